From an optimization exercise on the open Yosys and OpenROAD flow, aimed at small area and a short achievable clock period; shortcuts taken in it are not production practice.
Where RTL was checked, it was by simulation tests only, not by an equivalence proof against the original.
Runs are listed by start time; runs that overlapped did not see each other's results, and the first one shown may already differ from the original design.
Some runs may be left out. An edit can pass the tests and still lose a function that they never use.
No functional check of the RTL was part of runs 2 to 4, 6, 7, 14 to 21, 23, 25 to 29, 32, 33, 42, 43 and 49.

==> flow/design.v <==
`timescale 1ns / 1ps
module iir(
    input clk,
    input rst_n,
    input [31:0] x,
    output reg [31:0] y
    );
parameter [31:0] a1 = 32'd4;
parameter [31:0] a2 = 32'd3;
parameter [31:0] b0 = 32'd6;
parameter [31:0] b1 = 32'd1;
parameter [31:0] b2 = 32'd2;
reg [31:0] xn1, xn2, yn1, yn2;
always @(posedge clk or negedge rst_n)
begin
    if(!rst_n)
    begin
        xn1 <= 32'd0;
        xn2 <= 32'd0;
        yn1 <= 32'd0;
        yn2 <= 32'd0;
        y <= 32'd0;
    end
    else
    begin
        xn2 <= xn1;
        xn1 <= x;
        yn2 <= yn1;
        y <= b0 * x + b1 * xn1 + b2 * xn2 - a1 * yn1 - a2 * yn2;
        yn1 <= b0 * x + b1 * xn1 + b2 * xn2 - a1 * yn1 - a2 * yn2;
    end
end
endmodule
==> flow/run.sh <==
#!/bin/bash
# synth_recipe.tcl (not shown) runs the flow's synth.tcl, then flattens the netlist and writes it again
# the make line also repeats each setting of config.mk as NAME=value (left out here)
make -C /OpenROAD-flow-scripts/flow DESIGN_CONFIG=/design/flow/config.mk WORK_HOME=/design/flow/orfs CLKGATE_MAP_FILE= SYNTH_SCRIPT=/design/flow/synth_recipe.tcl finish
==> flow/config.mk <==
export PLATFORM = sky130hd
export DESIGN_NAME = iir
export DESIGN_NICKNAME = iir
export VERILOG_FILES = /design/flow/design.v
export SDC_FILE = /design/flow/constraint.sdc
export NUM_CORES = 4
export LEC_CHECK = 0
export CAP_MARGIN = 20
export CORE_MARGIN = 2
export CORE_UTILIZATION = 40
export SLEW_MARGIN = 20
==> flow/constraint.sdc <==
create_clock -name core_clock -period 7.5 [get_ports {clk}]
set_input_delay 1.5000 -clock core_clock [delete_from_list [all_inputs] [get_ports {clk}]]
set_output_delay 1.5000 -clock core_clock [all_outputs]
set_load 0.01 [all_outputs]
==> summary.md, run 1 <==
| Metric | Value |
|---|---|
| CP Launch Type | `primary input` |
| Routed len/inst | `14.8 um` |
| Hpwl dp | `15800 um` |
| # H-tree levels | `4` |
| CP Data Arrival Time | `7.61 ns` |
| Clock slew at reported path FFs | `0.06 ns` |
| Routed via count | `6167` |
| Sequential area share after synthesis | `0.342` |
| DR iter-0 viols | `289` |
| # DRC | `0` |
| Post-synth EDFFs | `0` |
| TritonCTS Buffers | `17` |
| Setup slack, reg-to-reg | `2.95 ns` |
| Crit path capture type | `flop` |
| End of the critical path | `y[31]$_DFF_PN0_` |
| Post-route setup TNS | `0 ns` |
| RePlAce Congestion | `0.850` |
| FP Rows | `55` |
| Largest net degree at the start of global routing | `78` |
| Layout Area Growth over Synthesis | `27.4%` |
| Core area | `0.0227 mm^2` |
| Initial antenna violation count | `0` |
| Top post-synthesis cells by count | `229 x inv_1, 127 x dfrtp_1, 119 x fa_1, 64 x ha_1, 49 x a21oi_1` |
| Drt via density | `4.62` |
| Avg Cell Area, Syn | `10.9 um^2` |
| Post-Syn Instances | `850` |
| CTS tree | `done` |
| Post-synth cell types | `52` |
| DRT Pass-1 Iters | `4` |
| Root buf cell | `clkbuf_16` |
| Drt total wl | `19700 um` |
| Hold_buf cts | `0` |
| Netlist Area Pre-Place | `0.00930 mm^2` |
| Min-delay worst type | `reg2reg` |
| Max-Cap Viols | `0` |
| Worst-case reg-to-reg path depth | `17` |
| Global-route wire length before repair | `33800 um` |
| Slew headroom | `0.520` |
| Initial core utilization | `0.410` |
| Ys async rst share | `1.00` |
| Layout cells sized above 1 | `0.164` |
| Gr usage total | `0.180` |
| Fin. Hold Viols | `0` |
| Die ar. | `0.0245 mm^2` |
| Ys flop type | `dfrtp_1` |
| Critical path required time | `7.85 ns` |
| Top cells by area, synth | `dfrtp_1 34%, fa_1 26%, inv_1 9.2%` |
| Final setup viols | `0` |
| ANT nets after route | `0` |
| Vias in the first global route | `6782` |
| Slew Viols, Final | `0` |
| Synth area leader | `dfrtp_1` |
| Yosys top cell area share | `0.342` |
| Critical path class | `in2reg` |
| Synth Warn # | `1` |
| Port bufs | `65` |
| Min Tclk post-route | `7.26 ns` |
| Worst-Margin Slew | `0.719 ns` |
| Grt ovf | `0` |
| Worst clock skew | `0.00715 ns` |
| N_diodes | `0` |
| Final nets | `1253` |
| Sink Count | `127` |
| Worst-case clock buffer depth | `2` |
| Reg-to-reg critical path startpoint | `y[15]$_DFF_PN0_` |
| Register bit total from synthesis | `127` |
| Status | `complete, no violations` |
| Crit path from | `x[10]` |
| CP max FO | `3` |
| Clock latency (worst-skew pair) | `0.43 ns` |
| # IOs | `66` |
| Synthesized Nets | `1067` |
| Tcrit/Tclk final | `0.969` |
| Cell with the most instances after synthesis | `inv_1` |
| Chip Width | `157 um` |
| Die height | `157 um` |
| F_max | `138 MHz` |
| End of the worst register-to-register path | `y[31]$_DFF_PN0_` |
==> flip-flops by register name (all words and copies together), names as in the netlist <==
register	count
xn1	32
yn2	32
y	32
xn2	31
==> worst max-delay path, cell delays in order <==
cell             delay [ns]
clkdlybuf4s50_1        0.51
ha_1                   0.35
and3_1                 0.19
nand2_1                0.07
o32ai_2                0.33
nor2_2                 0.09
o31ai_4                0.25
a21o_1                 0.17
a21oi_1                0.07
xor2_1                 0.23
fa_1                   0.46
fa_1                   0.47
fa_1                   0.54
inv_1                  0.04
ha_1                   0.30
nand4_1                0.17
or4_4                  0.57
a311oi_4               0.27
nor3_2                 0.11
nor4b_2                0.27
buf_4                  0.17
a21oi_2                0.07
a21oi_2                0.13
xnor2_1                0.14
xnor2_1                0.13
==> kinds of logic (layout without fill, tap and decap cells) <==
kind of cell    count (synthesis)  in the layout  synth area share
compound gates                150            150             0.113
xor+xnor                       66             66            0.0621
fa+ha+maj                     183            183             0.342
buf+inv                       235            434            0.0953
flops                         127            127             0.342
simple gates                   89             89            0.0456
==> routing by layer <==
layer	global-route usage	share of wire	up-vias
met5	0	0	-
met4	0.0406	0.0070	0
met3	0.0352	0.030	12
met2	0.289	0.48	72
met1	0.256	0.49	3052
li1	-	-	3031
==> cell usage in the layout, fill, tap and decap left out, drive strengths merged, types with 2 or more instances in the layout <==
cell type,count
nand2b,2
o21ai,14
o21bai,6
a31oi,2
nor2,28
o22ai,2
clkdlybuf4s50,54
o2111ai,2
a211oi,2
a311oi,2
a21o,30
a2111oi,3
a211o,8
ha,64
and3,6
fa,119
nor2b,4
o31ai,3
inv,236
a21oi,51
clkinv,3
o211a,2
o211ai,3
nand3,10
dlymetal6s2s,6
clkbuf,20
dfrtp,127
clkinvlp,3
nand2,24
xor2,21
nor3,5
buf,110
o21a,10
xnor2,45
nand4,4
==> final cells by class <==
class,instances,area [um^2]
flip-flops and latches,127,3180
multi-input cells,488,5410
clock buffers,19,443
clock inverters,13,130
inverters,230,863
fillers,2062,10900
repair buffers,172,1470
well taps,285,357
==> how the worst min path moves through the flow <==
stage	from	to	cells past startpoint
6_report	xn1[29]$_DFF_PN0_	xn2[29]$_DFF_PN0_	0
5_1_grt	xn1[10]$_DFF_PN0_	xn2[10]$_DFF_PN0_	0
4_1_cts	xn1[17]$_DFF_PN0_	xn2[17]$_DFF_PN0_	0
3_5_place_dp	xn1[17]$_DFF_PN0_	xn2[17]$_DFF_PN0_	0
3_3_place_gp	xn1[18]$_DFF_PN0_	xn2[18]$_DFF_PN0_	0
2_1_floorplan	xn1[10]$_DFF_PN0_	xn2[10]$_DFF_PN0_	0
==> through the flow <==
| stage | cells | setup slack, ns | hold WS (ns) | area [um^2] | utilization |
|---|---|---|---|---|---|
| 2_1_floorplan | 850 | 0.181 | 0.354 | 9300 | - |
| 3_3_place_gp | 1284 | -0.765 | 0.357 | 11000 | 0.482 |
| 3_5_place_dp | 1284 | -0.921 | 0.359 | 11000 | 0.482 |
| 4_1_cts | 1330 | 0.0675 | 0.372 | 11700 | 0.514 |
| 5_1_grt | 1334 | -0.00929 | 0.385 | 11900 | 0.522 |
| 6_report | 1334 | 0.236 | 0.372 | 11900 | 0.522 |
==> what timing repair did <==
item,CTS,global route
setup buffers,14,4
setup endpoints to repair,7,9
gates resized for setup,15,38
pin swaps,24,26
Power of run 1 is not shown: default switching activity piles up to over one toggle a cycle in this logic, so the estimate is an artifact.
==> inputs of run 2 (changes only) <==
==> flow/design.v (replaced) <==
module iir(
    input clk,
    input rst_n,
    input [31:0] x,
    output reg [31:0] y
    );
reg [31:0] x1, p;
always @(posedge clk or negedge rst_n)
begin
    if (!rst_n)
    begin
        x1 <= 32'd0;
        p  <= 32'd0;
        y  <= 32'd0;
    end
    else
    begin
        x1 <= x;
        p  <= x + (x1 << 1) - 32'd3 * y;
        y  <= 32'd6 * x - (y << 2) + p;
    end
end
endmodule
==> run 2 against run 1 <==
Net effect:
- still clean on timing, DRC and antenna
- final area decreased by 13%
- die area shrank 2.9%
- first-iteration DRC count grew 16%
- wire length grew 3.9%
- highest routed layer unchanged
==> summary.md, run 2 <==
| Metric | Value |
|---|---|
| Hpwl dp | `16700 um (+5.5%)` |
| CTS resizes | `0 (-15)` |
| F_max | `147 MHz (+6.6%)` |
| Initial core utilization | `0.411 (+0.00141)` |
| FP Rows | `54 (-1.8%)` |
| Clock slew at reported path FFs | `0.07 ns (about the same)` |
| Synth area leader | `dfrtp_1` |
| Die height | `154 um (-1.5%)` |
| Hold Crit Start | `p[0]$_DFF_PN0_` |
| Initial antenna violation count | `0 (unchanged)` |
| Setup WS pre-CTS | `0.203 ns (+1.12 ns)` |
| Gr usage total | `0.185 (+0.00489)` |
| # H-tree levels | `3 (-1)` |
| Slew headroom | `0.434 (-0.0864)` |
| Top post-synthesis cells by count | `135 x inv_1, 95 x dfrtp_1, 94 x ha_1, 90 x fa_1, 63 x a21oi_1` |
| CP Launch Type | `primary input` |
| Dpl cells | `1243 (-3.2%)` |
| TritonCTS Buffers | `9 (-8)` |
| Synthesized Nets | `1118 (+4.8%)` |
| Crit path capture type | `flop` |
| Largest regs | `p: 32 flops, y: 32 flops, x1: 31 flops` |
| Avg Cell Area, Syn | `10.0 um^2 (-8.4%)` |
| End of the critical path | `y[30]$_DFF_PN0_` |
| Ys flop type | `dfrtp_1` |
| Slew Viols, Final | `0 (unchanged)` |
| Min-delay worst type | `reg2reg` |
| Number of fill cells in the layout | `2090 (+1.4%)` |
| Drt total wl | `20500 um (+3.9%)` |
| Global-route wire length before repair | `35200 um (+4.1%)` |
| Status | `complete, no violations` |
| Routed len/inst | `16.3 um (+10%)` |
| Worst-case reg-to-reg path depth | `13 (-4)` |
| ANT nets after route | `0 (unchanged)` |
| Layout cells sized above 1 | `0.0318 (-0.132)` |
| DRT Pass-1 Iters | `5 (+1)` |
| Final core utilization | `0.469 (-0.0528)` |
| Vias in the first global route | `6906 (+1.8%)` |
| Port bufs | `65 (unchanged)` |
| CTS tree | `done` |
| # DRC | `0 (unchanged)` |
| Cell with the most instances after synthesis | `inv_1` |
| Routed via count | `6535 (+6.0%)` |
| # IOs | `66 (unchanged)` |
| Top cells by area, synth | `dfrtp_1 26%, fa_1 20%, ha_1 13%` |
| Min Tclk post-route | `6.82 ns (-0.449 ns)` |
| Ys async rst share | `1.00 (unchanged)` |
| Synth Warn # | `1 (unchanged)` |
| CP max FO | `7 (+4)` |
| Clock latency (worst-skew pair) | `0.35 ns (-0.08 ns)` |
| Reg-to-reg critical path startpoint | `y[2]$_DFF_PN0_` |
| Worst clock skew | `0.00851 ns (+0.00136 ns)` |
| Tcrit/Tclk final | `0.909 (-0.0599)` |
| Setup ws final | `0.685 ns (+0.449 ns)` |
| Max-Cap Viols | `0 (unchanged)` |
| Worst-Margin Slew | `0.849 ns (+0.130 ns)` |
| Area post-placement | `0.0100 mm^2 (-8.5%)` |
| Post-synth cell types | `64 (+23%)` |
| Yosys top cell area share | `0.263 (-0.0782)` |
| N_diodes | `0 (unchanged)` |
| Chip Width | `154 um (-1.5%)` |
| CP Data Arrival Time | `7.05 ns (-0.56 ns)` |
| Sink Count | `95 (-25%)` |
| Hold_buf cts | `0 (unchanged)` |
| Post-route setup TNS | `0 ns (unchanged)` |
| Worst-case clock buffer depth | `2 (unchanged)` |
| Commonest non-fill, non-tap cell in the layout | `inv_1` |
| Critical path class | `in2reg` |
| Register bit total from synthesis | `95 (-25%)` |
| Netlist Area Pre-Place | `0.00903 mm^2 (-3.0%)` |
| Grt ovf | `0 (unchanged)` |
| Drt via density | `5.20 (+13%)` |
==> run 2: cell count changes after synthesis, moves of 15 or more <==
cell      change
fa_1         -29
inv_1        -94
ha_1         +30
o21ai_0      +24
dfrtp_1      -32
o21bai_1     +15
nor2_1       +17
==> run 2: cells by family (layout without fill, tap and decap cells) <==
| family | after synthesis | after routing | synth area share |
|---|---|---|---|
| AO/OA/AOI/OAI | 237 | 237 | 0.179 |
| adder cells (fa/ha/maj) | 184 | 184 | 0.330 |
| AND/OR/NAND/NOR | 152 | 152 | 0.0808 |
| buffers and inverters | 141 | 217 | 0.0590 |
| flip-flops | 95 | 95 | 0.263 |
| XOR/XNOR | 90 | 90 | 0.0873 |
| multiplexers | 1 | 1 | 0.00111 |
==> run 2: metal layers <==
metal	track usage	vias to the layer above	wire, um
li1	-	3222	-
met5	0	-	0
met3	0.0255	27	667
met4	0.0543	0	332
met2	0.296	106	9450
met1	0.264	3180	10000
==> run 2: worst max-delay path, cell delays in order <==
cell,delay (ns)
clkdlybuf4s50_1,0.51
ha_1,0.27
fa_1,0.42
a21o_1,0.19
a21oi_1,0.22
o21ai_0,0.32
a211o_1,0.36
a21oi_1,0.21
o21bai_1,0.09
a21oi_1,0.18
xor2_1,0.10
fa_1,0.49
inv_1,0.04
ha_1,0.35
nand2_1,0.19
o21ai_0,0.12
a2111oi_0,0.40
nor2_1,0.14
o41ai_2,0.32
a21oi_1,0.17
a31oi_1,0.21
o21bai_1,0.09
xor2_1,0.14
==> run 2: worst min-delay path by stage <==
stage	end	slack, ns	depth (start not counted)
after global placement	y[0]$_DFF_PN0_	0.33	0
after global routing	y[0]$_DFF_PN0_	0.36	0
after detailed placement	y[0]$_DFF_PN0_	0.33	0
after CTS	y[0]$_DFF_PN0_	0.35	0
after floorplan	y[0]$_DFF_PN0_	0.33	0
final	y[0]$_DFF_PN0_	0.35	0
==> run 2: cell type report <==
class | instances | area [um^2] | area share
flip-flops and latches | 95 | 2380 | 0.231
well taps | 280 | 350 | 0.0340
multi-input cells | 664 | 6120 | 0.594
clock buffers | 11 | 233 | 0.0226
inverters | 135 | 507 | 0.0492
clock inverters | 2 | 35.0 | 0.00340
repair buffers | 69 | 678 | 0.0658
Power of run 2 is left out for the same reason.
==> inputs of run 3 (changes only) <==
--- a/flow/config.mk
+++ b/flow/config.mk
@@ -5,6 +5,7 @@
 export SDC_FILE = /design/flow/constraint.sdc
 export NUM_CORES = 4
 export LEC_CHECK = 0
+export ABC_CLOCK_PERIOD_IN_PS = 2500
 export CAP_MARGIN = 20
 export CORE_MARGIN = 2
 export CORE_UTILIZATION = 40
==> run 3 against run 2 <==
Net effect:
- die area unchanged
- via count unchanged
- flip-flop and latch count unchanged
- synthesized area unchanged
- first-iteration DRC count unchanged
- critical path type unchanged
- synthesized cell count unchanged
- utilization unchanged
- still clean on timing, DRC and antenna
==> summary.md, run 3 <==
| Metric | Value |
|---|---|
| Status | `complete, no violations` |
| Global-route wire length before repair | `35200 um (unchanged)` |
| Port bufs | `65 (unchanged)` |
| Most frequent cells in the layout | `135 x inv_1, 95 x dfrtp_1, 94 x ha_1, 90 x fa_1, 64 x clkdlybuf4s50_1` |
| Layout Area Growth over Synthesis | `14.2%` |
| Slew headroom | `0.434 (unchanged)` |
| # DRC | `0 (unchanged)` |
| Crit path capture type | `flop` |
| # H-tree levels | `3 (unchanged)` |
| Slew Viols, Final | `0 (unchanged)` |
| Sequential area share after synthesis | `0.263` |
| Die height | `154 um (unchanged)` |
| CP Launch Type | `primary input` |
| Crit path from | `x[1]` |
| Gr usage total | `0.185 (unchanged)` |
| Post-synth EDFFs | `0` |
| Top post-synthesis cells by count | `135 x inv_1, 95 x dfrtp_1, 94 x ha_1, 90 x fa_1, 63 x a21oi_1` |
| Chip Width | `154 um (unchanged)` |
| FP Rows | `54 (unchanged)` |
| Clock latency (worst-skew pair) | `0.35 ns (about the same)` |
| CP Data Arrival Time | `7.05 ns (about the same)` |
| Final setup viols | `0` |
| Min-delay worst type | `reg2reg` |
| RSZ-0062 raised after global routing | `no` |
| TritonCTS Buffers | `9 (unchanged)` |
| Commonest non-fill, non-tap cell in the layout | `inv_1` |
| Worst-case clock buffer depth | `2 (unchanged)` |
| Fin. Hold Viols | `0` |
| Worst-case reg-to-reg path depth | `13 (unchanged)` |
| Worst clock skew | `0.00851 ns (unchanged)` |
| Hold_buf cts | `0 (unchanged)` |
| Sink Count | `95 (unchanged)` |
| N_diodes | `0 (unchanged)` |
| F_max | `147 MHz (unchanged)` |
| Ys async rst share | `1.00 (unchanged)` |
| Layout cells sized above 1 | `0.0318 (unchanged)` |
| Routed via count | `6535 (unchanged)` |
| Initial core utilization | `0.411 (unchanged)` |
| Post-route setup TNS | `0 ns (unchanged)` |
| Largest net degree at the start of global routing | `63` |
| Drt total wl | `20500 um (unchanged)` |
| DR iter-0 viols | `334` |
| Critical path required time | `7.74 ns` |
| Routed len/inst | `16.3 um (unchanged)` |
| CTS tree | `done` |
| Synthesized Nets | `1118 (unchanged)` |
| Dpl cells | `1243 (unchanged)` |
| Cell with the most instances after synthesis | `inv_1` |
| Number of fill cells in the layout | `2090 (unchanged)` |
| Worst hold path depth | `0 (unchanged)` |
| Register bit total from synthesis | `95 (unchanged)` |
| Netlist Area Pre-Place | `0.00903 mm^2 (unchanged)` |
| Filler-free cell count of the finished design | `1256` |
| Yosys top cell area share | `0.263 (unchanged)` |
| Critical path class | `in2reg` |
| Hold Crit Start | `p[0]$_DFF_PN0_` |
| Grt ovf | `0 (unchanged)` |
| Tcrit/Tclk final | `0.909 (unchanged)` |
| RePlAce Congestion | `0.851` |
| Max-Cap Viols | `0 (unchanged)` |
| Root buf cell | `clkbuf_16` |
| Setup slack, reg-to-reg | `2.78 ns` |
| Worst-Margin Slew | `0.849 ns (unchanged)` |
| End of the critical path | `y[30]$_DFF_PN0_` |
| Largest regs | `p: 32 flops, y: 32 flops, x1: 31 flops` |
| Synth area leader | `dfrtp_1` |
| ANT nets after route | `0 (unchanged)` |
| Hold Crit Endpoint | `y[0]$_DFF_PN0_` |
| Synth Warn # | `1 (unchanged)` |
| Drt via density | `5.20 (unchanged)` |
| Clock slew at reported path FFs | `0.07 ns (about the same)` |
| Die ar. | `0.0238 mm^2` |
| Initial antenna violation count | `0 (unchanged)` |
| End of the worst register-to-register path | `p[30]$_DFF_PN0_` |
| Ys flop type | `dfrtp_1` |
| Min Tclk post-route | `6.82 ns (unchanged)` |
| Reg-to-reg critical path startpoint | `y[2]$_DFF_PN0_` |
| CP max FO | `7 (unchanged)` |
| DRT Pass-1 Iters | `5 (unchanged)` |
| Avg Cell Area, Syn | `10.0 um^2 (unchanged)` |
| Top cells by area, synth | `dfrtp_1 26%, fa_1 20%, ha_1 13%` |
| Final nets | `1192` |
| Core area | `0.0220 mm^2` |
| # IOs | `66 (unchanged)` |
| Post-synth cell types | `64 (unchanged)` |
| Vias in the first global route | `6906 (unchanged)` |
| Post-Syn Instances | `900` |
| Hpwl dp | `16700 um (unchanged)` |
[run 3: cell counts after synthesis]
No cell type changed its count.
[run 3: logic make-up after synthesis]
kind of cell	synth area share
adders and majority gates	0.330
DFF	0.263
muxes	0.00111
and+or+nand+nor	0.0808
xor gates and xnor gates	0.0873
AOI/OAI and AO/OA	0.179
buffers and inverters	0.0590
[run 3: metal layers]
| layer | GRT usage | up-vias | part of all wire |
|---|---|---|---|
| met2 | 0.296 | 106 | 0.46 |
| met5 | 0 | - | 0 |
| li1 | - | 3222 | - |
| met1 | 0.264 | 3180 | 0.49 |
| met4 | 0.0543 | 0 | 0.016 |
| met3 | 0.0255 | 27 | 0.033 |
[run 3: critical path, cell delays in order]
cell and delay [ns]:
clkdlybuf4s50_1 0.51, ha_1 0.27, fa_1 0.42, a21o_1 0.19, a21oi_1 0.22, o21ai_0 0.32
a211o_1 0.36, a21oi_1 0.21, o21bai_1 0.09, a21oi_1 0.18, xor2_1 0.10, fa_1 0.49
inv_1 0.04, ha_1 0.35, nand2_1 0.19, o21ai_0 0.12, a2111oi_0 0.40, nor2_1 0.14
o41ai_2 0.32, a21oi_1 0.17, a31oi_1 0.21, o21bai_1 0.09, xor2_1 0.14
[run 3: cell type report]
type	instances	area, um^2	share of cell area
Clock buffer	11	233	0.0226
Clock inverter	2	35.0	0.00340
Inverter	135	507	0.0492
Multi-Input combinational cell	664	6120	0.594
Sequential cell	95	2380	0.231
Tap cell	280	350	0.0340
Timing Repair Buffer	69	678	0.0658
[run 3: stage by stage]
stage | setup WS, ns | hold WS, ns | instance area [um^2] | utilization
CTS | 0.579 | 0.350 | 10300 | 0.469
finish | 0.685 | 0.349 | 10300 | 0.469
detailed placement | 0.203 | 0.335 | 10000 | 0.457
global placement | 0.302 | 0.333 | 10000 | 0.457
global route | 0.0751 | 0.357 | 10300 | 0.469
floorplan | 1.35 | 0.331 | 9030 | -
[run 3: what timing repair did]
action                                  4_1_cts  5_1_grt
buffers inserted                              0        0
resized for setup                             0        1
endpoints found under the setup margin        0        2
Power of run 3 is left out for the same reason.
--- run 4: outline of the changes from run 3 ---
flow/design.v: 23 -> 691 lines; modules unchanged: 0
  iir: edited, 23 -> 691 lines, not shown
--- a/flow/config.mk
+++ b/flow/config.mk
@@ -5,7 +5,6 @@
 export SDC_FILE = /design/flow/constraint.sdc
 export NUM_CORES = 4
 export LEC_CHECK = 0
-export ABC_CLOCK_PERIOD_IN_PS = 2500
 export CAP_MARGIN = 20
 export CORE_MARGIN = 2
 export CORE_UTILIZATION = 40
==> run 4 against run 3 <==
Net effect:
- worst setup slack gained 1.1 ns
- die area fell by 13%
- non-clock buffer count is 3 lower
- worst hold slack improved by 0.0078 ns
- utilization up 0.34 points
- final cell count fell by 21%
- clock skew barely moved
==> summary.md, run 4 <==
| Metric | Value |
|---|---|
| Routed len/inst | `14.9 um (-8.6%)` |
| CP max FO | `4 (-3)` |
| ANT nets after route | `0 (unchanged)` |
| Reg-to-reg critical path startpoint | `y[0]$_DFF_PN0_` |
| Setup ws final | `1.83 ns (+1.15 ns)` |
| Netlist Area Pre-Place | `0.00786 mm^2 (-13%)` |
| Crit path capture type | `flop` |
| DR iter-0 viols | `170 (-49%)` |
| Top post-synthesis cells by count | `192 x inv_1, 145 x fa_1, 95 x dfrtp_1, 61 x ha_1, 23 x xor2_1` |
| Layout Area Growth over Synthesis | `16.7%` |
| Min-delay worst type | `reg2reg` |
| Gr usage total | `0.169 (-0.0166)` |
| End of the worst register-to-register path | `y[31]$_DFF_PN0_` |
| Avg Cell Area, Syn | `12.1 um^2 (+20%)` |
| Min Tclk post-route | `5.67 ns (-1.15 ns)` |
| Ys async rst share | `1.00 (unchanged)` |
| Cell with the most instances after synthesis | `inv_1` |
| Crit path from | `x[11]` |
| Post-CTS Setup Repair Bufs | `0 (unchanged)` |
| Vias in the first global route | `5637 (-18%)` |
| Final nets | `968 (-19%)` |
| DRT Pass-1 Iters | `6 (+1)` |
| Port bufs | `65 (unchanged)` |
| CP Launch Type | `primary input` |
| Worst-case clock buffer depth | `2 (unchanged)` |
| Routed via count | `4504 (-31%)` |
| Critical path class | `in2reg` |
| TritonCTS Buffers | `9 (unchanged)` |
| Die height | `144 um (-6.5%)` |
| Slew Viols, Final | `0 (unchanged)` |
| Hpwl dp | `12500 um (-25%)` |
| Critical path required time | `7.77 ns (+0.03 ns)` |
| Initial antenna violation count | `0 (unchanged)` |
| Register bit total from synthesis | `95 (unchanged)` |
| Most frequent cells in the layout | `192 x inv_1, 145 x fa_1, 95 x dfrtp_1, 64 x clkdlybuf4s50_1, 61 x ha_1` |
| Setup slack, reg-to-reg | `2.87 ns (+0.09 ns)` |
| N_diodes | `0 (unchanged)` |
| Largest regs | `p: 32 flops, y: 32 flops, x1: 31 flops` |
| Ys flop type | `dfrtp_1` |
| Core area | `0.0194 mm^2 (-12%)` |
| Synth area leader | `fa_1` |
| CTS tree | `done` |
| Setup WS pre-CTS | `1.47 ns (+1.26 ns)` |
| Commonest non-fill, non-tap cell in the layout | `inv_1` |
| Status | `complete, no violations` |
| Die ar. | `0.0208 mm^2 (-13%)` |
| Hold_buf cts | `0 (unchanged)` |
| Root buf cell | `clkbuf_16` |
| Worst clock skew | `0.00867 ns (+0.000162 ns)` |
| Clock latency (worst-skew pair) | `0.36 ns (about the same)` |
| CTS resizes | `0 (unchanged)` |
| # H-tree levels | `3 (unchanged)` |
| Hold Crit Start | `p[0]$_DFF_PN0_` |
| Clock slew at reported path FFs | `0.07 ns (about the same)` |
| Synth Warn # | `1 (unchanged)` |
| Post-route setup TNS | `0 ns (unchanged)` |
| # IOs | `66 (unchanged)` |
| Post-synth EDFFs | `0 (unchanged)` |
| RePlAce Congestion | `0.829 (-2.6%)` |
| FP Rows | `51 (-5.6%)` |
| Post-Syn Instances | `651 (-28%)` |
| End of the critical path | `y[31]$_DFF_PN0_` |
| RSZ-0062 raised after global routing | `no` |
| Slew headroom | `0.458 (+0.0241)` |
| CP Data Arrival Time | `5.94 ns (-1.11 ns)` |
| Drt via density | `4.51 (-13%)` |
| Yosys top cell area share | `0.369 (+0.106)` |
| Drt total wl | `14900 um (-27%)` |
| Grt ovf | `0 (unchanged)` |
| Tcrit/Tclk final | `0.756 (-0.153)` |
| F_max | `176 MHz (+20%)` |
| Final setup viols | `0 (unchanged)` |
| Post-synth cell types | `40 (-38%)` |
| Worst-case reg-to-reg path depth | `17 (+4)` |
| Layout cells sized above 1 | `0.0368 (+0.00507)` |
| Global-route wire length before repair | `26800 um (-24%)` |
| # DRC | `0 (unchanged)` |
| Initial core utilization | `0.405 (-0.00612)` |
| Max-Cap Viols | `0 (unchanged)` |
| Top cells by area, synth | `fa_1 37%, dfrtp_1 30%, ha_1 9.7%` |
| Fin. Hold Viols | `0 (unchanged)` |
| Largest net degree at the start of global routing | `61 (-3.2%)` |
| Worst-Margin Slew | `0.813 ns (-0.0361 ns)` |
| Synthesized Nets | `891 (-20%)` |
| Sequential area share after synthesis | `0.303 (+0.0393)` |
| Chip Width | `144 um (-6.5%)` |
| Sink Count | `95 (unchanged)` |
## run 4: metrics by stage
step	hold slack, ns	std cells	util	cell area, um^2
2_1_floorplan	0.331	651	-	7860
3_3_place_gp	0.334	982	0.456	8840
3_5_place_dp	0.338	982	0.456	8840
4_1_cts	0.354	998	0.473	9170
5_1_grt	0.373	998	0.473	9170
6_report	0.356	998	0.473	9170
## run 4: worst max-delay path, stage by stage
cell and delay, ns:
clkdlybuf4s50_1 0.59, inv_1 0.09, fa_1 0.50, inv_1 0.05, fa_1 0.43, ha_1 0.35
a21oi_2 0.18, o21bai_1 0.08, a221o_1 0.35, a311oi_2 0.45, o31ai_2 0.16, a31oi_1 0.22
o21ai_1 0.12, fa_1 0.38, xor2_1 0.16, xnor2_1 0.19, xnor2_1 0.14
## run 4: cells by family (layout without fill, tap and decap cells)
| kind of cell | after synthesis | in the layout | synth area share |
|---|---|---|---|
| adder cells (fa/ha/maj) | 206 | 206 | 0.467 |
| buffers and inverters | 192 | 274 | 0.0917 |
| flip-flops | 95 | 95 | 0.303 |
| AO/OA/AOI/OAI | 72 | 72 | 0.0650 |
| AND/OR/NAND/NOR | 46 | 46 | 0.0295 |
| XOR/XNOR | 40 | 40 | 0.0446 |
## run 4: worst min-delay path by stage
stage	endpoint	slack, ns	cells past startpoint
after floorplan	y[0]$_DFF_PN0_	0.33	0
after global placement	y[0]$_DFF_PN0_	0.33	0
after detailed placement	y[0]$_DFF_PN0_	0.34	0
after CTS	y[0]$_DFF_PN0_	0.35	0
after global routing	y[0]$_DFF_PN0_	0.37	0
final	y[0]$_DFF_PN0_	0.36	0
## run 4: final cells by class
cell class / count / area [um^2]
Clock buffer: 13 / 260
Clock inverter: 3 / 65.1
Fill cell: 1789 / 10200
Inverter: 192 / 721
Multi-Input combinational cell: 364 / 4760
Sequential cell: 95 / 2380
Tap cell: 265 / 332
Timing Repair Buffer: 66 / 656
## run 4: metal layers
metal	track usage	routed length, um	vias to the layer above
met1	0.202	6120	2327
met5	0	0	-
met3	0.0411	536	16
li1	-	-	2098
met4	0.0383	178	0
met2	0.308	8040	63
Power of run 4 is left out for the same reason.
--- run 5: outline of the changes from run 4 ---
flow/design.v: 691 -> 763 lines; modules unchanged: 0
  iir: edited, 691 -> 763 lines, not shown
==> run 5 against run 4 <==
Net effect:
- first-iteration DRC count fell by 3.5%
- register-to-register slack better by 0.32 ns
- critical path depth shrank 2
- highest routed layer unchanged
==> summary.md, run 5 <==
| Metric | Value |
|---|---|
| Initial core utilization | `0.405 (about the same)` |
| Status | `complete, no violations` |
| Sequential area share after synthesis | `0.305 (+0.00218)` |
| # DRC | `0 (unchanged)` |
| Die ar. | `0.0206 mm^2 (-0.70%)` |
| Synthesized Nets | `904 (+1.5%)` |
| Hold Crit Start | `p[0]$_DFF_PN0_` |
| Worst-Margin Slew | `0.794 ns (-0.0192 ns)` |
| Global-route wire length before repair | `26200 um (-2.1%)` |
| CP max FO | `5 (+1)` |
| Fin area | `0.00914 mm^2 (-0.29%)` |
| Clock latency (worst-skew pair) | `0.35 ns (about the same)` |
| Register bit total from synthesis | `95 (unchanged)` |
| Post-synth cell types | `49 (+23%)` |
| FP Rows | `51 (unchanged)` |
| ANT nets after route | `0 (unchanged)` |
| Drt total wl | `15100 um (+1.5%)` |
| Top post-synthesis cells by count | `181 x inv_1, 123 x fa_1, 95 x dfrtp_1, 63 x ha_1, 44 x nor2_1` |
| CP Data Arrival Time | `5.41 ns (-0.53 ns)` |
| DRT Pass-1 Iters | `7 (+1)` |
| Max-Cap Viols | `0 (unchanged)` |
| Vias in the first global route | `5540 (-1.7%)` |
| Top cells by area, synth | `fa_1 32%, dfrtp_1 30%, ha_1 10%` |
| Cell with the most instances after synthesis | `inv_1` |
| Routed len/inst | `14.6 um (-1.7%)` |
| Final setup viols | `0 (unchanged)` |
| F_max | `195 MHz (+10%)` |
| Largest regs | `p: 32 flops, y: 32 flops, x1: 31 flops` |
| Setup WS pre-CTS | `2.00 ns (+0.531 ns)` |
| Hold_buf cts | `0 (unchanged)` |
| Chip Width | `144 um (-0.35%)` |
| Register Area | `0.00238 mm^2 (unchanged)` |
| Synth area leader | `fa_1` |
| Post-CTS Setup Repair Bufs | `0 (unchanged)` |
| Min Tclk post-route | `5.14 ns (-0.529 ns)` |
| Clock slew at reported path FFs | `0.07 ns (about the same)` |
| Setup ws final | `2.36 ns (+0.529 ns)` |
| Most frequent cells in the layout | `181 x inv_1, 123 x fa_1, 95 x dfrtp_1, 64 x clkdlybuf4s50_1, 63 x ha_1` |
| Synth Warn # | `1 (unchanged)` |
| Netlist Area Pre-Place | `0.00780 mm^2 (-0.72%)` |
| Filler-free cell count of the finished design | `1031 (+3.3%)` |
| RePlAce Congestion | `0.840 (+1.3%)` |
| Sink Count | `95 (unchanged)` |
| Critical path class | `in2reg` |
| Root buf cell | `clkbuf_16` |
| Grt ovf | `0 (unchanged)` |
| TritonCTS Buffers | `9 (unchanged)` |
| Final nets | `981 (+1.3%)` |
| Initial antenna violation count | `0 (unchanged)` |
| RSZ-0062 raised after global routing | `no` |
| Ys async rst share | `1.00 (unchanged)` |
| Worst clock skew | `0.0104 ns (+0.00174 ns)` |
| Avg Cell Area, Syn | `11.4 um^2 (-5.5%)` |
| # H-tree levels | `3 (unchanged)` |
| Crit path capture type | `flop` |
| Yosys top cell area share | `0.316 (-0.0538)` |
| CP Launch Type | `primary input` |
| Tcrit/Tclk final | `0.685 (-0.0706)` |
| Critical path required time | `7.77 ns (about the same)` |
| Area post-placement | `0.00879 mm^2 (-0.64%)` |
| Worst Hold Margin | `0.358 ns (+0.00205 ns)` |
| N_diodes | `0 (unchanged)` |
| # IOs | `66 (unchanged)` |
| Largest net degree at the start of global routing | `61 (unchanged)` |
| Ys flop type | `dfrtp_1` |
| Post-synth EDFFs | `0 (unchanged)` |
| Reg-to-reg critical path startpoint | `y[8]$_DFF_PN0_` |
| DR iter-0 viols | `164 (-3.5%)` |
| Multi-input gate area | `0.00474 mm^2 (-0.32%)` |
| Hpwl dp | `12600 um (+0.26%)` |
| Layout cells sized above 1 | `0.0470 (+0.0102)` |
[run 5: cell types whose count changed in the layout (fill, tap and decap cells not counted), moves of 7 or more]
cell     before  now
nor2_1        8   44
fa_1        145  123
xnor2_1      17   33
inv_1       192  181
nor3_1        1   10
xor2_1       23   14
a21o_1       19   12
[run 5: path summary, 6_finish.rpt]
check / slack [ns] / endpoint / cells past startpoint
worst min register to register: 0.36 / y[0]$_DFF_PN0_ / 0
max in group asynchronous: 5.23 / x1[27]$_DFF_PN0_ / 2
worst max register to register: 3.19 / p[31]$_DFF_PN0_ / 13
worst min-delay path: 0.36 / y[0]$_DFF_PN0_ / 0
min in group asynchronous: 1.10 / p[2]$_DFF_PN0_ / 1
worst max-delay path: 2.36 / y[23]$_DFF_PN0_ / 15
[run 5: layout make-up]
type	instances	share of cell area
Multi-Input combinational cell	408	0.519
Clock inverter	6	0.0127
Timing Repair Buffer	66	0.0717
Inverter	181	0.0743
Sequential cell	95	0.260
Clock buffer	10	0.0261
Tap cell	265	0.0363
[run 5: per-layer routing]
| layer | track usage | vias to the layer above | share of wire |
|---|---|---|---|
| met2 | 0.302 | 74 | 0.52 |
| met5 | 0 | - | 0 |
| li1 | - | 2257 | - |
| met4 | 0.0335 | 0 | 0.0094 |
| met1 | 0.202 | 2422 | 0.44 |
| met3 | 0.0327 | 12 | 0.028 |
[run 5: kinds of logic (layout without fill, tap and decap cells)]
group                    after synthesis  after routing  synth area share
flip-flops                            95             95             0.305
AND/OR/NAND/NOR                       94             94            0.0569
buffers and inverters                181            263            0.0871
XOR/XNOR                              47             47            0.0528
adder cells (fa/ha/maj)              186            186             0.417
AO/OA/AOI/OAI                         81             81            0.0816
[run 5: critical path, cell delays in order]
cell,delay [ns]
clkdlybuf4s50_1,0.57
inv_1,0.12
fa_1,0.52
inv_1,0.05
fa_1,0.44
ha_1,0.36
a21oi_1,0.19
nor2_1,0.08
o31ai_1,0.31
a41oi_2,0.26
o21ai_0,0.35
a21boi_0,0.20
o21a_1,0.22
nor2_1,0.11
xnor2_1,0.13
Power of run 5 is left out for the same reason.
==> run 6: too many edits to list; what changed since run 5 <==
flow/design.v: 763 -> 899 lines; modules unchanged: 0
  iir: edited, 763 -> 899 lines, not shown
==> run 6 against run 5 <==
Net effect:
- critical path depth down 1
- flip-flop and latch count is the same
- largest cell class unchanged
- synthesized area increased by 9.0%
- critical endpoint is now y[28]$_DFF_PN0_
- global-route usage grew 1.8 points
- worst setup slack lost 0.0094 ns
- still clean on timing, DRC and antenna
- utilization down 0.86 points
- register-to-register slack improved by 0.05 ns
==> summary.md, run 6 <==
| Metric | Value |
|---|---|
| Post-CTS Setup Repair Bufs | `0 (unchanged)` |
| Tcrit/Tclk final | `0.687 (+0.00125)` |
| F_max | `194 MHz (-0.18%)` |
| Post-synthesis mux area share | `0.00294 (+0.00294)` |
| Top cells by area, synth | `dfrtp_1 28%, fa_1 28%, ha_1 9.3%` |
| Final nets | `1107 (+13%)` |
| Hpwl dp | `15100 um (+20%)` |
| Compound-Gate Fraction of Synth Area | `0.132 (+0.0499)` |
| Hold Crit Start | `p[0]$_DFF_PN0_` |
| Met1 Usage GRT | `0.264 (+0.0621)` |
| Worst-case reg-to-reg path depth | `16 (+3)` |
| Clock latency (worst-skew pair) | `0.36 ns (about the same)` |
| Initial core utilization | `0.406 (+0.00115)` |
| Min Tclk post-route | `5.15 ns (+0.00937 ns)` |
| ANT nets after route | `0 (unchanged)` |
| Worst-Margin Slew | `0.781 ns (-0.0125 ns)` |
| Initial antenna violation count | `0 (unchanged)` |
| Final setup viols | `0 (unchanged)` |
| Post-Synth Simple-Gate Area | `0.0706 (+0.0137)` |
| Crit path capture type | `flop` |
| DRT Pass-1 Iters | `4 (-3)` |
| Setup slack, reg-to-reg | `3.24 ns (+0.05 ns)` |
| # H-tree levels | `3 (unchanged)` |
| Die ar. | `0.0224 mm^2 (+8.8%)` |
| Hold_buf cts | `0 (unchanged)` |
| Root buf cell | `clkbuf_16` |
| Top post-synthesis cells by count | `171 x inv_1, 117 x fa_1, 95 x dfrtp_1, 66 x a21oi_1, 63 x ha_1` |
| CP Data Arrival Time | `5.37 ns (-0.04 ns)` |
| CP max FO | `4 (-1)` |
| Largest net degree at the start of global routing | `58 (-4.9%)` |
| Layout cells sized above 1 | `0.0334 (-0.0136)` |
| Yosys top cell area share | `0.279 (-0.0362)` |
| Worst clock skew | `0.0120 ns (+0.00163 ns)` |
| FP Rows | `53 (+3.9%)` |
| Worst hold path depth | `0 (unchanged)` |
| Synthesized Nets | `1040 (+15%)` |
| Reg-to-reg critical path startpoint | `y[0]$_DFF_PN0_` |
| Post-synth cell types | `53 (+8.2%)` |
| Critical path required time | `7.72 ns (-0.05 ns)` |
| RSZ-0062 raised after global routing | `no` |
| Largest regs | `p: 32 flops, y: 32 flops, x1: 31 flops` |
| TritonCTS Buffers | `9 (unchanged)` |
| Global-route wire length before repair | `31900 um (+22%)` |
| Cell with the most instances after synthesis | `inv_1` |
| Max-Cap Viols | `0 (unchanged)` |
| N_diodes | `0 (unchanged)` |
| Met2 Usage GRT | `0.289 (-0.0132)` |
| Ys flop type | `dfrtp_1` |
| Post-synth EDFFs | `0 (unchanged)` |
| Synth area leader | `dfrtp_1` |
| Grt ovf | `0 (unchanged)` |
| Vias in the first global route | `6228 (+12%)` |
| Ys async rst share | `1.00 (unchanged)` |
| Chip Width | `150 um (+4.3%)` |
| RePlAce Congestion | `0.843 (+0.44%)` |
| Grt peak-use layer | `met2` |
| End of the worst register-to-register path | `y[28]$_DFF_PN0_` |
| Drt total wl | `18600 um (+23%)` |
| CP Launch Type | `primary input` |
| Avg Cell Area, Syn | `10.3 um^2 (-9.7%)` |
| Register bit total from synthesis | `95 (unchanged)` |
| Critical path class | `in2reg` |
| Routed len/inst | `15.9 um (+8.5%)` |
| Status | `complete, no violations` |
| DR iter-0 viols | `255 (+55%)` |
| Post-synthesis adder-cell area fraction | `0.368 (-0.0487)` |
| Netlist Area Pre-Place | `0.00851 mm^2 (+9.0%)` |
| Synth Warn # | `1 (unchanged)` |
| # IOs | `66 (unchanged)` |
| CTS tree | `done` |
| # DRC | `0 (unchanged)` |
==> run 6: cell types whose count changed after synthesis, moves of 6 or more <==
cell,before,now
a21oi_1,17,66
nand2_1,11,47
o21ai_0,9,28
nor2_1,44,27
xnor2_1,33,46
inv_1,181,171
nand4_1,3,11
o21bai_1,2,10
clkbuf_1,0,6
fa_1,123,117
==> run 6: worst max-delay path, stage by stage <==
cell and delay [ns]:
clkdlybuf4s50_1 0.61, inv_1 0.09, fa_1 0.51, inv_1 0.05, fa_1 0.46, ha_1 0.37
a21oi_1 0.13, a21boi_0 0.16, o21ai_0 0.18, nand2_1 0.12, o31ai_1 0.53, a41oi_1 0.36
a21oi_1 0.19, o21ai_0 0.10
==> run 6: worst max-delay path by stage <==
stage / from / end / slack, ns / cells past startpoint
6_report: x[7] / y[28]$_DFF_PN0_ / 2.35 / 14
5_1_grt: x[7] / y[30]$_DFF_PN0_ / 2.07 / 14
4_1_cts: x[5] / y[29]$_DFF_PN0_ / 2.33 / 14
3_5_place_dp: x[5] / y[29]$_DFF_PN0_ / 1.94 / 14
3_3_place_gp: x[5] / y[28]$_DFF_PN0_ / 2.00 / 14
2_1_floorplan: x[7] / y[30]$_DFF_PN0_ / 2.97 / 13
==> run 6: layout make-up <==
cell class              instances  area, um^2
fillers                      2038       11200
multi-input cells             550        5440
flip-flops and latches         95        2380
repair buffers                 66         656
inverters                     171         642
well taps                     275         344
clock buffers                  10         239
clock inverters                 6        60.1
==> run 6: cells by family after synthesis <==
family          Yosys count
compound gates          175
simple gates            128
mux                       2
buf+inv                 181
fa+ha+maj               180
xor+xnor                 65
flops                    95
==> run 6: metrics by stage <==
step	utilization	cell area, um^2	hold WS, ns	std cells	setup WS [ns]
2_1_floorplan	-	8510	0.331	826	2.97
3_3_place_gp	0.452	9460	0.335	1157	2.00
3_5_place_dp	0.452	9460	0.336	1157	1.94
4_1_cts	0.466	9760	0.351	1173	2.33
5_1_grt	0.466	9760	0.371	1173	2.07
6_report	0.466	9760	0.349	1173	2.35
==> run 6: routing by layer <==
metal / wire length [um] / up-vias
li1: - / 2819
met1: 8930 / 2910
met2: 8700 / 105
met3: 693 / 22
met4: 322 / 0
met5: 0 / -
Power of run 6 is left out for the same reason.
==> inputs of run 7 (changes only) <==
==> flow/design.v (replaced) <==
module iir(
    input clk,
    input rst_n,
    input [31:0] x,
    output reg [31:0] y
    );
reg [31:0] x1, p;
wire s1 = 1'b1 ^ ~y[0] ^ p[2];
wire c2 = (1'b1 & ~y[0]) | (1'b1 & p[2]) | (~y[0] & p[2]);
wire s3 = s1 ^ x[0] ^ x[1];
wire c4 = (s1 & x[0]) | (s1 & x[1]) | (x[0] & x[1]);
wire s5 = ~y[1] ^ p[3] ^ c2;
wire c6 = (~y[1] & p[3]) | (~y[1] & c2) | (p[3] & c2);
wire s7 = s5 ^ x[1] ^ x[2];
wire c8 = (s5 & x[1]) | (s5 & x[2]) | (x[1] & x[2]);
wire s9 = ~y[2] ^ p[4] ^ c6;
wire c10 = (~y[2] & p[4]) | (~y[2] & c6) | (p[4] & c6);
wire s11 = x[2] ^ x[3] ^ s9;
wire c12 = (x[2] & x[3]) | (x[2] & s9) | (x[3] & s9);
wire s13 = ~y[3] ^ p[5] ^ x[3];
wire c14 = (~y[3] & p[5]) | (~y[3] & x[3]) | (p[5] & x[3]);
wire s15 = x[4] ^ c10 ^ s13;
wire c16 = (x[4] & c10) | (x[4] & s13) | (c10 & s13);
wire s17 = ~y[4] ^ p[6] ^ x[4];
wire c18 = (~y[4] & p[6]) | (~y[4] & x[4]) | (p[6] & x[4]);
wire s19 = x[5] ^ c14 ^ s17;
wire c20 = (x[5] & c14) | (x[5] & s17) | (c14 & s17);
wire s21 = ~y[5] ^ p[7] ^ x[5];
wire c22 = (~y[5] & p[7]) | (~y[5] & x[5]) | (p[7] & x[5]);
wire s23 = x[6] ^ c18 ^ s21;
wire c24 = (x[6] & c18) | (x[6] & s21) | (c18 & s21);
wire s25 = ~y[6] ^ p[8] ^ x[6];
wire c26 = (~y[6] & p[8]) | (~y[6] & x[6]) | (p[8] & x[6]);
wire s27 = x[7] ^ c22 ^ s25;
wire c28 = (x[7] & c22) | (x[7] & s25) | (c22 & s25);
wire s29 = ~y[7] ^ p[9] ^ x[7];
wire c30 = (~y[7] & p[9]) | (~y[7] & x[7]) | (p[9] & x[7]);
wire s31 = x[8] ^ c26 ^ s29;
wire c32 = (x[8] & c26) | (x[8] & s29) | (c26 & s29);
wire s33 = ~y[8] ^ p[10] ^ x[8];
wire c34 = (~y[8] & p[10]) | (~y[8] & x[8]) | (p[10] & x[8]);
wire s35 = x[9] ^ c30 ^ s33;
wire c36 = (x[9] & c30) | (x[9] & s33) | (c30 & s33);
wire s37 = ~y[9] ^ p[11] ^ x[9];
wire c38 = (~y[9] & p[11]) | (~y[9] & x[9]) | (p[11] & x[9]);
wire s39 = x[10] ^ c34 ^ s37;
wire c40 = (x[10] & c34) | (x[10] & s37) | (c34 & s37);
wire s41 = ~y[10] ^ p[12] ^ x[10];
wire c42 = (~y[10] & p[12]) | (~y[10] & x[10]) | (p[12] & x[10]);
wire s43 = x[11] ^ c38 ^ s41;
wire c44 = (x[11] & c38) | (x[11] & s41) | (c38 & s41);
wire s45 = ~y[11] ^ p[13] ^ x[11];
wire c46 = (~y[11] & p[13]) | (~y[11] & x[11]) | (p[13] & x[11]);
wire s47 = x[12] ^ c42 ^ s45;
wire c48 = (x[12] & c42) | (x[12] & s45) | (c42 & s45);
wire s49 = ~y[12] ^ p[14] ^ x[12];
wire c50 = (~y[12] & p[14]) | (~y[12] & x[12]) | (p[14] & x[12]);
wire s51 = x[13] ^ c46 ^ s49;
wire c52 = (x[13] & c46) | (x[13] & s49) | (c46 & s49);
wire s53 = ~y[13] ^ p[15] ^ x[13];
wire c54 = (~y[13] & p[15]) | (~y[13] & x[13]) | (p[15] & x[13]);
wire s55 = x[14] ^ c50 ^ s53;
wire c56 = (x[14] & c50) | (x[14] & s53) | (c50 & s53);
wire s57 = ~y[14] ^ p[16] ^ x[14];
wire c58 = (~y[14] & p[16]) | (~y[14] & x[14]) | (p[16] & x[14]);
wire s59 = x[15] ^ c54 ^ s57;
wire c60 = (x[15] & c54) | (x[15] & s57) | (c54 & s57);
wire s61 = ~y[15] ^ p[17] ^ x[15];
wire c62 = (~y[15] & p[17]) | (~y[15] & x[15]) | (p[17] & x[15]);
wire s63 = x[16] ^ c58 ^ s61;
wire c64 = (x[16] & c58) | (x[16] & s61) | (c58 & s61);
wire s65 = ~y[16] ^ p[18] ^ x[16];
wire c66 = (~y[16] & p[18]) | (~y[16] & x[16]) | (p[18] & x[16]);
wire s67 = x[17] ^ c62 ^ s65;
wire c68 = (x[17] & c62) | (x[17] & s65) | (c62 & s65);
wire s69 = ~y[17] ^ p[19] ^ x[17];
wire c70 = (~y[17] & p[19]) | (~y[17] & x[17]) | (p[19] & x[17]);
wire s71 = x[18] ^ c66 ^ s69;
wire c72 = (x[18] & c66) | (x[18] & s69) | (c66 & s69);
wire s73 = ~y[18] ^ p[20] ^ x[18];
wire c74 = (~y[18] & p[20]) | (~y[18] & x[18]) | (p[20] & x[18]);
wire s75 = x[19] ^ c70 ^ s73;
wire c76 = (x[19] & c70) | (x[19] & s73) | (c70 & s73);
wire s77 = ~y[19] ^ p[21] ^ x[19];
wire c78 = (~y[19] & p[21]) | (~y[19] & x[19]) | (p[21] & x[19]);
wire s79 = x[20] ^ c74 ^ s77;
wire c80 = (x[20] & c74) | (x[20] & s77) | (c74 & s77);
wire s81 = ~y[20] ^ p[22] ^ x[20];
wire c82 = (~y[20] & p[22]) | (~y[20] & x[20]) | (p[22] & x[20]);
wire s83 = x[21] ^ c78 ^ s81;
wire c84 = (x[21] & c78) | (x[21] & s81) | (c78 & s81);
wire s85 = ~y[21] ^ p[23] ^ x[21];
wire c86 = (~y[21] & p[23]) | (~y[21] & x[21]) | (p[23] & x[21]);
wire s87 = x[22] ^ c82 ^ s85;
wire c88 = (x[22] & c82) | (x[22] & s85) | (c82 & s85);
wire s89 = ~y[22] ^ p[24] ^ x[22];
wire c90 = (~y[22] & p[24]) | (~y[22] & x[22]) | (p[24] & x[22]);
wire s91 = x[23] ^ c86 ^ s89;
wire c92 = (x[23] & c86) | (x[23] & s89) | (c86 & s89);
wire s93 = ~y[23] ^ p[25] ^ x[23];
wire c94 = (~y[23] & p[25]) | (~y[23] & x[23]) | (p[25] & x[23]);
wire s95 = x[24] ^ c90 ^ s93;
wire c96 = (x[24] & c90) | (x[24] & s93) | (c90 & s93);
wire s97 = ~y[24] ^ p[26] ^ x[24];
wire c98 = (~y[24] & p[26]) | (~y[24] & x[24]) | (p[26] & x[24]);
wire s99 = x[25] ^ c94 ^ s97;
wire c100 = (x[25] & c94) | (x[25] & s97) | (c94 & s97);
wire s101 = ~y[25] ^ p[27] ^ x[25];
wire c102 = (~y[25] & p[27]) | (~y[25] & x[25]) | (p[27] & x[25]);
wire s103 = x[26] ^ c98 ^ s101;
wire c104 = (x[26] & c98) | (x[26] & s101) | (c98 & s101);
wire s105 = ~y[26] ^ p[28] ^ x[26];
wire c106 = (~y[26] & p[28]) | (~y[26] & x[26]) | (p[28] & x[26]);
wire s107 = x[27] ^ c102 ^ s105;
wire c108 = (x[27] & c102) | (x[27] & s105) | (c102 & s105);
wire s109 = ~y[27] ^ p[29] ^ x[27];
wire c110 = (~y[27] & p[29]) | (~y[27] & x[27]) | (p[29] & x[27]);
wire s111 = x[28] ^ c106 ^ s109;
wire c112 = (x[28] & c106) | (x[28] & s109) | (c106 & s109);
wire s113 = ~y[28] ^ p[30] ^ x[28];
wire c114 = (~y[28] & p[30]) | (~y[28] & x[28]) | (p[30] & x[28]);
wire s115 = x[29] ^ c110 ^ s113;
wire c116 = (x[29] & c110) | (x[29] & s113) | (c110 & s113);
wire s117 = ~y[29] ^ p[31] ^ x[29];
wire c118 = (~y[29] & p[31]) | (~y[29] & x[29]) | (p[31] & x[29]);
wire s119 = x[30] ^ c114 ^ s117;
wire c120 = (x[30] & c114) | (x[30] & s117) | (c114 & s117);
wire va121 = {c116, c112, c108, c104, c100, c96, c92, c88, c84, c80, c76, c72, c68, c64, c60, c56, c52, c48, c44, c40, c36, c32, c28, c24, c20, c16, c12, c8, c4, s3, p[1], p[0]};
wire s122 = 1'b1 ^ ~y[0] ^ x[0];
wire c123 = (1'b1 & ~y[0]) | (1'b1 & x[0]) | (~y[0] & x[0]);
wire s124 = 1'b1 ^ x1[0] ^ ~y[0];
wire c125 = (1'b1 & x1[0]) | (1'b1 & ~y[0]) | (x1[0] & ~y[0]);
wire s126 = ~y[1] ^ s124 ^ x[1];
wire c127 = (~y[1] & s124) | (~y[1] & x[1]) | (s124 & x[1]);
wire s128 = x1[1] ^ ~y[1] ^ ~y[2];
wire c129 = (x1[1] & ~y[1]) | (x1[1] & ~y[2]) | (~y[1] & ~y[2]);
wire s130 = c125 ^ s128 ^ x[2];
wire c131 = (c125 & s128) | (c125 & x[2]) | (s128 & x[2]);
wire s132 = x1[2] ^ ~y[2] ^ ~y[3];
wire c133 = (x1[2] & ~y[2]) | (x1[2] & ~y[3]) | (~y[2] & ~y[3]);
wire s134 = c129 ^ s132 ^ x[3];
wire c135 = (c129 & s132) | (c129 & x[3]) | (s132 & x[3]);
wire s136 = x1[3] ^ ~y[3] ^ ~y[4];
wire c137 = (x1[3] & ~y[3]) | (x1[3] & ~y[4]) | (~y[3] & ~y[4]);
wire s138 = c133 ^ s136 ^ x[4];
wire c139 = (c133 & s136) | (c133 & x[4]) | (s136 & x[4]);
wire s140 = x1[4] ^ ~y[4] ^ ~y[5];
wire c141 = (x1[4] & ~y[4]) | (x1[4] & ~y[5]) | (~y[4] & ~y[5]);
wire s142 = c137 ^ s140 ^ x[5];
wire c143 = (c137 & s140) | (c137 & x[5]) | (s140 & x[5]);
wire s144 = x1[5] ^ ~y[5] ^ ~y[6];
wire c145 = (x1[5] & ~y[5]) | (x1[5] & ~y[6]) | (~y[5] & ~y[6]);
wire s146 = c141 ^ s144 ^ x[6];
wire c147 = (c141 & s144) | (c141 & x[6]) | (s144 & x[6]);
wire s148 = x1[6] ^ ~y[6] ^ ~y[7];
wire c149 = (x1[6] & ~y[6]) | (x1[6] & ~y[7]) | (~y[6] & ~y[7]);
wire s150 = c145 ^ s148 ^ x[7];
wire c151 = (c145 & s148) | (c145 & x[7]) | (s148 & x[7]);
wire s152 = x1[7] ^ ~y[7] ^ ~y[8];
wire c153 = (x1[7] & ~y[7]) | (x1[7] & ~y[8]) | (~y[7] & ~y[8]);
wire s154 = c149 ^ s152 ^ x[8];
wire c155 = (c149 & s152) | (c149 & x[8]) | (s152 & x[8]);
wire s156 = x1[8] ^ ~y[8] ^ ~y[9];
wire c157 = (x1[8] & ~y[8]) | (x1[8] & ~y[9]) | (~y[8] & ~y[9]);
wire s158 = c153 ^ s156 ^ x[9];
wire c159 = (c153 & s156) | (c153 & x[9]) | (s156 & x[9]);
wire s160 = x1[9] ^ ~y[9] ^ ~y[10];
wire c161 = (x1[9] & ~y[9]) | (x1[9] & ~y[10]) | (~y[9] & ~y[10]);
wire s162 = c157 ^ s160 ^ x[10];
wire c163 = (c157 & s160) | (c157 & x[10]) | (s160 & x[10]);
wire s164 = x1[10] ^ ~y[10] ^ ~y[11];
wire c165 = (x1[10] & ~y[10]) | (x1[10] & ~y[11]) | (~y[10] & ~y[11]);
wire s166 = c161 ^ s164 ^ x[11];
wire c167 = (c161 & s164) | (c161 & x[11]) | (s164 & x[11]);
wire s168 = x1[11] ^ ~y[11] ^ ~y[12];
wire c169 = (x1[11] & ~y[11]) | (x1[11] & ~y[12]) | (~y[11] & ~y[12]);
wire s170 = c165 ^ s168 ^ x[12];
wire c171 = (c165 & s168) | (c165 & x[12]) | (s168 & x[12]);
wire s172 = x1[12] ^ ~y[12] ^ ~y[13];
wire c173 = (x1[12] & ~y[12]) | (x1[12] & ~y[13]) | (~y[12] & ~y[13]);
wire s174 = c169 ^ s172 ^ x[13];
wire c175 = (c169 & s172) | (c169 & x[13]) | (s172 & x[13]);
wire s176 = x1[13] ^ ~y[13] ^ ~y[14];
wire c177 = (x1[13] & ~y[13]) | (x1[13] & ~y[14]) | (~y[13] & ~y[14]);
wire s178 = c173 ^ s176 ^ x[14];
wire c179 = (c173 & s176) | (c173 & x[14]) | (s176 & x[14]);
wire s180 = x1[14] ^ ~y[14] ^ ~y[15];
wire c181 = (x1[14] & ~y[14]) | (x1[14] & ~y[15]) | (~y[14] & ~y[15]);
wire s182 = c177 ^ s180 ^ x[15];
wire c183 = (c177 & s180) | (c177 & x[15]) | (s180 & x[15]);
wire s184 = x1[15] ^ ~y[15] ^ ~y[16];
wire c185 = (x1[15] & ~y[15]) | (x1[15] & ~y[16]) | (~y[15] & ~y[16]);
wire s186 = c181 ^ s184 ^ x[16];
wire c187 = (c181 & s184) | (c181 & x[16]) | (s184 & x[16]);
wire s188 = x1[16] ^ ~y[16] ^ ~y[17];
wire c189 = (x1[16] & ~y[16]) | (x1[16] & ~y[17]) | (~y[16] & ~y[17]);
wire s190 = c185 ^ s188 ^ x[17];
wire c191 = (c185 & s188) | (c185 & x[17]) | (s188 & x[17]);
wire s192 = x1[17] ^ ~y[17] ^ ~y[18];
wire c193 = (x1[17] & ~y[17]) | (x1[17] & ~y[18]) | (~y[17] & ~y[18]);
wire s194 = c189 ^ s192 ^ x[18];
wire c195 = (c189 & s192) | (c189 & x[18]) | (s192 & x[18]);
wire s196 = x1[18] ^ ~y[18] ^ ~y[19];
wire c197 = (x1[18] & ~y[18]) | (x1[18] & ~y[19]) | (~y[18] & ~y[19]);
wire s198 = c193 ^ s196 ^ x[19];
wire c199 = (c193 & s196) | (c193 & x[19]) | (s196 & x[19]);
wire s200 = x1[19] ^ ~y[19] ^ ~y[20];
wire c201 = (x1[19] & ~y[19]) | (x1[19] & ~y[20]) | (~y[19] & ~y[20]);
wire s202 = c197 ^ s200 ^ x[20];
wire c203 = (c197 & s200) | (c197 & x[20]) | (s200 & x[20]);
wire s204 = x1[20] ^ ~y[20] ^ ~y[21];
wire c205 = (x1[20] & ~y[20]) | (x1[20] & ~y[21]) | (~y[20] & ~y[21]);
wire s206 = c201 ^ s204 ^ x[21];
wire c207 = (c201 & s204) | (c201 & x[21]) | (s204 & x[21]);
wire s208 = x1[21] ^ ~y[21] ^ ~y[22];
wire c209 = (x1[21] & ~y[21]) | (x1[21] & ~y[22]) | (~y[21] & ~y[22]);
wire s210 = c205 ^ s208 ^ x[22];
wire c211 = (c205 & s208) | (c205 & x[22]) | (s208 & x[22]);
wire s212 = x1[22] ^ ~y[22] ^ ~y[23];
wire c213 = (x1[22] & ~y[22]) | (x1[22] & ~y[23]) | (~y[22] & ~y[23]);
wire s214 = c209 ^ s212 ^ x[23];
wire c215 = (c209 & s212) | (c209 & x[23]) | (s212 & x[23]);
wire s216 = x1[23] ^ ~y[23] ^ ~y[24];
wire c217 = (x1[23] & ~y[23]) | (x1[23] & ~y[24]) | (~y[23] & ~y[24]);
wire s218 = c213 ^ s216 ^ x[24];
wire c219 = (c213 & s216) | (c213 & x[24]) | (s216 & x[24]);
wire s220 = x1[24] ^ ~y[24] ^ ~y[25];
wire c221 = (x1[24] & ~y[24]) | (x1[24] & ~y[25]) | (~y[24] & ~y[25]);
wire s222 = c217 ^ s220 ^ x[25];
wire c223 = (c217 & s220) | (c217 & x[25]) | (s220 & x[25]);
wire s224 = x1[25] ^ ~y[25] ^ ~y[26];
wire c225 = (x1[25] & ~y[25]) | (x1[25] & ~y[26]) | (~y[25] & ~y[26]);
wire s226 = c221 ^ s224 ^ x[26];
wire c227 = (c221 & s224) | (c221 & x[26]) | (s224 & x[26]);
wire s228 = x1[26] ^ ~y[26] ^ ~y[27];
wire c229 = (x1[26] & ~y[26]) | (x1[26] & ~y[27]) | (~y[26] & ~y[27]);
wire s230 = c225 ^ s228 ^ x[27];
wire c231 = (c225 & s228) | (c225 & x[27]) | (s228 & x[27]);
wire s232 = x1[27] ^ ~y[27] ^ ~y[28];
wire c233 = (x1[27] & ~y[27]) | (x1[27] & ~y[28]) | (~y[27] & ~y[28]);
wire s234 = c229 ^ s232 ^ x[28];
wire c235 = (c229 & s232) | (c229 & x[28]) | (s232 & x[28]);
wire s236 = x1[28] ^ ~y[28] ^ ~y[29];
wire c237 = (x1[28] & ~y[28]) | (x1[28] & ~y[29]) | (~y[28] & ~y[29]);
wire s238 = c233 ^ s236 ^ x[29];
wire c239 = (c233 & s236) | (c233 & x[29]) | (s236 & x[29]);
wire s240 = x1[29] ^ ~y[29] ^ ~y[30];
wire c241 = (x1[29] & ~y[29]) | (x1[29] & ~y[30]) | (~y[29] & ~y[30]);
wire s242 = c237 ^ s240 ^ x[30];
wire c243 = (c237 & s240) | (c237 & x[30]) | (s240 & x[30]);
wire s244 = x1[30] ^ ~y[30] ^ ~y[31];
wire c245 = (x1[30] & ~y[30]) | (x1[30] & ~y[31]) | (~y[30] & ~y[31]);
wire s246 = c241 ^ s244 ^ x[31];
wire c247 = (c241 & s244) | (c241 & x[31]) | (s244 & x[31]);
wire va248 = {c243, c239, c235, c231, c227, c223, c219, c215, c211, c207, c203, c199, c195, c191, c187, c183, c179, c175, c171, c167, c163, c159, c155, c151, c147, c143, c139, c135, c131, c127, c123, s122};
wire [31:0] y_next = {c116, c112, c108, c104, c100, c96, c92, c88, c84, c80, c76, c72, c68, c64, c60, c56, c52, c48, c44, c40, c36, c32, c28, c24, c20, c16, c12, c8, c4, s3, p[1], p[0]} + {s119, s115, s111, s107, s103, s99, s95, s91, s87, s83, s79, s75, s71, s67, s63, s59, s55, s51, s47, s43, s39, s35, s31, s27, s23, s19, s15, s11, s7, 1'b0, x[0], 1'b0};
wire [31:0] p_next = {c243, c239, c235, c231, c227, c223, c219, c215, c211, c207, c203, c199, c195, c191, c187, c183, c179, c175, c171, c167, c163, c159, c155, c151, c147, c143, c139, c135, c131, c127, c123, s122} + {s246, s242, s238, s234, s230, s226, s222, s218, s214, s210, s206, s202, s198, s194, s190, s186, s182, s178, s174, s170, s166, s162, s158, s154, s150, s146, s142, s138, s134, s130, s126, 1'b0};
always @(posedge clk or negedge rst_n)
begin
    if (!rst_n)
    begin
        x1 <= 32'd0;
        p  <= 32'd0;
        y  <= 32'd0;
    end
    else
    begin
        x1 <= x;
        p  <= p_next;
        y  <= y_next;
    end
end
endmodule
==> run 7 against run 6 <==
Net effect:
- die area grew 1.3%
- still clean
- synthesized cell count grew 0.61%
- utilization grew 0.29 points
- largest cell class unchanged
- global-route usage grew 0.48 points
==> summary.md, run 7 <==
| Metric | Value |
|---|---|
| Final setup viols | `0 (unchanged)` |
| Grt ovf | `0 (unchanged)` |
| Largest regs | `p: 32 flops, y: 32 flops, x1: 31 flops` |
| Netlist Area Pre-Place | `0.00862 mm^2 (+1.3%)` |
| Post-synth EDFFs | `0 (unchanged)` |
| RePlAce Congestion | `0.871 (+3.3%)` |
| Status | `complete, no violations` |
| Synthesized Nets | `1045 (+0.48%)` |
| FP Rows | `53 (unchanged)` |
| Routed via count | `5966` |
| Avg Cell Area, Syn | `10.4 um^2 (+0.69%)` |
| Post-CTS Setup Repair Bufs | `0 (unchanged)` |
| CTS tree | `done` |
| F_max | `196 MHz (+0.75%)` |
| Hold_buf cts | `0 (unchanged)` |
| Top cells by area, synth | `dfrtp_1 28%, fa_1 27%, ha_1 9.1%` |
| Tcrit/Tclk final | `0.682 (-0.00510)` |
| Critical path required time | `7.73 ns (about the same)` |
| Layout cells sized above 1 | `0.0313 (-0.00216)` |
| Global-route wire length before repair | `33100 um (+3.7%)` |
| Initial core utilization | `0.409 (+0.00267)` |
| Max-Cap Viols | `0 (unchanged)` |
| Family with the most delay on the worst path | `compound AO/OA/AOI/OAI gates` |
| CP max FO | `5 (+1)` |
| CP Data Arrival Time | `5.34 ns (-0.03 ns)` |
| Filler-free cell count of the finished design | `1171 (-0.17%)` |
| Vias in the first global route | `6396 (+2.7%)` |
| Setup slack, reg-to-reg | `3.17 ns (-0.07 ns)` |
| # H-tree levels | `3 (unchanged)` |
| Cell with the most instances after synthesis | `inv_1` |
| End of the worst register-to-register path | `y[24]$_DFF_PN0_` |
| # IOs | `66 (unchanged)` |
| Metal2 WL | `8930 um (+2.7%)` |
| Critical path class | `in2reg` |
| Hold Crit Endpoint | `y[0]$_DFF_PN0_` |
| ANT nets after route | `0 (unchanged)` |
| Buf/Inv on CP | `3 (unchanged)` |
| Synth area leader | `dfrtp_1` |
| Critical-path cell list | `clkdlybuf4s50_1, inv_1, fa_1, inv_1, fa_1, ha_1, or3_4, o221a_4, a221oi_4, o21ai_0, a21oi_1, o21ai_0, xor2_1` |
| WL met1 | `9400 um (+5.3%)` |
| N_diodes | `0 (unchanged)` |
| Ys async rst share | `1.00 (unchanged)` |
| Ys flop type | `dfrtp_1` |
| Hpwl dp | `15500 um (+2.2%)` |
| Drt total wl | `19200 um (+3.1%)` |
| DRT Pass-1 Iters | `5 (+1)` |
| Worst hold path depth | `0 (unchanged)` |
| RSZ-0062 raised after global routing | `no` |
| Root buf cell | `clkbuf_16` |
| # DRC | `0 (unchanged)` |
| Max layer used | `met4` |
| Routed len/inst | `16.4 um (+3.3%)` |
| Clock latency (worst-skew pair) | `0.36 ns (about the same)` |
| Hold Crit Start | `p[0]$_DFF_PN0_` |
| Reg-to-reg critical path startpoint | `y[0]$_DFF_PN0_` |
| Yosys top cell area share | `0.276 (-0.00357)` |
| Register bit total from synthesis | `95 (unchanged)` |
| Chip Width | `151 um (+0.63%)` |
| Initial antenna violation count | `0 (unchanged)` |
| CP Launch Type | `primary input` |
| Crit path capture type | `flop` |
| Top post-synthesis cells by count | `163 x inv_1, 117 x fa_1, 95 x dfrtp_1, 63 x ha_1, 59 x a21oi_1` |
| Die ar. | `0.0227 mm^2 (+1.3%)` |
| Worst-Margin Slew | `0.678 ns (-0.103 ns)` |
| DR iter-0 viols | `297 (+16%)` |
| Critical Path Max Stage Delay | `0.53 ns (-0.08 ns)` |
| Slowest CP cell | `clkdlybuf4s50_1` |
| Worst-case reg-to-reg path depth | `15 (-1)` |
| Post-synth cell types | `61 (+15%)` |
| Worst clock skew | `0.00871 ns (-0.00333 ns)` |
| TritonCTS Buffers | `9 (unchanged)` |
run 7: changes by cell type after synthesis, moves of 4 or more:
cell	delta
nor2b_1	+4
a21o_1	+11
o21ai_1	-5
nor4_1	+4
nand2_1	-11
buf_2	-4
clkbuf_1	+10
xnor2_1	-6
nor3_1	-4
inv_1	-8
a21oi_1	-7
a31oi_1	+6
run 7: layer usage:
layer,global-route usage,vias to the layer above
met2,0.296,118
met4,0.0374,0
met3,0.0273,15
li1,-,2848
met5,0,-
met1,0.278,2985
run 7: per-stage QoR:
stage          hold slack [ns]   util  setup WS (ns)  instance area, um^2
2_1_floorplan            0.331      -           2.89                 8620
6_report                 0.359  0.469           2.39                 9880
3_5_place_dp             0.349  0.453           2.03                 9550
3_3_place_gp             0.340  0.453           2.07                 9550
4_1_cts                  0.365  0.469           2.38                 9880
5_1_grt                  0.380  0.469           2.04                 9880
run 7: worst max path at each step:
stage / startpoint / to / slack [ns] / depth (start not counted)
2_1_floorplan: x[3] / y[26]$_DFF_PN0_ / 2.89 / 11
3_3_place_gp: x[3] / y[24]$_DFF_PN0_ / 2.07 / 13
3_5_place_dp: x[3] / y[24]$_DFF_PN0_ / 2.03 / 13
4_1_cts: x[21] / y[30]$_DFF_PN0_ / 2.38 / 13
5_1_grt: x[21] / y[30]$_DFF_PN0_ / 2.04 / 13
6_report: x[3] / y[24]$_DFF_PN0_ / 2.39 / 13
run 7: cells by family after synthesis:
family / Yosys count / share of synthesized area
XOR/XNOR: 62 / 0.0630
multiplexers: 1 / 0.00116
AO/OA/AOI/OAI: 178 / 0.139
buffers and inverters: 180 / 0.0784
flip-flops: 95 / 0.276
AND/OR/NAND/NOR: 135 / 0.0790
adder cells (fa/ha/maj): 180 / 0.363
run 7: area by class of cell:
| cell class | instances | area, um^2 |
|---|---|---|
| Sequential cell | 95 | 2380 |
| Clock inverter | 4 | 76.3 |
| Fill cell | 2004 | 11200 |
| Multi-Input combinational cell | 556 | 5560 |
| Clock buffer | 12 | 256 |
| Inverter | 163 | 612 |
| Timing Repair Buffer | 66 | 656 |
| Tap cell | 275 | 344 |
Power of run 7 is left out for the same reason.
==> inputs of run 8 (changes only) <==
==> flow/design.v: back to that of run 5 <==
--- a/flow/config.mk
+++ b/flow/config.mk
@@ -8,4 +8,5 @@
 export CAP_MARGIN = 20
 export CORE_MARGIN = 2
 export CORE_UTILIZATION = 40
+export SETUP_SLACK_MARGIN = 2
 export SLEW_MARGIN = 20
==> run 8 against run 7 <==
Net effect:
- final area shrank 7.5%
- synthesized area shrank 9.5%
- sequential share of layout area rose by 2.0 points
==> summary.md, run 8 <==
| Metric | Value |
|---|---|
| ANT nets after route | `0 (unchanged)` |
| Top post-synthesis cells by count | `181 x inv_1, 123 x fa_1, 95 x dfrtp_1, 63 x ha_1, 44 x nor2_1` |
| Ys flop type | `dfrtp_1` |
| Drt total wl | `15100 um (-21%)` |
| Core area | `0.0193 mm^2` |
| Ys async rst share | `1.00 (unchanged)` |
| Post-Syn Instances | `684` |
| Yosys top cell area share | `0.316 (+0.0398)` |
| Synth area leader | `fa_1` |
| Critical Path Max Stage Delay | `0.57 ns (+0.04 ns)` |
| Slowest CP cell | `clkdlybuf4s50_1` |
| # H-tree levels | `3 (unchanged)` |
| Die height | `144 um` |
| Filler-free cell count of the finished design | `1031 (-12%)` |
| Vias in the first global route | `5540 (-13%)` |
| Worst-Margin Slew | `0.794 ns (+0.116 ns)` |
| CP max FO | `5 (unchanged)` |
| Sink Count | `95` |
| Compound-Gate Fraction of Synth Area | `0.0816 (-0.0575)` |
| Die ar. | `0.0206 mm^2 (-9.2%)` |
| Final setup viols | `0 (unchanged)` |
| # DRC | `0 (unchanged)` |
| Crit path capture type | `flop` |
| Commonest non-fill, non-tap cell in the layout | `inv_1` |
| Slew Viols, Final | `0` |
| N_diodes | `0 (unchanged)` |
| Clock slew at reported path FFs | `0.07 ns` |
| Post-synth EDFFs | `0 (unchanged)` |
| Avg Cell Area, Syn | `11.4 um^2 (+10%)` |
| Post-synth cell types | `49 (-20%)` |
| Largest family of logic cells by synthesized area | `adder cells` |
| Min Tclk post-route | `5.14 ns` |
| Largest regs | `p: 32 flops, y: 32 flops, x1: 31 flops` |
| DR iter-0 viols | `164 (-45%)` |
| Routed len/inst | `14.6 um (-11%)` |
| Post-CTS Setup Repair Bufs | `0 (unchanged)` |
| Post-route setup TNS | `0 ns` |
| CP Launch Type | `primary input` |
| Drt via density | `4.62` |
| FP Rows | `51 (-3.8%)` |
| Max-Cap Viols | `0 (unchanged)` |
| CTS tree | `done` |
| XOR/XNOR Fraction of Synth Area | `0.0528 (-0.0103)` |
| Root buf cell | `clkbuf_16` |
| Post-Synth Simple-Gate Area | `0.0569 (-0.0221)` |
| Register bit total from synthesis | `95 (unchanged)` |
| Status | `complete, no violations` |
| Post-synthesis adder-cell area fraction | `0.417 (+0.0534)` |
| Worst clock skew | `0.0104 ns (+0.00170 ns)` |
| Global-route wire length before repair | `26200 um (-21%)` |
| Grt ovf | `0 (unchanged)` |
| Most frequent cells in the layout | `181 x inv_1, 123 x fa_1, 95 x dfrtp_1, 64 x clkdlybuf4s50_1, 63 x ha_1` |
| Clock latency (worst-skew pair) | `0.35 ns (about the same)` |
| Top cells by area, synth | `fa_1 32%, dfrtp_1 30%, ha_1 10%` |
| # IOs | `66 (unchanged)` |
| CP Data Arrival Time | `5.41 ns (+0.07 ns)` |
| Netlist Area Pre-Place | `0.00780 mm^2 (-9.5%)` |
| Tcrit/Tclk final | `0.685 (+0.00385)` |
| F_max | `195 MHz (-0.56%)` |
| Final nets | `981` |
| TritonCTS Buffers | `9 (unchanged)` |
| Dpl cells | `1015` |
| Post-synthesis mux area share | `0 (-0.00116)` |
| Layout Area Growth over Synthesis | `17.2%` |
| Synthesized Nets | `904 (-13%)` |
| Critical-path cell list | `clkdlybuf4s50_1, inv_1, fa_1, inv_1, fa_1, ha_1, a21oi_1, nor2_1, o31ai_1, a41oi_2, o21ai_0, a21boi_0, o21a_1, nor2_1, xnor2_1` |
| RSZ-0062 raised after global routing | `no` |
| CTS resizes | `0` |
| Layout cells sized above 1 | `0.0470 (+0.0157)` |
| Port bufs | `65` |
| Critical path class | `in2reg` |
| Hold_buf cts | `0 (unchanged)` |
| Slew headroom | `0.471` |
| Synth Warn # | `1` |
| Gr usage total | `0.165` |
| Routed via count | `4765 (-20%)` |
| Worst-case clock buffer depth | `2` |
| Initial core utilization | `0.405 (-0.00382)` |
| RePlAce Congestion | `0.840 (-3.6%)` |
| Cell with the most instances after synthesis | `inv_1` |
| Hpwl dp | `12600 um (-19%)` |
| Largest net degree at the start of global routing | `61` |
| Chip Width | `144 um (-4.7%)` |
| Min-delay worst type | `reg2reg` |
| Initial antenna violation count | `0 (unchanged)` |
| Fin. Hold Viols | `0` |
| Critical path required time | `7.77 ns (+0.04 ns)` |
| DRT Pass-1 Iters | `7 (+2)` |
| Sequential area share after synthesis | `0.305` |
-- run 8: changes by cell type in the layout (fill, tap and decap cells not counted), moves of 9 or more --
cell / change
o21ai_0: -19
nand2_1: -25
nor2_1: +14
a21o_1: -16
inv_1: +18
nand4_1: -10
a21oi_1: -42
a31oi_1: -9
-- run 8: metrics by stage --
step,setup WS (ns),hold WS [ns],utilization,cell area [um^2]
after floorplan,2.94,0.331,-,7800
after global placement,2.04,0.333,0.456,8790
after global routing,2.02,0.367,0.474,9140
final,2.36,0.358,0.474,9140
after detailed placement,2.00,0.346,0.456,8790
after CTS,2.33,0.363,0.474,9140
-- run 8: critical path: cells and delay by family --
family | cells | cell delay (ns)
buf+inv | 3 | 0.74
fa+ha+maj | 3 | 1.32
simple gates | 2 | 0.19
xor+xnor | 1 | 0.13
compound gates | 6 | 1.53
-- run 8: final cells by class --
type                            count  area (um^2)
Clock buffer                       10          239
Clock inverter                      6          116
Fill cell                        1796        10100
Inverter                          181          679
Multi-Input combinational cell    408         4740
Sequential cell                    95         2380
Tap cell                          265          332
Timing Repair Buffer               66          656
-- run 8: path summary, 6_finish.rpt --
check,from,endpoint,slack (ns),cells past startpoint
min reg2reg,p[0]$_DFF_PN0_,y[0]$_DFF_PN0_,0.36,0
max reg2reg,y[8]$_DFF_PN0_,p[31]$_DFF_PN0_,3.19,13
max in group asynchronous,rst_n,x1[27]$_DFF_PN0_,5.23,2
min,p[0]$_DFF_PN0_,y[0]$_DFF_PN0_,0.36,0
min in group asynchronous,rst_n,p[2]$_DFF_PN0_,1.10,1
max,x[5],y[23]$_DFF_PN0_,2.36,15
-- run 8: logic make-up (layout without fill, tap and decap cells) --
| kind of cell | Yosys count | count (layout) |
|---|---|---|
| fa+ha+maj | 186 | 186 |
| buf+inv | 181 | 263 |
| flops | 95 | 95 |
| simple gates | 94 | 94 |
| compound gates | 81 | 81 |
| xor+xnor | 47 | 47 |
-- run 8: per-layer routing --
layer  vias to the layer above  share of wire  track usage
met2                        74           0.52        0.302
met4                         0         0.0094       0.0335
met3                        12          0.028       0.0327
met5                         -              0            0
met1                      2422           0.44        0.202
li1                       2257              -            -
Power of run 8 is left out for the same reason.
==> inputs of run 9 (changes only) <==
--- a/flow/config.mk
+++ b/flow/config.mk
@@ -8,5 +8,5 @@
 export CAP_MARGIN = 20
 export CORE_MARGIN = 2
 export CORE_UTILIZATION = 40
-export SETUP_SLACK_MARGIN = 2
+export SETUP_SLACK_MARGIN = 3
 export SLEW_MARGIN = 20
==> run 9 against run 8 <==
Net effect:
- worst setup slack improved by 0.68 ns
- count of clock-buffer cells in the layout increased by 1
- worst hold slack got worse by 0.0044 ns
- still clean
- global-route usage increased by 0.87 points
- non-clock buffer count increased by 23
- highest routed layer unchanged
- synthesized area unchanged
- critical path depth increased by 1
- die area unchanged
- sequential share of layout area decreased by 1.3 points
- maximum frequency increased by 15%
- clock skew increased by 0.0022 ns
==> summary.md, run 9 <==
| Metric | Value |
|---|---|
| Status | `complete, no violations` |
| Initial core utilization | `0.405 (unchanged)` |
| Initial antenna violation count | `0 (unchanged)` |
| Vias in the first global route | `5672 (+2.4%)` |
| Largest net degree at the start of global routing | `57 (-6.6%)` |
| Port bufs | `65 (unchanged)` |
| TritonCTS Buffers | `9 (unchanged)` |
| # DRC | `0 (unchanged)` |
| Drt total wl | `15800 um (+4.6%)` |
| Setup slack, reg-to-reg | `3.42 ns (+0.23 ns)` |
| CP max FO | `4 (-1)` |
| Core area | `0.0193 mm^2 (unchanged)` |
| Slew Viols, Final | `0 (unchanged)` |
| Filler-free cell count of the finished design | `1053 (+2.1%)` |
| DR iter-0 viols | `259 (+58%)` |
| Min Tclk post-route | `4.46 ns (-0.680 ns)` |
| Top post-synthesis cells by count | `181 x inv_1, 123 x fa_1, 95 x dfrtp_1, 63 x ha_1, 44 x nor2_1` |
| Cell with the most instances after synthesis | `inv_1` |
| Worst clock skew | `0.0126 ns (+0.00220 ns)` |
| Yosys top cell area share | `0.316 (unchanged)` |
| Worst Hold Margin | `0.354 ns (-0.00444 ns)` |
| CP Launch Type | `primary input` |
| RSZ-0062 raised after global routing | `yes` |
| Post-route setup TNS | `0 ns (unchanged)` |
| Final setup viols | `0 (unchanged)` |
| Clock slew at reported path FFs | `0.07 ns (about the same)` |
| Drt via density | `4.65 (+0.58%)` |
| Commonest non-fill, non-tap cell in the layout | `inv_1` |
| Synth area leader | `fa_1` |
| # IOs | `66 (unchanged)` |
| Crit path capture type | `flop` |
| Routed via count | `4895 (+2.7%)` |
| Clock latency (worst-skew pair) | `0.36 ns (about the same)` |
| Layout Area Growth over Synthesis | `23.4%` |
| Max-Cap Viols | `0 (unchanged)` |
| Dpl cells | `1015 (unchanged)` |
| Global-route wire length before repair | `27500 um (+4.8%)` |
| FP Rows | `51 (unchanged)` |
| Worst-case clock buffer depth | `2 (unchanged)` |
| Post-Syn Instances | `684 (unchanged)` |
| # H-tree levels | `3 (unchanged)` |
| Worst-Margin Slew | `0.748 ns (-0.0461 ns)` |
| Largest regs | `p: 32 flops, y: 32 flops, x1: 31 flops` |
| Area post-placement | `0.00882 mm^2 (+0.43%)` |
| F_max | `224 MHz (+15%)` |
| Ys async rst share | `1.00 (unchanged)` |
| Critical path required time | `7.74 ns (-0.03 ns)` |
| Grt ovf | `0 (unchanged)` |
| CP Data Arrival Time | `4.70 ns (-0.71 ns)` |
| Final nets | `1004 (+2.3%)` |
| Setup WS pre-CTS | `2.05 ns (+0.0521 ns)` |
| N_diodes | `0 (unchanged)` |
| Final core utilization | `0.499 (+0.0250)` |
| Layout cells sized above 1 | `0.155 (+0.108)` |
| Root buf cell | `clkbuf_16` |
| Fin. Hold Viols | `0 (unchanged)` |
| Critical path class | `in2reg` |
| Top cells by area, synth | `fa_1 32%, dfrtp_1 30%, ha_1 10%` |
| Tcrit/Tclk final | `0.595 (-0.0907)` |
| Chip Width | `144 um (unchanged)` |
| Die ar. | `0.0206 mm^2 (unchanged)` |
| Register bit total from synthesis | `95 (unchanged)` |
| Avg Cell Area, Syn | `11.4 um^2 (unchanged)` |
| Hpwl dp | `12700 um (+0.91%)` |
| Min-delay worst type | `reg2reg` |
| Sequential area share after synthesis | `0.305 (unchanged)` |
| Most frequent cells in the layout | `169 x inv_1, 120 x fa_1, 95 x dfrtp_1, 49 x ha_1, 41 x clkdlybuf4s50_1` |
| Setup ws final | `3.04 ns (+0.680 ns)` |
| Synthesized Nets | `904 (unchanged)` |
| Netlist Area Pre-Place | `0.00780 mm^2 (unchanged)` |
| Sink Count | `95 (unchanged)` |
-- run 9: changes by cell type in the layout (fill, tap and decap cells not counted), sizes merged --
| cell | delta |
|---|---|
| dlymetal6s2s | +2 |
| dlygate4sd2 | +5 |
| buf | +35 |
| clkdlybuf4s15 | +2 |
| clkinv | -1 |
| clkbuf | +3 |
| inv | -1 |
| clkdlybuf4s50 | -23 |
-- run 9: timing repair --
item / CTS / global route
hold buffers: 0 / 0
gates resized for setup: 112 / 35
endpoints found under the setup margin: 27 / 18
hold endpoints to repair: 0 / 0
pin swaps: 36 / 25
buffers inserted: 17 / 6
-- run 9: logic make-up after synthesis --
logic type / Yosys count / synth area share
fa+ha+maj: 186 / 0.417
compound gates: 81 / 0.0816
xor+xnor: 47 / 0.0528
simple gates: 94 / 0.0569
flops: 95 / 0.305
buf+inv: 181 / 0.0871
-- run 9: routing by layer --
metal,global-route usage,vias to the layer above,part of all wire
li1,-,2300,-
met1,0.217,2525,0.43
met2,0.316,57,0.54
met3,0.0237,13,0.021
met4,0.0449,0,0.012
met5,0,-,0
-- run 9: final cells by class --
| class | instances | area, um^2 |
|---|---|---|
| clock inverter | 4 | 95.1 |
| sequential | 95 | 2380 |
| clock buffer | 11 | 233 |
| inverter | 181 | 684 |
| timing repair buffer | 89 | 817 |
| fill | 1764 | 9650 |
| multi-input combinational | 408 | 5090 |
| tap | 265 | 332 |
-- run 9: final timing paths --
check,to,cells after the start,startpoint
min reg2reg,y[0]$_DFF_PN0_,0,p[0]$_DFF_PN0_
max reg2reg,p[31]$_DFF_PN0_,13,y[8]$_DFF_PN0_
max in group asynchronous,x1[29]$_DFF_PN0_,2,rst_n
max,y[29]$_DFF_PN0_,16,x[7]
min,y[0]$_DFF_PN0_,0,p[0]$_DFF_PN0_
min in group asynchronous,p[2]$_DFF_PN0_,1,rst_n
-- run 9: critical path, stage by stage --
cell and delay (ns):
buf_8 0.08, inv_2 0.03, fa_1 0.49, inv_2 0.05
fa_1 0.52, ha_4 0.30, nand4_1 0.17, nor2_2 0.23
o31ai_4 0.11, a41oi_4 0.29, a21oi_4 0.12, buf_12 0.14
a2111oi_4 0.30, o21a_1 0.17, nor2_1 0.06, xnor2_1 0.12
Power of run 9 is left out for the same reason.
==> inputs of run 10 (changes only) <==
--- a/flow/config.mk
+++ b/flow/config.mk
@@ -8,5 +8,5 @@
 export CAP_MARGIN = 20
 export CORE_MARGIN = 2
 export CORE_UTILIZATION = 40
-export SETUP_SLACK_MARGIN = 3
+export SETUP_SLACK_MARGIN = 4
 export SLEW_MARGIN = 20
==> run 10 against run 9 <==
Net effect:
- still clean on timing, DRC and antenna
- synthesized cell count stayed put
- synthesized area stayed put
- first-iteration DRC count is 60% lower
- final cell count is 4.0% higher
- via count is 4.0% higher
- non-clock buffer count is 42 higher
- maximum frequency is 2.8% higher
- critical path type unchanged
- largest cell class unchanged
==> summary.md, run 10 <==
| Metric | Value |
|---|---|
| Post-route setup TNS | `0 ns (unchanged)` |
| Max layer used | `met4` |
| Largest family of logic cells by synthesized area | `adder cells` |
| Ys async rst share | `1.00 (unchanged)` |
| Critical path class | `in2reg` |
| # IOs | `66 (unchanged)` |
| Number of fill cells in the layout | `1696 (-3.9%)` |
| Crit path from | `x[12]` |
| Yosys top cell area share | `0.316 (unchanged)` |
| TritonCTS Buffers | `9 (unchanged)` |
| Register Area | `0.00238 mm^2 (unchanged)` |
| Slew Viols, Final | `0 (unchanged)` |
| Top post-synthesis cells by count | `181 x inv_1, 123 x fa_1, 95 x dfrtp_1, 63 x ha_1, 44 x nor2_1` |
| Synth area leader | `fa_1` |
| Core area | `0.0193 mm^2 (unchanged)` |
| CP Launch Type | `primary input` |
| Clock latency (worst-skew pair) | `0.36 ns (about the same)` |
| Clock slew at reported path FFs | `0.07 ns (about the same)` |
| Reg-to-reg critical path startpoint | `y[0]$_DFF_PN0_` |
| DR iter-0 viols | `104 (-60%)` |
| Area post-placement | `0.00913 mm^2 (+3.5%)` |
| Register bit total from synthesis | `95 (unchanged)` |
| Crit path capture type | `flop` |
| Initial antenna violation count | `0 (unchanged)` |
| Chip Width | `144 um (unchanged)` |
| Root buf cell | `clkbuf_16` |
| Most frequent cells in the layout | `165 x inv_1, 113 x fa_1, 95 x dfrtp_1, 55 x buf_4, 41 x clkdlybuf4s50_1` |
| Die ar. | `0.0206 mm^2 (unchanged)` |
| Routed via count | `5089 (+4.0%)` |
| Drt via density | `4.65 (about the same)` |
| # H-tree levels | `3 (unchanged)` |
| Sequential area share after synthesis | `0.305 (unchanged)` |
| Hold_buf cts | `0 (unchanged)` |
| FP Rows | `51 (unchanged)` |
| Netlist Area Pre-Place | `0.00780 mm^2 (unchanged)` |
| Final nets | `1046 (+4.2%)` |
| RSZ-0062 raised after global routing | `yes` |
| Routed len/inst | `14.8 um` |
| Global-route wire length before repair | `27700 um (+0.60%)` |
| Hpwl dp | `12300 um (-3.0%)` |
| Dpl cells | `1015 (unchanged)` |
| XOR/XNOR Fraction of Synth Area | `0.0528 (unchanged)` |
| CP max FO | `4 (unchanged)` |
| Critical path required time | `7.74 ns (about the same)` |
| Port bufs | `65 (unchanged)` |
| Synth Warn # | `1` |
| Layout cells sized above 1 | `0.270 (+0.115)` |
| Cell with the most instances after synthesis | `inv_1` |
| Grt ovf | `0 (unchanged)` |
| Worst-case clock buffer depth | `2 (unchanged)` |
| Top cells by area, synth | `fa_1 32%, dfrtp_1 30%, ha_1 10%` |
| F_max | `230 MHz (+2.8%)` |
| Post-synthesis mux area share | `0 (unchanged)` |
| Largest net degree at the start of global routing | `51 (-11%)` |
| Final setup viols | `0 (unchanged)` |
| End of the worst register-to-register path | `y[29]$_DFF_PN0_` |
| Post-Syn Instances | `684 (unchanged)` |
| Min Tclk post-route | `4.34 ns (-0.122 ns)` |
| Drt total wl | `16200 um (+2.8%)` |
| Post-synthesis adder-cell area fraction | `0.417 (unchanged)` |
| Setup slack, reg-to-reg | `3.50 ns (+0.08 ns)` |
| Min-delay worst type | `reg2reg` |
| Met2 Usage GRT | `0.298 (-0.0173)` |
| Tcrit/Tclk final | `0.579 (-0.0162)` |
| Worst-Margin Slew | `0.667 ns (-0.0806 ns)` |
| N_diodes | `0 (unchanged)` |
| Compound-Gate Fraction of Synth Area | `0.0816 (unchanged)` |
| Status | `complete, no violations` |
| Worst clock skew | `0.00756 ns (-0.00506 ns)` |
| Commonest non-fill, non-tap cell in the layout | `inv_1` |
| Met3 usage | `0.0267 (+0.00300)` |
run 10: cell counts after synthesis:
Identical to the previous run, type by type.
run 10: worst min-delay path by stage:
stage / from / end / slack, ns / cells past startpoint
2_1_floorplan: p[0]$_DFF_PN0_ / y[0]$_DFF_PN0_ / 0.33 / 0
3_3_place_gp: p[0]$_DFF_PN0_ / y[0]$_DFF_PN0_ / 0.33 / 0
3_5_place_dp: p[0]$_DFF_PN0_ / y[0]$_DFF_PN0_ / 0.34 / 0
4_1_cts: p[0]$_DFF_PN0_ / y[0]$_DFF_PN0_ / 0.36 / 0
5_1_grt: p[0]$_DFF_PN0_ / y[0]$_DFF_PN0_ / 0.38 / 0
6_report: p[0]$_DFF_PN0_ / y[0]$_DFF_PN0_ / 0.36 / 0
run 10: critical path, stage by stage:
cell and delay [ns]:
buf_8 0.09, inv_2 0.04, fa_1 0.50, inv_1 0.05, fa_1 0.49, ha_4 0.31, buf_4 0.11, and4_2 0.27
o31ai_4 0.09, a41oi_4 0.18, a21oi_4 0.11, buf_6 0.14, a2111oi_4 0.32, o21a_1 0.21, nor2_2 0.05, xnor2_1 0.12
run 10: area by class of cell:
type | count | share of cell area
clock buffers | 11 | 0.0243
flip-flops and latches | 95 | 0.229
repair buffers | 131 | 0.118
well taps | 265 | 0.0319
inverters | 181 | 0.0692
clock inverters | 4 | 0.00433
multi-input cells | 408 | 0.523
run 10: through the flow:
step	hold WS (ns)	util	setup WS, ns
after detailed placement	0.343	0.474	2.09
after CTS	0.359	0.524	3.10
after global routing	0.378	0.539	3.01
final	0.356	0.539	3.16
after global placement	0.334	0.474	2.14
after floorplan	0.331	-	3.07
run 10: logic make-up (layout without fill, tap and decap cells):
family	Yosys count	after routing
adders and majority gates	186	186
buffers and inverters	181	327
DFF	95	95
and+or+nand+nor	94	94
AOI/OAI and AO/OA	81	81
xor gates and xnor gates	47	47
run 10: repair_timing:
item                                    CTS  global route
endpoints found under the setup margin   53            48
pin swaps                                70            53
cloned                                    0             0
gates resized for setup                 180            41
buffers inserted                         44            21
Power of run 10 is left out for the same reason.
==> inputs of run 11 (changes only) <==
==> flow/flow/run.sh (new file) <==
#!/bin/bash
# Standard ORFS layout (standard.sh, standard synthesis unchanged); the
# only change is the cell used for the input/output port buffers.
set -euo pipefail
export BUFFER_PORTS_ARGS="-buffer_cell sky130_fd_sc_hd__buf_2"
bash standard.sh finish > standard_flow.log 2>&1
==> flow/standard.sh (new file) <==
#!/bin/bash
# synth_recipe.tcl (not shown) runs the flow's synth.tcl, then flattens the netlist and writes it again
# the make line also repeats each setting of config.mk as NAME=value (left out here)
make -C /OpenROAD-flow-scripts/flow DESIGN_CONFIG=/design/flow/config.mk WORK_HOME=/design/flow/orfs CLKGATE_MAP_FILE= SYNTH_SCRIPT=/design/flow/synth_recipe.tcl "${@:-finish}"
--- a/flow/config.mk
+++ b/flow/config.mk
@@ -8,5 +8,5 @@
 export CAP_MARGIN = 20
 export CORE_MARGIN = 2
 export CORE_UTILIZATION = 40
-export SETUP_SLACK_MARGIN = 4
+export SETUP_SLACK_MARGIN = 3
 export SLEW_MARGIN = 20
removed: flow/run.sh
==> run 11 against run 10 <==
Net effect:
- synthesized area unchanged
- via count decreased by 6.2%
- wire length decreased by 8.6%
- clock skew about the same
- worst setup slack got worse by 0.16 ns
- sequential share of layout area increased by 3.0 points
- still clean
- non-clock buffer count decreased by 53
- critical endpoint unchanged
- register-to-register slack got worse by 0.11 ns
- maximum frequency decreased by 3.6%
- critical path depth increased by 1
- final cell count decreased by 4.7%
- worst hold slack improved by 0.0072 ns
==> summary.md, run 11 <==
| Metric | Value |
|---|---|
| DR iter-0 viols | `136 (+31%)` |
| Root buf cell | `clkbuf_16` |
| Fin. Hold Viols | `0` |
| Core area | `0.0193 mm^2 (unchanged)` |
| Slew headroom | `0.456` |
| Global-route wire length before repair | `24900 um (-9.9%)` |
| Top post-synthesis cells by count | `181 x inv_1, 123 x fa_1, 95 x dfrtp_1, 63 x ha_1, 44 x nor2_1` |
| Min Tclk post-route | `4.50 ns (+0.162 ns)` |
| Synthesized Nets | `904` |
| Routed len/inst | `14.2 um (-4.0%)` |
| Number of fill cells in the layout | `1825 (+7.6%)` |
| Dpl cells | `1015 (unchanged)` |
| Layout cells sized above 1 | `0.186 (-0.0835)` |
| Post-route setup TNS | `0 ns (unchanged)` |
| CP Launch Type | `primary input` |
| Layout Area Growth over Synthesis | `17.6%` |
| Port bufs | `65 (unchanged)` |
| F_max | `222 MHz (-3.6%)` |
| Worst clock skew | `0.00746 ns (-0.0000971 ns)` |
| Final nets | `993 (-5.1%)` |
| Drt via density | `4.58 (-1.6%)` |
| Initial antenna violation count | `0 (unchanged)` |
| TritonCTS Buffers | `9 (unchanged)` |
| Filler-free cell count of the finished design | `1043` |
| Largest net degree at the start of global routing | `61 (+20%)` |
| Critical path required time | `7.74 ns (about the same)` |
| Hold_buf cts | `0 (unchanged)` |
| Die ar. | `0.0206 mm^2 (unchanged)` |
| Commonest non-fill, non-tap cell in the layout | `inv_1` |
| Routed via count | `4772 (-6.2%)` |
| Sink Count | `95` |
| DRT Pass-1 Iters | `4` |
| Chip Width | `144 um (unchanged)` |
| Post-Syn Instances | `684 (unchanged)` |
| Worst-Margin Slew | `0.817 ns (+0.150 ns)` |
| Worst-case clock buffer depth | `2 (unchanged)` |
| Avg Cell Area, Syn | `11.4 um^2` |
| Largest regs | `p: 32 flops, y: 32 flops, x1: 31 flops` |
| RePlAce Congestion | `0.790` |
| Max-Cap Viols | `0` |
| CTS tree | `done` |
| Most frequent cells in the layout | `174 x inv_1, 119 x fa_1, 95 x dfrtp_1, 56 x buf_2, 52 x ha_1` |
| Clock slew at reported path FFs | `0.07 ns (about the same)` |
| Setup WS pre-CTS | `2.55 ns (+0.460 ns)` |
| Setup ws final | `3.00 ns (-0.162 ns)` |
| Final core utilization | `0.476 (-0.0632)` |
| Min-delay worst type | `reg2reg` |
| Initial core utilization | `0.405` |
| RSZ-0062 raised after global routing | `yes` |
| Status | `complete, no violations` |
| Synth area leader | `fa_1` |
| Grt ovf | `0 (unchanged)` |
| Area post-placement | `0.00850 mm^2 (-6.9%)` |
| Hpwl dp | `12200 um (-1.0%)` |
| ANT nets after route | `0` |
| Vias in the first global route | `5184` |
| N_diodes | `0 (unchanged)` |
| Fin area | `0.00918 mm^2` |
| Register bit total from synthesis | `95 (unchanged)` |
| Ys flop type | `dfrtp_1` |
| Final setup viols | `0 (unchanged)` |
| Critical path class | `in2reg` |
| Die height | `144 um` |
| Sequential area share after synthesis | `0.305 (unchanged)` |
| Yosys top cell area share | `0.316 (unchanged)` |
| CP Data Arrival Time | `4.74 ns` |
| CP max FO | `4 (unchanged)` |
| Worst Hold Margin | `0.363 ns (+0.00721 ns)` |
| # DRC | `0` |
| FP Rows | `51 (unchanged)` |
| Drt total wl | `14900 um (-8.6%)` |
| # H-tree levels | `3 (unchanged)` |
| Gr usage total | `0.158` |
| Synth Warn # | `1 (unchanged)` |
| Slew Viols, Final | `0 (unchanged)` |
| Tcrit/Tclk final | `0.600 (+0.0216)` |
| Post-synth EDFFs | `0` |
| Ys async rst share | `1.00 (unchanged)` |
| Crit path capture type | `flop` |
| # IOs | `66 (unchanged)` |
| Cell with the most instances after synthesis | `inv_1` |
| Netlist Area Pre-Place | `0.00780 mm^2 (unchanged)` |
| Clock latency (worst-skew pair) | `0.36 ns (about the same)` |
| Top cells by area, synth | `fa_1 32%, dfrtp_1 30%, ha_1 10%` |
| Post-synth cell types | `49` |
==> run 11: per-layer routing <==
layer | wire length (um) | GRT usage | part of all wire | vias to the layer above
li1 | - | - | - | 2283
met1 | 6590 | 0.201 | 0.44 | 2426
met2 | 7800 | 0.282 | 0.53 | 53
met3 | 321 | 0.0267 | 0.022 | 10
met4 | 141 | 0.0341 | 0.0095 | 0
met5 | 0 | 0 | 0 | -
==> run 11: layout make-up <==
class                           count  area [um^2]  area share
Clock buffer                       12          256      0.0280
Clock inverter                      4         37.5     0.00409
Inverter                          181          687      0.0749
Multi-Input combinational cell    408         4990       0.544
Sequential cell                    95         2380       0.259
Tap cell                          265          332      0.0361
Timing Repair Buffer               78          492      0.0536
==> run 11: critical path, cell delays in order <==
cell and delay, ns:
buf_8 0.09, inv_1 0.05, fa_1 0.48, inv_1 0.05, fa_1 0.51, ha_4 0.32, nand4_1 0.15, nor2_1 0.16
o2111ai_2 0.13, a41oi_2 0.19, buf_6 0.15, a21oi_4 0.07, buf_6 0.13, a2111oi_4 0.39, o21a_1 0.22, nor2_2 0.04
xnor2_1 0.11
==> run 11: worst paths after layout <==
path / from / to / slack [ns] / cells past startpoint
max in group asynchronous: rst_n / x1[23]$_DFF_PN0_ / 5.19 / 2
min in group asynchronous: rst_n / p[4]$_DFF_PN0_ / 1.10 / 1
hold reg to reg: p[0]$_DFF_PN0_ / y[0]$_DFF_PN0_ / 0.36 / 0
setup / recovery: x[7] / y[29]$_DFF_PN0_ / 3.00 / 17
hold / removal: p[0]$_DFF_PN0_ / y[0]$_DFF_PN0_ / 0.36 / 0
setup reg to reg: y[0]$_DFF_PN0_ / y[31]$_DFF_PN0_ / 3.39 / 18
==> run 11: cell families (layout without fill, tap and decap cells) <==
kind of cell             Yosys count  in the layout  share of synthesized area
AO/OA/AOI/OAI                     81             81                     0.0816
XOR/XNOR                          47             47                     0.0528
adder cells (fa/ha/maj)          186            186                      0.417
buffers and inverters            181            275                     0.0871
flip-flops                        95             95                      0.305
AND/OR/NAND/NOR                   94             94                     0.0569
==> run 11: what timing repair did <==
item | 4_1_cts | 5_1_grt
endpoints found under the setup margin | 4 | 8
setup buffers | 2 | 10
resized for setup | 4 | 59
pin swaps | 3 | 28
endpoints found under the hold margin | 0 | 0
Power of run 11 is left out for the same reason.
==> inputs of run 12 (changes only) <==
--- a/flow/config.mk
+++ b/flow/config.mk
@@ -7,6 +7,6 @@
 export LEC_CHECK = 0
 export CAP_MARGIN = 20
 export CORE_MARGIN = 2
-export CORE_UTILIZATION = 40
+export CORE_UTILIZATION = 75
 export SETUP_SLACK_MARGIN = 3
 export SLEW_MARGIN = 20
==> run 12 against run 11 <==
Net effect:
- synthesized cell count stayed put
- final cell count is 12% lower
- critical path depth is 2 lower
- worst hold slack better by 0.016 ns
- final area is 2.7% lower
- count of clock-buffer cells in the layout is 1 lower
- still clean
- die area is 46% lower
- global-route usage is 16 points higher
- maximum frequency is 0.61% higher
- critical endpoint is now y[30]$_DFF_PN0_
- wire length is 10% higher
- synthesized area stayed put
- sequential share of layout area is 0.73 points higher
==> summary.md, run 12 <==
| Metric | Value |
|---|---|
| Status | `complete, no violations` |
| # DRC | `0 (unchanged)` |
| Post-route setup TNS | `0 ns (unchanged)` |
| Routed len/inst | `17.9 um (+26%)` |
| Synth area leader | `fa_1` |
| CTS tree | `done` |
| Gr usage total | `0.314 (+0.156)` |
| Yosys top cell area share | `0.316 (unchanged)` |
| Setup WS pre-CTS | `2.56 ns (+0.0140 ns)` |
| Initial core utilization | `0.762 (+0.358)` |
| Initial antenna violation count | `0 (unchanged)` |
| Commonest non-fill, non-tap cell in the layout | `inv_1` |
| Synthesized Nets | `904 (unchanged)` |
| # IOs | `66 (unchanged)` |
| Port bufs | `65 (unchanged)` |
| Hold_buf cts | `0 (unchanged)` |
| Cell with the most instances after synthesis | `inv_1` |
| Sequential area share after synthesis | `0.305 (unchanged)` |
| Top cells by area, synth | `fa_1 32%, dfrtp_1 30%, ha_1 10%` |
| Number of fill cells in the layout | `485 (-73%)` |
| Worst Hold Margin | `0.379 ns (+0.0162 ns)` |
| Largest net degree at the start of global routing | `53 (-13%)` |
| Slew headroom | `0.537 (+0.0810)` |
| Core area | `0.0102 mm^2 (-47%)` |
| Max-Cap Viols | `0 (unchanged)` |
| Min Tclk post-route | `4.47 ns (-0.0271 ns)` |
| Post-Syn Instances | `684 (unchanged)` |
| Ys async rst share | `1.00 (unchanged)` |
| RSZ-0062 raised after global routing | `no` |
| Grt ovf | `0 (unchanged)` |
| ANT nets after route | `0 (unchanged)` |
| Post-synth cell types | `49 (unchanged)` |
| Final core utilization | `0.872 (+0.396)` |
| Critical path class | `in2reg` |
| DR iter-0 viols | `262 (+93%)` |
| Fin. Hold Viols | `0 (unchanged)` |
| Clock slew at reported path FFs | `0.10 ns (+0.03 ns)` |
| N_diodes | `0 (unchanged)` |
| Die height | `106 um (-26%)` |
| Post-synth EDFFs | `0 (unchanged)` |
| Worst clock skew | `0.0105 ns (+0.00302 ns)` |
| Die ar. | `0.0112 mm^2 (-46%)` |
| Sink Count | `95 (unchanged)` |
| Clock latency (worst-skew pair) | `0.39 ns (+0.03 ns)` |
| Top post-synthesis cells by count | `181 x inv_1, 123 x fa_1, 95 x dfrtp_1, 63 x ha_1, 44 x nor2_1` |
| Most frequent cells in the layout | `173 x inv_1, 118 x fa_1, 95 x dfrtp_1, 55 x buf_2, 53 x ha_1` |
| Largest regs | `p: 32 flops, y: 32 flops, x1: 31 flops` |
| Final nets | `993 (unchanged)` |
| Slew Viols, Final | `0 (unchanged)` |
| Critical-path cell list | `buf_2, inv_1, fa_1, inv_1, fa_2, ha_4, a21o_1, a21o_1, nand2_1, a41oi_2, a21oi_4, a2111oi_4, a2111oi_4, buf_4, xnor2_1` |
| TritonCTS Buffers | `9 (unchanged)` |
| Drt via density | `5.52 (+21%)` |
| Drt total wl | `16400 um (+10%)` |
| CP max FO | `6 (+2)` |
| Register bit total from synthesis | `95 (unchanged)` |
| RePlAce Congestion | `0.858 (+8.7%)` |
| # H-tree levels | `3 (unchanged)` |
| Tcrit/Tclk final | `0.597 (-0.00361)` |
| Global-route wire length before repair | `26600 um (+6.7%)` |
| Final setup viols | `0 (unchanged)` |
| Avg Cell Area, Syn | `11.4 um^2 (unchanged)` |
| Slowest CP cell | `fa_2` |
| Root buf cell | `clkbuf_8` |
| Worst-case clock buffer depth | `2 (unchanged)` |
| Min-delay worst type | `reg2reg` |
| DRT Pass-1 Iters | `4 (unchanged)` |
| Worst-Margin Slew | `0.690 ns (-0.127 ns)` |
| CP Launch Type | `primary input` |
| Routed via count | `5045 (+5.7%)` |
| Layout cells sized above 1 | `0.189 (+0.00257)` |
| Setup ws final | `3.03 ns (+0.0271 ns)` |
| Chip Width | `106 um (-26%)` |
| CP Data Arrival Time | `4.78 ns (+0.04 ns)` |
| Layout Area Growth over Synthesis | `14.4%` |
| FP Rows | `37 (-27%)` |
| Synth Warn # | `1 (unchanged)` |
| Crit path capture type | `flop` |
| Critical Path Max Stage Delay | `0.56 ns (+0.05 ns)` |
| Netlist Area Pre-Place | `0.00780 mm^2 (unchanged)` |
| Critical path required time | `7.81 ns (+0.07 ns)` |
| Ys flop type | `dfrtp_1` |
| Hpwl dp | `12200 um (about the same)` |
| Vias in the first global route | `5655 (+9.1%)` |
| F_max | `224 MHz (+0.61%)` |
==> run 12: worst paths after layout <==
check                      cells past startpoint         endpoint            from  slack, ns
max                                           15  y[30]$_DFF_PN0_           x[11]       3.03
min                                            0   y[0]$_DFF_PN0_  p[0]$_DFF_PN0_       0.38
max reg2reg                                   16  p[29]$_DFF_PN0_  y[1]$_DFF_PN0_       3.25
min reg2reg                                    0   y[0]$_DFF_PN0_  p[0]$_DFF_PN0_       0.38
max in group asynchronous                      2  p[20]$_DFF_PN0_           rst_n       5.27
min in group asynchronous                      1  x1[1]$_DFF_PN0_           rst_n       1.11
==> run 12: repair_timing <==
item / in CTS / in global routing
buffers inserted: 5 / 7
pin swaps: 15 / 27
gates resized for setup: 18 / 39
setup endpoints to repair: 3 / 11
==> run 12: layout make-up <==
cell class / instances / area, um^2 / area share
multi-input combinational: 408 / 4990 / 0.560
inverter: 181 / 682 / 0.0764
tap: 136 / 170 / 0.0191
sequential: 95 / 2380 / 0.266
clock buffer: 11 / 151 / 0.0170
clock inverter: 5 / 80.1 / 0.00897
timing repair buffer: 78 / 468 / 0.0524
==> run 12: routing by layer <==
metal	global-route usage	wire, um	share of wire	vias to the layer above
li1	-	-	-	2281
met1	0.399	6720	0.41	2595
met2	0.540	8580	0.52	135
met3	0.0723	675	0.041	34
met4	0.102	397	0.024	0
met5	0	0	0	-
==> run 12: cell families after synthesis <==
family / synth area share
AOI/OAI and AO/OA: 0.0816
xor gates and xnor gates: 0.0528
adders and majority gates: 0.417
buffers and inverters: 0.0871
DFF: 0.305
and+or+nand+nor: 0.0569
==> run 12: critical path, delay by kind of cell <==
family,cells,cell delay (ns)
XOR/XNOR,1,0.12
AO/OA/AOI/OAI,6,1.28
AND/OR/NAND/NOR,1,0.12
buffers and inverters,4,0.47
adder cells (fa/ha/maj),3,1.30
==> run 12: per-stage QoR <==
stage	instances	instance area, um^2
2_1_floorplan	684	7840
3_3_place_gp	886	8340
3_5_place_dp	886	8340
4_1_cts	907	8700
5_1_grt	914	8920
6_report	914	8920
Power of run 12 is left out for the same reason.
==> inputs of run 13 (changes only) <==
--- a/flow/config.mk
+++ b/flow/config.mk
@@ -7,6 +7,6 @@
 export LEC_CHECK = 0
 export CAP_MARGIN = 20
 export CORE_MARGIN = 2
-export CORE_UTILIZATION = 75
+export CORE_UTILIZATION = 60
 export SETUP_SLACK_MARGIN = 3
 export SLEW_MARGIN = 20
==> run 13 against run 12 <==
Net effect:
- final area increased by 0.55%
- largest cell class unchanged
- via count decreased by 5.0%
- critical path depth increased by 1
- highest routed layer unchanged
- die area increased by 24%
- still clean
==> summary.md, run 13 <==
| Metric | Value |
|---|---|
| Status | `complete, no violations` |
| Min Tclk post-route | `4.39 ns (-0.0865 ns)` |
| Fin. Hold Viols | `0 (unchanged)` |
| Worst-case clock buffer depth | `2 (unchanged)` |
| Netlist Area Pre-Place | `0.00780 mm^2 (unchanged)` |
| RePlAce Congestion | `0.880 (+2.5%)` |
| TritonCTS Buffers | `9 (unchanged)` |
| CP max FO | `3 (-3)` |
| Worst hold path depth | `0 (unchanged)` |
| Slowest CP cell | `fa_1` |
| FP Rows | `41 (+11%)` |
| Min-delay worst type | `reg2reg` |
| Met2 Usage GRT | `0.390 (-0.150)` |
| Critical path class | `in2reg` |
| Tcrit/Tclk final | `0.585 (-0.0115)` |
| CP Launch Type | `primary input` |
| RSZ-0062 raised after global routing | `no` |
| Gr usage total | `0.229 (-0.0846)` |
| Sequential area share after synthesis | `0.305 (unchanged)` |
| Synthesized Nets | `904 (unchanged)` |
| Critical-path cell list | `buf_4, inv_2, fa_1, inv_1, fa_1, ha_4, nand4_1, nor2_2, o2111ai_2, a41oi_2, a21oi_4, buf_6, a2111oi_4, o21a_1, nor2_1, xnor2_1` |
| Die ar. | `0.0139 mm^2 (+24%)` |
| Crit path capture type | `flop` |
| Buf/Inv on CP | `4 (unchanged)` |
| CP Data Arrival Time | `4.62 ns (-0.16 ns)` |
| Post-synth EDFFs | `0 (unchanged)` |
| Drt via density | `5.05 (-8.5%)` |
| Routed via count | `4793 (-5.0%)` |
| Hold_buf cts | `0 (unchanged)` |
| WL met1 | `6690 um (-0.46%)` |
| Synth area leader | `fa_1` |
| Largest regs | `p: 32 flops, y: 32 flops, x1: 31 flops` |
| Root buf cell | `clkbuf_16` |
| Slew Viols, Final | `0 (unchanged)` |
| Grt peak-use layer | `met2` |
| Top cells by area, synth | `fa_1 32%, dfrtp_1 30%, ha_1 10%` |
| Critical path required time | `7.73 ns (-0.08 ns)` |
| Vias in the first global route | `5385 (-4.8%)` |
| Family with the most delay on the worst path | `adder cells` |
| Port bufs | `65 (unchanged)` |
| Drt total wl | `14500 um (-12%)` |
| Metal2 WL | `7310 um (-15%)` |
| DRT Pass-1 Iters | `4 (unchanged)` |
| Post-Syn Instances | `684 (unchanged)` |
| Initial core utilization | `0.616 (-0.147)` |
| CTS tree | `done` |
| Top post-synthesis cells by count | `181 x inv_1, 123 x fa_1, 95 x dfrtp_1, 63 x ha_1, 44 x nor2_1` |
| Worst path depth | `16 (+1)` |
| Final setup viols | `0 (unchanged)` |
| Worst clock skew | `0.00870 ns (-0.00178 ns)` |
| Ys async rst share | `1.00 (unchanged)` |
| # H-tree levels | `3 (unchanged)` |
| Post-synth cell types | `49 (unchanged)` |
| Routed len/inst | `15.3 um (-15%)` |
| # DRC | `0 (unchanged)` |
| Slew headroom | `0.384 (-0.153)` |
| Met1 Usage GRT | `0.310 (-0.0886)` |
| Synth Warn # | `1 (unchanged)` |
| Final nets | `992 (-0.10%)` |
| Post-route setup TNS | `0 ns (unchanged)` |
| ANT nets after route | `0 (unchanged)` |
| Worst-Margin Slew | `0.924 ns (+0.235 ns)` |
| Worst-case reg-to-reg path depth | `15 (-1)` |
| Met3 usage | `0.0281 (-0.0442)` |
| Clock latency (worst-skew pair) | `0.35 ns (-0.04 ns)` |
| Met3 WL | `285 um (-58%)` |
| Max layer used | `met4` |
| Global-route wire length before repair | `24900 um (-6.4%)` |
| N_diodes | `0 (unchanged)` |
| DR iter-0 viols | `182 (-31%)` |
| Hpwl dp | `11800 um (-2.9%)` |
-- run 13: cell count changes in the layout (fill, tap and decap cells not counted), moves of 2 or more --
cell,previous run,this run
inv_2,7,5
clkbuf_8,11,1
inv_1,173,176
fa_1,118,120
clkinv_2,1,3
fa_2,5,3
buf_4,17,15
buf_2,55,58
clkbuf_16,0,9
-- run 13: final cells by class --
cell class,instances,area (um^2)
Clock buffer,10,239
Clock inverter,6,60.1
Fill cell,952,3700
Inverter,181,679
Multi-Input combinational cell,408,4960
Sequential cell,95,2380
Tap cell,172,215
Timing Repair Buffer,77,440
-- run 13: path summary, 6_finish.rpt --
check / slack, ns / startpoint / end
hold / removal: 0.35 / p[0]$_DFF_PN0_ / y[0]$_DFF_PN0_
hold reg to reg: 0.35 / p[0]$_DFF_PN0_ / y[0]$_DFF_PN0_
min in group asynchronous: 1.05 / rst_n / x1[3]$_DFF_PN0_
setup reg to reg: 3.39 / y[1]$_DFF_PN0_ / p[31]$_DFF_PN0_
max in group asynchronous: 5.21 / rst_n / y[17]$_DFF_PN0_
setup / recovery: 3.11 / x[6] / y[29]$_DFF_PN0_
-- run 13: stage by stage --
stage | cells | hold slack, ns | utilization | worst slack [ns] | instance area, um^2
after floorplan | 684 | 0.331 | - | 3.04 | 7840
after global placement | 922 | 0.335 | 0.662 | 2.59 | 8390
after detailed placement | 922 | 0.342 | 0.662 | 2.51 | 8390
after CTS | 946 | 0.356 | 0.697 | 3.00 | 8830
after global routing | 949 | 0.359 | 0.708 | 2.98 | 8970
final | 949 | 0.351 | 0.708 | 3.11 | 8970
-- run 13: cell families (layout without fill, tap and decap cells) --
group,Yosys count,after routing,share of synthesized area
buffers and inverters,181,274,0.0871
adders and majority gates,186,186,0.417
DFF,95,95,0.305
AOI/OAI and AO/OA,81,81,0.0816
and+or+nand+nor,94,94,0.0569
xor gates and xnor gates,47,47,0.0528
-- run 13: timing repair --
action,4_1_cts,5_1_grt
pin swaps,14,24
resized for setup,14,27
endpoints found under the setup margin,4,10
buffers inserted,8,3
cloned,0,0
Power of run 13 is left out for the same reason.
## Run 14: large edit since run 13, in outline
flow/design.v: 763 -> 872 lines; modules unchanged: 0
  iir: edited, 763 -> 872 lines, not shown
new, not shown: flow/flow/gen2.py
==> flow/flow/run.sh (replaced) <==
#!/bin/bash
# Layout flow: the standard ORFS flow (standard.sh), with two changes:
#  1. the combinational logic of the standard synthesis is replaced by the
#     gate-level netlist that gen2.py writes from the same description as
#     rtl/iir.v (same registers, same names and cell types; checked by
#     swap_netlist.py, and the standard netlist is kept if they differ);
#  2. the port buffers are buf_2 cells instead of the default.
set -euo pipefail
export BUFFER_PORTS_ARGS="-buffer_cell sky130_fd_sc_hd__buf_2"
R=orfs/results/sky130hd/iir/base
bash standard.sh synth > standard_synth.log 2>&1
python3 flow/gen2.py --net custom_netlist.v > gen2.log 2>&1
if python3 flow/swap_netlist.py $R/1_2_yosys.v custom_netlist.v > swap_netlist.log 2>&1; then
  cp $R/1_2_yosys.v standard_1_2_yosys.v
  cp custom_netlist.v $R/1_2_yosys.v
  touch $R/1_2_yosys.v
  rm -f $R/1_synth.odb $R/1_synth.sdc
fi
bash standard.sh finish > standard_finish.log 2>&1
==> flow/flow/swap_netlist.py (new file) <==
#!/usr/bin/env python3
"""Check that a hand-built netlist keeps the standard synthesis's registers
(same instance names and cell types) and ports; exit 1 if not.
usage: swap_netlist.py STANDARD.v CUSTOM.v"""
import re, sys

def info(path):
    t = open(path).read()
    ffs = {}
    for cell, name in re.findall(r'\b(sky130_fd_sc_hd__df\w+)\s+(\\\S+|\S+)\s*\(', t):
        ffs[name.lstrip('\\')] = cell
    m = re.search(r'module\s+iir\s*\((.*?)\);', t, re.S)
    ports = sorted(p.strip() for p in m.group(1).split(','))
    decl = sorted(re.findall(r'^\s*(input|output)\s+(\[[^\]]*\])?\s*(\w+);', t, re.M))
    return ffs, ports, decl

a = info(sys.argv[1])
b = info(sys.argv[2])
ok = True
if a[0] != b[0]:
    ok = False
    print('registers differ:')
    for k in sorted(set(a[0]) | set(b[0])):
        if a[0].get(k) != b[0].get(k):
            print('  ', k, a[0].get(k), b[0].get(k))
if a[1] != b[1] or a[2] != b[2]:
    ok = False
    print('ports differ:', a[1:], b[1:])
print('registers:', len(a[0]), 'match' if ok else 'MISMATCH')
sys.exit(0 if ok else 1)
==> run 14 against run 13 <==
Net effect:
- global-route usage rose by 2.2 points
- die area rose by 0.39%
- flip-flop and latch count unchanged
- via count up 13%
- clock skew is essentially flat
- critical path depth down 5
- worst hold slack better by 0.013 ns
==> summary.md, run 14 <==
| Metric | Value |
|---|---|
| Grt peak-use layer | `met2` |
| Routed len/inst | `14.7 um (-3.7%)` |
| Synthesized Nets | `970 (+7.3%)` |
| # DRC | `0 (unchanged)` |
| Final core utilization | `0.691 (-0.0168)` |
| Port bufs | `65 (unchanged)` |
| Slowest CP cell | `o21ai_1` |
| Initial core utilization | `0.618 (+0.00247)` |
| Critical-path cell list | `buf_2, fa_1, fa_1, nor2_1, nor2_1, a21oi_1, o21ai_1, a21oi_1, buf_4, o21ai_1, xor2_1` |
| Min Tclk post-route | `4.05 ns (-0.339 ns)` |
| Final setup viols | `0 (unchanged)` |
| Commonest non-fill, non-tap cell in the layout | `inv_1` |
| CP Launch Type | `primary input` |
| Tcrit/Tclk final | `0.540 (-0.0452)` |
| Final nets | `1050 (+5.8%)` |
| Critical path required time | `7.77 ns (+0.04 ns)` |
| Fin. Hold Viols | `0 (unchanged)` |
| Reg-to-reg critical path startpoint | `y[14]$_DFF_PN0_` |
| Chip Width | `118 um` |
| Crit path from | `x[1]` |
| Hold_buf cts | `0 (unchanged)` |
| Clock latency (worst-skew pair) | `0.35 ns (about the same)` |
| Worst-case reg-to-reg path depth | `10 (-5)` |
| F_max | `247 MHz` |
| Setup ws final | `3.45 ns (+0.339 ns)` |
| Die height | `118 um` |
| TritonCTS Buffers | `9 (unchanged)` |
| CP Data Arrival Time | `4.32 ns (-0.30 ns)` |
| Netlist Area Pre-Place | `0.00783 mm^2 (+0.40%)` |
| Met3 usage | `0.0598 (+0.0317)` |
| Setup WS pre-CTS | `3.08 ns (+0.571 ns)` |
| RSZ-0062 raised after global routing | `no` |
| Worst-Margin Slew | `0.872 ns (-0.0519 ns)` |
| Routed via count | `5433 (+13%)` |
| # H-tree levels | `3 (unchanged)` |
| RePlAce Congestion | `0.817 (-7.1%)` |
| Slew headroom | `0.418 (+0.0346)` |
| Worst-case clock buffer depth | `2 (unchanged)` |
| Clock slew at reported path FFs | `0.07 ns` |
| End of the worst register-to-register path | `p[27]$_DFF_PN0_` |
| Grt ovf | `0` |
| Post-route setup TNS | `0 ns (unchanged)` |
| Vias in the first global route | `6020 (+12%)` |
| Hpwl dp | `12800 um (+8.7%)` |
| Largest regs | `p: 32 flops, y: 32 flops, x1: 31 flops` |
| CTS resizes | `0 (-14)` |
| Largest net degree at the start of global routing | `69` |
| CP max FO | `16 (+13)` |
| Number of fill cells in the layout | `1021 (+7.2%)` |
| ANT nets after route | `0 (unchanged)` |
| CTS tree | `done` |
| Root buf cell | `clkbuf_16` |
| Most frequent cells in the layout | `123 x inv_1, 119 x fa_1, 107 x nor2_1, 101 x nand2_1, 100 x xor2_1` |
| Global-route wire length before repair | `27700 um (+11%)` |
| Status | `complete, no violations` |
| Slew Viols, Final | `0 (unchanged)` |
| Met2 Usage GRT | `0.451 (+0.0610)` |
| Layout Area Growth over Synthesis | `11.9%` |
| Crit path capture type | `flop` |
| Max-Cap Viols | `0` |
| N_diodes | `0 (unchanged)` |
| DRT Pass-1 Iters | `4 (unchanged)` |
| Sink Count | `95` |
| Worst clock skew | `0.00863 ns (-0.0000695 ns)` |
| End of the critical path | `y[24]$_DFF_PN0_` |
| FP Rows | `41 (unchanged)` |
| Critical path class | `in2reg` |
| # IOs | `66` |
| Post-CTS Setup Repair Bufs | `0 (-8)` |
| Min-delay worst type | `reg2reg` |
| Post-Syn Instances | `817 (+19%)` |
| Critical Path Max Stage Delay | `0.59 ns` |
| DR iter-0 viols | `305 (+68%)` |
| Core area | `0.0127 mm^2` |
| Synth Warn # | `1 (unchanged)` |
| Drt total wl | `15800 um (+8.9%)` |
| Layout cells sized above 1 | `0.0942` |
| Die ar. | `0.0140 mm^2 (+0.39%)` |
| Initial antenna violation count | `0` |
| Met1 Usage GRT | `0.308 (-0.00234)` |
| Setup slack, reg-to-reg | `4.04 ns (+0.65 ns)` |
| Drt via density | `5.06 (+0.16%)` |
| Gr usage total | `0.251 (+0.0216)` |
| Worst hold path depth | `0 (unchanged)` |
| Avg Cell Area, Syn | `9.59 um^2` |
-- run 14: metal layers --
layer,part of all wire,vias to the layer above
li1,-,2647
met1,0.42,2687
met2,0.54,84
met3,0.033,15
met4,0.012,0
met5,0,-
-- run 14: metrics by stage --
stage	instances	area [um^2]	hold WS, ns
2_1_floorplan	817	7830	0.331
3_3_place_gp	1058	8400	0.339
3_5_place_dp	1058	8400	0.344
4_1_cts	1074	8760	0.366
5_1_grt	1074	8760	0.382
6_report	1074	8760	0.364
-- run 14: worst min path at each step --
| stage | endpoint | start |
|---|---|---|
| after floorplan | y[0]$_DFF_PN0_ | p[0]$_DFF_PN0_ |
| after global placement | y[0]$_DFF_PN0_ | p[0]$_DFF_PN0_ |
| after detailed placement | y[0]$_DFF_PN0_ | p[0]$_DFF_PN0_ |
| after CTS | y[0]$_DFF_PN0_ | p[0]$_DFF_PN0_ |
| after global routing | y[0]$_DFF_PN0_ | p[0]$_DFF_PN0_ |
| final | y[0]$_DFF_PN0_ | p[0]$_DFF_PN0_ |
-- run 14: critical path, delay by kind of cell --
kind	cells	cell delay (ns)
buf+inv	2	0.37
compound gates	4	1.09
simple gates	2	0.15
fa+ha+maj	2	1.02
xor+xnor	1	0.18
-- run 14: area by class of cell --
cell class / count / area, um^2 / share of cell area
multi-input cells: 599 / 4990 / 0.570
flip-flops and latches: 95 / 2380 / 0.271
inverters: 123 / 462 / 0.0527
repair buffers: 69 / 358 / 0.0409
clock buffers: 10 / 239 / 0.0273
well taps: 172 / 215 / 0.0246
clock inverters: 6 / 116 / 0.0133
Power of run 14 is left out for the same reason.
==> inputs of run 15 (changes only) <==
--- a/flow/config.mk
+++ b/flow/config.mk
@@ -8,5 +8,5 @@
 export CAP_MARGIN = 20
 export CORE_MARGIN = 2
 export CORE_UTILIZATION = 60
-export SETUP_SLACK_MARGIN = 3
+export SETUP_SLACK_MARGIN = 4
 export SLEW_MARGIN = 20
==> run 15 against run 14 <==
Net effect:
- register-to-register slack better by 0.35 ns
- maximum frequency is 12% higher
- critical path type unchanged
- final area is 6.9% higher
- utilization is 4.8 points higher
- final cell count is 1.5% higher
- count of clock-buffer cells in the layout stayed put
==> summary.md, run 15 <==
| Metric | Value |
|---|---|
| Status | `complete, no violations` |
| Final nets | `1066 (+1.5%)` |
| Netlist Area Pre-Place | `0.00783 mm^2 (unchanged)` |
| Max-Cap Viols | `0 (unchanged)` |
| Largest net degree at the start of global routing | `67 (-2.9%)` |
| Avg Cell Area, Syn | `9.59 um^2 (unchanged)` |
| Sink Count | `95 (unchanged)` |
| DRT Pass-1 Iters | `5 (+1)` |
| Drt via density | `5.25 (+3.8%)` |
| Critical path required time | `7.72 ns (-0.05 ns)` |
| Core area | `0.0127 mm^2 (unchanged)` |
| Routed via count | `5723 (+5.3%)` |
| Clock slew at reported path FFs | `0.07 ns (about the same)` |
| Worst-case clock buffer depth | `2 (unchanged)` |
| Crit path capture type | `flop` |
| Die ar. | `0.0140 mm^2 (unchanged)` |
| Root buf cell | `clkbuf_16` |
| Layout cells sized above 1 | `0.195 (+0.101)` |
| Number of fill cells in the layout | `940 (-7.9%)` |
| CP Data Arrival Time | `3.83 ns (-0.49 ns)` |
| Final setup viols | `0 (unchanged)` |
| Clock latency (worst-skew pair) | `0.35 ns (about the same)` |
| RePlAce Congestion | `0.821 (+0.45%)` |
| Hold_buf cts | `0 (unchanged)` |
| Slew headroom | `0.434 (+0.0152)` |
| Drt total wl | `17400 um (+11%)` |
| Synth Warn # | `1 (unchanged)` |
| CP max FO | `8 (-8)` |
| Port bufs | `65 (unchanged)` |
| Initial antenna violation count | `0 (unchanged)` |
| FP Rows | `41 (unchanged)` |
| # DRC | `0 (unchanged)` |
| Die height | `118 um (unchanged)` |
| ANT nets after route | `0 (unchanged)` |
| Grt ovf | `0 (unchanged)` |
| Largest regs | `p: 32 flops, y: 32 flops, x1: 31 flops` |
| Critical-path cell list | `buf_8, fa_1, fa_1, nor2_2, nor2_2, a21oi_2, o21ai_4, a21oi_4, buf_12, o21ai_2, xor2_1` |
| Commonest non-fill, non-tap cell in the layout | `inv_1` |
| Post-route setup TNS | `0 ns (unchanged)` |
| Min-delay worst type | `reg2reg` |
| Slew Viols, Final | `0 (unchanged)` |
| Layout Area Growth over Synthesis | `19.6%` |
| Multi-input gate area | `0.00543 mm^2 (+8.7%)` |
| Critical Path Max Stage Delay | `0.55 ns (-0.04 ns)` |
| CTS tree | `done` |
| Worst clock skew | `0.0113 ns (+0.00264 ns)` |
| Most frequent cells in the layout | `123 x inv_1, 112 x fa_1, 100 x xor2_1, 95 x nand2_1, 95 x dfrtp_1` |
| # H-tree levels | `3 (unchanged)` |
| Synthesized Nets | `970 (unchanged)` |
| Slowest CP cell | `fa_1` |
| Chip Width | `118 um (unchanged)` |
| Critical path class | `in2reg` |
| Fin. Hold Viols | `0 (unchanged)` |
| Initial core utilization | `0.618 (unchanged)` |
| DR iter-0 viols | `334 (+9.5%)` |
| Min Tclk post-route | `3.61 ns (-0.440 ns)` |
| Routed len/inst | `16.0 um (+8.9%)` |
| Tcrit/Tclk final | `0.481 (-0.0587)` |
| Global-route wire length before repair | `28800 um (+3.8%)` |
| Vias in the first global route | `6059 (+0.65%)` |
| Hpwl dp | `13100 um (+2.3%)` |
| Gr usage total | `0.262 (+0.0110)` |
| N_diodes | `0 (unchanged)` |
| TritonCTS Buffers | `9 (unchanged)` |
| CP Launch Type | `primary input` |
| RSZ-0062 raised after global routing | `yes` |
| Worst-Margin Slew | `0.850 ns (-0.0228 ns)` |
| Register Area | `0.00238 mm^2 (unchanged)` |
| F_max | `277 MHz (+12%)` |
| # IOs | `66 (unchanged)` |
| Post-Syn Instances | `817 (unchanged)` |
| Final core utilization | `0.739 (+0.0478)` |
==> run 15: path summary, 6_finish.rpt <==
kind | start | depth (start not counted) | slack, ns | end
min | p[0]$_DFF_PN0_ | 0 | 0.36 | y[0]$_DFF_PN0_
max reg2reg | y[15]$_DFF_PN0_ | 10 | 4.39 | p[25]$_DFF_PN0_
min reg2reg | p[0]$_DFF_PN0_ | 0 | 0.36 | y[0]$_DFF_PN0_
min in group asynchronous | rst_n | 1 | 1.07 | p[7]$_DFF_PN0_
max | x[5] | 11 | 3.89 | y[25]$_DFF_PN0_
max in group asynchronous | rst_n | 2 | 5.26 | p[15]$_DFF_PN0_
==> run 15: worst max-delay path: cells and delay by family <==
kind / cells / cell delay, ns
simple gates: 2 / 0.24
fa+ha+maj: 2 / 1.07
xor+xnor: 1 / 0.17
buf+inv: 2 / 0.29
compound gates: 4 / 0.55
==> run 15: metal layers <==
metal,share of wire,vias to the layer above,global-route usage,wire (um)
met3,0.033,32,0.0526,571
li1,-,2689,-,-
met4,0.023,0,0.0730,403
met2,0.54,123,0.465,9500
met1,0.40,2879,0.326,6960
met5,0,-,0,0
==> run 15: metrics by stage <==
stage                     instance area [um^2]  hold WS, ns  worst slack (ns)  instances
after global routing                      9370        0.377              3.82       1090
after CTS                                 8910        0.371              3.98       1077
final                                     9370        0.364              3.89       1090
after floorplan                           7880        0.331              3.81        817
after detailed placement                  8430        0.358              3.29       1056
after global placement                    8430        0.338              3.38       1056
==> run 15: timing repair <==
| item | in CTS | in global routing |
|---|---|---|
| resized for setup | 21 | 84 |
| pin swaps | 5 | 22 |
| buffers inserted | 5 | 12 |
| gates cloned | 0 | 1 |
| setup endpoints to repair | 31 | 37 |
==> run 15: cell type report <==
| cell class | count | area share |
|---|---|---|
| Multi-Input combinational cell | 599 | 0.579 |
| Sequential cell | 95 | 0.254 |
| Timing Repair Buffer | 85 | 0.0593 |
| Inverter | 123 | 0.0493 |
| Clock buffer | 10 | 0.0255 |
| Tap cell | 172 | 0.0230 |
| Clock inverter | 6 | 0.00975 |
Power of run 15 is left out for the same reason.
==> inputs of run 16 (changes only) <==
--- a/flow/config.mk
+++ b/flow/config.mk
@@ -8,5 +8,5 @@
 export CAP_MARGIN = 20
 export CORE_MARGIN = 2
 export CORE_UTILIZATION = 60
-export SETUP_SLACK_MARGIN = 4
+export SETUP_SLACK_MARGIN = 4.5
 export SLEW_MARGIN = 20
==> run 16 against run 15 <==
Net effect:
- still clean on timing, DRC and antenna
- sequential share of layout area fell by 3.0 points
- first-iteration DRC count rose by 24%
- flip-flop and latch count is the same
- utilization grew 9.8 points
- die area stayed put
- register-to-register slack about the same
- non-clock buffer count is 53 higher
==> summary.md, run 16 <==
| Metric | Value |
|---|---|
| Status | `complete, no violations` |
| CP max FO | `8 (unchanged)` |
| Largest regs | `p: 32 flops, y: 32 flops, x1: 31 flops` |
| N_diodes | `0 (unchanged)` |
| Post-route setup TNS | `0 ns (unchanged)` |
| Drt total wl | `22300 um (+28%)` |
| Die ar. | `0.0140 mm^2 (unchanged)` |
| Global-route wire length before repair | `31300 um (+8.8%)` |
| ANT nets after route | `0 (unchanged)` |
| Netlist Area Pre-Place | `0.00783 mm^2 (unchanged)` |
| Grt ovf | `0 (unchanged)` |
| Chip Width | `118 um (unchanged)` |
| # DRC | `0 (unchanged)` |
| RSZ-0062 raised after global routing | `yes` |
| Fin. Hold Viols | `0 (unchanged)` |
| Routed len/inst | `19.5 um (+22%)` |
| Layout cells sized above 1 | `0.351 (+0.156)` |
| Final nets | `1119 (+5.0%)` |
| Clock latency (worst-skew pair) | `0.35 ns (about the same)` |
| Worst-Margin Slew | `0.701 ns (-0.149 ns)` |
| Most frequent cells in the layout | `122 x inv_1, 100 x fa_1, 100 x xor2_1, 95 x dfrtp_1, 86 x nand2_1` |
| Largest net degree at the start of global routing | `53 (-21%)` |
| Sink Count | `95 (unchanged)` |
| Synthesized Nets | `970 (unchanged)` |
| Final core utilization | `0.837 (+0.0981)` |
| Clock slew at reported path FFs | `0.07 ns (about the same)` |
| Hold_buf cts | `0 (unchanged)` |
| Critical path required time | `7.72 ns (about the same)` |
| Critical path class | `in2reg` |
| Crit path capture type | `flop` |
| TritonCTS Buffers | `9 (unchanged)` |
| Post-CTS Setup Repair Bufs | `41 (+36)` |
| FP Rows | `41 (unchanged)` |
| Port bufs | `65 (unchanged)` |
| CP Data Arrival Time | `3.90 ns (+0.07 ns)` |
| Final setup viols | `0 (unchanged)` |
| Slew Viols, Final | `0 (unchanged)` |
| Slew headroom | `0.533 (+0.0994)` |
| Avg Cell Area, Syn | `9.59 um^2 (unchanged)` |
| Worst clock skew | `0.00911 ns (-0.00216 ns)` |
| F_max | `272 MHz (-1.8%)` |
| Min Tclk post-route | `3.68 ns (+0.0672 ns)` |
| Tcrit/Tclk final | `0.490 (+0.00896)` |
| DR iter-0 viols | `415 (+24%)` |
| Layout Area Growth over Synthesis | `35.5%` |
| Root buf cell | `clkbuf_16` |
| Vias in the first global route | `6468 (+6.8%)` |
| Initial core utilization | `0.618 (unchanged)` |
| DRT Pass-1 Iters | `5 (unchanged)` |
| CP Launch Type | `primary input` |
| Worst-case clock buffer depth | `2 (unchanged)` |
| Drt via density | `5.58 (+6.2%)` |
| Core area | `0.0127 mm^2 (unchanged)` |
| RePlAce Congestion | `0.838 (+2.0%)` |
| Min-delay worst type | `reg2reg` |
| Post-Syn Instances | `817 (unchanged)` |
| Hpwl dp | `12900 um (-1.9%)` |
| CTS tree | `done` |
| Die height | `118 um (unchanged)` |
| Initial antenna violation count | `0 (unchanged)` |
| Routed via count | `6376 (+11%)` |
| CTS resizes | `137 (+550%)` |
| # IOs | `66 (unchanged)` |
| Synth Warn # | `1 (unchanged)` |
| Gr usage total | `0.287 (+0.0252)` |
| Commonest non-fill, non-tap cell in the layout | `inv_1` |
| Max-Cap Viols | `0 (unchanged)` |
| # H-tree levels | `3 (unchanged)` |
-- run 16: changes by cell type in the layout (fill, tap and decap cells not counted), moves of 22 or more --
cell / before / now
o21ai_1: 63 / 38
nor2_2: 14 / 36
nor2_1: 89 / 54
buf_4: 17 / 44
buf_6: 0 / 24
a21oi_1: 39 / 16
-- run 16: layer usage --
layer  routed length, um  vias up  global-route usage
met3                 953       85              0.0541
met2               12400      232               0.529
met1                7970     3255               0.350
met5                   0        -                   0
li1                    -     2804                   -
met4                 963        0              0.0633
-- run 16: path summary, 6_finish.rpt --
| check | from | cells after the start | endpoint | slack (ns) |
|---|---|---|---|---|
| worst min register to register | p[0]$_DFF_PN0_ | 0 | y[0]$_DFF_PN0_ | 0.35 |
| worst max register to register | y[2]$_DFF_PN0_ | 12 | p[22]$_DFF_PN0_ | 4.40 |
| min in group asynchronous | rst_n | 1 | y[2]$_DFF_PN0_ | 1.14 |
| worst max-delay path | x[5] | 11 | y[29]$_DFF_PN0_ | 3.82 |
| worst min-delay path | p[0]$_DFF_PN0_ | 0 | y[0]$_DFF_PN0_ | 0.35 |
| max in group asynchronous | rst_n | 2 | y[31]$_DFF_PN0_ | 5.24 |
-- run 16: critical path, cell delays in order --
cell and delay [ns]:
buf_8 0.11, fa_1 0.51, fa_1 0.49, nor2_1 0.23, o21ai_1 0.12, a21oi_2 0.17
o21ai_4 0.11, a21oi_4 0.22, clkbuf_16 0.22, o21ai_4 0.06, xor2_1 0.15
-- run 16: final cells by class --
cell class	instances	area (um^2)
clock inverters	7	73.8
fillers	720	2060
inverters	123	464
well taps	172	215
clock buffers	9	225
multi-input cells	599	6050
repair buffers	138	1200
flip-flops and latches	95	2380
-- run 16: per-stage QoR --
stage / std cells / hold WS (ns) / instance area (um^2) / setup slack (ns)
6_report: 1143 / 0.352 / 10600 / 3.82
5_1_grt: 1143 / 0.369 / 10600 / 3.78
4_1_cts: 1113 / 0.352 / 9630 / 3.99
3_5_place_dp: 1055 / 0.336 / 8450 / 3.31
3_3_place_gp: 1055 / 0.338 / 8450 / 3.43
2_1_floorplan: 817 / 0.331 / 7900 / 3.81
Power of run 16 is left out for the same reason.
==> inputs of run 17 (changes only) <==
--- a/flow/flow/run.sh
+++ b/flow/flow/run.sh
@@ -4,9 +4,9 @@
 #     gate-level netlist that gen2.py writes from the same description as
 #     rtl/iir.v (same registers, same names and cell types; checked by
 #     swap_netlist.py, and the standard netlist is kept if they differ);
-#  2. the port buffers are buf_2 cells instead of the default.
+#  2. the port buffers are buf_1 cells instead of the default.
 set -euo pipefail
-export BUFFER_PORTS_ARGS="-buffer_cell sky130_fd_sc_hd__buf_2"
+export BUFFER_PORTS_ARGS="-buffer_cell sky130_fd_sc_hd__buf_1"
 R=orfs/results/sky130hd/iir/base
 bash standard.sh synth > standard_synth.log 2>&1
 python3 flow/gen2.py --net custom_netlist.v > gen2.log 2>&1
--- a/flow/config.mk
+++ b/flow/config.mk
@@ -8,5 +8,5 @@
 export CAP_MARGIN = 20
 export CORE_MARGIN = 2
 export CORE_UTILIZATION = 60
-export SETUP_SLACK_MARGIN = 4.5
+export SETUP_SLACK_MARGIN = 4
 export SLEW_MARGIN = 20
==> run 17 against run 16 <==
Net effect:
- first-iteration DRC count down 36%
- register-to-register slack worse by 0.02 ns
- largest cell class unchanged
- via count down 10%
- synthesized area unchanged
- worst setup slack better by 0.11 ns
- maximum frequency up 3.0%
- final area down 13%
- non-clock buffer count down 50
- still clean
- final cell count down 4.4%
- utilization down 11 points
- wire length down 24%
- sequential share of layout area up 3.3 points
==> summary.md, run 17 <==
| Metric | Value |
|---|---|
| Fin. Hold Viols | `0 (unchanged)` |
| Synth Warn # | `1 (unchanged)` |
| Crit path capture type | `flop` |
| RePlAce Congestion | `0.831 (-0.84%)` |
| Routed via count | `5724 (-10%)` |
| # H-tree levels | `3 (unchanged)` |
| Gr usage total | `0.256 (-0.0306)` |
| Slew headroom | `0.552 (+0.0186)` |
| Post-route setup TNS | `0 ns (unchanged)` |
| Netlist Area Pre-Place | `0.00783 mm^2 (unchanged)` |
| Most frequent cells in the layout | `123 x inv_1, 111 x fa_1, 100 x xor2_1, 95 x dfrtp_1, 94 x nand2_1` |
| Layout cells sized above 1 | `0.138 (-0.213)` |
| Buf/Inv on CP | `2 (unchanged)` |
| DRT Pass-1 Iters | `5 (unchanged)` |
| Slowest CP cell | `fa_2` |
| FP Rows | `41 (unchanged)` |
| Vias in the first global route | `5934 (-8.3%)` |
| Area post-placement | `0.00835 mm^2 (-1.1%)` |
| Final setup viols | `0 (unchanged)` |
| F_max | `280 MHz (+3.0%)` |
| CP Launch Type | `primary input` |
| Hpwl dp | `12800 um (-0.65%)` |
| Worst-Margin Slew | `0.673 ns (-0.0279 ns)` |
| Die ar. | `0.0140 mm^2 (unchanged)` |
| Clock latency (worst-skew pair) | `0.35 ns (about the same)` |
| Critical-path cell list | `buf_2, fa_1, fa_2, nor2_2, nor2_2, nand2_2, nor2_4, a21oi_4, clkbuf_16, o21ai_2, xor2_1` |
| Hold_buf cts | `0 (unchanged)` |
| Slew Viols, Final | `0 (unchanged)` |
| TritonCTS Buffers | `9 (unchanged)` |
| Largest net degree at the start of global routing | `53 (unchanged)` |
| Min Tclk post-route | `3.57 ns (-0.108 ns)` |
| Worst clock skew | `0.00977 ns (+0.000666 ns)` |
| Critical path required time | `7.76 ns (+0.04 ns)` |
| Sink Count | `95 (unchanged)` |
| Largest regs | `p: 32 flops, y: 32 flops, x1: 31 flops` |
| Port bufs | `65 (unchanged)` |
| Root buf cell | `clkbuf_16` |
| Most Frequent Cell on Critical Path | `nor2_2` |
| Avg Cell Area, Syn | `9.59 um^2 (unchanged)` |
| Fin area | `0.00924 mm^2 (-13%)` |
| CP max FO | `8 (unchanged)` |
| Drt via density | `5.24 (-6.1%)` |
| Tcrit/Tclk final | `0.476 (-0.0144)` |
| # IOs | `66 (unchanged)` |
| RSZ-0062 raised after global routing | `yes` |
| Max-Cap Viols | `0 (unchanged)` |
| DR iter-0 viols | `266 (-36%)` |
| Clock slew at reported path FFs | `0.07 ns (about the same)` |
| Global-route wire length before repair | `28200 um (-9.8%)` |
| Status | `complete, no violations` |
| Core area | `0.0127 mm^2 (unchanged)` |
| Final nets | `1069 (-4.5%)` |
| Initial antenna violation count | `0 (unchanged)` |
| Family with the most delay on the worst path | `adder cells` |
| Commonest non-fill, non-tap cell in the layout | `inv_1` |
| Post-Syn Instances | `817 (unchanged)` |
| Critical path class | `in2reg` |
| ANT nets after route | `0 (unchanged)` |
| CP Data Arrival Time | `3.83 ns (-0.07 ns)` |
| Chip Width | `118 um (unchanged)` |
| # DRC | `0 (unchanged)` |
| N_diodes | `0 (unchanged)` |
| Layout Area Growth over Synthesis | `18.0%` |
| Critical Path Max Stage Delay | `0.59 ns (+0.08 ns)` |
| Routed len/inst | `15.6 um (-20%)` |
| Grt ovf | `0 (unchanged)` |
| CTS tree | `done` |
| Drt total wl | `17000 um (-24%)` |
| Synthesized Nets | `970 (unchanged)` |
| Min-delay worst type | `reg2reg` |
| Die height | `118 um (unchanged)` |
| Initial core utilization | `0.618 (unchanged)` |
| Worst-case clock buffer depth | `2 (unchanged)` |
## run 17: final timing paths
path,cells after the start,endpoint,from,slack [ns]
worst max-delay path,11,y[18]$_DFF_PN0_,x[7],3.93
worst min-delay path,0,y[0]$_DFF_PN0_,p[0]$_DFF_PN0_,0.36
worst max register to register,10,p[27]$_DFF_PN0_,y[15]$_DFF_PN0_,4.38
worst min register to register,0,y[0]$_DFF_PN0_,p[0]$_DFF_PN0_,0.36
max in group asynchronous,2,y[26]$_DFF_PN0_,rst_n,5.21
min in group asynchronous,1,p[1]$_DFF_PN0_,rst_n,1.19
## run 17: stage by stage
stage	hold WS (ns)	cells	worst slack [ns]	util
CTS	0.358	1077	3.98	0.700
detailed placement	0.350	1056	3.14	0.659
finish	0.356	1093	3.93	0.730
global route	0.367	1093	3.88	0.730
global placement	0.337	1056	3.25	0.659
floorplan	0.331	817	3.81	-
## run 17: worst register-to-register path: stages (launching register included)
cell and delay (ns):
dfrtp_1 0.42, inv_1 0.14, fa_1 0.47, fa_1 0.59, nor2_1 0.08, nor2_1 0.26, nand2_1 0.25, nor2_2 0.37
nand2_1 0.11, o21ai_1 0.17, xor2_1 0.18
## run 17: routing by layer
layer,GRT usage,part of all wire
met1,0.318,0.41
met2,0.461,0.54
met3,0.0555,0.034
met4,0.0550,0.017
met5,0,0
## run 17: layout make-up
cell class,count,area (um^2)
fillers,984,3430
clock inverters,3,90.1
multi-input cells,599,5330
flip-flops and latches,95,2380
clock buffers,13,250
repair buffers,88,519
inverters,123,462
well taps,172,215
## run 17: what timing repair did
action                                  CTS  global route
pin swaps                                 5            11
buffers inserted                          5            15
gates resized for setup                  44            69
cloned                                    0             1
endpoints found under the setup margin   39            38
Power of run 17 is left out for the same reason.
==> inputs of run 18 (changes only) <==
--- a/flow/flow/run.sh
+++ b/flow/flow/run.sh
@@ -4,9 +4,9 @@
 #     gate-level netlist that gen2.py writes from the same description as
 #     rtl/iir.v (same registers, same names and cell types; checked by
 #     swap_netlist.py, and the standard netlist is kept if they differ);
-#  2. the port buffers are buf_1 cells instead of the default.
+#  2. the port buffers are buf_2 cells instead of the default.
 set -euo pipefail
-export BUFFER_PORTS_ARGS="-buffer_cell sky130_fd_sc_hd__buf_1"
+export BUFFER_PORTS_ARGS="-buffer_cell sky130_fd_sc_hd__buf_2"
 R=orfs/results/sky130hd/iir/base
 bash standard.sh synth > standard_synth.log 2>&1
 python3 flow/gen2.py --net custom_netlist.v > gen2.log 2>&1
--- a/flow/config.mk
+++ b/flow/config.mk
@@ -7,6 +7,7 @@
 export LEC_CHECK = 0
 export CAP_MARGIN = 20
 export CORE_MARGIN = 2
-export CORE_UTILIZATION = 60
+export CORE_UTILIZATION = 70
+export CTS_BUF_LIST = sky130_fd_sc_hd__clkbuf_4 sky130_fd_sc_hd__clkbuf_8
 export SETUP_SLACK_MARGIN = 4
 export SLEW_MARGIN = 20
==> run 18 against run 17 <==
Net effect:
- flip-flop and latch count is the same
- global-route usage grew 5.8 points
- largest cell class unchanged
- worst hold slack gained 0.014 ns
- first-iteration DRC count grew 46%
- die area shrank 14%
==> summary.md, run 18 <==
| Metric | Value |
|---|---|
| Layout Area Growth over Synthesis | `17.4%` |
| Area post-placement | `0.00839 mm^2 (+0.48%)` |
| Crit path capture type | `flop` |
| N_diodes | `0 (unchanged)` |
| Sink Count | `95 (unchanged)` |
| Synth Warn # | `1 (unchanged)` |
| Fin area | `0.00919 mm^2 (-0.57%)` |
| Min-delay worst type | `reg2reg` |
| Drt via density | `5.60 (+6.9%)` |
| Gr usage total | `0.314 (+0.0578)` |
| Final nets | `1070 (+0.094%)` |
| Grt ovf | `0 (unchanged)` |
| Worst clock skew | `0.0165 ns (+0.00673 ns)` |
| # IOs | `66 (unchanged)` |
| Die ar. | `0.0120 mm^2 (-14%)` |
| Status | `complete, no violations` |
| Post-Syn Instances | `817 (unchanged)` |
| Tcrit/Tclk final | `0.484 (+0.00868)` |
| Largest net degree at the start of global routing | `56 (+5.7%)` |
| FP Rows | `38 (-7.3%)` |
| Post-route setup TNS | `0 ns (unchanged)` |
| Crit path from | `x[10]` |
| CP Data Arrival Time | `3.89 ns (+0.06 ns)` |
| F_max | `275 MHz (-1.8%)` |
| Most frequent cells in the layout | `123 x inv_1, 114 x fa_1, 100 x xor2_1, 95 x dfrtp_1, 93 x nand2_1` |
| Final core utilization | `0.844 (+0.115)` |
| Layout cells sized above 1 | `0.187 (+0.0487)` |
| Worst-case clock buffer depth | `2 (unchanged)` |
| ANT nets after route | `0 (unchanged)` |
| Critical path class | `in2reg` |
| Reg-to-reg critical path startpoint | `y[7]$_DFF_PN0_` |
| CTS tree | `done` |
| DR iter-0 viols | `388 (+46%)` |
| Initial antenna violation count | `0 (unchanged)` |
| Commonest non-fill, non-tap cell in the layout | `inv_1` |
| CP max FO | `8 (unchanged)` |
| Initial core utilization | `0.719 (+0.101)` |
| Vias in the first global route | `6119 (+3.1%)` |
| Root buf cell | `clkbuf_8` |
| Final setup viols | `0 (unchanged)` |
| Min Tclk post-route | `3.63 ns (+0.0651 ns)` |
| Clock slew at reported path FFs | `0.10 ns (+0.03 ns)` |
| Largest regs | `p: 32 flops, y: 32 flops, x1: 31 flops` |
| Critical path required time | `7.76 ns (about the same)` |
| Max-Cap Viols | `0 (unchanged)` |
| Fin. Hold Viols | `0 (unchanged)` |
| Hpwl dp | `13100 um (+2.3%)` |
| Slew headroom | `0.527 (-0.0249)` |
| Slew Viols, Final | `0 (unchanged)` |
| Netlist Area Pre-Place | `0.00783 mm^2 (unchanged)` |
| # DRC | `0 (unchanged)` |
| Routed via count | `5946 (+3.9%)` |
| Avg Cell Area, Syn | `9.59 um^2 (unchanged)` |
| Chip Width | `110 um (-7.2%)` |
| Hold Crit Start | `p[0]$_DFF_PN0_` |
| Worst Hold Margin | `0.370 ns (+0.0144 ns)` |
| Global-route wire length before repair | `28500 um (+0.93%)` |
| Die height | `110 um (-7.2%)` |
| CP Launch Type | `primary input` |
| DRT Pass-1 Iters | `5 (unchanged)` |
| RePlAce Congestion | `0.856 (+3.1%)` |
| RSZ-0062 raised after global routing | `yes` |
| Synthesized Nets | `970 (unchanged)` |
| # H-tree levels | `3 (unchanged)` |
| Clock latency (worst-skew pair) | `0.39 ns (+0.04 ns)` |
| Routed len/inst | `17.8 um (+14%)` |
| Worst-Margin Slew | `0.710 ns (+0.0373 ns)` |
| Drt total wl | `18900 um (+11%)` |
| Port bufs | `65 (unchanged)` |
| Core area | `0.0109 mm^2 (-14%)` |
| Number of fill cells in the layout | `594 (-40%)` |
| TritonCTS Buffers | `9 (unchanged)` |
run 18: worst paths after layout:
check                              endpoint  slack [ns]  cells after the start
setup / recovery            y[29]$_DFF_PN0_        3.87                     11
hold / removal               y[0]$_DFF_PN0_        0.37                      0
setup reg to reg            p[20]$_DFF_PN0_        4.12                     11
hold reg to reg              y[0]$_DFF_PN0_        0.37                      0
max in group asynchronous  x1[27]$_DFF_PN0_        5.31                      2
min in group asynchronous    y[2]$_DFF_PN0_        1.07                      1
run 18: layer usage:
| layer | track usage | share of wire | up-vias |
|---|---|---|---|
| li1 | - | - | 2697 |
| met1 | 0.383 | 0.38 | 3015 |
| met2 | 0.570 | 0.55 | 176 |
| met3 | 0.0462 | 0.040 | 58 |
| met4 | 0.110 | 0.034 | 0 |
| met5 | 0 | 0 | - |
run 18: worst max-delay path, stage by stage:
cell and delay, ns:
buf_2 0.17, fa_1 0.45, fa_1 0.52, nor2_1 0.30, nor2_2 0.10, nand2_2 0.12, nor2_4 0.06, a21oi_4 0.22
clkbuf_16 0.21, o21ai_4 0.07, xor2_1 0.18
run 18: layout make-up:
| type | count | area [um^2] | area share |
|---|---|---|---|
| Sequential cell | 95 | 2380 | 0.259 |
| Timing Repair Buffer | 89 | 596 | 0.0648 |
| Multi-Input combinational cell | 599 | 5330 | 0.580 |
| Tap cell | 140 | 175 | 0.0191 |
| Clock inverter | 6 | 115 | 0.0125 |
| Clock buffer | 10 | 138 | 0.0150 |
| Inverter | 123 | 462 | 0.0502 |
run 18: metrics by stage:
step / setup slack, ns / std cells
finish: 3.87 / 1062
global route: 3.83 / 1062
CTS: 3.94 / 1047
detailed placement: 3.27 / 1024
global placement: 3.41 / 1024
floorplan: 3.81 / 817
run 18: repair_timing:
action	4_1_cts	5_1_grt
hold buffers	0	0
pin swaps	8	30
buffers inserted	7	14
gates resized for setup	16	79
cloned	0	1
setup endpoints to repair	31	32
Power of run 18 is left out for the same reason.
--- run 19: outline of the changes from run 18 ---
flow/design.v: 872 -> 931 lines; modules unchanged: 0
  iir: edited, 872 -> 931 lines, not shown
changed, not shown: flow/flow/gen2.py
--- a/flow/flow/run.sh
+++ b/flow/flow/run.sh
@@ -9,7 +9,7 @@
 export BUFFER_PORTS_ARGS="-buffer_cell sky130_fd_sc_hd__buf_2"
 R=orfs/results/sky130hd/iir/base
 bash standard.sh synth > standard_synth.log 2>&1
-python3 flow/gen2.py --net custom_netlist.v > gen2.log 2>&1
+python3 flow/gen2.py --fa mix --net custom_netlist.v > gen2.log 2>&1
 if python3 flow/swap_netlist.py $R/1_2_yosys.v custom_netlist.v > swap_netlist.log 2>&1; then
   cp $R/1_2_yosys.v standard_1_2_yosys.v
   cp custom_netlist.v $R/1_2_yosys.v
--- a/flow/config.mk
+++ b/flow/config.mk
@@ -7,7 +7,6 @@
 export LEC_CHECK = 0
 export CAP_MARGIN = 20
 export CORE_MARGIN = 2
-export CORE_UTILIZATION = 70
-export CTS_BUF_LIST = sky130_fd_sc_hd__clkbuf_4 sky130_fd_sc_hd__clkbuf_8
+export CORE_UTILIZATION = 60
 export SETUP_SLACK_MARGIN = 4
 export SLEW_MARGIN = 20
==> run 19 against run 18 <==
Net effect:
- flip-flop and latch count unchanged
- count of clock-buffer cells in the layout is 4 higher
- maximum frequency rose by 4.9%
- synthesized area up 5.4%
- via count up 1.1%
- utilization is 14 points lower
- die area rose by 22%
- final area is 2.7% higher
- non-clock buffer count decreased by 14
- worst hold slack worse by 0.0064 ns
==> summary.md, run 19 <==
| Metric | Value |
|---|---|
| Critical path required time | `7.77 ns (about the same)` |
| Tcrit/Tclk final | `0.462 (-0.0226)` |
| Largest regs | `p: 32 flops, y: 32 flops, x1: 31 flops` |
| Grt ovf | `0 (unchanged)` |
| Synthesized Nets | `1027 (+5.9%)` |
| # DRC | `0 (unchanged)` |
| Initial antenna violation count | `0 (unchanged)` |
| Layout cells sized above 1 | `0.141 (-0.0451)` |
| F_max | `289 MHz (+4.9%)` |
| Synth Warn # | `1 (unchanged)` |
| Routed via count | `6013 (+1.1%)` |
| CP Launch Type | `primary input` |
| Max-Cap Viols | `0 (unchanged)` |
| Layout Area Growth over Synthesis | `14.3%` |
| Post-route setup TNS | `0 ns (unchanged)` |
| Largest net degree at the start of global routing | `70 (+25%)` |
| Die height | `121 um (+11%)` |
| # IOs | `66 (unchanged)` |
| Slew headroom | `0.395 (-0.131)` |
| Root buf cell | `clkbuf_16` |
| Most frequent cells in the layout | `219 x xor2_1, 122 x inv_1, 97 x nand2_1, 95 x dfrtp_1, 89 x nor2_1` |
| Chip Width | `121 um (+11%)` |
| Slew Viols, Final | `0 (unchanged)` |
| Min Tclk post-route | `3.46 ns (-0.169 ns)` |
| Global-route wire length before repair | `27600 um (-3.3%)` |
| TritonCTS Buffers | `9 (unchanged)` |
| Worst-Margin Slew | `0.907 ns (+0.197 ns)` |
| Drt total wl | `16200 um (-14%)` |
| Core area | `0.0133 mm^2 (+23%)` |
| Drt via density | `5.01 (-11%)` |
| Gr usage total | `0.239 (-0.0756)` |
| Die ar. | `0.0147 mm^2 (+22%)` |
| DRT Pass-1 Iters | `4 (-1)` |
| CP max FO | `16 (+8)` |
| Commonest non-fill, non-tap cell in the layout | `xor2_1` |
| Final core utilization | `0.707 (-0.137)` |
| Netlist Area Pre-Place | `0.00826 mm^2 (+5.4%)` |
| Hold_buf cts | `0 (unchanged)` |
| Filler-free cell count of the finished design | `1201 (+13%)` |
| Status | `complete, no violations` |
| Initial core utilization | `0.619 (-0.101)` |
| DR iter-0 viols | `233 (-40%)` |
| Critical path class | `in2reg` |
| Worst-case clock buffer depth | `2 (unchanged)` |
| Fin. Hold Viols | `0 (unchanged)` |
| RSZ-0062 raised after global routing | `yes` |
| Avg Cell Area, Syn | `8.84 um^2 (-7.8%)` |
| CTS tree | `done` |
| Worst clock skew | `0.00757 ns (-0.00894 ns)` |
| Vias in the first global route | `5964 (-2.5%)` |
| N_diodes | `0 (unchanged)` |
| CP Data Arrival Time | `3.74 ns (-0.15 ns)` |
| Final setup viols | `0 (unchanged)` |
| Crit path capture type | `flop` |
| Sink Count | `95 (unchanged)` |
| Final nets | `1113 (+4.0%)` |
| FP Rows | `42 (+11%)` |
| Dpl cells | `1177 (+15%)` |
| Clock latency (worst-skew pair) | `0.35 ns (-0.04 ns)` |
| Number of fill cells in the layout | `1110 (+87%)` |
| RePlAce Congestion | `0.826 (-3.6%)` |
| Routed len/inst | `13.5 um (-24%)` |
| Post-Syn Instances | `934 (+14%)` |
| Hpwl dp | `12500 um (-4.7%)` |
| Port bufs | `65 (unchanged)` |
| # H-tree levels | `3 (unchanged)` |
| ANT nets after route | `0 (unchanged)` |
| Min-delay worst type | `reg2reg` |
| Clock slew at reported path FFs | `0.06 ns (-0.04 ns)` |
[run 19: final timing paths]
kind / start / to / slack (ns) / depth (start not counted)
min in group asynchronous: rst_n / p[26]$_DFF_PN0_ / 1.07 / 1
max: x[9] / y[22]$_DFF_PN0_ / 4.04 / 11
min: p[0]$_DFF_PN0_ / y[0]$_DFF_PN0_ / 0.36 / 0
max reg2reg: y[17]$_DFF_PN0_ / p[31]$_DFF_PN0_ / 4.27 / 11
min reg2reg: p[0]$_DFF_PN0_ / y[0]$_DFF_PN0_ / 0.36 / 0
max in group asynchronous: rst_n / p[12]$_DFF_PN0_ / 5.19 / 2
[run 19: worst max-delay path, stage by stage]
cell and delay, ns:
buf_2 0.15, maj3_1 0.40, fa_2 0.57, nor2_1 0.09, nor2_2 0.18, nand2_1 0.12
o21ai_2 0.19, a21oi_4 0.05, buf_12 0.15, o21ai_1 0.17, xor2_1 0.16
[run 19: final cells by class]
cell class | count | area (um^2) | share of cell area
Multi-Input combinational cell | 717 | 5650 | 0.599
Sequential cell | 95 | 2380 | 0.252
Timing Repair Buffer | 75 | 433 | 0.0459
Clock inverter | 2 | 12.5 | 0.00133
Inverter | 122 | 458 | 0.0485
Tap cell | 176 | 220 | 0.0233
Clock buffer | 14 | 284 | 0.0301
[run 19: metal layers]
metal,vias up,track usage,wire length [um]
met3,13,0.0301,465
met5,-,0,0
li1,3096,-,-
met1,2840,0.309,7340
met2,64,0.421,8230
met4,0,0.0682,179
[run 19: through the flow]
stage	instance area (um^2)	hold WS (ns)	setup WS (ns)
after floorplan	8330	0.331	3.94
after global placement	8890	0.347	3.46
after detailed placement	8890	0.337	3.40
after CTS	9250	0.366	4.02
after global routing	9440	0.380	3.91
final	9440	0.364	4.04
[run 19: repair_timing]
action,in CTS,in global routing
pin swaps,3,12
endpoints found under the setup margin,31,24
buffers inserted,4,4
gates resized for setup,3,48
Power of run 19 is left out for the same reason.
## Run 20: large edit since run 19, in outline
flow/design.v: 931 -> 990 lines; modules unchanged: 0
  iir: edited, 931 -> 990 lines, not shown
--- a/flow/flow/run.sh
+++ b/flow/flow/run.sh
@@ -9,7 +9,7 @@
 export BUFFER_PORTS_ARGS="-buffer_cell sky130_fd_sc_hd__buf_2"
 R=orfs/results/sky130hd/iir/base
 bash standard.sh synth > standard_synth.log 2>&1
-python3 flow/gen2.py --fa mix --net custom_netlist.v > gen2.log 2>&1
+python3 flow/gen2.py --fa xor --net custom_netlist.v > gen2.log 2>&1
 if python3 flow/swap_netlist.py $R/1_2_yosys.v custom_netlist.v > swap_netlist.log 2>&1; then
   cp $R/1_2_yosys.v standard_1_2_yosys.v
   cp custom_netlist.v $R/1_2_yosys.v
==> run 20 against run 19 <==
Net effect:
- highest routed layer unchanged
- still clean on timing, DRC and antenna
- non-clock buffer count unchanged
- critical path type unchanged
- synthesized area up 5.1%
- count of clock-buffer cells in the layout fell by 4
- clock skew is 0.0029 ns lower
- largest cell class unchanged
==> summary.md, run 20 <==
| Metric | Value |
|---|---|
| Status | `complete, no violations` |
| DRT Pass-1 Iters | `4 (unchanged)` |
| Most Frequent Cell on Critical Path | `maj3_1` |
| Register Area | `0.00238 mm^2 (unchanged)` |
| Most frequent cells in the layout | `330 x xor2_1, 122 x inv_1, 111 x maj3_1, 99 x nand2_1, 97 x nor2_1` |
| # H-tree levels | `3 (unchanged)` |
| Routed len/inst | `13.3 um (-1.8%)` |
| Worst-case clock buffer depth | `2 (unchanged)` |
| Critical-path cell list | `buf_2, maj3_1, maj3_1, nor2_1, o21ai_2, a21oi_2, o21ai_4, a21oi_1, o21ai_1, xor2_1` |
| # DRC | `0 (unchanged)` |
| Slew headroom | `0.396 (about the same)` |
| Critical path class | `in2reg` |
| Fin. Hold Viols | `0 (unchanged)` |
| Worst clock skew | `0.00465 ns (-0.00292 ns)` |
| CP max FO | `8 (-8)` |
| Vias in the first global route | `6510 (+9.2%)` |
| N_diodes | `0 (unchanged)` |
| Hpwl dp | `13300 um (+6.3%)` |
| End of the worst register-to-register path | `p[20]$_DFF_PN0_` |
| Min Tclk post-route | `3.41 ns (-0.0545 ns)` |
| TritonCTS Buffers | `9 (unchanged)` |
| Clock latency (worst-skew pair) | `0.35 ns (about the same)` |
| Reg-to-reg critical path startpoint | `y[1]$_DFF_PN0_` |
| DR iter-0 viols | `223 (-4.3%)` |
| Setup slack, reg-to-reg | `4.53 ns (+0.26 ns)` |
| RePlAce Congestion | `0.822 (-0.38%)` |
| Tcrit/Tclk final | `0.455 (-0.00727)` |
| Crit path capture type | `flop` |
| ANT nets after route | `0 (unchanged)` |
| Hold Crit Start | `p[0]$_DFF_PN0_` |
| Layout Area Growth over Synthesis | `13.4%` |
| Drt total wl | `17500 um (+8.0%)` |
| Critical Path Max Stage Delay | `0.42 ns (-0.15 ns)` |
| Worst Hold Margin | `0.349 ns (-0.0150 ns)` |
| Post-Syn Instances | `1050 (+12%)` |
| Root buf cell | `clkbuf_16` |
| Avg Cell Area, Syn | `8.27 um^2 (-6.5%)` |
| Port bufs | `65 (unchanged)` |
| Commonest non-fill, non-tap cell in the layout | `xor2_1` |
| Slowest CP cell | `maj3_1` |
| CP Launch Type | `primary input` |
| CTS tree | `done` |
| Final setup viols | `0 (unchanged)` |
| Core area | `0.0140 mm^2 (+4.8%)` |
| Synth Warn # | `1 (unchanged)` |
| Grt ovf | `0 (unchanged)` |
| Hold_buf cts | `0 (unchanged)` |
| Layout cells sized above 1 | `0.114 (-0.0275)` |
| Final nets | `1170 (+5.1%)` |
| Worst hold path depth | `0 (unchanged)` |
| Chip Width | `124 um (+2.4%)` |
| F_max | `293 MHz (+1.6%)` |
| Synthesized Nets | `1084 (+5.6%)` |
| Largest regs | `p: 32 flops, y: 32 flops, x1: 31 flops` |
| Multi-input gate area | `0.00604 mm^2 (+6.8%)` |
| Number of fill cells in the layout | `1211 (+9.1%)` |
| Max-Cap Viols | `0 (unchanged)` |
| Critical path required time | `7.73 ns (-0.04 ns)` |
| Die height | `124 um (+2.4%)` |
| Largest net degree at the start of global routing | `70 (unchanged)` |
| Initial antenna violation count | `0 (unchanged)` |
| Dpl cells | `1296 (+10%)` |
| Routed via count | `6806 (+13%)` |
| Slew Viols, Final | `0 (unchanged)` |
| # IOs | `66 (unchanged)` |
| CP Data Arrival Time | `3.64 ns (-0.10 ns)` |
| Drt via density | `5.15 (+2.9%)` |
| Min-delay worst type | `reg2reg` |
| Gr usage total | `0.230 (-0.00885)` |
| Post-route setup TNS | `0 ns (unchanged)` |
| Worst-Margin Slew | `0.907 ns (-0.000578 ns)` |
| Global-route wire length before repair | `29400 um (+6.7%)` |
| Netlist Area Pre-Place | `0.00868 mm^2 (+5.1%)` |
| Hold Crit Endpoint | `y[0]$_DFF_PN0_` |
| Sink Count | `95 (unchanged)` |
| Die ar. | `0.0154 mm^2 (+5.0%)` |
| Worst-case reg-to-reg path depth | `12 (+1)` |
| FP Rows | `43 (+2.4%)` |
| Filler-free cell count of the finished design | `1321 (+10%)` |
| RSZ-0062 raised after global routing | `no` |
| Clock slew at reported path FFs | `0.07 ns (about the same)` |
| Initial core utilization | `0.621 (+0.00190)` |
## run 20: critical path: cells and delay by family
kind	cells	cell delay, ns
buffers and inverters	1	0.16
XOR/XNOR	1	0.15
adder cells (fa/ha/maj)	2	0.84
AND/OR/NAND/NOR	1	0.23
AO/OA/AOI/OAI	5	0.75
## run 20: layer usage
| layer | share of wire | up-vias | track usage |
|---|---|---|---|
| met1 | 0.45 | 3201 | 0.284 |
| met2 | 0.51 | 87 | 0.418 |
| li1 | - | 3501 | - |
| met5 | 0 | - | 0 |
| met4 | 0.016 | 0 | 0.0740 |
| met3 | 0.022 | 17 | 0.0258 |
## run 20: worst max path at each step
stage | start | to | slack (ns) | depth (start not counted)
floorplan | x[1] | y[17]$_DFF_PN0_ | 4.01 | 9
global route | x[17] | y[31]$_DFF_PN0_ | 3.95 | 10
global placement | x[2] | p[20]$_DFF_PN0_ | 3.45 | 9
CTS | x[13] | y[30]$_DFF_PN0_ | 4.00 | 10
finish | x[17] | y[31]$_DFF_PN0_ | 4.09 | 10
detailed placement | x[2] | p[20]$_DFF_PN0_ | 3.33 | 9
## run 20: what timing repair did
item                                    in CTS  in global routing
cloned                                       0                  0
buffers inserted                             5                  4
gates resized for setup                      4                 32
endpoints found under the setup margin      32                 24
pin swaps                                    3                 18
## run 20: area by class of cell
type / instances / share of cell area
Sequential cell: 95 / 0.241
Clock inverter: 6 / 0.00851
Multi-Input combinational cell: 833 / 0.613
Clock buffer: 10 / 0.0243
Timing Repair Buffer: 75 / 0.0435
Tap cell: 180 / 0.0229
Inverter: 122 / 0.0465
## run 20: metrics by stage
| stage | util | instance area, um^2 | setup slack [ns] |
|---|---|---|---|
| global route | 0.704 | 9850 | 3.95 |
| finish | 0.704 | 9850 | 4.09 |
| CTS | 0.692 | 9680 | 4.00 |
| detailed placement | 0.663 | 9280 | 3.33 |
| global placement | 0.663 | 9280 | 3.45 |
| floorplan | - | 8720 | 4.01 |
Power of run 20 is left out for the same reason.
--- run 21: outline of the changes from run 20 ---
flow/design.v: 990 -> 900 lines; modules unchanged: 0
  iir: edited, 990 -> 900 lines, not shown
changed, not shown: flow/flow/gen2.py
==> flow/flow/run.sh (replaced) <==
#!/bin/bash
# Layout flow: the standard ORFS flow (standard.sh), with two changes:
#  1. the combinational logic of the standard synthesis is replaced by the
#     gate-level netlist that gen2.py writes from the same description as
#     rtl/iir.v (same registers, same names and cell types; checked by
#     swap_netlist.py, and the standard netlist is kept if they differ);
#  2. the port buffers are buf_1 cells instead of the default.
set -euo pipefail
export BUFFER_PORTS_ARGS="-buffer_cell sky130_fd_sc_hd__buf_1"
R=orfs/results/sky130hd/iir/base
bash standard.sh synth > standard_synth.log 2>&1
python3 flow/gen2.py --fay mix --fap cell --net custom_netlist.v > gen2.log 2>&1
if python3 flow/swap_netlist.py $R/1_2_yosys.v custom_netlist.v > swap_netlist.log 2>&1; then
  cp $R/1_2_yosys.v standard_1_2_yosys.v
  cp custom_netlist.v $R/1_2_yosys.v
  touch $R/1_2_yosys.v
  rm -f $R/1_synth.odb $R/1_synth.sdc
fi
bash standard.sh finish > standard_finish.log 2>&1
--- a/flow/config.mk
+++ b/flow/config.mk
@@ -7,6 +7,7 @@
 export LEC_CHECK = 0
 export CAP_MARGIN = 20
 export CORE_MARGIN = 2
-export CORE_UTILIZATION = 60
+export CORE_UTILIZATION = 70
+export CTS_BUF_LIST = sky130_fd_sc_hd__clkbuf_4 sky130_fd_sc_hd__clkbuf_8
 export SETUP_SLACK_MARGIN = 4
 export SLEW_MARGIN = 20
==> run 21 against run 20 <==
Net effect:
- still clean on timing, DRC and antenna
- critical path depth rose by 1
- sequential share of layout area rose by 1.5 points
- synthesized area fell by 7.4%
- utilization rose by 12 points
==> summary.md, run 21 <==
| Metric | Value |
|---|---|
| Min-delay worst type | `reg2reg` |
| Worst-Margin Slew | `0.874 ns (-0.0322 ns)` |
| DR iter-0 viols | `361 (+62%)` |
| RSZ-0062 raised after global routing | `yes` |
| Post-route setup TNS | `0 ns (unchanged)` |
| Sink Count | `95 (unchanged)` |
| Root buf cell | `clkbuf_8` |
| CTS tree | `done` |
| FP Rows | `39 (-9.3%)` |
| Fin. Hold Viols | `0 (unchanged)` |
| Routed via count | `6160 (-9.5%)` |
| DRT Pass-1 Iters | `5 (+1)` |
| ANT nets after route | `0 (unchanged)` |
| Initial core utilization | `0.710 (+0.0892)` |
| Synth Warn # | `1 (unchanged)` |
| Critical path required time | `7.77 ns (+0.04 ns)` |
| Setup ws final | `4.00 ns (-0.0904 ns)` |
| Initial antenna violation count | `0 (unchanged)` |
| Largest net degree at the start of global routing | `69 (-1.4%)` |
| Max-Cap Viols | `0 (unchanged)` |
| Core area | `0.0113 mm^2 (-19%)` |
| Layout Area Growth over Synthesis | `15.6%` |
| Drt via density | `5.53 (+7.4%)` |
| Tcrit/Tclk final | `0.467 (+0.0121)` |
| Gr usage total | `0.306 (+0.0766)` |
| Slew Viols, Final | `0 (unchanged)` |
| Routed len/inst | `16.6 um (+25%)` |
| CP Data Arrival Time | `3.77 ns (+0.13 ns)` |
| Critical path class | `in2reg` |
| # DRC | `0 (unchanged)` |
| TritonCTS Buffers | `9 (unchanged)` |
| Status | `complete, no violations` |
| Hpwl dp | `13200 um (-0.53%)` |
| Slew headroom | `0.417 (+0.0215)` |
| Largest regs | `p: 32 flops, y: 32 flops, x1: 31 flops` |
| # H-tree levels | `3 (unchanged)` |
| Worst clock skew | `0.0173 ns (+0.0127 ns)` |
| Drt total wl | `18500 um (+5.5%)` |
| Grt ovf | `0 (unchanged)` |
| Final core utilization | `0.820 (+0.116)` |
| Layout cells sized above 1 | `0.133 (+0.0191)` |
| N_diodes | `0 (unchanged)` |
| Met3 usage | `0.0623 (+0.0366)` |
| Synthesized Nets | `997 (-8.0%)` |
| Met2 Usage GRT | `0.540 (+0.123)` |
| Post-Syn Instances | `873 (-17%)` |
| Worst Hold Margin | `0.359 ns (+0.0106 ns)` |
| F_max | `286 MHz (-2.6%)` |
| # IOs | `66 (unchanged)` |
| Most frequent cells in the layout | `156 x xor2_1, 122 x inv_1, 95 x nand2_1, 95 x dfrtp_1, 83 x nor2_1` |
| Port bufs | `65 (unchanged)` |
| Global-route wire length before repair | `30100 um (+2.5%)` |
| Clock latency (worst-skew pair) | `0.39 ns (+0.04 ns)` |
| Netlist Area Pre-Place | `0.00804 mm^2 (-7.4%)` |
| Setup WS pre-CTS | `3.19 ns (-0.138 ns)` |
| Avg Cell Area, Syn | `9.20 um^2 (+11%)` |
| Die ar. | `0.0124 mm^2 (-20%)` |
| Chip Width | `111 um (-11%)` |
| Met1 Usage GRT | `0.372 (+0.0877)` |
| CP max FO | `8 (unchanged)` |
| Crit path capture type | `flop` |
| Commonest non-fill, non-tap cell in the layout | `xor2_1` |
| Final nets | `1090 (-6.8%)` |
| CP Launch Type | `primary input` |
| Clock slew at reported path FFs | `0.09 ns (+0.02 ns)` |
| Die height | `111 um (-11%)` |
| RePlAce Congestion | `0.885 (+7.6%)` |
| Final setup viols | `0 (unchanged)` |
| Worst-case clock buffer depth | `2 (unchanged)` |
| Grt peak-use layer | `met2` |
| Min Tclk post-route | `3.50 ns (+0.0904 ns)` |
| Vias in the first global route | `6551 (+0.63%)` |
[run 21: metrics by stage]
stage / instance area [um^2] / std cells
after CTS: 8910 / 1102
after global routing: 9290 / 1113
after floorplan: 8100 / 873
after detailed placement: 8540 / 1082
after global placement: 8540 / 1082
final: 9290 / 1113
[run 21: final timing paths]
check / depth (start not counted) / end / from / slack (ns)
max in group asynchronous: 2 / x1[30]$_DFF_PN0_ / rst_n / 5.20
worst min-delay path: 0 / y[0]$_DFF_PN0_ / p[0]$_DFF_PN0_ / 0.36
worst min register to register: 0 / y[0]$_DFF_PN0_ / p[0]$_DFF_PN0_ / 0.36
min in group asynchronous: 1 / x1[3]$_DFF_PN0_ / rst_n / 1.07
worst max register to register: 11 / p[30]$_DFF_PN0_ / y[3]$_DFF_PN0_ / 4.41
worst max-delay path: 11 / y[17]$_DFF_PN0_ / x[6] / 4.00
[run 21: final cells by class]
cell class | instances | area, um^2
Sequential cell | 95 | 2380
Timing Repair Buffer | 82 | 442
Multi-Input combinational cell | 656 | 5580
Tap cell | 143 | 179
Inverter | 122 | 458
Fill cell | 694 | 2030
Clock inverter | 3 | 90.1
Clock buffer | 12 | 159
[run 21: worst max-delay path: stages]
cell	delay (ns)
clkbuf_2	0.15
maj3_2	0.36
fa_2	0.51
nor2_4	0.19
o21ai_4	0.09
a21oi_4	0.21
o21ai_2	0.09
a21oi_4	0.21
clkbuf_16	0.22
o21ai_1	0.07
xor2_1	0.15
[run 21: repair_timing]
item                                    4_1_cts  5_1_grt
pin swaps                                     8       28
buffers inserted                              5       10
gates cloned                                  0        1
endpoints found under the setup margin       33       36
hold buffers                                  0        0
gates resized for setup                      19       88
[run 21: routing by layer]
metal | wire (um) | share of wire
met1 | 7220 | 0.39
met4 | 560 | 0.030
met5 | 0 | 0
met2 | 10000 | 0.54
met3 | 714 | 0.039
Power of run 21 is left out for the same reason.
## Run 22: large edit since run 21, in outline
flow/design.v: 900 -> 930 lines; modules unchanged: 0
  iir: edited, 900 -> 930 lines, not shown
--- a/flow/flow/run.sh
+++ b/flow/flow/run.sh
@@ -9,7 +9,7 @@
 export BUFFER_PORTS_ARGS="-buffer_cell sky130_fd_sc_hd__buf_1"
 R=orfs/results/sky130hd/iir/base
 bash standard.sh synth > standard_synth.log 2>&1
-python3 flow/gen2.py --fay mix --fap cell --net custom_netlist.v > gen2.log 2>&1
+python3 flow/gen2.py --fay xor --fap cell --net custom_netlist.v > gen2.log 2>&1
 if python3 flow/swap_netlist.py $R/1_2_yosys.v custom_netlist.v > swap_netlist.log 2>&1; then
   cp $R/1_2_yosys.v standard_1_2_yosys.v
   cp custom_netlist.v $R/1_2_yosys.v
==> run 22 against run 21 <==
Net effect:
- final cell count grew 4.8%
- still clean on timing, DRC and antenna
- maximum frequency is 0.99% higher
- clock skew down 0.0044 ns
- final area is 1.0% lower
- die area increased by 2.6%
- sequential share of layout area increased by 0.27 points
- critical endpoint is now y[30]$_DFF_PN0_
==> summary.md, run 22 <==
| Metric | Value |
|---|---|
| Status | `complete, no violations` |
| Number of fill cells in the layout | `760 (+9.5%)` |
| Drt via density | `5.47 (-1.1%)` |
| Grt ovf | `0 (unchanged)` |
| Min-delay worst type | `reg2reg` |
| Critical path required time | `7.76 ns (about the same)` |
| DR iter-0 viols | `406 (+12%)` |
| Global-route wire length before repair | `30500 um (+1.3%)` |
| Root buf cell | `clkbuf_8` |
| Critical Path Max Stage Delay | `0.44 ns (-0.07 ns)` |
| Final setup viols | `0 (unchanged)` |
| Post-Syn Instances | `932 (+6.8%)` |
| Largest net degree at the start of global routing | `69 (unchanged)` |
| Critical-path cell list | `clkbuf_2, maj3_1, maj3_1, nor2_2, o21ai_2, a21oi_2, o21ai_4, a21oi_1, o21ai_1, xor2_1` |
| Worst clock skew | `0.0129 ns (-0.00439 ns)` |
| TritonCTS Buffers | `9 (unchanged)` |
| Most frequent cells in the layout | `210 x xor2_1, 122 x inv_1, 100 x nor2_1, 99 x nand2_1, 95 x dfrtp_1` |
| Largest regs | `p: 32 flops, y: 32 flops, x1: 31 flops` |
| Vias in the first global route | `6550 (-0.015%)` |
| Tcrit/Tclk final | `0.462 (-0.00459)` |
| CTS tree | `done` |
| Slew Viols, Final | `0 (unchanged)` |
| Initial antenna violation count | `0 (unchanged)` |
| Layout Area Growth over Synthesis | `11.4%` |
| Met1 Usage GRT | `0.385 (+0.0136)` |
| Max-Cap Viols | `0 (unchanged)` |
| CP Data Arrival Time | `3.73 ns (-0.04 ns)` |
| Critical path class | `in2reg` |
| # DRC | `0 (unchanged)` |
| Core area | `0.0115 mm^2 (+1.3%)` |
| Hold_buf cts | `0 (unchanged)` |
| Crit path capture type | `flop` |
| Die ar. | `0.0127 mm^2 (+2.6%)` |
| Worst-Margin Slew | `0.877 ns (+0.00266 ns)` |
| Post-route setup TNS | `0 ns (unchanged)` |
| Commonest non-fill, non-tap cell in the layout | `xor2_1` |
| Routed len/inst | `15.3 um (-8.1%)` |
| Most Frequent Cell on Critical Path | `maj3_1` |
| Synthesized Nets | `1026 (+2.9%)` |
| Layout cells sized above 1 | `0.0792 (-0.0538)` |
| RePlAce Congestion | `0.875 (-1.1%)` |
| # H-tree levels | `3 (unchanged)` |
| Chip Width | `113 um (+1.3%)` |
| Port bufs | `65 (unchanged)` |
| Netlist Area Pre-Place | `0.00825 mm^2 (+2.7%)` |
| Setup WS pre-CTS | `3.21 ns (+0.0185 ns)` |
| Filler-free cell count of the finished design | `1166 (+4.8%)` |
| CP Launch Type | `primary input` |
| Routed via count | `6382 (+3.6%)` |
| F_max | `289 MHz (+0.99%)` |
| Initial core utilization | `0.719 (+0.00971)` |
| Die height | `113 um (+1.3%)` |
| Slowest CP cell | `maj3_1` |
| Hpwl dp | `13400 um (+1.7%)` |
| Avg Cell Area, Syn | `8.85 um^2 (-3.8%)` |
| Met2 Usage GRT | `0.525 (-0.0153)` |
| Worst-case clock buffer depth | `2 (unchanged)` |
| Dpl cells | `1141 (+5.5%)` |
| Sink Count | `95 (unchanged)` |
| Drt total wl | `17800 um (-3.7%)` |
| Met3 usage | `0.0346 (-0.0278)` |
| Fin area | `0.00919 mm^2 (-1.0%)` |
| Slew headroom | `0.415 (-0.00178)` |
| Final nets | `1112 (+2.0%)` |
| Setup ws final | `4.04 ns (+0.0344 ns)` |
| Gr usage total | `0.299 (-0.00758)` |
| Synth Warn # | `1 (unchanged)` |
| ANT nets after route | `0 (unchanged)` |
| Clock slew at reported path FFs | `0.09 ns (about the same)` |
| RSZ-0062 raised after global routing | `yes` |
| N_diodes | `0 (unchanged)` |
| Area post-placement | `0.00872 mm^2 (+2.2%)` |
| Buf/Inv on CP | `1 (-1)` |
| DRT Pass-1 Iters | `8 (+3)` |
| Grt peak-use layer | `met2` |
| # IOs | `66 (unchanged)` |
| Family with the most delay on the worst path | `compound AO/OA/AOI/OAI gates` |
| Clock latency (worst-skew pair) | `0.38 ns (about the same)` |
| Fin. Hold Viols | `0 (unchanged)` |
| Min Tclk post-route | `3.46 ns (-0.0344 ns)` |
| CP max FO | `8 (unchanged)` |
| FP Rows | `39 (unchanged)` |
==> run 22: cell count changes in the layout (fill, tap and decap cells not counted), moves of 7 or more <==
cell,before,now
nor2_1,83,100
xor2_1,156,210
o21ai_1,70,81
fa_2,9,0
fa_1,81,60
maj3_1,19,54
nor2_4,11,1
clkbuf_2,11,19
nor2_2,13,6
==> run 22: worst paths after layout <==
check	startpoint	slack, ns	cells past startpoint	end
max	x[13]	4.04	10	y[30]$_DFF_PN0_
min	p[0]$_DFF_PN0_	0.36	0	y[0]$_DFF_PN0_
max reg2reg	y[17]$_DFF_PN0_	4.36	10	p[30]$_DFF_PN0_
min reg2reg	p[0]$_DFF_PN0_	0.36	0	y[0]$_DFF_PN0_
max in group asynchronous	rst_n	5.21	2	y[14]$_DFF_PN0_
min in group asynchronous	rst_n	1.06	1	y[21]$_DFF_PN0_
==> run 22: layout make-up <==
class	instances	area, um^2	share of cell area
clock inverters	7	96.3	0.0105
repair buffers	75	374	0.0407
clock buffers	9	124	0.0135
inverters	122	458	0.0498
multi-input cells	715	5580	0.607
flip-flops and latches	95	2380	0.259
well taps	143	179	0.0195
==> run 22: metal layers <==
layer  up-vias  wire (um)
met5         -          0
met3        25        495
met4         0        329
li1       3072          -
met2       142       9210
met1      3143       7770
==> run 22: what timing repair did <==
item / 4_1_cts / 5_1_grt
pin swaps: 4 / 15
setup endpoints to repair: 33 / 38
buffers inserted: 4 / 5
resized for setup: 9 / 41
==> run 22: metrics by stage <==
step                       util  hold slack [ns]
after floorplan               -            0.331
after global placement    0.761            0.335
after detailed placement  0.761            0.339
after CTS                 0.787            0.360
final                     0.801            0.362
after global routing      0.801            0.362
Power of run 22 is left out for the same reason.
==> run 23: too many edits to list; what changed since run 22 <==
flow/design.v: 930 -> 1074 lines; modules unchanged: 0
  iir: edited, 930 -> 1074 lines, not shown
changed, not shown: flow/flow/gen2.py
--- a/flow/flow/run.sh
+++ b/flow/flow/run.sh
@@ -9,7 +9,7 @@
 export BUFFER_PORTS_ARGS="-buffer_cell sky130_fd_sc_hd__buf_1"
 R=orfs/results/sky130hd/iir/base
 bash standard.sh synth > standard_synth.log 2>&1
-python3 flow/gen2.py --fay xor --fap cell --net custom_netlist.v > gen2.log 2>&1
+python3 flow/gen2.py --ytree fast42 --fap mix --net custom_netlist.v > gen2.log 2>&1
 if python3 flow/swap_netlist.py $R/1_2_yosys.v custom_netlist.v > swap_netlist.log 2>&1; then
   cp $R/1_2_yosys.v standard_1_2_yosys.v
   cp custom_netlist.v $R/1_2_yosys.v
==> run 23 against run 22 <==
Net effect:
- final cell count increased by 17%
- global-route usage decreased by 1.7 points
- synthesized area up 6.2%
- worst hold slack improved by 0.00072 ns
- synthesized cell count increased by 19%
- critical path type unchanged
- critical endpoint is now p[26]$_DFF_PN0_
- highest routed layer unchanged
==> summary.md, run 23 <==
| Metric | Value |
|---|---|
| Root buf cell | `clkbuf_8` |
| Slew Viols, Final | `0 (unchanged)` |
| Worst-Margin Slew | `0.930 ns (+0.0525 ns)` |
| Slew headroom | `0.380 (-0.0350)` |
| Crit path capture type | `flop` |
| N_diodes | `0 (unchanged)` |
| Final setup viols | `0 (unchanged)` |
| Fin. Hold Viols | `0 (unchanged)` |
| Max-Cap Viols | `0 (unchanged)` |
| # IOs | `66 (unchanged)` |
| Hpwl dp | `13500 um (+0.74%)` |
| Core area | `0.0121 mm^2 (+5.6%)` |
| Synth Warn # | `1 (unchanged)` |
| Clock slew at reported path FFs | `0.10 ns (about the same)` |
| # H-tree levels | `3 (unchanged)` |
| Most Frequent Cell on Critical Path | `o21ai_1` |
| Drt via density | `5.20 (-5.0%)` |
| Min-delay worst type | `reg2reg` |
| Slowest CP cell | `a21oi_1` |
| Post-route setup TNS | `0 ns (unchanged)` |
| Initial antenna violation count | `0 (unchanged)` |
| Buf/Inv on CP | `2 (+1)` |
| Vias in the first global route | `6653 (+1.6%)` |
| Sink Count | `95 (unchanged)` |
| Tcrit/Tclk final | `0.456 (-0.00582)` |
| Critical-path cell list | `clkbuf_2, maj3_1, nor2_1, o21ai_1, a21oi_1, o21ai_1, a21oi_4, buf_12, o21ai_1, xor2_1` |
| CP max FO | `12 (+4)` |
| Commonest non-fill, non-tap cell in the layout | `xor2_1` |
| Most frequent cells in the layout | `246 x xor2_1, 133 x nor2_1, 129 x nand2_1, 123 x inv_1, 106 x a21oi_1` |
| Layout cells sized above 1 | `0.0569 (-0.0223)` |
| Chip Width | `116 um (+3.0%)` |
| CP Launch Type | `primary input` |
| CTS tree | `done` |
| Family with the most delay on the worst path | `compound AO/OA/AOI/OAI gates` |
| Netlist Area Pre-Place | `0.00876 mm^2 (+6.2%)` |
| ANT nets after route | `0 (unchanged)` |
| Post-Syn Instances | `1108 (+19%)` |
| # DRC | `0 (unchanged)` |
| Synthesized Nets | `1171 (+14%)` |
| Worst-case clock buffer depth | `2 (unchanged)` |
| Min Tclk post-route | `3.42 ns (-0.0437 ns)` |
| DR iter-0 viols | `274 (-33%)` |
| FP Rows | `40 (+2.6%)` |
| Largest regs | `p: 32 flops, y: 32 flops, x1: 31 flops` |
| Critical Path Max Stage Delay | `0.52 ns (+0.08 ns)` |
| Layout Area Growth over Synthesis | `10.7%` |
| Port bufs | `65 (unchanged)` |
| Status | `complete, no violations` |
| Die ar. | `0.0134 mm^2 (+6.0%)` |
| Die height | `116 um (+3.0%)` |
| F_max | `292 MHz (+1.3%)` |
| Gr usage total | `0.282 (-0.0173)` |
| CP Data Arrival Time | `3.69 ns (-0.04 ns)` |
| Worst Hold Margin | `0.362 ns (+0.000723 ns)` |
| RSZ-0062 raised after global routing | `yes` |
| Clock latency (worst-skew pair) | `0.39 ns (about the same)` |
| TritonCTS Buffers | `9 (unchanged)` |
| Drt total wl | `18100 um (+1.7%)` |
| Number of fill cells in the layout | `898 (+18%)` |
| Critical path required time | `7.77 ns (about the same)` |
| Final nets | `1254 (+13%)` |
| Routed via count | `7090 (+11%)` |
| Global-route wire length before repair | `29900 um (-2.1%)` |
| Avg Cell Area, Syn | `7.91 um^2 (-11%)` |
| RePlAce Congestion | `0.846 (-3.2%)` |
| Largest net degree at the start of global routing | `71 (+2.9%)` |
| Initial core utilization | `0.724 (+0.00418)` |
| Routed len/inst | `13.3 um (-13%)` |
| Grt ovf | `0 (unchanged)` |
| Critical path class | `in2reg` |
| Worst clock skew | `0.00962 ns (-0.00333 ns)` |
| DRT Pass-1 Iters | `5 (-3)` |
==> run 23: worst paths after layout <==
path                                    to      startpoint  cells after the start  slack (ns)
setup / recovery           p[26]$_DFF_PN0_            x[8]                     10        4.08
min in group asynchronous   p[0]$_DFF_PN0_           rst_n                      1        1.03
hold reg to reg             y[0]$_DFF_PN0_  p[0]$_DFF_PN0_                      0        0.36
setup reg to reg           p[26]$_DFF_PN0_  y[7]$_DFF_PN0_                     12        4.31
max in group asynchronous  p[27]$_DFF_PN0_           rst_n                      2        5.21
hold / removal              y[0]$_DFF_PN0_  p[0]$_DFF_PN0_                      0        0.36
==> run 23: final cells by class <==
type                    count  area [um^2]  share of cell area
multi-input cells         890         6070               0.626
flip-flops and latches     95         2380               0.245
inverters                 123          462              0.0476
repair buffers             72          352              0.0362
well taps                 168          210              0.0217
clock buffers              10          138              0.0142
clock inverters             6         93.8             0.00967
==> run 23: routing by layer <==
layer,up-vias,track usage,wire (um)
met3,30,0.0345,402
met4,0,0.104,397
met1,3310,0.344,7920
li1,3646,-,-
met2,104,0.511,9380
met5,-,0,0
==> run 23: repair_timing <==
item | in CTS | in global routing
hold buffers | 0 | 0
gates resized for setup | 11 | 34
endpoints found under the hold margin | 0 | 0
pin swaps | 2 | 4
endpoints found under the setup margin | 39 | 27
setup buffers | 3 | 2
==> run 23: stage by stage <==
stage / setup slack [ns] / cells / cell area, um^2 / util
2_1_floorplan: 4.00 / 1108 / 8790 / -
3_3_place_gp: 3.32 / 1343 / 9260 / 0.765
3_5_place_dp: 3.21 / 1343 / 9260 / 0.765
4_1_cts: 4.04 / 1362 / 9570 / 0.790
5_1_grt: 3.95 / 1364 / 9710 / 0.801
6_report: 4.08 / 1364 / 9710 / 0.801
Power of run 23 is left out for the same reason.
--- run 24: outline of the changes from run 23 ---
flow/design.v: 1074 -> 1043 lines; modules unchanged: 0
  iir: edited, 1074 -> 1043 lines, not shown
--- a/flow/flow/run.sh
+++ b/flow/flow/run.sh
@@ -9,7 +9,7 @@
 export BUFFER_PORTS_ARGS="-buffer_cell sky130_fd_sc_hd__buf_1"
 R=orfs/results/sky130hd/iir/base
 bash standard.sh synth > standard_synth.log 2>&1
-python3 flow/gen2.py --ytree fast42 --fap mix --net custom_netlist.v > gen2.log 2>&1
+python3 flow/gen2.py --ytree fast42 --fap cell --net custom_netlist.v > gen2.log 2>&1
 if python3 flow/swap_netlist.py $R/1_2_yosys.v custom_netlist.v > swap_netlist.log 2>&1; then
   cp $R/1_2_yosys.v standard_1_2_yosys.v
   cp custom_netlist.v $R/1_2_yosys.v
==> run 24 against run 23 <==
Net effect:
- maximum frequency is 1.6% higher
- utilization decreased by 1.2 points
- critical path depth is 2 higher
- still clean
- worst hold slack improved by 0.0044 ns
- global-route usage increased by 1.3 points
- register-to-register slack better by 0.07 ns
- critical endpoint is now y[23]$_DFF_PN0_
==> summary.md, run 24 <==
| Metric | Value |
|---|---|
| Number of fill cells in the layout | `892 (-0.67%)` |
| Slew headroom | `0.432 (+0.0519)` |
| CP Launch Type | `primary input` |
| TritonCTS Buffers | `9 (unchanged)` |
| Initial core utilization | `0.714 (-0.00954)` |
| Largest regs | `p: 32 flops, y: 32 flops, x1: 31 flops` |
| Initial antenna violation count | `0 (unchanged)` |
| Chip Width | `114 um (-1.2%)` |
| Root buf cell | `clkbuf_8` |
| Synth Warn # | `1 (unchanged)` |
| Status | `complete, no violations` |
| Post-Syn Instances | `1047 (-5.5%)` |
| Drt via density | `5.30 (+1.9%)` |
| Dpl cells | `1261 (-6.1%)` |
| Drt total wl | `18100 um (-0.20%)` |
| Hold_buf cts | `0 (unchanged)` |
| Layout cells sized above 1 | `0.0591 (+0.00223)` |
| ANT nets after route | `0 (unchanged)` |
| Reg-to-reg critical path startpoint | `y[1]$_DFF_PN0_` |
| Avg Cell Area, Syn | `8.16 um^2 (+3.1%)` |
| Routed len/inst | `14.1 um (+6.3%)` |
| FP Rows | `40 (unchanged)` |
| Routed via count | `6783 (-4.3%)` |
| Worst-Margin Slew | `0.852 ns (-0.0779 ns)` |
| F_max | `297 MHz (+1.6%)` |
| Setup WS pre-CTS | `3.23 ns (+0.0198 ns)` |
| Multi-input gate area | `0.00585 mm^2 (-3.7%)` |
| Commonest non-fill, non-tap cell in the layout | `xor2_1` |
| Critical path class | `in2reg` |
| Clock slew at reported path FFs | `0.10 ns (about the same)` |
| End of the critical path | `y[23]$_DFF_PN0_` |
| Filler-free cell count of the finished design | `1281 (-6.1%)` |
| Hpwl dp | `13800 um (+1.8%)` |
| Setup ws final | `4.13 ns (+0.0526 ns)` |
| Netlist Area Pre-Place | `0.00854 mm^2 (-2.5%)` |
| Min-delay worst type | `reg2reg` |
| Die height | `114 um (-1.2%)` |
| Worst-case clock buffer depth | `2 (unchanged)` |
| Worst-case reg-to-reg path depth | `12 (unchanged)` |
| Port bufs | `65 (unchanged)` |
| Vias in the first global route | `6817 (+2.5%)` |
| Max-Cap Viols | `0 (unchanged)` |
| Register Area | `0.00238 mm^2 (unchanged)` |
| CP Data Arrival Time | `3.68 ns (about the same)` |
| Gr usage total | `0.295 (+0.0132)` |
| Tcrit/Tclk final | `0.449 (-0.00701)` |
| Most frequent cells in the layout | `187 x xor2_1, 133 x nor2_1, 129 x nand2_1, 123 x inv_1, 105 x a21oi_1` |
| DR iter-0 viols | `443 (+62%)` |
| Grt ovf | `0 (unchanged)` |
| N_diodes | `0 (unchanged)` |
| Die ar. | `0.0131 mm^2 (-2.5%)` |
| Global-route wire length before repair | `30600 um (+2.5%)` |
| RePlAce Congestion | `0.884 (+4.4%)` |
| RSZ-0062 raised after global routing | `yes` |
| Sink Count | `95 (unchanged)` |
| # IOs | `66 (unchanged)` |
| Min Tclk post-route | `3.37 ns (-0.0526 ns)` |
| Crit path capture type | `flop` |
| Worst hold path depth | `0 (unchanged)` |
| CTS tree | `done` |
| DRT Pass-1 Iters | `5 (unchanged)` |
| Final setup viols | `0 (unchanged)` |
| CP max FO | `16 (+4)` |
| Post-route setup TNS | `0 ns (unchanged)` |
| Slew Viols, Final | `0 (unchanged)` |
| Critical path required time | `7.81 ns (+0.04 ns)` |
| Largest net degree at the start of global routing | `65 (-8.5%)` |
| End of the worst register-to-register path | `p[28]$_DFF_PN0_` |
| Layout Area Growth over Synthesis | `10.5%` |
| Final nets | `1223 (-2.5%)` |
| # DRC | `0 (unchanged)` |
| Setup slack, reg-to-reg | `4.38 ns (+0.07 ns)` |
| Worst clock skew | `0.0116 ns (+0.00200 ns)` |
| Synthesized Nets | `1141 (-2.6%)` |
| Core area | `0.0120 mm^2 (-1.2%)` |
| # H-tree levels | `3 (unchanged)` |
| Worst Hold Margin | `0.367 ns (+0.00438 ns)` |
| Clock latency (worst-skew pair) | `0.38 ns (about the same)` |
| Crit path from | `x[1]` |
| Fin. Hold Viols | `0 (unchanged)` |
[run 24: how the worst min path moves through the flow]
stage,endpoint,slack (ns),from
global placement,y[0]$_DFF_PN0_,0.33,p[0]$_DFF_PN0_
floorplan,y[0]$_DFF_PN0_,0.33,p[0]$_DFF_PN0_
global route,y[0]$_DFF_PN0_,0.39,p[0]$_DFF_PN0_
CTS,y[0]$_DFF_PN0_,0.37,p[0]$_DFF_PN0_
detailed placement,y[0]$_DFF_PN0_,0.34,p[0]$_DFF_PN0_
finish,y[0]$_DFF_PN0_,0.37,p[0]$_DFF_PN0_
[run 24: repair_timing]
action	in CTS	in global routing
cloned	0	0
setup buffers	3	1
gates resized for setup	10	36
pin swaps	2	2
setup endpoints to repair	39	35
[run 24: layout make-up]
class | count | area share
Multi-Input combinational cell | 829 | 0.620
Sequential cell | 95 | 0.252
Inverter | 123 | 0.0489
Timing Repair Buffer | 71 | 0.0366
Tap cell | 147 | 0.0195
Clock buffer | 9 | 0.0131
Clock inverter | 7 | 0.0103
[run 24: per-stage QoR]
| stage | util | instance area (um^2) |
|---|---|---|
| final | 0.789 | 9440 |
| after global routing | 0.789 | 9440 |
| after CTS | 0.779 | 9320 |
| after detailed placement | 0.753 | 9010 |
| after global placement | 0.753 | 9010 |
| after floorplan | - | 8560 |
[run 24: per-layer routing]
| metal | vias up | global-route usage | routed length [um] |
|---|---|---|---|
| met5 | - | 0 | 0 |
| met4 | 0 | 0.111 | 425 |
| met3 | 33 | 0.0360 | 618 |
| met2 | 144 | 0.514 | 9060 |
| met1 | 3193 | 0.376 | 7960 |
| li1 | 3413 | - | - |
[run 24: worst max-delay path: stages]
cell and delay [ns]:
buf_1 0.24, xor2_1 0.28, xor2_1 0.13, xnor2_1 0.29, nor2_1 0.09, nor2_1 0.22
a21oi_4 0.13, o21ai_4 0.22, a21oi_4 0.08, buf_12 0.15, o21ai_1 0.16, xor2_1 0.16
Power of run 24 is left out for the same reason.
==> run 25: too many edits to list; what changed since run 24 <==
flow/design.v: 1043 -> 892 lines; modules unchanged: 0
  iir: edited, 1043 -> 892 lines, not shown
==> flow/flow/run.sh (replaced) <==
#!/bin/bash
# Layout flow: the standard ORFS flow (standard.sh), with two changes:
#  1. the combinational logic of the standard synthesis is replaced by the
#     gate-level netlist that gen2.py writes from the same description as
#     rtl/iir.v (same registers, same names and cell types; checked by
#     swap_netlist.py, and the standard netlist is kept if they differ);
#  2. the port buffers are buf_2 cells instead of the default.
set -euo pipefail
export BUFFER_PORTS_ARGS="-buffer_cell sky130_fd_sc_hd__buf_2"
R=orfs/results/sky130hd/iir/base
bash standard.sh synth > standard_synth.log 2>&1
python3 flow/gen2.py --fay xor --fap cell --polmode 1 --net custom_netlist.v > gen2.log 2>&1
if python3 flow/swap_netlist.py $R/1_2_yosys.v custom_netlist.v > swap_netlist.log 2>&1; then
  cp $R/1_2_yosys.v standard_1_2_yosys.v
  cp custom_netlist.v $R/1_2_yosys.v
  touch $R/1_2_yosys.v
  rm -f $R/1_synth.odb $R/1_synth.sdc
fi
bash standard.sh finish > standard_finish.log 2>&1
--- a/flow/flow/gen2.py
+++ b/flow/flow/gen2.py
@@ -34,6 +34,7 @@
 ap.add_argument('--carry', default='maj', choices=['maj', 'mux'])
 # 'fast42': y' uses 4:2 compressors built from xor2/xnor2 and and-or-invert
 # gates, with the inputs x entering last
+ap.add_argument('--polmode', type=int, default=0)
 ap.add_argument('--ytree', default='wallace', choices=['wallace', 'fast42'])
 args = ap.parse_args()
 
@@ -179,7 +180,7 @@
     for pol in (0, 1):
         late = max([t(sp[0]) + (0.05 if sp[1] != pol else 0) for sp in sigs] + [-1])
         extra = sum(1 for sp in sigs if sp[1] != pol and sp[0] not in inv_cache)
-        key = (round(late, 3), extra)
+        key = (extra, round(late, 3)) if args.polmode == 1 else (round(late, 3), extra)
         if best is None or key < best[0]:
             best = (key, pol)
     pol = best[1]
==> run 25 against run 24 <==
Net effect:
- still clean on timing, DRC and antenna
- maximum frequency is 2.9% lower
- flip-flop and latch count stayed put
- synthesized cell count is 15% lower
- worst hold slack better by 0.0042 ns
- clock skew is 0.0015 ns higher
- critical path type unchanged
==> summary.md, run 25 <==
| Metric | Value |
|---|---|
| Status | `complete, no violations` |
| DRT Pass-1 Iters | `8 (+3)` |
| Gr usage total | `0.321 (+0.0263)` |
| Core area | `0.0114 mm^2 (-4.9%)` |
| Synthesized Nets | `988 (-13%)` |
| Layout Area Growth over Synthesis | `13.3%` |
| Clock slew at reported path FFs | `0.10 ns (about the same)` |
| Largest regs | `p: 32 flops, y: 32 flops, x1: 31 flops` |
| Min-delay worst type | `reg2reg` |
| Port bufs | `65 (unchanged)` |
| # H-tree levels | `3 (unchanged)` |
| Most frequent cells in the layout | `203 x xor2_1, 112 x nor2_1, 95 x dfrtp_1, 87 x nand2_1, 85 x o21ai_1` |
| Fin. Hold Viols | `0 (unchanged)` |
| CP max FO | `6 (-10)` |
| Critical path class | `in2reg` |
| TritonCTS Buffers | `9 (unchanged)` |
| N_diodes | `0 (unchanged)` |
| Synth Warn # | `1 (unchanged)` |
| Die ar. | `0.0125 mm^2 (-4.9%)` |
| Metal2 WL | `10400 um (+14%)` |
| CP Launch Type | `primary input` |
| Routed len/inst | `17.0 um (+21%)` |
| Slew headroom | `0.486 (+0.0543)` |
| F_max | `288 MHz (-2.9%)` |
| Critical path required time | `7.81 ns (about the same)` |
| Clock latency (worst-skew pair) | `0.38 ns (about the same)` |
| Sink Count | `95 (unchanged)` |
| Avg Cell Area, Syn | `9.07 um^2 (+11%)` |
| Met3 WL | `808 um (+31%)` |
| FP Rows | `39 (-2.5%)` |
| RePlAce Congestion | `0.862 (-2.5%)` |
| Commonest non-fill, non-tap cell in the layout | `xor2_1` |
| CTS tree | `done` |
| Tcrit/Tclk final | `0.463 (+0.0135)` |
| Routed via count | `6429 (-5.2%)` |
| Largest net degree at the start of global routing | `59 (-9.2%)` |
| ANT nets after route | `0 (unchanged)` |
| DR iter-0 viols | `465 (+5.0%)` |
| Grt ovf | `0 (unchanged)` |
| Netlist Area Pre-Place | `0.00811 mm^2 (-5.1%)` |
| Final setup viols | `0 (unchanged)` |
| Vias in the first global route | `6897 (+1.2%)` |
| Drt total wl | `19200 um (+6.4%)` |
| Drt via density | `5.70 (+7.6%)` |
| Final nets | `1074 (-12%)` |
| Min Tclk post-route | `3.47 ns (+0.101 ns)` |
| Slew Viols, Final | `0 (unchanged)` |
| # IOs | `66 (unchanged)` |
| Post-route setup TNS | `0 ns (unchanged)` |
| Max layer used | `met4` |
| Met2 Usage GRT | `0.592 (+0.0779)` |
| Post-Syn Instances | `894 (-15%)` |
| Setup slack, reg-to-reg | `4.32 ns (-0.06 ns)` |
| Worst clock skew | `0.0131 ns (+0.00149 ns)` |
| Worst-Margin Slew | `0.770 ns (-0.0814 ns)` |
| WL met1 | `7600 um (-4.6%)` |
| RSZ-0062 raised after global routing | `yes` |
| Chip Width | `112 um (-2.5%)` |
| Hpwl dp | `14300 um (+3.6%)` |
| Die height | `112 um (-2.5%)` |
| Crit path capture type | `flop` |
| # DRC | `0 (unchanged)` |
| Met3 usage | `0.0631 (+0.0271)` |
| CP Data Arrival Time | `3.78 ns (+0.10 ns)` |
| Number of fill cells in the layout | `743 (-17%)` |
| Global-route wire length before repair | `31700 um (+3.7%)` |
| Worst-case clock buffer depth | `2 (unchanged)` |
| Max-Cap Viols | `0 (unchanged)` |
| Initial core utilization | `0.713 (-0.00101)` |
| Met1 Usage GRT | `0.369 (-0.00763)` |
| Root buf cell | `clkbuf_8` |
| Worst hold path depth | `0 (unchanged)` |
| Worst-case reg-to-reg path depth | `11 (-1)` |
| Layout cells sized above 1 | `0.141 (+0.0820)` |
| Grt peak-use layer | `met2` |
| Initial antenna violation count | `1 (+1)` |
run 25: cell types whose count changed in the layout (fill, tap and decap cells not counted), sizes merged, moves of 27 or more:
cell | before | now
or2 | 31 | 2
and2 | 29 | 0
buf | 48 | 75
a21oi | 115 | 54
inv | 123 | 85
maj3 | 0 | 57
nand2 | 129 | 88
run 25: path summary, 6_finish.rpt:
check / startpoint / end
setup / recovery: x[21] / y[31]$_DFF_PN0_
hold / removal: p[0]$_DFF_PN0_ / y[0]$_DFF_PN0_
setup reg to reg: y[8]$_DFF_PN0_ / p[20]$_DFF_PN0_
hold reg to reg: p[0]$_DFF_PN0_ / y[0]$_DFF_PN0_
max in group asynchronous: rst_n / y[2]$_DFF_PN0_
min in group asynchronous: rst_n / x1[20]$_DFF_PN0_
run 25: area by class of cell:
type                    count  area, um^2  share of cell area
multi-input cells         715        5640               0.614
flip-flops and latches     95        2380               0.259
repair buffers             75         407              0.0443
inverters                  84         318              0.0346
well taps                 143         179              0.0195
clock inverters             7         144              0.0157
clock buffers               9         124              0.0135
run 25: timing repair:
| action | in CTS | in global routing |
|---|---|---|
| hold buffers | 0 | 0 |
| resized for setup | 7 | 28 |
| setup buffers | 6 | 3 |
| endpoints found under the hold margin | 0 | 0 |
| pin swaps | 3 | 12 |
| endpoints found under the setup margin | 31 | 26 |
run 25: worst max-delay path: stages:
cell     delay [ns]
buf_2          0.17
maj3_1         0.40
maj3_1         0.42
nor2_1         0.17
o21ai_1        0.17
a21oi_2        0.25
inv_1          0.09
a21oi_1        0.23
o21ai_1        0.12
a21oi_2        0.13
xnor2_1        0.12
run 25: per-stage QoR:
| step | instances | hold WS (ns) | utilization | setup WS (ns) | cell area, um^2 |
|---|---|---|---|---|---|
| after floorplan | 894 | 0.331 | - | 4.00 | 8180 |
| after global placement | 1103 | 0.337 | 0.764 | 3.48 | 8690 |
| after detailed placement | 1103 | 0.352 | 0.764 | 3.37 | 8690 |
| after CTS | 1125 | 0.379 | 0.794 | 4.06 | 9030 |
| after global routing | 1128 | 0.396 | 0.808 | 3.95 | 9190 |
| final | 1128 | 0.371 | 0.808 | 4.03 | 9190 |
Power of run 25 is left out for the same reason.
## Run 26: large edit since run 25, in outline
flow/design.v: 892 -> 1004 lines; modules unchanged: 0
  iir: edited, 892 -> 1004 lines, not shown
--- a/flow/flow/run.sh
+++ b/flow/flow/run.sh
@@ -9,7 +9,7 @@
 export BUFFER_PORTS_ARGS="-buffer_cell sky130_fd_sc_hd__buf_2"
 R=orfs/results/sky130hd/iir/base
 bash standard.sh synth > standard_synth.log 2>&1
-python3 flow/gen2.py --fay xor --fap cell --polmode 1 --net custom_netlist.v > gen2.log 2>&1
+python3 flow/gen2.py --ytree fast42 --fap cell --polmode 1 --net custom_netlist.v > gen2.log 2>&1
 if python3 flow/swap_netlist.py $R/1_2_yosys.v custom_netlist.v > swap_netlist.log 2>&1; then
   cp $R/1_2_yosys.v standard_1_2_yosys.v
   cp custom_netlist.v $R/1_2_yosys.v
==> run 26 against run 25 <==
Net effect:
- count of clock-buffer cells in the layout rose by 3
- non-clock buffer count grew 4
- synthesized cell count grew 13%
- die area grew 3.4%
- worst setup slack better by 0.0046 ns
- flip-flop and latch count unchanged
- via count rose by 5.0%
- first-iteration DRC count shrank 1.5%
- synthesized area is 3.5% higher
- global-route usage decreased by 2.2 points
- critical path type unchanged
- critical endpoint is now y[30]$_DFF_PN0_
- highest routed layer unchanged
==> summary.md, run 26 <==
| Metric | Value |
|---|---|
| Clock slew at reported path FFs | `0.09 ns (about the same)` |
| # IOs | `66 (unchanged)` |
| Crit path capture type | `flop` |
| Slew headroom | `0.499 (+0.0121)` |
| Post-Syn Instances | `1008 (+13%)` |
| CP Launch Type | `primary input` |
| Vias in the first global route | `6398 (-7.2%)` |
| F_max | `289 MHz (+0.13%)` |
| # DRC | `0 (unchanged)` |
| Root buf cell | `clkbuf_8` |
| Drt via density | `5.42 (-4.9%)` |
| Clock latency (worst-skew pair) | `0.38 ns (about the same)` |
| CP Data Arrival Time | `3.77 ns (about the same)` |
| TritonCTS Buffers | `9 (unchanged)` |
| Slew Viols, Final | `0 (unchanged)` |
| Critical path required time | `7.81 ns (about the same)` |
| Worst-Margin Slew | `0.752 ns (-0.0182 ns)` |
| Initial core utilization | `0.726 (+0.0128)` |
| CP max FO | `7 (+1)` |
| Chip Width | `114 um (+1.7%)` |
| Synth Warn # | `1 (unchanged)` |
| Worst clock skew | `0.0113 ns (-0.00180 ns)` |
| Routed len/inst | `14.8 um (-13%)` |
| Hold_buf cts | `0 (unchanged)` |
| Largest net degree at the start of global routing | `58 (-1.7%)` |
| Most frequent cells in the layout | `173 x xor2_1, 146 x nor2_1, 115 x nand2_1, 102 x a21oi_1, 95 x dfrtp_1` |
| Drt total wl | `18400 um (-4.1%)` |
| CTS tree | `done` |
| Hpwl dp | `13900 um (-2.3%)` |
| Post-route setup TNS | `0 ns (unchanged)` |
| RSZ-0062 raised after global routing | `yes` |
| Global-route wire length before repair | `30600 um (-3.7%)` |
| Die height | `114 um (+1.7%)` |
| Initial antenna violation count | `0 (-1)` |
| Core area | `0.0116 mm^2 (+1.7%)` |
| DRT Pass-1 Iters | `5 (-3)` |
| Max-Cap Viols | `0 (unchanged)` |
| Netlist Area Pre-Place | `0.00840 mm^2 (+3.5%)` |
| # H-tree levels | `3 (unchanged)` |
| Tcrit/Tclk final | `0.462 (-0.000612)` |
| Critical path class | `in2reg` |
| Port bufs | `65 (unchanged)` |
| Synthesized Nets | `1102 (+12%)` |
| Status | `complete, no violations` |
| Grt ovf | `0 (unchanged)` |
| Worst-case clock buffer depth | `2 (unchanged)` |
| ANT nets after route | `0 (unchanged)` |
| N_diodes | `0 (unchanged)` |
| Die ar. | `0.0129 mm^2 (+3.4%)` |
| Filler-free cell count of the finished design | `1246 (+10%)` |
| Commonest non-fill, non-tap cell in the layout | `xor2_1` |
| Dpl cells | `1217 (+10%)` |
| Min Tclk post-route | `3.47 ns (-0.00459 ns)` |
| DR iter-0 viols | `458 (-1.5%)` |
| Layout Area Growth over Synthesis | `12.4%` |
| Min-delay worst type | `reg2reg` |
| RePlAce Congestion | `0.885 (+2.8%)` |
| Avg Cell Area, Syn | `8.33 um^2 (-8.2%)` |
| Layout cells sized above 1 | `0.118 (-0.0233)` |
| Sink Count | `95 (unchanged)` |
| Largest regs | `p: 32 flops, y: 32 flops, x1: 31 flops` |
| Final nets | `1192 (+11%)` |
| Routed via count | `6753 (+5.0%)` |
| Gr usage total | `0.299 (-0.0217)` |
| Fin. Hold Viols | `0 (unchanged)` |
| Final setup viols | `0 (unchanged)` |
| FP Rows | `39 (unchanged)` |
## run 26: routing by layer
metal,vias to the layer above,global-route usage,wire (um)
li1,3344,-,-
met1,3216,0.456,8900
met2,173,0.457,8480
met3,20,0.0372,803
met4,0,0.0829,253
met5,-,0,0
## run 26: timing repair
item,4_1_cts,5_1_grt
resized for setup,3,33
buffers inserted,8,5
pin swaps,1,5
setup endpoints to repair,21,26
## run 26: per-stage QoR
stage          hold slack, ns   util  cell area (um^2)  setup WS, ns
3_5_place_dp            0.340  0.774              8950          3.37
3_3_place_gp            0.335  0.774              8950          3.49
5_1_grt                 0.364  0.816              9440          3.92
4_1_cts                 0.361  0.797              9220          4.00
6_report                0.359  0.816              9440          4.03
2_1_floorplan           0.331      -              8430          4.02
## run 26: path summary, 6_finish.rpt
kind	startpoint	to	slack, ns	depth (start not counted)
max in group asynchronous	rst_n	y[28]$_DFF_PN0_	5.29	2
min in group asynchronous	rst_n	p[5]$_DFF_PN0_	1.08	1
max	x[4]	y[30]$_DFF_PN0_	4.03	12
min reg2reg	p[0]$_DFF_PN0_	y[0]$_DFF_PN0_	0.36	0
min	p[0]$_DFF_PN0_	y[0]$_DFF_PN0_	0.36	0
max reg2reg	y[3]$_DFF_PN0_	p[27]$_DFF_PN0_	4.34	11
## run 26: critical path: stages
cell     delay [ns]
buf_2          0.18
xor2_2         0.23
xor2_1         0.23
xnor2_1        0.22
nor2_1         0.14
nor2_1         0.22
nand2_1        0.13
o21ai_4        0.27
a21oi_4        0.13
buf_4          0.18
o21ai_1        0.16
xor2_1         0.18
## run 26: final cells by class
| cell class | count | area, um^2 |
|---|---|---|
| well taps | 143 | 179 |
| flip-flops and latches | 95 | 2380 |
| fillers | 788 | 2130 |
| multi-input cells | 829 | 5930 |
| inverters | 84 | 315 |
| repair buffers | 79 | 435 |
| clock inverters | 4 | 45.0 |
| clock buffers | 12 | 153 |
Power of run 26 is left out for the same reason.
==> inputs of run 27 (changes only) <==
==> flow/design.v: back to that of run 25 <==
--- a/flow/flow/run.sh
+++ b/flow/flow/run.sh
@@ -9,7 +9,7 @@
 export BUFFER_PORTS_ARGS="-buffer_cell sky130_fd_sc_hd__buf_2"
 R=orfs/results/sky130hd/iir/base
 bash standard.sh synth > standard_synth.log 2>&1
-python3 flow/gen2.py --ytree fast42 --fap cell --polmode 1 --net custom_netlist.v > gen2.log 2>&1
+python3 flow/gen2.py --fay xor --fap cell --polmode 1 --net custom_netlist.v > gen2.log 2>&1
 if python3 flow/swap_netlist.py $R/1_2_yosys.v custom_netlist.v > swap_netlist.log 2>&1; then
   cp $R/1_2_yosys.v standard_1_2_yosys.v
   cp custom_netlist.v $R/1_2_yosys.v
--- a/flow/config.mk
+++ b/flow/config.mk
@@ -9,5 +9,5 @@
 export CORE_MARGIN = 2
 export CORE_UTILIZATION = 70
 export CTS_BUF_LIST = sky130_fd_sc_hd__clkbuf_4 sky130_fd_sc_hd__clkbuf_8
-export SETUP_SLACK_MARGIN = 4
+export SETUP_SLACK_MARGIN = 3.5
 export SLEW_MARGIN = 20
==> run 27 against run 26 <==
Net effect:
- still clean on timing, DRC and antenna
- sequential share of layout area increased by 1.6 points
- wire length decreased by 5.0%
- die area decreased by 3.3%
- register-to-register slack got worse by 0.36 ns
- maximum frequency decreased by 9.9%
- via count decreased by 8.4%
- worst setup slack got worse by 0.38 ns
- critical endpoint is now y[21]$_DFF_PN0_
- largest cell class unchanged
==> summary.md, run 27 <==
| Metric | Value |
|---|---|
| Post-route setup TNS | `0 ns (unchanged)` |
| Min-delay worst type | `reg2reg` |
| # H-tree levels | `3 (unchanged)` |
| CP max FO | `7 (unchanged)` |
| Synthesized Nets | `988 (-10%)` |
| Area post-placement | `0.00864 mm^2 (-3.4%)` |
| Worst clock skew | `0.00958 ns (-0.00173 ns)` |
| Routed len/inst | `15.6 um (+5.5%)` |
| Initial antenna violation count | `0 (unchanged)` |
| Gr usage total | `0.305 (+0.00532)` |
| Worst-case reg-to-reg path depth | `12 (+1)` |
| Worst path depth | `11 (-1)` |
| Critical path class | `in2reg` |
| Critical path required time | `7.81 ns (about the same)` |
| Avg Cell Area, Syn | `9.07 um^2 (+8.9%)` |
| Sink Count | `95 (unchanged)` |
| RSZ-0062 raised after global routing | `no` |
| TritonCTS Buffers | `9 (unchanged)` |
| Drt total wl | `17500 um (-5.0%)` |
| Clock latency (worst-skew pair) | `0.38 ns (about the same)` |
| Die height | `112 um (-1.7%)` |
| RePlAce Congestion | `0.861 (-2.8%)` |
| Worst Hold Margin | `0.358 ns (-0.00113 ns)` |
| Layout Area Growth over Synthesis | `9.34%` |
| DRT Pass-1 Iters | `5 (unchanged)` |
| Final setup viols | `0 (unchanged)` |
| F_max | `260 MHz (-9.9%)` |
| Vias in the first global route | `6594 (+3.1%)` |
| Hold_buf cts | `0 (unchanged)` |
| Critical Path Max Stage Delay | `0.42 ns (+0.15 ns)` |
| Chip Width | `112 um (-1.7%)` |
| Slew headroom | `0.557 (+0.0582)` |
| Fin area | `0.00886 mm^2 (-6.1%)` |
| Max-Cap Viols | `0 (unchanged)` |
| ANT nets after route | `0 (unchanged)` |
| Drt via density | `5.51 (+1.6%)` |
| Min Tclk post-route | `3.85 ns (+0.380 ns)` |
| Initial core utilization | `0.713 (-0.0128)` |
| Global-route wire length before repair | `30400 um (-0.56%)` |
| Port bufs | `65 (unchanged)` |
| Netlist Area Pre-Place | `0.00811 mm^2 (-3.4%)` |
| N_diodes | `0 (unchanged)` |
| Most frequent cells in the layout | `211 x xor2_1, 120 x nor2_1, 95 x dfrtp_1, 92 x o21ai_1, 88 x nand2_1` |
| Clock slew at reported path FFs | `0.09 ns (about the same)` |
| CP Data Arrival Time | `4.15 ns (+0.38 ns)` |
| Grt ovf | `0 (unchanged)` |
| Crit path capture type | `flop` |
| Slowest CP cell | `maj3_1` |
| Setup slack, reg-to-reg | `3.98 ns (-0.36 ns)` |
| # IOs | `66 (unchanged)` |
| DR iter-0 viols | `384 (-16%)` |
| Commonest non-fill, non-tap cell in the layout | `xor2_1` |
| Root buf cell | `clkbuf_8` |
| Die ar. | `0.0125 mm^2 (-3.3%)` |
| CP Launch Type | `primary input` |
| CTS tree | `done` |
| Final nets | `1069 (-10%)` |
| Layout cells sized above 1 | `0.0898 (-0.0281)` |
| Core area | `0.0114 mm^2 (-1.7%)` |
| Post-Syn Instances | `894 (-11%)` |
| Critical-path cell list | `buf_2, maj3_1, maj3_1, nor2_1, o21ai_1, a21oi_1, o21ai_1, a21oi_4, inv_1, a21oi_1, xnor2_1` |
| Buf/Inv on CP | `2 (unchanged)` |
| Routed via count | `6184 (-8.4%)` |
| # DRC | `0 (unchanged)` |
| Slew Viols, Final | `0 (unchanged)` |
| Synth Warn # | `1 (unchanged)` |
| FP Rows | `39 (unchanged)` |
| Fin. Hold Viols | `0 (unchanged)` |
| Hpwl dp | `14100 um (+1.1%)` |
| Worst hold path depth | `0 (unchanged)` |
| Status | `complete, no violations` |
| Worst-Margin Slew | `0.665 ns (-0.0872 ns)` |
| Largest regs | `p: 32 flops, y: 32 flops, x1: 31 flops` |
| Largest net degree at the start of global routing | `49 (-16%)` |
| Family with the most delay on the worst path | `compound AO/OA/AOI/OAI gates` |
| Tcrit/Tclk final | `0.513 (+0.0507)` |
| Worst-case clock buffer depth | `2 (unchanged)` |
==> run 27: cell types whose count changed in the layout (fill, tap and decap cells not counted), moves of 24 or more <==
cell | before | now
maj3_1 | 0 | 57
a21oi_1 | 102 | 52
xor2_1 | 173 | 211
and2_1 | 29 | 0
or2_1 | 31 | 2
nand2_1 | 115 | 88
nor2_1 | 146 | 120
xnor2_1 | 55 | 31
==> run 27: layout make-up <==
cell class / count / area (um^2)
multi-input cells: 715 / 5430
fillers: 773 / 2500
flip-flops and latches: 95 / 2380
repair buffers: 70 / 365
inverters: 84 / 315
well taps: 143 / 179
clock buffers: 10 / 138
clock inverters: 6 / 60.1
==> run 27: path summary, 6_finish.rpt <==
kind,startpoint,end
worst min-delay path,p[0]$_DFF_PN0_,y[0]$_DFF_PN0_
min in group asynchronous,rst_n,y[20]$_DFF_PN0_
worst max register to register,y[1]$_DFF_PN0_,p[31]$_DFF_PN0_
worst max-delay path,x[5],y[21]$_DFF_PN0_
max in group asynchronous,rst_n,p[10]$_DFF_PN0_
worst min register to register,p[0]$_DFF_PN0_,y[0]$_DFF_PN0_
==> run 27: stage by stage <==
step	utilization	worst slack (ns)	std cells
after floorplan	-	3.60	894
after global placement	0.760	3.14	1105
after detailed placement	0.760	3.01	1105
after CTS	0.778	3.61	1121
after global routing	0.780	3.50	1123
final	0.780	3.65	1123
==> run 27: repair_timing <==
item                                    in CTS  in global routing
buffers inserted                             0                  2
resized for setup                            1                  1
endpoints found under the setup margin       5                 10
==> run 27: layer usage <==
metal  GRT usage  share of wire
met1       0.372           0.42
met5           0              0
met4       0.120          0.028
met2       0.549           0.52
met3      0.0403          0.029
==> run 27: worst register-to-register path, stage by stage (launching register included) <==
cell and delay [ns]:
dfrtp_1 0.42, inv_1 0.14, fa_1 0.45, fa_1 0.52, nor2_1 0.17, o21ai_1 0.11
a21oi_2 0.27, o21ai_1 0.27, a21oi_1 0.21, buf_4 0.24, inv_1 0.16, a21oi_1 0.32
xnor2_1 0.16
Power of run 27 is left out for the same reason.
==> run 28: too many edits to list; what changed since run 27 <==
flow/design.v: 892 -> 1098 lines; modules unchanged: 0
  iir: edited, 892 -> 1098 lines, not shown
changed, not shown: flow/flow/gen2.py
--- a/flow/flow/run.sh
+++ b/flow/flow/run.sh
@@ -9,7 +9,7 @@
 export BUFFER_PORTS_ARGS="-buffer_cell sky130_fd_sc_hd__buf_2"
 R=orfs/results/sky130hd/iir/base
 bash standard.sh synth > standard_synth.log 2>&1
-python3 flow/gen2.py --fay xor --fap cell --polmode 1 --net custom_netlist.v > gen2.log 2>&1
+python3 flow/gen2.py --ytree pre --fay xor --fap mix --polmode 1 --net custom_netlist.v > gen2.log 2>&1
 if python3 flow/swap_netlist.py $R/1_2_yosys.v custom_netlist.v > swap_netlist.log 2>&1; then
   cp $R/1_2_yosys.v standard_1_2_yosys.v
   cp custom_netlist.v $R/1_2_yosys.v
--- a/flow/config.mk
+++ b/flow/config.mk
@@ -9,5 +9,5 @@
 export CORE_MARGIN = 2
 export CORE_UTILIZATION = 70
 export CTS_BUF_LIST = sky130_fd_sc_hd__clkbuf_4 sky130_fd_sc_hd__clkbuf_8
-export SETUP_SLACK_MARGIN = 3.5
+export SETUP_SLACK_MARGIN = 4
 export SLEW_MARGIN = 20
==> run 28 against run 27 <==
Net effect:
- critical path depth increased by 7
- count of clock-buffer cells in the layout grew 1
- non-clock buffer count increased by 65
- wire length grew 39%
- maximum frequency rose by 7.0%
- critical path type is now reg2reg
- highest routed layer unchanged
==> summary.md, run 28 <==
| Metric | Value |
|---|---|
| # H-tree levels | `3 (unchanged)` |
| Global-route wire length before repair | `34200 um (+13%)` |
| Initial antenna violation count | `0 (unchanged)` |
| Routed via count | `8216 (+33%)` |
| # DRC | `0 (unchanged)` |
| Worst-case reg-to-reg path depth | `18 (+6)` |
| Critical path class | `reg2reg` |
| RSZ-0062 raised after global routing | `yes` |
| Family with the most delay on the worst path | `compound AO/OA/AOI/OAI gates` |
| Netlist Area Pre-Place | `0.00890 mm^2 (+9.7%)` |
| CP Launch Type | `flop` |
| CP Data Arrival Time | `3.90 ns (-0.25 ns)` |
| Critical path required time | `7.81 ns (about the same)` |
| Post-Syn Instances | `1129 (+26%)` |
| Crit path capture type | `flop` |
| Die height | `117 um (+4.6%)` |
| Commonest non-fill, non-tap cell in the layout | `xor2_1` |
| Buf/Inv on CP | `3 (+1)` |
| Initial core utilization | `0.711 (-0.00239)` |
| Slew Viols, Final | `0 (unchanged)` |
| Largest net degree at the start of global routing | `51 (+4.1%)` |
| Worst-Margin Slew | `0.697 ns (+0.0317 ns)` |
| Sink Count | `95 (unchanged)` |
| Min-delay worst type | `reg2reg` |
| Port bufs | `65 (unchanged)` |
| Critical-path cell list | `inv_2, nor2_2, o21ai_1, a21oi_2, o21ai_4, buf_6, a21oi_1, xnor2_1, xor2_1, xor2_1, nor2_1, nor2_1, nand2_2, o21ai_4, a21oi_4, buf_8, o21ai_2, xor2_2` |
| Fin. Hold Viols | `0 (unchanged)` |
| Vias in the first global route | `7464 (+13%)` |
| Gr usage total | `0.322 (+0.0176)` |
| Min Tclk post-route | `3.60 ns (-0.251 ns)` |
| Root buf cell | `clkbuf_8` |
| Hold_buf cts | `0 (unchanged)` |
| Die ar. | `0.0136 mm^2 (+9.4%)` |
| Final setup viols | `0 (unchanged)` |
| Worst hold path depth | `0 (unchanged)` |
| Synthesized Nets | `1192 (+21%)` |
| Critical Path Max Stage Delay | `0.43 ns (about the same)` |
| N_diodes | `0 (unchanged)` |
| Worst path depth | `18 (+7)` |
| FP Rows | `41 (+5.1%)` |
| Post-route setup TNS | `0 ns (unchanged)` |
| Grt ovf | `0 (unchanged)` |
| Met1 Usage GRT | `0.381 (+0.00838)` |
| Routed len/inst | `16.8 um (+7.4%)` |
| Chip Width | `117 um (+4.6%)` |
| Largest regs | `p: 32 flops, y: 32 flops, x1: 31 flops` |
| Met2 Usage GRT | `0.579 (+0.0305)` |
| Worst-case clock buffer depth | `2 (unchanged)` |
| Grt peak-use layer | `met2` |
| Tcrit/Tclk final | `0.479 (-0.0334)` |
| CP max FO | `11 (+4)` |
| Max-Cap Viols | `0 (unchanged)` |
| Worst clock skew | `0.0117 ns (+0.00209 ns)` |
| Core area | `0.0125 mm^2 (+10%)` |
| ANT nets after route | `0 (unchanged)` |
| Number of fill cells in the layout | `706 (-8.7%)` |
| Synth Warn # | `1 (unchanged)` |
| Layout Area Growth over Synthesis | `21.2%` |
| Met3 usage | `0.0581 (+0.0178)` |
| TritonCTS Buffers | `9 (unchanged)` |
| Slew headroom | `0.536 (-0.0211)` |
| Clock latency (worst-skew pair) | `0.39 ns (about the same)` |
| RePlAce Congestion | `0.944 (+9.7%)` |
| Clock slew at reported path FFs | `0.09 ns (about the same)` |
| DRT Pass-1 Iters | `5 (unchanged)` |
| Layout cells sized above 1 | `0.225 (+0.135)` |
| Drt via density | `5.66 (+2.8%)` |
| Drt total wl | `24300 um (+39%)` |
| # IOs | `66 (unchanged)` |
| Slowest CP cell | `dfrtp_1` |
| F_max | `278 MHz (+7.0%)` |
| DR iter-0 viols | `613 (+60%)` |
| Final nets | `1338 (+25%)` |
| Most frequent cells in the layout | `256 x xor2_1, 135 x nor2_1, 123 x nand2_1, 114 x o21ai_1, 93 x dfrtp_1` |
| Hpwl dp | `15500 um (+10%)` |
| Status | `complete, no violations` |
| CTS tree | `done` |
| Avg Cell Area, Syn | `7.88 um^2 (-13%)` |
-- run 28: stage by stage --
stage                     hold slack (ns)  area [um^2]  std cells  setup slack (ns)  utilization
after floorplan                     0.331         8930       1129              4.03            -
after global placement              0.331         9490       1368              3.40        0.758
after detailed placement            0.356         9490       1368              3.30        0.758
after CTS                           0.377        10100       1411              4.00        0.804
after global routing                0.391        10800       1452              3.79        0.862
final                               0.382        10800       1452              3.90        0.862
-- run 28: worst register-to-register path: cells and delay by family, from the launching register on --
family | cells | cell delay (ns)
AND/OR/NAND/NOR | 4 | 0.66
buffers and inverters | 3 | 0.39
XOR/XNOR | 4 | 0.95
AO/OA/AOI/OAI | 7 | 1.07
flip-flops | 1 | 0.43
-- run 28: final cells by class --
class,count,area (um^2),share of cell area
Timing Repair Buffer,135,888,0.0824
Sequential cell,95,2380,0.221
Multi-Input combinational cell,924,6640,0.615
Tap cell,172,215,0.0200
Inverter,110,415,0.0385
Clock buffer,11,145,0.0135
Clock inverter,5,105,0.00974
-- run 28: path summary, 6_finish.rpt --
path	startpoint	end	slack, ns
worst max register to register	y[3]$_DFF_PN0_	y[17]$_DFF_PN0_	3.90
max in group asynchronous	rst_n	y[13]$_DFF_PN0_	5.24
worst min register to register	p[0]$_DFF_PN0_	y[0]$_DFF_PN0_	0.38
min in group asynchronous	rst_n	x1[20]$_DFF_PN0_	1.10
worst max-delay path	y[3]$_DFF_PN0_	y[17]$_DFF_PN0_	3.90
worst min-delay path	p[0]$_DFF_PN0_	y[0]$_DFF_PN0_	0.38
-- run 28: per-layer routing --
metal | vias up | share of wire
met2 | 323 | 0.51
met4 | 0 | 0.043
met3 | 97 | 0.052
met5 | - | 0
li1 | 3891 | -
met1 | 3905 | 0.39
-- run 28: what timing repair did --
item,CTS,global route
gates resized for setup,37,121
pin swaps,15,62
buffers inserted,27,41
setup endpoints to repair,22,23
Power of run 28 is left out for the same reason.
==> run 29: too many edits to list; what changed since run 28 <==
flow/design.v: 1098 -> 1037 lines; modules unchanged: 0
  iir: edited, 1098 -> 1037 lines, not shown
--- a/flow/flow/run.sh
+++ b/flow/flow/run.sh
@@ -9,7 +9,7 @@
 export BUFFER_PORTS_ARGS="-buffer_cell sky130_fd_sc_hd__buf_2"
 R=orfs/results/sky130hd/iir/base
 bash standard.sh synth > standard_synth.log 2>&1
-python3 flow/gen2.py --ytree pre --fay xor --fap mix --polmode 1 --net custom_netlist.v > gen2.log 2>&1
+python3 flow/gen2.py --ytree pre --fay cell --fap cell --polmode 1 --net custom_netlist.v > gen2.log 2>&1
 if python3 flow/swap_netlist.py $R/1_2_yosys.v custom_netlist.v > swap_netlist.log 2>&1; then
   cp $R/1_2_yosys.v standard_1_2_yosys.v
   cp custom_netlist.v $R/1_2_yosys.v
==> run 29 against run 28 <==
Net effect:
- still clean
- final cell count shrank 11%
- count of clock-buffer cells in the layout shrank 1
- via count shrank 12%
- sequential share of layout area grew 1.5 points
- die area shrank 4.8%
- worst hold slack lost 0.017 ns
- wire length shrank 13%
- flip-flop and latch count is the same
- utilization shrank 1.3 points
- highest routed layer unchanged
==> summary.md, run 29 <==
| Metric | Value |
|---|---|
| Status | `complete, no violations` |
| DRT Pass-1 Iters | `5 (unchanged)` |
| Commonest non-fill, non-tap cell in the layout | `xor2_1` |
| Global-route wire length before repair | `30900 um (-9.6%)` |
| Met3 WL | `1050 um (-17%)` |
| Netlist Area Pre-Place | `0.00846 mm^2 (-4.9%)` |
| Hpwl dp | `14500 um (-6.4%)` |
| Core area | `0.0119 mm^2 (-4.8%)` |
| # IOs | `66 (unchanged)` |
| DR iter-0 viols | `576 (-6.0%)` |
| Most frequent cells in the layout | `135 x xor2_1, 134 x nor2_1, 126 x nand2_1, 118 x o21ai_1, 94 x inv_1` |
| Routed via count | `7218 (-12%)` |
| Number of fill cells in the layout | `691 (-2.1%)` |
| Synthesized Nets | `1133 (-4.9%)` |
| ANT nets after route | `0 (unchanged)` |
| WL met1 | `8800 um (-7.6%)` |
| Worst-Margin Slew | `0.685 ns (-0.0117 ns)` |
| Vias in the first global route | `6694 (-10%)` |
| Largest net degree at the start of global routing | `54 (+5.9%)` |
| Final core utilization | `0.849 (-0.0127)` |
| Max-Cap Viols | `0 (unchanged)` |
| F_max | `273 MHz (-1.8%)` |
| Buf/Inv on CP | `2 (-1)` |
| Slew headroom | `0.543 (+0.00780)` |
| Critical path required time | `7.76 ns (-0.05 ns)` |
| # DRC | `0 (unchanged)` |
| Min-delay worst type | `reg2reg` |
| Die height | `114 um (-2.4%)` |
| Initial antenna violation count | `0 (unchanged)` |
| Worst clock skew | `0.00960 ns (-0.00207 ns)` |
| CP max FO | `6 (-5)` |
| Routed len/inst | `16.4 um (-2.0%)` |
| Crit path capture type | `flop` |
| Max layer used | `met4` |
| Critical Path Max Stage Delay | `0.63 ns (+0.20 ns)` |
| Min Tclk post-route | `3.66 ns (+0.0663 ns)` |
| Sink Count | `95 (unchanged)` |
| Worst-case clock buffer depth | `2 (unchanged)` |
| Slew Viols, Final | `0 (unchanged)` |
| Drt total wl | `21200 um (-13%)` |
| Post-route setup TNS | `0 ns (unchanged)` |
| Grt ovf | `0 (unchanged)` |
| Critical path class | `reg2reg` |
| Largest regs | `p: 32 flops, y: 32 flops, x1: 31 flops` |
| Family with the most delay on the worst path | `compound AO/OA/AOI/OAI gates` |
| Gr usage total | `0.307 (-0.0157)` |
| Clock latency (worst-skew pair) | `0.38 ns (about the same)` |
| Post-Syn Instances | `1009 (-11%)` |
| Crit path from | `y[0]$_DFF_PN0_` |
| Die ar. | `0.0130 mm^2 (-4.8%)` |
| TritonCTS Buffers | `9 (unchanged)` |
| Slowest CP cell | `fa_1` |
| Initial core utilization | `0.710 (about the same)` |
| CP Launch Type | `flop` |
| Layout cells sized above 1 | `0.228 (+0.00315)` |
| Fin. Hold Viols | `0 (unchanged)` |
| Drt via density | `5.59 (-1.2%)` |
| Critical-path cell list | `inv_2, nor2_1, nor2_2, nor2_4, o21ai_4, a21oi_4, o21ai_1, xor2_1, fa_1, nor2_2, o21ai_2, a21oi_2, o21ai_4, inv_1, o21ai_1, a21oi_2, xnor2_1` |
| Clock slew at reported path FFs | `0.09 ns (about the same)` |
| Layout Area Growth over Synthesis | `19.6%` |
| Final nets | `1263 (-5.6%)` |
| Metal2 WL | `10800 um (-13%)` |
| # H-tree levels | `3 (unchanged)` |
| CTS tree | `done` |
| Final setup viols | `0 (unchanged)` |
| Hold_buf cts | `0 (unchanged)` |
| N_diodes | `0 (unchanged)` |
| Reg-to-reg critical path startpoint | `y[0]$_DFF_PN0_` |
| Port bufs | `65 (unchanged)` |
| CP Data Arrival Time | `3.92 ns (+0.02 ns)` |
| Root buf cell | `clkbuf_8` |
| Hold Crit Start | `p[0]$_DFF_PN0_` |
| FP Rows | `40 (-2.4%)` |
| Chip Width | `114 um (-2.4%)` |
| Avg Cell Area, Syn | `8.38 um^2 (+6.4%)` |
| RePlAce Congestion | `0.880 (-6.8%)` |
| Tcrit/Tclk final | `0.488 (+0.00884)` |
| Synth Warn # | `1 (unchanged)` |
| RSZ-0062 raised after global routing | `yes` |
run 29: layer usage:
metal	track usage	vias up
li1	-	3429
met1	0.413	3515
met2	0.519	231
met3	0.0473	43
met4	0.0919	0
met5	0	-
run 29: cell type report:
cell class / count / area [um^2] / share of cell area
multi-input cells: 804 / 6130 / 0.607
flip-flops and latches: 95 / 2380 / 0.235
repair buffers: 119 / 778 / 0.0770
inverters: 110 / 420 / 0.0416
well taps: 147 / 184 / 0.0182
clock buffers: 10 / 131 / 0.0130
clock inverters: 6 / 85.1 / 0.00841
run 29: per-stage QoR:
step / setup slack [ns] / area (um^2) / hold slack, ns / cells
floorplan: 4.01 / 8510 / 0.331 / 1009
global placement: 3.39 / 9020 / 0.333 / 1222
detailed placement: 3.35 / 9020 / 0.356 / 1222
CTS: 3.99 / 9540 / 0.371 / 1257
global route: 3.72 / 10100 / 0.372 / 1291
finish: 3.84 / 10100 / 0.365 / 1291
run 29: worst paths after layout:
kind / end / slack [ns] / cells past startpoint
min reg2reg: y[0]$_DFF_PN0_ / 0.36 / 0
min in group asynchronous: p[5]$_DFF_PN0_ / 1.10 / 1
min: y[0]$_DFF_PN0_ / 0.36 / 0
max: y[31]$_DFF_PN0_ / 3.84 / 17
max in group asynchronous: y[4]$_DFF_PN0_ / 5.29 / 2
max reg2reg: y[31]$_DFF_PN0_ / 3.84 / 17
run 29: repair_timing:
action | CTS | global route
pin swaps | 20 | 33
cloned | 0 | 1
endpoints found under the setup margin | 22 | 34
gates resized for setup | 42 | 98
setup buffers | 19 | 33
Power of run 29 is left out for the same reason.
==> inputs of run 30 (changes only) <==
==> flow/design.v: back to that of run 22 <==
==> flow/flow/run.sh (replaced) <==
#!/bin/bash
# Layout flow: the standard ORFS flow (standard.sh), with two changes:
#  1. the combinational logic of the standard synthesis is replaced by the
#     gate-level netlist that gen2.py writes from the same description as
#     rtl/iir.v (same registers, same names and cell types; checked by
#     swap_netlist.py, and the standard netlist is kept if they differ);
#  2. the port buffers are buf_1 cells instead of the default.
set -euo pipefail
export BUFFER_PORTS_ARGS="-buffer_cell sky130_fd_sc_hd__buf_1"
R=orfs/results/sky130hd/iir/base
bash standard.sh synth > standard_synth.log 2>&1
python3 flow/gen2.py --fay xor --fap cell --net custom_netlist.v > gen2.log 2>&1
if python3 flow/swap_netlist.py $R/1_2_yosys.v custom_netlist.v > swap_netlist.log 2>&1; then
  cp $R/1_2_yosys.v standard_1_2_yosys.v
  cp custom_netlist.v $R/1_2_yosys.v
  touch $R/1_2_yosys.v
  rm -f $R/1_synth.odb $R/1_synth.sdc
fi
bash standard.sh finish > standard_finish.log 2>&1
--- a/flow/config.mk
+++ b/flow/config.mk
@@ -9,5 +9,5 @@
 export CORE_MARGIN = 2
 export CORE_UTILIZATION = 70
 export CTS_BUF_LIST = sky130_fd_sc_hd__clkbuf_4 sky130_fd_sc_hd__clkbuf_8
-export SETUP_SLACK_MARGIN = 4
+export SETUP_SLACK_MARGIN = 4.3
 export SLEW_MARGIN = 20
==> run 30 against run 29 <==
Net effect:
- still clean
- register-to-register slack improved by 0.24 ns
- critical path depth is 4 lower
- count of clock-buffer cells in the layout up 2
==> summary.md, run 30 <==
| Metric | Value |
|---|---|
| Initial core utilization | `0.719 (+0.00939)` |
| DRT Pass-1 Iters | `9 (+4)` |
| F_max | `285 MHz (+4.3%)` |
| Fin. Hold Viols | `0 (unchanged)` |
| Status | `complete, no violations` |
| Grt ovf | `0 (unchanged)` |
| Met3 WL | `2720 um (+160%)` |
| Largest net degree at the start of global routing | `56 (+3.7%)` |
| TritonCTS Buffers | `9 (unchanged)` |
| Gr usage total | `0.335 (+0.0288)` |
| Tcrit/Tclk final | `0.468 (-0.0199)` |
| Buf/Inv on CP | `3 (+1)` |
| Chip Width | `113 um (-1.2%)` |
| ANT nets after route | `0 (unchanged)` |
| Synth Warn # | `1 (unchanged)` |
| Family with the most delay on the worst path | `XOR/XNOR gates` |
| RSZ-0062 raised after global routing | `yes` |
| Area post-placement | `0.00882 mm^2 (-2.3%)` |
| Drt total wl | `30100 um (+42%)` |
| Netlist Area Pre-Place | `0.00825 mm^2 (-2.5%)` |
| Layout Area Growth over Synthesis | `30.4%` |
| Setup WS pre-CTS | `3.43 ns (+0.0786 ns)` |
| Final setup viols | `0 (unchanged)` |
| Metal2 WL | `14800 um (+37%)` |
| Layout cells sized above 1 | `0.288 (+0.0597)` |
| CP max FO | `8 (+2)` |
| Clock slew at reported path FFs | `0.10 ns (about the same)` |
| Fin area | `0.0108 mm^2 (+6.4%)` |
| Worst-Margin Slew | `0.727 ns (+0.0421 ns)` |
| Most frequent cells in the layout | `170 x xor2_1, 122 x inv_1, 95 x dfrtp_1, 89 x nand2_1` |
| Sink Count | `95 (unchanged)` |
| Worst clock skew | `0.0116 ns (+0.00203 ns)` |
| Critical path class | `in2reg` |
| Die height | `113 um (-1.2%)` |
| Routed len/inst | `24.7 um (+50%)` |
| Core area | `0.0115 mm^2 (-3.7%)` |
| RePlAce Congestion | `0.880 (unchanged)` |
| Critical Path Max Stage Delay | `0.30 ns (-0.33 ns)` |
| Critical path required time | `7.81 ns (+0.05 ns)` |
| Min-delay worst type | `reg2reg` |
| Max layer used | `met4` |
| CP Data Arrival Time | `3.82 ns (-0.10 ns)` |
| WL met1 | `10100 um (+15%)` |
| Avg Cell Area, Syn | `8.85 um^2 (+5.6%)` |
| FP Rows | `39 (-2.5%)` |
| Initial antenna violation count | `0 (unchanged)` |
| Min Tclk post-route | `3.51 ns (-0.149 ns)` |
| Critical-path cell list | `buf_12, xor2_4, xor2_2, xor2_1, buf_4, nor2_4, o21ai_4, a21oi_4, o21ai_4, a21oi_4, buf_12, o21ai_2, xor2_1` |
| Hpwl dp | `13900 um (-4.2%)` |
| N_diodes | `0 (unchanged)` |
| Slowest CP cell | `xor2_2` |
| CTS tree | `done` |
| Slew headroom | `0.515 (-0.0280)` |
| # IOs | `66 (unchanged)` |
| Largest regs | `p: 32 flops, y: 32 flops, x1: 31 flops` |
| # DRC | `0 (unchanged)` |
| Worst-case clock buffer depth | `2 (unchanged)` |
| Clock latency (worst-skew pair) | `0.40 ns (+0.02 ns)` |
| CP Launch Type | `primary input` |
| Final nets | `1167 (-7.6%)` |
| Synthesized Nets | `1026 (-9.4%)` |
| Commonest non-fill, non-tap cell in the layout | `xor2_1` |
| Final core utilization | `0.938 (+0.0895)` |
| Post-Syn Instances | `932 (-7.6%)` |
| Port bufs | `65 (unchanged)` |
| # H-tree levels | `3 (unchanged)` |
| Global-route wire length before repair | `33700 um (+9.0%)` |
| Routed via count | `8099 (+12%)` |
| Hold_buf cts | `0 (unchanged)` |
| Die ar. | `0.0127 mm^2 (-2.4%)` |
| Post-route setup TNS | `0 ns (unchanged)` |
| Vias in the first global route | `7024 (+4.9%)` |
| Root buf cell | `clkbuf_8` |
| Crit path capture type | `flop` |
| Setup ws final | `3.99 ns (+0.149 ns)` |
| DR iter-0 viols | `1007 (+75%)` |
| Max-Cap Viols | `0 (unchanged)` |
| Drt via density | `6.64 (+19%)` |
| Slew Viols, Final | `0 (unchanged)` |
-- run 30: worst register-to-register path: cells and delay by family, from the launching register on --
kind | cells | cell delay [ns]
flops | 1 | 0.48
simple gates | 1 | 0.15
xor+xnor | 5 | 1.49
buf+inv | 2 | 0.36
compound gates | 5 | 0.87
-- run 30: area by class of cell --
| type | instances | area (um^2) |
|---|---|---|
| timing repair buffer | 129 | 911 |
| sequential | 95 | 2380 |
| clock inverter | 3 | 90.1 |
| fill | 351 | 706 |
| clock buffer | 12 | 159 |
| inverter | 122 | 458 |
| multi-input combinational | 716 | 6590 |
| tap | 143 | 179 |
-- run 30: path summary, 6_finish.rpt --
path,startpoint,endpoint,slack (ns),cells past startpoint
worst min register to register,p[0]$_DFF_PN0_,y[0]$_DFF_PN0_,0.38,0
min in group asynchronous,rst_n,p[20]$_DFF_PN0_,1.12,1
worst min-delay path,p[0]$_DFF_PN0_,y[0]$_DFF_PN0_,0.38,0
worst max-delay path,x[7],y[19]$_DFF_PN0_,3.99,13
max in group asynchronous,rst_n,y[2]$_DFF_PN0_,5.24,2
worst max register to register,y[6]$_DFF_PN0_,y[19]$_DFF_PN0_,4.08,13
-- run 30: stage by stage --
| stage | cells | hold WS (ns) |
|---|---|---|
| 2_1_floorplan | 932 | 0.331 |
| 3_3_place_gp | 1141 | 0.335 |
| 3_5_place_dp | 1141 | 0.346 |
| 4_1_cts | 1185 | 0.350 |
| 5_1_grt | 1220 | 0.394 |
| 6_report | 1220 | 0.381 |
-- run 30: routing by layer --
| layer | vias to the layer above | track usage |
|---|---|---|
| met3 | 281 | 0.0491 |
| li1 | 3159 | - |
| met1 | 3908 | 0.426 |
| met2 | 751 | 0.586 |
| met4 | 0 | 0.124 |
| met5 | - | 0 |
-- run 30: what timing repair did --
action                                  4_1_cts  5_1_grt
setup buffers                                28       35
endpoints found under the setup margin       39       37
pin swaps                                    39       81
gates cloned                                  1        0
gates resized for setup                      93      183
Power of run 30 is left out for the same reason.
==> inputs of run 31 (changes only) <==
==> flow/design.v: back to that of run 24 <==
--- a/flow/flow/run.sh
+++ b/flow/flow/run.sh
@@ -9,7 +9,7 @@
 export BUFFER_PORTS_ARGS="-buffer_cell sky130_fd_sc_hd__buf_1"
 R=orfs/results/sky130hd/iir/base
 bash standard.sh synth > standard_synth.log 2>&1
-python3 flow/gen2.py --fay xor --fap cell --net custom_netlist.v > gen2.log 2>&1
+python3 flow/gen2.py --ytree fast42 --fap cell --net custom_netlist.v > gen2.log 2>&1
 if python3 flow/swap_netlist.py $R/1_2_yosys.v custom_netlist.v > swap_netlist.log 2>&1; then
   cp $R/1_2_yosys.v standard_1_2_yosys.v
   cp custom_netlist.v $R/1_2_yosys.v
==> run 31 against run 30 <==
Net effect:
- worst hold slack worse by 0.013 ns
- wire length is 23% lower
- register-to-register slack improved by 0.29 ns
==> summary.md, run 31 <==
| Metric | Value |
|---|---|
| Status | `complete, no violations` |
| CTS tree | `done` |
| Family with the most delay on the worst path | `XOR/XNOR gates` |
| Drt total wl | `23100 um (-23%)` |
| DRT Pass-1 Iters | `6 (-3)` |
| Initial core utilization | `0.714 (-0.00535)` |
| Tcrit/Tclk final | `0.438 (-0.0306)` |
| Chip Width | `114 um (+1.7%)` |
| Most frequent cells in the layout | `145 x xor2_1, 123 x inv_1, 122 x nand2_1, 95 x dfrtp_1, 92 x nor2_1` |
| Crit path capture type | `flop` |
| Layout Area Growth over Synthesis | `25.3%` |
| Root buf cell | `clkbuf_8` |
| Hold_buf cts | `0 (unchanged)` |
| Slew headroom | `0.367 (-0.148)` |
| Vias in the first global route | `6680 (-4.9%)` |
| Critical path class | `in2reg` |
| Drt via density | `5.74 (-14%)` |
| Die ar. | `0.0131 mm^2 (+3.4%)` |
| Worst clock skew | `0.00994 ns (-0.00169 ns)` |
| N_diodes | `0 (unchanged)` |
| # IOs | `66 (unchanged)` |
| Avg Cell Area, Syn | `8.16 um^2 (-7.8%)` |
| Post-route setup TNS | `0 ns (unchanged)` |
| Die height | `114 um (+1.7%)` |
| CP Data Arrival Time | `3.60 ns (-0.22 ns)` |
| Initial antenna violation count | `0 (unchanged)` |
| FP Rows | `40 (+2.6%)` |
| CP max FO | `8 (unchanged)` |
| Clock latency (worst-skew pair) | `0.39 ns (about the same)` |
| Worst-Margin Slew | `0.949 ns (+0.222 ns)` |
| Synthesized Nets | `1141 (+11%)` |
| Commonest non-fill, non-tap cell in the layout | `xor2_1` |
| Clock slew at reported path FFs | `0.10 ns (about the same)` |
| CP Launch Type | `primary input` |
| Final core utilization | `0.895 (-0.0436)` |
| Synth Warn # | `1 (unchanged)` |
| Routed via count | `7469 (-7.8%)` |
| Buf/Inv on CP | `2 (-1)` |
| F_max | `305 MHz (+7.0%)` |
| # H-tree levels | `3 (unchanged)` |
| Sink Count | `95 (unchanged)` |
| Slew Viols, Final | `0 (unchanged)` |
| # DRC | `0 (unchanged)` |
| Layout cells sized above 1 | `0.217 (-0.0712)` |
| Setup ws final | `4.22 ns (+0.229 ns)` |
| Min-delay worst type | `reg2reg` |
| Routed len/inst | `17.8 um (-28%)` |
| Grt ovf | `0 (unchanged)` |
| RSZ-0062 raised after global routing | `yes` |
| Register Area | `0.00238 mm^2 (unchanged)` |
| Gr usage total | `0.306 (-0.0292)` |
| Global-route wire length before repair | `31600 um (-6.3%)` |
| Critical Path Max Stage Delay | `0.26 ns (-0.04 ns)` |
| Final nets | `1243 (+6.5%)` |
| DR iter-0 viols | `695 (-31%)` |
| Critical-path cell list | `clkbuf_4, xor2_4, xor2_2, xnor2_2, nor2_2, nor2_1, nand2_1, o21ai_2, a21oi_4, buf_12, o21ai_1, xor2_1` |
| Core area | `0.0120 mm^2 (+4.3%)` |
| Post-Syn Instances | `1047 (+12%)` |
| Setup slack, reg-to-reg | `4.37 ns (+0.29 ns)` |
| Port bufs | `65 (unchanged)` |
| Netlist Area Pre-Place | `0.00854 mm^2 (+3.5%)` |
| Multi-input gate area | `0.00689 mm^2 (+4.6%)` |
| Setup WS pre-CTS | `3.40 ns (-0.0230 ns)` |
| Hpwl dp | `14300 um (+3.1%)` |
| Largest regs | `p: 32 flops, y: 32 flops, x1: 31 flops` |
| Max-Cap Viols | `0 (unchanged)` |
| Final setup viols | `0 (unchanged)` |
| Number of fill cells in the layout | `559 (+59%)` |
| RePlAce Congestion | `0.840 (-4.5%)` |
| Min Tclk post-route | `3.28 ns (-0.229 ns)` |
| Filler-free cell count of the finished design | `1301 (+6.6%)` |
| Fin. Hold Viols | `0 (unchanged)` |
| Largest net degree at the start of global routing | `69 (+23%)` |
| Critical path required time | `7.81 ns (about the same)` |
| Worst-case clock buffer depth | `2 (unchanged)` |
| TritonCTS Buffers | `9 (unchanged)` |
| Dpl cells | `1260 (+10%)` |
| ANT nets after route | `0 (unchanged)` |
| Slowest CP cell | `xnor2_2` |
[run 31: stage by stage]
step                hold WS, ns  instance area [um^2]
floorplan                 0.331                  8680
global placement          0.334                  9110
detailed placement        0.350                  9110
CTS                       0.371                  9600
global route              0.371                 10700
finish                    0.368                 10700
[run 31: worst paths after layout]
path	startpoint	endpoint	depth (start not counted)
max	x[13]	y[17]$_DFF_PN0_	12
max reg2reg	y[10]$_DFF_PN0_	p[26]$_DFF_PN0_	11
min in group asynchronous	rst_n	p[4]$_DFF_PN0_	1
min reg2reg	p[0]$_DFF_PN0_	y[0]$_DFF_PN0_	0
max in group asynchronous	rst_n	y[13]$_DFF_PN0_	2
min	p[0]$_DFF_PN0_	y[0]$_DFF_PN0_	0
[run 31: layer usage]
layer,vias to the layer above,global-route usage,share of wire
met2,320,0.502,0.49
met3,76,0.0371,0.057
met4,0,0.0927,0.033
met1,3657,0.432,0.42
li1,3416,-,-
met5,-,0,0
[run 31: repair_timing]
action / in CTS / in global routing
buffers inserted: 8 / 16
cloned: 0 / 1
pin swaps: 20 / 60
endpoints found under the setup margin: 42 / 40
endpoints found under the hold margin: 0 / 0
gates resized for setup: 55 / 198
[run 31: worst register-to-register path: stages, from the launching register on]
cell	delay (ns)
dfrtp_1	0.44
inv_1	0.23
fa_1	0.54
fa_1	0.64
nor2_1	0.13
nor2_2	0.15
nand2_1	0.12
nor2_2	0.17
a21oi_4	0.08
buf_4	0.17
o21ai_1	0.16
xor2_1	0.20
[run 31: final cells by class]
| class | count | area share |
|---|---|---|
| multi-input cells | 829 | 0.644 |
| flip-flops and latches | 95 | 0.222 |
| repair buffers | 91 | 0.0549 |
| inverters | 123 | 0.0431 |
| well taps | 147 | 0.0172 |
| clock buffers | 11 | 0.0136 |
| clock inverters | 5 | 0.00538 |
Power of run 31 is left out for the same reason.
## Run 32: large edit since run 31, in outline
flow/design.v: 1043 -> 826 lines; modules unchanged: 0
  iir: edited, 1043 -> 826 lines, not shown
changed, not shown: flow/flow/gen2.py
--- a/flow/flow/run.sh
+++ b/flow/flow/run.sh
@@ -9,7 +9,7 @@
 export BUFFER_PORTS_ARGS="-buffer_cell sky130_fd_sc_hd__buf_1"
 R=orfs/results/sky130hd/iir/base
 bash standard.sh synth > standard_synth.log 2>&1
-python3 flow/gen2.py --ytree fast42 --fap cell --net custom_netlist.v > gen2.log 2>&1
+python3 flow/gen2.py --fay cell --fap cell --prefix hc --net custom_netlist.v > gen2.log 2>&1
 if python3 flow/swap_netlist.py $R/1_2_yosys.v custom_netlist.v > swap_netlist.log 2>&1; then
   cp $R/1_2_yosys.v standard_1_2_yosys.v
   cp custom_netlist.v $R/1_2_yosys.v
--- a/flow/config.mk
+++ b/flow/config.mk
@@ -9,5 +9,5 @@
 export CORE_MARGIN = 2
 export CORE_UTILIZATION = 70
 export CTS_BUF_LIST = sky130_fd_sc_hd__clkbuf_4 sky130_fd_sc_hd__clkbuf_8
-export SETUP_SLACK_MARGIN = 4.3
+export SETUP_SLACK_MARGIN = 4
 export SLEW_MARGIN = 20
==> run 32 against run 31 <==
Net effect:
- still clean on timing, DRC and antenna
- worst hold slack got worse by 0.0087 ns
- via count fell by 18%
- worst setup slack got worse by 0.39 ns
- flip-flop and latch count did not move
- maximum frequency fell by 11%
- non-clock buffer count fell by 4
- critical path depth fell by 2
- wire length fell by 9.4%
- global-route usage rose by 5.5 points
- sequential share of layout area rose by 3.8 points
- clock skew rose by 0.0015 ns
- largest cell class unchanged
- highest routed layer unchanged
==> summary.md, run 32 <==
| Metric | Value |
|---|---|
| Status | `complete, no violations` |
| Reg-to-reg critical path startpoint | `y[3]$_DFF_PN0_` |
| CP Launch Type | `primary input` |
| Crit path capture type | `flop` |
| Drt total wl | `21000 um (-9.4%)` |
| Setup ws final | `3.82 ns (-0.394 ns)` |
| Clock latency (worst-skew pair) | `0.39 ns (about the same)` |
| ANT nets after route | `0 (unchanged)` |
| Largest regs | `p: 32 flops, y: 32 flops, x1: 31 flops` |
| # H-tree levels | `3 (unchanged)` |
| Crit path from | `x[8]` |
| RePlAce Congestion | `1.01 (+21%)` |
| Hpwl dp | `15000 um (+4.9%)` |
| Vias in the first global route | `6247 (-6.5%)` |
| Worst-Margin Slew | `0.702 ns (-0.248 ns)` |
| Die height | `109 um (-5.1%)` |
| Critical Path Max Stage Delay | `0.59 ns (+0.33 ns)` |
| Met2 Usage GRT | `0.595 (+0.0933)` |
| Dpl cells | `977 (-22%)` |
| Synth Warn # | `1 (unchanged)` |
| Tcrit/Tclk final | `0.490 (+0.0525)` |
| Initial core utilization | `0.713 (-0.00138)` |
| Grt ovf | `0 (unchanged)` |
| Post-Syn Instances | `771 (-26%)` |
| Layout cells sized above 1 | `0.216 (-0.000391)` |
| Worst-case clock buffer depth | `2 (unchanged)` |
| CP Data Arrival Time | `3.96 ns (+0.36 ns)` |
| Slowest CP cell | `fa_1` |
| F_max | `272 MHz (-11%)` |
| Gr usage total | `0.361 (+0.0548)` |
| # DRC | `0 (unchanged)` |
| Max-Cap Viols | `0 (unchanged)` |
| N_diodes | `0 (unchanged)` |
| Critical path class | `in2reg` |
| CP max FO | `4 (-4)` |
| Layout Area Growth over Synthesis | `19.6%` |
| CTS tree | `done` |
| Critical-path cell list | `buf_2, fa_1, fa_1, nand2_1, o21ai_4, a21oi_4, o21ai_1, a21oi_1, o21ai_2, xor2_1` |
| Met1 Usage GRT | `0.486 (+0.0540)` |
| Final nets | `1022 (-18%)` |
| Buf/Inv on CP | `1 (-1)` |
| Setup WS pre-CTS | `2.95 ns (-0.455 ns)` |
| Routed len/inst | `20.7 um (+16%)` |
| RSZ-0062 raised after global routing | `yes` |
| Met3 usage | `0.0512 (+0.0142)` |
| DRT Pass-1 Iters | `5 (-1)` |
| Final setup viols | `0 (unchanged)` |
| Most Frequent Cell on Critical Path | `fa_1` |
| FP Rows | `38 (-5.0%)` |
| Chip Width | `109 um (-5.1%)` |
| Family with the most delay on the worst path | `adder cells` |
| Port bufs | `65 (unchanged)` |
| Post-route setup TNS | `0 ns (unchanged)` |
| # IOs | `66 (unchanged)` |
| Clock slew at reported path FFs | `0.10 ns (about the same)` |
| DR iter-0 viols | `449 (-35%)` |
| Hold Crit Start | `p[0]$_DFF_PN0_` |
| Fin. Hold Viols | `0 (unchanged)` |
| Most frequent cells in the layout | `106 x fa_1, 95 x dfrtp_1, 89 x nand2_1, 87 x xor2_1, 76 x inv_1` |
| Core area | `0.0107 mm^2 (-10%)` |
| Netlist Area Pre-Place | `0.00766 mm^2 (-10%)` |
| TritonCTS Buffers | `9 (unchanged)` |
| Synthesized Nets | `924 (-19%)` |
| Min-delay worst type | `reg2reg` |
| Min Tclk post-route | `3.68 ns (+0.394 ns)` |
| Sink Count | `95 (unchanged)` |
| Critical path required time | `7.79 ns (-0.02 ns)` |
| Routed via count | `6123 (-18%)` |
| Slew headroom | `0.532 (+0.165)` |
| Die ar. | `0.0118 mm^2 (-10%)` |
| Filler-free cell count of the finished design | `1014 (-22%)` |
| Root buf cell | `clkbuf_8` |
| Initial antenna violation count | `0 (unchanged)` |
| Avg Cell Area, Syn | `9.93 um^2 (+22%)` |
| Commonest non-fill, non-tap cell in the layout | `fa_1` |
| Hold_buf cts | `0 (unchanged)` |
| Number of fill cells in the layout | `590 (+5.5%)` |
| Drt via density | `6.04 (+5.2%)` |
| Slew Viols, Final | `0 (unchanged)` |
| Grt peak-use layer | `met2` |
| Global-route wire length before repair | `31500 um (-0.28%)` |
| Worst clock skew | `0.0114 ns (+0.00150 ns)` |
| Largest net degree at the start of global routing | `55 (-20%)` |
[run 32: through the flow]
stage	hold WS (ns)	instance area [um^2]	utilization
floorplan	0.331	7730	-
global route	0.373	9160	0.852
CTS	0.362	8630	0.803
detailed placement	0.347	8160	0.759
finish	0.359	9160	0.852
global placement	0.335	8160	0.759
[run 32: area by class of cell]
cell class,count,area (um^2),area share
timing repair buffer,87,498,0.0544
inverter,77,289,0.0316
clock buffer,9,124,0.0135
sequential,95,2380,0.260
clock inverter,7,57.6,0.00629
tap,140,175,0.0191
multi-input combinational,599,5640,0.616
[run 32: what timing repair did]
item                                   CTS  global route
pin swaps                               16            40
buffers inserted                        10            11
setup endpoints to repair               26            28
resized for setup                       72           122
endpoints found under the hold margin    0             0
[run 32: final timing paths]
| check | slack (ns) | end | depth (start not counted) |
|---|---|---|---|
| max in group asynchronous | 5.24 | y[29]$_DFF_PN0_ | 2 |
| worst min-delay path | 0.36 | y[0]$_DFF_PN0_ | 0 |
| worst max-delay path | 3.82 | y[18]$_DFF_PN0_ | 10 |
| worst max register to register | 4.23 | p[31]$_DFF_PN0_ | 11 |
| worst min register to register | 0.36 | y[0]$_DFF_PN0_ | 0 |
| min in group asynchronous | 1.13 | y[15]$_DFF_PN0_ | 1 |
[run 32: metal layers]
layer	vias to the layer above	routed length [um]
met1	3108	8060
met5	-	0
met2	321	10600
li1	2613	-
met4	0	887
met3	81	1360
[run 32: worst register-to-register path, cell delays in order, from the launching register on]
cell and delay (ns):
dfrtp_1 0.46, inv_1 0.15, fa_1 0.48, fa_1 0.60
nor2_1 0.09, nor2_1 0.22, nand2_1 0.11, o21ai_1 0.36
a21oi_1 0.21, o21ai_1 0.24, a21oi_1 0.12, xnor2_1 0.13
Power of run 32 is left out for the same reason.
--- run 33: outline of the changes from run 32 ---
flow/design.v: 826 -> 864 lines; modules unchanged: 0
  iir: edited, 826 -> 864 lines, not shown
--- a/flow/flow/run.sh
+++ b/flow/flow/run.sh
@@ -9,7 +9,7 @@
 export BUFFER_PORTS_ARGS="-buffer_cell sky130_fd_sc_hd__buf_1"
 R=orfs/results/sky130hd/iir/base
 bash standard.sh synth > standard_synth.log 2>&1
-python3 flow/gen2.py --fay cell --fap cell --prefix hc --net custom_netlist.v > gen2.log 2>&1
+python3 flow/gen2.py --fay xor --fap cell --prefix hc --polmode 1 --net custom_netlist.v > gen2.log 2>&1
 if python3 flow/swap_netlist.py $R/1_2_yosys.v custom_netlist.v > swap_netlist.log 2>&1; then
   cp $R/1_2_yosys.v standard_1_2_yosys.v
   cp custom_netlist.v $R/1_2_yosys.v
==> run 33 against run 32 <==
Net effect:
- maximum frequency is 4.5% higher
- worst hold slack better by 0.0055 ns
- non-clock buffer count is 11 higher
- register-to-register slack better by 0.04 ns
- via count is 5.0% higher
- clock skew is 0.0085 ns higher
- sequential share of layout area is 0.87 points lower
- final cell count is 11% higher
- critical path depth is 3 higher
==> summary.md, run 33 <==
| Metric | Value |
|---|---|
| RSZ-0062 raised after global routing | `yes` |
| Hold_buf cts | `0 (unchanged)` |
| RePlAce Congestion | `0.972 (-4.2%)` |
| Largest net degree at the start of global routing | `50 (-9.1%)` |
| ClkCell Share | `0.0201 (+0.000260)` |
| Port bufs | `65 (unchanged)` |
| # IOs | `66 (unchanged)` |
| Tcrit/Tclk final | `0.469 (-0.0213)` |
| Status | `complete, no violations` |
| Clock buffers | `13 (+4)` |
| Commonest non-fill, non-tap cell in the layout | `xor2_1` |
| Synthesized Nets | `960 (+3.9%)` |
| Most frequent cells in the layout | `201 x xor2_1, 98 x nand2_1, 95 x dfrtp_1, 70 x nor2_1, 67 x o21ai_1` |
| Root buf cell | `clkbuf_8` |
| Layout cells sized above 1 | `0.197 (-0.0189)` |
| Clock latency (worst-skew pair) | `0.39 ns (about the same)` |
| Initial core utilization | `0.710 (-0.00278)` |
| Crit path capture type | `flop` |
| Clock slew at reported path FFs | `0.09 ns (about the same)` |
| Final setup viols | `0 (unchanged)` |
| Tap Count | `143 (+2.1%)` |
| N_diodes | `0 (unchanged)` |
| Min-delay worst type | `reg2reg` |
| Worst-case clock buffer depth | `2 (unchanged)` |
| Hpwl dp | `15300 um (+2.1%)` |
| Drt via density | `5.73 (-5.0%)` |
| Initial antenna violation count | `0 (unchanged)` |
| # H-tree levels | `3 (unchanged)` |
| Global-route wire length before repair | `32100 um (+1.8%)` |
| Final nets | `1069 (+4.6%)` |
| Critical path required time | `7.80 ns (about the same)` |
| Fraction of area in multi-input gates | `0.631 (+0.0159)` |
| Slew headroom | `0.544 (+0.0120)` |
| Dominant class by area | `multi-input combinational cells` |
| Layout Area Growth over Synthesis | `18.4%` |
| Non-Clock Buffer Count | `98 (+13%)` |
| Vias in the first global route | `6696 (+7.2%)` |
| Sink Count | `95 (unchanged)` |
| # DRC | `0 (unchanged)` |
| Min Tclk post-route | `3.52 ns (-0.160 ns)` |
| Routed len/inst | `17.8 um (-14%)` |
| Seq_cells | `95 (unchanged)` |
| Avg Cell Area, Syn | `9.24 um^2 (-7.0%)` |
| Seq/total area | `0.251 (-0.00871)` |
| TritonCTS Buffers | `9 (unchanged)` |
| CP max FO | `6 (+2)` |
| Worst-Margin Slew | `0.684 ns (-0.0180 ns)` |
| CP Launch Type | `primary input` |
| DR iter-0 viols | `405 (-9.8%)` |
| ANT nets after route | `0 (unchanged)` |
| F_max | `284 MHz (+4.5%)` |
| Inverter count | `56 (-27%)` |
| Max-Cap Viols | `0 (unchanged)` |
| CTS tree | `done` |
| Signal buf overhead | `0.0565 (+0.00214)` |
| Die height | `111 um (+2.1%)` |
| Grt ovf | `0 (unchanged)` |
| Critical path class | `in2reg` |
| FP Rows | `39 (+2.6%)` |
| Register Area | `0.00238 mm^2 (unchanged)` |
| Die ar. | `0.0123 mm^2 (+4.3%)` |
| Chip Width | `111 um (+2.1%)` |
| Worst clock skew | `0.0200 ns (+0.00855 ns)` |
| Fin. Hold Viols | `0 (unchanged)` |
| Drt total wl | `20000 um (-4.6%)` |
| Number of fill cells in the layout | `694 (+18%)` |
| Post-Syn Instances | `866 (+12%)` |
| Setup slack, reg-to-reg | `4.27 ns (+0.04 ns)` |
| Synth Warn # | `1 (unchanged)` |
| CP Data Arrival Time | `3.82 ns (-0.14 ns)` |
| Post-route setup TNS | `0 ns (unchanged)` |
| Routed via count | `6428 (+5.0%)` |
| Multi-input gates | `715 (+19%)` |
| Netlist Area Pre-Place | `0.00800 mm^2 (+4.5%)` |
| Gr usage total | `0.329 (-0.0319)` |
| Core area | `0.0113 mm^2 (+4.9%)` |
| Slew Viols, Final | `0 (unchanged)` |
| Largest regs | `p: 32 flops, y: 32 flops, x1: 31 flops` |
| DRT Pass-1 Iters | `5 (unchanged)` |
| Multi-input gate area | `0.00598 mm^2 (+6.1%)` |
[run 33: cell count changes in the layout (fill, tap and decap cells not counted), moves of 12 or more]
cell,delta
o21ai_1,+18
buf_4,+12
maj3_1,+54
nor2_4,-22
fa_2,-13
nor2_2,+21
xor2_2,+23
xnor2_1,-18
xor2_1,+114
inv_1,-21
fa_1,-46
[run 33: what timing repair did]
item,CTS,global route
pin swaps,9,46
buffers inserted,11,21
setup endpoints to repair,28,23
gates resized for setup,44,115
[run 33: worst max-delay path, cell delays in order]
cell     delay [ns]
buf_2          0.19
xor2_2         0.20
xor2_1         0.24
xor2_1         0.30
nor2_1         0.13
nor2_2         0.17
nand2_1        0.14
o21ai_4        0.22
inv_1          0.14
o21ai_2        0.19
inv_1          0.05
o21ai_1        0.16
xor2_1         0.20
[run 33: path summary, 6_finish.rpt]
| path | start | end | cells after the start |
|---|---|---|---|
| setup / recovery | x[2] | y[23]$_DFF_PN0_ | 13 |
| hold / removal | p[0]$_DFF_PN0_ | y[0]$_DFF_PN0_ | 0 |
| setup reg to reg | y[7]$_DFF_PN0_ | p[31]$_DFF_PN0_ | 12 |
| hold reg to reg | p[0]$_DFF_PN0_ | y[0]$_DFF_PN0_ | 0 |
| max in group asynchronous | rst_n | p[15]$_DFF_PN0_ | 2 |
| min in group asynchronous | rst_n | x1[21]$_DFF_PN0_ | 1 |
[run 33: metal layers]
metal  wire length [um]  vias to the layer above  global-route usage
met5                  0                        -                   0
met4                693                        0               0.133
met3                905                       59              0.0612
met2              10200                      196               0.575
met1               8150                     3197               0.404
li1                   -                     2976                   -
[run 33: stage by stage]
stage / hold slack (ns) / utilization / setup slack (ns) / cells / cell area, um^2
floorplan: 0.331 / - / 4.03 / 866 / 8010
global placement: 0.343 / 0.749 / 3.23 / 1075 / 8440
detailed placement: 0.338 / 0.749 / 3.12 / 1075 / 8440
CTS: 0.366 / 0.782 / 3.94 / 1100 / 8820
global route: 0.379 / 0.841 / 3.85 / 1121 / 9480
finish: 0.365 / 0.841 / 3.98 / 1121 / 9480
Power of run 33 is left out for the same reason.
==> inputs of run 34 (changes only) <==
==> flow/design.v: back to that of run 24 <==
--- a/flow/flow/run.sh
+++ b/flow/flow/run.sh
@@ -9,7 +9,7 @@
 export BUFFER_PORTS_ARGS="-buffer_cell sky130_fd_sc_hd__buf_1"
 R=orfs/results/sky130hd/iir/base
 bash standard.sh synth > standard_synth.log 2>&1
-python3 flow/gen2.py --fay xor --fap cell --prefix hc --polmode 1 --net custom_netlist.v > gen2.log 2>&1
+python3 flow/gen2.py --ytree fast42 --fap cell --net custom_netlist.v > gen2.log 2>&1
 if python3 flow/swap_netlist.py $R/1_2_yosys.v custom_netlist.v > swap_netlist.log 2>&1; then
   cp $R/1_2_yosys.v standard_1_2_yosys.v
   cp custom_netlist.v $R/1_2_yosys.v
==> flow/flow/gen2.py: back to that of run 23 <==
--- a/flow/config.mk
+++ b/flow/config.mk
@@ -11,3 +11,4 @@
 export CTS_BUF_LIST = sky130_fd_sc_hd__clkbuf_4 sky130_fd_sc_hd__clkbuf_8
 export SETUP_SLACK_MARGIN = 4
 export SLEW_MARGIN = 20
+export TNS_END_PERCENT = 0
==> run 34 against run 33 <==
Net effect:
- still clean on timing, DRC and antenna
- worst setup slack improved by 0.11 ns
- die area rose by 6.5%
- critical path depth fell by 1
- synthesized area rose by 6.7%
- register-to-register slack improved by 0.11 ns
- count of clock-buffer cells in the layout fell by 2
- via count rose by 4.9%
- utilization fell by 4.9 points
- clock skew fell by 0.013 ns
- synthesized cell count rose by 21%
- global-route usage fell by 4.2 points
- critical endpoint is now y[22]$_DFF_PN0_
- highest routed layer unchanged
==> summary.md, run 34 <==
| Metric | Value |
|---|---|
| Synth Warn # | `1 (unchanged)` |
| Hold_buf cts | `0 (unchanged)` |
| Die height | `114 um (+3.2%)` |
| Netlist Area Pre-Place | `0.00854 mm^2 (+6.7%)` |
| Number of fill cells in the layout | `914 (+32%)` |
| Core area | `0.0120 mm^2 (+6.1%)` |
| Drt via density | `5.24 (-8.6%)` |
| Min-delay worst type | `reg2reg` |
| # H-tree levels | `3 (unchanged)` |
| RePlAce Congestion | `0.895 (-7.9%)` |
| Post-Syn Instances | `1047 (+21%)` |
| Hpwl dp | `13700 um (-10%)` |
| Largest net degree at the start of global routing | `52 (+4.0%)` |
| ANT nets after route | `0 (unchanged)` |
| TritonCTS Buffers | `9 (unchanged)` |
| Layout Area Growth over Synthesis | `10.8%` |
| Area post-placement | `0.00901 mm^2 (+6.8%)` |
| Most frequent cells in the layout | `186 x xor2_1, 133 x nor2_1, 129 x nand2_1, 123 x inv_1, 104 x a21oi_1` |
| Commonest non-fill, non-tap cell in the layout | `xor2_1` |
| Tcrit/Tclk final | `0.454 (-0.0150)` |
| F_max | `294 MHz (+3.3%)` |
| Port bufs | `65 (unchanged)` |
| Final setup viols | `0 (unchanged)` |
| Clock latency (worst-skew pair) | `0.38 ns (about the same)` |
| Min Tclk post-route | `3.40 ns (-0.113 ns)` |
| Worst-Margin Slew | `0.687 ns (+0.00344 ns)` |
| Post-route setup TNS | `0 ns (unchanged)` |
| Largest regs | `p: 32 flops, y: 32 flops, x1: 31 flops` |
| Setup WS pre-CTS | `3.18 ns (+0.0650 ns)` |
| Initial antenna violation count | `0 (unchanged)` |
| Clock slew at reported path FFs | `0.10 ns (about the same)` |
| DR iter-0 viols | `392 (-3.2%)` |
| # IOs | `66 (unchanged)` |
| Grt ovf | `0 (unchanged)` |
| Vias in the first global route | `6483 (-3.2%)` |
| DRT Pass-1 Iters | `5 (unchanged)` |
| Avg Cell Area, Syn | `8.16 um^2 (-12%)` |
| Sink Count | `95 (unchanged)` |
| Final nets | `1228 (+15%)` |
| RSZ-0062 raised after global routing | `yes` |
| # DRC | `0 (unchanged)` |
| Setup ws final | `4.10 ns (+0.113 ns)` |
| Worst-case clock buffer depth | `2 (unchanged)` |
| Die ar. | `0.0131 mm^2 (+6.5%)` |
| Layout cells sized above 1 | `0.0632 (-0.134)` |
| Critical path required time | `7.80 ns (about the same)` |
| Worst clock skew | `0.00679 ns (-0.0132 ns)` |
| Drt total wl | `17900 um (-11%)` |
| Synthesized Nets | `1141 (+19%)` |
| Slew Viols, Final | `0 (unchanged)` |
| Status | `complete, no violations` |
| Fin. Hold Viols | `0 (unchanged)` |
| CTS tree | `done` |
| FP Rows | `40 (+2.6%)` |
| CP Launch Type | `primary input` |
| Final core utilization | `0.791 (-0.0495)` |
| Gr usage total | `0.287 (-0.0419)` |
| Initial core utilization | `0.714 (+0.00416)` |
| CP Data Arrival Time | `3.70 ns (-0.12 ns)` |
| N_diodes | `0 (unchanged)` |
| Slew headroom | `0.542 (-0.00229)` |
| Max-Cap Viols | `0 (unchanged)` |
| Fin area | `0.00946 mm^2 (-0.13%)` |
| Crit path capture type | `flop` |
| CP max FO | `16 (+10)` |
| Critical path class | `in2reg` |
| Routed via count | `6741 (+4.9%)` |
| Chip Width | `114 um (+3.2%)` |
| Root buf cell | `clkbuf_8` |
| Global-route wire length before repair | `29600 um (-7.6%)` |
| Routed len/inst | `13.9 um (-22%)` |
run 34: routing by layer:
layer  track usage  vias to the layer above  wire (um)
met5             0                        -          0
met4         0.102                        0        415
li1              -                     3430          -
met1         0.382                     3158       8100
met2         0.488                      124       8760
met3        0.0344                       29        596
run 34: worst paths after layout:
path,from,endpoint,slack [ns],cells after the start
hold / removal,p[0]$_DFF_PN0_,y[0]$_DFF_PN0_,0.36,0
max in group asynchronous,rst_n,x1[12]$_DFF_PN0_,5.22,2
hold reg to reg,p[0]$_DFF_PN0_,y[0]$_DFF_PN0_,0.36,0
min in group asynchronous,rst_n,x1[21]$_DFF_PN0_,1.14,1
setup reg to reg,y[1]$_DFF_PN0_,p[22]$_DFF_PN0_,4.38,12
setup / recovery,x[7],y[22]$_DFF_PN0_,4.10,12
run 34: what timing repair did:
| action | 4_1_cts | 5_1_grt |
|---|---|---|
| endpoints found under the hold margin | 0 | 0 |
| endpoints found under the setup margin | 39 | 35 |
| setup buffers | 3 | 6 |
| gates resized for setup | 9 | 35 |
| pin swaps | 3 | 4 |
run 34: layout make-up:
cell class	instances	area, um^2	area share
inverters	123	462	0.0488
repair buffers	76	378	0.0399
multi-input cells	829	5860	0.619
clock buffers	11	145	0.0153
flip-flops and latches	95	2380	0.251
well taps	147	184	0.0194
clock inverters	5	57.6	0.00608
run 34: worst max-delay path: stages:
cell	delay (ns)
clkbuf_2	0.19
xor2_1	0.29
xor2_1	0.13
xnor2_1	0.30
nor2_1	0.13
nor2_1	0.20
nand2_1	0.16
nor2_1	0.20
a21oi_4	0.09
buf_12	0.16
o21ai_1	0.15
xor2_1	0.20
run 34: through the flow:
step,cells,hold WS (ns)
2_1_floorplan,1047,0.331
3_3_place_gp,1261,0.334
3_5_place_dp,1261,0.343
4_1_cts,1280,0.365
5_1_grt,1286,0.371
6_report,1286,0.364
Power of run 34 is left out for the same reason.
==> inputs of run 35 (changes only) <==
--- a/flow/config.mk
+++ b/flow/config.mk
@@ -11,4 +11,4 @@
 export CTS_BUF_LIST = sky130_fd_sc_hd__clkbuf_4 sky130_fd_sc_hd__clkbuf_8
 export SETUP_SLACK_MARGIN = 4
 export SLEW_MARGIN = 20
-export TNS_END_PERCENT = 0
+export TNS_END_PERCENT = 20
==> run 35 against run 34 <==
Net effect:
- still clean on timing, DRC and antenna
- global-route usage stayed put
- wire length rose by 0.39%
- die area unchanged
- utilization rose by 0.24 points
- clock skew is 0.00092 ns higher
- largest cell class unchanged
==> summary.md, run 35 <==
| Metric | Value |
|---|---|
| Status | `complete, no violations` |
| Tcrit/Tclk final | `0.453 (-0.00100)` |
| Hold_buf cts | `0 (unchanged)` |
| Post-route setup TNS | `0 ns (unchanged)` |
| Routed len/inst | `14.0 um (+0.39%)` |
| RePlAce Congestion | `0.895 (unchanged)` |
| Worst-case reg-to-reg path depth | `12 (unchanged)` |
| Post-Syn Instances | `1047 (unchanged)` |
| Routed via count | `6740 (-0.015%)` |
| Chip Width | `114 um (unchanged)` |
| Root buf cell | `clkbuf_8` |
| Final nets | `1228 (unchanged)` |
| DRT Pass-1 Iters | `5 (unchanged)` |
| End of the worst register-to-register path | `p[22]$_DFF_PN0_` |
| Synthesized Nets | `1141 (unchanged)` |
| Max-Cap Viols | `0 (unchanged)` |
| TritonCTS Buffers | `9 (unchanged)` |
| Most frequent cells in the layout | `183 x xor2_1, 133 x nor2_1, 129 x nand2_1, 123 x inv_1, 103 x a21oi_1` |
| Initial antenna violation count | `0 (unchanged)` |
| Layout cells sized above 1 | `0.0685 (+0.00527)` |
| Worst clock skew | `0.00771 ns (+0.000923 ns)` |
| Crit path capture type | `flop` |
| Final setup viols | `0 (unchanged)` |
| Hpwl dp | `13700 um (unchanged)` |
| Drt via density | `5.24 (about the same)` |
| Synth Warn # | `1 (unchanged)` |
| # IOs | `66 (unchanged)` |
| Drt total wl | `17900 um (+0.39%)` |
| RSZ-0062 raised after global routing | `no` |
| Fin. Hold Viols | `0 (unchanged)` |
| Largest regs | `p: 32 flops, y: 32 flops, x1: 31 flops` |
| Die ar. | `0.0131 mm^2 (unchanged)` |
| Largest net degree at the start of global routing | `52 (unchanged)` |
| Die height | `114 um (unchanged)` |
| Worst hold path depth | `0 (unchanged)` |
| Critical path class | `in2reg` |
| Min-delay worst type | `reg2reg` |
| Layout Area Growth over Synthesis | `11.1%` |
| ANT nets after route | `0 (unchanged)` |
| Hold Crit Endpoint | `y[0]$_DFF_PN0_` |
| Min Tclk post-route | `3.40 ns (-0.00752 ns)` |
| Worst-Margin Slew | `0.688 ns (+0.000810 ns)` |
| Sink Count | `95 (unchanged)` |
| Slew headroom | `0.541 (about the same)` |
| Critical path required time | `7.80 ns (about the same)` |
| Hold Crit Start | `p[0]$_DFF_PN0_` |
| Number of fill cells in the layout | `900 (-1.5%)` |
| CP Launch Type | `primary input` |
| Worst Hold Margin | `0.364 ns (-0.000230 ns)` |
| F_max | `294 MHz (+0.22%)` |
| # DRC | `0 (unchanged)` |
| Global-route wire length before repair | `29600 um (about the same)` |
| Grt ovf | `0 (unchanged)` |
| Reg-to-reg critical path startpoint | `y[1]$_DFF_PN0_` |
| DR iter-0 viols | `403 (+2.8%)` |
| Gr usage total | `0.287 (unchanged)` |
| Avg Cell Area, Syn | `8.16 um^2 (unchanged)` |
| Worst-case clock buffer depth | `2 (unchanged)` |
| Vias in the first global route | `6479 (-0.062%)` |
| N_diodes | `0 (unchanged)` |
| Netlist Area Pre-Place | `0.00854 mm^2 (unchanged)` |
| CP max FO | `16 (unchanged)` |
| Clock slew at reported path FFs | `0.10 ns (about the same)` |
| Initial core utilization | `0.714 (unchanged)` |
| FP Rows | `40 (unchanged)` |
| CP Data Arrival Time | `3.69 ns (about the same)` |
| Commonest non-fill, non-tap cell in the layout | `xor2_1` |
| CTS tree | `done` |
| Port bufs | `65 (unchanged)` |
| Slew Viols, Final | `0 (unchanged)` |
| Core area | `0.0120 mm^2 (unchanged)` |
| Setup slack, reg-to-reg | `4.39 ns (about the same)` |
| Clock latency (worst-skew pair) | `0.38 ns (about the same)` |
| # H-tree levels | `3 (unchanged)` |
==> run 35: critical path, stage by stage <==
cell and delay [ns]:
clkbuf_2 0.18, xor2_1 0.28, xor2_1 0.13, xnor2_1 0.30, nor2_1 0.11, nor2_1 0.18
nand2_1 0.12, o21ai_4 0.27, a21oi_4 0.10, buf_12 0.16, o21ai_1 0.15, xor2_1 0.20
==> run 35: stage by stage <==
stage	cells	util	setup slack, ns	instance area (um^2)
floorplan	1047	-	3.99	8560
global placement	1261	0.753	3.31	9010
detailed placement	1261	0.753	3.18	9010
CTS	1280	0.778	3.97	9300
global route	1286	0.794	3.97	9490
finish	1286	0.794	4.10	9490
==> run 35: worst max path at each step <==
stage | depth (start not counted) | slack (ns) | endpoint | start
6_report | 12 | 4.10 | y[22]$_DFF_PN0_ | x[3]
5_1_grt | 12 | 3.97 | y[22]$_DFF_PN0_ | x[9]
4_1_cts | 12 | 3.97 | y[17]$_DFF_PN0_ | x[3]
3_5_place_dp | 11 | 3.18 | y[17]$_DFF_PN0_ | x[1]
3_3_place_gp | 11 | 3.31 | y[31]$_DFF_PN0_ | x[2]
2_1_floorplan | 10 | 3.99 | y[20]$_DFF_PN0_ | x[1]
==> run 35: layer usage <==
layer | global-route usage | share of wire | up-vias
li1 | - | - | 3426
met1 | 0.382 | 0.46 | 3184
met2 | 0.488 | 0.49 | 103
met3 | 0.0344 | 0.028 | 27
met4 | 0.102 | 0.022 | 0
met5 | 0 | 0 | -
==> run 35: area by class of cell <==
class                      instances  area [um^2]  area share
multi-input combinational        829         5890       0.620
sequential                        95         2380       0.250
inverter                         123          462      0.0486
timing repair buffer              76          380      0.0401
tap                              147          184      0.0194
clock buffer                      11          145      0.0153
clock inverter                     5         57.6     0.00606
==> run 35: repair_timing <==
| item | CTS | global route |
|---|---|---|
| pin swaps | 3 | 6 |
| resized for setup | 11 | 39 |
| endpoints found under the setup margin | 39 | 35 |
| buffers inserted | 3 | 6 |
| cloned | 0 | 0 |
Power of run 35 is left out for the same reason.
==> inputs of run 36 (changes only) <==
--- a/flow/config.mk
+++ b/flow/config.mk
@@ -9,6 +9,7 @@
 export CORE_MARGIN = 2
 export CORE_UTILIZATION = 70
 export CTS_BUF_LIST = sky130_fd_sc_hd__clkbuf_4 sky130_fd_sc_hd__clkbuf_8
+export GPL_ROUTABILITY_DRIVEN = 0
+export PLACE_DENSITY = 0.75
 export SETUP_SLACK_MARGIN = 4
 export SLEW_MARGIN = 20
-export TNS_END_PERCENT = 20
==> run 36 against run 35 <==
Net effect:
- wire length rose by 0.68%
- register-to-register slack hardly changed
- first-iteration DRC count rose by 9.9%
- utilization decreased by 0.45 points
- synthesized cell count unchanged
- critical path depth did not move
- flip-flop and latch count stayed put
- maximum frequency rose by 0.82%
- final area shrank 0.57%
- via count grew 0.64%
==> summary.md, run 36 <==
| Metric | Value |
|---|---|
| Worst-Margin Slew | `0.852 ns (+0.164 ns)` |
| Grt ovf | `0 (unchanged)` |
| # DRC | `0 (unchanged)` |
| Min-delay worst type | `reg2reg` |
| Global-route wire length before repair | `30600 um (+3.3%)` |
| Die ar. | `0.0131 mm^2 (unchanged)` |
| Clock latency (worst-skew pair) | `0.38 ns (about the same)` |
| Vias in the first global route | `6817 (+5.2%)` |
| ANT nets after route | `0 (unchanged)` |
| Netlist Area Pre-Place | `0.00854 mm^2 (unchanged)` |
| Met3 WL | `618 um (+24%)` |
| Largest net degree at the start of global routing | `65 (+25%)` |
| CTS tree | `done` |
| Tcrit/Tclk final | `0.449 (-0.00370)` |
| Core area | `0.0120 mm^2 (unchanged)` |
| Min Tclk post-route | `3.37 ns (-0.0278 ns)` |
| Drt total wl | `18100 um (+0.68%)` |
| Synth Warn # | `1 (unchanged)` |
| Worst clock skew | `0.0116 ns (+0.00391 ns)` |
| Post-Syn Instances | `1047 (unchanged)` |
| Avg Cell Area, Syn | `8.16 um^2 (unchanged)` |
| Largest regs | `p: 32 flops, y: 32 flops, x1: 31 flops` |
| Sink Count | `95 (unchanged)` |
| Initial core utilization | `0.714 (unchanged)` |
| Port bufs | `65 (unchanged)` |
| Setup WS pre-CTS | `3.23 ns (+0.0495 ns)` |
| Post-route setup TNS | `0 ns (unchanged)` |
| End of the worst register-to-register path | `p[28]$_DFF_PN0_` |
| Crit path from | `x[1]` |
| Metal2 WL | `9060 um (+2.6%)` |
| Worst-case clock buffer depth | `2 (unchanged)` |
| Die height | `114 um (unchanged)` |
| Gr usage total | `0.295 (+0.00760)` |
| Most frequent cells in the layout | `187 x xor2_1, 133 x nor2_1, 129 x nand2_1, 123 x inv_1, 105 x a21oi_1` |
| Setup ws final | `4.13 ns (+0.0278 ns)` |
| # IOs | `66 (unchanged)` |
| Routed len/inst | `14.1 um (+1.1%)` |
| WL met1 | `7960 um (-3.2%)` |
| Root buf cell | `clkbuf_8` |
| Routed via count | `6783 (+0.64%)` |
| Max layer used | `met4` |
| Critical path required time | `7.81 ns (about the same)` |
| Initial antenna violation count | `0 (unchanged)` |
| CP max FO | `16 (unchanged)` |
| Fin. Hold Viols | `0 (unchanged)` |
| DR iter-0 viols | `443 (+9.9%)` |
| DRT Pass-1 Iters | `5 (unchanged)` |
| TritonCTS Buffers | `9 (unchanged)` |
| Synthesized Nets | `1141 (unchanged)` |
| # H-tree levels | `3 (unchanged)` |
| Commonest non-fill, non-tap cell in the layout | `xor2_1` |
| Reg-to-reg critical path startpoint | `y[1]$_DFF_PN0_` |
| Layout Area Growth over Synthesis | `10.5%` |
| Clock slew at reported path FFs | `0.10 ns (about the same)` |
| FP Rows | `40 (unchanged)` |
| Chip Width | `114 um (unchanged)` |
| Layout cells sized above 1 | `0.0591 (-0.00940)` |
| Slew headroom | `0.432 (-0.109)` |
| Status | `complete, no violations` |
| CP Data Arrival Time | `3.68 ns (about the same)` |
| Worst-case reg-to-reg path depth | `12 (unchanged)` |
| Drt via density | `5.30 (+1.0%)` |
| Final nets | `1223 (-0.41%)` |
| CP Launch Type | `primary input` |
| Setup slack, reg-to-reg | `4.38 ns (about the same)` |
| F_max | `297 MHz (+0.82%)` |
| Final setup viols | `0 (unchanged)` |
| Hold_buf cts | `0 (unchanged)` |
| Hpwl dp | `13800 um (+0.28%)` |
| Slew Viols, Final | `0 (unchanged)` |
| Crit path capture type | `flop` |
| Max-Cap Viols | `0 (unchanged)` |
| RSZ-0062 raised after global routing | `yes` |
| End of the critical path | `y[23]$_DFF_PN0_` |
| Critical path class | `in2reg` |
| N_diodes | `0 (unchanged)` |
run 36: how the worst min path moves through the flow:
stage	depth (start not counted)	start	end	slack (ns)
after global routing	0	p[0]$_DFF_PN0_	y[0]$_DFF_PN0_	0.39
after detailed placement	0	p[0]$_DFF_PN0_	y[0]$_DFF_PN0_	0.34
after CTS	0	p[0]$_DFF_PN0_	y[0]$_DFF_PN0_	0.37
after floorplan	0	p[0]$_DFF_PN0_	y[0]$_DFF_PN0_	0.33
final	0	p[0]$_DFF_PN0_	y[0]$_DFF_PN0_	0.37
after global placement	0	p[0]$_DFF_PN0_	y[0]$_DFF_PN0_	0.33
run 36: critical path: stages:
cell and delay (ns):
buf_1 0.24, xor2_1 0.28, xor2_1 0.13, xnor2_1 0.29, nor2_1 0.09, nor2_1 0.22, a21oi_4 0.13, o21ai_4 0.22
a21oi_4 0.08, buf_12 0.15, o21ai_1 0.16, xor2_1 0.16
run 36: layer usage:
layer  global-route usage  up-vias
met5                    0        -
met4                0.111        0
met3               0.0360       33
met2                0.514      144
met1                0.376     3193
li1                     -     3413
run 36: stage by stage:
step	utilization	hold slack [ns]	instance area (um^2)	std cells
6_report	0.789	0.367	9440	1281
5_1_grt	0.789	0.390	9440	1281
4_1_cts	0.779	0.368	9320	1280
3_5_place_dp	0.753	0.342	9010	1261
3_3_place_gp	0.753	0.332	9010	1261
2_1_floorplan	-	0.331	8560	1047
run 36: what timing repair did:
item	4_1_cts	5_1_grt
endpoints found under the setup margin	39	35
hold endpoints to repair	0	0
gates cloned	0	0
setup buffers	3	1
gates resized for setup	10	36
pin swaps	2	2
run 36: cell type report:
| class | instances | area (um^2) |
|---|---|---|
| clock inverter | 7 | 97.6 |
| tap | 147 | 184 |
| timing repair buffer | 71 | 345 |
| sequential | 95 | 2380 |
| clock buffer | 9 | 124 |
| fill | 892 | 2520 |
| multi-input combinational | 829 | 5850 |
| inverter | 123 | 462 |
Power of run 36 is left out for the same reason.
==> inputs of run 37 (changes only) <==
--- a/flow/config.mk
+++ b/flow/config.mk
@@ -9,7 +9,7 @@
 export CORE_MARGIN = 2
 export CORE_UTILIZATION = 70
 export CTS_BUF_LIST = sky130_fd_sc_hd__clkbuf_4 sky130_fd_sc_hd__clkbuf_8
-export GPL_ROUTABILITY_DRIVEN = 0
-export PLACE_DENSITY = 0.75
+export CTS_CLUSTER_DIAMETER = 60
+export CTS_CLUSTER_SIZE = 30
 export SETUP_SLACK_MARGIN = 4
 export SLEW_MARGIN = 20
==> run 37 against run 36 <==
Net effect:
- synthesized area is the same
- first-iteration DRC count did not move
- final cell count stayed put
- count of clock-buffer cells in the layout unchanged
- die area unchanged
- critical path depth unchanged
- maximum frequency unchanged
- synthesized cell count stayed put
- final area unchanged
- flip-flop and latch count did not move
- clock skew unchanged
- worst setup slack stayed put
- largest cell class unchanged
==> summary.md, run 37 <==
| Metric | Value |
|---|---|
| Synth Warn # | `1 (unchanged)` |
| Worst hold path depth | `0 (unchanged)` |
| ANT nets after route | `0 (unchanged)` |
| TritonCTS Buffers | `9 (unchanged)` |
| Worst clock skew | `0.0116 ns (unchanged)` |
| RSZ-0062 raised after global routing | `yes` |
| # H-tree levels | `3 (unchanged)` |
| Grt ovf | `0 (unchanged)` |
| Clock slew at reported path FFs | `0.10 ns (about the same)` |
| Slowest CP cell | `xnor2_1` |
| Setup slack, reg-to-reg | `4.38 ns (about the same)` |
| RePlAce Congestion | `0.884` |
| Routed len/inst | `14.1 um (unchanged)` |
| Netlist Area Pre-Place | `0.00854 mm^2 (unchanged)` |
| # DRC | `0 (unchanged)` |
| DR iter-0 viols | `443 (unchanged)` |
| Root buf cell | `clkbuf_8` |
| FP Rows | `40 (unchanged)` |
| # IOs | `66 (unchanged)` |
| Max-Cap Viols | `0 (unchanged)` |
| Worst Hold Margin | `0.367 ns (unchanged)` |
| Post-Syn Instances | `1047 (unchanged)` |
| Hold Crit Endpoint | `y[0]$_DFF_PN0_` |
| Synthesized Nets | `1141 (unchanged)` |
| Critical path class | `in2reg` |
| Initial antenna violation count | `0 (unchanged)` |
| Worst-case clock buffer depth | `2 (unchanged)` |
| Fin. Hold Viols | `0 (unchanged)` |
| Die height | `114 um (unchanged)` |
| Tcrit/Tclk final | `0.449 (unchanged)` |
| Layout cells sized above 1 | `0.0591 (unchanged)` |
| Crit path capture type | `flop` |
| CP Launch Type | `primary input` |
| Commonest non-fill, non-tap cell in the layout | `xor2_1` |
| Reg-to-reg critical path startpoint | `y[1]$_DFF_PN0_` |
| Setup ws final | `4.13 ns (unchanged)` |
| End of the worst register-to-register path | `p[28]$_DFF_PN0_` |
| Final nets | `1223 (unchanged)` |
| Vias in the first global route | `6817 (unchanged)` |
| Slew headroom | `0.432 (unchanged)` |
| CTS tree | `done` |
| Number of fill cells in the layout | `892 (unchanged)` |
| Chip Width | `114 um (unchanged)` |
| Critical path required time | `7.81 ns (about the same)` |
| Sink Count | `95 (unchanged)` |
| Core area | `0.0120 mm^2 (unchanged)` |
| Clock latency (worst-skew pair) | `0.38 ns (about the same)` |
| F_max | `297 MHz (unchanged)` |
| Post-route setup TNS | `0 ns (unchanged)` |
| DRT Pass-1 Iters | `5 (unchanged)` |
| Largest net degree at the start of global routing | `65 (unchanged)` |
| Port bufs | `65 (unchanged)` |
| Most frequent cells in the layout | `187 x xor2_1, 133 x nor2_1, 129 x nand2_1, 123 x inv_1, 105 x a21oi_1` |
| Drt via density | `5.30 (unchanged)` |
| CP Data Arrival Time | `3.68 ns (about the same)` |
| Initial core utilization | `0.714 (unchanged)` |
| CP max FO | `16 (unchanged)` |
| Crit path from | `x[1]` |
| Most Frequent Cell on Critical Path | `xor2_1` |
| Setup WS pre-CTS | `3.23 ns (unchanged)` |
| Status | `complete, no violations` |
| Global-route wire length before repair | `30600 um (unchanged)` |
| Routed via count | `6783 (unchanged)` |
| Worst-case reg-to-reg path depth | `12 (unchanged)` |
| Critical-path cell list | `buf_1, xor2_1, xor2_1, xnor2_1, nor2_1, nor2_1, a21oi_4, o21ai_4, a21oi_4, buf_12, o21ai_1, xor2_1` |
| Avg Cell Area, Syn | `8.16 um^2 (unchanged)` |
| Min Tclk post-route | `3.37 ns (unchanged)` |
| Slew Viols, Final | `0 (unchanged)` |
| Hpwl dp | `13800 um (unchanged)` |
| Die ar. | `0.0131 mm^2 (unchanged)` |
| Hold Crit Start | `p[0]$_DFF_PN0_` |
| Fin area | `0.00944 mm^2 (unchanged)` |
| Worst-Margin Slew | `0.852 ns (unchanged)` |
| Area post-placement | `0.00901 mm^2 (unchanged)` |
| Critical Path Max Stage Delay | `0.29 ns (about the same)` |
| Final setup viols | `0 (unchanged)` |
| Drt total wl | `18100 um (unchanged)` |
| N_diodes | `0 (unchanged)` |
| Gr usage total | `0.295 (unchanged)` |
| Layout Area Growth over Synthesis | `10.5% (unchanged)` |
| Min-delay worst type | `reg2reg` |
| Largest regs | `p: 32 flops, y: 32 flops, x1: 31 flops` |
-- run 37: worst max-delay path by stage --
stage	to	slack, ns	depth (start not counted)
6_report	y[23]$_DFF_PN0_	4.13	12
5_1_grt	y[29]$_DFF_PN0_	3.93	12
4_1_cts	y[29]$_DFF_PN0_	4.00	11
3_5_place_dp	y[22]$_DFF_PN0_	3.23	11
3_3_place_gp	y[31]$_DFF_PN0_	3.34	11
2_1_floorplan	y[17]$_DFF_PN0_	4.00	10
-- run 37: critical path, delay by kind of cell --
kind                      cells  cell delay [ns]
xor gates and xnor gates      4             0.86
AOI/OAI and AO/OA             4             0.59
buffers and inverters         2             0.39
and+or+nand+nor               2             0.31
-- run 37: stage by stage --
step | utilization | std cells
final | 0.789 | 1281
after global routing | 0.789 | 1281
after CTS | 0.779 | 1280
after detailed placement | 0.753 | 1261
after global placement | 0.753 | 1261
after floorplan | - | 1047
-- run 37: final cells by class --
cell class | count | area [um^2] | area share
sequential | 95 | 2380 | 0.252
inverter | 123 | 462 | 0.0489
clock inverter | 7 | 97.6 | 0.0103
clock buffer | 9 | 124 | 0.0131
tap | 147 | 184 | 0.0195
multi-input combinational | 829 | 5850 | 0.620
timing repair buffer | 71 | 345 | 0.0366
-- run 37: per-layer routing --
metal	share of wire	vias to the layer above	routed length (um)	track usage
met5	0	-	0	0
met4	0.024	0	425	0.111
met3	0.034	33	618	0.0360
met2	0.50	144	9060	0.514
met1	0.44	3193	7960	0.376
li1	-	3413	-	-
-- run 37: what timing repair did --
action | 4_1_cts | 5_1_grt
gates resized for setup | 10 | 36
setup endpoints to repair | 39 | 35
hold buffers | 0 | 0
pin swaps | 2 | 2
buffers inserted | 3 | 1
endpoints found under the hold margin | 0 | 0
Power of run 37 is left out for the same reason.
==> inputs of run 38 (changes only) <==
--- a/flow/config.mk
+++ b/flow/config.mk
@@ -9,7 +9,5 @@
 export CORE_MARGIN = 2
 export CORE_UTILIZATION = 70
 export CTS_BUF_LIST = sky130_fd_sc_hd__clkbuf_4 sky130_fd_sc_hd__clkbuf_8
-export CTS_CLUSTER_DIAMETER = 60
-export CTS_CLUSTER_SIZE = 30
-export SETUP_SLACK_MARGIN = 4
+export SETUP_SLACK_MARGIN = 4.2
 export SLEW_MARGIN = 20
==> run 38 against run 37 <==
Net effect:
- highest routed layer unchanged
- largest cell class unchanged
- register-to-register slack better by 0.04 ns
- sequential share of layout area down 1.3 points
- first-iteration DRC count up 11%
- synthesized area unchanged
- flip-flop and latch count unchanged
- synthesized cell count unchanged
- non-clock buffer count up 6
- final cell count up 0.47%
- die area unchanged
- maximum frequency up 2.4%
- final area up 5.6%
==> summary.md, run 38 <==
| Metric | Value |
|---|---|
| Vias in the first global route | `6503 (-4.6%)` |
| Tcrit/Tclk final | `0.439 (-0.0104)` |
| Family with the most delay on the worst path | `XOR/XNOR gates` |
| Crit path capture type | `flop` |
| N_diodes | `0 (unchanged)` |
| Initial antenna violation count | `0 (unchanged)` |
| # H-tree levels | `3 (unchanged)` |
| Chip Width | `114 um (unchanged)` |
| Critical-path cell list | `buf_2, xor2_2, xor2_1, xnor2_1, nor2_1, nor2_2, a21oi_2, o21ai_2, a21oi_4, buf_12, o21ai_1, xor2_1` |
| ANT nets after route | `0 (unchanged)` |
| Post-route setup TNS | `0 ns (unchanged)` |
| Netlist Area Pre-Place | `0.00854 mm^2 (unchanged)` |
| Setup slack, reg-to-reg | `4.42 ns (+0.04 ns)` |
| Sink Count | `95 (unchanged)` |
| Final nets | `1229 (+0.49%)` |
| Drt total wl | `19600 um (+8.3%)` |
| Largest regs | `p: 32 flops, y: 32 flops, x1: 31 flops` |
| Worst clock skew | `0.0114 ns (-0.000200 ns)` |
| Clock slew at reported path FFs | `0.10 ns (about the same)` |
| Root buf cell | `clkbuf_8` |
| Clock latency (worst-skew pair) | `0.40 ns (+0.02 ns)` |
| CP max FO | `16 (unchanged)` |
| Status | `complete, no violations` |
| CP Launch Type | `primary input` |
| # DRC | `0 (unchanged)` |
| Layout cells sized above 1 | `0.127 (+0.0681)` |
| Layout Area Growth over Synthesis | `16.7%` |
| Critical path class | `in2reg` |
| DR iter-0 viols | `492 (+11%)` |
| Gr usage total | `0.304 (+0.00948)` |
| Most frequent cells in the layout | `160 x xor2_1, 125 x nand2_1, 123 x inv_1, 123 x nor2_1, 96 x a21oi_1` |
| Critical path required time | `7.77 ns (-0.04 ns)` |
| Slew Viols, Final | `0 (unchanged)` |
| Die height | `114 um (unchanged)` |
| Buf/Inv on CP | `2 (unchanged)` |
| Fin. Hold Viols | `0 (unchanged)` |
| F_max | `304 MHz (+2.4%)` |
| Final core utilization | `0.833 (+0.0441)` |
| Min Tclk post-route | `3.29 ns (-0.0780 ns)` |
| Port bufs | `65 (unchanged)` |
| FP Rows | `40 (unchanged)` |
| RePlAce Congestion | `0.850 (-3.9%)` |
| Grt ovf | `0 (unchanged)` |
| Synth Warn # | `1 (unchanged)` |
| Largest net degree at the start of global routing | `62 (-4.6%)` |
| Die ar. | `0.0131 mm^2 (unchanged)` |
| Post-Syn Instances | `1047 (unchanged)` |
| RSZ-0062 raised after global routing | `yes` |
| Commonest non-fill, non-tap cell in the layout | `xor2_1` |
| Most Frequent Cell on Critical Path | `xor2_1` |
| CP Data Arrival Time | `3.56 ns (-0.12 ns)` |
| Final setup viols | `0 (unchanged)` |
| Min-delay worst type | `reg2reg` |
| Routed len/inst | `15.2 um (+7.8%)` |
| Slew headroom | `0.451 (+0.0190)` |
| Synthesized Nets | `1141 (unchanged)` |
| DRT Pass-1 Iters | `5 (unchanged)` |
| Slowest CP cell | `a21oi_2` |
| CTS tree | `done` |
| Avg Cell Area, Syn | `8.16 um^2 (unchanged)` |
| # IOs | `66 (unchanged)` |
| Drt via density | `5.36 (+1.3%)` |
| Hpwl dp | `14000 um (+1.8%)` |
| Worst-case clock buffer depth | `2 (unchanged)` |
| Routed via count | `6902 (+1.8%)` |
| Global-route wire length before repair | `30800 um (+0.56%)` |
| Initial core utilization | `0.714 (unchanged)` |
| TritonCTS Buffers | `9 (unchanged)` |
| Core area | `0.0120 mm^2 (unchanged)` |
| Max-Cap Viols | `0 (unchanged)` |
| Critical Path Max Stage Delay | `0.30 ns (about the same)` |
| Worst-Margin Slew | `0.823 ns (-0.0285 ns)` |
-- run 38: layout make-up --
cell class / instances / area (um^2)
clock buffer: 9 / 124
fill: 750 / 2000
multi-input combinational: 829 / 6310
timing repair buffer: 77 / 403
sequential: 95 / 2380
clock inverter: 7 / 104
inverter: 123 / 462
tap: 147 / 184
-- run 38: final timing paths --
path,start,end,depth (start not counted)
setup reg to reg,y[15]$_DFF_PN0_,p[25]$_DFF_PN0_,10
min in group asynchronous,rst_n,y[2]$_DFF_PN0_,1
setup / recovery,x[8],y[22]$_DFF_PN0_,12
hold / removal,p[0]$_DFF_PN0_,y[0]$_DFF_PN0_,0
hold reg to reg,p[0]$_DFF_PN0_,y[0]$_DFF_PN0_,0
max in group asynchronous,rst_n,y[20]$_DFF_PN0_,2
-- run 38: timing repair --
item / in CTS / in global routing
gates resized for setup: 32 / 90
setup endpoints to repair: 36 / 38
pin swaps: 9 / 19
setup buffers: 5 / 6
hold buffers: 0 / 0
-- run 38: metal layers --
layer	routed length (um)	up-vias	share of wire	GRT usage
met3	897	30	0.046	0.0603
met5	0	-	0	0
met4	314	0	0.016	0.0837
met2	9690	170	0.50	0.495
li1	-	3410	-	-
met1	8670	3292	0.44	0.420
-- run 38: metrics by stage --
step           setup WS, ns  instance area, um^2  std cells  hold WS, ns
6_report               4.21                 9970       1287        0.363
2_1_floorplan          4.20                 8600       1047        0.331
4_1_cts                4.17                 9420       1281        0.363
3_3_place_gp           3.45                 9040       1260        0.336
3_5_place_dp           3.41                 9040       1260        0.342
5_1_grt                4.09                 9970       1287        0.367
-- run 38: worst reg2reg max path, delay by kind of cell (launching register included) --
kind / cells / cell delay (ns)
xor+xnor: 1 / 0.15
buf+inv: 1 / 0.19
flops: 1 / 0.46
compound gates: 5 / 1.08
simple gates: 1 / 0.07
fa+ha+maj: 2 / 1.07
Power of run 38 is left out for the same reason.
==> inputs of run 39 (changes only) <==
--- a/flow/config.mk
+++ b/flow/config.mk
@@ -9,5 +9,5 @@
 export CORE_MARGIN = 2
 export CORE_UTILIZATION = 70
 export CTS_BUF_LIST = sky130_fd_sc_hd__clkbuf_4 sky130_fd_sc_hd__clkbuf_8
-export SETUP_SLACK_MARGIN = 4.2
+export SETUP_SLACK_MARGIN = 4.1
 export SLEW_MARGIN = 20
==> run 39 against run 38 <==
Net effect:
- still clean on timing, DRC and antenna
- clock skew is 0.0015 ns higher
- synthesized cell count unchanged
- worst hold slack better by 0.0089 ns
- critical endpoint unchanged
- largest cell class unchanged
==> summary.md, run 39 <==
| Metric | Value |
|---|---|
| Routed via count | `6723 (-2.6%)` |
| # H-tree levels | `3 (unchanged)` |
| Tcrit/Tclk final | `0.444 (+0.00538)` |
| Critical path class | `in2reg` |
| Largest regs | `p: 32 flops, y: 32 flops, x1: 31 flops` |
| Vias in the first global route | `6601 (+1.5%)` |
| Layout cells sized above 1 | `0.0880 (-0.0392)` |
| # IOs | `66 (unchanged)` |
| Worst-Margin Slew | `0.737 ns (-0.0860 ns)` |
| TritonCTS Buffers | `9 (unchanged)` |
| CP Launch Type | `primary input` |
| Layout Area Growth over Synthesis | `12.5%` |
| Synthesized Nets | `1141 (unchanged)` |
| Worst clock skew | `0.0129 ns (+0.00149 ns)` |
| Setup WS pre-CTS | `3.29 ns (-0.125 ns)` |
| Buf/Inv on CP | `2 (unchanged)` |
| Root buf cell | `clkbuf_8` |
| Largest net degree at the start of global routing | `77 (+24%)` |
| Critical Path Max Stage Delay | `0.38 ns (+0.08 ns)` |
| Min Tclk post-route | `3.33 ns (+0.0403 ns)` |
| CP Data Arrival Time | `3.63 ns (+0.07 ns)` |
| Die ar. | `0.0131 mm^2 (unchanged)` |
| Routed len/inst | `13.4 um (-12%)` |
| Post-route setup TNS | `0 ns (unchanged)` |
| ANT nets after route | `0 (unchanged)` |
| Final setup viols | `0 (unchanged)` |
| RSZ-0062 raised after global routing | `yes` |
| Fin. Hold Viols | `0 (unchanged)` |
| Setup slack, reg-to-reg | `4.46 ns (+0.04 ns)` |
| Synth Warn # | `1 (unchanged)` |
| Drt total wl | `17200 um (-12%)` |
| RePlAce Congestion | `0.859 (+1.1%)` |
| Initial antenna violation count | `0 (unchanged)` |
| Fin area | `0.00961 mm^2 (-3.6%)` |
| Avg Cell Area, Syn | `8.16 um^2 (unchanged)` |
| Sink Count | `95 (unchanged)` |
| CP max FO | `16 (unchanged)` |
| Global-route wire length before repair | `29300 um (-4.7%)` |
| Drt via density | `5.24 (-2.4%)` |
| DRT Pass-1 Iters | `8 (+3)` |
| Critical path required time | `7.80 ns (+0.03 ns)` |
| Clock latency (worst-skew pair) | `0.39 ns (about the same)` |
| Hold_buf cts | `0 (unchanged)` |
| CTS tree | `done` |
| Chip Width | `114 um (unchanged)` |
| Gr usage total | `0.282 (-0.0218)` |
| Slew headroom | `0.508 (+0.0573)` |
| Die height | `114 um (unchanged)` |
| Port bufs | `65 (unchanged)` |
| F_max | `300 MHz (-1.2%)` |
| Clock slew at reported path FFs | `0.10 ns (about the same)` |
| Slowest CP cell | `xnor2_1` |
| DR iter-0 viols | `422 (-14%)` |
| Max-Cap Viols | `0 (unchanged)` |
| N_diodes | `0 (unchanged)` |
| Hpwl dp | `13100 um (-6.6%)` |
| Crit path capture type | `flop` |
| Min-delay worst type | `reg2reg` |
| Slew Viols, Final | `0 (unchanged)` |
| Setup ws final | `4.17 ns (-0.0403 ns)` |
| Post-Syn Instances | `1047 (unchanged)` |
| Critical-path cell list | `buf_2, xor2_2, xor2_1, xnor2_1, nor2_2, o21ai_2, a21oi_2, o21ai_2, a21oi_4, buf_12, o21ai_1, xor2_1` |
| Filler-free cell count of the finished design | `1284 (-0.23%)` |
| # DRC | `0 (unchanged)` |
| Dpl cells | `1261 (+0.079%)` |
| FP Rows | `40 (unchanged)` |
| Core area | `0.0120 mm^2 (unchanged)` |
| Worst-case clock buffer depth | `2 (unchanged)` |
| Commonest non-fill, non-tap cell in the layout | `xor2_1` |
| Status | `complete, no violations` |
| Initial core utilization | `0.714 (unchanged)` |
| Final nets | `1226 (-0.24%)` |
| Family with the most delay on the worst path | `XOR/XNOR gates` |
| Grt ovf | `0 (unchanged)` |
| Area post-placement | `0.00903 mm^2 (-0.12%)` |
| Most frequent cells in the layout | `176 x xor2_1, 128 x nand2_1, 127 x nor2_1, 123 x inv_1, 103 x a21oi_1` |
| Netlist Area Pre-Place | `0.00854 mm^2 (unchanged)` |
[run 39: final timing paths]
check	from	endpoint	cells past startpoint
worst max register to register	y[3]$_DFF_PN0_	p[20]$_DFF_PN0_	12
max in group asynchronous	rst_n	p[3]$_DFF_PN0_	2
min in group asynchronous	rst_n	x1[21]$_DFF_PN0_	1
worst min register to register	p[0]$_DFF_PN0_	y[0]$_DFF_PN0_	0
worst min-delay path	p[0]$_DFF_PN0_	y[0]$_DFF_PN0_	0
worst max-delay path	x[7]	y[22]$_DFF_PN0_	12
[run 39: cell type report]
type	count	area (um^2)
Timing Repair Buffer	74	373
Clock buffer	10	138
Tap cell	147	184
Multi-Input combinational cell	829	6020
Sequential cell	95	2380
Fill cell	846	2350
Inverter	123	462
Clock inverter	6	60.1
[run 39: layer usage]
| metal | GRT usage | part of all wire |
|---|---|---|
| met1 | 0.368 | 0.44 |
| met2 | 0.484 | 0.51 |
| met3 | 0.0312 | 0.027 |
| met4 | 0.114 | 0.024 |
| met5 | 0 | 0 |
[run 39: per-stage QoR]
stage | hold WS (ns) | utilization
4_1_cts | 0.374 | 0.783
6_report | 0.372 | 0.803
5_1_grt | 0.374 | 0.803
2_1_floorplan | 0.331 | -
3_5_place_dp | 0.351 | 0.755
3_3_place_gp | 0.334 | 0.755
[run 39: what timing repair did]
item                                    CTS  global route
setup buffers                             6             1
endpoints found under the setup margin   34            36
cloned                                    0             0
pin swaps                                 4             8
hold endpoints to repair                  0             0
resized for setup                        24            49
Power of run 39 is left out for the same reason.
==> inputs of run 40 (changes only) <==
--- a/flow/flow/run.sh
+++ b/flow/flow/run.sh
@@ -7,6 +7,7 @@
 #  2. the port buffers are buf_1 cells instead of the default.
 set -euo pipefail
 export BUFFER_PORTS_ARGS="-buffer_cell sky130_fd_sc_hd__buf_1"
+export RECOVER_POWER=100
 R=orfs/results/sky130hd/iir/base
 bash standard.sh synth > standard_synth.log 2>&1
 python3 flow/gen2.py --ytree fast42 --fap cell --net custom_netlist.v > gen2.log 2>&1
--- a/flow/config.mk
+++ b/flow/config.mk
@@ -9,5 +9,5 @@
 export CORE_MARGIN = 2
 export CORE_UTILIZATION = 70
 export CTS_BUF_LIST = sky130_fd_sc_hd__clkbuf_4 sky130_fd_sc_hd__clkbuf_8
-export SETUP_SLACK_MARGIN = 4.1
+export SETUP_SLACK_MARGIN = 4
 export SLEW_MARGIN = 20
==> run 40 against run 39 <==
Net effect:
- now fails the layout checks on max-capacitance violations, max-slew violations
- worst setup slack worse by 0.86 ns
- via count is 0.89% higher
- critical path depth is the same
- maximum frequency down 20%
- die area stayed put
==> summary.md, run 40 <==
| Metric | Value |
|---|---|
| Worst hold path depth | `0 (unchanged)` |
| N_diodes | `0 (unchanged)` |
| Tcrit/Tclk final | `0.558 (+0.114)` |
| DR iter-0 viols | `421 (-0.24%)` |
| Drt via density | `5.30 (+1.1%)` |
| Layout cells sized above 1 | `0.0309 (-0.0571)` |
| Met1 Usage GRT | `0.376 (+0.00883)` |
| Family with the most delay on the worst path | `compound AO/OA/AOI/OAI gates` |
| Met2 Usage GRT | `0.514 (+0.0300)` |
| Die height | `114 um (unchanged)` |
| F_max | `239 MHz (-20%)` |
| RSZ-0062 raised after global routing | `yes` |
| Most Frequent Cell on Critical Path | `xor2_1` |
| Min-delay worst type | `reg2reg` |
| Most frequent cells in the layout | `187 x xor2_1, 133 x nor2_1, 129 x nand2_1, 123 x inv_1, 108 x a21oi_1` |
| Status | `complete, but fails checks` |
| ANT nets after route | `0 (unchanged)` |
| Critical-path cell list | `clkbuf_1, xor2_1, xor2_1, xnor2_1, nor2_1, nor2_1, a21oi_1, o21ai_0, a21oi_4, clkbuf_1, o21ai_0, xor2_1` |
| CTS tree | `done` |
| Grt ovf | `0 (unchanged)` |
| Die ar. | `0.0131 mm^2 (unchanged)` |
| Multi-input gate area | `0.00581 mm^2 (-3.4%)` |
| Final setup viols | `0 (unchanged)` |
| Critical Path Max Stage Delay | `0.56 ns (+0.18 ns)` |
| Netlist Area Pre-Place | `0.00854 mm^2 (unchanged)` |
| # DRC | `0 (unchanged)` |
| Hpwl dp | `13800 um (+5.2%)` |
| Worst-case reg-to-reg path depth | `12 (unchanged)` |
| Synth Warn # | `1 (unchanged)` |
| Met3 usage | `0.0360 (+0.00476)` |
| Post-Syn Instances | `1047 (unchanged)` |
| Worst clock skew | `0.0126 ns (-0.000312 ns)` |
| # IOs | `66 (unchanged)` |
| Crit path capture type | `flop` |
| # H-tree levels | `3 (unchanged)` |
| Clock latency (worst-skew pair) | `0.38 ns (about the same)` |
| Register Area | `0.00238 mm^2 (unchanged)` |
| Routed via count | `6783 (+0.89%)` |
| Vias in the first global route | `6817 (+3.3%)` |
| CP Data Arrival Time | `4.45 ns (+0.82 ns)` |
| Initial antenna violation count | `0 (unchanged)` |
| Initial core utilization | `0.714 (unchanged)` |
| Post-route setup TNS | `0 ns (unchanged)` |
| RePlAce Congestion | `0.884 (+2.9%)` |
| Hold_buf cts | `0 (unchanged)` |
| Routed len/inst | `14.1 um (+5.2%)` |
| Worst path depth | `12 (unchanged)` |
| CP max FO | `16 (unchanged)` |
| Worst-case clock buffer depth | `2 (unchanged)` |
| Min Tclk post-route | `4.19 ns (+0.855 ns)` |
| Layout Area Growth over Synthesis | `9.17%` |
| Slew Viols, Final | `33 (+33)` |
| Worst-Margin Slew | `1.82 ns (+1.08 ns)` |
| Grt peak-use layer | `met2` |
| Critical path required time | `7.76 ns (-0.04 ns)` |
| Max-Cap Viols | `1 (+1)` |
| Drt total wl | `18000 um (+4.9%)` |
| Root buf cell | `clkbuf_8` |
| FP Rows | `40 (unchanged)` |
| SO Faults | `max-capacitance violations, max-slew violations` |
| Avg Cell Area, Syn | `8.16 um^2 (unchanged)` |
| Number of fill cells in the layout | `923 (+9.1%)` |
| Global-route wire length before repair | `30600 um (+4.4%)` |
| Slowest CP cell | `clkbuf_1` |
| Setup WS pre-CTS | `3.23 ns (-0.0574 ns)` |
| Largest regs | `p: 32 flops, y: 32 flops, x1: 31 flops` |
| Commonest non-fill, non-tap cell in the layout | `xor2_1` |
| CP Launch Type | `primary input` |
| Final nets | `1223 (-0.24%)` |
| Fin. Hold Viols | `0 (unchanged)` |
| TritonCTS Buffers | `9 (unchanged)` |
| Largest net degree at the start of global routing | `65 (-16%)` |
| Core area | `0.0120 mm^2 (unchanged)` |
| Critical path class | `in2reg` |
| Buf/Inv on CP | `2 (unchanged)` |
| Setup ws final | `3.31 ns (-0.855 ns)` |
| Gr usage total | `0.295 (+0.0123)` |
| Synthesized Nets | `1141 (unchanged)` |
| DRT Pass-1 Iters | `6 (-2)` |
| Slew headroom | `-0.215 (-0.723)` |
| Port bufs | `65 (unchanged)` |
| Sink Count | `95 (unchanged)` |
| Clock slew at reported path FFs | `0.10 ns (about the same)` |
| Chip Width | `114 um (unchanged)` |
run 40: layout make-up:
type,instances,share of cell area
Multi-Input combinational cell,829,0.623
Sequential cell,95,0.255
Inverter,123,0.0495
Timing Repair Buffer,71,0.0290
Tap cell,147,0.0197
Clock buffer,9,0.0133
Clock inverter,7,0.0105
run 40: path summary, 6_finish.rpt:
path / end / slack (ns) / startpoint
max: y[24]$_DFF_PN0_ / 3.31 / x[1]
min in group asynchronous: p[22]$_DFF_PN0_ / 1.59 / rst_n
max reg2reg: p[23]$_DFF_PN0_ / 3.67 / y[1]$_DFF_PN0_
min reg2reg: y[0]$_DFF_PN0_ / 0.37 / p[0]$_DFF_PN0_
min: y[0]$_DFF_PN0_ / 0.37 / p[0]$_DFF_PN0_
max in group asynchronous: y[16]$_DFF_PN0_ / 4.20 / rst_n
run 40: per-stage QoR:
step / hold slack [ns] / instance area, um^2 / utilization / std cells
6_report: 0.366 / 9330 / 0.780 / 1281
5_1_grt: 0.390 / 9330 / 0.780 / 1281
4_1_cts: 0.368 / 9320 / 0.779 / 1280
3_5_place_dp: 0.342 / 9010 / 0.753 / 1261
3_3_place_gp: 0.332 / 9010 / 0.753 / 1261
2_1_floorplan: 0.331 / 8560 / - / 1047
run 40: routing by layer:
metal | vias up | part of all wire
met5 | - | 0
met4 | 0 | 0.025
met3 | 39 | 0.033
met2 | 151 | 0.50
met1 | 3179 | 0.44
li1 | 3414 | -
run 40: what timing repair did:
| action | 4_1_cts | 5_1_grt |
|---|---|---|
| pin swaps | 2 | 2 |
| setup buffers | 3 | 1 |
| gates cloned | 0 | 0 |
| endpoints found under the setup margin | 39 | 35 |
| gates resized for setup | 10 | 36 |
Power of run 40 is left out for the same reason.
==> inputs of run 41 (changes only) <==
--- a/flow/flow/run.sh
+++ b/flow/flow/run.sh
@@ -7,7 +7,6 @@
 #  2. the port buffers are buf_1 cells instead of the default.
 set -euo pipefail
 export BUFFER_PORTS_ARGS="-buffer_cell sky130_fd_sc_hd__buf_1"
-export RECOVER_POWER=100
 R=orfs/results/sky130hd/iir/base
 bash standard.sh synth > standard_synth.log 2>&1
 python3 flow/gen2.py --ytree fast42 --fap cell --net custom_netlist.v > gen2.log 2>&1
--- a/flow/config.mk
+++ b/flow/config.mk
@@ -9,5 +9,5 @@
 export CORE_MARGIN = 2
 export CORE_UTILIZATION = 70
 export CTS_BUF_LIST = sky130_fd_sc_hd__clkbuf_4 sky130_fd_sc_hd__clkbuf_8
-export SETUP_SLACK_MARGIN = 4
+export SETUP_SLACK_MARGIN = 3.85
 export SLEW_MARGIN = 20
==> run 41 against run 40 <==
Net effect:
- the run now finishes clean
- sequential share of layout area decreased by 0.075 points
- wire length is 2.6% lower
- count of clock-buffer cells in the layout unchanged
- first-iteration DRC count is 6.2% lower
- die area is the same
- critical path depth up 1
- synthesized cell count unchanged
- global-route usage decreased by 0.88 points
- utilization increased by 0.23 points
- synthesized area is the same
==> summary.md, run 41 <==
| Metric | Value |
|---|---|
| Setup ws final | `4.02 ns (+0.702 ns)` |
| Min-delay worst type | `reg2reg` |
| DR iter-0 viols | `395 (-6.2%)` |
| Core area | `0.0120 mm^2 (unchanged)` |
| # IOs | `66 (unchanged)` |
| # H-tree levels | `3 (unchanged)` |
| Commonest non-fill, non-tap cell in the layout | `xor2_1` |
| Routed len/inst | `13.7 um (-2.5%)` |
| Hold Crit Start | `p[0]$_DFF_PN0_` |
| FP Rows | `40 (unchanged)` |
| Initial antenna violation count | `0 (unchanged)` |
| DRT Pass-1 Iters | `6 (unchanged)` |
| Clock slew at reported path FFs | `0.10 ns (about the same)` |
| Root buf cell | `clkbuf_8` |
| F_max | `287 MHz (+20%)` |
| Synth Warn # | `1 (unchanged)` |
| Post-route setup TNS | `0 ns (unchanged)` |
| Largest net degree at the start of global routing | `51 (-22%)` |
| Family with the most delay on the worst path | `XOR/XNOR gates` |
| Setup WS pre-CTS | `2.98 ns (-0.248 ns)` |
| Largest regs | `p: 32 flops, y: 32 flops, x1: 31 flops` |
| Crit path from | `x[4]` |
| RePlAce Congestion | `0.833 (-5.7%)` |
| CTS tree | `done` |
| Min Tclk post-route | `3.48 ns (-0.702 ns)` |
| Fin. Hold Viols | `0 (unchanged)` |
| Reg-to-reg critical path startpoint | `y[3]$_DFF_PN0_` |
| Netlist Area Pre-Place | `0.00854 mm^2 (unchanged)` |
| Buf/Inv on CP | `3 (+1)` |
| Worst-case clock buffer depth | `2 (unchanged)` |
| Hold_buf cts | `0 (unchanged)` |
| Avg Cell Area, Syn | `8.16 um^2 (unchanged)` |
| Initial core utilization | `0.714 (unchanged)` |
| Slew headroom | `0.557 (+0.772)` |
| Hpwl dp | `13500 um (-2.0%)` |
| CP max FO | `16 (unchanged)` |
| Status | `complete, no violations` |
| Gr usage total | `0.286 (-0.00876)` |
| Final nets | `1221 (-0.16%)` |
| Clock latency (worst-skew pair) | `0.40 ns (+0.02 ns)` |
| CP Data Arrival Time | `3.80 ns (-0.65 ns)` |
| N_diodes | `0 (unchanged)` |
| Global-route wire length before repair | `29400 um (-4.0%)` |
| Critical path class | `in2reg` |
| Drt total wl | `17600 um (-2.6%)` |
| Post-Syn Instances | `1047 (unchanged)` |
| TritonCTS Buffers | `9 (unchanged)` |
| Layout Area Growth over Synthesis | `9.49%` |
| Critical-path cell list | `buf_1, xor2_1, xor2_1, xnor2_1, nor2_1, nor2_1, nand2_1, o21ai_1, buf_4, a21oi_4, buf_12, o21ai_1, xor2_1` |
| Critical Path Max Stage Delay | `0.30 ns (-0.26 ns)` |
| Routed via count | `6768 (-0.22%)` |
| Layout cells sized above 1 | `0.0406 (+0.00977)` |
| ANT nets after route | `0 (unchanged)` |
| Critical path required time | `7.81 ns (+0.05 ns)` |
| Port bufs | `65 (unchanged)` |
| Crit path capture type | `flop` |
| Die ar. | `0.0131 mm^2 (unchanged)` |
| Worst-Margin Slew | `0.664 ns (-1.16 ns)` |
| Max-Cap Viols | `0 (-1)` |
| # DRC | `0 (unchanged)` |
| Final setup viols | `0 (unchanged)` |
| Chip Width | `114 um (unchanged)` |
| Synthesized Nets | `1141 (unchanged)` |
| Most Frequent Cell on Critical Path | `xor2_1` |
| Die height | `114 um (unchanged)` |
| Slew Viols, Final | `0 (-100%)` |
| Vias in the first global route | `6317 (-7.3%)` |
| Slowest CP cell | `buf_1` |
| RSZ-0062 raised after global routing | `no` |
| Drt via density | `5.29 (about the same)` |
| Tcrit/Tclk final | `0.465 (-0.0936)` |
| CP Launch Type | `primary input` |
| Grt ovf | `0 (unchanged)` |
| Most frequent cells in the layout | `188 x xor2_1, 134 x nor2_1, 129 x nand2_1, 123 x inv_1, 107 x a21oi_1` |
| Worst clock skew | `0.0117 ns (-0.000852 ns)` |
| Sink Count | `95 (unchanged)` |
run 41: cell types whose count changed in the layout (fill, tap and decap cells not counted), sizes merged:
cell and change:
buf +22, clkinvlp +1, inv +1, clkinv -2, clkbuf -24
run 41: repair_timing:
action,4_1_cts,5_1_grt
setup buffers,2,0
setup endpoints to repair,32,32
resized for setup,4,23
pin swaps,1,0
run 41: area by class of cell:
class / instances / area, um^2
clock inverter: 7 / 96.3
clock buffer: 9 / 124
tap: 147 / 184
timing repair buffer: 69 / 317
fill: 903 / 2610
inverter: 123 / 462
multi-input combinational: 829 / 5790
sequential: 95 / 2380
run 41: path summary, 6_finish.rpt:
path / end / slack [ns] / cells past startpoint
max in group asynchronous: x1[29]$_DFF_PN0_ / 5.25 / 2
min in group asynchronous: y[2]$_DFF_PN0_ / 1.14 / 1
min reg2reg: y[0]$_DFF_PN0_ / 0.36 / 0
max: y[22]$_DFF_PN0_ / 4.02 / 13
max reg2reg: p[21]$_DFF_PN0_ / 4.29 / 11
min: y[0]$_DFF_PN0_ / 0.36 / 0
run 41: worst reg2reg max path: cells and delay by family (launching register included):
kind	cells	cell delay [ns]
flops	1	0.47
simple gates	3	0.37
compound gates	3	0.73
fa+ha+maj	2	1.04
xor+xnor	1	0.17
buf+inv	2	0.35
run 41: per-layer routing:
layer | global-route usage | part of all wire | vias up
met5 | 0 | 0 | -
met4 | 0.0821 | 0.016 | 0
met3 | 0.0402 | 0.041 | 24
met2 | 0.441 | 0.45 | 158
met1 | 0.425 | 0.49 | 3183
li1 | - | - | 3403
run 41: through the flow:
| stage | instances | util | instance area, um^2 | hold WS, ns |
|---|---|---|---|---|
| after floorplan | 1047 | - | 8550 | 0.331 |
| after global placement | 1261 | 0.752 | 9000 | 0.333 |
| after detailed placement | 1261 | 0.752 | 9000 | 0.337 |
| after CTS | 1279 | 0.776 | 9280 | 0.359 |
| after global routing | 1279 | 0.782 | 9350 | 0.362 |
| final | 1279 | 0.782 | 9350 | 0.356 |
Power of run 41 is left out for the same reason.
==> run 42: too many edits to list; what changed since run 41 <==
flow/design.v: 1043 -> 967 lines; modules unchanged: 0
  iir: edited, 1043 -> 967 lines, not shown
changed, not shown: flow/flow/gen2.py
--- a/flow/flow/run.sh
+++ b/flow/flow/run.sh
@@ -9,7 +9,7 @@
 export BUFFER_PORTS_ARGS="-buffer_cell sky130_fd_sc_hd__buf_1"
 R=orfs/results/sky130hd/iir/base
 bash standard.sh synth > standard_synth.log 2>&1
-python3 flow/gen2.py --ytree fast42 --fap cell --net custom_netlist.v > gen2.log 2>&1
+python3 flow/gen2.py --fay xor --fap cell --prefixy ks --prefix hc --net custom_netlist.v > gen2.log 2>&1
 if python3 flow/swap_netlist.py $R/1_2_yosys.v custom_netlist.v > swap_netlist.log 2>&1; then
   cp $R/1_2_yosys.v standard_1_2_yosys.v
   cp custom_netlist.v $R/1_2_yosys.v
--- a/flow/config.mk
+++ b/flow/config.mk
@@ -9,5 +9,5 @@
 export CORE_MARGIN = 2
 export CORE_UTILIZATION = 70
 export CTS_BUF_LIST = sky130_fd_sc_hd__clkbuf_4 sky130_fd_sc_hd__clkbuf_8
-export SETUP_SLACK_MARGIN = 3.85
+export SETUP_SLACK_MARGIN = 4
 export SLEW_MARGIN = 20
==> run 42 against run 41 <==
Net effect:
- via count fell by 0.28%
- register-to-register slack got worse by 0.04 ns
- non-clock buffer count rose by 3
- flip-flop and latch count did not move
- first-iteration DRC count fell by 11%
==> summary.md, run 42 <==
| Metric | Value |
|---|---|
| Slew headroom | `0.560 (+0.00326)` |
| Sink Count | `95 (unchanged)` |
| Crit path capture type | `flop` |
| Most frequent cells in the layout | `203 x xor2_1, 121 x nand2_1, 109 x nor2_1, 96 x o21ai_1, 95 x dfrtp_1` |
| Area post-placement | `0.00886 mm^2 (-1.5%)` |
| Fin area | `0.00939 mm^2 (+0.37%)` |
| Drt total wl | `21000 um (+19%)` |
| RSZ-0062 raised after global routing | `yes` |
| Routed via count | `6749 (-0.28%)` |
| Slew Viols, Final | `0 (unchanged)` |
| RePlAce Congestion | `0.960 (+15%)` |
| Critical path required time | `7.77 ns (-0.04 ns)` |
| Tcrit/Tclk final | `0.469 (+0.00403)` |
| Filler-free cell count of the finished design | `1197 (-6.4%)` |
| Hpwl dp | `17100 um (+27%)` |
| Chip Width | `114 um (-0.67%)` |
| Netlist Area Pre-Place | `0.00842 mm^2 (-1.4%)` |
| CP Data Arrival Time | `3.79 ns (about the same)` |
| Min-delay worst type | `reg2reg` |
| Core area | `0.0119 mm^2 (-0.84%)` |
| Synth Warn # | `1 (unchanged)` |
| Clock slew at reported path FFs | `0.09 ns (about the same)` |
| ANT nets after route | `0 (unchanged)` |
| Critical-path cell list | `buf_2, fa_1, nand2_1, o21ai_1, a21oi_2, o21ai_1, inv_1, o21ai_1, a21oi_1, xnor2_1` |
| Largest net degree at the start of global routing | `53 (+3.9%)` |
| Gr usage total | `0.344 (+0.0583)` |
| Min Tclk post-route | `3.51 ns (+0.0302 ns)` |
| Post-route setup TNS | `0 ns (unchanged)` |
| F_max | `285 MHz (-0.86%)` |
| FP Rows | `40 (unchanged)` |
| CP max FO | `6 (-10)` |
| Initial core utilization | `0.710 (-0.00399)` |
| Commonest non-fill, non-tap cell in the layout | `xor2_1` |
| Dpl cells | `1176 (-6.7%)` |
| Global-route wire length before repair | `33800 um (+15%)` |
| TritonCTS Buffers | `9 (unchanged)` |
| Worst clock skew | `0.0107 ns (-0.00107 ns)` |
| Die height | `114 um (-0.67%)` |
| Final nets | `1140 (-6.6%)` |
| Hold_buf cts | `0 (unchanged)` |
| Most Frequent Cell on Critical Path | `o21ai_1` |
| Layout Area Growth over Synthesis | `11.5%` |
| Worst-case clock buffer depth | `2 (unchanged)` |
| Clock latency (worst-skew pair) | `0.38 ns (-0.02 ns)` |
| Routed len/inst | `17.5 um (+28%)` |
| Buf/Inv on CP | `2 (-1)` |
| Layout cells sized above 1 | `0.107 (+0.0660)` |
| Synthesized Nets | `1057 (-7.4%)` |
| Max-Cap Viols | `0 (unchanged)` |
| # DRC | `0 (unchanged)` |
| DRT Pass-1 Iters | `5 (-1)` |
| # IOs | `66 (unchanged)` |
| Port bufs | `65 (unchanged)` |
| Die ar. | `0.0129 mm^2 (-1.3%)` |
| CP Launch Type | `primary input` |
| Root buf cell | `clkbuf_8` |
| Family with the most delay on the worst path | `compound AO/OA/AOI/OAI gates` |
| Status | `complete, no violations` |
| Vias in the first global route | `6841 (+8.3%)` |
| Critical Path Max Stage Delay | `0.57 ns (+0.27 ns)` |
| Critical path class | `in2reg` |
| Post-Syn Instances | `963 (-8.0%)` |
| # H-tree levels | `3 (unchanged)` |
| Slowest CP cell | `fa_1` |
| N_diodes | `0 (unchanged)` |
| Initial antenna violation count | `0 (unchanged)` |
| Worst-Margin Slew | `0.660 ns (-0.00489 ns)` |
| Fin. Hold Viols | `0 (unchanged)` |
| Final setup viols | `0 (unchanged)` |
| Avg Cell Area, Syn | `8.75 um^2 (+7.2%)` |
| Grt ovf | `0 (unchanged)` |
| Final core utilization | `0.791 (+0.00955)` |
| CTS tree | `done` |
| Largest regs | `p: 32 flops, y: 32 flops, x1: 31 flops` |
| DR iter-0 viols | `351 (-11%)` |
| Drt via density | `5.64 (+6.6%)` |
## run 42: worst paths after layout
path                                  from         endpoint  slack, ns  depth (start not counted)
max                                   x[2]  p[25]$_DFF_PN0_       3.99                         10
min in group asynchronous            rst_n  y[22]$_DFF_PN0_       1.14                          1
max in group asynchronous            rst_n   p[8]$_DFF_PN0_       5.26                          2
min                         p[0]$_DFF_PN0_   y[0]$_DFF_PN0_       0.37                          0
max reg2reg                y[21]$_DFF_PN0_  p[27]$_DFF_PN0_       4.25                         11
min reg2reg                 p[0]$_DFF_PN0_   y[0]$_DFF_PN0_       0.37                          0
## run 42: worst register-to-register path: cells and delay by family, from the launching register on
family | cells | cell delay (ns)
adder cells (fa/ha/maj) | 2 | 1.08
AND/OR/NAND/NOR | 5 | 0.83
AO/OA/AOI/OAI | 2 | 0.48
flip-flops | 1 | 0.44
buffers and inverters | 1 | 0.17
XOR/XNOR | 1 | 0.15
## run 42: area by class of cell
class | instances | area [um^2]
clock inverter | 3 | 42.5
sequential | 95 | 2380
multi-input combinational | 805 | 6060
fill | 859 | 2470
timing repair buffer | 72 | 332
clock buffer | 12 | 159
inverter | 63 | 236
tap | 147 | 184
## run 42: through the flow
stage                     hold WS (ns)  setup WS (ns)
after floorplan                  0.331           4.14
after global placement           0.350           3.29
after detailed placement         0.338           3.25
after CTS                        0.369           3.94
after global routing             0.382           3.91
final                            0.366           3.99
## run 42: routing by layer
metal  track usage  wire length, um  vias up
met2         0.592            10500      183
met5             0                0        -
met4         0.124              646        0
li1              -                -     3270
met1         0.432             8650     3255
met3        0.0739             1130       41
## run 42: what timing repair did
item	4_1_cts	5_1_grt
resized for setup	17	73
pin swaps	2	12
buffers inserted	0	6
setup endpoints to repair	19	30
Power of run 42 is left out for the same reason.
## Run 43: large edit since run 42, in outline
flow/design.v: 967 -> 1079 lines; modules unchanged: 0
  iir: edited, 967 -> 1079 lines, not shown
--- a/flow/flow/run.sh
+++ b/flow/flow/run.sh
@@ -9,7 +9,7 @@
 export BUFFER_PORTS_ARGS="-buffer_cell sky130_fd_sc_hd__buf_1"
 R=orfs/results/sky130hd/iir/base
 bash standard.sh synth > standard_synth.log 2>&1
-python3 flow/gen2.py --fay xor --fap cell --prefixy ks --prefix hc --net custom_netlist.v > gen2.log 2>&1
+python3 flow/gen2.py --ytree fast42 --fap cell --prefixy ks --prefix hc --net custom_netlist.v > gen2.log 2>&1
 if python3 flow/swap_netlist.py $R/1_2_yosys.v custom_netlist.v > swap_netlist.log 2>&1; then
   cp $R/1_2_yosys.v standard_1_2_yosys.v
   cp custom_netlist.v $R/1_2_yosys.v
==> run 43 against run 42 <==
Net effect:
- still clean on timing, DRC and antenna
- utilization rose by 0.95 points
- maximum frequency up 1.4%
- via count increased by 9.9%
- sequential share of layout area shrank 0.72 points
- first-iteration DRC count rose by 41%
- critical path depth rose by 1
- count of clock-buffer cells in the layout shrank 3
- global-route usage increased by 0.22 points
- register-to-register slack improved by 0.04 ns
- wire length grew 6.3%
- non-clock buffer count decreased by 6
- synthesized area rose by 3.4%
==> summary.md, run 43 <==
| Metric | Value |
|---|---|
| Sink Count | `95 (unchanged)` |
| Largest regs | `p: 32 flops, y: 32 flops, x1: 31 flops` |
| Layout cells sized above 1 | `0.0829 (-0.0238)` |
| Slowest CP cell | `xnor2_1` |
| CP Launch Type | `primary input` |
| Min-delay worst type | `reg2reg` |
| Layout Area Growth over Synthesis | `10.9%` |
| Slew Viols, Final | `0 (unchanged)` |
| Worst-Margin Slew | `0.753 ns (+0.0937 ns)` |
| Min Tclk post-route | `3.47 ns (-0.0484 ns)` |
| Routed len/inst | `16.8 um (-4.0%)` |
| Critical path class | `in2reg` |
| Post-route setup TNS | `0 ns (unchanged)` |
| DR iter-0 viols | `496 (+41%)` |
| Vias in the first global route | `7322 (+7.0%)` |
| Worst Hold Margin | `0.359 ns (-0.00749 ns)` |
| Most frequent cells in the layout | `177 x xor2_1, 155 x nor2_1, 149 x nand2_1, 127 x a21oi_1, 96 x o21ai_1` |
| Avg Cell Area, Syn | `8.09 um^2 (-7.5%)` |
| Initial antenna violation count | `0 (unchanged)` |
| Port bufs | `65 (unchanged)` |
| Hold_buf cts | `0 (unchanged)` |
| Final setup viols | `0 (unchanged)` |
| Synthesized Nets | `1171 (+11%)` |
| N_diodes | `0 (unchanged)` |
| Status | `complete, no violations` |
| CP max FO | `6 (unchanged)` |
| Commonest non-fill, non-tap cell in the layout | `xor2_1` |
| Clock latency (worst-skew pair) | `0.39 ns (about the same)` |
| Core area | `0.0121 mm^2 (+1.7%)` |
| Fin area | `0.00966 mm^2 (+2.9%)` |
| Tcrit/Tclk final | `0.462 (-0.00646)` |
| CTS tree | `done` |
| Final nets | `1248 (+9.5%)` |
| Post-Syn Instances | `1077 (+12%)` |
| CP Data Arrival Time | `3.76 ns (-0.03 ns)` |
| Critical-path cell list | `clkbuf_2, xor2_1, xor2_1, xnor2_1, nand2_1, o21ai_1, a21oi_1, o21ai_1, a21oi_2, o21ai_1, xor2_1` |
| Netlist Area Pre-Place | `0.00871 mm^2 (+3.4%)` |
| Global-route wire length before repair | `35000 um (+3.3%)` |
| F_max | `288 MHz (+1.4%)` |
| Fin. Hold Viols | `0 (unchanged)` |
| Drt via density | `5.60 (-0.77%)` |
| Synth Warn # | `1 (unchanged)` |
| RePlAce Congestion | `0.974 (+1.5%)` |
| Buf/Inv on CP | `1 (-1)` |
| Die ar. | `0.0134 mm^2 (+3.3%)` |
| Area post-placement | `0.00918 mm^2 (+3.5%)` |
| Post-CTS Setup Repair Bufs | `0 (unchanged)` |
| # H-tree levels | `3 (unchanged)` |
| Worst-case clock buffer depth | `2 (unchanged)` |
| Die height | `116 um (+1.6%)` |
| # IOs | `66 (unchanged)` |
| Largest net degree at the start of global routing | `57 (+7.5%)` |
| TritonCTS Buffers | `9 (unchanged)` |
| Drt total wl | `22300 um (+6.3%)` |
| RSZ-0062 raised after global routing | `yes` |
| DRT Pass-1 Iters | `6 (+1)` |
| Number of fill cells in the layout | `841 (-2.1%)` |
| Clock slew at reported path FFs | `0.09 ns (about the same)` |
| ANT nets after route | `0 (unchanged)` |
| Max-Cap Viols | `0 (unchanged)` |
| Hpwl dp | `18200 um (+6.4%)` |
| Family with the most delay on the worst path | `compound AO/OA/AOI/OAI gates` |
| Worst clock skew | `0.0139 ns (+0.00321 ns)` |
| Root buf cell | `clkbuf_8` |
| Slew headroom | `0.498 (-0.0624)` |
| Gr usage total | `0.347 (+0.00221)` |
| Initial core utilization | `0.722 (+0.0121)` |
| Routed via count | `7419 (+9.9%)` |
| Chip Width | `116 um (+1.6%)` |
| Critical Path Max Stage Delay | `0.29 ns (-0.28 ns)` |
| FP Rows | `40 (unchanged)` |
| Critical path required time | `7.79 ns (+0.02 ns)` |
| # DRC | `0 (unchanged)` |
| Grt ovf | `0 (unchanged)` |
| Crit path capture type | `flop` |
==> run 43: changes by cell type in the layout (fill, tap and decap cells not counted), sizes merged, moves of 3 or more <==
cell,change
nor2,+28
nand2,+28
a21oi,+57
or2,+29
buf,-8
xnor2,+29
clkinv,+3
xor2,-29
maj3,-57
and2,+29
==> run 43: worst reg2reg max path: cells and delay by family (launching register included) <==
kind,cells,cell delay (ns)
buffers and inverters,1,0.14
AOI/OAI and AO/OA,3,0.55
and+or+nand+nor,4,0.77
xor gates and xnor gates,1,0.14
DFF,1,0.44
adders and majority gates,2,1.06
==> run 43: metal layers <==
| metal | up-vias | GRT usage | part of all wire |
|---|---|---|---|
| met4 | 0 | 0.142 | 0.040 |
| li1 | 3615 | - | - |
| met2 | 246 | 0.590 | 0.50 |
| met3 | 65 | 0.0649 | 0.050 |
| met5 | - | 0 | 0 |
| met1 | 3493 | 0.438 | 0.41 |
==> run 43: worst paths after layout <==
kind	cells after the start	startpoint	end	slack [ns]
setup / recovery	11	x[1]	y[27]$_DFF_PN0_	4.03
hold / removal	0	p[0]$_DFF_PN0_	y[0]$_DFF_PN0_	0.36
setup reg to reg	11	y[11]$_DFF_PN0_	p[31]$_DFF_PN0_	4.29
hold reg to reg	0	p[0]$_DFF_PN0_	y[0]$_DFF_PN0_	0.36
max in group asynchronous	2	rst_n	p[31]$_DFF_PN0_	5.25
min in group asynchronous	1	rst_n	p[0]$_DFF_PN0_	1.10
==> run 43: final cells by class <==
cell class	count	area (um^2)	share of cell area
clock buffer	9	124	0.0128
multi-input combinational	919	6380	0.660
timing repair buffer	66	289	0.0299
tap	168	210	0.0218
sequential	95	2380	0.246
clock inverter	6	47.5	0.00492
inverter	63	236	0.0245
==> run 43: stage by stage <==
step           setup slack (ns)   util  cells
3_5_place_dp               3.37  0.761   1311
5_1_grt                    3.89  0.801   1326
2_1_floorplan              4.21      -   1077
4_1_cts                    4.00  0.780   1326
6_report                   4.03  0.801   1326
3_3_place_gp               3.42  0.761   1311
==> run 43: repair_timing <==
action	CTS	global route
gates cloned	0	0
gates resized for setup	15	65
pin swaps	1	2
endpoints found under the setup margin	14	34
Power of run 43 is left out for the same reason.
==> inputs of run 44 (changes only) <==
==> flow/design.v: back to that of run 24 <==
--- a/flow/flow/run.sh
+++ b/flow/flow/run.sh
@@ -9,7 +9,7 @@
 export BUFFER_PORTS_ARGS="-buffer_cell sky130_fd_sc_hd__buf_1"
 R=orfs/results/sky130hd/iir/base
 bash standard.sh synth > standard_synth.log 2>&1
-python3 flow/gen2.py --ytree fast42 --fap cell --prefixy ks --prefix hc --net custom_netlist.v > gen2.log 2>&1
+python3 flow/gen2.py --ytree fast42 --fap cell --net custom_netlist.v > gen2.log 2>&1
 if python3 flow/swap_netlist.py $R/1_2_yosys.v custom_netlist.v > swap_netlist.log 2>&1; then
   cp $R/1_2_yosys.v standard_1_2_yosys.v
   cp custom_netlist.v $R/1_2_yosys.v
==> flow/flow/gen2.py: back to that of run 23 <==
--- a/flow/config.mk
+++ b/flow/config.mk
@@ -9,5 +9,6 @@
 export CORE_MARGIN = 2
 export CORE_UTILIZATION = 70
 export CTS_BUF_LIST = sky130_fd_sc_hd__clkbuf_4 sky130_fd_sc_hd__clkbuf_8
+export GPL_TIMING_DRIVEN = 0
 export SETUP_SLACK_MARGIN = 4
 export SLEW_MARGIN = 20
==> run 44 against run 43 <==
Net effect:
- still clean
- first-iteration DRC count down 43%
- die area down 1.9%
- clock skew down 0.0046 ns
- wire length down 19%
- non-clock buffer count up 6
- maximum frequency up 2.7%
- count of clock-buffer cells in the layout up 1
- utilization up 0.20 points
- final cell count down 3.3%
- synthesized area down 1.9%
- highest routed layer unchanged
==> summary.md, run 44 <==
| Metric | Value |
|---|---|
| Final setup viols | `0 (unchanged)` |
| CTS tree | `done` |
| Port bufs | `65 (unchanged)` |
| FP Rows | `40 (unchanged)` |
| Min-delay worst type | `reg2reg` |
| F_max | `296 MHz (+2.7%)` |
| Post-route setup TNS | `0 ns (unchanged)` |
| Setup slack, reg-to-reg | `4.38 ns (+0.09 ns)` |
| Slew Viols, Final | `0 (unchanged)` |
| Crit path capture type | `flop` |
| Worst clock skew | `0.00925 ns (-0.00463 ns)` |
| TritonCTS Buffers | `9 (unchanged)` |
| Family with the most delay on the worst path | `XOR/XNOR gates` |
| Sink Count | `95 (unchanged)` |
| Critical path required time | `7.80 ns (about the same)` |
| ANT nets after route | `0 (unchanged)` |
| Reg-to-reg critical path startpoint | `y[6]$_DFF_PN0_` |
| # H-tree levels | `3 (unchanged)` |
| Die height | `114 um (-0.94%)` |
| Worst-Margin Slew | `0.677 ns (-0.0766 ns)` |
| Hold Crit Start | `p[0]$_DFF_PN0_` |
| Most Frequent Cell on Critical Path | `xor2_1` |
| Met3 usage | `0.0408 (-0.0241)` |
| Most frequent cells in the layout | `181 x xor2_1, 132 x nor2_1, 128 x nand2_1, 123 x inv_1, 102 x a21oi_1` |
| Met1 Usage GRT | `0.371 (-0.0670)` |
| Worst hold path depth | `0 (unchanged)` |
| Min Tclk post-route | `3.38 ns (-0.0912 ns)` |
| Hold Crit Endpoint | `y[0]$_DFF_PN0_` |
| Initial antenna violation count | `0 (unchanged)` |
| Hold_buf cts | `0 (unchanged)` |
| Clock latency (worst-skew pair) | `0.38 ns (about the same)` |
| RePlAce Congestion | `0.807 (-17%)` |
| # DRC | `0 (unchanged)` |
| Critical-path cell list | `clkbuf_2, xor2_1, xor2_1, xnor2_1, nor2_1, nor2_1, nand2_1, o21ai_4, a21oi_4, buf_12, o21ai_1, xor2_1` |
| Register Area | `0.00238 mm^2 (unchanged)` |
| Layout Area Growth over Synthesis | `12.4%` |
| Met2 Usage GRT | `0.523 (-0.0672)` |
| N_diodes | `0 (unchanged)` |
| Worst-case reg-to-reg path depth | `11 (unchanged)` |
| Clock slew at reported path FFs | `0.10 ns (about the same)` |
| CP Data Arrival Time | `3.68 ns (-0.08 ns)` |
| CP Launch Type | `primary input` |
| DR iter-0 viols | `283 (-43%)` |
| Die ar. | `0.0131 mm^2 (-1.9%)` |
| Routed via count | `6805 (-8.3%)` |
| Critical path class | `in2reg` |
| Vias in the first global route | `6825 (-6.8%)` |
| Largest regs | `p: 32 flops, y: 32 flops, x1: 31 flops` |
| Max-Cap Viols | `0 (unchanged)` |
| Commonest non-fill, non-tap cell in the layout | `xor2_1` |
| Global-route wire length before repair | `30500 um (-13%)` |
| Slew headroom | `0.549 (+0.0510)` |
| Grt peak-use layer | `met2` |
| Slowest CP cell | `xor2_1` |
| Buf/Inv on CP | `2 (+1)` |
| Tcrit/Tclk final | `0.450 (-0.0122)` |
| Routed len/inst | `14.0 um (-16%)` |
| Drt total wl | `18000 um (-19%)` |
| Post-Syn Instances | `1047 (-2.8%)` |
| Avg Cell Area, Syn | `8.16 um^2 (+0.87%)` |
| Chip Width | `114 um (-0.94%)` |
| Hpwl dp | `13900 um (-24%)` |
| Gr usage total | `0.293 (-0.0531)` |
| Worst-case clock buffer depth | `2 (unchanged)` |
| Number of fill cells in the layout | `838 (-0.36%)` |
| DRT Pass-1 Iters | `5 (-1)` |
| RSZ-0062 raised after global routing | `yes` |
| Final nets | `1224 (-1.9%)` |
| Multi-input gate area | `0.00594 mm^2 (-6.8%)` |
| Layout cells sized above 1 | `0.0722 (-0.0107)` |
| Status | `complete, no violations` |
| # IOs | `66 (unchanged)` |
| Drt via density | `5.31 (-5.1%)` |
| CP max FO | `12 (+6)` |
| Synth Warn # | `1 (unchanged)` |
| Synthesized Nets | `1141 (-2.6%)` |
| Grt ovf | `0 (unchanged)` |
| Fin. Hold Viols | `0 (unchanged)` |
| Initial core utilization | `0.714 (-0.00808)` |
| Critical Path Max Stage Delay | `0.32 ns (+0.03 ns)` |
| Largest net degree at the start of global routing | `28 (-51%)` |
| Netlist Area Pre-Place | `0.00854 mm^2 (-1.9%)` |
| Root buf cell | `clkbuf_8` |
| End of the worst register-to-register path | `p[21]$_DFF_PN0_` |
| Core area | `0.0120 mm^2 (-0.83%)` |
## run 44: worst max path at each step
stage                     start               to  slack, ns  depth (start not counted)
after floorplan            x[3]  y[17]$_DFF_PN0_       4.00                         10
after global placement    rst_n  y[10]$_DFF_PN0_       0.70                          1
after detailed placement   x[3]  y[21]$_DFF_PN0_       2.93                         11
after CTS                  x[5]  y[21]$_DFF_PN0_       3.99                         12
after global routing      x[20]  y[27]$_DFF_PN0_       3.97                         11
final                      x[4]  y[21]$_DFF_PN0_       4.12                         12
## run 44: area by class of cell
| class | instances | area share |
|---|---|---|
| clock buffers | 10 | 0.0143 |
| flip-flops and latches | 95 | 0.248 |
| clock inverters | 6 | 0.0112 |
| inverters | 123 | 0.0481 |
| repair buffers | 72 | 0.0409 |
| well taps | 147 | 0.0192 |
| multi-input cells | 829 | 0.619 |
## run 44: worst register-to-register path: cells and delay by family (launching register included)
| family | cells | cell delay (ns) |
|---|---|---|
| fa+ha+maj | 2 | 1.09 |
| compound gates | 5 | 0.91 |
| flops | 1 | 0.43 |
| buf+inv | 2 | 0.30 |
| xor+xnor | 1 | 0.22 |
| simple gates | 1 | 0.10 |
## run 44: what timing repair did
item                       CTS  global route
pin swaps                    3             2
buffers inserted             4             0
setup endpoints to repair   43            39
gates resized for setup     13            47
## run 44: through the flow
stage               instance area, um^2  utilization  std cells  setup WS (ns)  hold WS (ns)
finish                             9600        0.803       1282           4.12         0.359
global route                       9600        0.803       1282           3.97         0.378
CTS                                9410        0.786       1282           3.99         0.362
detailed placement                 9060        0.758       1262           2.93         0.337
global placement                   8990        0.752       1259          0.699         0.335
floorplan                          8560            -       1047           4.00         0.331
## run 44: routing by layer
layer	vias to the layer above	wire length (um)
met2	115	9530
met4	0	255
met3	22	542
met1	3257	7690
li1	3411	-
met5	-	0
Power of run 44 is left out for the same reason.
==> inputs of run 45 (changes only) <==
==> flow/config.mk (replaced) <==
export PLATFORM = sky130hd
export DESIGN_NAME = iir
export DESIGN_NICKNAME = iir
export VERILOG_FILES = /design/flow/design.v
export SDC_FILE = /design/flow/constraint.sdc
export NUM_CORES = 4
export LEC_CHECK = 0
export CAP_MARGIN = 0
export CORE_MARGIN = 2
export CORE_UTILIZATION = 70
export CTS_BUF_LIST = sky130_fd_sc_hd__clkbuf_4 sky130_fd_sc_hd__clkbuf_8
export SETUP_SLACK_MARGIN = 4
export SLEW_MARGIN = 0
==> run 45 against run 44 <==
Net effect:
- non-clock buffer count fell by 1
- critical path type unchanged
- synthesized area is the same
- still clean
- global-route usage increased by 0.13 points
- synthesized cell count unchanged
- critical path depth unchanged
- count of clock-buffer cells in the layout shrank 1
==> summary.md, run 45 <==
| Metric | Value |
|---|---|
| Status | `complete, no violations` |
| Worst-case clock buffer depth | `2 (unchanged)` |
| Critical path required time | `7.81 ns (about the same)` |
| Grt ovf | `0 (unchanged)` |
| Die height | `114 um (unchanged)` |
| Critical Path Max Stage Delay | `0.29 ns (-0.03 ns)` |
| Critical-path cell list | `buf_1, xor2_1, xor2_1, xnor2_1, nor2_1, nor2_1, a21oi_4, o21ai_4, a21oi_4, buf_12, o21ai_1, xor2_1` |
| Most frequent cells in the layout | `187 x xor2_1, 133 x nor2_1, 129 x nand2_1, 123 x inv_1, 105 x a21oi_1` |
| Gr usage total | `0.295 (+0.00130)` |
| Root buf cell | `clkbuf_8` |
| Clock slew at reported path FFs | `0.10 ns (about the same)` |
| # H-tree levels | `3 (unchanged)` |
| Routed via count | `6783 (-0.32%)` |
| CP Launch Type | `primary input` |
| Register Area | `0.00238 mm^2 (unchanged)` |
| Fin area | `0.00944 mm^2 (-1.7%)` |
| Fin. Hold Viols | `0 (unchanged)` |
| Area post-placement | `0.00901 mm^2 (-0.55%)` |
| Routed len/inst | `14.1 um (+0.40%)` |
| Initial antenna violation count | `0 (unchanged)` |
| Worst clock skew | `0.0116 ns (+0.00236 ns)` |
| Core area | `0.0120 mm^2 (unchanged)` |
| CP Data Arrival Time | `3.68 ns (about the same)` |
| Drt total wl | `18100 um (+0.32%)` |
| Synth Warn # | `1 (unchanged)` |
| Layout Area Growth over Synthesis | `10.5%` |
| CP max FO | `16 (+4)` |
| Slew Viols, Final | `0 (unchanged)` |
| Initial core utilization | `0.714 (unchanged)` |
| DRT Pass-1 Iters | `5 (unchanged)` |
| FP Rows | `40 (unchanged)` |
| ANT nets after route | `0 (unchanged)` |
| Slowest CP cell | `xnor2_1` |
| Slew headroom | `0.432 (-0.117)` |
| Final nets | `1223 (-0.082%)` |
| RePlAce Congestion | `0.884 (+9.5%)` |
| Layout cells sized above 1 | `0.0591 (-0.0132)` |
| Max-Cap Viols | `0 (unchanged)` |
| N_diodes | `0 (unchanged)` |
| Most Frequent Cell on Critical Path | `xor2_1` |
| Avg Cell Area, Syn | `8.16 um^2 (unchanged)` |
| F_max | `297 MHz (+0.19%)` |
| # DRC | `0 (unchanged)` |
| Synthesized Nets | `1141 (unchanged)` |
| Post-route setup TNS | `0 ns (unchanged)` |
| Commonest non-fill, non-tap cell in the layout | `xor2_1` |
| Hpwl dp | `13800 um (-0.68%)` |
| Netlist Area Pre-Place | `0.00854 mm^2 (unchanged)` |
| CTS tree | `done` |
| Multi-input gate area | `0.00585 mm^2 (-1.6%)` |
| Final setup viols | `0 (unchanged)` |
| Worst-Margin Slew | `0.852 ns (+0.175 ns)` |
| Largest net degree at the start of global routing | `65 (+130%)` |
| Critical path class | `in2reg` |
| Vias in the first global route | `6817 (-0.12%)` |
| Hold_buf cts | `0 (unchanged)` |
| Clock latency (worst-skew pair) | `0.38 ns (about the same)` |
| Min-delay worst type | `reg2reg` |
| Global-route wire length before repair | `30600 um (+0.36%)` |
| Number of fill cells in the layout | `892 (+6.4%)` |
| Die ar. | `0.0131 mm^2 (unchanged)` |
| Port bufs | `65 (unchanged)` |
| Final core utilization | `0.789 (-0.0139)` |
| Tcrit/Tclk final | `0.449 (-0.000869)` |
| TritonCTS Buffers | `9 (unchanged)` |
| Drt via density | `5.30 (-0.25%)` |
| Min Tclk post-route | `3.37 ns (-0.00652 ns)` |
| Largest regs | `p: 32 flops, y: 32 flops, x1: 31 flops` |
| DR iter-0 viols | `443 (+57%)` |
| Crit path capture type | `flop` |
| Sink Count | `95 (unchanged)` |
| # IOs | `66 (unchanged)` |
| Post-Syn Instances | `1047 (unchanged)` |
| RSZ-0062 raised after global routing | `yes` |
| Chip Width | `114 um (unchanged)` |
[run 45: cell type report]
class,instances,area share
multi-input cells,829,0.620
flip-flops and latches,95,0.252
inverters,123,0.0489
repair buffers,71,0.0366
well taps,147,0.0195
clock buffers,9,0.0131
clock inverters,7,0.0103
[run 45: routing by layer]
layer | vias to the layer above | track usage | share of wire
met3 | 33 | 0.0360 | 0.034
met5 | - | 0 | 0
li1 | 3413 | - | -
met2 | 144 | 0.514 | 0.50
met1 | 3193 | 0.376 | 0.44
met4 | 0 | 0.111 | 0.024
[run 45: per-stage QoR]
step                      worst slack (ns)  std cells  hold WS, ns
after global placement                3.34       1261        0.332
after detailed placement              3.23       1261        0.342
after CTS                             4.00       1280        0.368
after floorplan                       4.00       1047        0.331
final                                 4.13       1281        0.367
after global routing                  3.93       1281        0.390
[run 45: worst max-delay path, delay by kind of cell]
kind / cells / cell delay [ns]
xor gates and xnor gates: 4 / 0.86
buffers and inverters: 2 / 0.39
and+or+nand+nor: 2 / 0.31
AOI/OAI and AO/OA: 4 / 0.59
[run 45: what timing repair did]
action,CTS,global route
setup endpoints to repair,39,35
gates resized for setup,10,36
pin swaps,2,2
setup buffers,3,1
hold endpoints to repair,0,0
[run 45: worst paths after layout]
kind | start | to | slack (ns) | cells past startpoint
max in group asynchronous | rst_n | y[16]$_DFF_PN0_ | 5.18 | 2
worst max-delay path | x[1] | y[23]$_DFF_PN0_ | 4.13 | 12
worst min register to register | p[0]$_DFF_PN0_ | y[0]$_DFF_PN0_ | 0.37 | 0
min in group asynchronous | rst_n | x1[21]$_DFF_PN0_ | 1.08 | 1
worst max register to register | y[1]$_DFF_PN0_ | p[28]$_DFF_PN0_ | 4.38 | 12
worst min-delay path | p[0]$_DFF_PN0_ | y[0]$_DFF_PN0_ | 0.37 | 0
Power of run 45 is left out for the same reason.
==> inputs of run 46 (changes only) <==
--- a/flow/flow/run.sh
+++ b/flow/flow/run.sh
@@ -7,6 +7,7 @@
 #  2. the port buffers are buf_1 cells instead of the default.
 set -euo pipefail
 export BUFFER_PORTS_ARGS="-buffer_cell sky130_fd_sc_hd__buf_1"
+export CTS_ARGS="-sink_clustering_enable -repair_clock_nets -dont_use_dummy_load -buf_list {sky130_fd_sc_hd__clkbuf_4 sky130_fd_sc_hd__clkbuf_8}"
 R=orfs/results/sky130hd/iir/base
 bash standard.sh synth > standard_synth.log 2>&1
 python3 flow/gen2.py --ytree fast42 --fap cell --net custom_netlist.v > gen2.log 2>&1
--- a/flow/config.mk
+++ b/flow/config.mk
@@ -5,9 +5,9 @@
 export SDC_FILE = /design/flow/constraint.sdc
 export NUM_CORES = 4
 export LEC_CHECK = 0
-export CAP_MARGIN = 0
+export CAP_MARGIN = 20
 export CORE_MARGIN = 2
 export CORE_UTILIZATION = 70
 export CTS_BUF_LIST = sky130_fd_sc_hd__clkbuf_4 sky130_fd_sc_hd__clkbuf_8
 export SETUP_SLACK_MARGIN = 4
-export SLEW_MARGIN = 0
+export SLEW_MARGIN = 20
==> run 46 against run 45 <==
Net effect:
- non-clock buffer count is the same
- worst hold slack is essentially flat
- maximum frequency is essentially flat
- count of clock-buffer cells in the layout is the same
- final area shrank 0.50%
- flip-flop and latch count is the same
- critical path depth is the same
- clock skew grew 0.0052 ns
- register-to-register slack is essentially flat
- wire length shrank 0.84%
- largest cell class unchanged
==> summary.md, run 46 <==
| Metric | Value |
|---|---|
| Status | `complete, no violations` |
| Number of fill cells in the layout | `888 (-0.45%)` |
| Routed len/inst | `14.1 um (-0.29%)` |
| Final setup viols | `0 (unchanged)` |
| Layout Area Growth over Synthesis | `9.93%` |
| Slew headroom | `0.437 (+0.00517)` |
| Largest net degree at the start of global routing | `65 (unchanged)` |
| Slew Viols, Final | `0 (unchanged)` |
| CP Launch Type | `primary input` |
| Global-route wire length before repair | `30300 um (-0.95%)` |
| Critical path class | `in2reg` |
| Initial core utilization | `0.714 (unchanged)` |
| Drt via density | `5.31 (+0.31%)` |
| Clock latency (worst-skew pair) | `0.38 ns (about the same)` |
| Post-route setup TNS | `0 ns (unchanged)` |
| Clock slew at reported path FFs | `0.10 ns (about the same)` |
| Critical path required time | `7.79 ns (-0.02 ns)` |
| Drt total wl | `17900 um (-0.84%)` |
| Vias in the first global route | `6758 (-0.87%)` |
| RSZ-0062 raised after global routing | `yes` |
| DRT Pass-1 Iters | `7 (+2)` |
| Crit path capture type | `flop` |
| Root buf cell | `clkbuf_8` |
| Min-delay worst type | `reg2reg` |
| Chip Width | `114 um (unchanged)` |
| Worst-Margin Slew | `0.844 ns (-0.00776 ns)` |
| Die height | `114 um (unchanged)` |
| Worst-case clock buffer depth | `2 (unchanged)` |
| Die ar. | `0.0131 mm^2 (unchanged)` |
| Worst-case reg-to-reg path depth | `12 (unchanged)` |
| Final nets | `1223 (unchanged)` |
| # IOs | `66 (unchanged)` |
| Worst hold path depth | `0 (unchanged)` |
| Post-Syn Instances | `1047 (unchanged)` |
| Min Tclk post-route | `3.37 ns (-0.00275 ns)` |
| CP Data Arrival Time | `3.66 ns (-0.02 ns)` |
| Tcrit/Tclk final | `0.449 (about the same)` |
| Hpwl dp | `13800 um (unchanged)` |
| Hold_buf cts | `0 (unchanged)` |
| Synthesized Nets | `1141 (unchanged)` |
| Sink Count | `95 (unchanged)` |
| Port bufs | `65 (unchanged)` |
| Max-Cap Viols | `0 (unchanged)` |
| Avg Cell Area, Syn | `8.16 um^2 (unchanged)` |
| Grt ovf | `0 (unchanged)` |
| Routed via count | `6767 (-0.24%)` |
| Layout cells sized above 1 | `0.0603 (+0.00125)` |
| Most frequent cells in the layout | `182 x xor2_1, 133 x nor2_1, 129 x nand2_1, 123 x inv_1, 104 x a21oi_1` |
| # H-tree levels | `3 (unchanged)` |
| Commonest non-fill, non-tap cell in the layout | `xor2_1` |
| N_diodes | `0 (unchanged)` |
| CP max FO | `16 (unchanged)` |
| CTS tree | `done` |
| Synth Warn # | `1 (unchanged)` |
| Worst clock skew | `0.0168 ns (+0.00518 ns)` |
| Core area | `0.0120 mm^2 (unchanged)` |
| FP Rows | `40 (unchanged)` |
| ANT nets after route | `0 (unchanged)` |
| Fin. Hold Viols | `0 (unchanged)` |
| RePlAce Congestion | `0.884 (unchanged)` |
| Initial antenna violation count | `0 (unchanged)` |
| DR iter-0 viols | `348 (-21%)` |
| F_max | `297 MHz (about the same)` |
| # DRC | `0 (unchanged)` |
| Netlist Area Pre-Place | `0.00854 mm^2 (unchanged)` |
| Gr usage total | `0.291 (-0.00357)` |
| TritonCTS Buffers | `9 (unchanged)` |
| Largest regs | `p: 32 flops, y: 32 flops, x1: 31 flops` |
run 46: per-stage QoR:
stage / cells / setup WS, ns / utilization / hold slack [ns] / cell area (um^2)
2_1_floorplan: 1047 / 4.00 / - / 0.331 / 8560
3_3_place_gp: 1261 / 3.34 / 0.753 / 0.332 / 9010
3_5_place_dp: 1261 / 3.23 / 0.753 / 0.342 / 9010
4_1_cts: 1273 / 4.00 / 0.772 / 0.368 / 9230
5_1_grt: 1274 / 3.99 / 0.785 / 0.390 / 9390
6_report: 1274 / 4.13 / 0.785 / 0.367 / 9390
run 46: per-layer routing:
layer | GRT usage | wire, um | vias to the layer above | part of all wire
met3 | 0.0365 | 547 | 37 | 0.031
li1 | - | - | 3403 | -
met1 | 0.375 | 7940 | 3196 | 0.44
met5 | 0 | 0 | - | 0
met2 | 0.507 | 8970 | 131 | 0.50
met4 | 0.103 | 458 | 0 | 0.026
run 46: worst max-delay path: stages:
cell,delay (ns)
clkbuf_2,0.20
xor2_1,0.28
xor2_1,0.26
xnor2_2,0.19
nor2_1,0.10
nor2_1,0.19
nand2_1,0.16
nor2_1,0.20
a21oi_4,0.08
buf_12,0.15
o21ai_1,0.17
xor2_1,0.16
run 46: timing repair:
item,CTS,global route
setup buffers,3,1
hold endpoints to repair,0,0
gates resized for setup,12,42
setup endpoints to repair,39,33
pin swaps,3,3
run 46: final cells by class:
type | count | area (um^2) | share of cell area
clock buffers | 9 | 124 | 0.0132
inverters | 123 | 462 | 0.0492
multi-input cells | 829 | 5900 | 0.628
flip-flops and latches | 95 | 2380 | 0.253
well taps | 147 | 184 | 0.0196
repair buffers | 71 | 347 | 0.0369
run 46: final timing paths:
| kind | startpoint | end | slack, ns |
|---|---|---|---|
| setup / recovery | x[8] | y[24]$_DFF_PN0_ | 4.13 |
| hold / removal | p[0]$_DFF_PN0_ | y[0]$_DFF_PN0_ | 0.37 |
| setup reg to reg | y[1]$_DFF_PN0_ | p[22]$_DFF_PN0_ | 4.37 |
| hold reg to reg | p[0]$_DFF_PN0_ | y[0]$_DFF_PN0_ | 0.37 |
| max in group asynchronous | rst_n | y[16]$_DFF_PN0_ | 5.18 |
| min in group asynchronous | rst_n | x1[19]$_DFF_PN0_ | 1.09 |
Power of run 46 is left out for the same reason.
==> inputs of run 47 (changes only) <==
--- a/flow/flow/run.sh
+++ b/flow/flow/run.sh
@@ -6,8 +6,8 @@
 #     swap_netlist.py, and the standard netlist is kept if they differ);
 #  2. the port buffers are buf_1 cells instead of the default.
 set -euo pipefail
-export BUFFER_PORTS_ARGS="-buffer_cell sky130_fd_sc_hd__buf_1"
-export CTS_ARGS="-sink_clustering_enable -repair_clock_nets -dont_use_dummy_load -buf_list {sky130_fd_sc_hd__clkbuf_4 sky130_fd_sc_hd__clkbuf_8}"
+export BUFFER_PORTS_ARGS="-inputs -buffer_cell sky130_fd_sc_hd__buf_4"
+export PRE_GLOBAL_PLACE_TCL="$PWD/flow/buffer_outputs.tcl"
 R=orfs/results/sky130hd/iir/base
 bash standard.sh synth > standard_synth.log 2>&1
 python3 flow/gen2.py --ytree fast42 --fap cell --net custom_netlist.v > gen2.log 2>&1
==> flow/flow/buffer_outputs.tcl (new file) <==
# Runs just before ORFS's buffer_ports (which buffers the inputs, see run.sh):
# give every output port a buf_1 buffer.
buffer_ports -outputs -buffer_cell sky130_fd_sc_hd__buf_1
==> run 47 against run 46 <==
Net effect:
- synthesized area did not move
- wire length fell by 1.4%
- worst setup slack improved by 0.034 ns
- flip-flop and latch count did not move
- final area barely moved
- global-route usage fell by 0.17 points
- final cell count fell by 2.0%
- register-to-register slack got worse by 0.09 ns
- via count fell by 2.7%
- largest cell class unchanged
- count of clock-buffer cells in the layout did not move
- die area did not move
==> summary.md, run 47 <==
| Metric | Value |
|---|---|
| Status | `complete, no violations` |
| Hold Crit Endpoint | `y[0]$_DFF_PN0_` |
| Hpwl dp | `13500 um (-1.6%)` |
| FP Rows | `40 (unchanged)` |
| Worst-case clock buffer depth | `2 (unchanged)` |
| End of the worst register-to-register path | `p[24]$_DFF_PN0_` |
| Final setup viols | `0 (unchanged)` |
| F_max | `300 MHz (+1.0%)` |
| Routed via count | `6582 (-2.7%)` |
| ANT nets after route | `0 (unchanged)` |
| Hold Crit Start | `p[0]$_DFF_PN0_` |
| RePlAce Congestion | `0.882 (-0.23%)` |
| Final core utilization | `0.785 (about the same)` |
| Most frequent cells in the layout | `187 x xor2_1, 133 x nor2_1, 129 x nand2_1, 123 x inv_1, 109 x a21oi_1` |
| Synth Warn # | `1 (unchanged)` |
| # DRC | `0 (unchanged)` |
| Number of fill cells in the layout | `847 (-4.6%)` |
| # H-tree levels | `3 (unchanged)` |
| Synthesized Nets | `1141 (unchanged)` |
| Port bufs | `65 (unchanged)` |
| Final nets | `1191 (-2.6%)` |
| Family with the most delay on the worst path | `compound AO/OA/AOI/OAI gates` |
| Post-route setup TNS | `0 ns (unchanged)` |
| Critical Path Max Stage Delay | `0.50 ns (+0.22 ns)` |
| Initial antenna violation count | `0 (unchanged)` |
| Netlist Area Pre-Place | `0.00854 mm^2 (unchanged)` |
| Drt total wl | `17700 um (-1.4%)` |
| Slowest CP cell | `fa_1` |
| Slew Viols, Final | `0 (unchanged)` |
| Post-Syn Instances | `1047 (unchanged)` |
| Most Frequent Cell on Critical Path | `o21ai_1` |
| Drt via density | `5.27 (-0.79%)` |
| # IOs | `66 (unchanged)` |
| Worst-case reg-to-reg path depth | `10 (-2)` |
| Die ar. | `0.0131 mm^2 (unchanged)` |
| N_diodes | `0 (unchanged)` |
| Chip Width | `114 um (unchanged)` |
| Layout cells sized above 1 | `0.0662 (+0.00591)` |
| CP max FO | `12 (-4)` |
| Min-delay worst type | `reg2reg` |
| Root buf cell | `clkbuf_8` |
| Buf/Inv on CP | `2 (unchanged)` |
| Grt ovf | `0 (unchanged)` |
| CTS tree | `done` |
| Tcrit/Tclk final | `0.444 (-0.00459)` |
| Hold_buf cts | `0 (unchanged)` |
| Clock slew at reported path FFs | `0.10 ns (about the same)` |
| Slew headroom | `0.527 (+0.0894)` |
| Min Tclk post-route | `3.33 ns (-0.0344 ns)` |
| Sink Count | `95 (unchanged)` |
| Critical path class | `in2reg` |
| CP Data Arrival Time | `3.59 ns (-0.07 ns)` |
| Worst Hold Margin | `0.363 ns (-0.00321 ns)` |
| Setup slack, reg-to-reg | `4.28 ns (-0.09 ns)` |
| Routed len/inst | `14.1 um (+0.58%)` |
| RSZ-0062 raised after global routing | `yes` |
| Die height | `114 um (unchanged)` |
| Largest regs | `p: 32 flops, y: 32 flops, x1: 31 flops` |
| Layout Area Growth over Synthesis | `9.90% (about the same)` |
| Avg Cell Area, Syn | `8.16 um^2 (unchanged)` |
| TritonCTS Buffers | `9 (unchanged)` |
| Worst clock skew | `0.00871 ns (-0.00809 ns)` |
| Crit path capture type | `flop` |
| Worst hold path depth | `0 (unchanged)` |
| Critical-path cell list | `buf_4, fa_1, nor2_1, o21ai_1, a21oi_1, o21ai_1, a21oi_4, buf_12, o21ai_1, xor2_1` |
| Vias in the first global route | `6747 (-0.16%)` |
| DRT Pass-1 Iters | `5 (-2)` |
| CP Launch Type | `primary input` |
| Reg-to-reg critical path startpoint | `y[15]$_DFF_PN0_` |
| Worst-Margin Slew | `0.710 ns (-0.134 ns)` |
| Global-route wire length before repair | `30500 um (+0.66%)` |
| DR iter-0 viols | `275 (-21%)` |
| Clock latency (worst-skew pair) | `0.38 ns (about the same)` |
| Critical path required time | `7.76 ns (-0.03 ns)` |
| Commonest non-fill, non-tap cell in the layout | `xor2_1` |
| Gr usage total | `0.290 (-0.00170)` |
| Fin. Hold Viols | `0 (unchanged)` |
| Largest net degree at the start of global routing | `53 (-18%)` |
| Initial core utilization | `0.714 (unchanged)` |
| Max-Cap Viols | `0 (unchanged)` |
| Core area | `0.0120 mm^2 (unchanged)` |
-- run 47: changes by cell type in the layout (fill, tap and decap cells not counted), moves of 2 or more --
cell | before | now
clkinv_4 | 0 | 2
buf_2 | 2 | 0
buf_1 | 41 | 0
xor2_2 | 7 | 2
a21oi_2 | 8 | 4
clkbuf_2 | 21 | 0
clkinvlp_4 | 0 | 2
a21oi_1 | 104 | 109
buf_4 | 4 | 37
bufinv_16 | 0 | 2
xor2_1 | 182 | 187
-- run 47: routing by layer --
layer | global-route usage | vias up | share of wire
li1 | - | 3343 | -
met4 | 0.0870 | 0 | 0.016
met1 | 0.372 | 3128 | 0.45
met2 | 0.508 | 94 | 0.50
met5 | 0 | - | 0
met3 | 0.0418 | 17 | 0.033
-- run 47: worst max path at each step --
stage	from	depth (start not counted)	end	slack, ns
finish	x[9]	10	p[24]$_DFF_PN0_	4.17
global route	x[15]	11	y[29]$_DFF_PN0_	3.97
CTS	x[15]	11	y[29]$_DFF_PN0_	4.02
detailed placement	x[1]	11	y[20]$_DFF_PN0_	3.30
global placement	x[1]	11	y[31]$_DFF_PN0_	3.47
floorplan	x[3]	10	y[17]$_DFF_PN0_	4.00
-- run 47: layout make-up --
| class | instances | area (um^2) | share of cell area |
|---|---|---|---|
| Inverter | 123 | 462 | 0.0492 |
| Multi-Input combinational cell | 829 | 5830 | 0.621 |
| Clock inverter | 7 | 97.6 | 0.0104 |
| Tap cell | 147 | 184 | 0.0196 |
| Clock buffer | 9 | 124 | 0.0132 |
| Sequential cell | 95 | 2380 | 0.253 |
| Timing Repair Buffer | 39 | 318 | 0.0339 |
-- run 47: per-stage QoR --
stage | std cells | cell area, um^2 | worst slack [ns]
finish | 1249 | 9390 | 4.17
global route | 1249 | 9390 | 3.97
floorplan | 1047 | 8560 | 4.00
detailed placement | 1229 | 9010 | 3.30
CTS | 1248 | 9290 | 4.02
global placement | 1229 | 9010 | 3.47
-- run 47: what timing repair did --
action	CTS	global route
gates cloned	0	0
setup endpoints to repair	31	32
buffers inserted	3	1
pin swaps	2	2
resized for setup	2	17
Power of run 47 is left out for the same reason.
==> inputs of run 48 (changes only) <==
==> flow/design.v: back to that of run 22 <==
--- a/flow/flow/run.sh
+++ b/flow/flow/run.sh
@@ -10,7 +10,7 @@
 export PRE_GLOBAL_PLACE_TCL="$PWD/flow/buffer_outputs.tcl"
 R=orfs/results/sky130hd/iir/base
 bash standard.sh synth > standard_synth.log 2>&1
-python3 flow/gen2.py --ytree fast42 --fap cell --net custom_netlist.v > gen2.log 2>&1
+python3 flow/gen2.py --fay xor --fap cell --net custom_netlist.v > gen2.log 2>&1
 if python3 flow/swap_netlist.py $R/1_2_yosys.v custom_netlist.v > swap_netlist.log 2>&1; then
   cp $R/1_2_yosys.v standard_1_2_yosys.v
   cp custom_netlist.v $R/1_2_yosys.v
==> flow/flow/gen2.py: back to that of run 21 <==
==> run 48 against run 47 <==
Net effect:
- synthesized cell count decreased by 11%
- count of clock-buffer cells in the layout increased by 3
- non-clock buffer count increased by 11
- final cell count decreased by 8.6%
- final area decreased by 2.5%
- worst hold slack got worse by 0.0053 ns
- utilization increased by 1.4 points
- flip-flop and latch count unchanged
- critical path depth increased by 1
- first-iteration DRC count increased by 21%
- synthesized area decreased by 3.4%
==> summary.md, run 48 <==
| Metric | Value |
|---|---|
| Min Tclk post-route | `3.51 ns (+0.181 ns)` |
| Largest regs | `p: 32 flops, y: 32 flops, x1: 31 flops` |
| Routed via count | `6284 (-4.5%)` |
| Worst-Margin Slew | `0.750 ns (+0.0399 ns)` |
| Crit path from | `x[3]` |
| Die height | `113 um (-1.7%)` |
| Worst-case reg-to-reg path depth | `10 (unchanged)` |
| CP Launch Type | `primary input` |
| Synthesized Nets | `1026 (-10%)` |
| Post-Syn Instances | `932 (-11%)` |
| WL met1 | `7130 um (-10%)` |
| Global-route wire length before repair | `28900 um (-5.4%)` |
| Min-delay worst type | `reg2reg` |
| Avg Cell Area, Syn | `8.85 um^2 (+8.5%)` |
| Routed len/inst | `15.3 um (+8.4%)` |
| Netlist Area Pre-Place | `0.00825 mm^2 (-3.4%)` |
| Root buf cell | `clkbuf_8` |
| Die ar. | `0.0127 mm^2 (-3.3%)` |
| Chip Width | `113 um (-1.7%)` |
| # H-tree levels | `3 (unchanged)` |
| Commonest non-fill, non-tap cell in the layout | `xor2_1` |
| Met3 WL | `630 um (+8.2%)` |
| Initial core utilization | `0.719 (+0.00535)` |
| Most frequent cells in the layout | `214 x xor2_1, 122 x inv_1, 103 x nor2_1, 100 x nand2_1, 95 x dfrtp_1` |
| Port bufs | `65 (unchanged)` |
| Drt total wl | `17500 um (-1.0%)` |
| # IOs | `66 (unchanged)` |
| End of the worst register-to-register path | `p[30]$_DFF_PN0_` |
| Reg-to-reg critical path startpoint | `y[15]$_DFF_PN0_` |
| F_max | `285 MHz (-5.2%)` |
| Layout Area Growth over Synthesis | `11.0%` |
| Slew Viols, Final | `0 (unchanged)` |
| N_diodes | `0 (unchanged)` |
| DRT Pass-1 Iters | `5 (unchanged)` |
| Initial antenna violation count | `0 (unchanged)` |
| Number of fill cells in the layout | `726 (-14%)` |
| Worst hold path depth | `0 (unchanged)` |
| Critical path class | `in2reg` |
| Setup slack, reg-to-reg | `4.23 ns (-0.05 ns)` |
| Tcrit/Tclk final | `0.468 (+0.0241)` |
| # DRC | `0 (unchanged)` |
| Post-route setup TNS | `0 ns (unchanged)` |
| Sink Count | `95 (unchanged)` |
| Largest net degree at the start of global routing | `81 (+53%)` |
| DR iter-0 viols | `333 (+21%)` |
| CP max FO | `6 (-6)` |
| Hold Crit Start | `p[0]$_DFF_PN0_` |
| Layout cells sized above 1 | `0.0882 (+0.0219)` |
| Core area | `0.0115 mm^2 (-4.1%)` |
| TritonCTS Buffers | `9 (unchanged)` |
| FP Rows | `39 (-2.5%)` |
| Hpwl dp | `13400 um (-1.0%)` |
| Clock slew at reported path FFs | `0.09 ns (about the same)` |
| Final setup viols | `0 (unchanged)` |
| Slew headroom | `0.500 (-0.0266)` |
| Clock latency (worst-skew pair) | `0.39 ns (about the same)` |
| Grt ovf | `0 (unchanged)` |
| Worst clock skew | `0.00745 ns (-0.00126 ns)` |
| Fin. Hold Viols | `0 (unchanged)` |
| Worst-case clock buffer depth | `2 (unchanged)` |
| Vias in the first global route | `6448 (-4.4%)` |
| CTS tree | `done` |
| Status | `complete, no violations` |
| Synth Warn # | `1 (unchanged)` |
| ANT nets after route | `0 (unchanged)` |
| Crit path capture type | `flop` |
| RePlAce Congestion | `0.856 (-2.9%)` |
| CP Data Arrival Time | `3.78 ns (+0.19 ns)` |
| Max layer used | `met4` |
| Final nets | `1087 (-8.7%)` |
| RSZ-0062 raised after global routing | `yes` |
| Gr usage total | `0.284 (-0.00502)` |
| Max-Cap Viols | `0 (unchanged)` |
| Critical path required time | `7.77 ns (about the same)` |
| Drt via density | `5.51 (+4.5%)` |
| Metal2 WL | `9280 um (+4.9%)` |
| Hold Crit Endpoint | `y[0]$_DFF_PN0_` |
## run 48: stage by stage
stage	hold WS [ns]	std cells	cell area, um^2	setup WS, ns	utilization
after floorplan	0.331	932	8290	4.01	-
after global placement	0.334	1109	8720	3.49	0.761
after detailed placement	0.339	1109	8720	3.37	0.761
after CTS	0.360	1129	8980	4.01	0.784
after global routing	0.374	1141	9160	3.90	0.798
final	0.358	1141	9160	3.99	0.798
## run 48: how the worst max path moves through the flow
stage / endpoint / slack (ns)
final: y[18]$_DFF_PN0_ / 3.99
after global routing: y[18]$_DFF_PN0_ / 3.90
after CTS: p[20]$_DFF_PN0_ / 4.01
after detailed placement: y[31]$_DFF_PN0_ / 3.37
after global placement: p[20]$_DFF_PN0_ / 3.49
after floorplan: p[20]$_DFF_PN0_ / 4.01
## run 48: metal layers
| metal | vias to the layer above | global-route usage |
|---|---|---|
| met1 | 3088 | 0.346 |
| met3 | 33 | 0.0432 |
| met4 | 0 | 0.124 |
| li1 | 3021 | - |
| met2 | 142 | 0.503 |
| met5 | - | 0 |
## run 48: final cells by class
cell class | count | area [um^2] | share of cell area
inverter | 122 | 458 | 0.0500
multi-input combinational | 715 | 5540 | 0.605
tap | 143 | 179 | 0.0195
timing repair buffer | 50 | 404 | 0.0441
sequential | 95 | 2380 | 0.260
clock inverter | 4 | 45.0 | 0.00492
clock buffer | 12 | 153 | 0.0167
## run 48: worst max-delay path, stage by stage
cell     delay [ns]
buf_4          0.15
maj3_1         0.40
maj3_1         0.43
nor2_1         0.18
o21ai_1        0.14
a21oi_2        0.19
o21ai_4        0.14
a21oi_4        0.22
buf_4          0.18
o21ai_1        0.10
xor2_1         0.15
## run 48: repair_timing
action	CTS	global route
pin swaps	2	9
buffers inserted	4	12
hold buffers	0	0
gates resized for setup	2	17
setup endpoints to repair	32	31
Power of run 48 is left out for the same reason.
==> inputs of run 49 (changes only) <==
==> flow/design.v: back to that of run 23 <==
--- a/flow/flow/run.sh
+++ b/flow/flow/run.sh
@@ -10,7 +10,7 @@
 export PRE_GLOBAL_PLACE_TCL="$PWD/flow/buffer_outputs.tcl"
 R=orfs/results/sky130hd/iir/base
 bash standard.sh synth > standard_synth.log 2>&1
-python3 flow/gen2.py --fay xor --fap cell --net custom_netlist.v > gen2.log 2>&1
+python3 flow/gen2.py --ytree fast42 --fap mix --net custom_netlist.v > gen2.log 2>&1
 if python3 flow/swap_netlist.py $R/1_2_yosys.v custom_netlist.v > swap_netlist.log 2>&1; then
   cp $R/1_2_yosys.v standard_1_2_yosys.v
   cp custom_netlist.v $R/1_2_yosys.v
==> flow/flow/gen2.py: back to that of run 42 <==
==> run 49 against run 48 <==
Net effect:
- critical path depth shrank 1
- flip-flop and latch count is the same
- worst hold slack gained 0.0087 ns
- sequential share of layout area shrank 0.99 points
- via count grew 9.7%
- clock skew grew 0.014 ns
- maximum frequency grew 5.2%
- wire length grew 0.30%
==> summary.md, run 49 <==
| Metric | Value |
|---|---|
| DRT Pass-1 Iters | `5 (unchanged)` |
| Filler-free cell count of the finished design | `1330 (+17%)` |
| Netlist Area Pre-Place | `0.00876 mm^2 (+6.2%)` |
| Post-Syn Instances | `1108 (+19%)` |
| Root buf cell | `clkbuf_8` |
| Dpl cells | `1311 (+18%)` |
| F_max | `300 MHz (+5.2%)` |
| Clock slew at reported path FFs | `0.10 ns (about the same)` |
| Worst clock skew | `0.0213 ns (+0.0138 ns)` |
| Routed len/inst | `13.2 um (-14%)` |
| Most frequent cells in the layout | `251 x xor2_1, 133 x nor2_1, 129 x nand2_1, 123 x inv_1, 111 x a21oi_1` |
| Tcrit/Tclk final | `0.445 (-0.0234)` |
| Layout Area Growth over Synthesis | `8.59%` |
| Crit path capture type | `flop` |
| CP Data Arrival Time | `3.60 ns (-0.18 ns)` |
| Drt via density | `5.18 (-5.9%)` |
| Post-route setup TNS | `0 ns (unchanged)` |
| Chip Width | `116 um (+3.0%)` |
| Clock latency (worst-skew pair) | `0.39 ns (about the same)` |
| Critical-path cell list | `buf_4, maj3_1, nor2_1, o21ai_1, a21oi_1, o21ai_1, a21oi_4, buf_12, o21ai_1, xor2_1` |
| # DRC | `0 (unchanged)` |
| Initial core utilization | `0.724 (+0.00418)` |
| # IOs | `66 (unchanged)` |
| Worst Hold Margin | `0.367 ns (+0.00868 ns)` |
| Avg Cell Area, Syn | `7.91 um^2 (-11%)` |
| N_diodes | `0 (unchanged)` |
| Critical path class | `in2reg` |
| Area post-placement | `0.00926 mm^2 (+6.2%)` |
| Initial antenna violation count | `0 (unchanged)` |
| TritonCTS Buffers | `9 (unchanged)` |
| Layout cells sized above 1 | `0.0542 (-0.0340)` |
| ANT nets after route | `0 (unchanged)` |
| Fin. Hold Viols | `0 (unchanged)` |
| Gr usage total | `0.277 (-0.00764)` |
| Largest net degree at the start of global routing | `71 (-12%)` |
| Worst-case clock buffer depth | `2 (unchanged)` |
| Hpwl dp | `13600 um (+1.7%)` |
| Largest regs | `p: 32 flops, y: 32 flops, x1: 31 flops` |
| Min-delay worst type | `reg2reg` |
| Vias in the first global route | `6666 (+3.4%)` |
| FP Rows | `40 (+2.6%)` |
| RePlAce Congestion | `0.841 (-1.8%)` |
| Fin area | `0.00952 mm^2 (+3.9%)` |
| CP max FO | `16 (+10)` |
| Grt ovf | `0 (unchanged)` |
| DR iter-0 viols | `387 (+16%)` |
| Die height | `116 um (+3.0%)` |
| Most Frequent Cell on Critical Path | `o21ai_1` |
| Sink Count | `95 (unchanged)` |
| Final nets | `1220 (+12%)` |
| Drt total wl | `17500 um (+0.30%)` |
| Met3 usage | `0.0612 (+0.0180)` |
| Port bufs | `65 (unchanged)` |
| Met2 Usage GRT | `0.489 (-0.0141)` |
| Met1 Usage GRT | `0.338 (-0.00839)` |
| CP Launch Type | `primary input` |
| Synthesized Nets | `1171 (+14%)` |
| Routed via count | `6894 (+9.7%)` |
| Worst-Margin Slew | `0.935 ns (+0.185 ns)` |
| Min Tclk post-route | `3.34 ns (-0.175 ns)` |
| Core area | `0.0121 mm^2 (+5.6%)` |
| RSZ-0062 raised after global routing | `yes` |
| Number of fill cells in the layout | `884 (+22%)` |
| Commonest non-fill, non-tap cell in the layout | `xor2_1` |
| Slew Viols, Final | `0 (unchanged)` |
| Global-route wire length before repair | `29500 um (+2.2%)` |
| Critical path required time | `7.76 ns (about the same)` |
| CTS tree | `done` |
| Status | `complete, no violations` |
| Max-Cap Viols | `0 (unchanged)` |
| Final setup viols | `0 (unchanged)` |
| Slowest CP cell | `a21oi_1` |
| Slew headroom | `0.377 (-0.123)` |
| Synth Warn # | `1 (unchanged)` |
| Grt peak-use layer | `met2` |
| # H-tree levels | `3 (unchanged)` |
| Die ar. | `0.0134 mm^2 (+6.0%)` |
| Critical Path Max Stage Delay | `0.48 ns (+0.05 ns)` |
[run 49: cell types whose count changed in the layout (fill, tap and decap cells not counted), sizes merged, moves of 2 or more]
cell    previous run  this run
xor2             217       251
inv              122       125
nand2            101       129
a21oi             59       115
maj3              57        30
clkbuf            12        10
and2               0        29
buf               50        38
nor2             107       135
fa                60        29
xnor2             25        53
or2                2        31
[run 49: what timing repair did]
item,4_1_cts,5_1_grt
buffers inserted,2,1
hold buffers,0,0
pin swaps,2,1
gates resized for setup,1,7
endpoints found under the setup margin,31,24
[run 49: path summary, 6_finish.rpt]
kind                           startpoint         endpoint  slack, ns  depth (start not counted)
max reg2reg                y[6]$_DFF_PN0_  p[22]$_DFF_PN0_       4.31                         11
max                                  x[8]  p[22]$_DFF_PN0_       4.16                         10
min reg2reg                p[0]$_DFF_PN0_   y[0]$_DFF_PN0_       0.37                          0
max in group asynchronous           rst_n  p[27]$_DFF_PN0_       5.23                          2
min in group asynchronous           rst_n  x1[6]$_DFF_PN0_       1.01                          1
min                        p[0]$_DFF_PN0_   y[0]$_DFF_PN0_       0.37                          0
[run 49: metrics by stage]
step	utilization	setup WS, ns
3_5_place_dp	0.765	3.40
4_1_cts	0.783	4.03
5_1_grt	0.786	3.97
3_3_place_gp	0.765	3.52
2_1_floorplan	-	4.00
6_report	0.786	4.16
[run 49: layer usage]
metal	up-vias	part of all wire	wire length, um
met5	-	0	0
met3	33	0.040	710
met4	0	0.020	353
li1	3571	-	-
met2	115	0.51	8980
met1	3175	0.43	7500
[run 49: area by class of cell]
class                      instances  area [um^2]  area share
timing repair buffer              38          310      0.0326
clock inverter                     6         41.3     0.00434
multi-input combinational        890         5980       0.628
sequential                        95         2380       0.250
inverter                         123          462      0.0485
tap                              168          210      0.0221
clock buffer                      10          138      0.0145
[run 49: worst max-delay path: cells and delay by family]
family | cells | cell delay, ns
buffers and inverters | 2 | 0.33
and+or+nand+nor | 1 | 0.16
adders and majority gates | 1 | 0.40
xor gates and xnor gates | 1 | 0.14
AOI/OAI and AO/OA | 5 | 1.05
Power of run 49 is left out for the same reason.
==> inputs of run 50 (changes only) <==
==> flow/design.v: back to that of run 24 <==
--- a/flow/flow/run.sh
+++ b/flow/flow/run.sh
@@ -4,13 +4,14 @@
 #     gate-level netlist that gen2.py writes from the same description as
 #     rtl/iir.v (same registers, same names and cell types; checked by
 #     swap_netlist.py, and the standard netlist is kept if they differ);
-#  2. the port buffers are buf_1 cells instead of the default.
+#  2. the port buffers are buf_4 cells on the inputs and buf_1 cells on the
+#     outputs (flow/buffer_outputs.tcl) instead of the default cell.
 set -euo pipefail
 export BUFFER_PORTS_ARGS="-inputs -buffer_cell sky130_fd_sc_hd__buf_4"
 export PRE_GLOBAL_PLACE_TCL="$PWD/flow/buffer_outputs.tcl"
 R=orfs/results/sky130hd/iir/base
 bash standard.sh synth > standard_synth.log 2>&1
-python3 flow/gen2.py --ytree fast42 --fap mix --net custom_netlist.v > gen2.log 2>&1
+python3 flow/gen2.py --ytree fast42 --fap cell --net custom_netlist.v > gen2.log 2>&1
 if python3 flow/swap_netlist.py $R/1_2_yosys.v custom_netlist.v > swap_netlist.log 2>&1; then
   cp $R/1_2_yosys.v standard_1_2_yosys.v
   cp custom_netlist.v $R/1_2_yosys.v
==> run 50 against run 49 <==
Net effect:
- worst hold slack got worse by 0.0033 ns
- global-route usage increased by 1.3 points
- synthesized cell count decreased by 5.5%
- synthesized area decreased by 2.5%
- die area decreased by 2.5%
- critical path depth unchanged
- count of clock-buffer cells in the layout decreased by 1
- first-iteration DRC count decreased by 29%
- worst setup slack improved by 0.0059 ns
- critical path type unchanged
- highest routed layer unchanged
==> summary.md, run 50 <==
| Metric | Value |
|---|---|
| Status | `complete, no violations` |
| FP Rows | `40 (unchanged)` |
| Min-delay worst type | `reg2reg` |
| Worst-case clock buffer depth | `2 (unchanged)` |
| CTS tree | `done` |
| Largest net degree at the start of global routing | `53 (-25%)` |
| Critical path class | `in2reg` |
| CP Data Arrival Time | `3.59 ns (about the same)` |
| Critical path required time | `7.76 ns (about the same)` |
| Grt ovf | `0 (unchanged)` |
| Synth Warn # | `1 (unchanged)` |
| Synthesized Nets | `1141 (-2.6%)` |
| Worst clock skew | `0.00871 ns (-0.0126 ns)` |
| Slew Viols, Final | `0 (unchanged)` |
| RePlAce Congestion | `0.882 (+4.9%)` |
| Drt total wl | `17700 um (+0.71%)` |
| Layout Area Growth over Synthesis | `9.90%` |
| Routed len/inst | `14.1 um (+7.2%)` |
| Post-route setup TNS | `0 ns (unchanged)` |
| Final setup viols | `0 (unchanged)` |
| Hold Crit Endpoint | `y[0]$_DFF_PN0_` |
| Clock latency (worst-skew pair) | `0.38 ns (about the same)` |
| Sink Count | `95 (unchanged)` |
| Worst-Margin Slew | `0.710 ns (-0.225 ns)` |
| Post-Syn Instances | `1047 (-5.5%)` |
| Gr usage total | `0.290 (+0.0127)` |
| Routed via count | `6582 (-4.5%)` |
| # DRC | `0 (unchanged)` |
| Initial antenna violation count | `0 (unchanged)` |
| Commonest non-fill, non-tap cell in the layout | `xor2_1` |
| Hold Crit Start | `p[0]$_DFF_PN0_` |
| Setup slack, reg-to-reg | `4.28 ns (-0.03 ns)` |
| Dpl cells | `1229 (-6.3%)` |
| Met3 usage | `0.0418 (-0.0194)` |
| Hold_buf cts | `0 (unchanged)` |
| RSZ-0062 raised after global routing | `yes` |
| Worst hold path depth | `0 (unchanged)` |
| Hpwl dp | `13500 um (-0.69%)` |
| TritonCTS Buffers | `9 (unchanged)` |
| Fin. Hold Viols | `0 (unchanged)` |
| Slew headroom | `0.527 (+0.150)` |
| F_max | `300 MHz (+0.18%)` |
| Die ar. | `0.0131 mm^2 (-2.5%)` |
| Chip Width | `114 um (-1.2%)` |
| Met1 Usage GRT | `0.372 (+0.0343)` |
| Port bufs | `65 (unchanged)` |
| DRT Pass-1 Iters | `5 (unchanged)` |
| Vias in the first global route | `6747 (+1.2%)` |
| Crit path capture type | `flop` |
| End of the worst register-to-register path | `p[24]$_DFF_PN0_` |
| Most frequent cells in the layout | `187 x xor2_1, 133 x nor2_1, 129 x nand2_1, 123 x inv_1, 109 x a21oi_1` |
| Max-Cap Viols | `0 (unchanged)` |
| Clock slew at reported path FFs | `0.10 ns (about the same)` |
| Netlist Area Pre-Place | `0.00854 mm^2 (-2.5%)` |
| DR iter-0 viols | `275 (-29%)` |
| Drt via density | `5.27 (+1.7%)` |
| Area post-placement | `0.00901 mm^2 (-2.7%)` |
| N_diodes | `0 (unchanged)` |
| Global-route wire length before repair | `30500 um (+3.4%)` |
| Final nets | `1191 (-2.4%)` |
| Met2 Usage GRT | `0.508 (+0.0196)` |
| CP Launch Type | `primary input` |
| Worst-case reg-to-reg path depth | `10 (-1)` |
| Layout cells sized above 1 | `0.0662 (+0.0120)` |
| CP max FO | `12 (-4)` |
| Filler-free cell count of the finished design | `1249 (-6.1%)` |
| Largest regs | `p: 32 flops, y: 32 flops, x1: 31 flops` |
| # IOs | `66 (unchanged)` |
| Min Tclk post-route | `3.33 ns (-0.00589 ns)` |
| # H-tree levels | `3 (unchanged)` |
| Avg Cell Area, Syn | `8.16 um^2 (+3.1%)` |
| Grt peak-use layer | `met2` |
| Core area | `0.0120 mm^2 (-1.2%)` |
| Fin area | `0.00939 mm^2 (-1.4%)` |
| Reg-to-reg critical path startpoint | `y[15]$_DFF_PN0_` |
| Initial core utilization | `0.714 (-0.00954)` |
| Die height | `114 um (-1.2%)` |
| Root buf cell | `clkbuf_8` |
| ANT nets after route | `0 (unchanged)` |
| Tcrit/Tclk final | `0.444 (-0.000785)` |
-- run 50: changes by cell type in the layout (fill, tap and decap cells not counted), moves of 2 or more --
| cell | delta |
|---|---|
| a21oi_1 | -2 |
| a21oi_2 | +2 |
| bufinv_16 | +2 |
| clkinv_2 | -2 |
| clkinvlp_4 | +2 |
| fa_1 | +31 |
| inv_6 | -2 |
| maj3_1 | -30 |
| xnor2_1 | -4 |
| xnor2_2 | +4 |
| xor2_1 | -64 |
| xor2_2 | +2 |
-- run 50: what timing repair did --
item,in CTS,in global routing
gates resized for setup,2,17
pin swaps,2,2
setup endpoints to repair,31,32
buffers inserted,3,1
-- run 50: worst max path at each step --
| stage | from | to | depth (start not counted) |
|---|---|---|---|
| after CTS | x[15] | y[29]$_DFF_PN0_ | 11 |
| after floorplan | x[3] | y[17]$_DFF_PN0_ | 10 |
| after global placement | x[1] | y[31]$_DFF_PN0_ | 11 |
| after global routing | x[15] | y[29]$_DFF_PN0_ | 11 |
| after detailed placement | x[1] | y[20]$_DFF_PN0_ | 11 |
| final | x[9] | p[24]$_DFF_PN0_ | 10 |
-- run 50: critical path: stages --
cell and delay [ns]:
buf_4 0.14, fa_1 0.50, nor2_1 0.16, o21ai_1 0.13, a21oi_1 0.41, o21ai_1 0.16, a21oi_4 0.18, buf_12 0.16
o21ai_1 0.08, xor2_1 0.16
-- run 50: per-stage QoR --
step | hold slack (ns) | worst slack, ns | utilization
6_report | 0.363 | 4.17 | 0.785
3_5_place_dp | 0.344 | 3.30 | 0.753
5_1_grt | 0.368 | 3.97 | 0.785
4_1_cts | 0.366 | 4.02 | 0.776
2_1_floorplan | 0.331 | 4.00 | -
3_3_place_gp | 0.334 | 3.47 | 0.753
-- run 50: area by class of cell --
| cell class | count | area, um^2 |
|---|---|---|
| Fill cell | 847 | 2570 |
| Timing Repair Buffer | 39 | 318 |
| Inverter | 123 | 462 |
| Clock buffer | 9 | 124 |
| Clock inverter | 7 | 97.6 |
| Tap cell | 147 | 184 |
| Sequential cell | 95 | 2380 |
| Multi-Input combinational cell | 829 | 5830 |
-- run 50: metal layers --
metal | wire length [um] | vias to the layer above
met5 | 0 | -
met4 | 276 | 0
met3 | 582 | 17
met2 | 8850 | 94
met1 | 7970 | 3128
li1 | - | 3343
Power of run 50 is left out for the same reason.
==> inputs of run 51 (changes only) <==
--- a/flow/config.mk
+++ b/flow/config.mk
@@ -7,7 +7,7 @@
 export LEC_CHECK = 0
 export CAP_MARGIN = 20
 export CORE_MARGIN = 2
-export CORE_UTILIZATION = 70
+export CORE_UTILIZATION = 75
 export CTS_BUF_LIST = sky130_fd_sc_hd__clkbuf_4 sky130_fd_sc_hd__clkbuf_8
 export SETUP_SLACK_MARGIN = 4
 export SLEW_MARGIN = 20
==> run 51 against run 50 <==
Net effect:
- critical path depth did not move
- first-iteration DRC count rose by 81%
- critical endpoint is now p[20]$_DFF_PN0_
- utilization rose by 7.3 points
- worst hold slack barely moved
- global-route usage rose by 2.3 points
- still clean on timing, DRC and antenna
- wire length rose by 5.7%
==> summary.md, run 51 <==
| Metric | Value |
|---|---|
| Largest regs | `p: 32 flops, y: 32 flops, x1: 31 flops` |
| Die ar. | `0.0123 mm^2 (-6.4%)` |
| Worst-case reg-to-reg path depth | `11 (+1)` |
| Synthesized Nets | `1141 (unchanged)` |
| Most Frequent Cell on Critical Path | `o21ai_1` |
| Core area | `0.0110 mm^2 (-8.2%)` |
| Die height | `111 um (-3.3%)` |
| RePlAce Congestion | `0.876 (-0.70%)` |
| Global-route wire length before repair | `31100 um (+1.9%)` |
| RSZ-0062 raised after global routing | `yes` |
| CP Launch Type | `primary input` |
| Slew Viols, Final | `0 (unchanged)` |
| Status | `complete, no violations` |
| Port bufs | `65 (unchanged)` |
| Final nets | `1192 (+0.084%)` |
| Initial core utilization | `0.778 (+0.0636)` |
| Fin area | `0.00942 mm^2 (+0.31%)` |
| DR iter-0 viols | `499 (+81%)` |
| Min-delay worst type | `reg2reg` |
| Netlist Area Pre-Place | `0.00854 mm^2 (unchanged)` |
| Crit path capture type | `flop` |
| Fin. Hold Viols | `0 (unchanged)` |
| Setup slack, reg-to-reg | `4.22 ns (-0.06 ns)` |
| Worst hold path depth | `0 (unchanged)` |
| Post-route setup TNS | `0 ns (unchanged)` |
| Gr usage total | `0.313 (+0.0233)` |
| Grt ovf | `0 (unchanged)` |
| CP max FO | `16 (+4)` |
| # IOs | `66 (unchanged)` |
| FP Rows | `38 (-5.0%)` |
| TritonCTS Buffers | `9 (unchanged)` |
| Slowest CP cell | `fa_1` |
| CTS tree | `done` |
| Tcrit/Tclk final | `0.453 (+0.00898)` |
| Max-Cap Viols | `0 (unchanged)` |
| Synth Warn # | `1 (unchanged)` |
| Hpwl dp | `13800 um (+1.8%)` |
| Most frequent cells in the layout | `188 x xor2_1, 133 x nor2_1, 128 x nand2_1, 123 x inv_1, 109 x a21oi_1` |
| CP Data Arrival Time | `3.67 ns (+0.08 ns)` |
| Root buf cell | `clkbuf_8` |
| Vias in the first global route | `6720 (-0.40%)` |
| Clock slew at reported path FFs | `0.09 ns (about the same)` |
| Initial antenna violation count | `0 (unchanged)` |
| Slew headroom | `0.433 (-0.0938)` |
| End of the worst register-to-register path | `p[20]$_DFF_PN0_` |
| Chip Width | `111 um (-3.3%)` |
| Critical-path cell list | `buf_4, fa_1, nor2_1, o21ai_1, a21oi_1, o21ai_2, a21oi_4, buf_12, o21ai_1, xor2_1` |
| Layout cells sized above 1 | `0.0644 (-0.00187)` |
| Avg Cell Area, Syn | `8.16 um^2 (unchanged)` |
| Commonest non-fill, non-tap cell in the layout | `xor2_1` |
| N_diodes | `0 (unchanged)` |
| Final setup viols | `0 (unchanged)` |
| Critical path class | `in2reg` |
| Reg-to-reg critical path startpoint | `y[1]$_DFF_PN0_` |
| ANT nets after route | `0 (unchanged)` |
| Routed via count | `6856 (+4.2%)` |
| Min Tclk post-route | `3.40 ns (+0.0674 ns)` |
| Worst-case clock buffer depth | `2 (unchanged)` |
| Hold Crit Start | `p[0]$_DFF_PN0_` |
| Post-Syn Instances | `1047 (unchanged)` |
| Layout Area Growth over Synthesis | `10.2%` |
| Drt via density | `5.52 (+4.7%)` |
| Largest net degree at the start of global routing | `66 (+25%)` |
| F_max | `294 MHz (-2.0%)` |
| Clock latency (worst-skew pair) | `0.39 ns (about the same)` |
| Critical path required time | `7.77 ns (about the same)` |
| Worst clock skew | `0.0121 ns (+0.00338 ns)` |
| Routed len/inst | `15.0 um (+6.2%)` |
| # H-tree levels | `3 (unchanged)` |
| Hold Crit Endpoint | `y[0]$_DFF_PN0_` |
| DRT Pass-1 Iters | `7 (+2)` |
| Area post-placement | `0.00899 mm^2 (-0.18%)` |
| Drt total wl | `18700 um (+5.7%)` |
| Critical Path Max Stage Delay | `0.49 ns (about the same)` |
| # DRC | `0 (unchanged)` |
| Worst-Margin Slew | `0.851 ns (+0.141 ns)` |
| Sink Count | `95 (unchanged)` |
## run 51: repair_timing
item | 4_1_cts | 5_1_grt
buffers inserted | 2 | 4
resized for setup | 3 | 13
pin swaps | 2 | 3
setup endpoints to repair | 34 | 31
hold buffers | 0 | 0
endpoints found under the hold margin | 0 | 0
## run 51: how the worst max path moves through the flow
stage	slack, ns	start	endpoint
floorplan	4.00	x[3]	y[17]$_DFF_PN0_
global placement	3.42	x[3]	y[29]$_DFF_PN0_
detailed placement	3.27	x[1]	y[19]$_DFF_PN0_
CTS	3.99	x[2]	y[22]$_DFF_PN0_
global route	3.97	x[8]	y[19]$_DFF_PN0_
finish	4.10	x[3]	p[20]$_DFF_PN0_
## run 51: metal layers
metal,up-vias,part of all wire,GRT usage,routed length (um)
li1,3358,-,-,-
met1,3299,0.45,0.425,8370
met2,159,0.49,0.519,9140
met3,40,0.041,0.0498,764
met4,0,0.022,0.103,405
met5,-,0,0,0
## run 51: stage by stage
step	cells	utilization	hold WS [ns]	setup WS (ns)
2_1_floorplan	1047	-	0.331	4.00
3_3_place_gp	1221	0.819	0.334	3.42
3_5_place_dp	1221	0.819	0.344	3.27
4_1_cts	1239	0.849	0.366	3.99
5_1_grt	1243	0.857	0.372	3.97
6_report	1243	0.857	0.364	4.10
## run 51: critical path, delay by kind of cell
| family | cells | cell delay (ns) |
|---|---|---|
| buffers and inverters | 2 | 0.31 |
| AO/OA/AOI/OAI | 5 | 1.05 |
| XOR/XNOR | 1 | 0.17 |
| adder cells (fa/ha/maj) | 1 | 0.49 |
| AND/OR/NAND/NOR | 1 | 0.15 |
## run 51: layout make-up
| class | count | area [um^2] |
|---|---|---|
| Clock buffer | 11 | 151 |
| Clock inverter | 5 | 128 |
| Fill cell | 650 | 1570 |
| Inverter | 123 | 462 |
| Multi-Input combinational cell | 829 | 5800 |
| Sequential cell | 95 | 2380 |
| Tap cell | 140 | 175 |
| Timing Repair Buffer | 40 | 325 |
Power of run 51 is left out for the same reason.
==> inputs of run 52 (changes only) <==
--- a/flow/config.mk
+++ b/flow/config.mk
@@ -7,7 +7,7 @@
 export LEC_CHECK = 0
 export CAP_MARGIN = 20
 export CORE_MARGIN = 2
-export CORE_UTILIZATION = 75
+export CORE_UTILIZATION = 70
 export CTS_BUF_LIST = sky130_fd_sc_hd__clkbuf_4 sky130_fd_sc_hd__clkbuf_8
-export SETUP_SLACK_MARGIN = 4
+export SETUP_SLACK_MARGIN = 3.95
 export SLEW_MARGIN = 20
==> run 52 against run 51 <==
Net effect:
- utilization is 8.1 points lower
- maximum frequency shrank 0.36%
- synthesized area is the same
- sequential share of layout area increased by 0.34 points
==> summary.md, run 52 <==
| Metric | Value |
|---|---|
| Status | `complete, no violations` |
| Dpl cells | `1229 (+0.66%)` |
| Slew headroom | `0.503 (+0.0699)` |
| F_max | `293 MHz (-0.36%)` |
| Critical Path Max Stage Delay | `0.28 ns (-0.21 ns)` |
| Routed len/inst | `14.0 um (-6.9%)` |
| Layout cells sized above 1 | `0.0555 (-0.00886)` |
| Slew Viols, Final | `0 (unchanged)` |
| Commonest non-fill, non-tap cell in the layout | `xor2_1` |
| Min Tclk post-route | `3.41 ns (+0.0122 ns)` |
| Hold Crit Endpoint | `y[0]$_DFF_PN0_` |
| Netlist Area Pre-Place | `0.00854 mm^2 (unchanged)` |
| CP Data Arrival Time | `3.71 ns (+0.04 ns)` |
| CP Launch Type | `primary input` |
| Global-route wire length before repair | `29500 um (-5.1%)` |
| Clock latency (worst-skew pair) | `0.38 ns (about the same)` |
| Hold_buf cts | `0 (unchanged)` |
| Most frequent cells in the layout | `189 x xor2_1, 133 x nor2_1, 129 x nand2_1, 123 x inv_1, 111 x a21oi_1` |
| Routed via count | `6558 (-4.3%)` |
| Vias in the first global route | `6382 (-5.0%)` |
| Slowest CP cell | `xor2_1` |
| # DRC | `0 (unchanged)` |
| End of the worst register-to-register path | `p[30]$_DFF_PN0_` |
| Filler-free cell count of the finished design | `1246 (+0.24%)` |
| TritonCTS Buffers | `9 (unchanged)` |
| Drt total wl | `17400 um (-6.7%)` |
| N_diodes | `0 (unchanged)` |
| Clock slew at reported path FFs | `0.09 ns (about the same)` |
| RSZ-0062 raised after global routing | `no` |
| Core area | `0.0120 mm^2 (+8.9%)` |
| Hold Crit Start | `p[0]$_DFF_PN0_` |
| Avg Cell Area, Syn | `8.16 um^2 (unchanged)` |
| Post-route setup TNS | `0 ns (unchanged)` |
| Chip Width | `114 um (+3.4%)` |
| Hpwl dp | `13400 um (-3.0%)` |
| Worst-case clock buffer depth | `2 (unchanged)` |
| Synth Warn # | `1 (unchanged)` |
| Largest net degree at the start of global routing | `58 (-12%)` |
| Port bufs | `65 (unchanged)` |
| FP Rows | `40 (+5.3%)` |
| Initial antenna violation count | `0 (unchanged)` |
| RePlAce Congestion | `0.909 (+3.8%)` |
| Crit path capture type | `flop` |
| CP max FO | `16 (unchanged)` |
| Worst clock skew | `0.0106 ns (-0.00147 ns)` |
| Worst-case reg-to-reg path depth | `10 (-1)` |
| Critical-path cell list | `buf_4, xor2_1, xor2_1, xnor2_1, nand2_1, o21ai_1, a21oi_1, o21ai_1, a21oi_4, buf_12, o21ai_1, xor2_1` |
| Worst-Margin Slew | `0.746 ns (-0.105 ns)` |
| Drt via density | `5.26 (-4.6%)` |
| Max-Cap Viols | `0 (unchanged)` |
| Layout Area Growth over Synthesis | `8.77%` |
| Grt ovf | `0 (unchanged)` |
| Final nets | `1189 (-0.25%)` |
| # IOs | `66 (unchanged)` |
| Setup slack, reg-to-reg | `4.22 ns (about the same)` |
| Die ar. | `0.0131 mm^2 (+6.9%)` |
| Post-Syn Instances | `1047 (unchanged)` |
| Largest regs | `p: 32 flops, y: 32 flops, x1: 31 flops` |
| Worst hold path depth | `0 (unchanged)` |
| Fin. Hold Viols | `0 (unchanged)` |
| Gr usage total | `0.284 (-0.0285)` |
| Sink Count | `95 (unchanged)` |
| Die height | `114 um (+3.4%)` |
| DRT Pass-1 Iters | `5 (-2)` |
| Min-delay worst type | `reg2reg` |
| Buf/Inv on CP | `2 (unchanged)` |
| Final setup viols | `0 (unchanged)` |
| Tcrit/Tclk final | `0.455 (+0.00163)` |
| Reg-to-reg critical path startpoint | `y[15]$_DFF_PN0_` |
| Number of fill cells in the layout | `876 (+35%)` |
| Critical path required time | `7.79 ns (+0.02 ns)` |
| ANT nets after route | `0 (unchanged)` |
| CTS tree | `done` |
| DR iter-0 viols | `338 (-32%)` |
| Root buf cell | `clkbuf_8` |
| Synthesized Nets | `1141 (unchanged)` |
| Critical path class | `in2reg` |
| # H-tree levels | `3 (unchanged)` |
| Initial core utilization | `0.714 (-0.0636)` |
| Family with the most delay on the worst path | `XOR/XNOR gates` |
-- run 52: cell types whose count changed in the layout (fill, tap and decap cells not counted), sizes merged --
cell / delta
clkinvlp: -1
buf: -3
bufinv: -3
clkbuf: +1
clkinv: +2
-- run 52: layer usage --
metal,track usage,up-vias,wire [um]
li1,-,3347,-
met1,0.373,3085,7850
met2,0.492,104,8770
met3,0.0349,22,525
met4,0.0927,0,287
met5,0,-,0
-- run 52: worst max path at each step --
stage               cells past startpoint  start               to
detailed placement                     11   x[1]  y[25]$_DFF_PN0_
CTS                                    11  x[15]  y[25]$_DFF_PN0_
finish                                 12   x[6]  y[24]$_DFF_PN0_
global placement                       11   x[1]  y[31]$_DFF_PN0_
floorplan                               8   x[3]  p[20]$_DFF_PN0_
global route                           12   x[2]  y[24]$_DFF_PN0_
-- run 52: metrics by stage --
| stage | utilization | hold WS (ns) | instance area, um^2 | setup slack (ns) |
|---|---|---|---|---|
| floorplan | - | 0.331 | 8560 | 3.99 |
| global route | 0.777 | 0.375 | 9290 | 3.94 |
| detailed placement | 0.753 | 0.345 | 9010 | 3.39 |
| CTS | 0.774 | 0.362 | 9260 | 3.99 |
| global placement | 0.753 | 0.335 | 9010 | 3.48 |
| finish | 0.777 | 0.360 | 9290 | 4.09 |
-- run 52: timing repair --
action	4_1_cts	5_1_grt
buffers inserted	2	0
endpoints found under the setup margin	18	22
pin swaps	2	1
gates resized for setup	2	8
-- run 52: final cells by class --
class | count | area (um^2) | share of cell area
Inverter | 123 | 462 | 0.0497
Clock buffer | 12 | 153 | 0.0164
Multi-Input combinational cell | 829 | 5770 | 0.621
Timing Repair Buffer | 37 | 303 | 0.0326
Sequential cell | 95 | 2380 | 0.256
Clock inverter | 3 | 43.8 | 0.00471
Tap cell | 147 | 184 | 0.0198
-- run 52: worst reg2reg max path: cells and delay by family, from the launching register on --
kind	cells	cell delay (ns)
compound gates	5	1.13
fa+ha+maj	2	1.01
flops	1	0.51
simple gates	1	0.21
buf+inv	1	0.16
xor+xnor	1	0.15
Power of run 52 is left out for the same reason.
==> inputs of run 53 (changes only) <==
--- a/flow/config.mk
+++ b/flow/config.mk
@@ -9,5 +9,5 @@
 export CORE_MARGIN = 2
 export CORE_UTILIZATION = 70
 export CTS_BUF_LIST = sky130_fd_sc_hd__clkbuf_4 sky130_fd_sc_hd__clkbuf_8
-export SETUP_SLACK_MARGIN = 3.95
+export SETUP_SLACK_MARGIN = 4.05
 export SLEW_MARGIN = 20
==> run 53 against run 52 <==
Net effect:
- first-iteration DRC count increased by 24%
- synthesized cell count unchanged
- synthesized area unchanged
- non-clock buffer count increased by 4
- register-to-register slack improved by 0.04 ns
- utilization increased by 1.7 points
- clock skew increased by 0.0024 ns
==> summary.md, run 53 <==
| Metric | Value |
|---|---|
| Final nets | `1193 (+0.34%)` |
| # DRC | `0 (unchanged)` |
| Netlist Area Pre-Place | `0.00854 mm^2 (unchanged)` |
| Worst clock skew | `0.0130 ns (+0.00241 ns)` |
| Commonest non-fill, non-tap cell in the layout | `xor2_1` |
| RSZ-0062 raised after global routing | `yes` |
| Clock slew at reported path FFs | `0.10 ns (about the same)` |
| Multi-input gate area | `0.00594 mm^2 (+3.0%)` |
| Critical path required time | `7.77 ns (-0.02 ns)` |
| Post-Syn Instances | `1047 (unchanged)` |
| Routed len/inst | `14.3 um (+2.5%)` |
| Slew Viols, Final | `0 (unchanged)` |
| CTS tree | `done` |
| Worst-Margin Slew | `0.896 ns (+0.151 ns)` |
| Largest regs | `p: 32 flops, y: 32 flops, x1: 31 flops` |
| N_diodes | `0 (unchanged)` |
| CP max FO | `9 (-7)` |
| Vias in the first global route | `6525 (+2.2%)` |
| ANT nets after route | `0 (unchanged)` |
| Die ar. | `0.0131 mm^2 (unchanged)` |
| Fin. Hold Viols | `0 (unchanged)` |
| CP Launch Type | `primary input` |
| Most frequent cells in the layout | `184 x xor2_1, 130 x nor2_1, 128 x nand2_1, 123 x inv_1, 108 x a21oi_1` |
| Max-Cap Viols | `0 (unchanged)` |
| Avg Cell Area, Syn | `8.16 um^2 (unchanged)` |
| Hold_buf cts | `0 (unchanged)` |
| Gr usage total | `0.289 (+0.00449)` |
| DR iter-0 viols | `419 (+24%)` |
| Crit path capture type | `flop` |
| Initial core utilization | `0.714 (unchanged)` |
| Status | `complete, no violations` |
| Synthesized Nets | `1141 (unchanged)` |
| Drt via density | `5.31 (+0.80%)` |
| Initial antenna violation count | `0 (unchanged)` |
| Min Tclk post-route | `3.36 ns (-0.0550 ns)` |
| Die height | `114 um (unchanged)` |
| Number of fill cells in the layout | `888 (+1.4%)` |
| Slew headroom | `0.402 (-0.100)` |
| # IOs | `66 (unchanged)` |
| CP Data Arrival Time | `3.63 ns (-0.08 ns)` |
| FP Rows | `40 (unchanged)` |
| Clock latency (worst-skew pair) | `0.39 ns (about the same)` |
| Port bufs | `65 (unchanged)` |
| # H-tree levels | `3 (unchanged)` |
| Grt ovf | `0 (unchanged)` |
| DRT Pass-1 Iters | `5 (unchanged)` |
| Critical path class | `in2reg` |
| Min-delay worst type | `reg2reg` |
| TritonCTS Buffers | `9 (unchanged)` |
| Layout Area Growth over Synthesis | `11.1%` |
| Largest net degree at the start of global routing | `67 (+16%)` |
| Root buf cell | `clkbuf_8` |
| Post-route setup TNS | `0 ns (unchanged)` |
| Worst-case clock buffer depth | `2 (unchanged)` |
| Final setup viols | `0 (unchanged)` |
| Register Area | `0.00238 mm^2 (unchanged)` |
| Synth Warn # | `1 (unchanged)` |
| Routed via count | `6637 (+1.2%)` |
| Core area | `0.0120 mm^2 (unchanged)` |
| Chip Width | `114 um (unchanged)` |
| Drt total wl | `17900 um (+3.0%)` |
| Layout cells sized above 1 | `0.0833 (+0.0278)` |
| Hpwl dp | `13500 um (+0.69%)` |
| Global-route wire length before repair | `30000 um (+1.5%)` |
| RePlAce Congestion | `0.877 (-3.5%)` |
| F_max | `298 MHz (+1.6%)` |
| Tcrit/Tclk final | `0.447 (-0.00734)` |
| Sink Count | `95 (unchanged)` |
==> run 53: final timing paths <==
path / from / endpoint / slack (ns) / cells past startpoint
max in group asynchronous: rst_n / p[12]$_DFF_PN0_ / 5.24 / 2
min: p[0]$_DFF_PN0_ / y[0]$_DFF_PN0_ / 0.37 / 0
max: x[9] / p[23]$_DFF_PN0_ / 4.14 / 10
max reg2reg: y[6]$_DFF_PN0_ / p[29]$_DFF_PN0_ / 4.26 / 11
min in group asynchronous: rst_n / x1[20]$_DFF_PN0_ / 1.02 / 1
min reg2reg: p[0]$_DFF_PN0_ / y[0]$_DFF_PN0_ / 0.37 / 0
==> run 53: area by class of cell <==
class | instances | share of cell area
clock buffers | 10 | 0.0145
clock inverters | 6 | 0.00712
inverters | 123 | 0.0486
multi-input cells | 829 | 0.626
flip-flops and latches | 95 | 0.250
well taps | 147 | 0.0194
repair buffers | 41 | 0.0337
==> run 53: stage by stage <==
step / setup slack (ns) / util / cell area (um^2) / std cells / hold WS [ns]
3_5_place_dp: 3.45 / 0.753 / 9010 / 1228 / 0.338
2_1_floorplan: 4.09 / - / 8570 / 1047 / 0.331
6_report: 4.14 / 0.794 / 9490 / 1251 / 0.366
3_3_place_gp: 3.53 / 0.753 / 9010 / 1228 / 0.335
4_1_cts: 4.08 / 0.775 / 9270 / 1247 / 0.372
5_1_grt: 3.99 / 0.794 / 9490 / 1251 / 0.380
==> run 53: critical path, cell delays in order <==
cell,delay [ns]
buf_4,0.15
fa_1,0.51
nor2_1,0.16
o21ai_1,0.14
a21oi_1,0.41
o21ai_1,0.16
a21oi_4,0.14
buf_4,0.20
o21ai_1,0.10
xor2_1,0.16
==> run 53: what timing repair did <==
item                       CTS  global route
cloned                       0             0
pin swaps                    2             8
setup endpoints to repair   30            31
resized for setup            3            34
buffers inserted             3             4
==> run 53: per-layer routing <==
layer,wire length (um),share of wire,GRT usage
met5,0,0,0
met4,295,0.016,0.0854
met3,665,0.037,0.0397
met2,9070,0.51,0.502
met1,7910,0.44,0.378
Power of run 53 is left out for the same reason.
==> inputs of run 54 (changes only) <==
--- a/flow/flow/run.sh
+++ b/flow/flow/run.sh
@@ -11,7 +11,7 @@
 export PRE_GLOBAL_PLACE_TCL="$PWD/flow/buffer_outputs.tcl"
 R=orfs/results/sky130hd/iir/base
 bash standard.sh synth > standard_synth.log 2>&1
-python3 flow/gen2.py --ytree fast42 --fap cell --net custom_netlist.v > gen2.log 2>&1
+python3 flow/gen2.py --ytree fast42 --fap cell --size2 4 --size4 8 --net custom_netlist.v > gen2.log 2>&1
 if python3 flow/swap_netlist.py $R/1_2_yosys.v custom_netlist.v > swap_netlist.log 2>&1; then
   cp $R/1_2_yosys.v standard_1_2_yosys.v
   cp custom_netlist.v $R/1_2_yosys.v
--- a/flow/flow/gen2.py
+++ b/flow/flow/gen2.py
@@ -38,6 +38,10 @@
 # prefix tree of the carry-propagate adders: Sklansky, Kogge-Stone, Han-Carlson
 ap.add_argument('--prefix', default='sk', choices=['sk', 'ks', 'hc'])
 ap.add_argument('--prefixy', choices=['sk', 'ks', 'hc'])   # for y' only
+# netlist drive strengths by fanout: a gate driving at least SIZE2 inputs
+# gets the _2 cell, at least SIZE4 the _4 cell (0 = all _1)
+ap.add_argument('--size2', type=int, default=0)
+ap.add_argument('--size4', type=int, default=0)
 ap.add_argument('--ytree', default='wallace', choices=['wallace', 'fast42', 'pre'])
 args = ap.parse_args()
 
@@ -494,9 +498,18 @@
         wires.add(f'q_x1_{i}')
     for w in sorted(wires):
         o.append(f'  wire {w};')
+    fo = {}
+    for kind, ins, outs in gates:
+        for s in ins:
+            fo[s] = fo.get(s, 0) + 1
     k = 0
     for kind, ins, outs in gates:
         cell, ip, op = CELL[kind]
+        f = max(fo.get(s, 0) for s in outs)
+        if args.size4 and f >= args.size4 and kind not in ('HA',):
+            cell = cell[:-2] + '_4'
+        elif args.size2 and f >= args.size2 and kind not in ('HA',):
+            cell = cell[:-2] + '_2'
         pins = [f'.{p}({netname(s)})' for p, s in zip(ip, ins)]
         pins += [f'.{p}({netname(s)})' for p, s in zip(op, outs)]
         o.append(f'  sky130_fd_sc_hd__{cell} g{k} ({", ".join(pins)});')
--- a/flow/config.mk
+++ b/flow/config.mk
@@ -9,5 +9,5 @@
 export CORE_MARGIN = 2
 export CORE_UTILIZATION = 70
 export CTS_BUF_LIST = sky130_fd_sc_hd__clkbuf_4 sky130_fd_sc_hd__clkbuf_8
-export SETUP_SLACK_MARGIN = 4.05
+export SETUP_SLACK_MARGIN = 4
 export SLEW_MARGIN = 20
==> run 54 against run 53 <==
Net effect:
- utilization shrank 1.4 points
- flip-flop and latch count unchanged
- clock skew shrank 0.0037 ns
- register-to-register slack better by 0.11 ns
- global-route usage shrank 0.49 points
- final cell count is 1.4% higher
- count of clock-buffer cells in the layout decreased by 1
- synthesized cell count did not move
- sequential share of layout area rose by 0.22 points
- synthesized area increased by 1.6%
- worst setup slack gained 0.0078 ns
- critical endpoint is now y[30]$_DFF_PN0_
- highest routed layer unchanged
==> summary.md, run 54 <==
| Metric | Value |
|---|---|
| Status | `complete, no violations` |
| Vias in the first global route | `6430 (-1.5%)` |
| Most Frequent Cell on Critical Path | `xor2_1` |
| Initial core utilization | `0.719 (+0.00507)` |
| DRT Pass-1 Iters | `5 (unchanged)` |
| Reg-to-reg critical path startpoint | `y[3]$_DFF_PN0_` |
| Die height | `115 um (+0.75%)` |
| Hold Crit Start | `p[0]$_DFF_PN0_` |
| Hpwl dp | `13400 um (-0.28%)` |
| Worst-Margin Slew | `0.924 ns (+0.0272 ns)` |
| Min-delay worst type | `reg2reg` |
| Avg Cell Area, Syn | `8.29 um^2 (+1.6%)` |
| Sink Count | `95 (unchanged)` |
| Largest regs | `p: 32 flops, y: 32 flops, x1: 31 flops` |
| Routed len/inst | `13.9 um (-3.1%)` |
| RSZ-0062 raised after global routing | `no` |
| Port bufs | `65 (unchanged)` |
| DR iter-0 viols | `395 (-5.7%)` |
| Worst hold path depth | `0 (unchanged)` |
| Clock slew at reported path FFs | `0.10 ns (about the same)` |
| Min Tclk post-route | `3.35 ns (-0.00780 ns)` |
| Crit path capture type | `flop` |
| Layout Area Growth over Synthesis | `8.47%` |
| WL met1 | `8240 um (+4.2%)` |
| Metal2 WL | `8350 um (-7.9%)` |
| Drt via density | `5.20 (-2.0%)` |
| # H-tree levels | `3 (unchanged)` |
| Most frequent cells in the layout | `187 x xor2_1, 131 x nor2_1, 123 x nand2_1, 105 x a21oi_1, 95 x dfrtp_1` |
| Final setup viols | `0 (unchanged)` |
| CP Launch Type | `primary input` |
| Crit path from | `x[3]` |
| Chip Width | `115 um (+0.75%)` |
| Netlist Area Pre-Place | `0.00867 mm^2 (+1.6%)` |
| Critical Path Max Stage Delay | `0.30 ns (-0.21 ns)` |
| Tcrit/Tclk final | `0.446 (-0.00104)` |
| Worst-case reg-to-reg path depth | `11 (unchanged)` |
| Core area | `0.0121 mm^2 (+0.84%)` |
| CP Data Arrival Time | `3.68 ns (+0.05 ns)` |
| Worst clock skew | `0.00930 ns (-0.00374 ns)` |
| Slowest CP cell | `o21ai_4` |
| Hold_buf cts | `0 (unchanged)` |
| Slew headroom | `0.384 (-0.0182)` |
| Layout cells sized above 1 | `0.101 (+0.0176)` |
| Met3 WL | `861 um (+29%)` |
| Gr usage total | `0.284 (-0.00492)` |
| Drt total wl | `17600 um (-1.8%)` |
| Worst-case clock buffer depth | `2 (unchanged)` |
| Fin. Hold Viols | `0 (unchanged)` |
| Root buf cell | `clkbuf_8` |
| Routed via count | `6594 (-0.65%)` |
| TritonCTS Buffers | `9 (unchanged)` |
| Commonest non-fill, non-tap cell in the layout | `xor2_1` |
| RePlAce Congestion | `0.860 (-2.0%)` |
| Dpl cells | `1249 (+1.7%)` |
| Die ar. | `0.0133 mm^2 (+1.5%)` |
| Post-Syn Instances | `1047 (unchanged)` |
| Final nets | `1189 (-0.34%)` |
| Grt ovf | `0 (unchanged)` |
| Critical path required time | `7.83 ns (+0.06 ns)` |
| # DRC | `0 (unchanged)` |
| CTS tree | `done` |
| Synth Warn # | `1 (unchanged)` |
| N_diodes | `0 (unchanged)` |
| # IOs | `66 (unchanged)` |
| Global-route wire length before repair | `29600 um (-1.2%)` |
| ANT nets after route | `0 (unchanged)` |
| Critical-path cell list | `buf_4, xor2_1, xor2_1, xnor2_1, nor2_1, nor2_1, nand2_1, o21ai_4, a21oi_4, buf_12, o21ai_1, xor2_1` |
| CP max FO | `16 (+7)` |
| F_max | `299 MHz (+0.23%)` |
| FP Rows | `40 (unchanged)` |
| Max layer used | `met4` |
| Critical path class | `in2reg` |
| Initial antenna violation count | `0 (unchanged)` |
| Synthesized Nets | `1141 (unchanged)` |
| Clock latency (worst-skew pair) | `0.39 ns (about the same)` |
| Post-route setup TNS | `0 ns (unchanged)` |
| Filler-free cell count of the finished design | `1268 (+1.4%)` |
| Slew Viols, Final | `0 (unchanged)` |
| Largest net degree at the start of global routing | `70 (+4.5%)` |
| Number of fill cells in the layout | `906 (+2.0%)` |
| Max-Cap Viols | `0 (unchanged)` |
[run 54: area by class of cell]
type                    count  area, um^2  share of cell area
well taps                 168         210              0.0223
multi-input cells         829        5870               0.624
flip-flops and latches     95        2380               0.253
repair buffers             37         303              0.0322
clock buffers               9         124              0.0132
clock inverters             7        60.1             0.00638
inverters                 123         462              0.0491
[run 54: final timing paths]
path	to	slack [ns]
min reg2reg	y[0]$_DFF_PN0_	0.38
min in group asynchronous	x1[9]$_DFF_PN0_	1.00
max in group asynchronous	p[22]$_DFF_PN0_	5.25
max	y[30]$_DFF_PN0_	4.15
min	y[0]$_DFF_PN0_	0.38
max reg2reg	p[22]$_DFF_PN0_	4.37
[run 54: layer usage]
metal  track usage  vias to the layer above
met2         0.468                      132
met5             0                        -
li1              -                     3351
met3        0.0717                       17
met4        0.0554                        0
met1         0.385                     3094
[run 54: what timing repair did]
action                     CTS  global route
buffers inserted             0             3
setup endpoints to repair    0            31
resized for setup            0             5
[run 54: critical path, delay by kind of cell]
kind            cells  cell delay, ns
buf+inv             2            0.29
xor+xnor            4            0.82
compound gates      3            0.61
simple gates        3            0.46
[run 54: through the flow]
step	setup slack, ns	utilization	hold slack, ns	cell area, um^2
finish	4.15	0.780	0.376	9410
global route	3.99	0.780	0.388	9410
CTS	4.01	0.773	0.381	9320
global placement	3.66	0.758	0.345	9140
detailed placement	3.58	0.758	0.347	9140
floorplan	4.13	-	0.331	8670
Power of run 54 is left out for the same reason.
==> inputs of run 55 (changes only) <==
--- a/flow/flow/run.sh
+++ b/flow/flow/run.sh
@@ -11,7 +11,7 @@
 export PRE_GLOBAL_PLACE_TCL="$PWD/flow/buffer_outputs.tcl"
 R=orfs/results/sky130hd/iir/base
 bash standard.sh synth > standard_synth.log 2>&1
-python3 flow/gen2.py --ytree fast42 --fap cell --size2 4 --size4 8 --net custom_netlist.v > gen2.log 2>&1
+python3 flow/gen2.py --ytree fast42 --fap cell --size2 3 --size4 6 --net custom_netlist.v > gen2.log 2>&1
 if python3 flow/swap_netlist.py $R/1_2_yosys.v custom_netlist.v > swap_netlist.log 2>&1; then
   cp $R/1_2_yosys.v standard_1_2_yosys.v
   cp custom_netlist.v $R/1_2_yosys.v
==> run 55 against run 54 <==
Net effect:
- still clean on timing, DRC and antenna
- largest cell class unchanged
- final cell count increased by 0.71%
- wire length increased by 0.96%
- synthesized area increased by 8.1%
- critical path depth unchanged
- worst setup slack improved by 0.029 ns
- global-route usage decreased by 1.4 points
- first-iteration DRC count decreased by 12%
- maximum frequency increased by 0.86%
- clock skew increased by 0.0045 ns
- worst hold slack got worse by 0.010 ns
- flip-flop and latch count unchanged
==> summary.md, run 55 <==
| Metric | Value |
|---|---|
| Slew headroom | `0.540 (+0.156)` |
| Post-Syn Instances | `1047 (unchanged)` |
| Largest net degree at the start of global routing | `55 (-21%)` |
| Port bufs | `65 (unchanged)` |
| Post-route setup TNS | `0 ns (unchanged)` |
| Clock latency (worst-skew pair) | `0.38 ns (about the same)` |
| Worst-case reg-to-reg path depth | `11 (unchanged)` |
| Netlist Area Pre-Place | `0.00938 mm^2 (+8.1%)` |
| Root buf cell | `clkbuf_8` |
| FP Rows | `42 (+5.0%)` |
| Layout cells sized above 1 | `0.231 (+0.130)` |
| Hold Crit Endpoint | `y[0]$_DFF_PN0_` |
| Commonest non-fill, non-tap cell in the layout | `xor2_1` |
| Layout Area Growth over Synthesis | `7.52%` |
| CTS resizes | `0 (unchanged)` |
| Hold Crit Start | `p[0]$_DFF_PN0_` |
| Routed via count | `6552 (-0.64%)` |
| Critical Path Max Stage Delay | `0.33 ns (+0.03 ns)` |
| Worst hold path depth | `0 (unchanged)` |
| # DRC | `0 (unchanged)` |
| DR iter-0 viols | `347 (-12%)` |
| CP Data Arrival Time | `3.63 ns (-0.05 ns)` |
| Die height | `120 um (+3.9%)` |
| Hold_buf cts | `0 (unchanged)` |
| Final nets | `1190 (+0.084%)` |
| CP Launch Type | `primary input` |
| Hpwl dp | `14100 um (+4.9%)` |
| Critical-path cell list | `buf_4, xor2_2, xor2_1, xnor2_2, nor2_1, nor2_1, nand2_1, o21ai_4, a21oi_4, buf_4, o21ai_1, xor2_1` |
| Status | `complete, no violations` |
| Clock slew at reported path FFs | `0.10 ns (about the same)` |
| Drt total wl | `17800 um (+0.96%)` |
| Routed len/inst | `13.9 um (+0.25%)` |
| End of the worst register-to-register path | `p[20]$_DFF_PN0_` |
| Chip Width | `120 um (+3.9%)` |
| Setup slack, reg-to-reg | `4.40 ns (+0.03 ns)` |
| Buf/Inv on CP | `2 (unchanged)` |
| N_diodes | `0 (unchanged)` |
| Max-Cap Viols | `0 (unchanged)` |
| Reg-to-reg critical path startpoint | `y[1]$_DFF_PN0_` |
| Synthesized Nets | `1141 (unchanged)` |
| Grt ovf | `0 (unchanged)` |
| CP max FO | `9 (-7)` |
| Largest regs | `p: 32 flops, y: 32 flops, x1: 31 flops` |
| Vias in the first global route | `6481 (+0.79%)` |
| Number of fill cells in the layout | `980 (+8.2%)` |
| Slew Viols, Final | `0 (unchanged)` |
| CTS tree | `done` |
| TritonCTS Buffers | `9 (unchanged)` |
| Drt via density | `5.13 (-1.3%)` |
| DRT Pass-1 Iters | `5 (unchanged)` |
| RSZ-0062 raised after global routing | `no` |
| Global-route wire length before repair | `30600 um (+3.2%)` |
| RePlAce Congestion | `0.827 (-3.8%)` |
| Family with the most delay on the worst path | `XOR/XNOR gates` |
| Final setup viols | `0 (unchanged)` |
| Initial core utilization | `0.711 (-0.00804)` |
| Die ar. | `0.0143 mm^2 (+7.8%)` |
| Multi-input gate area | `0.00654 mm^2 (+11%)` |
| Worst-Margin Slew | `0.690 ns (-0.234 ns)` |
| ANT nets after route | `0 (unchanged)` |
| Core area | `0.0132 mm^2 (+9.4%)` |
| Fin. Hold Viols | `0 (unchanged)` |
| Tcrit/Tclk final | `0.443 (-0.00381)` |
| Final core utilization | `0.765 (-0.0154)` |
| Initial antenna violation count | `0 (unchanged)` |
| Register Area | `0.00238 mm^2 (unchanged)` |
| Crit path capture type | `flop` |
| Worst clock skew | `0.0138 ns (+0.00453 ns)` |
| Sink Count | `95 (unchanged)` |
| Slowest CP cell | `o21ai_4` |
| Min Tclk post-route | `3.32 ns (-0.0286 ns)` |
| Critical path class | `in2reg` |
| Critical path required time | `7.81 ns (-0.02 ns)` |
| Gr usage total | `0.270 (-0.0136)` |
| # H-tree levels | `3 (unchanged)` |
| Synth Warn # | `1 (unchanged)` |
| # IOs | `66 (unchanged)` |
| Min-delay worst type | `reg2reg` |
| Worst-case clock buffer depth | `2 (unchanged)` |
| Avg Cell Area, Syn | `8.96 um^2 (+8.1%)` |
| Most frequent cells in the layout | `161 x xor2_1, 122 x nand2_1, 115 x nor2_1, 95 x dfrtp_1, 94 x inv_1` |
| F_max | `301 MHz (+0.86%)` |
-- run 55: how the worst max path moves through the flow --
stage	start	end	slack, ns	depth (start not counted)
after CTS	x[2]	p[20]$_DFF_PN0_	4.00	9
after global placement	x[3]	y[30]$_DFF_PN0_	3.63	11
after detailed placement	x[2]	p[20]$_DFF_PN0_	3.56	9
after floorplan	x[3]	y[20]$_DFF_PN0_	4.10	10
final	x[5]	y[23]$_DFF_PN0_	4.18	12
after global routing	x[3]	y[20]$_DFF_PN0_	4.04	12
-- run 55: layer usage --
layer,global-route usage,up-vias,wire length [um]
met3,0.0528,10,787
li1,-,3337,-
met4,0.0463,0,127
met1,0.380,3086,8310
met2,0.447,119,8570
met5,0,-,0
-- run 55: cell type report --
class / instances / area share
inverters: 123 / 0.0458
clock inverters: 7 / 0.00633
clock buffers: 9 / 0.0123
well taps: 176 / 0.0218
flip-flops and latches: 95 / 0.236
multi-input cells: 829 / 0.649
repair buffers: 38 / 0.0295
-- run 55: timing repair --
action	in CTS	in global routing
pin swaps	1	2
setup buffers	0	4
endpoints found under the setup margin	1	31
-- run 55: stage by stage --
stage          instances  instance area, um^2  hold WS, ns  setup slack, ns
3_5_place_dp        1257                 9860        0.339             3.56
3_3_place_gp        1257                 9860        0.336             3.63
4_1_cts             1273                10000        0.369             4.00
2_1_floorplan       1047                 9380        0.331             4.10
6_report            1277                10100        0.366             4.18
5_1_grt             1277                10100        0.369             4.04
Power of run 55 is left out for the same reason.
==> inputs of run 56 (changes only) <==
--- a/flow/flow/run.sh
+++ b/flow/flow/run.sh
@@ -11,7 +11,7 @@
 export PRE_GLOBAL_PLACE_TCL="$PWD/flow/buffer_outputs.tcl"
 R=orfs/results/sky130hd/iir/base
 bash standard.sh synth > standard_synth.log 2>&1
-python3 flow/gen2.py --ytree fast42 --fap cell --size2 3 --size4 6 --net custom_netlist.v > gen2.log 2>&1
+python3 flow/gen2.py --ytree fast42 --fap cell --net custom_netlist.v > gen2.log 2>&1
 if python3 flow/swap_netlist.py $R/1_2_yosys.v custom_netlist.v > swap_netlist.log 2>&1; then
   cp $R/1_2_yosys.v standard_1_2_yosys.v
   cp custom_netlist.v $R/1_2_yosys.v
--- a/flow/flow/gen2.py
+++ b/flow/flow/gen2.py
@@ -38,10 +38,6 @@
 # prefix tree of the carry-propagate adders: Sklansky, Kogge-Stone, Han-Carlson
 ap.add_argument('--prefix', default='sk', choices=['sk', 'ks', 'hc'])
 ap.add_argument('--prefixy', choices=['sk', 'ks', 'hc'])   # for y' only
-# netlist drive strengths by fanout: a gate driving at least SIZE2 inputs
-# gets the _2 cell, at least SIZE4 the _4 cell (0 = all _1)
-ap.add_argument('--size2', type=int, default=0)
-ap.add_argument('--size4', type=int, default=0)
 ap.add_argument('--ytree', default='wallace', choices=['wallace', 'fast42', 'pre'])
 args = ap.parse_args()
 
@@ -498,18 +494,9 @@
         wires.add(f'q_x1_{i}')
     for w in sorted(wires):
         o.append(f'  wire {w};')
-    fo = {}
-    for kind, ins, outs in gates:
-        for s in ins:
-            fo[s] = fo.get(s, 0) + 1
     k = 0
     for kind, ins, outs in gates:
         cell, ip, op = CELL[kind]
-        f = max(fo.get(s, 0) for s in outs)
-        if args.size4 and f >= args.size4 and kind not in ('HA',):
-            cell = cell[:-2] + '_4'
-        elif args.size2 and f >= args.size2 and kind not in ('HA',):
-            cell = cell[:-2] + '_2'
         pins = [f'.{p}({netname(s)})' for p, s in zip(ip, ins)]
         pins += [f'.{p}({netname(s)})' for p, s in zip(op, outs)]
         o.append(f'  sky130_fd_sc_hd__{cell} g{k} ({", ".join(pins)});')
--- a/flow/config.mk
+++ b/flow/config.mk
@@ -8,6 +8,6 @@
 export CAP_MARGIN = 20
 export CORE_MARGIN = 2
 export CORE_UTILIZATION = 70
-export CTS_BUF_LIST = sky130_fd_sc_hd__clkbuf_4 sky130_fd_sc_hd__clkbuf_8
+export CTS_BUF_LIST = sky130_fd_sc_hd__clkbuf_8
 export SETUP_SLACK_MARGIN = 4
 export SLEW_MARGIN = 20
==> run 56 against run 55 <==
Net effect:
- critical path depth decreased by 2
- clock skew decreased by 0.0051 ns
- maximum frequency down 0.36%
- synthesized cell count did not move
- utilization rose by 2.0 points
- sequential share of layout area grew 1.8 points
- die area is 8.6% lower
- worst hold slack worse by 0.0022 ns
- synthesized area fell by 8.9%
- non-clock buffer count grew 1
- final area shrank 6.9%
- final cell count fell by 2.2%
- largest cell class unchanged
==> summary.md, run 56 <==
| Metric | Value |
|---|---|
| Die height | `114 um (-4.4%)` |
| Layout Area Growth over Synthesis | `9.90%` |
| Final core utilization | `0.785 (+0.0202)` |
| Max-Cap Viols | `0 (unchanged)` |
| Min-delay worst type | `reg2reg` |
| Post-route setup TNS | `0 ns (unchanged)` |
| Sink Count | `95 (unchanged)` |
| TritonCTS Buffers | `9 (unchanged)` |
| Setup ws final | `4.17 ns (-0.0118 ns)` |
| Drt total wl | `17700 um (-0.72%)` |
| Grt ovf | `0 (unchanged)` |
| Fin. Hold Viols | `0 (unchanged)` |
| Die ar. | `0.0131 mm^2 (-8.6%)` |
| Clock latency (worst-skew pair) | `0.38 ns (about the same)` |
| Gr usage total | `0.290 (+0.0192)` |
| Synthesized Nets | `1141 (unchanged)` |
| DR iter-0 viols | `275 (-21%)` |
| Netlist Area Pre-Place | `0.00854 mm^2 (-8.9%)` |
| RSZ-0062 raised after global routing | `yes` |
| Chip Width | `114 um (-4.4%)` |
| # DRC | `0 (unchanged)` |
| Port bufs | `65 (unchanged)` |
| Routed via count | `6582 (+0.46%)` |
| Critical path required time | `7.76 ns (-0.05 ns)` |
| Commonest non-fill, non-tap cell in the layout | `xor2_1` |
| Core area | `0.0120 mm^2 (-9.3%)` |
| Worst hold path depth | `0 (unchanged)` |
| Post-Syn Instances | `1047 (unchanged)` |
| Largest regs | `p: 32 flops, y: 32 flops, x1: 31 flops` |
| # H-tree levels | `3 (unchanged)` |
| Metal2 WL | `8850 um (+3.2%)` |
| Initial antenna violation count | `0 (unchanged)` |
| Routed len/inst | `14.1 um (+1.5%)` |
| CP Launch Type | `primary input` |
| Worst clock skew | `0.00871 ns (-0.00512 ns)` |
| Slew Viols, Final | `0 (unchanged)` |
| Worst-Margin Slew | `0.710 ns (+0.0204 ns)` |
| RePlAce Congestion | `0.882 (+6.6%)` |
| Layout cells sized above 1 | `0.0662 (-0.164)` |
| FP Rows | `40 (-4.8%)` |
| CTS tree | `done` |
| Largest net degree at the start of global routing | `53 (-3.6%)` |
| Setup WS pre-CTS | `3.30 ns (-0.265 ns)` |
| ANT nets after route | `0 (unchanged)` |
| Final setup viols | `0 (unchanged)` |
| WL met1 | `7970 um (-4.2%)` |
| F_max | `300 MHz (-0.36%)` |
| Worst Hold Margin | `0.363 ns (-0.00218 ns)` |
| Vias in the first global route | `6747 (+4.1%)` |
| Slew headroom | `0.527 (-0.0136)` |
| N_diodes | `0 (unchanged)` |
| Met3 WL | `582 um (-26%)` |
| Status | `complete, no violations` |
| Most frequent cells in the layout | `187 x xor2_1, 133 x nor2_1, 129 x nand2_1, 123 x inv_1, 109 x a21oi_1` |
| Worst-case clock buffer depth | `2 (unchanged)` |
| Global-route wire length before repair | `30500 um (-0.18%)` |
| Final nets | `1191 (+0.084%)` |
| Drt via density | `5.27 (+2.7%)` |
| Clock slew at reported path FFs | `0.10 ns (about the same)` |
| Root buf cell | `clkbuf_8` |
| Hold_buf cts | `0 (unchanged)` |
| Initial core utilization | `0.714 (+0.00297)` |
| Hpwl dp | `13500 um (-3.8%)` |
| Critical path class | `in2reg` |
| # IOs | `66 (unchanged)` |
| DRT Pass-1 Iters | `5 (unchanged)` |
| Tcrit/Tclk final | `0.444 (+0.00158)` |
| Setup slack, reg-to-reg | `4.28 ns (-0.12 ns)` |
| Max layer used | `met4` |
| Avg Cell Area, Syn | `8.16 um^2 (-8.9%)` |
| Min Tclk post-route | `3.33 ns (+0.0118 ns)` |
| Synth Warn # | `1 (unchanged)` |
| Worst-case reg-to-reg path depth | `10 (-1)` |
| Number of fill cells in the layout | `847 (-14%)` |
| Crit path capture type | `flop` |
| CP Data Arrival Time | `3.59 ns (-0.04 ns)` |
| CP max FO | `12 (+3)` |
[run 56: critical path, cell delays in order]
cell	delay (ns)
buf_4	0.14
fa_1	0.50
nor2_1	0.16
o21ai_1	0.13
a21oi_1	0.41
o21ai_1	0.16
a21oi_4	0.18
buf_12	0.16
o21ai_1	0.08
xor2_1	0.16
[run 56: layer usage]
layer / global-route usage / vias to the layer above
li1: - / 3343
met2: 0.508 / 94
met3: 0.0418 / 17
met5: 0 / -
met1: 0.372 / 3128
met4: 0.0870 / 0
[run 56: metrics by stage]
| step | cells | area, um^2 |
|---|---|---|
| 2_1_floorplan | 1047 | 8560 |
| 3_3_place_gp | 1229 | 9010 |
| 3_5_place_dp | 1229 | 9010 |
| 4_1_cts | 1248 | 9290 |
| 5_1_grt | 1249 | 9390 |
| 6_report | 1249 | 9390 |
[run 56: final timing paths]
kind	from	endpoint
min in group asynchronous	rst_n	p[22]$_DFF_PN0_
min	p[0]$_DFF_PN0_	y[0]$_DFF_PN0_
max	x[9]	p[24]$_DFF_PN0_
max reg2reg	y[15]$_DFF_PN0_	p[24]$_DFF_PN0_
max in group asynchronous	rst_n	x1[13]$_DFF_PN0_
min reg2reg	p[0]$_DFF_PN0_	y[0]$_DFF_PN0_
[run 56: layout make-up]
class	count	area (um^2)	share of cell area
multi-input cells	829	5830	0.621
clock buffers	9	124	0.0132
well taps	147	184	0.0196
flip-flops and latches	95	2380	0.253
inverters	123	462	0.0492
repair buffers	39	318	0.0339
clock inverters	7	97.6	0.0104
[run 56: timing repair]
action,CTS,global route
pin swaps,2,2
setup endpoints to repair,31,32
hold endpoints to repair,0,0
buffers inserted,3,1
resized for setup,2,17
Power of run 56 is left out for the same reason.
==> inputs of run 57 (changes only) <==
--- a/flow/config.mk
+++ b/flow/config.mk
@@ -7,7 +7,7 @@
 export LEC_CHECK = 0
 export CAP_MARGIN = 20
 export CORE_MARGIN = 2
-export CORE_UTILIZATION = 70
-export CTS_BUF_LIST = sky130_fd_sc_hd__clkbuf_8
+export CORE_UTILIZATION = 65
+export CTS_BUF_LIST = sky130_fd_sc_hd__clkbuf_4 sky130_fd_sc_hd__clkbuf_8
 export SETUP_SLACK_MARGIN = 4
 export SLEW_MARGIN = 20
==> run 57 against run 56 <==
Net effect:
- still clean
- flip-flop and latch count unchanged
- synthesized cell count unchanged
- worst setup slack got worse by 0.021 ns
- global-route usage decreased by 1.8 points
- critical path depth unchanged
- synthesized area unchanged
- die area increased by 7.4%
- wire length increased by 0.20%
- final area increased by 0.77%
- via count about the same
- non-clock buffer count decreased by 1
- clock skew about the same
- highest routed layer unchanged
==> summary.md, run 57 <==
| Metric | Value |
|---|---|
| F_max | `298 MHz (-0.62%)` |
| Number of fill cells in the layout | `1037 (+22%)` |
| Root buf cell | `clkbuf_8` |
| Max-Cap Viols | `0 (unchanged)` |
| Vias in the first global route | `6404 (-5.1%)` |
| Initial core utilization | `0.671 (-0.0427)` |
| Worst-case clock buffer depth | `2 (unchanged)` |
| RePlAce Congestion | `0.843 (-4.4%)` |
| Setup slack, reg-to-reg | `4.26 ns (-0.02 ns)` |
| Crit path capture type | `flop` |
| Fin. Hold Viols | `0 (unchanged)` |
| Routed via count | `6579 (-0.046%)` |
| Sink Count | `95 (unchanged)` |
| Port bufs | `65 (unchanged)` |
| Netlist Area Pre-Place | `0.00854 mm^2 (unchanged)` |
| Drt via density | `5.17 (-1.9%)` |
| Slew headroom | `0.522 (-0.00509)` |
| Routed len/inst | `13.9 um (-1.7%)` |
| # H-tree levels | `3 (unchanged)` |
| Largest net degree at the start of global routing | `56 (+5.7%)` |
| Synthesized Nets | `1141 (unchanged)` |
| Largest regs | `p: 32 flops, y: 32 flops, x1: 31 flops` |
| Post-route setup TNS | `0 ns (unchanged)` |
| Commonest non-fill, non-tap cell in the layout | `xor2_1` |
| Hold_buf cts | `0 (unchanged)` |
| Worst clock skew | `0.00843 ns (-0.000283 ns)` |
| # IOs | `66 (unchanged)` |
| Core area | `0.0127 mm^2 (+6.4%)` |
| Layout Area Growth over Synthesis | `10.8%` |
| Avg Cell Area, Syn | `8.16 um^2 (unchanged)` |
| Chip Width | `119 um (+3.6%)` |
| Status | `complete, no violations` |
| Min Tclk post-route | `3.35 ns (+0.0209 ns)` |
| Layout cells sized above 1 | `0.0745 (+0.00823)` |
| Critical path required time | `7.80 ns (+0.04 ns)` |
| Die height | `119 um (+3.6%)` |
| Initial antenna violation count | `0 (unchanged)` |
| Grt ovf | `0 (unchanged)` |
| FP Rows | `41 (+2.5%)` |
| Most frequent cells in the layout | `183 x xor2_1, 132 x nor2_1, 129 x nand2_1, 123 x inv_1, 107 x a21oi_1` |
| Clock latency (worst-skew pair) | `0.39 ns (about the same)` |
| CP Launch Type | `primary input` |
| Gr usage total | `0.272 (-0.0178)` |
| ANT nets after route | `0 (unchanged)` |
| TritonCTS Buffers | `9 (unchanged)` |
| # DRC | `0 (unchanged)` |
| Final nets | `1190 (-0.084%)` |
| DRT Pass-1 Iters | `5 (unchanged)` |
| Global-route wire length before repair | `30700 um (+0.57%)` |
| N_diodes | `0 (unchanged)` |
| Worst-Margin Slew | `0.718 ns (+0.00763 ns)` |
| CP max FO | `16 (+4)` |
| Drt total wl | `17700 um (+0.20%)` |
| Critical path class | `in2reg` |
| Synth Warn # | `1 (unchanged)` |
| CP Data Arrival Time | `3.66 ns (+0.07 ns)` |
| Tcrit/Tclk final | `0.447 (+0.00278)` |
| Clock slew at reported path FFs | `0.09 ns (about the same)` |
| DR iter-0 viols | `342 (+24%)` |
| Slew Viols, Final | `0 (unchanged)` |
| Die ar. | `0.0141 mm^2 (+7.4%)` |
| Final setup viols | `0 (unchanged)` |
| Hpwl dp | `13700 um (+1.4%)` |
| CTS tree | `done` |
| RSZ-0062 raised after global routing | `no` |
| Post-Syn Instances | `1047 (unchanged)` |
| Min-delay worst type | `reg2reg` |
-- run 57: cell type report --
type	instances	area (um^2)	area share
well taps	172	215	0.0227
clock inverters	4	76.3	0.00807
repair buffers	38	298	0.0315
multi-input cells	829	5870	0.621
inverters	123	462	0.0488
flip-flops and latches	95	2380	0.251
clock buffers	12	159	0.0168
-- run 57: repair_timing --
action                     in CTS  in global routing
gates resized for setup         2                 26
setup buffers                   3                  0
setup endpoints to repair      31                 30
pin swaps                       1                  5
cloned                          0                  0
-- run 57: path summary, 6_finish.rpt --
check / from / end / cells after the start
worst min-delay path: p[0]$_DFF_PN0_ / y[0]$_DFF_PN0_ / 0
max in group asynchronous: rst_n / p[12]$_DFF_PN0_ / 2
min in group asynchronous: rst_n / p[4]$_DFF_PN0_ / 1
worst max register to register: y[3]$_DFF_PN0_ / p[20]$_DFF_PN0_ / 11
worst max-delay path: x[2] / p[20]$_DFF_PN0_ / 10
worst min register to register: p[0]$_DFF_PN0_ / y[0]$_DFF_PN0_ / 0
-- run 57: through the flow --
| stage | instance area, um^2 | cells | utilization | hold slack (ns) | setup slack [ns] |
|---|---|---|---|---|---|
| 2_1_floorplan | 8560 | 1047 | - | 0.331 | 4.00 |
| 3_3_place_gp | 9040 | 1254 | 0.711 | 0.333 | 3.38 |
| 3_5_place_dp | 9040 | 1254 | 0.711 | 0.340 | 3.30 |
| 4_1_cts | 9320 | 1273 | 0.733 | 0.365 | 4.05 |
| 5_1_grt | 9460 | 1273 | 0.744 | 0.366 | 4.01 |
| 6_report | 9460 | 1273 | 0.744 | 0.361 | 4.15 |
-- run 57: routing by layer --
metal | wire length (um) | track usage | vias up
li1 | - | - | 3352
met2 | 8200 | 0.427 | 144
met1 | 8570 | 0.389 | 3066
met4 | 189 | 0.0625 | 0
met5 | 0 | 0 | -
met3 | 749 | 0.0555 | 17
-- run 57: worst max-delay path, stage by stage --
cell and delay, ns:
buf_4 0.15, fa_1 0.55, nand2_1 0.09, o21ai_1 0.16, a21oi_2 0.10, o21ai_2 0.46
a21oi_4 0.12, buf_12 0.17, o21ai_1 0.15, xor2_1 0.19
Power of run 57 is left out for the same reason.

## afterwards: timing with drivers on the ports
The results above use ideal ports. As a check the final layouts listed here were re-extracted and re-timed, cells and wires unchanged.
Step 1 sets driving cells, clkbuf_16 on the clock port and buf_2 on the other inputs (assumed; they add their load-dependent delay and slew).
Step 2, shift: input delay + t, output delay - t, t = (earliest + latest rising clock arrival at the registers) / 2. This alone moves slack from input paths to output paths.
Three values: ideal ports, drivers, drivers and shift; two values: the first two.
| run | t, ns | setup WS [ns] | slew at the worst register clock pin (ns) |
|---|---|---|---|
| run 1 | 0.470 | 0.236 / 0.257 / -0.213 | 0.06 / 0.06 |
| run 2 | 0.393 | 0.685 / 0.711 / 0.319 | 0.07 / 0.07 |
| run 3 | 0.393 | 0.685 / 0.711 / 0.319 | 0.07 / 0.07 |
| run 4 | 0.396 | 1.830 / 1.844 / 1.448 | 0.07 / 0.07 |
| run 5 | 0.393 | 2.359 / 2.372 / 1.979 | 0.08 / 0.08 |
| run 6 | 0.398 | 2.350 / 2.369 / 1.971 | 0.08 / 0.08 |
| run 7 | 0.395 | 2.388 / 2.398 / 2.004 | 0.08 / 0.08 |
| run 8 | 0.393 | 2.359 / 2.372 / 1.979 | 0.08 / 0.08 |
| run 9 | 0.396 | 3.039 / 3.025 / 2.630 | 0.08 / 0.08 |
| run 10 | 0.394 | 3.161 / 3.138 / 2.744 | 0.07 / 0.07 |
| run 11 | 0.389 | 2.999 / 2.984 / 2.596 | 0.07 / 0.07 |
| run 12 | 0.423 | 3.026 / 3.041 / 2.618 | 0.10 / 0.10 |
| run 13 | 0.388 | 3.112 / 3.125 / 2.737 | 0.07 / 0.07 |
| run 14 | 0.393 | 3.452 / 3.474 / 3.082 | 0.07 / 0.07 |
| run 15 | 0.391 | 3.892 / 3.894 / 3.503 | 0.07 / 0.07 |
| run 16 | 0.390 | 3.825 / 3.826 / 3.436 | 0.07 / 0.07 |
| run 17 | 0.389 | 3.932 / 3.941 / 3.552 | 0.07 / 0.07 |
| run 18 | 0.412 | 3.867 / 3.863 / 3.451 | 0.11 / 0.11 |
| run 19 | 0.389 | 4.037 / 4.061 / 3.672 | 0.07 / 0.07 |
| run 20 | 0.390 | 4.091 / 4.114 / 3.725 | 0.07 / 0.07 |
| run 21 | 0.419 | 4.001 / 4.013 / 3.594 | 0.10 / 0.10 |
| run 22 | 0.413 | 4.035 / 4.049 / 3.636 | 0.11 / 0.11 |
| run 23 | 0.424 | 4.079 / 4.097 / 3.673 | 0.10 / 0.10 |
| run 24 | 0.413 | 4.131 / 4.147 / 3.734 | 0.10 / 0.10 |
| run 25 | 0.415 | 4.030 / 4.046 / 3.631 | 0.10 / 0.10 |
| run 26 | 0.410 | 4.035 / 4.047 / 3.637 | 0.10 / 0.10 |
| run 27 | 0.411 | 3.654 / 3.673 / 3.262 | 0.09 / 0.09 |
| run 28 | 0.428 | 3.905 / 3.905 / 3.683 | 0.10 / 0.10 |
| run 29 | 0.413 | 3.839 / 3.839 / 3.634 | 0.09 / 0.09 |
| run 30 | 0.431 | 3.988 / 3.957 / 3.526 | 0.11 / 0.11 |
| run 31 | 0.424 | 4.217 / 4.222 / 3.798 | 0.10 / 0.10 |
| run 32 | 0.425 | 3.824 / 3.841 / 3.415 | 0.10 / 0.10 |
| run 33 | 0.419 | 3.983 / 3.994 / 3.575 | 0.10 / 0.10 |
| run 34 | 0.416 | 4.096 / 4.109 / 3.692 | 0.10 / 0.10 |
| run 35 | 0.417 | 4.104 / 4.116 / 3.699 | 0.10 / 0.10 |
| run 36 | 0.413 | 4.131 / 4.147 / 3.734 | 0.10 / 0.10 |
| run 37 | 0.413 | 4.131 / 4.147 / 3.734 | 0.10 / 0.10 |
| run 38 | 0.432 | 4.209 / 4.208 / 3.775 | 0.10 / 0.10 |
| run 39 | 0.417 | 4.169 / 4.185 / 3.767 | 0.10 / 0.10 |
| run 40 | 0.413 | 3.314 / 3.329 / 2.916 | 0.11 / 0.11 |
| run 41 | 0.429 | 4.015 / 4.033 / 3.604 | 0.11 / 0.11 |
| run 42 | 0.411 | 3.985 / 4.004 / 3.592 | 0.09 / 0.09 |
| run 43 | 0.425 | 4.034 / 4.052 / 3.627 | 0.10 / 0.10 |
| run 44 | 0.413 | 4.125 / 4.127 / 3.714 | 0.10 / 0.10 |
| run 45 | 0.413 | 4.131 / 4.147 / 3.734 | 0.10 / 0.10 |
| run 46 | 0.405 | 4.134 / 4.148 / 3.743 | 0.10 / 0.10 |
| run 47 | 0.408 | 4.168 / 4.179 / 3.771 | 0.10 / 0.10 |
| run 48 | 0.422 | 3.987 / 4.005 / 3.583 | 0.10 / 0.10 |
| run 49 | 0.420 | 4.163 / 4.179 / 3.759 | 0.11 / 0.11 |
| run 50 | 0.408 | 4.168 / 4.179 / 3.771 | 0.10 / 0.10 |
| run 51 | 0.418 | 4.101 / 4.116 / 3.698 | 0.10 / 0.10 |
| run 52 | 0.410 | 4.089 / 4.100 / 3.689 | 0.10 / 0.10 |
| run 53 | 0.419 | 4.144 / 4.156 / 3.737 | 0.10 / 0.10 |
| run 54 | 0.422 | 4.152 / 4.162 / 3.740 | 0.10 / 0.10 |
| run 55 | 0.417 | 4.180 / 4.195 / 3.778 | 0.10 / 0.10 |
| run 56 | 0.408 | 4.168 / 4.179 / 3.771 | 0.10 / 0.10 |
| run 57 | 0.421 | 4.148 / 4.164 / 3.743 | 0.10 / 0.10 |
With both steps, setup timing fails in run 1, where it was met with ideal ports. For run 30, which loses most, drivers alone change the setup slack by -0.031 ns; drivers and shift together by -0.462 ns.
